This design comes from an exercise in tuning for small area and a short achievable clock period on the open sky130 flow, not from production work. At most, simulation tests tie the RTL to the original design; equivalence was not proved. Order is by start time. A run may have started before the one above it ended, and the first run may already hold edits. Some runs may be left out. An edit can pass the tests and still lose a function that they never use. The RTL of runs 2 to 9, 12, 13, 17 to 19, 27 and 28 was laid out without a check of its function. No activity file was given, so power comes from the tool's default toggle rates.

File: config.mk
export PLATFORM = sky130hd
export DESIGN_NAME = Top_Module
export DESIGN_NICKNAME = Top_Module
export VERILOG_FILES = /design/flow/design.v
export SDC_FILE = /design/flow/constraint.sdc
export NUM_CORES = 4
export LEC_CHECK = 0
export CAP_MARGIN = 20
export CORE_MARGIN = 2
export CORE_UTILIZATION = 40
export SLEW_MARGIN = 20
File: constraint.sdc
create_clock -name core_clock -period 11.0 [get_ports {clk}]
set_input_delay 2.2000 -clock core_clock [delete_from_list [all_inputs] [get_ports {clk}]]
set_output_delay 2.2000 -clock core_clock [all_outputs]
set_load 0.01 [all_outputs]
File: design.v
`timescale 1ns / 1ps
module Top_Module(
    input clk,
    input wire [31:0] Num1,
    input wire [31:0] Num2,
    output reg [31:0] out
);
    wire sign_out;
    wire [9:0] exp_out;
    wire [2:0] special_out;
    wire [47:0] mantissa_out;
    wire [22:0] mantissa_out_ulp;
    wire [1:0] exp_inc_ulp;
    wire [31:0] result_norm;
    reg sign_inter1,sign_inter2,sign_inter3,sign_inter4;
    reg [9:0] exp_inter1,exp_inter2,exp_inter3,exp_inter4;
    reg [2:0] special_inter1,special_inter2,special_inter3,special_inter4;
    signCalc sign_calc(.clk(clk), .sign1(Num1[31]), .sign2(Num2[31]), .out(sign_out));
    expAdd exp_calc(.clk(clk), .exp1(Num1[30:23]), .exp2(Num2[30:23]), .out(exp_out));
    specialCalc special_calc(.num1(Num1), .num2(Num2), .out(special_out));
    ManMult Man_Calc(.clk(clk), .man1(Num1[22:0]), .man2(Num2[22:0]), .out(mantissa_out));
    ULP ulp_calc(.clk(clk), .mantissa_in(mantissa_out), .mantissa_out(mantissa_out_ulp), .exp_inc(exp_inc_ulp));
    normalization norm(.sign_in(sign_inter4), .special_in(special_inter4), .mantissa_in(mantissa_out_ulp), .exp_inc(exp_inc_ulp), .exponent_in(exp_inter4), .result(result_norm));
    always @ (posedge clk)
    begin
    sign_inter1 <= sign_out;
    sign_inter2<=sign_inter1;
    sign_inter3<=sign_inter2;
    sign_inter4 <= sign_inter3;
    exp_inter1 <= exp_out;
    exp_inter2<=exp_inter1;
    exp_inter3<=exp_inter2;
    exp_inter4<=exp_inter3;
    special_inter1 <= special_out;
    special_inter2 <= special_inter1;
    special_inter3 <= special_inter2;
    special_inter4 <= special_inter3;
    end
    always @ (*)
    begin
        out = result_norm;
    end
endmodule
module signCalc(
    input wire sign1,
    input wire sign2,
    input clk,
    output reg out
);
    always @ (*)
        out = sign1 ^ sign2;
endmodule
module expAdd(
    input wire [7:0] exp1,
    input wire [7:0] exp2,
    input clk,
    output wire [9:0] out
);
    assign out = {2'b00, exp1} + {2'b00, exp2} - 10'd127;
endmodule
module specialCalc(
    input wire [31:0] num1,
    input wire [31:0] num2,
    output wire [2:0] out
);
    wire zero1 = (num1[30:23] == 8'h00);           
    wire zero2 = (num2[30:23] == 8'h00);
    wire inf1  = (num1[30:23] == 8'hFF) && (num1[22:0] == 23'd0);
    wire inf2  = (num2[30:23] == 8'hFF) && (num2[22:0] == 23'd0);
    wire nan1  = (num1[30:23] == 8'hFF) && (num1[22:0] != 23'd0);
    wire nan2  = (num2[30:23] == 8'hFF) && (num2[22:0] != 23'd0);
    wire is_nan = nan1 | nan2 | (inf1 & zero2) | (inf2 & zero1);
    assign out = {is_nan, ~is_nan & (inf1 | inf2), ~is_nan & (zero1 | zero2)};
endmodule
 module ManMult(
        input wire [22:0] man1,
        input wire [22:0] man2,
        input clk,
        output wire [47:0] out
    );
        wire [30:0] booth_out;
        wire [47:0] C;
        wire [23:0] man1_append, man2_append;
        wire [42:0] dsp_out;
        assign man1_append = {1'b1, man1};
        assign man2_append = {1'b1, man2};
        booth_multiplier booth_inst(
            .clk(clk),
            .A(man1_append),
            .B(man2_append[23:17]),
            .P(booth_out)
        );
        assign C = {booth_out, 17'd0};  
        wire[24:0] man1_dsp;
        wire[17:0] man2_dsp;
        assign man1_dsp = {1'b0,man1_append};   
        assign man2_dsp = {1'b0,man2_append[16:0]};
        dsp_macro_0 dsp_inst (
            .CLK(clk),
            .A(man1_dsp),
            .B(man2_dsp),
            .P(dsp_out)
        );
        assign out = {5'd0, dsp_out} + C;
    endmodule
module dsp_macro_0(
    input CLK,
    input [24:0] A,
    input [17:0] B,
    output reg [42:0] P
);
    reg [42:0] p1, p2, p3;
    always @(posedge CLK) begin
        p1 <= A * B;
        p2 <= p1;
        p3 <= p2;
        P  <= p3;
    end
endmodule
module normalization (
    input sign_in,
    input [2:0] special_in,          
    input [22:0] mantissa_in,        
    input [1:0] exp_inc,             
    input [9:0] exponent_in,         
    output reg [31:0] result
);
    reg [9:0] exponent_temp;
    always @(*) begin
        exponent_temp = exponent_in + {8'd0, exp_inc};
        if (special_in[2])
            result = 32'h7FC00000;
        else if (special_in[1])
            result = {sign_in, 8'hFF, 23'd0};
        else if (special_in[0])
            result = {sign_in, 31'd0};
        else if (!exponent_temp[9] && exponent_temp >= 10'd255)
            result = {sign_in, 8'hFF, 23'd0};           
        else if (exponent_temp[9] || exponent_temp == 10'd0)
            result = {sign_in, 31'd0};                  
        else
            result = {sign_in, exponent_temp[7:0], mantissa_in};
    end
endmodule
module ULP (
    input [47:0] mantissa_in,
    input clk,
    output wire [22:0] mantissa_out,
    output wire [1:0] exp_inc
);
    wire top = mantissa_in[47];
    wire [22:0] mantissa_truncated = top ? mantissa_in[46:24] : mantissa_in[45:23];
    wire guard_bit = top ? mantissa_in[23] : mantissa_in[22];
    wire sticky_bit = top ? |mantissa_in[22:0] : |mantissa_in[21:0];
    wire rounding_condition = guard_bit & (sticky_bit | mantissa_truncated[0]);
    wire [23:0] mantissa_rounded = {1'b0, mantissa_truncated} + {23'd0, rounding_condition};
    assign mantissa_out = mantissa_rounded[22:0];
    assign exp_inc = {1'b0, top} + {1'b0, mantissa_rounded[23]};
endmodule
module booth_multiplier(
        input [23:0] A,
        input [6:0] B,
        input clk,
        output reg [30:0] P
    );
        reg [30:0] partial_sum;
        reg [7:0] booth_reg;
        reg [30:0] inter1,inter2,inter3;
        integer i;
        always @(*) begin
            booth_reg = {B, 1'b0};
            partial_sum = 0;
            for (i = 0; i < 4; i = i + 1) begin
                case (booth_reg[2:0])
                    3'b000, 3'b111: partial_sum = partial_sum;
                    3'b001, 3'b010: partial_sum = partial_sum + ({7'd0, A} << (2 * i));
                    3'b011:          partial_sum = partial_sum + ({7'd0, A} << (2 * i + 1));
                    3'b100:          partial_sum = partial_sum - ({7'd0, A} << (2 * i + 1));
                    3'b101, 3'b110:  partial_sum = partial_sum - ({7'd0, A} << (2 * i));
                    default:         partial_sum = partial_sum;
                endcase
                booth_reg = booth_reg >> 2;
            end
        end
        always @(posedge clk)
        begin
        inter3 <= partial_sum;
        inter2<=inter3;
        inter1<=inter2;
        P<=inter1;
        end
    endmodule
File: run.sh
#!/bin/bash
# synth_recipe.tcl (not shown) runs the flow's synth.tcl, then flattens the netlist and writes it again
# the make line also repeats each setting of config.mk as NAME=value (left out here)
make -C /OpenROAD-flow-scripts/flow DESIGN_CONFIG=/design/flow/config.mk WORK_HOME=/design/flow/orfs CLKGATE_MAP_FILE= SYNTH_SCRIPT=/design/flow/synth_recipe.tcl finish
==> results.json, run 1 <==
{
  "status": "finished clean",
  "cpLargestDelayFamily": "compound AO/OA/AOI/OAI gates",
  "fin_nets": 4726,
  "dieArea_mm2": 0.0858,
  "cts_hold_buf": 0,
  "dpl.hpwl_um": 80900,
  "syn_area_per_cell_um2": 8.69,
  "antenna_found_initial": 12,
  "vias": 27800,
  "clock-skew-final_ns": 0.00600,
  "avgRoutedWirePerCell_um": 19.5,
  "drc_errors": 0,
  "synth.largest_area_cell": "dfxtp_1",
  "core-area_mm2": 0.0824,
  "antenna_left": 0,
  "arrival_ns": 10.89,
  "grt_pass1_vias": 27000,
  "die_h_um": 293,
  "ys.flop_type": "dfxtp_1",
  "drive_gt1_share_pct": 8.99,
  "worst_pin_slew_ns": 1.03,
  "synthCells": 3843,
  "clock-sinks": 344,
  "ios": 97,
  "path_common_cell": "ha_1",
  "relSlewSlack_pct": 31.1,
  "path_class": "in -> reg",
  "netlist_area_mm2": 0.0334,
  "cts_tree": "yes",
  "cp_max_fo": 4,
  "cp-end-kind": "flop",
  "yosysWarnings": 5,
  "cp.required_ns": 11.40,
  "rsz0062_at_grt": "no",
  "die_x_um": 293,
  "cp_slowest_cell": "clkdlybuf4s50_1",
  "synth_cell_types": 108,
  "slowest_delay_ns": 0.59,
  "start_util_pct": 40.5,
  "viasPerCell": 5.41,
  "fin_crit_sh_pct": 95.4,
  "synth_edf_count": 0,
  "cts_max_level": 2,
  "grt_use_total_pct": 23.2,
  "period_minus_slack_ns": 10.49,
  "grt_pass1_wl_um": 155000,
  "clk_pin_slew_worst_paths_ns": 0.06,
  "async_flop_share_pct": 0,
  "hold_path_class": "reg -> reg",
  "synth.most_common_cell": "nand2_1",
  "place.gp.congestion": 0.979,
  "maxSlewViolCount": 0,
  "cts-root-buf": "clkbuf_16",
  "dp_slack_ns": -0.00694,
  "insertion_delay_ns": 0.53,
  "drt-total-wl_um": 100000,
  "finalHoldViolCount": 0,
  "drt-initial-drc-count": 2035,
  "critPathLaunchType": "input pin",
  "syn_to_final_growth_pct": 13.5,
  "max_cap_viol_count": 0,
  "path_buf_inv": 4,
  "dr.pass1.iters": 5,
  "clock.fmax_ghz": 0.0953,
  "synth_top_area_share_pct": 20.6,
  "ys_seq_elements": 344,
  "setup_viol": 0,
  "numCtsBuffers": 34,
  "synth_common_cells": "487 x nand2_1, 425 x inv_1, 344 x dfxtp_1",
  "grt_max_degree": 49,
  "timing.hold.ws_ns": 0.321,
  "port_buffers": 96,
  "clk_path_buf_depth": 3,
  "netlist_top_cells_area": "dfxtp_1 21%, fa_1 20%, ha_1 11%",
  "num_rows": 105,
  "ys_seq_area_share_pct": 20.6,
  "worst_slack_ns": 0.509,
  "grt-ovfl-total": 0
}
-- layer usage --
layer | wire, µm | track usage, % | part of all wire, %
met4 | 3170 | 7.37 | 3.2
met5 | 38 | 0 | 0.038
met2 | 44300 | 37.0 | 44
met1 | 45200 | 32.5 | 45
met3 | 7440 | 2.93 | 7.4
-- area by class of cell --
class | instances | area [µm²]
fill | 8002 | 44500
timing repair buffer | 316 | 2610
tap | 1070 | 1340
antenna | 1 | 2.50
inverter | 431 | 1620
clock inverter | 17 | 203
clock buffer | 43 | 935
multi-input combinational | 2911 | 24300
sequential | 344 | 6890
-- cells by family (layout without fill, tap and decap cells) --
logic type | Yosys count | count (layout) | synth area share [%]
and+or+nand+nor | 1182 | 1182 | 16.8
AOI/OAI and AO/OA | 739 | 739 | 15.1
adders and majority gates | 632 | 632 | 31.2
buffers and inverters | 588 | 807 | 6.74
DFF | 344 | 344 | 20.6
xor gates and xnor gates | 339 | 339 | 8.89
muxes | 19 | 19 | 0.596
other | 0 | 1 | 0
-- registers in the layout (all words and copies together) (netlist names), 10 cells and up --
register                    flops
Man_Calc.dsp_inst.P            41
exp_inter2                     10
Man_Calc.dsp_inst.p3           41
exp_inter1                     10
Man_Calc.booth_inst.inter3     31
Man_Calc.booth_inst.inter2     31
Man_Calc.booth_inst.inter1     31
Man_Calc.dsp_inst.p1           41
exp_inter4                     10
exp_inter3                     10
Man_Calc.booth_inst.P          31
Man_Calc.dsp_inst.p2           41
-- cells in the final DEF, fill, tap and decap left out, types with 86 or more instances in the layout --
| master | Yosys | final |
|---|---|---|
| and2_1 | 112 | 113 |
| buf_4 | 3 | 220 |
| nor2_1 | 251 | 250 |
| a21o_1 | 86 | 86 |
| ha_1 | 285 | 285 |
| xnor2_1 | 225 | 225 |
| o21ai_0 | 138 | 137 |
| clkdlybuf4s50_1 | 0 | 93 |
| a21oi_1 | 194 | 191 |
| fa_1 | 338 | 338 |
| nand2_1 | 487 | 487 |
| xor2_1 | 114 | 113 |
| inv_1 | 425 | 425 |
| dfxtp_1 | 344 | 344 |
-- final timing paths --
path | from | endpoint | slack [ns] | depth (start not counted)
setup / recovery | Num1[0] | Man_Calc.booth_inst.inter3[30] | 0.51 | 41
hold / removal | Man_Calc.dsp_inst.p2[8] | Man_Calc.dsp_inst.p3[8] | 0.32 | 0
hold reg to reg | Man_Calc.dsp_inst.p2[8] | Man_Calc.dsp_inst.p3[8] | 0.32 | 0
setup reg to reg | Man_Calc.dsp_inst.p3[40] | Man_Calc.dsp_inst.P[40] | 10.51 | 0
-- through the flow --
stage	utilization (%)	cells	cell area (µm²)	setup TNS, ns
finish	46.0	5133	37900	0
global route	46.0	5132	37900	0
CTS	45.9	5131	37800	0
detailed placement	44.5	5071	36700	-0.00694
global placement	44.5	5071	36700	0
floorplan	-	3843	33400	0
-- timing repair --
item                                   in CTS  in global routing
endpoints found under the hold margin       0                  0
setup endpoints to repair                   0                 15
gates resized for setup                     0                 12
setup buffers                               0                  1
Power of run 1 is not shown: the default activity estimate is doubtful for this run.
--- run 2: outline of the changes from run 1 ---
design.v: 192 -> 1665 lines; modules unchanged: 0
  Top_Module: edited, 42 -> 1665 lines, shown in part
  removed: signCalc, expAdd, specialCalc, ManMult, dsp_macro_0, normalization, ULP, booth_multiplier
  code outside the modules changed too, not shown
==> module Top_Module, changes in run 2, first 41 of 1696 lines <==
@@ -4,39 +4,1662 @@
     input wire [31:0] Num2,
     output reg [31:0] out
 );
-    wire sign_out;
-    wire [9:0] exp_out;
-    wire [2:0] special_out;
-    wire [47:0] mantissa_out;
-    wire [22:0] mantissa_out_ulp;
-    wire [1:0] exp_inc_ulp;
-    wire [31:0] result_norm;
-    reg sign_inter1,sign_inter2,sign_inter3,sign_inter4;
-    reg [9:0] exp_inter1,exp_inter2,exp_inter3,exp_inter4;
-    reg [2:0] special_inter1,special_inter2,special_inter3,special_inter4;
-    signCalc sign_calc(.clk(clk), .sign1(Num1[31]), .sign2(Num2[31]), .out(sign_out));
-    expAdd exp_calc(.clk(clk), .exp1(Num1[30:23]), .exp2(Num2[30:23]), .out(exp_out));
-    specialCalc special_calc(.num1(Num1), .num2(Num2), .out(special_out));
-    ManMult Man_Calc(.clk(clk), .man1(Num1[22:0]), .man2(Num2[22:0]), .out(mantissa_out));
-    ULP ulp_calc(.clk(clk), .mantissa_in(mantissa_out), .mantissa_out(mantissa_out_ulp), .exp_inc(exp_inc_ulp));
-    normalization norm(.sign_in(sign_inter4), .special_in(special_inter4), .mantissa_in(mantissa_out_ulp), .exp_inc(exp_inc_ulp), .exponent_in(exp_inter4), .result(result_norm));
-    always @ (posedge clk)
-    begin
-    sign_inter1 <= sign_out;
-    sign_inter2<=sign_inter1;
-    sign_inter3<=sign_inter2;
-    sign_inter4 <= sign_inter3;
-    exp_inter1 <= exp_out;
-    exp_inter2<=exp_inter1;
-    exp_inter3<=exp_inter2;
-    exp_inter4<=exp_inter3;
-    special_inter1 <= special_out;
-    special_inter2 <= special_inter1;
-    special_inter3 <= special_inter2;
-    special_inter4 <= special_inter3;
+    wire [7:0] ea = Num1[30:23];
+    wire [7:0] eb = Num2[30:23];
+    wire zero1 = (ea == 8'h00);
+    wire zero2 = (eb == 8'h00);
+    wire max1  = (ea == 8'hFF);
+    wire max2  = (eb == 8'hFF);
+    wire fz1   = (Num1[22:0] == 23'd0);
==> results.json, run 2 <==
{
  "path_cells": "buf_4, nand2_1, a2111oi_4, nand4b_2, or3b_4, nor3b_4, and2_4, nand3_1, fa_1, inv_1, ha_1, and3_1, nand3_1, xor2_1, nand4_1, nor3b_1, a21oi_1, o221ai_1, or3_1, a2111oi_0",
  "dieArea_mm2": 0.0634,
  "synth-simple-area-share_pct": 17.0,
  "ys_seq_elements": 233,
  "worst_pin_slew_ns": 0.975,
  "cts_setup_buffers": 0,
  "antenna_found_initial": 4,
  "synth_xor_area_share_pct": 2.10,
  "cts_resized": 0,
  "synth_cell_types": 82,
  "finalHoldViolCount": 0,
  "start_util_pct": 40.6,
  "reg2reg_slack_ns": 5.04,
  "syn_to_final_growth_pct": 10.9,
  "power_frac_clock_pct": 13.6,
  "cp-end-kind": "flop",
  "synthCells": 2546,
  "synth_top_family_by_area": "adder cells",
  "clock.fmax_ghz": 0.168,
  "synth_top_area_share_pct": 39.6,
  "synth_compound_area_share_pct": 6.26,
  "maxSlewViolCount": 0,
  "synth_common_cells": "508 x inv_1, 486 x fa_1, 337 x and2_1",
  "synth.largest_area_cell": "fa_1",
  "drive_gt1_share_pct": 4.66,
  "port_buffers": 96,
  "synthAdderAreaFrac_pct": 45.1,
  "path_common_cell": "nand3_1",
  "drc_errors": 0,
  "ys.flop_type": "dfxtp_1",
  "grt_max_degree": 50,
  "synth_edf_count": 0,
  "cts_max_level": 1,
  "combPwrFrac_pct": 65.7,
  "status": "finished clean",
  "avgRoutedWirePerCell_um": 19.9,
  "place.gp.congestion": 0.873,
  "rsz0062_at_grt": "no",
  "p_leak_nw": 12.6,
  "regMostFlops": "rx",
  "largest_register_ffs": 47,
  "layout_commonest_cell": "inv_1",
  "total_power_mw": 6.72,
  "p_switching_mw": 3.16,
  "grt_use_total_pct": 22.1,
  "clock-skew-final_ns": 0.0353,
  "dpl.hpwl_um": 48100,
  "relSlewSlack_pct": 34.9,
  "clk_path_buf_depth": 3,
  "insertion_delay_ns": 0.60,
  "numCtsBuffers": 27,
  "fin_util_pct": 45.0,
  "viasPerCell": 5.11,
  "die_x_um": 252,
  "cts_hold_buf": 0,
  "timing.hold.ws_ns": 0.326,
  "async_flop_share_pct": 0,
  "critPathLaunchType": "flop",
  "p_int_mw": 3.56,
  "hold_path_class": "reg -> reg",
  "arrival_ns": 6.42,
  "multiInputGateArea_mm2": 0.0174,
  "path_class": "reg -> reg",
  "synth_mux_area_share_pct": 0.550,
  "cp_slowest_cell": "or3_1",
  "cts_tree": "yes",
  "fin_crit_sh_pct": 54.2,
  "top_regs": "rx (47), ry (45), out (32)",
  "ys_seq_area_share_pct": 19.0,
  "clk_pin_slew_worst_paths_ns": 0.06,
  "tns_ns": 0,
  "clock-sinks": 233,
  "ir_worst_vdd_v": 0.000127,
  "yosysWarnings": 1,
  "grt_pass1_vias": 19200,
  "setup_viol": 0,
  "layout_common_cells": "508 x inv_1, 486 x fa_1, 337 x and2_1, 233 x dfxtp_1, 228 x nand2_1",
  "netlist_area_mm2": 0.0245,
  "power_density_mw_per_mm2": 247,
  "cp.required_ns": 11.46,
  "period_minus_slack_ns": 5.96,
  "antenna_left": 0,
  "syn_area_per_cell_um2": 9.64,
  "vias": 17400,
  "core-area_mm2": 0.0605,
  "max_cap_viol_count": 0,
  "p_sw_share_pct": 47.0,
  "grt-ovfl-total": 0,
  "cp_max_fo": 49,
  "cts-root-buf": "clkbuf_16",
  "regArea_mm2": 0.00466,
  "grt_pass1_wl_um": 108000,
  "netlist_top_cells_area": "fa_1 40%, dfxtp_1 19%, and2_1 8.6%",
  "dr.pass1.iters": 5,
  "n_fill_cell": 5751,
  "drt-total-wl_um": 67800,
  "p_seq_share_pct": 20.7,
  "num_rows": 90,
  "die_h_um": 252,
  "ios": 97,
  "synth.most_common_cell": "inv_1",
  "slowest_delay_ns": 0.70,
  "fin_nets": 3253,
  "drt-initial-drc-count": 1103
}
## run 2: per-stage QoR
| step | instance area (µm²) | instances | worst slack (ns) |
|---|---|---|---|
| finish | 27200 | 3400 | 5.04 |
| global placement | 26300 | 3348 | 5.30 |
| CTS | 27200 | 3398 | 5.06 |
| global route | 27200 | 3398 | 4.45 |
| floorplan | 24500 | 2546 | 5.39 |
| detailed placement | 26300 | 3348 | 5.08 |
## run 2: cells by family (layout without fill, tap and decap cells)
kind of cell,Yosys count,count (layout)
and+or+nand+nor,782,782
buffers and inverters,631,701
adders and majority gates,593,593
AOI/OAI and AO/OA,235,235
DFF,233,233
xor gates and xnor gates,59,59
muxes,13,13
other,0,2
## run 2: layout make-up
cell class | instances | share of cell area, %
Inverter | 509 | 7.02
Sequential cell | 233 | 17.1
Antenna cell | 2 | 0.0184
Tap cell | 782 | 3.60
Clock inverter | 18 | 0.667
Timing Repair Buffer | 142 | 4.80
Clock buffer | 32 | 2.70
Multi-Input combinational cell | 1682 | 64.1
## run 2: path summary, 6_finish.rpt
check                           startpoint       to  depth (start not counted)
worst min-delay path                 x2[1]    x3[1]                          0
worst min register to register       x2[1]    x3[1]                          0
worst max-delay path                p3[25]  out[10]                         20
worst max register to register      p3[25]  out[10]                         20
## run 2: power by group through the flow
stage	Combinational (mW)	Sequential, mW	Clock, mW
global placement	4.30	1.41	0
floorplan	2.94	1.36	0
finish	4.42	1.39	0.913
global route	4.99	1.43	0.973
detailed placement	4.37	1.41	0
CTS	4.39	1.40	0.943
## run 2: worst max-delay path, delay by kind of cell (launching register included)
family | cells | cell delay, ns
and+or+nand+nor | 11 | 2.75
AOI/OAI and AO/OA | 4 | 1.30
buffers and inverters | 2 | 0.50
adders and majority gates | 2 | 0.65
DFF | 1 | 0.38
xor gates and xnor gates | 1 | 0.21
## run 2: routing by layer
| metal | vias to the layer above | track usage (%) | share of wire, % |
|---|---|---|---|
| met5 | - | 0 | 0 |
| met4 | 0 | 8.45 | 3.8 |
| met3 | 169 | 3.98 | 8.1 |
| met2 | 679 | 35.6 | 46 |
| met1 | 8784 | 29.8 | 43 |
| li1 | 7753 | - | - |
==> inputs of run 3 (changes only) <==
==> design.v (replaced) <==
module Top_Module(
    input clk,
    input wire [31:0] Num1,
    input wire [31:0] Num2,
    output reg [31:0] out
);
    wire [24:0] be = {1'b1, Num2[22:0], 1'b0};
    reg [11:0] bo, bt, bn;         
    reg [22:0] ma;
    reg [7:0]  ea1, eb1;
    reg        fa1, fb1, s1;
    integer k;
    always @(posedge clk) begin
        for (k = 0; k < 12; k = k + 1) begin
            bo[k] <= be[2*k+1] ^ be[2*k];
            bt[k] <= (be[2*k+2] & ~be[2*k+1] & ~be[2*k]) | (~be[2*k+2] & be[2*k+1] & be[2*k]);
            bn[k] <= be[2*k+2];
        end
        ma  <= Num1[22:0];
        ea1 <= Num1[30:23];
        eb1 <= Num2[30:23];
        fa1 <= (Num1[22:0] == 23'd0);
        fb1 <= (Num2[22:0] == 23'd0);
        s1  <= Num1[31] ^ Num2[31];
    end
    wire zero1 = (ea1 == 8'h00);
    wire zero2 = (eb1 == 8'h00);
    wire max1  = (ea1 == 8'hFF);
    wire max2  = (eb1 == 8'hFF);
    wire inf1  = max1 & fa1;
    wire inf2  = max2 & fb1;
    wire is_nan = (max1 & ~fa1) | (max2 & ~fb1) | (inf1 & zero2) | (inf2 & zero1);
    wire is_inf = inf1 | inf2;
    wire is_zero = zero1 | zero2;
    wire [9:0] esum = {2'b00, ea1} + {2'b00, eb1} - 10'd127;
    wire [9:0] e2 = (is_nan | is_inf) ? 10'd383 : is_zero ? 10'h380 : esum;
    wire pp_0_0 = bn[0] ^ ((bo[0] & ma[0]));
    wire pp_0_1 = bn[0] ^ ((bo[0] & ma[1]) | (bt[0] & ma[0]));
    wire pp_0_2 = bn[0] ^ ((bo[0] & ma[2]) | (bt[0] & ma[1]));
    wire pp_0_3 = bn[0] ^ ((bo[0] & ma[3]) | (bt[0] & ma[2]));
    wire pp_0_4 = bn[0] ^ ((bo[0] & ma[4]) | (bt[0] & ma[3]));
    wire pp_0_5 = bn[0] ^ ((bo[0] & ma[5]) | (bt[0] & ma[4]));
    wire pp_0_6 = bn[0] ^ ((bo[0] & ma[6]) | (bt[0] & ma[5]));
    wire pp_0_7 = bn[0] ^ ((bo[0] & ma[7]) | (bt[0] & ma[6]));
    wire pp_0_8 = bn[0] ^ ((bo[0] & ma[8]) | (bt[0] & ma[7]));
    wire pp_0_9 = bn[0] ^ ((bo[0] & ma[9]) | (bt[0] & ma[8]));
    wire pp_0_10 = bn[0] ^ ((bo[0] & ma[10]) | (bt[0] & ma[9]));
    wire pp_0_11 = bn[0] ^ ((bo[0] & ma[11]) | (bt[0] & ma[10]));
    wire pp_0_12 = bn[0] ^ ((bo[0] & ma[12]) | (bt[0] & ma[11]));
    wire pp_0_13 = bn[0] ^ ((bo[0] & ma[13]) | (bt[0] & ma[12]));
    wire pp_0_14 = bn[0] ^ ((bo[0] & ma[14]) | (bt[0] & ma[13]));
    wire pp_0_15 = bn[0] ^ ((bo[0] & ma[15]) | (bt[0] & ma[14]));
    wire pp_0_16 = bn[0] ^ ((bo[0] & ma[16]) | (bt[0] & ma[15]));
    wire pp_0_17 = bn[0] ^ ((bo[0] & ma[17]) | (bt[0] & ma[16]));
    wire pp_0_18 = bn[0] ^ ((bo[0] & ma[18]) | (bt[0] & ma[17]));
    wire pp_0_19 = bn[0] ^ ((bo[0] & ma[19]) | (bt[0] & ma[18]));
    wire pp_0_20 = bn[0] ^ ((bo[0] & ma[20]) | (bt[0] & ma[19]));
    wire pp_0_21 = bn[0] ^ ((bo[0] & ma[21]) | (bt[0] & ma[20]));
    wire pp_0_22 = bn[0] ^ ((bo[0] & ma[22]) | (bt[0] & ma[21]));
    wire pp_0_23 = bn[0] ^ (bo[0] | (bt[0] & ma[22]));
    wire pp_0_24 = bn[0] ^ (bt[0]);
    wire sn_0 = ~bn[0];
    wire pp_1_0 = bn[1] ^ ((bo[1] & ma[0]));
    wire pp_1_1 = bn[1] ^ ((bo[1] & ma[1]) | (bt[1] & ma[0]));
    wire pp_1_2 = bn[1] ^ ((bo[1] & ma[2]) | (bt[1] & ma[1]));
    wire pp_1_3 = bn[1] ^ ((bo[1] & ma[3]) | (bt[1] & ma[2]));
    wire pp_1_4 = bn[1] ^ ((bo[1] & ma[4]) | (bt[1] & ma[3]));
    wire pp_1_5 = bn[1] ^ ((bo[1] & ma[5]) | (bt[1] & ma[4]));
    wire pp_1_6 = bn[1] ^ ((bo[1] & ma[6]) | (bt[1] & ma[5]));
    wire pp_1_7 = bn[1] ^ ((bo[1] & ma[7]) | (bt[1] & ma[6]));
    wire pp_1_8 = bn[1] ^ ((bo[1] & ma[8]) | (bt[1] & ma[7]));
    wire pp_1_9 = bn[1] ^ ((bo[1] & ma[9]) | (bt[1] & ma[8]));
    wire pp_1_10 = bn[1] ^ ((bo[1] & ma[10]) | (bt[1] & ma[9]));
    wire pp_1_11 = bn[1] ^ ((bo[1] & ma[11]) | (bt[1] & ma[10]));
    wire pp_1_12 = bn[1] ^ ((bo[1] & ma[12]) | (bt[1] & ma[11]));
    wire pp_1_13 = bn[1] ^ ((bo[1] & ma[13]) | (bt[1] & ma[12]));
    wire pp_1_14 = bn[1] ^ ((bo[1] & ma[14]) | (bt[1] & ma[13]));
    wire pp_1_15 = bn[1] ^ ((bo[1] & ma[15]) | (bt[1] & ma[14]));
    wire pp_1_16 = bn[1] ^ ((bo[1] & ma[16]) | (bt[1] & ma[15]));
    wire pp_1_17 = bn[1] ^ ((bo[1] & ma[17]) | (bt[1] & ma[16]));
    wire pp_1_18 = bn[1] ^ ((bo[1] & ma[18]) | (bt[1] & ma[17]));
    wire pp_1_19 = bn[1] ^ ((bo[1] & ma[19]) | (bt[1] & ma[18]));
    wire pp_1_20 = bn[1] ^ ((bo[1] & ma[20]) | (bt[1] & ma[19]));
    wire pp_1_21 = bn[1] ^ ((bo[1] & ma[21]) | (bt[1] & ma[20]));
    wire pp_1_22 = bn[1] ^ ((bo[1] & ma[22]) | (bt[1] & ma[21]));
    wire pp_1_23 = bn[1] ^ (bo[1] | (bt[1] & ma[22]));
    wire pp_1_24 = bn[1] ^ (bt[1]);
    wire sn_1 = ~bn[1];
    wire pp_2_0 = bn[2] ^ ((bo[2] & ma[0]));
    wire pp_2_1 = bn[2] ^ ((bo[2] & ma[1]) | (bt[2] & ma[0]));
    wire pp_2_2 = bn[2] ^ ((bo[2] & ma[2]) | (bt[2] & ma[1]));
    wire pp_2_3 = bn[2] ^ ((bo[2] & ma[3]) | (bt[2] & ma[2]));
    wire pp_2_4 = bn[2] ^ ((bo[2] & ma[4]) | (bt[2] & ma[3]));
    wire pp_2_5 = bn[2] ^ ((bo[2] & ma[5]) | (bt[2] & ma[4]));
    wire pp_2_6 = bn[2] ^ ((bo[2] & ma[6]) | (bt[2] & ma[5]));
    wire pp_2_7 = bn[2] ^ ((bo[2] & ma[7]) | (bt[2] & ma[6]));
    wire pp_2_8 = bn[2] ^ ((bo[2] & ma[8]) | (bt[2] & ma[7]));
    wire pp_2_9 = bn[2] ^ ((bo[2] & ma[9]) | (bt[2] & ma[8]));
    wire pp_2_10 = bn[2] ^ ((bo[2] & ma[10]) | (bt[2] & ma[9]));
    wire pp_2_11 = bn[2] ^ ((bo[2] & ma[11]) | (bt[2] & ma[10]));
    wire pp_2_12 = bn[2] ^ ((bo[2] & ma[12]) | (bt[2] & ma[11]));
    wire pp_2_13 = bn[2] ^ ((bo[2] & ma[13]) | (bt[2] & ma[12]));
    wire pp_2_14 = bn[2] ^ ((bo[2] & ma[14]) | (bt[2] & ma[13]));
    wire pp_2_15 = bn[2] ^ ((bo[2] & ma[15]) | (bt[2] & ma[14]));
    wire pp_2_16 = bn[2] ^ ((bo[2] & ma[16]) | (bt[2] & ma[15]));
    wire pp_2_17 = bn[2] ^ ((bo[2] & ma[17]) | (bt[2] & ma[16]));
    wire pp_2_18 = bn[2] ^ ((bo[2] & ma[18]) | (bt[2] & ma[17]));
    wire pp_2_19 = bn[2] ^ ((bo[2] & ma[19]) | (bt[2] & ma[18]));
    wire pp_2_20 = bn[2] ^ ((bo[2] & ma[20]) | (bt[2] & ma[19]));
    wire pp_2_21 = bn[2] ^ ((bo[2] & ma[21]) | (bt[2] & ma[20]));
    wire pp_2_22 = bn[2] ^ ((bo[2] & ma[22]) | (bt[2] & ma[21]));
    wire pp_2_23 = bn[2] ^ (bo[2] | (bt[2] & ma[22]));
    wire pp_2_24 = bn[2] ^ (bt[2]);
    wire sn_2 = ~bn[2];
    wire pp_3_0 = bn[3] ^ ((bo[3] & ma[0]));
    wire pp_3_1 = bn[3] ^ ((bo[3] & ma[1]) | (bt[3] & ma[0]));
    wire pp_3_2 = bn[3] ^ ((bo[3] & ma[2]) | (bt[3] & ma[1]));
    wire pp_3_3 = bn[3] ^ ((bo[3] & ma[3]) | (bt[3] & ma[2]));
    wire pp_3_4 = bn[3] ^ ((bo[3] & ma[4]) | (bt[3] & ma[3]));
    wire pp_3_5 = bn[3] ^ ((bo[3] & ma[5]) | (bt[3] & ma[4]));
    wire pp_3_6 = bn[3] ^ ((bo[3] & ma[6]) | (bt[3] & ma[5]));
    wire pp_3_7 = bn[3] ^ ((bo[3] & ma[7]) | (bt[3] & ma[6]));
    wire pp_3_8 = bn[3] ^ ((bo[3] & ma[8]) | (bt[3] & ma[7]));
    wire pp_3_9 = bn[3] ^ ((bo[3] & ma[9]) | (bt[3] & ma[8]));
    wire pp_3_10 = bn[3] ^ ((bo[3] & ma[10]) | (bt[3] & ma[9]));
    wire pp_3_11 = bn[3] ^ ((bo[3] & ma[11]) | (bt[3] & ma[10]));
    wire pp_3_12 = bn[3] ^ ((bo[3] & ma[12]) | (bt[3] & ma[11]));
    wire pp_3_13 = bn[3] ^ ((bo[3] & ma[13]) | (bt[3] & ma[12]));
    wire pp_3_14 = bn[3] ^ ((bo[3] & ma[14]) | (bt[3] & ma[13]));
    wire pp_3_15 = bn[3] ^ ((bo[3] & ma[15]) | (bt[3] & ma[14]));
    wire pp_3_16 = bn[3] ^ ((bo[3] & ma[16]) | (bt[3] & ma[15]));
    wire pp_3_17 = bn[3] ^ ((bo[3] & ma[17]) | (bt[3] & ma[16]));
    wire pp_3_18 = bn[3] ^ ((bo[3] & ma[18]) | (bt[3] & ma[17]));
    wire pp_3_19 = bn[3] ^ ((bo[3] & ma[19]) | (bt[3] & ma[18]));
    wire pp_3_20 = bn[3] ^ ((bo[3] & ma[20]) | (bt[3] & ma[19]));
    wire pp_3_21 = bn[3] ^ ((bo[3] & ma[21]) | (bt[3] & ma[20]));
    wire pp_3_22 = bn[3] ^ ((bo[3] & ma[22]) | (bt[3] & ma[21]));
    wire pp_3_23 = bn[3] ^ (bo[3] | (bt[3] & ma[22]));
    wire pp_3_24 = bn[3] ^ (bt[3]);
    wire sn_3 = ~bn[3];
    wire pp_4_0 = bn[4] ^ ((bo[4] & ma[0]));
    wire pp_4_1 = bn[4] ^ ((bo[4] & ma[1]) | (bt[4] & ma[0]));
    wire pp_4_2 = bn[4] ^ ((bo[4] & ma[2]) | (bt[4] & ma[1]));
    wire pp_4_3 = bn[4] ^ ((bo[4] & ma[3]) | (bt[4] & ma[2]));
    wire pp_4_4 = bn[4] ^ ((bo[4] & ma[4]) | (bt[4] & ma[3]));
    wire pp_4_5 = bn[4] ^ ((bo[4] & ma[5]) | (bt[4] & ma[4]));
    wire pp_4_6 = bn[4] ^ ((bo[4] & ma[6]) | (bt[4] & ma[5]));
    wire pp_4_7 = bn[4] ^ ((bo[4] & ma[7]) | (bt[4] & ma[6]));
    wire pp_4_8 = bn[4] ^ ((bo[4] & ma[8]) | (bt[4] & ma[7]));
    wire pp_4_9 = bn[4] ^ ((bo[4] & ma[9]) | (bt[4] & ma[8]));
    wire pp_4_10 = bn[4] ^ ((bo[4] & ma[10]) | (bt[4] & ma[9]));
    wire pp_4_11 = bn[4] ^ ((bo[4] & ma[11]) | (bt[4] & ma[10]));
    wire pp_4_12 = bn[4] ^ ((bo[4] & ma[12]) | (bt[4] & ma[11]));
    wire pp_4_13 = bn[4] ^ ((bo[4] & ma[13]) | (bt[4] & ma[12]));
    wire pp_4_14 = bn[4] ^ ((bo[4] & ma[14]) | (bt[4] & ma[13]));
    wire pp_4_15 = bn[4] ^ ((bo[4] & ma[15]) | (bt[4] & ma[14]));
    wire pp_4_16 = bn[4] ^ ((bo[4] & ma[16]) | (bt[4] & ma[15]));
    wire pp_4_17 = bn[4] ^ ((bo[4] & ma[17]) | (bt[4] & ma[16]));
    wire pp_4_18 = bn[4] ^ ((bo[4] & ma[18]) | (bt[4] & ma[17]));
    wire pp_4_19 = bn[4] ^ ((bo[4] & ma[19]) | (bt[4] & ma[18]));
    wire pp_4_20 = bn[4] ^ ((bo[4] & ma[20]) | (bt[4] & ma[19]));
    wire pp_4_21 = bn[4] ^ ((bo[4] & ma[21]) | (bt[4] & ma[20]));
    wire pp_4_22 = bn[4] ^ ((bo[4] & ma[22]) | (bt[4] & ma[21]));
    wire pp_4_23 = bn[4] ^ (bo[4] | (bt[4] & ma[22]));
    wire pp_4_24 = bn[4] ^ (bt[4]);
    wire sn_4 = ~bn[4];
    wire pp_5_0 = bn[5] ^ ((bo[5] & ma[0]));
    wire pp_5_1 = bn[5] ^ ((bo[5] & ma[1]) | (bt[5] & ma[0]));
    wire pp_5_2 = bn[5] ^ ((bo[5] & ma[2]) | (bt[5] & ma[1]));
    wire pp_5_3 = bn[5] ^ ((bo[5] & ma[3]) | (bt[5] & ma[2]));
    wire pp_5_4 = bn[5] ^ ((bo[5] & ma[4]) | (bt[5] & ma[3]));
    wire pp_5_5 = bn[5] ^ ((bo[5] & ma[5]) | (bt[5] & ma[4]));
    wire pp_5_6 = bn[5] ^ ((bo[5] & ma[6]) | (bt[5] & ma[5]));
    wire pp_5_7 = bn[5] ^ ((bo[5] & ma[7]) | (bt[5] & ma[6]));
    wire pp_5_8 = bn[5] ^ ((bo[5] & ma[8]) | (bt[5] & ma[7]));
    wire pp_5_9 = bn[5] ^ ((bo[5] & ma[9]) | (bt[5] & ma[8]));
    wire pp_5_10 = bn[5] ^ ((bo[5] & ma[10]) | (bt[5] & ma[9]));
    wire pp_5_11 = bn[5] ^ ((bo[5] & ma[11]) | (bt[5] & ma[10]));
    wire pp_5_12 = bn[5] ^ ((bo[5] & ma[12]) | (bt[5] & ma[11]));
    wire pp_5_13 = bn[5] ^ ((bo[5] & ma[13]) | (bt[5] & ma[12]));
    wire pp_5_14 = bn[5] ^ ((bo[5] & ma[14]) | (bt[5] & ma[13]));
    wire pp_5_15 = bn[5] ^ ((bo[5] & ma[15]) | (bt[5] & ma[14]));
    wire pp_5_16 = bn[5] ^ ((bo[5] & ma[16]) | (bt[5] & ma[15]));
    wire pp_5_17 = bn[5] ^ ((bo[5] & ma[17]) | (bt[5] & ma[16]));
    wire pp_5_18 = bn[5] ^ ((bo[5] & ma[18]) | (bt[5] & ma[17]));
    wire pp_5_19 = bn[5] ^ ((bo[5] & ma[19]) | (bt[5] & ma[18]));
    wire pp_5_20 = bn[5] ^ ((bo[5] & ma[20]) | (bt[5] & ma[19]));
    wire pp_5_21 = bn[5] ^ ((bo[5] & ma[21]) | (bt[5] & ma[20]));
    wire pp_5_22 = bn[5] ^ ((bo[5] & ma[22]) | (bt[5] & ma[21]));
    wire pp_5_23 = bn[5] ^ (bo[5] | (bt[5] & ma[22]));
    wire pp_5_24 = bn[5] ^ (bt[5]);
    wire sn_5 = ~bn[5];
    wire pp_6_0 = bn[6] ^ ((bo[6] & ma[0]));
    wire pp_6_1 = bn[6] ^ ((bo[6] & ma[1]) | (bt[6] & ma[0]));
    wire pp_6_2 = bn[6] ^ ((bo[6] & ma[2]) | (bt[6] & ma[1]));
    wire pp_6_3 = bn[6] ^ ((bo[6] & ma[3]) | (bt[6] & ma[2]));
    wire pp_6_4 = bn[6] ^ ((bo[6] & ma[4]) | (bt[6] & ma[3]));
    wire pp_6_5 = bn[6] ^ ((bo[6] & ma[5]) | (bt[6] & ma[4]));
    wire pp_6_6 = bn[6] ^ ((bo[6] & ma[6]) | (bt[6] & ma[5]));
    wire pp_6_7 = bn[6] ^ ((bo[6] & ma[7]) | (bt[6] & ma[6]));
    wire pp_6_8 = bn[6] ^ ((bo[6] & ma[8]) | (bt[6] & ma[7]));
    wire pp_6_9 = bn[6] ^ ((bo[6] & ma[9]) | (bt[6] & ma[8]));
    wire pp_6_10 = bn[6] ^ ((bo[6] & ma[10]) | (bt[6] & ma[9]));
    wire pp_6_11 = bn[6] ^ ((bo[6] & ma[11]) | (bt[6] & ma[10]));
    wire pp_6_12 = bn[6] ^ ((bo[6] & ma[12]) | (bt[6] & ma[11]));
    wire pp_6_13 = bn[6] ^ ((bo[6] & ma[13]) | (bt[6] & ma[12]));
    wire pp_6_14 = bn[6] ^ ((bo[6] & ma[14]) | (bt[6] & ma[13]));
    wire pp_6_15 = bn[6] ^ ((bo[6] & ma[15]) | (bt[6] & ma[14]));
    wire pp_6_16 = bn[6] ^ ((bo[6] & ma[16]) | (bt[6] & ma[15]));
    wire pp_6_17 = bn[6] ^ ((bo[6] & ma[17]) | (bt[6] & ma[16]));
    wire pp_6_18 = bn[6] ^ ((bo[6] & ma[18]) | (bt[6] & ma[17]));
    wire pp_6_19 = bn[6] ^ ((bo[6] & ma[19]) | (bt[6] & ma[18]));
    wire pp_6_20 = bn[6] ^ ((bo[6] & ma[20]) | (bt[6] & ma[19]));
    wire pp_6_21 = bn[6] ^ ((bo[6] & ma[21]) | (bt[6] & ma[20]));
    wire pp_6_22 = bn[6] ^ ((bo[6] & ma[22]) | (bt[6] & ma[21]));
    wire pp_6_23 = bn[6] ^ (bo[6] | (bt[6] & ma[22]));
    wire pp_6_24 = bn[6] ^ (bt[6]);
    wire sn_6 = ~bn[6];
    wire pp_7_0 = bn[7] ^ ((bo[7] & ma[0]));
    wire pp_7_1 = bn[7] ^ ((bo[7] & ma[1]) | (bt[7] & ma[0]));
    wire pp_7_2 = bn[7] ^ ((bo[7] & ma[2]) | (bt[7] & ma[1]));
    wire pp_7_3 = bn[7] ^ ((bo[7] & ma[3]) | (bt[7] & ma[2]));
    wire pp_7_4 = bn[7] ^ ((bo[7] & ma[4]) | (bt[7] & ma[3]));
    wire pp_7_5 = bn[7] ^ ((bo[7] & ma[5]) | (bt[7] & ma[4]));
    wire pp_7_6 = bn[7] ^ ((bo[7] & ma[6]) | (bt[7] & ma[5]));
    wire pp_7_7 = bn[7] ^ ((bo[7] & ma[7]) | (bt[7] & ma[6]));
    wire pp_7_8 = bn[7] ^ ((bo[7] & ma[8]) | (bt[7] & ma[7]));
    wire pp_7_9 = bn[7] ^ ((bo[7] & ma[9]) | (bt[7] & ma[8]));
    wire pp_7_10 = bn[7] ^ ((bo[7] & ma[10]) | (bt[7] & ma[9]));
    wire pp_7_11 = bn[7] ^ ((bo[7] & ma[11]) | (bt[7] & ma[10]));
    wire pp_7_12 = bn[7] ^ ((bo[7] & ma[12]) | (bt[7] & ma[11]));
    wire pp_7_13 = bn[7] ^ ((bo[7] & ma[13]) | (bt[7] & ma[12]));
    wire pp_7_14 = bn[7] ^ ((bo[7] & ma[14]) | (bt[7] & ma[13]));
    wire pp_7_15 = bn[7] ^ ((bo[7] & ma[15]) | (bt[7] & ma[14]));
    wire pp_7_16 = bn[7] ^ ((bo[7] & ma[16]) | (bt[7] & ma[15]));
    wire pp_7_17 = bn[7] ^ ((bo[7] & ma[17]) | (bt[7] & ma[16]));
    wire pp_7_18 = bn[7] ^ ((bo[7] & ma[18]) | (bt[7] & ma[17]));
    wire pp_7_19 = bn[7] ^ ((bo[7] & ma[19]) | (bt[7] & ma[18]));
    wire pp_7_20 = bn[7] ^ ((bo[7] & ma[20]) | (bt[7] & ma[19]));
    wire pp_7_21 = bn[7] ^ ((bo[7] & ma[21]) | (bt[7] & ma[20]));
    wire pp_7_22 = bn[7] ^ ((bo[7] & ma[22]) | (bt[7] & ma[21]));
    wire pp_7_23 = bn[7] ^ (bo[7] | (bt[7] & ma[22]));
    wire pp_7_24 = bn[7] ^ (bt[7]);
    wire sn_7 = ~bn[7];
    wire pp_8_0 = bn[8] ^ ((bo[8] & ma[0]));
    wire pp_8_1 = bn[8] ^ ((bo[8] & ma[1]) | (bt[8] & ma[0]));
    wire pp_8_2 = bn[8] ^ ((bo[8] & ma[2]) | (bt[8] & ma[1]));
    wire pp_8_3 = bn[8] ^ ((bo[8] & ma[3]) | (bt[8] & ma[2]));
    wire pp_8_4 = bn[8] ^ ((bo[8] & ma[4]) | (bt[8] & ma[3]));
    wire pp_8_5 = bn[8] ^ ((bo[8] & ma[5]) | (bt[8] & ma[4]));
    wire pp_8_6 = bn[8] ^ ((bo[8] & ma[6]) | (bt[8] & ma[5]));
    wire pp_8_7 = bn[8] ^ ((bo[8] & ma[7]) | (bt[8] & ma[6]));
    wire pp_8_8 = bn[8] ^ ((bo[8] & ma[8]) | (bt[8] & ma[7]));
    wire pp_8_9 = bn[8] ^ ((bo[8] & ma[9]) | (bt[8] & ma[8]));
    wire pp_8_10 = bn[8] ^ ((bo[8] & ma[10]) | (bt[8] & ma[9]));
    wire pp_8_11 = bn[8] ^ ((bo[8] & ma[11]) | (bt[8] & ma[10]));
    wire pp_8_12 = bn[8] ^ ((bo[8] & ma[12]) | (bt[8] & ma[11]));
    wire pp_8_13 = bn[8] ^ ((bo[8] & ma[13]) | (bt[8] & ma[12]));
    wire pp_8_14 = bn[8] ^ ((bo[8] & ma[14]) | (bt[8] & ma[13]));
    wire pp_8_15 = bn[8] ^ ((bo[8] & ma[15]) | (bt[8] & ma[14]));
    wire pp_8_16 = bn[8] ^ ((bo[8] & ma[16]) | (bt[8] & ma[15]));
    wire pp_8_17 = bn[8] ^ ((bo[8] & ma[17]) | (bt[8] & ma[16]));
    wire pp_8_18 = bn[8] ^ ((bo[8] & ma[18]) | (bt[8] & ma[17]));
    wire pp_8_19 = bn[8] ^ ((bo[8] & ma[19]) | (bt[8] & ma[18]));
    wire pp_8_20 = bn[8] ^ ((bo[8] & ma[20]) | (bt[8] & ma[19]));
    wire pp_8_21 = bn[8] ^ ((bo[8] & ma[21]) | (bt[8] & ma[20]));
    wire pp_8_22 = bn[8] ^ ((bo[8] & ma[22]) | (bt[8] & ma[21]));
    wire pp_8_23 = bn[8] ^ (bo[8] | (bt[8] & ma[22]));
    wire pp_8_24 = bn[8] ^ (bt[8]);
    wire sn_8 = ~bn[8];
    wire pp_9_0 = bn[9] ^ ((bo[9] & ma[0]));
    wire pp_9_1 = bn[9] ^ ((bo[9] & ma[1]) | (bt[9] & ma[0]));
    wire pp_9_2 = bn[9] ^ ((bo[9] & ma[2]) | (bt[9] & ma[1]));
    wire pp_9_3 = bn[9] ^ ((bo[9] & ma[3]) | (bt[9] & ma[2]));
    wire pp_9_4 = bn[9] ^ ((bo[9] & ma[4]) | (bt[9] & ma[3]));
    wire pp_9_5 = bn[9] ^ ((bo[9] & ma[5]) | (bt[9] & ma[4]));
    wire pp_9_6 = bn[9] ^ ((bo[9] & ma[6]) | (bt[9] & ma[5]));
    wire pp_9_7 = bn[9] ^ ((bo[9] & ma[7]) | (bt[9] & ma[6]));
    wire pp_9_8 = bn[9] ^ ((bo[9] & ma[8]) | (bt[9] & ma[7]));
    wire pp_9_9 = bn[9] ^ ((bo[9] & ma[9]) | (bt[9] & ma[8]));
    wire pp_9_10 = bn[9] ^ ((bo[9] & ma[10]) | (bt[9] & ma[9]));
    wire pp_9_11 = bn[9] ^ ((bo[9] & ma[11]) | (bt[9] & ma[10]));
    wire pp_9_12 = bn[9] ^ ((bo[9] & ma[12]) | (bt[9] & ma[11]));
    wire pp_9_13 = bn[9] ^ ((bo[9] & ma[13]) | (bt[9] & ma[12]));
    wire pp_9_14 = bn[9] ^ ((bo[9] & ma[14]) | (bt[9] & ma[13]));
    wire pp_9_15 = bn[9] ^ ((bo[9] & ma[15]) | (bt[9] & ma[14]));
    wire pp_9_16 = bn[9] ^ ((bo[9] & ma[16]) | (bt[9] & ma[15]));
    wire pp_9_17 = bn[9] ^ ((bo[9] & ma[17]) | (bt[9] & ma[16]));
    wire pp_9_18 = bn[9] ^ ((bo[9] & ma[18]) | (bt[9] & ma[17]));
    wire pp_9_19 = bn[9] ^ ((bo[9] & ma[19]) | (bt[9] & ma[18]));
    wire pp_9_20 = bn[9] ^ ((bo[9] & ma[20]) | (bt[9] & ma[19]));
    wire pp_9_21 = bn[9] ^ ((bo[9] & ma[21]) | (bt[9] & ma[20]));
    wire pp_9_22 = bn[9] ^ ((bo[9] & ma[22]) | (bt[9] & ma[21]));
    wire pp_9_23 = bn[9] ^ (bo[9] | (bt[9] & ma[22]));
    wire pp_9_24 = bn[9] ^ (bt[9]);
    wire sn_9 = ~bn[9];
    wire pp_10_0 = bn[10] ^ ((bo[10] & ma[0]));
    wire pp_10_1 = bn[10] ^ ((bo[10] & ma[1]) | (bt[10] & ma[0]));
    wire pp_10_2 = bn[10] ^ ((bo[10] & ma[2]) | (bt[10] & ma[1]));
    wire pp_10_3 = bn[10] ^ ((bo[10] & ma[3]) | (bt[10] & ma[2]));
    wire pp_10_4 = bn[10] ^ ((bo[10] & ma[4]) | (bt[10] & ma[3]));
    wire pp_10_5 = bn[10] ^ ((bo[10] & ma[5]) | (bt[10] & ma[4]));
    wire pp_10_6 = bn[10] ^ ((bo[10] & ma[6]) | (bt[10] & ma[5]));
    wire pp_10_7 = bn[10] ^ ((bo[10] & ma[7]) | (bt[10] & ma[6]));
    wire pp_10_8 = bn[10] ^ ((bo[10] & ma[8]) | (bt[10] & ma[7]));
    wire pp_10_9 = bn[10] ^ ((bo[10] & ma[9]) | (bt[10] & ma[8]));
    wire pp_10_10 = bn[10] ^ ((bo[10] & ma[10]) | (bt[10] & ma[9]));
    wire pp_10_11 = bn[10] ^ ((bo[10] & ma[11]) | (bt[10] & ma[10]));
    wire pp_10_12 = bn[10] ^ ((bo[10] & ma[12]) | (bt[10] & ma[11]));
    wire pp_10_13 = bn[10] ^ ((bo[10] & ma[13]) | (bt[10] & ma[12]));
    wire pp_10_14 = bn[10] ^ ((bo[10] & ma[14]) | (bt[10] & ma[13]));
    wire pp_10_15 = bn[10] ^ ((bo[10] & ma[15]) | (bt[10] & ma[14]));
    wire pp_10_16 = bn[10] ^ ((bo[10] & ma[16]) | (bt[10] & ma[15]));
    wire pp_10_17 = bn[10] ^ ((bo[10] & ma[17]) | (bt[10] & ma[16]));
    wire pp_10_18 = bn[10] ^ ((bo[10] & ma[18]) | (bt[10] & ma[17]));
    wire pp_10_19 = bn[10] ^ ((bo[10] & ma[19]) | (bt[10] & ma[18]));
    wire pp_10_20 = bn[10] ^ ((bo[10] & ma[20]) | (bt[10] & ma[19]));
    wire pp_10_21 = bn[10] ^ ((bo[10] & ma[21]) | (bt[10] & ma[20]));
    wire pp_10_22 = bn[10] ^ ((bo[10] & ma[22]) | (bt[10] & ma[21]));
    wire pp_10_23 = bn[10] ^ (bo[10] | (bt[10] & ma[22]));
    wire pp_10_24 = bn[10] ^ (bt[10]);
    wire sn_10 = ~bn[10];
    wire pp_11_0 = bn[11] ^ ((bo[11] & ma[0]));
    wire pp_11_1 = bn[11] ^ ((bo[11] & ma[1]) | (bt[11] & ma[0]));
    wire pp_11_2 = bn[11] ^ ((bo[11] & ma[2]) | (bt[11] & ma[1]));
    wire pp_11_3 = bn[11] ^ ((bo[11] & ma[3]) | (bt[11] & ma[2]));
    wire pp_11_4 = bn[11] ^ ((bo[11] & ma[4]) | (bt[11] & ma[3]));
    wire pp_11_5 = bn[11] ^ ((bo[11] & ma[5]) | (bt[11] & ma[4]));
    wire pp_11_6 = bn[11] ^ ((bo[11] & ma[6]) | (bt[11] & ma[5]));
    wire pp_11_7 = bn[11] ^ ((bo[11] & ma[7]) | (bt[11] & ma[6]));
    wire pp_11_8 = bn[11] ^ ((bo[11] & ma[8]) | (bt[11] & ma[7]));
    wire pp_11_9 = bn[11] ^ ((bo[11] & ma[9]) | (bt[11] & ma[8]));
    wire pp_11_10 = bn[11] ^ ((bo[11] & ma[10]) | (bt[11] & ma[9]));
    wire pp_11_11 = bn[11] ^ ((bo[11] & ma[11]) | (bt[11] & ma[10]));
    wire pp_11_12 = bn[11] ^ ((bo[11] & ma[12]) | (bt[11] & ma[11]));
    wire pp_11_13 = bn[11] ^ ((bo[11] & ma[13]) | (bt[11] & ma[12]));
    wire pp_11_14 = bn[11] ^ ((bo[11] & ma[14]) | (bt[11] & ma[13]));
    wire pp_11_15 = bn[11] ^ ((bo[11] & ma[15]) | (bt[11] & ma[14]));
    wire pp_11_16 = bn[11] ^ ((bo[11] & ma[16]) | (bt[11] & ma[15]));
    wire pp_11_17 = bn[11] ^ ((bo[11] & ma[17]) | (bt[11] & ma[16]));
    wire pp_11_18 = bn[11] ^ ((bo[11] & ma[18]) | (bt[11] & ma[17]));
    wire pp_11_19 = bn[11] ^ ((bo[11] & ma[19]) | (bt[11] & ma[18]));
    wire pp_11_20 = bn[11] ^ ((bo[11] & ma[20]) | (bt[11] & ma[19]));
    wire pp_11_21 = bn[11] ^ ((bo[11] & ma[21]) | (bt[11] & ma[20]));
    wire pp_11_22 = bn[11] ^ ((bo[11] & ma[22]) | (bt[11] & ma[21]));
    wire pp_11_23 = bn[11] ^ (bo[11] | (bt[11] & ma[22]));
    wire pp_11_24 = bn[11] ^ (bt[11]);
    wire sn_11 = ~bn[11];
    wire f0_s, f0_c;
    fa u_f0 (.a(bn[1]), .b(pp_0_2), .c(pp_1_0), .s(f0_s), .co(f0_c));
    wire h0_s, h0_c;
    ha u_h0 (.a(pp_0_3), .b(pp_1_1), .s(h0_s), .co(h0_c));
    wire f1_s, f1_c;
    fa u_f1 (.a(bn[2]), .b(pp_0_4), .c(pp_1_2), .s(f1_s), .co(f1_c));
    wire h1_s, h1_c;
    ha u_h1 (.a(pp_2_0), .b(h0_c), .s(h1_s), .co(h1_c));
    wire f2_s, f2_c;
    fa u_f2 (.a(pp_0_5), .b(pp_1_3), .c(pp_2_1), .s(f2_s), .co(f2_c));
    wire f3_s, f3_c;
    fa u_f3 (.a(f1_c), .b(h1_c), .c(f2_s), .s(f3_s), .co(f3_c));
    wire f4_s, f4_c;
    fa u_f4 (.a(bn[3]), .b(pp_0_6), .c(pp_1_4), .s(f4_s), .co(f4_c));
    wire f5_s, f5_c;
    fa u_f5 (.a(pp_2_2), .b(pp_3_0), .c(f2_c), .s(f5_s), .co(f5_c));
    wire f6_s, f6_c;
    fa u_f6 (.a(f4_s), .b(f3_c), .c(f5_s), .s(f6_s), .co(f6_c));
    wire f7_s, f7_c;
    fa u_f7 (.a(pp_0_7), .b(pp_1_5), .c(pp_2_3), .s(f7_s), .co(f7_c));
    wire f8_s, f8_c;
    fa u_f8 (.a(pp_3_1), .b(f4_c), .c(f7_s), .s(f8_s), .co(f8_c));
    wire h2_s, h2_c;
    ha u_h2 (.a(f5_c), .b(f8_s), .s(h2_s), .co(h2_c));
    wire f9_s, f9_c;
    fa u_f9 (.a(bn[4]), .b(pp_0_8), .c(pp_1_6), .s(f9_s), .co(f9_c));
    wire f10_s, f10_c;
    fa u_f10 (.a(pp_2_4), .b(pp_3_2), .c(pp_4_0), .s(f10_s), .co(f10_c));
    wire f11_s, f11_c;
    fa u_f11 (.a(f7_c), .b(f9_s), .c(f10_s), .s(f11_s), .co(f11_c));
    wire f12_s, f12_c;
    fa u_f12 (.a(f8_c), .b(f11_s), .c(h2_c), .s(f12_s), .co(f12_c));
    wire f13_s, f13_c;
    fa u_f13 (.a(pp_0_9), .b(pp_1_7), .c(pp_2_5), .s(f13_s), .co(f13_c));
    wire f14_s, f14_c;
    fa u_f14 (.a(pp_3_3), .b(pp_4_1), .c(f9_c), .s(f14_s), .co(f14_c));
    wire f15_s, f15_c;
    fa u_f15 (.a(f10_c), .b(f13_s), .c(f11_c), .s(f15_s), .co(f15_c));
    wire f16_s, f16_c;
    fa u_f16 (.a(f14_s), .b(f15_s), .c(f12_c), .s(f16_s), .co(f16_c));
    wire f17_s, f17_c;
    fa u_f17 (.a(bn[5]), .b(pp_0_10), .c(pp_1_8), .s(f17_s), .co(f17_c));
    wire f18_s, f18_c;
    fa u_f18 (.a(pp_2_6), .b(pp_3_4), .c(pp_4_2), .s(f18_s), .co(f18_c));
    wire f19_s, f19_c;
    fa u_f19 (.a(pp_5_0), .b(f13_c), .c(f17_s), .s(f19_s), .co(f19_c));
    wire f20_s, f20_c;
    fa u_f20 (.a(f18_s), .b(f14_c), .c(f19_s), .s(f20_s), .co(f20_c));
    wire h3_s, h3_c;
    ha u_h3 (.a(f15_c), .b(f20_s), .s(h3_s), .co(h3_c));
    wire f21_s, f21_c;
    fa u_f21 (.a(pp_0_11), .b(pp_1_9), .c(pp_2_7), .s(f21_s), .co(f21_c));
    wire f22_s, f22_c;
    fa u_f22 (.a(pp_3_5), .b(pp_4_3), .c(pp_5_1), .s(f22_s), .co(f22_c));
    wire f23_s, f23_c;
    fa u_f23 (.a(f17_c), .b(f18_c), .c(f21_s), .s(f23_s), .co(f23_c));
    wire f24_s, f24_c;
    fa u_f24 (.a(f22_s), .b(f19_c), .c(f23_s), .s(f24_s), .co(f24_c));
    wire f25_s, f25_c;
    fa u_f25 (.a(f20_c), .b(f24_s), .c(h3_c), .s(f25_s), .co(f25_c));
    wire f26_s, f26_c;
    fa u_f26 (.a(bn[6]), .b(pp_0_12), .c(pp_1_10), .s(f26_s), .co(f26_c));
    wire f27_s, f27_c;
    fa u_f27 (.a(pp_2_8), .b(pp_3_6), .c(pp_4_4), .s(f27_s), .co(f27_c));
    wire f28_s, f28_c;
    fa u_f28 (.a(pp_5_2), .b(pp_6_0), .c(f21_c), .s(f28_s), .co(f28_c));
    wire f29_s, f29_c;
    fa u_f29 (.a(f22_c), .b(f26_s), .c(f27_s), .s(f29_s), .co(f29_c));
    wire f30_s, f30_c;
    fa u_f30 (.a(f23_c), .b(f28_s), .c(f29_s), .s(f30_s), .co(f30_c));
    wire h4_s, h4_c;
    ha u_h4 (.a(f24_c), .b(f30_s), .s(h4_s), .co(h4_c));
    wire f31_s, f31_c;
    fa u_f31 (.a(pp_0_13), .b(pp_1_11), .c(pp_2_9), .s(f31_s), .co(f31_c));
    wire f32_s, f32_c;
    fa u_f32 (.a(pp_3_7), .b(pp_4_5), .c(pp_5_3), .s(f32_s), .co(f32_c));
    wire f33_s, f33_c;
    fa u_f33 (.a(pp_6_1), .b(f26_c), .c(f27_c), .s(f33_s), .co(f33_c));
    wire f34_s, f34_c;
    fa u_f34 (.a(f31_s), .b(f32_s), .c(f28_c), .s(f34_s), .co(f34_c));
    wire f35_s, f35_c;
    fa u_f35 (.a(f29_c), .b(f33_s), .c(f34_s), .s(f35_s), .co(f35_c));
    wire f36_s, f36_c;
    fa u_f36 (.a(f30_c), .b(h4_c), .c(f35_s), .s(f36_s), .co(f36_c));
    wire f37_s, f37_c;
    fa u_f37 (.a(bn[7]), .b(pp_0_14), .c(pp_1_12), .s(f37_s), .co(f37_c));
    wire f38_s, f38_c;
    fa u_f38 (.a(pp_2_10), .b(pp_3_8), .c(pp_4_6), .s(f38_s), .co(f38_c));
    wire f39_s, f39_c;
    fa u_f39 (.a(pp_5_4), .b(pp_6_2), .c(pp_7_0), .s(f39_s), .co(f39_c));
    wire f40_s, f40_c;
    fa u_f40 (.a(f31_c), .b(f32_c), .c(f37_s), .s(f40_s), .co(f40_c));
    wire f41_s, f41_c;
    fa u_f41 (.a(f38_s), .b(f39_s), .c(f33_c), .s(f41_s), .co(f41_c));
    wire f42_s, f42_c;
    fa u_f42 (.a(f40_s), .b(f34_c), .c(f41_s), .s(f42_s), .co(f42_c));
    wire h5_s, h5_c;
    ha u_h5 (.a(f35_c), .b(f42_s), .s(h5_s), .co(h5_c));
    wire f43_s, f43_c;
    fa u_f43 (.a(pp_0_15), .b(pp_1_13), .c(pp_2_11), .s(f43_s), .co(f43_c));
    wire f44_s, f44_c;
    fa u_f44 (.a(pp_3_9), .b(pp_4_7), .c(pp_5_5), .s(f44_s), .co(f44_c));
    wire f45_s, f45_c;
    fa u_f45 (.a(pp_6_3), .b(pp_7_1), .c(f37_c), .s(f45_s), .co(f45_c));
    wire f46_s, f46_c;
    fa u_f46 (.a(f38_c), .b(f39_c), .c(f43_s), .s(f46_s), .co(f46_c));
    wire f47_s, f47_c;
    fa u_f47 (.a(f44_s), .b(f40_c), .c(f45_s), .s(f47_s), .co(f47_c));
    wire f48_s, f48_c;
    fa u_f48 (.a(f46_s), .b(f41_c), .c(f47_s), .s(f48_s), .co(f48_c));
    wire f49_s, f49_c;
    fa u_f49 (.a(f42_c), .b(f48_s), .c(h5_c), .s(f49_s), .co(f49_c));
    wire f50_s, f50_c;
    fa u_f50 (.a(bn[8]), .b(pp_0_16), .c(pp_1_14), .s(f50_s), .co(f50_c));
    wire f51_s, f51_c;
    fa u_f51 (.a(pp_2_12), .b(pp_3_10), .c(pp_4_8), .s(f51_s), .co(f51_c));
    wire f52_s, f52_c;
    fa u_f52 (.a(pp_5_6), .b(pp_6_4), .c(pp_7_2), .s(f52_s), .co(f52_c));
    wire f53_s, f53_c;
    fa u_f53 (.a(pp_8_0), .b(f43_c), .c(f44_c), .s(f53_s), .co(f53_c));
    wire f54_s, f54_c;
    fa u_f54 (.a(f50_s), .b(f51_s), .c(f52_s), .s(f54_s), .co(f54_c));
    wire f55_s, f55_c;
    fa u_f55 (.a(f45_c), .b(f46_c), .c(f53_s), .s(f55_s), .co(f55_c));
    wire f56_s, f56_c;
    fa u_f56 (.a(f54_s), .b(f47_c), .c(f55_s), .s(f56_s), .co(f56_c));
    wire h6_s, h6_c;
    ha u_h6 (.a(f48_c), .b(f56_s), .s(h6_s), .co(h6_c));
    wire f57_s, f57_c;
    fa u_f57 (.a(pp_0_17), .b(pp_1_15), .c(pp_2_13), .s(f57_s), .co(f57_c));
    wire f58_s, f58_c;
    fa u_f58 (.a(pp_3_11), .b(pp_4_9), .c(pp_5_7), .s(f58_s), .co(f58_c));
    wire f59_s, f59_c;
    fa u_f59 (.a(pp_6_5), .b(pp_7_3), .c(pp_8_1), .s(f59_s), .co(f59_c));
    wire f60_s, f60_c;
    fa u_f60 (.a(f50_c), .b(f51_c), .c(f52_c), .s(f60_s), .co(f60_c));
    wire f61_s, f61_c;
    fa u_f61 (.a(f57_s), .b(f58_s), .c(f59_s), .s(f61_s), .co(f61_c));
    wire f62_s, f62_c;
    fa u_f62 (.a(f53_c), .b(f54_c), .c(f60_s), .s(f62_s), .co(f62_c));
    wire f63_s, f63_c;
    fa u_f63 (.a(f61_s), .b(f55_c), .c(f62_s), .s(f63_s), .co(f63_c));
    wire f64_s, f64_c;
    fa u_f64 (.a(f56_c), .b(f63_s), .c(h6_c), .s(f64_s), .co(f64_c));
    wire f65_s, f65_c;
    fa u_f65 (.a(bn[9]), .b(pp_0_18), .c(pp_1_16), .s(f65_s), .co(f65_c));
    wire f66_s, f66_c;
    fa u_f66 (.a(pp_2_14), .b(pp_3_12), .c(pp_4_10), .s(f66_s), .co(f66_c));
    wire f67_s, f67_c;
    fa u_f67 (.a(pp_5_8), .b(pp_6_6), .c(pp_7_4), .s(f67_s), .co(f67_c));
    wire f68_s, f68_c;
    fa u_f68 (.a(pp_8_2), .b(pp_9_0), .c(f57_c), .s(f68_s), .co(f68_c));
    wire f69_s, f69_c;
    fa u_f69 (.a(f58_c), .b(f59_c), .c(f65_s), .s(f69_s), .co(f69_c));
    wire f70_s, f70_c;
    fa u_f70 (.a(f66_s), .b(f67_s), .c(f60_c), .s(f70_s), .co(f70_c));
    wire f71_s, f71_c;
    fa u_f71 (.a(f61_c), .b(f68_s), .c(f69_s), .s(f71_s), .co(f71_c));
    wire f72_s, f72_c;
    fa u_f72 (.a(f62_c), .b(f70_s), .c(f71_s), .s(f72_s), .co(f72_c));
    wire h7_s, h7_c;
    ha u_h7 (.a(f63_c), .b(f72_s), .s(h7_s), .co(h7_c));
    wire f73_s, f73_c;
    fa u_f73 (.a(pp_0_19), .b(pp_1_17), .c(pp_2_15), .s(f73_s), .co(f73_c));
    wire f74_s, f74_c;
    fa u_f74 (.a(pp_3_13), .b(pp_4_11), .c(pp_5_9), .s(f74_s), .co(f74_c));
    wire f75_s, f75_c;
    fa u_f75 (.a(pp_6_7), .b(pp_7_5), .c(pp_8_3), .s(f75_s), .co(f75_c));
    wire f76_s, f76_c;
    fa u_f76 (.a(pp_9_1), .b(f65_c), .c(f66_c), .s(f76_s), .co(f76_c));
    wire f77_s, f77_c;
    fa u_f77 (.a(f67_c), .b(f73_s), .c(f74_s), .s(f77_s), .co(f77_c));
    wire f78_s, f78_c;
    fa u_f78 (.a(f75_s), .b(f68_c), .c(f69_c), .s(f78_s), .co(f78_c));
    wire f79_s, f79_c;
    fa u_f79 (.a(f76_s), .b(f77_s), .c(f70_c), .s(f79_s), .co(f79_c));
    wire f80_s, f80_c;
    fa u_f80 (.a(f71_c), .b(f78_s), .c(f79_s), .s(f80_s), .co(f80_c));
    wire f81_s, f81_c;
    fa u_f81 (.a(f72_c), .b(f80_s), .c(h7_c), .s(f81_s), .co(f81_c));
    wire f82_s, f82_c;
    fa u_f82 (.a(bn[10]), .b(pp_0_20), .c(pp_1_18), .s(f82_s), .co(f82_c));
    wire f83_s, f83_c;
    fa u_f83 (.a(pp_2_16), .b(pp_3_14), .c(pp_4_12), .s(f83_s), .co(f83_c));
    wire f84_s, f84_c;
    fa u_f84 (.a(pp_5_10), .b(pp_6_8), .c(pp_7_6), .s(f84_s), .co(f84_c));
    wire f85_s, f85_c;
    fa u_f85 (.a(pp_8_4), .b(pp_9_2), .c(pp_10_0), .s(f85_s), .co(f85_c));
    wire f86_s, f86_c;
    fa u_f86 (.a(f73_c), .b(f74_c), .c(f75_c), .s(f86_s), .co(f86_c));
    wire f87_s, f87_c;
    fa u_f87 (.a(f82_s), .b(f83_s), .c(f84_s), .s(f87_s), .co(f87_c));
    wire f88_s, f88_c;
    fa u_f88 (.a(f85_s), .b(f76_c), .c(f77_c), .s(f88_s), .co(f88_c));
    wire f89_s, f89_c;
    fa u_f89 (.a(f86_s), .b(f87_s), .c(f78_c), .s(f89_s), .co(f89_c));
    wire f90_s, f90_c;
    fa u_f90 (.a(f88_s), .b(f79_c), .c(f89_s), .s(f90_s), .co(f90_c));
    wire h8_s, h8_c;
    ha u_h8 (.a(f80_c), .b(f90_s), .s(h8_s), .co(h8_c));
    wire f91_s, f91_c;
    fa u_f91 (.a(pp_0_21), .b(pp_1_19), .c(pp_2_17), .s(f91_s), .co(f91_c));
    wire f92_s, f92_c;
    fa u_f92 (.a(pp_3_15), .b(pp_4_13), .c(pp_5_11), .s(f92_s), .co(f92_c));
    wire f93_s, f93_c;
    fa u_f93 (.a(pp_6_9), .b(pp_7_7), .c(pp_8_5), .s(f93_s), .co(f93_c));
    wire f94_s, f94_c;
    fa u_f94 (.a(pp_9_3), .b(pp_10_1), .c(f82_c), .s(f94_s), .co(f94_c));
    wire f95_s, f95_c;
    fa u_f95 (.a(f83_c), .b(f84_c), .c(f85_c), .s(f95_s), .co(f95_c));
    wire f96_s, f96_c;
    fa u_f96 (.a(f91_s), .b(f92_s), .c(f93_s), .s(f96_s), .co(f96_c));
    wire f97_s, f97_c;
    fa u_f97 (.a(f86_c), .b(f87_c), .c(f94_s), .s(f97_s), .co(f97_c));
    wire f98_s, f98_c;
    fa u_f98 (.a(f95_s), .b(f96_s), .c(f88_c), .s(f98_s), .co(f98_c));
    wire f99_s, f99_c;
    fa u_f99 (.a(f97_s), .b(f89_c), .c(f98_s), .s(f99_s), .co(f99_c));
    wire f100_s, f100_c;
    fa u_f100 (.a(f90_c), .b(f99_s), .c(h8_c), .s(f100_s), .co(f100_c));
    wire f101_s, f101_c;
    fa u_f101 (.a(bn[11]), .b(pp_0_22), .c(pp_1_20), .s(f101_s), .co(f101_c));
    wire f102_s, f102_c;
    fa u_f102 (.a(pp_2_18), .b(pp_3_16), .c(pp_4_14), .s(f102_s), .co(f102_c));
    wire f103_s, f103_c;
    fa u_f103 (.a(pp_5_12), .b(pp_6_10), .c(pp_7_8), .s(f103_s), .co(f103_c));
    wire f104_s, f104_c;
    fa u_f104 (.a(pp_8_6), .b(pp_9_4), .c(pp_10_2), .s(f104_s), .co(f104_c));
    wire f105_s, f105_c;
    fa u_f105 (.a(pp_11_0), .b(f91_c), .c(f92_c), .s(f105_s), .co(f105_c));
    wire f106_s, f106_c;
    fa u_f106 (.a(f93_c), .b(f101_s), .c(f102_s), .s(f106_s), .co(f106_c));
    wire f107_s, f107_c;
    fa u_f107 (.a(f103_s), .b(f104_s), .c(f94_c), .s(f107_s), .co(f107_c));
    wire f108_s, f108_c;
    fa u_f108 (.a(f95_c), .b(f96_c), .c(f105_s), .s(f108_s), .co(f108_c));
    wire f109_s, f109_c;
    fa u_f109 (.a(f106_s), .b(f97_c), .c(f107_s), .s(f109_s), .co(f109_c));
    wire f110_s, f110_c;
    fa u_f110 (.a(f108_s), .b(f98_c), .c(f109_s), .s(f110_s), .co(f110_c));
    wire h9_s, h9_c;
    ha u_h9 (.a(f99_c), .b(f110_s), .s(h9_s), .co(h9_c));
    wire f111_s, f111_c;
    fa u_f111 (.a(pp_0_23), .b(pp_1_21), .c(pp_2_19), .s(f111_s), .co(f111_c));
    wire f112_s, f112_c;
    fa u_f112 (.a(pp_3_17), .b(pp_4_15), .c(pp_5_13), .s(f112_s), .co(f112_c));
    wire f113_s, f113_c;
    fa u_f113 (.a(pp_6_11), .b(pp_7_9), .c(pp_8_7), .s(f113_s), .co(f113_c));
    wire f114_s, f114_c;
    fa u_f114 (.a(pp_9_5), .b(pp_10_3), .c(pp_11_1), .s(f114_s), .co(f114_c));
    wire f115_s, f115_c;
    fa u_f115 (.a(f101_c), .b(f102_c), .c(f103_c), .s(f115_s), .co(f115_c));
    wire f116_s, f116_c;
    fa u_f116 (.a(f104_c), .b(f111_s), .c(f112_s), .s(f116_s), .co(f116_c));
    wire f117_s, f117_c;
    fa u_f117 (.a(f113_s), .b(f114_s), .c(f105_c), .s(f117_s), .co(f117_c));
    wire f118_s, f118_c;
    fa u_f118 (.a(f106_c), .b(f115_s), .c(f116_s), .s(f118_s), .co(f118_c));
    wire f119_s, f119_c;
    fa u_f119 (.a(f107_c), .b(f108_c), .c(f117_s), .s(f119_s), .co(f119_c));
    wire f120_s, f120_c;
    fa u_f120 (.a(f118_s), .b(f109_c), .c(f119_s), .s(f120_s), .co(f120_c));
    wire f121_s, f121_c;
    fa u_f121 (.a(f110_c), .b(f120_s), .c(h9_c), .s(f121_s), .co(f121_c));
    wire f122_s, f122_c;
    fa u_f122 (.a(ma[0]), .b(pp_0_24), .c(pp_1_22), .s(f122_s), .co(f122_c));
    wire f123_s, f123_c;
    fa u_f123 (.a(pp_2_20), .b(pp_3_18), .c(pp_4_16), .s(f123_s), .co(f123_c));
    wire f124_s, f124_c;
    fa u_f124 (.a(pp_5_14), .b(pp_6_12), .c(pp_7_10), .s(f124_s), .co(f124_c));
    wire f125_s, f125_c;
    fa u_f125 (.a(pp_8_8), .b(pp_9_6), .c(pp_10_4), .s(f125_s), .co(f125_c));
    wire f126_s, f126_c;
    fa u_f126 (.a(pp_11_2), .b(f111_c), .c(f112_c), .s(f126_s), .co(f126_c));
    wire f127_s, f127_c;
    fa u_f127 (.a(f113_c), .b(f114_c), .c(f122_s), .s(f127_s), .co(f127_c));
    wire f128_s, f128_c;
    fa u_f128 (.a(f123_s), .b(f124_s), .c(f125_s), .s(f128_s), .co(f128_c));
    wire f129_s, f129_c;
    fa u_f129 (.a(f115_c), .b(f116_c), .c(f126_s), .s(f129_s), .co(f129_c));
    wire f130_s, f130_c;
    fa u_f130 (.a(f127_s), .b(f128_s), .c(f117_c), .s(f130_s), .co(f130_c));
    wire f131_s, f131_c;
    fa u_f131 (.a(f118_c), .b(f129_s), .c(f119_c), .s(f131_s), .co(f131_c));
    wire f132_s, f132_c;
    fa u_f132 (.a(f130_s), .b(f120_c), .c(f131_s), .s(f132_s), .co(f132_c));
    wire f133_s = ~(ma[1] ^ sn_0);
    wire f133_c = ma[1] | sn_0;
    wire f134_s, f134_c;
    fa u_f134 (.a(f133_s), .b(pp_1_23), .c(pp_2_21), .s(f134_s), .co(f134_c));
    wire f135_s, f135_c;
    fa u_f135 (.a(pp_3_19), .b(pp_4_17), .c(pp_5_15), .s(f135_s), .co(f135_c));
    wire f136_s, f136_c;
    fa u_f136 (.a(pp_6_13), .b(pp_7_11), .c(pp_8_9), .s(f136_s), .co(f136_c));
    wire f137_s, f137_c;
    fa u_f137 (.a(pp_9_7), .b(pp_10_5), .c(pp_11_3), .s(f137_s), .co(f137_c));
    wire f138_s, f138_c;
    fa u_f138 (.a(f122_c), .b(f123_c), .c(f124_c), .s(f138_s), .co(f138_c));
    wire f139_s, f139_c;
    fa u_f139 (.a(f125_c), .b(f134_s), .c(f135_s), .s(f139_s), .co(f139_c));
    wire f140_s, f140_c;
    fa u_f140 (.a(f136_s), .b(f137_s), .c(f126_c), .s(f140_s), .co(f140_c));
    wire f141_s, f141_c;
    fa u_f141 (.a(f127_c), .b(f128_c), .c(f138_s), .s(f141_s), .co(f141_c));
    wire f142_s, f142_c;
    fa u_f142 (.a(f139_s), .b(f129_c), .c(f140_s), .s(f142_s), .co(f142_c));
    wire f143_s, f143_c;
    fa u_f143 (.a(f141_s), .b(f130_c), .c(f142_s), .s(f143_s), .co(f143_c));
    wire h10_s, h10_c;
    ha u_h10 (.a(f131_c), .b(f143_s), .s(h10_s), .co(h10_c));
    wire f144_s = ~(ma[2] ^ f133_c);
    wire f144_c = ma[2] | f133_c;
    wire f145_s, f145_c;
    fa u_f145 (.a(f144_s), .b(pp_1_24), .c(pp_2_22), .s(f145_s), .co(f145_c));
    wire f146_s, f146_c;
    fa u_f146 (.a(pp_3_20), .b(pp_4_18), .c(pp_5_16), .s(f146_s), .co(f146_c));
    wire f147_s, f147_c;
    fa u_f147 (.a(pp_6_14), .b(pp_7_12), .c(pp_8_10), .s(f147_s), .co(f147_c));
    wire f148_s, f148_c;
    fa u_f148 (.a(pp_9_8), .b(pp_10_6), .c(pp_11_4), .s(f148_s), .co(f148_c));
    wire f149_s, f149_c;
    fa u_f149 (.a(f134_c), .b(f135_c), .c(f136_c), .s(f149_s), .co(f149_c));
    wire f150_s, f150_c;
    fa u_f150 (.a(f137_c), .b(f145_s), .c(f146_s), .s(f150_s), .co(f150_c));
    wire f151_s, f151_c;
    fa u_f151 (.a(f147_s), .b(f148_s), .c(f138_c), .s(f151_s), .co(f151_c));
    wire f152_s, f152_c;
    fa u_f152 (.a(f139_c), .b(f149_s), .c(f150_s), .s(f152_s), .co(f152_c));
    wire f153_s, f153_c;
    fa u_f153 (.a(f140_c), .b(f141_c), .c(f151_s), .s(f153_s), .co(f153_c));
    wire f154_s, f154_c;
    fa u_f154 (.a(f152_s), .b(f142_c), .c(f153_s), .s(f154_s), .co(f154_c));
    wire f155_s, f155_c;
    fa u_f155 (.a(f143_c), .b(f154_s), .c(h10_c), .s(f155_s), .co(f155_c));
    wire f156_s, f156_c;
    fa u_f156 (.a(ma[3]), .b(sn_1), .c(f144_c), .s(f156_s), .co(f156_c));
    wire f157_s, f157_c;
    fa u_f157 (.a(pp_2_23), .b(pp_3_21), .c(pp_4_19), .s(f157_s), .co(f157_c));
    wire f158_s, f158_c;
    fa u_f158 (.a(pp_5_17), .b(pp_6_15), .c(pp_7_13), .s(f158_s), .co(f158_c));
    wire f159_s, f159_c;
    fa u_f159 (.a(pp_8_11), .b(pp_9_9), .c(pp_10_7), .s(f159_s), .co(f159_c));
    wire f160_s, f160_c;
    fa u_f160 (.a(pp_11_5), .b(f156_s), .c(f145_c), .s(f160_s), .co(f160_c));
    wire f161_s, f161_c;
    fa u_f161 (.a(f146_c), .b(f147_c), .c(f148_c), .s(f161_s), .co(f161_c));
    wire f162_s, f162_c;
    fa u_f162 (.a(f157_s), .b(f158_s), .c(f159_s), .s(f162_s), .co(f162_c));
    wire f163_s, f163_c;
    fa u_f163 (.a(f149_c), .b(f150_c), .c(f160_s), .s(f163_s), .co(f163_c));
    wire f164_s, f164_c;
    fa u_f164 (.a(f161_s), .b(f162_s), .c(f151_c), .s(f164_s), .co(f164_c));
    wire f165_s, f165_c;
    fa u_f165 (.a(f152_c), .b(f163_s), .c(f153_c), .s(f165_s), .co(f165_c));
    wire f166_s, f166_c;
    fa u_f166 (.a(f164_s), .b(f154_c), .c(f165_s), .s(f166_s), .co(f166_c));
    wire f167_s = ~(ma[4] ^ pp_2_24);
    wire f167_c = ma[4] | pp_2_24;
    wire f168_s, f168_c;
    fa u_f168 (.a(pp_3_22), .b(pp_4_20), .c(pp_5_18), .s(f168_s), .co(f168_c));
    wire f169_s, f169_c;
    fa u_f169 (.a(pp_6_16), .b(pp_7_14), .c(pp_8_12), .s(f169_s), .co(f169_c));
    wire f170_s, f170_c;
    fa u_f170 (.a(pp_9_10), .b(pp_10_8), .c(pp_11_6), .s(f170_s), .co(f170_c));
    wire f171_s, f171_c;
    fa u_f171 (.a(f156_c), .b(f167_s), .c(f157_c), .s(f171_s), .co(f171_c));
    wire f172_s, f172_c;
    fa u_f172 (.a(f158_c), .b(f159_c), .c(f168_s), .s(f172_s), .co(f172_c));
    wire f173_s, f173_c;
    fa u_f173 (.a(f169_s), .b(f170_s), .c(f160_c), .s(f173_s), .co(f173_c));
    wire f174_s, f174_c;
    fa u_f174 (.a(f161_c), .b(f162_c), .c(f171_s), .s(f174_s), .co(f174_c));
    wire f175_s, f175_c;
    fa u_f175 (.a(f172_s), .b(f163_c), .c(f173_s), .s(f175_s), .co(f175_c));
    wire f176_s, f176_c;
    fa u_f176 (.a(f174_s), .b(f164_c), .c(f175_s), .s(f176_s), .co(f176_c));
    wire h11_s, h11_c;
    ha u_h11 (.a(f165_c), .b(f176_s), .s(h11_s), .co(h11_c));
    wire f177_s, f177_c;
    fa u_f177 (.a(ma[5]), .b(sn_2), .c(pp_3_23), .s(f177_s), .co(f177_c));
    wire f178_s, f178_c;
    fa u_f178 (.a(pp_4_21), .b(pp_5_19), .c(pp_6_17), .s(f178_s), .co(f178_c));
    wire f179_s, f179_c;
    fa u_f179 (.a(pp_7_15), .b(pp_8_13), .c(pp_9_11), .s(f179_s), .co(f179_c));
    wire f180_s, f180_c;
    fa u_f180 (.a(pp_10_9), .b(pp_11_7), .c(f167_c), .s(f180_s), .co(f180_c));
    wire f181_s, f181_c;
    fa u_f181 (.a(f168_c), .b(f169_c), .c(f170_c), .s(f181_s), .co(f181_c));
    wire f182_s, f182_c;
    fa u_f182 (.a(f177_s), .b(f178_s), .c(f179_s), .s(f182_s), .co(f182_c));
    wire f183_s, f183_c;
    fa u_f183 (.a(f180_s), .b(f171_c), .c(f172_c), .s(f183_s), .co(f183_c));
    wire f184_s, f184_c;
    fa u_f184 (.a(f181_s), .b(f182_s), .c(f173_c), .s(f184_s), .co(f184_c));
    wire f185_s, f185_c;
    fa u_f185 (.a(f174_c), .b(f183_s), .c(f175_c), .s(f185_s), .co(f185_c));
    wire f186_s, f186_c;
    fa u_f186 (.a(f184_s), .b(f176_c), .c(f185_s), .s(f186_s), .co(f186_c));
    wire f187_s = ~(ma[6] ^ pp_3_24);
    wire f187_c = ma[6] | pp_3_24;
    wire f188_s, f188_c;
    fa u_f188 (.a(pp_4_22), .b(pp_5_20), .c(pp_6_18), .s(f188_s), .co(f188_c));
    wire f189_s, f189_c;
    fa u_f189 (.a(pp_7_16), .b(pp_8_14), .c(pp_9_12), .s(f189_s), .co(f189_c));
    wire f190_s, f190_c;
    fa u_f190 (.a(pp_10_10), .b(pp_11_8), .c(f187_s), .s(f190_s), .co(f190_c));
    wire f191_s, f191_c;
    fa u_f191 (.a(f177_c), .b(f178_c), .c(f179_c), .s(f191_s), .co(f191_c));
    wire f192_s, f192_c;
    fa u_f192 (.a(f188_s), .b(f189_s), .c(f180_c), .s(f192_s), .co(f192_c));
    wire f193_s, f193_c;
    fa u_f193 (.a(f181_c), .b(f190_s), .c(f182_c), .s(f193_s), .co(f193_c));
    wire f194_s, f194_c;
    fa u_f194 (.a(f191_s), .b(f192_s), .c(f183_c), .s(f194_s), .co(f194_c));
    wire f195_s, f195_c;
    fa u_f195 (.a(f193_s), .b(f184_c), .c(f194_s), .s(f195_s), .co(f195_c));
    wire h12_s, h12_c;
    ha u_h12 (.a(f185_c), .b(f195_s), .s(h12_s), .co(h12_c));
    wire f196_s, f196_c;
    fa u_f196 (.a(ma[7]), .b(sn_3), .c(pp_4_23), .s(f196_s), .co(f196_c));
    wire f197_s, f197_c;
    fa u_f197 (.a(pp_5_21), .b(pp_6_19), .c(pp_7_17), .s(f197_s), .co(f197_c));
    wire f198_s, f198_c;
    fa u_f198 (.a(pp_8_15), .b(pp_9_13), .c(pp_10_11), .s(f198_s), .co(f198_c));
    wire f199_s, f199_c;
    fa u_f199 (.a(pp_11_9), .b(f187_c), .c(f188_c), .s(f199_s), .co(f199_c));
    wire f200_s, f200_c;
    fa u_f200 (.a(f189_c), .b(f196_s), .c(f197_s), .s(f200_s), .co(f200_c));
    wire f201_s, f201_c;
    fa u_f201 (.a(f198_s), .b(f190_c), .c(f191_c), .s(f201_s), .co(f201_c));
    wire f202_s, f202_c;
    fa u_f202 (.a(f199_s), .b(f192_c), .c(f200_s), .s(f202_s), .co(f202_c));
    wire f203_s, f203_c;
    fa u_f203 (.a(f193_c), .b(f201_s), .c(f202_s), .s(f203_s), .co(f203_c));
    wire f204_s, f204_c;
    fa u_f204 (.a(f194_c), .b(f203_s), .c(f195_c), .s(f204_s), .co(f204_c));
    wire f205_s = ~(ma[8] ^ pp_4_24);
    wire f205_c = ma[8] | pp_4_24;
    wire f206_s, f206_c;
    fa u_f206 (.a(pp_5_22), .b(pp_6_20), .c(pp_7_18), .s(f206_s), .co(f206_c));
    wire f207_s, f207_c;
    fa u_f207 (.a(pp_8_16), .b(pp_9_14), .c(pp_10_12), .s(f207_s), .co(f207_c));
    wire f208_s, f208_c;
    fa u_f208 (.a(pp_11_10), .b(f205_s), .c(f196_c), .s(f208_s), .co(f208_c));
    wire f209_s, f209_c;
    fa u_f209 (.a(f197_c), .b(f198_c), .c(f206_s), .s(f209_s), .co(f209_c));
    wire f210_s, f210_c;
    fa u_f210 (.a(f207_s), .b(f199_c), .c(f200_c), .s(f210_s), .co(f210_c));
    wire f211_s, f211_c;
    fa u_f211 (.a(f208_s), .b(f209_s), .c(f201_c), .s(f211_s), .co(f211_c));
    wire f212_s, f212_c;
    fa u_f212 (.a(f202_c), .b(f210_s), .c(f211_s), .s(f212_s), .co(f212_c));
    wire h13_s, h13_c;
    ha u_h13 (.a(f203_c), .b(f212_s), .s(h13_s), .co(h13_c));
    wire f213_s, f213_c;
    fa u_f213 (.a(ma[9]), .b(sn_4), .c(pp_5_23), .s(f213_s), .co(f213_c));
    wire f214_s, f214_c;
    fa u_f214 (.a(pp_6_21), .b(pp_7_19), .c(pp_8_17), .s(f214_s), .co(f214_c));
    wire f215_s, f215_c;
    fa u_f215 (.a(pp_9_15), .b(pp_10_13), .c(pp_11_11), .s(f215_s), .co(f215_c));
    wire f216_s, f216_c;
    fa u_f216 (.a(f205_c), .b(f206_c), .c(f207_c), .s(f216_s), .co(f216_c));
    wire f217_s, f217_c;
    fa u_f217 (.a(f213_s), .b(f214_s), .c(f215_s), .s(f217_s), .co(f217_c));
    wire f218_s, f218_c;
    fa u_f218 (.a(f208_c), .b(f209_c), .c(f216_s), .s(f218_s), .co(f218_c));
    wire f219_s, f219_c;
    fa u_f219 (.a(f217_s), .b(f210_c), .c(f218_s), .s(f219_s), .co(f219_c));
    wire f220_s, f220_c;
    fa u_f220 (.a(f211_c), .b(f219_s), .c(f212_c), .s(f220_s), .co(f220_c));
    wire f221_s = ~(ma[10] ^ pp_5_24);
    wire f221_c = ma[10] | pp_5_24;
    wire f222_s, f222_c;
    fa u_f222 (.a(pp_6_22), .b(pp_7_20), .c(pp_8_18), .s(f222_s), .co(f222_c));
    wire f223_s, f223_c;
    fa u_f223 (.a(pp_9_16), .b(pp_10_14), .c(pp_11_12), .s(f223_s), .co(f223_c));
    wire f224_s, f224_c;
    fa u_f224 (.a(f221_s), .b(f213_c), .c(f214_c), .s(f224_s), .co(f224_c));
    wire f225_s, f225_c;
    fa u_f225 (.a(f215_c), .b(f222_s), .c(f223_s), .s(f225_s), .co(f225_c));
    wire f226_s, f226_c;
    fa u_f226 (.a(f216_c), .b(f217_c), .c(f224_s), .s(f226_s), .co(f226_c));
    wire f227_s, f227_c;
    fa u_f227 (.a(f225_s), .b(f218_c), .c(f226_s), .s(f227_s), .co(f227_c));
    wire h14_s, h14_c;
    ha u_h14 (.a(f219_c), .b(f227_s), .s(h14_s), .co(h14_c));
    wire f228_s, f228_c;
    fa u_f228 (.a(ma[11]), .b(sn_5), .c(pp_6_23), .s(f228_s), .co(f228_c));
    wire f229_s, f229_c;
    fa u_f229 (.a(pp_7_21), .b(pp_8_19), .c(pp_9_17), .s(f229_s), .co(f229_c));
    wire f230_s, f230_c;
    fa u_f230 (.a(pp_10_15), .b(pp_11_13), .c(f221_c), .s(f230_s), .co(f230_c));
    wire f231_s, f231_c;
    fa u_f231 (.a(f222_c), .b(f223_c), .c(f228_s), .s(f231_s), .co(f231_c));
    wire f232_s, f232_c;
    fa u_f232 (.a(f229_s), .b(f230_s), .c(f224_c), .s(f232_s), .co(f232_c));
    wire f233_s, f233_c;
    fa u_f233 (.a(f225_c), .b(f231_s), .c(f226_c), .s(f233_s), .co(f233_c));
    wire f234_s, f234_c;
    fa u_f234 (.a(f232_s), .b(f227_c), .c(f233_s), .s(f234_s), .co(f234_c));
    wire f235_s = ~(ma[12] ^ pp_6_24);
    wire f235_c = ma[12] | pp_6_24;
    wire f236_s, f236_c;
    fa u_f236 (.a(pp_7_22), .b(pp_8_20), .c(pp_9_18), .s(f236_s), .co(f236_c));
    wire f237_s, f237_c;
    fa u_f237 (.a(pp_10_16), .b(pp_11_14), .c(f235_s), .s(f237_s), .co(f237_c));
    wire f238_s, f238_c;
    fa u_f238 (.a(f228_c), .b(f229_c), .c(f236_s), .s(f238_s), .co(f238_c));
    wire f239_s, f239_c;
    fa u_f239 (.a(f230_c), .b(f237_s), .c(f231_c), .s(f239_s), .co(f239_c));
    wire f240_s, f240_c;
    fa u_f240 (.a(f238_s), .b(f232_c), .c(f239_s), .s(f240_s), .co(f240_c));
    wire h15_s, h15_c;
    ha u_h15 (.a(f233_c), .b(f240_s), .s(h15_s), .co(h15_c));
    wire f241_s, f241_c;
    fa u_f241 (.a(ma[13]), .b(sn_6), .c(pp_7_23), .s(f241_s), .co(f241_c));
    wire f242_s, f242_c;
    fa u_f242 (.a(pp_8_21), .b(pp_9_19), .c(pp_10_17), .s(f242_s), .co(f242_c));
    wire f243_s, f243_c;
    fa u_f243 (.a(pp_11_15), .b(f235_c), .c(f236_c), .s(f243_s), .co(f243_c));
    wire f244_s, f244_c;
    fa u_f244 (.a(f241_s), .b(f242_s), .c(f237_c), .s(f244_s), .co(f244_c));
    wire f245_s, f245_c;
    fa u_f245 (.a(f238_c), .b(f243_s), .c(f244_s), .s(f245_s), .co(f245_c));
    wire f246_s, f246_c;
    fa u_f246 (.a(f239_c), .b(f245_s), .c(f240_c), .s(f246_s), .co(f246_c));
    wire f247_s = ~(ma[14] ^ pp_7_24);
    wire f247_c = ma[14] | pp_7_24;
    wire f248_s, f248_c;
    fa u_f248 (.a(pp_8_22), .b(pp_9_20), .c(pp_10_18), .s(f248_s), .co(f248_c));
    wire f249_s, f249_c;
    fa u_f249 (.a(pp_11_16), .b(f247_s), .c(f241_c), .s(f249_s), .co(f249_c));
    wire f250_s, f250_c;
    fa u_f250 (.a(f242_c), .b(f248_s), .c(f243_c), .s(f250_s), .co(f250_c));
    wire f251_s, f251_c;
    fa u_f251 (.a(f249_s), .b(f244_c), .c(f250_s), .s(f251_s), .co(f251_c));
    wire h16_s, h16_c;
    ha u_h16 (.a(f245_c), .b(f251_s), .s(h16_s), .co(h16_c));
    wire f252_s, f252_c;
    fa u_f252 (.a(ma[15]), .b(sn_7), .c(pp_8_23), .s(f252_s), .co(f252_c));
    wire f253_s, f253_c;
    fa u_f253 (.a(pp_9_21), .b(pp_10_19), .c(pp_11_17), .s(f253_s), .co(f253_c));
    wire f254_s, f254_c;
    fa u_f254 (.a(f247_c), .b(f248_c), .c(f252_s), .s(f254_s), .co(f254_c));
    wire f255_s, f255_c;
    fa u_f255 (.a(f253_s), .b(f249_c), .c(f254_s), .s(f255_s), .co(f255_c));
    wire f256_s, f256_c;
    fa u_f256 (.a(f250_c), .b(f255_s), .c(f251_c), .s(f256_s), .co(f256_c));
    wire f257_s = ~(ma[16] ^ pp_8_24);
    wire f257_c = ma[16] | pp_8_24;
    wire f258_s, f258_c;
    fa u_f258 (.a(pp_9_22), .b(pp_10_20), .c(pp_11_18), .s(f258_s), .co(f258_c));
    wire f259_s, f259_c;
    fa u_f259 (.a(f257_s), .b(f252_c), .c(f253_c), .s(f259_s), .co(f259_c));
    wire f260_s, f260_c;
    fa u_f260 (.a(f258_s), .b(f254_c), .c(f259_s), .s(f260_s), .co(f260_c));
    wire h17_s, h17_c;
    ha u_h17 (.a(f255_c), .b(f260_s), .s(h17_s), .co(h17_c));
    wire f261_s, f261_c;
    fa u_f261 (.a(ma[17]), .b(sn_8), .c(pp_9_23), .s(f261_s), .co(f261_c));
    wire f262_s, f262_c;
    fa u_f262 (.a(pp_10_21), .b(pp_11_19), .c(f257_c), .s(f262_s), .co(f262_c));
    wire f263_s, f263_c;
    fa u_f263 (.a(f258_c), .b(f261_s), .c(f262_s), .s(f263_s), .co(f263_c));
    wire f264_s, f264_c;
    fa u_f264 (.a(f259_c), .b(f263_s), .c(f260_c), .s(f264_s), .co(f264_c));
    wire f265_s = ~(ma[18] ^ pp_9_24);
    wire f265_c = ma[18] | pp_9_24;
    wire f266_s, f266_c;
    fa u_f266 (.a(pp_10_22), .b(pp_11_20), .c(f265_s), .s(f266_s), .co(f266_c));
    wire f267_s, f267_c;
    fa u_f267 (.a(f261_c), .b(f262_c), .c(f266_s), .s(f267_s), .co(f267_c));
    wire h18_s, h18_c;
    ha u_h18 (.a(f263_c), .b(f267_s), .s(h18_s), .co(h18_c));
    wire f268_s, f268_c;
    fa u_f268 (.a(ma[19]), .b(sn_9), .c(pp_10_23), .s(f268_s), .co(f268_c));
    wire f269_s, f269_c;
    fa u_f269 (.a(pp_11_21), .b(f265_c), .c(f268_s), .s(f269_s), .co(f269_c));
    wire f270_s, f270_c;
    fa u_f270 (.a(f266_c), .b(f269_s), .c(f267_c), .s(f270_s), .co(f270_c));
    wire f271_s = ~(ma[20] ^ pp_10_24);
    wire f271_c = ma[20] | pp_10_24;
    wire f272_s, f272_c;
    fa u_f272 (.a(pp_11_22), .b(f271_s), .c(f268_c), .s(f272_s), .co(f272_c));
    wire h19_s, h19_c;
    ha u_h19 (.a(f269_c), .b(f272_s), .s(h19_s), .co(h19_c));
    wire f273_s, f273_c;
    fa u_f273 (.a(ma[21]), .b(sn_10), .c(pp_11_23), .s(f273_s), .co(f273_c));
    wire f274_s, f274_c;
    fa u_f274 (.a(f271_c), .b(f273_s), .c(f272_c), .s(f274_s), .co(f274_c));
    wire f275_s = ~(ma[22] ^ pp_11_24);
    wire f275_c = ma[22] | pp_11_24;
    wire h20_s, h20_c;
    ha u_h20 (.a(f275_s), .b(f273_c), .s(h20_s), .co(h20_c));
    wire f276_s = ~(sn_11 ^ f275_c);
    wire f276_c = sn_11 | f275_c;
    wire [47:0] t0 = {f276_s, h20_s, h19_c, h19_s, h18_c, h18_s, h17_c, h17_s, h16_c, h16_s, h15_c, f234_c, h14_c, h14_s, h13_c, h13_s, h12_c, f186_c, h11_c, f166_c, f166_s, f155_s, f132_c, f132_s, f121_s, h9_s, f100_s, h8_s, f81_s, h7_s, f64_s, h6_s, f49_s, h5_s, f36_s, h4_s, f25_s, h3_s, f16_s, f12_s, f6_c, f6_s, f3_s, f1_s, h0_s, f0_s, pp_0_1, bn[0]};
    wire [47:0] t1 = {h20_c, f274_c, f274_s, f270_c, f270_s, f264_c, f264_s, f256_c, f256_s, f246_c, f246_s, h15_s, f234_s, f220_c, f220_s, f204_c, f204_s, h12_s, f186_s, h11_s, f155_c, 1'b0, h10_s, f121_c, 1'b0, f100_c, 1'b0, f81_c, 1'b0, f64_c, 1'b0, f49_c, 1'b0, f36_c, 1'b0, f25_c, 1'b0, f16_c, 1'b0, 1'b0, h2_s, 1'b0, 1'b0, h1_s, f0_c, 1'b0, 1'b0, pp_0_0};
    reg [47:0] r0, r1;
    reg        s2, n2;
    reg [9:0]  x2;
    always @(posedge clk) begin
        r0 <= t0;
        r1 <= t1;
        s2 <= s1 & ~is_nan;
        n2 <= is_nan;
        x2 <= e2;
    end
    wire [47:0] prod = r0 + r1;
    reg [25:0] p3;
    reg        st3, s3, n3;
    reg [9:0]  x3;
    always @(posedge clk) begin
        p3  <= prod[47:22];
        st3 <= |prod[21:0];
        s3  <= s2;
        n3  <= n2;
        x3  <= x2;
    end
    wire top = p3[25];
    wire [22:0] mt = top ? p3[24:2] : p3[23:1];
    wire guard = top ? p3[1] : p3[0];
    wire sticky = top ? (p3[0] | st3) : st3;
    wire rnd = guard & (sticky | mt[0]);
    wire [23:0] mr = {1'b0, mt} + {23'd0, rnd};
    wire [9:0] ex = x3 + {8'd0, top} + {8'd0, mr[23]};
    wire ovf = ~ex[9] & (ex[8] | (ex[7:0] == 8'hFF));
    wire unf = ex[9] | (ex == 10'd0);
    reg [31:0] res;
    always @(*) begin
        if (n3)
            res = 32'h7FC00000;
        else if (ovf)
            res = {s3, 8'hFF, 23'd0};
        else if (unf)
            res = {s3, 31'd0};
        else
            res = {s3, ex[7:0], mr[22:0]};
    end
    always @(posedge clk)
        out <= res;
endmodule
module fa(input a, input b, input c, output s, output co);
    assign s = a ^ b ^ c;
    assign co = (a & b) | (a & c) | (b & c);
endmodule
module ha(input a, input b, output s, output co);
    assign s = a ^ b;
    assign co = a & b;
endmodule
--- a/config.mk
+++ b/config.mk
@@ -9,3 +9,5 @@
 export CORE_MARGIN = 2
 export CORE_UTILIZATION = 40
 export SLEW_MARGIN = 20
+export SYNTH_HIERARCHICAL = 1
+export SYNTH_MINIMUM_KEEP_SIZE = 0
==> results.json, run 3 <==
{
  "synthCells": 1964,
  "netlist_area_mm2": 0.0203,
  "finalHoldViolCount": 0,
  "regMostFlops": "r0",
  "place.gp.congestion": 0.880,
  "p_leak_nw": 8.57,
  "num_rows": 82,
  "cts-root-buf": "clkbuf_16",
  "worst_slack_ns": 5.49,
  "clock.fmax_ghz": 0.182,
  "cts_hold_buf": 0,
  "dp_slack_ns": 5.44,
  "n_fill_cell": 4677,
  "cp_max_fo": 57,
  "avgRoutedWirePerCell_um": 21.8,
  "clock-skew-final_ns": 0.0252,
  "multiInputGateArea_mm2": 0.0146,
  "path_cells": "nand2_1, a21oi_1, and4bb_1, nand4_1, nor2_1, nor4bb_1, fa_1, ha_1, nand3_1, or2_1, xnor2_1, nor4_1, a31oi_1, nor2b_1, nor3_1, nand2_1, a2111oi_2",
  "ys_seq_elements": 242,
  "critPathLaunchType": "flop",
  "fin_crit_sh_pct": 50.1,
  "ios": 97,
  "die_h_um": 229,
  "clk_pin_slew_worst_paths_ns": 0.06,
  "drt-total-wl_um": 58200,
  "power_density_mw_per_mm2": 315,
  "netlist_top_cells_area": "fa_1 26%, dfxtp_1 24%, xnor2_1 14%",
  "path_buf_inv": 0,
  "placed_cells": 2624,
  "dieArea_mm2": 0.0526,
  "diodes": 0,
  "insertion_delay_ns": 0.58,
  "ys_seq_area_share_pct": 23.8,
  "vias": 15400,
  "grt_use_total_pct": 22.0,
  "syn_area_per_cell_um2": 10.3,
  "relSlewSlack_pct": 21.6,
  "path_common_cell": "nand2_1",
  "core-area_mm2": 0.0502,
  "synth.largest_area_cell": "fa_1",
  "die_x_um": 229,
  "viasPerCell": 5.75,
  "clock-sinks": 242,
  "grt_pass1_vias": 16300,
  "fin_nets": 2397,
  "worst_pin_slew_ns": 1.18,
  "syn_to_final_growth_pct": 12.6,
  "period_minus_slack_ns": 5.51,
  "antenna_left": 0,
  "synth_edf_count": 0,
  "drive_gt1_share_pct": 6.26,
  "cp-end-kind": "flop",
  "ys.flop_type": "dfxtp_1",
  "dr.pass1.iters": 6,
  "async_flop_share_pct": 0,
  "grt_pass1_wl_um": 91800,
  "rsz0062_at_grt": "no",
  "synth_cell_types": 76,
  "synth_top_area_share_pct": 26.2,
  "synth_common_cells": "316 x xnor2_1, 266 x a22oi_1, 266 x fa_1",
  "tns_ns": 0,
  "cts_tree": "yes",
  "grt_max_degree": 58,
  "antenna_found_initial": 1,
  "drt-initial-drc-count": 1357,
  "port_buffers": 96,
  "yosysWarnings": 7,
  "maxSlewViolCount": 0,
  "cpLargestDelayFamily": "simple AND/OR/NAND/NOR gates",
  "slowest_delay_ns": 1.02,
  "regArea_mm2": 0.00485,
  "start_util_pct": 40.5,
  "setup_viol": 0,
  "layout_commonest_cell": "xnor2_1",
  "max_cap_viol_count": 0,
  "ir_worst_vdd_v": 0.000170,
  "cts_max_level": 1,
  "synth.most_common_cell": "xnor2_1",
  "top_regs": "r0 (48), r1 (34), out (32)",
  "dpl.hpwl_um": 38600,
  "clk_path_buf_depth": 3,
  "status": "finished clean",
  "grt-ovfl-total": 0,
  "layout_common_cells": "316 x xnor2_1, 266 x a22oi_1, 266 x fa_1, 236 x dfxtp_1, 96 x clkdlybuf4s50_1",
  "arrival_ns": 5.99,
  "path_class": "reg -> reg",
  "cts_resized": 0,
  "cts_setup_buffers": 0,
  "hold_path_class": "reg -> reg",
  "cp_slowest_cell": "dfxtp_2",
  "largest_register_ffs": 48,
  "drc_errors": 0,
  "cp.required_ns": 11.48,
  "stdcell_count": 2670,
  "numCtsBuffers": 26
}
run 3: report_power, final:
group	internal, mW	total (mW)	switching, mW
registers	1.28	1.52	0.242
clock network	0.593	0.976	0.383
logic	2.13	4.71	2.58
total	4.00	7.20	3.21
run 3: area by class of cell:
type / count / area share, %
Multi-Input combinational cell: 1487 / 63.7
Clock inverter: 17 / 1.26
Inverter: 76 / 1.25
Tap cell: 672 / 3.68
Clock buffer: 29 / 2.98
Timing Repair Buffer: 147 / 5.88
Sequential cell: 242 / 21.2
run 3: per-stage QoR:
step | instance area, µm² | hold WS (ns) | power, mW | utilization [%]
floorplan | 20300 | 0.310 | 4.55 | -
finish | 22900 | 0.322 | 7.20 | 45.6
global placement | 21900 | 0.313 | 6.06 | 43.6
global route | 22900 | 0.326 | 7.90 | 45.6
CTS | 22900 | 0.324 | 7.18 | 45.6
detailed placement | 21900 | 0.313 | 6.18 | 43.6
run 3: final timing paths:
| kind | start | to | slack, ns | cells after the start |
|---|---|---|---|---|
| max reg2reg | p3[25] | out[19] | 5.49 | 17 |
| min | x2[4] | x3[4] | 0.32 | 0 |
| max | p3[25] | out[19] | 5.49 | 17 |
| min reg2reg | x2[4] | x3[4] | 0.32 | 0 |
run 3: kinds of logic after synthesis:
group	synth area share (%)
compound gates	17.0
xor+xnor	15.4
fa+ha+maj	31.5
simple gates	7.14
flops	23.8
buf+inv	4.40
mux	0.721
other cells	0.0185
run 3: Yosys stat by module, one instance, submodules excluded:
module      cells inside  flip-flops and latches  times used  area [µm²]
fa                     1                       0         264        20.0
ha                     1                       0          21        12.5
Top_Module          1679                     242           1       14800
run 3: metal layers:
layer | global-route usage, % | wire (µm) | up-vias
met5 | 0 | 0 | -
met4 | 7.71 | 1630 | 0
met3 | 5.08 | 5730 | 130
met2 | 34.7 | 26000 | 844
met1 | 29.7 | 24800 | 7544
li1 | - | - | 6845
==> inputs of run 4 (changes only) <==
==> flow/run.sh (new file) <==
#!/bin/bash
# standard layout, full log kept in this folder
bash standard.sh > standard.log 2>&1
==> standard.sh (new file) <==
#!/bin/bash
# synth_recipe.tcl (not shown) runs the flow's synth.tcl, then flattens the netlist and writes it again
# the make line also repeats each setting of config.mk as NAME=value (left out here)
make -C /OpenROAD-flow-scripts/flow DESIGN_CONFIG=/design/flow/config.mk WORK_HOME=/design/flow/orfs CLKGATE_MAP_FILE= SYNTH_SCRIPT=/design/flow/synth_recipe.tcl "${@:-finish}"
removed: run.sh
==> results.json, run 4 <==
{
  "tns_ns": 0,
  "cts_tree": "yes",
  "period_minus_slack_ns": 5.51,
  "insertion_delay_ns": 0.58,
  "worstHoldStart": "x2[4]",
  "vias": 15400,
  "drc_errors": 0,
  "hold_path_class": "reg -> reg",
  "grt_pass1_wl_um": 91800,
  "top_layer_used": "met4",
  "num_rows": 82,
  "hold_end": "x3[4]",
  "clock-sinks": 242,
  "drt-initial-drc-count": 1357,
  "yosysWarnings": 7,
  "n_fill_cell": 4677,
  "antenna_left": 0,
  "maxSlewViolCount": 0,
  "cp_max_fo": 57,
  "worst_pin_slew_ns": 1.18,
  "r2r-start": "p3[25]",
  "ios": 97,
  "viasPerCell": 5.75,
  "cts_setup_buffers": 0,
  "ys_seq_area_share_pct": 23.8,
  "grt_pass1_vias": 16300,
  "synth_edf_count": 0,
  "p_leak_nw": 8.57,
  "drt-total-wl_um": 58200,
  "dp_slack_ns": 5.44,
  "relSlewSlack_pct": 21.6,
  "top_regs": "r0 (48), r1 (34), out (32)",
  "largest_register_ffs": 48,
  "critPathLaunchType": "flop",
  "antenna_found_initial": 1,
  "grt-ovfl-total": 0,
  "clk_pin_slew_worst_paths_ns": 0.06,
  "port_buffers": 96,
  "die_h_um": 229,
  "placed_cells": 2624,
  "clock-skew-final_ns": 0.0252,
  "dr.pass1.iters": 6,
  "netlist_area_mm2": 0.0203,
  "finalHoldViolCount": 0,
  "regMostFlops": "r0",
  "route.met2.wl_um": 26000,
  "path_cells": "nand2_1, a21oi_1, and4bb_1, nand4_1, nor2_1, nor4bb_1, fa_1, ha_1, nand3_1, or2_1, xnor2_1, nor4_1, a31oi_1, nor2b_1, nor3_1, nand2_1, a2111oi_2",
  "avgRoutedWirePerCell_um": 21.8,
  "synth.most_common_cell": "xnor2_1",
  "slowest_delay_ns": 1.02,
  "cts_hold_buf": 0,
  "max_cap_viol_count": 0,
  "hold_depth": 0,
  "drive_gt1_share_pct": 6.26,
  "start_util_pct": 40.5,
  "arrival_ns": 5.99,
  "netlist_top_cells_area": "fa_1 26%, dfxtp_1 24%, xnor2_1 14%",
  "ys_seq_elements": 242,
  "ys.flop_type": "dfxtp_1",
  "path_class": "reg -> reg",
  "cts_resized": 0,
  "cts_max_level": 1,
  "crit_start": "p3[25]",
  "synth.largest_area_cell": "fa_1",
  "rsz0062_at_grt": "no",
  "layout_common_cells": "316 x xnor2_1, 266 x a22oi_1, 266 x fa_1, 236 x dfxtp_1, 96 x clkdlybuf4s50_1",
  "cp_slowest_cell": "dfxtp_2",
  "wl_met3_um": 5730,
  "worstRegToRegCells": 17,
  "layout_commonest_cell": "xnor2_1",
  "path_common_cell": "nand2_1",
  "stdcell_count": 2670,
  "cp-end-kind": "flop",
  "grt_use_total_pct": 22.0,
  "power_density_mw_per_mm2": 315,
  "synth_common_cells": "316 x xnor2_1, 266 x a22oi_1, 266 x fa_1",
  "cp.required_ns": 11.48,
  "syn_to_final_growth_pct": 12.6,
  "synthCells": 1964,
  "numCtsBuffers": 26,
  "reg2reg_slack_ns": 5.49,
  "synth_cell_types": 76,
  "dpl.hpwl_um": 38600,
  "status": "finished clean",
  "cts-root-buf": "clkbuf_16",
  "ir_worst_vdd_v": 0.000170,
  "grt_max_degree": 58,
  "synth_top_area_share_pct": 26.2,
  "total_power_mw": 7.20,
  "core-area_mm2": 0.0502,
  "met1_length_um": 24800,
  "clock.fmax_ghz": 0.182,
  "fin_crit_sh_pct": 50.1,
  "clk_path_buf_depth": 3,
  "async_flop_share_pct": 0,
  "worst_slack_ns": 5.49,
  "setup_viol": 0,
  "reg2reg_to": "out[19]",
  "fin_nets": 2397,
  "die_x_um": 229,
  "syn_area_per_cell_um2": 10.3,
  "dieArea_mm2": 0.0526,
  "place.gp.congestion": 0.880,
  "diodes": 0
}
==> run 4: per-stage QoR <==
| stage | hold slack, ns | cell area [µm²] | utilization (%) |
|---|---|---|---|
| 2_1_floorplan | 0.310 | 20300 | - |
| 3_3_place_gp | 0.313 | 21900 | 43.6 |
| 3_5_place_dp | 0.313 | 21900 | 43.6 |
| 4_1_cts | 0.324 | 22900 | 45.6 |
| 5_1_grt | 0.326 | 22900 | 45.6 |
| 6_report | 0.322 | 22900 | 45.6 |
==> run 4: power breakdown <==
part | leakage, nW | total [mW] | internal [mW] | switching, mW
Sequential | 2.04 | 1.52 | 1.28 | 0.242
Combinational | 6.08 | 4.71 | 2.13 | 2.58
Clock | 0.458 | 0.976 | 0.593 | 0.383
Total | 8.57 | 7.20 | 4.00 | 3.21
==> run 4: worst max path at each step <==
stage / to / cells past startpoint
floorplan: r0[23] / 10
global placement: out[19] / 17
detailed placement: out[19] / 17
CTS: out[19] / 17
global route: out[19] / 17
finish: out[19] / 17
==> run 4: per-module statistics from Yosys (local to each module, per instance) <==
module      cells  times used  area (µm²)  flops+latches
Top_Module   1679           1       14800            242
fa              1         264        20.0              0
ha              1          21        12.5              0
==> run 4: cell type report <==
cell class / instances / area [µm²] / share of cell area (%)
sequential: 242 / 4850 / 21.2
clock inverter: 17 / 289 / 1.26
multi-input combinational: 1487 / 14600 / 63.7
inverter: 76 / 285 / 1.25
tap: 672 / 841 / 3.68
timing repair buffer: 147 / 1340 / 5.88
clock buffer: 29 / 682 / 2.98
==> run 4: per-layer routing <==
metal  up-vias  global-route usage, %
met3       130                   5.08
met1      7544                   29.7
met4         0                   7.71
met2       844                   34.7
met5         -                      0
li1       6845                      -
==> run 4: critical path: cells and delay by family, from the launching register on <==
| family | cells | cell delay [ns] |
|---|---|---|
| AND/OR/NAND/NOR | 11 | 2.80 |
| flip-flops | 1 | 1.02 |
| AO/OA/AOI/OAI | 3 | 0.89 |
| adder cells (fa/ha/maj) | 2 | 0.54 |
| XOR/XNOR | 1 | 0.16 |
==> run 4: logic make-up (layout without fill, tap and decap cells) <==
kind of cell	count (synthesis)	in the layout	synth area share (%)
compound gates	479	479	17.0
xor+xnor	357	357	15.4
fa+ha+maj	352	352	31.5
buf+inv	235	269	4.40
flops	242	242	23.8
mux	14	14	0.721
other cells	1	1	0.0185
simple gates	284	284	7.14
==> inputs of run 5 (changes only) <==
==> run.sh (new file) <==
#!/bin/bash
# synth_recipe.tcl (not shown) runs the flow's synth.tcl, then flattens the netlist and writes it again
# the make line also repeats each setting of config.mk as NAME=value (left out here)
make -C /OpenROAD-flow-scripts/flow DESIGN_CONFIG=/design/flow/config.mk WORK_HOME=/design/flow/orfs CLKGATE_MAP_FILE= SYNTH_SCRIPT=/design/flow/synth_recipe.tcl finish
--- a/config.mk
+++ b/config.mk
@@ -5,6 +5,7 @@
 export SDC_FILE = /design/flow/constraint.sdc
 export NUM_CORES = 4
 export LEC_CHECK = 0
+export ABC_CLOCK_PERIOD_IN_PS = 2500
 export CAP_MARGIN = 20
 export CORE_MARGIN = 2
 export CORE_UTILIZATION = 40
removed: flow/run.sh
removed: standard.sh
==> results.json, run 5 <==
{
  "layout_common_cells": "316 x xnor2_1, 266 x a22oi_1, 266 x fa_1, 236 x dfxtp_1, 96 x clkdlybuf4s50_1",
  "ios": 97,
  "async_flop_share_pct": 0,
  "tns_ns": 0,
  "timing.hold.ws_ns": 0.322,
  "num_rows": 82,
  "grt_use_total_pct": 22.0,
  "ys.flop_type": "dfxtp_1",
  "ys_seq_elements": 242,
  "die_x_um": 229,
  "grt_max_degree": 58,
  "clock-sinks": 242,
  "synth_top_family_by_area": "adder cells",
  "syn_to_final_growth_pct": 12.6,
  "layout_commonest_cell": "xnor2_1",
  "total_power_mw": 7.20,
  "start_util_pct": 40.5,
  "maxSlewViolCount": 0,
  "synthAdderAreaFrac_pct": 31.5,
  "cts_max_level": 1,
  "dpl_cell_area_mm2": 0.0219,
  "dpl.hpwl_um": 38600,
  "status": "finished clean",
  "cp-end-kind": "flop",
  "p_leak_nw": 8.57,
  "arrival_ns": 5.99,
  "grt_pass1_wl_um": 91800,
  "top_regs": "r0 (48), r1 (34), out (32)",
  "met1_usage_pct": 29.7,
  "dp_slack_ns": 5.44,
  "drt-initial-drc-count": 1357,
  "stdcell_count": 2670,
  "hold_path_class": "reg -> reg",
  "critPathLaunchType": "flop",
  "max_cap_viol_count": 0,
  "worst_pin_slew_ns": 1.18,
  "synth_edf_count": 0,
  "cts-root-buf": "clkbuf_16",
  "met2_usage_pct": 34.7,
  "yosysWarnings": 7,
  "hold_end": "x3[4]",
  "worst_slack_ns": 5.49,
  "cts_resized": 0,
  "synth-simple-area-share_pct": 7.14,
  "synth_mux_area_share_pct": 0.721,
  "dr.pass1.iters": 6,
  "grt.busiest_layer": "met2",
  "clock-skew-final_ns": 0.0252,
  "power_density_mw_per_mm2": 315,
  "worstHoldStart": "x2[4]",
  "hold_depth": 0,
  "antenna_found_initial": 1,
  "clk_pin_slew_worst_paths_ns": 0.06,
  "core-area_mm2": 0.0502,
  "period_minus_slack_ns": 5.51,
  "drive_gt1_share_pct": 6.26,
  "reg2reg_to": "out[19]",
  "n_fill_cell": 4677,
  "synthCells": 1964,
  "clk_path_buf_depth": 3,
  "reg2reg_slack_ns": 5.49,
  "fin_nets": 2397,
  "placed_cells": 2624,
  "synth.most_common_cell": "xnor2_1",
  "largest_register_ffs": 48,
  "r2r-start": "p3[25]",
  "place.gp.congestion": 0.880,
  "synth.largest_area_cell": "fa_1",
  "diodes": 0,
  "port_buffers": 96,
  "ys_seq_area_share_pct": 23.8,
  "drt-total-wl_um": 58200,
  "dieArea_mm2": 0.0526,
  "cp_max_fo": 57,
  "vias": 15400,
  "synth_top_area_share_pct": 26.2,
  "synth_compound_area_share_pct": 17.0,
  "fin_util_pct": 45.6,
  "worstRegToRegCells": 17,
  "cp.required_ns": 11.48,
  "die_h_um": 229,
  "syn_area_per_cell_um2": 10.3,
  "grt_pass1_vias": 16300,
  "synth_xor_area_share_pct": 15.4,
  "fin_crit_sh_pct": 50.1,
  "netlist_area_mm2": 0.0203,
  "cts_setup_buffers": 0,
  "insertion_delay_ns": 0.58,
  "grt-ovfl-total": 0,
  "numCtsBuffers": 26,
  "netlist_top_cells_area": "fa_1 26%, dfxtp_1 24%, xnor2_1 14%",
  "antenna_left": 0,
  "synth_cell_types": 76,
  "clock.fmax_ghz": 0.182,
  "setup_viol": 0,
  "stdcell_area_mm2": 0.0229,
  "relSlewSlack_pct": 21.6,
  "drc_errors": 0,
  "synth_common_cells": "316 x xnor2_1, 266 x a22oi_1, 266 x fa_1",
  "avgRoutedWirePerCell_um": 21.8,
  "cts_tree": "yes",
  "path_class": "reg -> reg",
  "cts_hold_buf": 0,
  "rsz0062_at_grt": "no",
  "viasPerCell": 5.75,
  "finalHoldViolCount": 0,
  "ir_worst_vdd_v": 0.000170,
  "regMostFlops": "r0",
  "met3_usage_pct": 5.08
}
-- run 5: cell counts after synthesis --
No cell type changed its count.
-- run 5: cell families after synthesis --
group / Yosys count
AO/OA/AOI/OAI: 479
adder cells (fa/ha/maj): 352
buffers and inverters: 235
AND/OR/NAND/NOR: 284
multiplexers: 14
XOR/XNOR: 357
other: 1
flip-flops: 242
-- run 5: final cells by class --
type	instances	area (µm²)	share of cell area (%)
well taps	672	841	3.68
inverters	76	285	1.25
repair buffers	147	1340	5.88
clock inverters	17	289	1.26
clock buffers	29	682	2.98
flip-flops and latches	242	4850	21.2
multi-input cells	1487	14600	63.7
-- run 5: how the worst max path moves through the flow --
stage	from	end	slack, ns	cells after the start
4_1_cts	p3[25]	out[19]	5.43	17
2_1_floorplan	bn[1]	r0[23]	6.68	10
3_5_place_dp	p3[25]	out[19]	5.44	17
3_3_place_gp	p3[25]	out[19]	5.53	17
6_report	p3[25]	out[19]	5.49	17
5_1_grt	p3[25]	out[19]	4.82	17
-- run 5: layer usage --
metal / up-vias / part of all wire, %
met5: - / 0
met4: 0 / 2.8
met3: 130 / 9.9
met2: 844 / 45
met1: 7544 / 43
li1: 6845 / -
-- run 5: where the power goes --
group,total (mW),leakage [nW],switching [mW],internal [mW]
Sequential,1.52,2.04,0.242,1.28
Clock,0.976,0.458,0.383,0.593
Combinational,4.71,6.08,2.58,2.13
-- run 5: per-module statistics from Yosys (local to each module, per instance) --
module | cells inside | cell area [µm²] | flops+latches
Top_Module | 1679 | 14800 | 242
ha | 1 | 12.5 | 0
fa | 1 | 20.0 | 0
-- run 5: critical path: stages, from the launching register on --
cell and delay (ns):
dfxtp_2 1.02, nand2_1 0.10, a21oi_1 0.32, and4bb_1 0.33, nand4_1 0.24, nor2_1 0.29
nor4bb_1 0.42, fa_1 0.30, ha_1 0.24, nand3_1 0.14, or2_1 0.32, xnor2_1 0.16
nor4_1 0.08, a31oi_1 0.18, nor2b_1 0.07, nor3_1 0.33, nand2_1 0.48, a2111oi_2 0.39
==> inputs of run 6 (changes only) <==
==> flow/run.sh (new file) <==
#!/bin/bash
# Standard layout with port buffers of a faster cell and timing repair aimed
# below the clock period (a tighter repair target; constraints unchanged).
M=${SETUP_MARGIN:-7.5}
bash standard.sh SETUP_SLACK_MARGIN=$M "BUFFER_PORTS_ARGS=-buffer_cell sky130_fd_sc_hd__buf_2" finish > standard.log 2>&1
==> standard.sh (new file) <==
#!/bin/bash
# synth_recipe.tcl (not shown) runs the flow's synth.tcl, then flattens the netlist and writes it again
# the make line also repeats each setting of config.mk as NAME=value (left out here)
make -C /OpenROAD-flow-scripts/flow DESIGN_CONFIG=/design/flow/config.mk WORK_HOME=/design/flow/orfs CLKGATE_MAP_FILE= SYNTH_SCRIPT=/design/flow/synth_recipe.tcl "${@:-finish}"
--- a/config.mk
+++ b/config.mk
@@ -5,7 +5,6 @@
 export SDC_FILE = /design/flow/constraint.sdc
 export NUM_CORES = 4
 export LEC_CHECK = 0
-export ABC_CLOCK_PERIOD_IN_PS = 2500
 export CAP_MARGIN = 20
 export CORE_MARGIN = 2
 export CORE_UTILIZATION = 40
removed: run.sh
==> results.json, run 6 <==
{
  "status": "finished clean",
  "synth.most_common_cell": "xnor2_1",
  "grt_use_total_pct": 24.8,
  "cp_max_fo": 14,
  "fin_nets": 2550,
  "cts_max_level": 1,
  "path_class": "reg -> reg",
  "synth_cell_types": 76,
  "layout_commonest_cell": "xnor2_1",
  "rsz0062_at_grt": "yes",
  "period_minus_slack_ns": 3.90,
  "largest_register_ffs": 48,
  "avgRoutedWirePerCell_um": 24.0,
  "critPathLaunchType": "flop",
  "cp-end-kind": "flop",
  "clock.fmax_ghz": 0.256,
  "diodes": 0,
  "dp_slack_ns": 6.06,
  "max_cap_viol_count": 0,
  "drt-initial-drc-count": 1678,
  "grt_max_degree": 29,
  "syn_to_final_growth_pct": 31.4,
  "die_h_um": 229,
  "route.met2.wl_um": 30000,
  "syn_area_per_cell_um2": 10.3,
  "worst_pin_slew_ns": 0.771,
  "drc_errors": 0,
  "antenna_found_initial": 1,
  "clk_path_buf_depth": 3,
  "drt-total-wl_um": 67700,
  "top_regs": "r0 (48), r1 (34), out (32)",
  "ir_worst_vdd_v": 0.000268,
  "yosysWarnings": 7,
  "async_flop_share_pct": 0,
  "ys_seq_area_share_pct": 23.8,
  "num_rows": 82,
  "place.gp.congestion": 0.865,
  "ys.flop_type": "dfxtp_1",
  "tns_ns": 0,
  "worst_slack_ns": 7.10,
  "grt_pass1_vias": 17200,
  "dr.pass1.iters": 7,
  "synth_edf_count": 0,
  "antenna_left": 0,
  "dpl.hpwl_um": 39100,
  "netlist_area_mm2": 0.0203,
  "synth_common_cells": "316 x xnor2_1, 266 x a22oi_1, 266 x fa_1",
  "cp.required_ns": 11.52,
  "worstHoldStart": "x2[8]",
  "wl_met3_um": 7060,
  "regMostFlops": "r0",
  "regArea_mm2": 0.00497,
  "clock-sinks": 242,
  "cts_hold_buf": 0,
  "layout_common_cells": "274 x xnor2_1, 202 x dfxtp_1, 170 x a22oi_1, 155 x fa_1, 111 x fa_2",
  "arrival_ns": 4.42,
  "cts-root-buf": "clkbuf_16",
  "start_util_pct": 40.5,
  "drive_gt1_share_pct": 33.3,
  "netlist_top_cells_area": "fa_1 26%, dfxtp_1 24%, xnor2_1 14%",
  "reg2reg_to": "r0[23]",
  "multiInputGateArea_mm2": 0.0161,
  "n_fill_cell": 4135,
  "ys_seq_elements": 242,
  "top_layer_used": "met5",
  "die_x_um": 229,
  "numCtsBuffers": 27,
  "grt_pass1_wl_um": 101000,
  "clock-skew-final_ns": 0.0173,
  "hold_path_class": "reg -> reg",
  "total_power_mw": 7.90,
  "port_buffers": 96,
  "maxSlewViolCount": 0,
  "power_density_mw_per_mm2": 296,
  "insertion_delay_ns": 0.58,
  "hold_end": "x3[8]",
  "fin_crit_sh_pct": 35.4,
  "relSlewSlack_pct": 48.2,
  "core-area_mm2": 0.0502,
  "reg2reg_slack_ns": 7.10,
  "synth.largest_area_cell": "fa_1",
  "met1_length_um": 27100,
  "vias": 16700,
  "synth_top_area_share_pct": 26.2,
  "grt-ovfl-total": 0,
  "fin_util_pct": 53.2,
  "p_leak_nw": 10.3,
  "worstRegToRegCells": 8,
  "synthCells": 1964,
  "ios": 97,
  "viasPerCell": 5.92,
  "hold_depth": 0,
  "finalHoldViolCount": 0,
  "clk_pin_slew_worst_paths_ns": 0.06,
  "dieArea_mm2": 0.0526,
  "r2r-start": "ma[21]",
  "setup_viol": 0,
  "cts_tree": "yes"
}
## run 6: cells by family after synthesis
kind of cell               Yosys count  share of synthesized area (%)
AOI/OAI and AO/OA                  479                           17.0
xor gates and xnor gates           357                           15.4
adders and majority gates          352                           31.5
and+or+nand+nor                    284                           7.14
DFF                                242                           23.8
buffers and inverters              235                           4.40
muxes                               14                          0.721
other                                1                         0.0185
## run 6: final cells by class
| class | count | share of cell area [%] |
|---|---|---|
| inverters | 76 | 1.08 |
| clock buffers | 35 | 2.79 |
| well taps | 672 | 3.15 |
| repair buffers | 295 | 13.2 |
| multi-input cells | 1491 | 60.5 |
| clock inverters | 14 | 0.666 |
| flip-flops and latches | 242 | 18.6 |
## run 6: power by group
part | leakage (nW) | switching (mW) | internal (mW)
clock | 0.455 | 0.376 | 0.552
sequential | 2.05 | 0.235 | 1.28
combinational | 7.76 | 2.85 | 2.60
## run 6: repair_timing
| item | 4_1_cts | 5_1_grt |
|---|---|---|
| setup endpoints to repair | 78 | 63 |
| cloned | 33 | 4 |
| pin swaps | 75 | 79 |
| setup buffers | 72 | 43 |
| gates resized for setup | 358 | 136 |
## run 6: worst max-delay path by stage
| stage | from | to | slack [ns] |
|---|---|---|---|
| CTS | bt[6] | r0[23] | 7.22 |
| global route | p3[25] | out[28] | 7.05 |
| floorplan | ma[19] | r0[23] | 7.25 |
| detailed placement | p3[25] | out[19] | 6.06 |
| global placement | p3[25] | out[19] | 6.14 |
| finish | ma[21] | r0[23] | 7.10 |
## run 6: routing by layer
metal / up-vias / track usage (%)
met5: - / 0.735
met4: 2 / 11.8
met3: 247 / 5.83
met2: 1058 / 38.5
met1: 8235 / 32.7
li1: 7190 / -
## run 6: modules after synthesis (local to each module, per instance)
module / flip-flops and latches / cells inside
Top_Module: 242 / 1679
fa: 0 / 1
ha: 0 / 1
## run 6: critical path, stage by stage (launching register included)
cell,delay (ns)
dfxtp_4,0.53
a22oi_2,0.15
xnor2_1,0.29
fa_2,0.52
fa_2,0.41
fa_2,0.39
fa_2,0.56
fa_2,0.45
fa_2,0.53
## run 6: stage by stage
step                instances  hold WS [ns]  instance area [µm²]
floorplan                1964         0.310                21100
detailed placement       2624         0.312                21700
global route             2825         0.329                26700
finish                   2825         0.326                26700
CTS                      2778         0.326                25600
global placement         2624         0.311                21700
==> inputs of run 7 (changes only) <==
==> design.v (replaced) <==
module Top_Module(
    input clk,
    input wire [31:0] Num1,
    input wire [31:0] Num2,
    output reg [31:0] out
);
    wire [24:0] be = {1'b1, Num2[22:0], 1'b0};
    reg [11:0] bo, bt, bn;         
    reg [22:0] ma;
    reg [7:0]  ea1, eb1;
    reg        fa1, fb1, s1;
    integer k;
    always @(posedge clk) begin
        for (k = 0; k < 12; k = k + 1) begin
            bo[k] <= be[2*k+1] ^ be[2*k];
            bt[k] <= (be[2*k+2] & ~be[2*k+1] & ~be[2*k]) | (~be[2*k+2] & be[2*k+1] & be[2*k]);
            bn[k] <= be[2*k+2];
        end
        ma  <= Num1[22:0];
        ea1 <= Num1[30:23];
        eb1 <= Num2[30:23];
        fa1 <= (Num1[22:0] == 23'd0);
        fb1 <= (Num2[22:0] == 23'd0);
        s1  <= Num1[31] ^ Num2[31];
    end
    wire zero1 = (ea1 == 8'h00);
    wire zero2 = (eb1 == 8'h00);
    wire max1  = (ea1 == 8'hFF);
    wire max2  = (eb1 == 8'hFF);
    wire inf1  = max1 & fa1;
    wire inf2  = max2 & fb1;
    wire is_nan = (max1 & ~fa1) | (max2 & ~fb1) | (inf1 & zero2) | (inf2 & zero1);
    wire is_inf = inf1 | inf2;
    wire is_zero = zero1 | zero2;
    wire [9:0] esum = {2'b00, ea1} + {2'b00, eb1} - 10'd127;
    wire [9:0] e2 = (is_nan | is_inf) ? 10'd383 : is_zero ? 10'h380 : esum;
    wire pp_0_0 = bn[0] ^ ((bo[0] & ma[0]));
    wire pp_0_1 = bn[0] ^ ((bo[0] & ma[1]) | (bt[0] & ma[0]));
    wire pp_0_2 = bn[0] ^ ((bo[0] & ma[2]) | (bt[0] & ma[1]));
    wire pp_0_3 = bn[0] ^ ((bo[0] & ma[3]) | (bt[0] & ma[2]));
    wire pp_0_4 = bn[0] ^ ((bo[0] & ma[4]) | (bt[0] & ma[3]));
    wire pp_0_5 = bn[0] ^ ((bo[0] & ma[5]) | (bt[0] & ma[4]));
    wire pp_0_6 = bn[0] ^ ((bo[0] & ma[6]) | (bt[0] & ma[5]));
    wire pp_0_7 = bn[0] ^ ((bo[0] & ma[7]) | (bt[0] & ma[6]));
    wire pp_0_8 = bn[0] ^ ((bo[0] & ma[8]) | (bt[0] & ma[7]));
    wire pp_0_9 = bn[0] ^ ((bo[0] & ma[9]) | (bt[0] & ma[8]));
    wire pp_0_10 = bn[0] ^ ((bo[0] & ma[10]) | (bt[0] & ma[9]));
    wire pp_0_11 = bn[0] ^ ((bo[0] & ma[11]) | (bt[0] & ma[10]));
    wire pp_0_12 = bn[0] ^ ((bo[0] & ma[12]) | (bt[0] & ma[11]));
    wire pp_0_13 = bn[0] ^ ((bo[0] & ma[13]) | (bt[0] & ma[12]));
    wire pp_0_14 = bn[0] ^ ((bo[0] & ma[14]) | (bt[0] & ma[13]));
    wire pp_0_15 = bn[0] ^ ((bo[0] & ma[15]) | (bt[0] & ma[14]));
    wire pp_0_16 = bn[0] ^ ((bo[0] & ma[16]) | (bt[0] & ma[15]));
    wire pp_0_17 = bn[0] ^ ((bo[0] & ma[17]) | (bt[0] & ma[16]));
    wire pp_0_18 = bn[0] ^ ((bo[0] & ma[18]) | (bt[0] & ma[17]));
    wire pp_0_19 = bn[0] ^ ((bo[0] & ma[19]) | (bt[0] & ma[18]));
    wire pp_0_20 = bn[0] ^ ((bo[0] & ma[20]) | (bt[0] & ma[19]));
    wire pp_0_21 = bn[0] ^ ((bo[0] & ma[21]) | (bt[0] & ma[20]));
    wire pp_0_22 = bn[0] ^ ((bo[0] & ma[22]) | (bt[0] & ma[21]));
    wire pp_0_23 = bn[0] ^ (bo[0] | (bt[0] & ma[22]));
    wire pp_0_24 = bn[0] ^ (bt[0]);
    wire sn_0 = ~bn[0];
    wire pp_1_0 = bn[1] ^ ((bo[1] & ma[0]));
    wire pp_1_1 = bn[1] ^ ((bo[1] & ma[1]) | (bt[1] & ma[0]));
    wire pp_1_2 = bn[1] ^ ((bo[1] & ma[2]) | (bt[1] & ma[1]));
    wire pp_1_3 = bn[1] ^ ((bo[1] & ma[3]) | (bt[1] & ma[2]));
    wire pp_1_4 = bn[1] ^ ((bo[1] & ma[4]) | (bt[1] & ma[3]));
    wire pp_1_5 = bn[1] ^ ((bo[1] & ma[5]) | (bt[1] & ma[4]));
    wire pp_1_6 = bn[1] ^ ((bo[1] & ma[6]) | (bt[1] & ma[5]));
    wire pp_1_7 = bn[1] ^ ((bo[1] & ma[7]) | (bt[1] & ma[6]));
    wire pp_1_8 = bn[1] ^ ((bo[1] & ma[8]) | (bt[1] & ma[7]));
    wire pp_1_9 = bn[1] ^ ((bo[1] & ma[9]) | (bt[1] & ma[8]));
    wire pp_1_10 = bn[1] ^ ((bo[1] & ma[10]) | (bt[1] & ma[9]));
    wire pp_1_11 = bn[1] ^ ((bo[1] & ma[11]) | (bt[1] & ma[10]));
    wire pp_1_12 = bn[1] ^ ((bo[1] & ma[12]) | (bt[1] & ma[11]));
    wire pp_1_13 = bn[1] ^ ((bo[1] & ma[13]) | (bt[1] & ma[12]));
    wire pp_1_14 = bn[1] ^ ((bo[1] & ma[14]) | (bt[1] & ma[13]));
    wire pp_1_15 = bn[1] ^ ((bo[1] & ma[15]) | (bt[1] & ma[14]));
    wire pp_1_16 = bn[1] ^ ((bo[1] & ma[16]) | (bt[1] & ma[15]));
    wire pp_1_17 = bn[1] ^ ((bo[1] & ma[17]) | (bt[1] & ma[16]));
    wire pp_1_18 = bn[1] ^ ((bo[1] & ma[18]) | (bt[1] & ma[17]));
    wire pp_1_19 = bn[1] ^ ((bo[1] & ma[19]) | (bt[1] & ma[18]));
    wire pp_1_20 = bn[1] ^ ((bo[1] & ma[20]) | (bt[1] & ma[19]));
    wire pp_1_21 = bn[1] ^ ((bo[1] & ma[21]) | (bt[1] & ma[20]));
    wire pp_1_22 = bn[1] ^ ((bo[1] & ma[22]) | (bt[1] & ma[21]));
    wire pp_1_23 = bn[1] ^ (bo[1] | (bt[1] & ma[22]));
    wire pp_1_24 = bn[1] ^ (bt[1]);
    wire sn_1 = ~bn[1];
    wire pp_2_0 = bn[2] ^ ((bo[2] & ma[0]));
    wire pp_2_1 = bn[2] ^ ((bo[2] & ma[1]) | (bt[2] & ma[0]));
    wire pp_2_2 = bn[2] ^ ((bo[2] & ma[2]) | (bt[2] & ma[1]));
    wire pp_2_3 = bn[2] ^ ((bo[2] & ma[3]) | (bt[2] & ma[2]));
    wire pp_2_4 = bn[2] ^ ((bo[2] & ma[4]) | (bt[2] & ma[3]));
    wire pp_2_5 = bn[2] ^ ((bo[2] & ma[5]) | (bt[2] & ma[4]));
    wire pp_2_6 = bn[2] ^ ((bo[2] & ma[6]) | (bt[2] & ma[5]));
    wire pp_2_7 = bn[2] ^ ((bo[2] & ma[7]) | (bt[2] & ma[6]));
    wire pp_2_8 = bn[2] ^ ((bo[2] & ma[8]) | (bt[2] & ma[7]));
    wire pp_2_9 = bn[2] ^ ((bo[2] & ma[9]) | (bt[2] & ma[8]));
    wire pp_2_10 = bn[2] ^ ((bo[2] & ma[10]) | (bt[2] & ma[9]));
    wire pp_2_11 = bn[2] ^ ((bo[2] & ma[11]) | (bt[2] & ma[10]));
    wire pp_2_12 = bn[2] ^ ((bo[2] & ma[12]) | (bt[2] & ma[11]));
    wire pp_2_13 = bn[2] ^ ((bo[2] & ma[13]) | (bt[2] & ma[12]));
    wire pp_2_14 = bn[2] ^ ((bo[2] & ma[14]) | (bt[2] & ma[13]));
    wire pp_2_15 = bn[2] ^ ((bo[2] & ma[15]) | (bt[2] & ma[14]));
    wire pp_2_16 = bn[2] ^ ((bo[2] & ma[16]) | (bt[2] & ma[15]));
    wire pp_2_17 = bn[2] ^ ((bo[2] & ma[17]) | (bt[2] & ma[16]));
    wire pp_2_18 = bn[2] ^ ((bo[2] & ma[18]) | (bt[2] & ma[17]));
    wire pp_2_19 = bn[2] ^ ((bo[2] & ma[19]) | (bt[2] & ma[18]));
    wire pp_2_20 = bn[2] ^ ((bo[2] & ma[20]) | (bt[2] & ma[19]));
    wire pp_2_21 = bn[2] ^ ((bo[2] & ma[21]) | (bt[2] & ma[20]));
    wire pp_2_22 = bn[2] ^ ((bo[2] & ma[22]) | (bt[2] & ma[21]));
    wire pp_2_23 = bn[2] ^ (bo[2] | (bt[2] & ma[22]));
    wire pp_2_24 = bn[2] ^ (bt[2]);
    wire sn_2 = ~bn[2];
    wire pp_3_0 = bn[3] ^ ((bo[3] & ma[0]));
    wire pp_3_1 = bn[3] ^ ((bo[3] & ma[1]) | (bt[3] & ma[0]));
    wire pp_3_2 = bn[3] ^ ((bo[3] & ma[2]) | (bt[3] & ma[1]));
    wire pp_3_3 = bn[3] ^ ((bo[3] & ma[3]) | (bt[3] & ma[2]));
    wire pp_3_4 = bn[3] ^ ((bo[3] & ma[4]) | (bt[3] & ma[3]));
    wire pp_3_5 = bn[3] ^ ((bo[3] & ma[5]) | (bt[3] & ma[4]));
    wire pp_3_6 = bn[3] ^ ((bo[3] & ma[6]) | (bt[3] & ma[5]));
    wire pp_3_7 = bn[3] ^ ((bo[3] & ma[7]) | (bt[3] & ma[6]));
    wire pp_3_8 = bn[3] ^ ((bo[3] & ma[8]) | (bt[3] & ma[7]));
    wire pp_3_9 = bn[3] ^ ((bo[3] & ma[9]) | (bt[3] & ma[8]));
    wire pp_3_10 = bn[3] ^ ((bo[3] & ma[10]) | (bt[3] & ma[9]));
    wire pp_3_11 = bn[3] ^ ((bo[3] & ma[11]) | (bt[3] & ma[10]));
    wire pp_3_12 = bn[3] ^ ((bo[3] & ma[12]) | (bt[3] & ma[11]));
    wire pp_3_13 = bn[3] ^ ((bo[3] & ma[13]) | (bt[3] & ma[12]));
    wire pp_3_14 = bn[3] ^ ((bo[3] & ma[14]) | (bt[3] & ma[13]));
    wire pp_3_15 = bn[3] ^ ((bo[3] & ma[15]) | (bt[3] & ma[14]));
    wire pp_3_16 = bn[3] ^ ((bo[3] & ma[16]) | (bt[3] & ma[15]));
    wire pp_3_17 = bn[3] ^ ((bo[3] & ma[17]) | (bt[3] & ma[16]));
    wire pp_3_18 = bn[3] ^ ((bo[3] & ma[18]) | (bt[3] & ma[17]));
    wire pp_3_19 = bn[3] ^ ((bo[3] & ma[19]) | (bt[3] & ma[18]));
    wire pp_3_20 = bn[3] ^ ((bo[3] & ma[20]) | (bt[3] & ma[19]));
    wire pp_3_21 = bn[3] ^ ((bo[3] & ma[21]) | (bt[3] & ma[20]));
    wire pp_3_22 = bn[3] ^ ((bo[3] & ma[22]) | (bt[3] & ma[21]));
    wire pp_3_23 = bn[3] ^ (bo[3] | (bt[3] & ma[22]));
    wire pp_3_24 = bn[3] ^ (bt[3]);
    wire sn_3 = ~bn[3];
    wire pp_4_0 = bn[4] ^ ((bo[4] & ma[0]));
    wire pp_4_1 = bn[4] ^ ((bo[4] & ma[1]) | (bt[4] & ma[0]));
    wire pp_4_2 = bn[4] ^ ((bo[4] & ma[2]) | (bt[4] & ma[1]));
    wire pp_4_3 = bn[4] ^ ((bo[4] & ma[3]) | (bt[4] & ma[2]));
    wire pp_4_4 = bn[4] ^ ((bo[4] & ma[4]) | (bt[4] & ma[3]));
    wire pp_4_5 = bn[4] ^ ((bo[4] & ma[5]) | (bt[4] & ma[4]));
    wire pp_4_6 = bn[4] ^ ((bo[4] & ma[6]) | (bt[4] & ma[5]));
    wire pp_4_7 = bn[4] ^ ((bo[4] & ma[7]) | (bt[4] & ma[6]));
    wire pp_4_8 = bn[4] ^ ((bo[4] & ma[8]) | (bt[4] & ma[7]));
    wire pp_4_9 = bn[4] ^ ((bo[4] & ma[9]) | (bt[4] & ma[8]));
    wire pp_4_10 = bn[4] ^ ((bo[4] & ma[10]) | (bt[4] & ma[9]));
    wire pp_4_11 = bn[4] ^ ((bo[4] & ma[11]) | (bt[4] & ma[10]));
    wire pp_4_12 = bn[4] ^ ((bo[4] & ma[12]) | (bt[4] & ma[11]));
    wire pp_4_13 = bn[4] ^ ((bo[4] & ma[13]) | (bt[4] & ma[12]));
    wire pp_4_14 = bn[4] ^ ((bo[4] & ma[14]) | (bt[4] & ma[13]));
    wire pp_4_15 = bn[4] ^ ((bo[4] & ma[15]) | (bt[4] & ma[14]));
    wire pp_4_16 = bn[4] ^ ((bo[4] & ma[16]) | (bt[4] & ma[15]));
    wire pp_4_17 = bn[4] ^ ((bo[4] & ma[17]) | (bt[4] & ma[16]));
    wire pp_4_18 = bn[4] ^ ((bo[4] & ma[18]) | (bt[4] & ma[17]));
    wire pp_4_19 = bn[4] ^ ((bo[4] & ma[19]) | (bt[4] & ma[18]));
    wire pp_4_20 = bn[4] ^ ((bo[4] & ma[20]) | (bt[4] & ma[19]));
    wire pp_4_21 = bn[4] ^ ((bo[4] & ma[21]) | (bt[4] & ma[20]));
    wire pp_4_22 = bn[4] ^ ((bo[4] & ma[22]) | (bt[4] & ma[21]));
    wire pp_4_23 = bn[4] ^ (bo[4] | (bt[4] & ma[22]));
    wire pp_4_24 = bn[4] ^ (bt[4]);
    wire sn_4 = ~bn[4];
    wire pp_5_0 = bn[5] ^ ((bo[5] & ma[0]));
    wire pp_5_1 = bn[5] ^ ((bo[5] & ma[1]) | (bt[5] & ma[0]));
    wire pp_5_2 = bn[5] ^ ((bo[5] & ma[2]) | (bt[5] & ma[1]));
    wire pp_5_3 = bn[5] ^ ((bo[5] & ma[3]) | (bt[5] & ma[2]));
    wire pp_5_4 = bn[5] ^ ((bo[5] & ma[4]) | (bt[5] & ma[3]));
    wire pp_5_5 = bn[5] ^ ((bo[5] & ma[5]) | (bt[5] & ma[4]));
    wire pp_5_6 = bn[5] ^ ((bo[5] & ma[6]) | (bt[5] & ma[5]));
    wire pp_5_7 = bn[5] ^ ((bo[5] & ma[7]) | (bt[5] & ma[6]));
    wire pp_5_8 = bn[5] ^ ((bo[5] & ma[8]) | (bt[5] & ma[7]));
    wire pp_5_9 = bn[5] ^ ((bo[5] & ma[9]) | (bt[5] & ma[8]));
    wire pp_5_10 = bn[5] ^ ((bo[5] & ma[10]) | (bt[5] & ma[9]));
    wire pp_5_11 = bn[5] ^ ((bo[5] & ma[11]) | (bt[5] & ma[10]));
    wire pp_5_12 = bn[5] ^ ((bo[5] & ma[12]) | (bt[5] & ma[11]));
    wire pp_5_13 = bn[5] ^ ((bo[5] & ma[13]) | (bt[5] & ma[12]));
    wire pp_5_14 = bn[5] ^ ((bo[5] & ma[14]) | (bt[5] & ma[13]));
    wire pp_5_15 = bn[5] ^ ((bo[5] & ma[15]) | (bt[5] & ma[14]));
    wire pp_5_16 = bn[5] ^ ((bo[5] & ma[16]) | (bt[5] & ma[15]));
    wire pp_5_17 = bn[5] ^ ((bo[5] & ma[17]) | (bt[5] & ma[16]));
    wire pp_5_18 = bn[5] ^ ((bo[5] & ma[18]) | (bt[5] & ma[17]));
    wire pp_5_19 = bn[5] ^ ((bo[5] & ma[19]) | (bt[5] & ma[18]));
    wire pp_5_20 = bn[5] ^ ((bo[5] & ma[20]) | (bt[5] & ma[19]));
    wire pp_5_21 = bn[5] ^ ((bo[5] & ma[21]) | (bt[5] & ma[20]));
    wire pp_5_22 = bn[5] ^ ((bo[5] & ma[22]) | (bt[5] & ma[21]));
    wire pp_5_23 = bn[5] ^ (bo[5] | (bt[5] & ma[22]));
    wire pp_5_24 = bn[5] ^ (bt[5]);
    wire sn_5 = ~bn[5];
    wire pp_6_0 = bn[6] ^ ((bo[6] & ma[0]));
    wire pp_6_1 = bn[6] ^ ((bo[6] & ma[1]) | (bt[6] & ma[0]));
    wire pp_6_2 = bn[6] ^ ((bo[6] & ma[2]) | (bt[6] & ma[1]));
    wire pp_6_3 = bn[6] ^ ((bo[6] & ma[3]) | (bt[6] & ma[2]));
    wire pp_6_4 = bn[6] ^ ((bo[6] & ma[4]) | (bt[6] & ma[3]));
    wire pp_6_5 = bn[6] ^ ((bo[6] & ma[5]) | (bt[6] & ma[4]));
    wire pp_6_6 = bn[6] ^ ((bo[6] & ma[6]) | (bt[6] & ma[5]));
    wire pp_6_7 = bn[6] ^ ((bo[6] & ma[7]) | (bt[6] & ma[6]));
    wire pp_6_8 = bn[6] ^ ((bo[6] & ma[8]) | (bt[6] & ma[7]));
    wire pp_6_9 = bn[6] ^ ((bo[6] & ma[9]) | (bt[6] & ma[8]));
    wire pp_6_10 = bn[6] ^ ((bo[6] & ma[10]) | (bt[6] & ma[9]));
    wire pp_6_11 = bn[6] ^ ((bo[6] & ma[11]) | (bt[6] & ma[10]));
    wire pp_6_12 = bn[6] ^ ((bo[6] & ma[12]) | (bt[6] & ma[11]));
    wire pp_6_13 = bn[6] ^ ((bo[6] & ma[13]) | (bt[6] & ma[12]));
    wire pp_6_14 = bn[6] ^ ((bo[6] & ma[14]) | (bt[6] & ma[13]));
    wire pp_6_15 = bn[6] ^ ((bo[6] & ma[15]) | (bt[6] & ma[14]));
    wire pp_6_16 = bn[6] ^ ((bo[6] & ma[16]) | (bt[6] & ma[15]));
    wire pp_6_17 = bn[6] ^ ((bo[6] & ma[17]) | (bt[6] & ma[16]));
    wire pp_6_18 = bn[6] ^ ((bo[6] & ma[18]) | (bt[6] & ma[17]));
    wire pp_6_19 = bn[6] ^ ((bo[6] & ma[19]) | (bt[6] & ma[18]));
    wire pp_6_20 = bn[6] ^ ((bo[6] & ma[20]) | (bt[6] & ma[19]));
    wire pp_6_21 = bn[6] ^ ((bo[6] & ma[21]) | (bt[6] & ma[20]));
    wire pp_6_22 = bn[6] ^ ((bo[6] & ma[22]) | (bt[6] & ma[21]));
    wire pp_6_23 = bn[6] ^ (bo[6] | (bt[6] & ma[22]));
    wire pp_6_24 = bn[6] ^ (bt[6]);
    wire sn_6 = ~bn[6];
    wire pp_7_0 = bn[7] ^ ((bo[7] & ma[0]));
    wire pp_7_1 = bn[7] ^ ((bo[7] & ma[1]) | (bt[7] & ma[0]));
    wire pp_7_2 = bn[7] ^ ((bo[7] & ma[2]) | (bt[7] & ma[1]));
    wire pp_7_3 = bn[7] ^ ((bo[7] & ma[3]) | (bt[7] & ma[2]));
    wire pp_7_4 = bn[7] ^ ((bo[7] & ma[4]) | (bt[7] & ma[3]));
    wire pp_7_5 = bn[7] ^ ((bo[7] & ma[5]) | (bt[7] & ma[4]));
    wire pp_7_6 = bn[7] ^ ((bo[7] & ma[6]) | (bt[7] & ma[5]));
    wire pp_7_7 = bn[7] ^ ((bo[7] & ma[7]) | (bt[7] & ma[6]));
    wire pp_7_8 = bn[7] ^ ((bo[7] & ma[8]) | (bt[7] & ma[7]));
    wire pp_7_9 = bn[7] ^ ((bo[7] & ma[9]) | (bt[7] & ma[8]));
    wire pp_7_10 = bn[7] ^ ((bo[7] & ma[10]) | (bt[7] & ma[9]));
    wire pp_7_11 = bn[7] ^ ((bo[7] & ma[11]) | (bt[7] & ma[10]));
    wire pp_7_12 = bn[7] ^ ((bo[7] & ma[12]) | (bt[7] & ma[11]));
    wire pp_7_13 = bn[7] ^ ((bo[7] & ma[13]) | (bt[7] & ma[12]));
    wire pp_7_14 = bn[7] ^ ((bo[7] & ma[14]) | (bt[7] & ma[13]));
    wire pp_7_15 = bn[7] ^ ((bo[7] & ma[15]) | (bt[7] & ma[14]));
    wire pp_7_16 = bn[7] ^ ((bo[7] & ma[16]) | (bt[7] & ma[15]));
    wire pp_7_17 = bn[7] ^ ((bo[7] & ma[17]) | (bt[7] & ma[16]));
    wire pp_7_18 = bn[7] ^ ((bo[7] & ma[18]) | (bt[7] & ma[17]));
    wire pp_7_19 = bn[7] ^ ((bo[7] & ma[19]) | (bt[7] & ma[18]));
    wire pp_7_20 = bn[7] ^ ((bo[7] & ma[20]) | (bt[7] & ma[19]));
    wire pp_7_21 = bn[7] ^ ((bo[7] & ma[21]) | (bt[7] & ma[20]));
    wire pp_7_22 = bn[7] ^ ((bo[7] & ma[22]) | (bt[7] & ma[21]));
    wire pp_7_23 = bn[7] ^ (bo[7] | (bt[7] & ma[22]));
    wire pp_7_24 = bn[7] ^ (bt[7]);
    wire sn_7 = ~bn[7];
    wire pp_8_0 = bn[8] ^ ((bo[8] & ma[0]));
    wire pp_8_1 = bn[8] ^ ((bo[8] & ma[1]) | (bt[8] & ma[0]));
    wire pp_8_2 = bn[8] ^ ((bo[8] & ma[2]) | (bt[8] & ma[1]));
    wire pp_8_3 = bn[8] ^ ((bo[8] & ma[3]) | (bt[8] & ma[2]));
    wire pp_8_4 = bn[8] ^ ((bo[8] & ma[4]) | (bt[8] & ma[3]));
    wire pp_8_5 = bn[8] ^ ((bo[8] & ma[5]) | (bt[8] & ma[4]));
    wire pp_8_6 = bn[8] ^ ((bo[8] & ma[6]) | (bt[8] & ma[5]));
    wire pp_8_7 = bn[8] ^ ((bo[8] & ma[7]) | (bt[8] & ma[6]));
    wire pp_8_8 = bn[8] ^ ((bo[8] & ma[8]) | (bt[8] & ma[7]));
    wire pp_8_9 = bn[8] ^ ((bo[8] & ma[9]) | (bt[8] & ma[8]));
    wire pp_8_10 = bn[8] ^ ((bo[8] & ma[10]) | (bt[8] & ma[9]));
    wire pp_8_11 = bn[8] ^ ((bo[8] & ma[11]) | (bt[8] & ma[10]));
    wire pp_8_12 = bn[8] ^ ((bo[8] & ma[12]) | (bt[8] & ma[11]));
    wire pp_8_13 = bn[8] ^ ((bo[8] & ma[13]) | (bt[8] & ma[12]));
    wire pp_8_14 = bn[8] ^ ((bo[8] & ma[14]) | (bt[8] & ma[13]));
    wire pp_8_15 = bn[8] ^ ((bo[8] & ma[15]) | (bt[8] & ma[14]));
    wire pp_8_16 = bn[8] ^ ((bo[8] & ma[16]) | (bt[8] & ma[15]));
    wire pp_8_17 = bn[8] ^ ((bo[8] & ma[17]) | (bt[8] & ma[16]));
    wire pp_8_18 = bn[8] ^ ((bo[8] & ma[18]) | (bt[8] & ma[17]));
    wire pp_8_19 = bn[8] ^ ((bo[8] & ma[19]) | (bt[8] & ma[18]));
    wire pp_8_20 = bn[8] ^ ((bo[8] & ma[20]) | (bt[8] & ma[19]));
    wire pp_8_21 = bn[8] ^ ((bo[8] & ma[21]) | (bt[8] & ma[20]));
    wire pp_8_22 = bn[8] ^ ((bo[8] & ma[22]) | (bt[8] & ma[21]));
    wire pp_8_23 = bn[8] ^ (bo[8] | (bt[8] & ma[22]));
    wire pp_8_24 = bn[8] ^ (bt[8]);
    wire sn_8 = ~bn[8];
    wire pp_9_0 = bn[9] ^ ((bo[9] & ma[0]));
    wire pp_9_1 = bn[9] ^ ((bo[9] & ma[1]) | (bt[9] & ma[0]));
    wire pp_9_2 = bn[9] ^ ((bo[9] & ma[2]) | (bt[9] & ma[1]));
    wire pp_9_3 = bn[9] ^ ((bo[9] & ma[3]) | (bt[9] & ma[2]));
    wire pp_9_4 = bn[9] ^ ((bo[9] & ma[4]) | (bt[9] & ma[3]));
    wire pp_9_5 = bn[9] ^ ((bo[9] & ma[5]) | (bt[9] & ma[4]));
    wire pp_9_6 = bn[9] ^ ((bo[9] & ma[6]) | (bt[9] & ma[5]));
    wire pp_9_7 = bn[9] ^ ((bo[9] & ma[7]) | (bt[9] & ma[6]));
    wire pp_9_8 = bn[9] ^ ((bo[9] & ma[8]) | (bt[9] & ma[7]));
    wire pp_9_9 = bn[9] ^ ((bo[9] & ma[9]) | (bt[9] & ma[8]));
    wire pp_9_10 = bn[9] ^ ((bo[9] & ma[10]) | (bt[9] & ma[9]));
    wire pp_9_11 = bn[9] ^ ((bo[9] & ma[11]) | (bt[9] & ma[10]));
    wire pp_9_12 = bn[9] ^ ((bo[9] & ma[12]) | (bt[9] & ma[11]));
    wire pp_9_13 = bn[9] ^ ((bo[9] & ma[13]) | (bt[9] & ma[12]));
    wire pp_9_14 = bn[9] ^ ((bo[9] & ma[14]) | (bt[9] & ma[13]));
    wire pp_9_15 = bn[9] ^ ((bo[9] & ma[15]) | (bt[9] & ma[14]));
    wire pp_9_16 = bn[9] ^ ((bo[9] & ma[16]) | (bt[9] & ma[15]));
    wire pp_9_17 = bn[9] ^ ((bo[9] & ma[17]) | (bt[9] & ma[16]));
    wire pp_9_18 = bn[9] ^ ((bo[9] & ma[18]) | (bt[9] & ma[17]));
    wire pp_9_19 = bn[9] ^ ((bo[9] & ma[19]) | (bt[9] & ma[18]));
    wire pp_9_20 = bn[9] ^ ((bo[9] & ma[20]) | (bt[9] & ma[19]));
    wire pp_9_21 = bn[9] ^ ((bo[9] & ma[21]) | (bt[9] & ma[20]));
    wire pp_9_22 = bn[9] ^ ((bo[9] & ma[22]) | (bt[9] & ma[21]));
    wire pp_9_23 = bn[9] ^ (bo[9] | (bt[9] & ma[22]));
    wire pp_9_24 = bn[9] ^ (bt[9]);
    wire sn_9 = ~bn[9];
    wire pp_10_0 = bn[10] ^ ((bo[10] & ma[0]));
    wire pp_10_1 = bn[10] ^ ((bo[10] & ma[1]) | (bt[10] & ma[0]));
    wire pp_10_2 = bn[10] ^ ((bo[10] & ma[2]) | (bt[10] & ma[1]));
    wire pp_10_3 = bn[10] ^ ((bo[10] & ma[3]) | (bt[10] & ma[2]));
    wire pp_10_4 = bn[10] ^ ((bo[10] & ma[4]) | (bt[10] & ma[3]));
    wire pp_10_5 = bn[10] ^ ((bo[10] & ma[5]) | (bt[10] & ma[4]));
    wire pp_10_6 = bn[10] ^ ((bo[10] & ma[6]) | (bt[10] & ma[5]));
    wire pp_10_7 = bn[10] ^ ((bo[10] & ma[7]) | (bt[10] & ma[6]));
    wire pp_10_8 = bn[10] ^ ((bo[10] & ma[8]) | (bt[10] & ma[7]));
    wire pp_10_9 = bn[10] ^ ((bo[10] & ma[9]) | (bt[10] & ma[8]));
    wire pp_10_10 = bn[10] ^ ((bo[10] & ma[10]) | (bt[10] & ma[9]));
    wire pp_10_11 = bn[10] ^ ((bo[10] & ma[11]) | (bt[10] & ma[10]));
    wire pp_10_12 = bn[10] ^ ((bo[10] & ma[12]) | (bt[10] & ma[11]));
    wire pp_10_13 = bn[10] ^ ((bo[10] & ma[13]) | (bt[10] & ma[12]));
    wire pp_10_14 = bn[10] ^ ((bo[10] & ma[14]) | (bt[10] & ma[13]));
    wire pp_10_15 = bn[10] ^ ((bo[10] & ma[15]) | (bt[10] & ma[14]));
    wire pp_10_16 = bn[10] ^ ((bo[10] & ma[16]) | (bt[10] & ma[15]));
    wire pp_10_17 = bn[10] ^ ((bo[10] & ma[17]) | (bt[10] & ma[16]));
    wire pp_10_18 = bn[10] ^ ((bo[10] & ma[18]) | (bt[10] & ma[17]));
    wire pp_10_19 = bn[10] ^ ((bo[10] & ma[19]) | (bt[10] & ma[18]));
    wire pp_10_20 = bn[10] ^ ((bo[10] & ma[20]) | (bt[10] & ma[19]));
    wire pp_10_21 = bn[10] ^ ((bo[10] & ma[21]) | (bt[10] & ma[20]));
    wire pp_10_22 = bn[10] ^ ((bo[10] & ma[22]) | (bt[10] & ma[21]));
    wire pp_10_23 = bn[10] ^ (bo[10] | (bt[10] & ma[22]));
    wire pp_10_24 = bn[10] ^ (bt[10]);
    wire sn_10 = ~bn[10];
    wire pp_11_0 = bn[11] ^ ((bo[11] & ma[0]));
    wire pp_11_1 = bn[11] ^ ((bo[11] & ma[1]) | (bt[11] & ma[0]));
    wire pp_11_2 = bn[11] ^ ((bo[11] & ma[2]) | (bt[11] & ma[1]));
    wire pp_11_3 = bn[11] ^ ((bo[11] & ma[3]) | (bt[11] & ma[2]));
    wire pp_11_4 = bn[11] ^ ((bo[11] & ma[4]) | (bt[11] & ma[3]));
    wire pp_11_5 = bn[11] ^ ((bo[11] & ma[5]) | (bt[11] & ma[4]));
    wire pp_11_6 = bn[11] ^ ((bo[11] & ma[6]) | (bt[11] & ma[5]));
    wire pp_11_7 = bn[11] ^ ((bo[11] & ma[7]) | (bt[11] & ma[6]));
    wire pp_11_8 = bn[11] ^ ((bo[11] & ma[8]) | (bt[11] & ma[7]));
    wire pp_11_9 = bn[11] ^ ((bo[11] & ma[9]) | (bt[11] & ma[8]));
    wire pp_11_10 = bn[11] ^ ((bo[11] & ma[10]) | (bt[11] & ma[9]));
    wire pp_11_11 = bn[11] ^ ((bo[11] & ma[11]) | (bt[11] & ma[10]));
    wire pp_11_12 = bn[11] ^ ((bo[11] & ma[12]) | (bt[11] & ma[11]));
    wire pp_11_13 = bn[11] ^ ((bo[11] & ma[13]) | (bt[11] & ma[12]));
    wire pp_11_14 = bn[11] ^ ((bo[11] & ma[14]) | (bt[11] & ma[13]));
    wire pp_11_15 = bn[11] ^ ((bo[11] & ma[15]) | (bt[11] & ma[14]));
    wire pp_11_16 = bn[11] ^ ((bo[11] & ma[16]) | (bt[11] & ma[15]));
    wire pp_11_17 = bn[11] ^ ((bo[11] & ma[17]) | (bt[11] & ma[16]));
    wire pp_11_18 = bn[11] ^ ((bo[11] & ma[18]) | (bt[11] & ma[17]));
    wire pp_11_19 = bn[11] ^ ((bo[11] & ma[19]) | (bt[11] & ma[18]));
    wire pp_11_20 = bn[11] ^ ((bo[11] & ma[20]) | (bt[11] & ma[19]));
    wire pp_11_21 = bn[11] ^ ((bo[11] & ma[21]) | (bt[11] & ma[20]));
    wire pp_11_22 = bn[11] ^ ((bo[11] & ma[22]) | (bt[11] & ma[21]));
    wire pp_11_23 = bn[11] ^ (bo[11] | (bt[11] & ma[22]));
    wire pp_11_24 = bn[11] ^ (bt[11]);
    wire sn_11 = ~bn[11];
    wire f0_s, f0_c;
    fa u_f0 (.a(bn[3]), .b(pp_0_6), .c(pp_1_4), .s(f0_s), .co(f0_c));
    wire h0_s, h0_c;
    ha u_h0 (.a(pp_0_7), .b(pp_1_5), .s(h0_s), .co(h0_c));
    wire f1_s, f1_c;
    fa u_f1 (.a(bn[4]), .b(pp_0_8), .c(pp_1_6), .s(f1_s), .co(f1_c));
    wire h1_s, h1_c;
    ha u_h1 (.a(pp_2_4), .b(pp_3_2), .s(h1_s), .co(h1_c));
    wire f2_s, f2_c;
    fa u_f2 (.a(pp_0_9), .b(pp_1_7), .c(pp_2_5), .s(f2_s), .co(f2_c));
    wire f3_s, f3_c;
    fa u_f3 (.a(pp_3_3), .b(pp_4_1), .c(h1_c), .s(f3_s), .co(f3_c));
    wire f4_s, f4_c;
    fa u_f4 (.a(bn[5]), .b(pp_0_10), .c(pp_1_8), .s(f4_s), .co(f4_c));
    wire f5_s, f5_c;
    fa u_f5 (.a(pp_2_6), .b(pp_3_4), .c(pp_4_2), .s(f5_s), .co(f5_c));
    wire f6_s, f6_c;
    fa u_f6 (.a(pp_5_0), .b(f2_c), .c(f4_s), .s(f6_s), .co(f6_c));
    wire f7_s, f7_c;
    fa u_f7 (.a(pp_0_11), .b(pp_1_9), .c(pp_2_7), .s(f7_s), .co(f7_c));
    wire f8_s, f8_c;
    fa u_f8 (.a(pp_3_5), .b(pp_4_3), .c(pp_5_1), .s(f8_s), .co(f8_c));
    wire h2_s, h2_c;
    ha u_h2 (.a(f4_c), .b(f5_c), .s(h2_s), .co(h2_c));
    wire f9_s, f9_c;
    fa u_f9 (.a(bn[6]), .b(pp_0_12), .c(pp_1_10), .s(f9_s), .co(f9_c));
    wire f10_s, f10_c;
    fa u_f10 (.a(pp_2_8), .b(pp_3_6), .c(pp_4_4), .s(f10_s), .co(f10_c));
    wire f11_s, f11_c;
    fa u_f11 (.a(pp_5_2), .b(pp_6_0), .c(f7_c), .s(f11_s), .co(f11_c));
    wire h3_s, h3_c;
    ha u_h3 (.a(f8_c), .b(f9_s), .s(h3_s), .co(h3_c));
    wire f12_s, f12_c;
    fa u_f12 (.a(pp_0_13), .b(pp_1_11), .c(pp_2_9), .s(f12_s), .co(f12_c));
    wire f13_s, f13_c;
    fa u_f13 (.a(pp_3_7), .b(pp_4_5), .c(pp_5_3), .s(f13_s), .co(f13_c));
    wire f14_s, f14_c;
    fa u_f14 (.a(pp_6_1), .b(f9_c), .c(f10_c), .s(f14_s), .co(f14_c));
    wire f15_s, f15_c;
    fa u_f15 (.a(f12_s), .b(f13_s), .c(h3_c), .s(f15_s), .co(f15_c));
    wire f16_s, f16_c;
    fa u_f16 (.a(bn[7]), .b(pp_0_14), .c(pp_1_12), .s(f16_s), .co(f16_c));
    wire f17_s, f17_c;
    fa u_f17 (.a(pp_2_10), .b(pp_3_8), .c(pp_4_6), .s(f17_s), .co(f17_c));
    wire f18_s, f18_c;
    fa u_f18 (.a(pp_5_4), .b(pp_6_2), .c(pp_7_0), .s(f18_s), .co(f18_c));
    wire f19_s, f19_c;
    fa u_f19 (.a(f12_c), .b(f13_c), .c(f16_s), .s(f19_s), .co(f19_c));
    wire f20_s, f20_c;
    fa u_f20 (.a(f17_s), .b(f18_s), .c(f14_c), .s(f20_s), .co(f20_c));
    wire f21_s, f21_c;
    fa u_f21 (.a(pp_0_15), .b(pp_1_13), .c(pp_2_11), .s(f21_s), .co(f21_c));
    wire f22_s, f22_c;
    fa u_f22 (.a(pp_3_9), .b(pp_4_7), .c(pp_5_5), .s(f22_s), .co(f22_c));
    wire f23_s, f23_c;
    fa u_f23 (.a(pp_6_3), .b(pp_7_1), .c(f16_c), .s(f23_s), .co(f23_c));
    wire f24_s, f24_c;
    fa u_f24 (.a(f17_c), .b(f18_c), .c(f21_s), .s(f24_s), .co(f24_c));
    wire f25_s, f25_c;
    fa u_f25 (.a(f22_s), .b(f19_c), .c(f23_s), .s(f25_s), .co(f25_c));
    wire f26_s, f26_c;
    fa u_f26 (.a(bn[8]), .b(pp_0_16), .c(pp_1_14), .s(f26_s), .co(f26_c));
    wire f27_s, f27_c;
    fa u_f27 (.a(pp_2_12), .b(pp_3_10), .c(pp_4_8), .s(f27_s), .co(f27_c));
    wire f28_s, f28_c;
    fa u_f28 (.a(pp_5_6), .b(pp_6_4), .c(pp_7_2), .s(f28_s), .co(f28_c));
    wire f29_s, f29_c;
    fa u_f29 (.a(pp_8_0), .b(f21_c), .c(f22_c), .s(f29_s), .co(f29_c));
    wire f30_s, f30_c;
    fa u_f30 (.a(f26_s), .b(f27_s), .c(f28_s), .s(f30_s), .co(f30_c));
    wire h4_s, h4_c;
    ha u_h4 (.a(f23_c), .b(f24_c), .s(h4_s), .co(h4_c));
    wire f31_s, f31_c;
    fa u_f31 (.a(pp_0_17), .b(pp_1_15), .c(pp_2_13), .s(f31_s), .co(f31_c));
    wire f32_s, f32_c;
    fa u_f32 (.a(pp_3_11), .b(pp_4_9), .c(pp_5_7), .s(f32_s), .co(f32_c));
    wire f33_s, f33_c;
    fa u_f33 (.a(pp_6_5), .b(pp_7_3), .c(pp_8_1), .s(f33_s), .co(f33_c));
    wire f34_s, f34_c;
    fa u_f34 (.a(f26_c), .b(f27_c), .c(f28_c), .s(f34_s), .co(f34_c));
    wire f35_s, f35_c;
    fa u_f35 (.a(f31_s), .b(f32_s), .c(f33_s), .s(f35_s), .co(f35_c));
    wire f36_s, f36_c;
    fa u_f36 (.a(f29_c), .b(f30_c), .c(f34_s), .s(f36_s), .co(f36_c));
    wire f37_s, f37_c;
    fa u_f37 (.a(bn[9]), .b(pp_0_18), .c(pp_1_16), .s(f37_s), .co(f37_c));
    wire f38_s, f38_c;
    fa u_f38 (.a(pp_2_14), .b(pp_3_12), .c(pp_4_10), .s(f38_s), .co(f38_c));
    wire f39_s, f39_c;
    fa u_f39 (.a(pp_5_8), .b(pp_6_6), .c(pp_7_4), .s(f39_s), .co(f39_c));
    wire f40_s, f40_c;
    fa u_f40 (.a(pp_8_2), .b(pp_9_0), .c(f31_c), .s(f40_s), .co(f40_c));
    wire f41_s, f41_c;
    fa u_f41 (.a(f32_c), .b(f33_c), .c(f37_s), .s(f41_s), .co(f41_c));
    wire f42_s, f42_c;
    fa u_f42 (.a(f38_s), .b(f39_s), .c(f34_c), .s(f42_s), .co(f42_c));
    wire f43_s, f43_c;
    fa u_f43 (.a(f35_c), .b(f40_s), .c(f41_s), .s(f43_s), .co(f43_c));
    wire f44_s, f44_c;
    fa u_f44 (.a(pp_0_19), .b(pp_1_17), .c(pp_2_15), .s(f44_s), .co(f44_c));
    wire f45_s, f45_c;
    fa u_f45 (.a(pp_3_13), .b(pp_4_11), .c(pp_5_9), .s(f45_s), .co(f45_c));
    wire f46_s, f46_c;
    fa u_f46 (.a(pp_6_7), .b(pp_7_5), .c(pp_8_3), .s(f46_s), .co(f46_c));
    wire f47_s, f47_c;
    fa u_f47 (.a(pp_9_1), .b(f37_c), .c(f38_c), .s(f47_s), .co(f47_c));
    wire f48_s, f48_c;
    fa u_f48 (.a(f39_c), .b(f44_s), .c(f45_s), .s(f48_s), .co(f48_c));
    wire f49_s, f49_c;
    fa u_f49 (.a(f46_s), .b(f40_c), .c(f41_c), .s(f49_s), .co(f49_c));
    wire f50_s, f50_c;
    fa u_f50 (.a(f47_s), .b(f48_s), .c(f42_c), .s(f50_s), .co(f50_c));
    wire f51_s, f51_c;
    fa u_f51 (.a(bn[10]), .b(pp_0_20), .c(pp_1_18), .s(f51_s), .co(f51_c));
    wire f52_s, f52_c;
    fa u_f52 (.a(pp_2_16), .b(pp_3_14), .c(pp_4_12), .s(f52_s), .co(f52_c));
    wire f53_s, f53_c;
    fa u_f53 (.a(pp_5_10), .b(pp_6_8), .c(pp_7_6), .s(f53_s), .co(f53_c));
    wire f54_s, f54_c;
    fa u_f54 (.a(pp_8_4), .b(pp_9_2), .c(pp_10_0), .s(f54_s), .co(f54_c));
    wire f55_s, f55_c;
    fa u_f55 (.a(f44_c), .b(f45_c), .c(f46_c), .s(f55_s), .co(f55_c));
    wire f56_s, f56_c;
    fa u_f56 (.a(f51_s), .b(f52_s), .c(f53_s), .s(f56_s), .co(f56_c));
    wire f57_s, f57_c;
    fa u_f57 (.a(f54_s), .b(f47_c), .c(f48_c), .s(f57_s), .co(f57_c));
    wire f58_s, f58_c;
    fa u_f58 (.a(f55_s), .b(f56_s), .c(f49_c), .s(f58_s), .co(f58_c));
    wire f59_s, f59_c;
    fa u_f59 (.a(pp_0_21), .b(pp_1_19), .c(pp_2_17), .s(f59_s), .co(f59_c));
    wire f60_s, f60_c;
    fa u_f60 (.a(pp_3_15), .b(pp_4_13), .c(pp_5_11), .s(f60_s), .co(f60_c));
    wire f61_s, f61_c;
    fa u_f61 (.a(pp_6_9), .b(pp_7_7), .c(pp_8_5), .s(f61_s), .co(f61_c));
    wire f62_s, f62_c;
    fa u_f62 (.a(pp_9_3), .b(pp_10_1), .c(f51_c), .s(f62_s), .co(f62_c));
    wire f63_s, f63_c;
    fa u_f63 (.a(f52_c), .b(f53_c), .c(f54_c), .s(f63_s), .co(f63_c));
    wire f64_s, f64_c;
    fa u_f64 (.a(f59_s), .b(f60_s), .c(f61_s), .s(f64_s), .co(f64_c));
    wire f65_s, f65_c;
    fa u_f65 (.a(f55_c), .b(f56_c), .c(f62_s), .s(f65_s), .co(f65_c));
    wire h5_s, h5_c;
    ha u_h5 (.a(f63_s), .b(f64_s), .s(h5_s), .co(h5_c));
    wire f66_s, f66_c;
    fa u_f66 (.a(bn[11]), .b(pp_0_22), .c(pp_1_20), .s(f66_s), .co(f66_c));
    wire f67_s, f67_c;
    fa u_f67 (.a(pp_2_18), .b(pp_3_16), .c(pp_4_14), .s(f67_s), .co(f67_c));
    wire f68_s, f68_c;
    fa u_f68 (.a(pp_5_12), .b(pp_6_10), .c(pp_7_8), .s(f68_s), .co(f68_c));
    wire f69_s, f69_c;
    fa u_f69 (.a(pp_8_6), .b(pp_9_4), .c(pp_10_2), .s(f69_s), .co(f69_c));
    wire f70_s, f70_c;
    fa u_f70 (.a(pp_11_0), .b(f59_c), .c(f60_c), .s(f70_s), .co(f70_c));
    wire f71_s, f71_c;
    fa u_f71 (.a(f61_c), .b(f66_s), .c(f67_s), .s(f71_s), .co(f71_c));
    wire f72_s, f72_c;
    fa u_f72 (.a(f68_s), .b(f69_s), .c(f62_c), .s(f72_s), .co(f72_c));
    wire f73_s, f73_c;
    fa u_f73 (.a(f63_c), .b(f64_c), .c(f70_s), .s(f73_s), .co(f73_c));
    wire f74_s, f74_c;
    fa u_f74 (.a(f71_s), .b(h5_c), .c(f65_c), .s(f74_s), .co(f74_c));
    wire f75_s, f75_c;
    fa u_f75 (.a(pp_0_23), .b(pp_1_21), .c(pp_2_19), .s(f75_s), .co(f75_c));
    wire f76_s, f76_c;
    fa u_f76 (.a(pp_3_17), .b(pp_4_15), .c(pp_5_13), .s(f76_s), .co(f76_c));
    wire f77_s, f77_c;
    fa u_f77 (.a(pp_6_11), .b(pp_7_9), .c(pp_8_7), .s(f77_s), .co(f77_c));
    wire f78_s, f78_c;
    fa u_f78 (.a(pp_9_5), .b(pp_10_3), .c(pp_11_1), .s(f78_s), .co(f78_c));
    wire f79_s, f79_c;
    fa u_f79 (.a(f66_c), .b(f67_c), .c(f68_c), .s(f79_s), .co(f79_c));
    wire f80_s, f80_c;
    fa u_f80 (.a(f69_c), .b(f75_s), .c(f76_s), .s(f80_s), .co(f80_c));
    wire f81_s, f81_c;
    fa u_f81 (.a(f77_s), .b(f78_s), .c(f70_c), .s(f81_s), .co(f81_c));
    wire f82_s, f82_c;
    fa u_f82 (.a(f71_c), .b(f79_s), .c(f80_s), .s(f82_s), .co(f82_c));
    wire f83_s, f83_c;
    fa u_f83 (.a(f72_c), .b(f73_c), .c(f81_s), .s(f83_s), .co(f83_c));
    wire f84_s, f84_c;
    fa u_f84 (.a(ma[0]), .b(pp_0_24), .c(pp_1_22), .s(f84_s), .co(f84_c));
    wire f85_s, f85_c;
    fa u_f85 (.a(pp_2_20), .b(pp_3_18), .c(pp_4_16), .s(f85_s), .co(f85_c));
    wire f86_s, f86_c;
    fa u_f86 (.a(pp_5_14), .b(pp_6_12), .c(pp_7_10), .s(f86_s), .co(f86_c));
    wire f87_s, f87_c;
    fa u_f87 (.a(pp_8_8), .b(pp_9_6), .c(pp_10_4), .s(f87_s), .co(f87_c));
    wire f88_s, f88_c;
    fa u_f88 (.a(pp_11_2), .b(f75_c), .c(f76_c), .s(f88_s), .co(f88_c));
    wire f89_s, f89_c;
    fa u_f89 (.a(f77_c), .b(f78_c), .c(f84_s), .s(f89_s), .co(f89_c));
    wire f90_s, f90_c;
    fa u_f90 (.a(f85_s), .b(f86_s), .c(f87_s), .s(f90_s), .co(f90_c));
    wire f91_s, f91_c;
    fa u_f91 (.a(f79_c), .b(f80_c), .c(f88_s), .s(f91_s), .co(f91_c));
    wire f92_s, f92_c;
    fa u_f92 (.a(f89_s), .b(f90_s), .c(f81_c), .s(f92_s), .co(f92_c));
    wire f93_s = ~(ma[1] ^ sn_0);
    wire f93_c = ma[1] | sn_0;
    wire f94_s, f94_c;
    fa u_f94 (.a(f93_s), .b(pp_1_23), .c(pp_2_21), .s(f94_s), .co(f94_c));
    wire f95_s, f95_c;
    fa u_f95 (.a(pp_3_19), .b(pp_4_17), .c(pp_5_15), .s(f95_s), .co(f95_c));
    wire f96_s, f96_c;
    fa u_f96 (.a(pp_6_13), .b(pp_7_11), .c(pp_8_9), .s(f96_s), .co(f96_c));
    wire f97_s, f97_c;
    fa u_f97 (.a(pp_9_7), .b(pp_10_5), .c(pp_11_3), .s(f97_s), .co(f97_c));
    wire f98_s, f98_c;
    fa u_f98 (.a(f84_c), .b(f85_c), .c(f86_c), .s(f98_s), .co(f98_c));
    wire f99_s, f99_c;
    fa u_f99 (.a(f87_c), .b(f94_s), .c(f95_s), .s(f99_s), .co(f99_c));
    wire f100_s, f100_c;
    fa u_f100 (.a(f96_s), .b(f97_s), .c(f88_c), .s(f100_s), .co(f100_c));
    wire f101_s, f101_c;
    fa u_f101 (.a(f89_c), .b(f90_c), .c(f98_s), .s(f101_s), .co(f101_c));
    wire f102_s, f102_c;
    fa u_f102 (.a(f99_s), .b(f91_c), .c(f100_s), .s(f102_s), .co(f102_c));
    wire f103_s = ~(ma[2] ^ f93_c);
    wire f103_c = ma[2] | f93_c;
    wire f104_s, f104_c;
    fa u_f104 (.a(f103_s), .b(pp_1_24), .c(pp_2_22), .s(f104_s), .co(f104_c));
    wire f105_s, f105_c;
    fa u_f105 (.a(pp_3_20), .b(pp_4_18), .c(pp_5_16), .s(f105_s), .co(f105_c));
    wire f106_s, f106_c;
    fa u_f106 (.a(pp_6_14), .b(pp_7_12), .c(pp_8_10), .s(f106_s), .co(f106_c));
    wire f107_s, f107_c;
    fa u_f107 (.a(pp_9_8), .b(pp_10_6), .c(pp_11_4), .s(f107_s), .co(f107_c));
    wire f108_s, f108_c;
    fa u_f108 (.a(f94_c), .b(f95_c), .c(f96_c), .s(f108_s), .co(f108_c));
    wire f109_s, f109_c;
    fa u_f109 (.a(f97_c), .b(f104_s), .c(f105_s), .s(f109_s), .co(f109_c));
    wire f110_s, f110_c;
    fa u_f110 (.a(f106_s), .b(f107_s), .c(f98_c), .s(f110_s), .co(f110_c));
    wire f111_s, f111_c;
    fa u_f111 (.a(f99_c), .b(f108_s), .c(f109_s), .s(f111_s), .co(f111_c));
    wire f112_s, f112_c;
    fa u_f112 (.a(f100_c), .b(f101_c), .c(f110_s), .s(f112_s), .co(f112_c));
    wire f113_s, f113_c;
    fa u_f113 (.a(ma[3]), .b(sn_1), .c(f103_c), .s(f113_s), .co(f113_c));
    wire f114_s, f114_c;
    fa u_f114 (.a(pp_2_23), .b(pp_3_21), .c(pp_4_19), .s(f114_s), .co(f114_c));
    wire f115_s, f115_c;
    fa u_f115 (.a(pp_5_17), .b(pp_6_15), .c(pp_7_13), .s(f115_s), .co(f115_c));
    wire f116_s, f116_c;
    fa u_f116 (.a(pp_8_11), .b(pp_9_9), .c(pp_10_7), .s(f116_s), .co(f116_c));
    wire f117_s, f117_c;
    fa u_f117 (.a(pp_11_5), .b(f113_s), .c(f104_c), .s(f117_s), .co(f117_c));
    wire f118_s, f118_c;
    fa u_f118 (.a(f105_c), .b(f106_c), .c(f107_c), .s(f118_s), .co(f118_c));
    wire f119_s, f119_c;
    fa u_f119 (.a(f114_s), .b(f115_s), .c(f116_s), .s(f119_s), .co(f119_c));
    wire f120_s, f120_c;
    fa u_f120 (.a(f108_c), .b(f109_c), .c(f117_s), .s(f120_s), .co(f120_c));
    wire f121_s, f121_c;
    fa u_f121 (.a(f118_s), .b(f119_s), .c(f110_c), .s(f121_s), .co(f121_c));
    wire f122_s = ~(ma[4] ^ pp_2_24);
    wire f122_c = ma[4] | pp_2_24;
    wire f123_s, f123_c;
    fa u_f123 (.a(pp_3_22), .b(pp_4_20), .c(pp_5_18), .s(f123_s), .co(f123_c));
    wire f124_s, f124_c;
    fa u_f124 (.a(pp_6_16), .b(pp_7_14), .c(pp_8_12), .s(f124_s), .co(f124_c));
    wire f125_s, f125_c;
    fa u_f125 (.a(pp_9_10), .b(pp_10_8), .c(pp_11_6), .s(f125_s), .co(f125_c));
    wire f126_s, f126_c;
    fa u_f126 (.a(f113_c), .b(f122_s), .c(f114_c), .s(f126_s), .co(f126_c));
    wire f127_s, f127_c;
    fa u_f127 (.a(f115_c), .b(f116_c), .c(f123_s), .s(f127_s), .co(f127_c));
    wire f128_s, f128_c;
    fa u_f128 (.a(f124_s), .b(f125_s), .c(f117_c), .s(f128_s), .co(f128_c));
    wire f129_s, f129_c;
    fa u_f129 (.a(f118_c), .b(f119_c), .c(f126_s), .s(f129_s), .co(f129_c));
    wire f130_s, f130_c;
    fa u_f130 (.a(f127_s), .b(f120_c), .c(f128_s), .s(f130_s), .co(f130_c));
    wire f131_s, f131_c;
    fa u_f131 (.a(ma[5]), .b(sn_2), .c(pp_3_23), .s(f131_s), .co(f131_c));
    wire f132_s, f132_c;
    fa u_f132 (.a(pp_4_21), .b(pp_5_19), .c(pp_6_17), .s(f132_s), .co(f132_c));
    wire f133_s, f133_c;
    fa u_f133 (.a(pp_7_15), .b(pp_8_13), .c(pp_9_11), .s(f133_s), .co(f133_c));
    wire f134_s, f134_c;
    fa u_f134 (.a(pp_10_9), .b(pp_11_7), .c(f122_c), .s(f134_s), .co(f134_c));
    wire f135_s, f135_c;
    fa u_f135 (.a(f123_c), .b(f124_c), .c(f125_c), .s(f135_s), .co(f135_c));
    wire f136_s, f136_c;
    fa u_f136 (.a(f131_s), .b(f132_s), .c(f133_s), .s(f136_s), .co(f136_c));
    wire f137_s, f137_c;
    fa u_f137 (.a(f134_s), .b(f126_c), .c(f127_c), .s(f137_s), .co(f137_c));
    wire f138_s, f138_c;
    fa u_f138 (.a(f135_s), .b(f136_s), .c(f128_c), .s(f138_s), .co(f138_c));
    wire f139_s = ~(ma[6] ^ pp_3_24);
    wire f139_c = ma[6] | pp_3_24;
    wire f140_s, f140_c;
    fa u_f140 (.a(pp_4_22), .b(pp_5_20), .c(pp_6_18), .s(f140_s), .co(f140_c));
    wire f141_s, f141_c;
    fa u_f141 (.a(pp_7_16), .b(pp_8_14), .c(pp_9_12), .s(f141_s), .co(f141_c));
    wire f142_s, f142_c;
    fa u_f142 (.a(pp_10_10), .b(pp_11_8), .c(f139_s), .s(f142_s), .co(f142_c));
    wire f143_s, f143_c;
    fa u_f143 (.a(f131_c), .b(f132_c), .c(f133_c), .s(f143_s), .co(f143_c));
    wire f144_s, f144_c;
    fa u_f144 (.a(f140_s), .b(f141_s), .c(f134_c), .s(f144_s), .co(f144_c));
    wire f145_s, f145_c;
    fa u_f145 (.a(f135_c), .b(f142_s), .c(f136_c), .s(f145_s), .co(f145_c));
    wire f146_s, f146_c;
    fa u_f146 (.a(f143_s), .b(f144_s), .c(f137_c), .s(f146_s), .co(f146_c));
    wire f147_s, f147_c;
    fa u_f147 (.a(ma[7]), .b(sn_3), .c(pp_4_23), .s(f147_s), .co(f147_c));
    wire f148_s, f148_c;
    fa u_f148 (.a(pp_5_21), .b(pp_6_19), .c(pp_7_17), .s(f148_s), .co(f148_c));
    wire f149_s, f149_c;
    fa u_f149 (.a(pp_8_15), .b(pp_9_13), .c(pp_10_11), .s(f149_s), .co(f149_c));
    wire f150_s, f150_c;
    fa u_f150 (.a(pp_11_9), .b(f139_c), .c(f140_c), .s(f150_s), .co(f150_c));
    wire f151_s, f151_c;
    fa u_f151 (.a(f141_c), .b(f147_s), .c(f148_s), .s(f151_s), .co(f151_c));
    wire f152_s, f152_c;
    fa u_f152 (.a(f149_s), .b(f142_c), .c(f143_c), .s(f152_s), .co(f152_c));
    wire f153_s, f153_c;
    fa u_f153 (.a(f150_s), .b(f144_c), .c(f151_s), .s(f153_s), .co(f153_c));
    wire f154_s = ~(ma[8] ^ pp_4_24);
    wire f154_c = ma[8] | pp_4_24;
    wire f155_s, f155_c;
    fa u_f155 (.a(pp_5_22), .b(pp_6_20), .c(pp_7_18), .s(f155_s), .co(f155_c));
    wire f156_s, f156_c;
    fa u_f156 (.a(pp_8_16), .b(pp_9_14), .c(pp_10_12), .s(f156_s), .co(f156_c));
    wire f157_s, f157_c;
    fa u_f157 (.a(pp_11_10), .b(f154_s), .c(f147_c), .s(f157_s), .co(f157_c));
    wire f158_s, f158_c;
    fa u_f158 (.a(f148_c), .b(f149_c), .c(f155_s), .s(f158_s), .co(f158_c));
    wire f159_s, f159_c;
    fa u_f159 (.a(f156_s), .b(f150_c), .c(f151_c), .s(f159_s), .co(f159_c));
    wire f160_s, f160_c;
    fa u_f160 (.a(f157_s), .b(f158_s), .c(f152_c), .s(f160_s), .co(f160_c));
    wire f161_s, f161_c;
    fa u_f161 (.a(ma[9]), .b(sn_4), .c(pp_5_23), .s(f161_s), .co(f161_c));
    wire f162_s, f162_c;
    fa u_f162 (.a(pp_6_21), .b(pp_7_19), .c(pp_8_17), .s(f162_s), .co(f162_c));
    wire f163_s, f163_c;
    fa u_f163 (.a(pp_9_15), .b(pp_10_13), .c(pp_11_11), .s(f163_s), .co(f163_c));
    wire f164_s, f164_c;
    fa u_f164 (.a(f154_c), .b(f155_c), .c(f156_c), .s(f164_s), .co(f164_c));
    wire f165_s, f165_c;
    fa u_f165 (.a(f161_s), .b(f162_s), .c(f163_s), .s(f165_s), .co(f165_c));
    wire f166_s, f166_c;
    fa u_f166 (.a(f157_c), .b(f158_c), .c(f164_s), .s(f166_s), .co(f166_c));
    wire f167_s = ~(ma[10] ^ pp_5_24);
    wire f167_c = ma[10] | pp_5_24;
    wire f168_s, f168_c;
    fa u_f168 (.a(pp_6_22), .b(pp_7_20), .c(pp_8_18), .s(f168_s), .co(f168_c));
    wire f169_s, f169_c;
    fa u_f169 (.a(pp_9_16), .b(pp_10_14), .c(pp_11_12), .s(f169_s), .co(f169_c));
    wire f170_s, f170_c;
    fa u_f170 (.a(f167_s), .b(f161_c), .c(f162_c), .s(f170_s), .co(f170_c));
    wire f171_s, f171_c;
    fa u_f171 (.a(f163_c), .b(f168_s), .c(f169_s), .s(f171_s), .co(f171_c));
    wire h6_s, h6_c;
    ha u_h6 (.a(f164_c), .b(f165_c), .s(h6_s), .co(h6_c));
    wire f172_s, f172_c;
    fa u_f172 (.a(ma[11]), .b(sn_5), .c(pp_6_23), .s(f172_s), .co(f172_c));
    wire f173_s, f173_c;
    fa u_f173 (.a(pp_7_21), .b(pp_8_19), .c(pp_9_17), .s(f173_s), .co(f173_c));
    wire f174_s, f174_c;
    fa u_f174 (.a(pp_10_15), .b(pp_11_13), .c(f167_c), .s(f174_s), .co(f174_c));
    wire f175_s, f175_c;
    fa u_f175 (.a(f168_c), .b(f169_c), .c(f172_s), .s(f175_s), .co(f175_c));
    wire f176_s, f176_c;
    fa u_f176 (.a(f173_s), .b(f174_s), .c(f170_c), .s(f176_s), .co(f176_c));
    wire f177_s = ~(ma[12] ^ pp_6_24);
    wire f177_c = ma[12] | pp_6_24;
    wire f178_s, f178_c;
    fa u_f178 (.a(pp_7_22), .b(pp_8_20), .c(pp_9_18), .s(f178_s), .co(f178_c));
    wire f179_s, f179_c;
    fa u_f179 (.a(pp_10_16), .b(pp_11_14), .c(f177_s), .s(f179_s), .co(f179_c));
    wire f180_s, f180_c;
    fa u_f180 (.a(f172_c), .b(f173_c), .c(f178_s), .s(f180_s), .co(f180_c));
    wire f181_s, f181_c;
    fa u_f181 (.a(f174_c), .b(f179_s), .c(f175_c), .s(f181_s), .co(f181_c));
    wire f182_s, f182_c;
    fa u_f182 (.a(ma[13]), .b(sn_6), .c(pp_7_23), .s(f182_s), .co(f182_c));
    wire f183_s, f183_c;
    fa u_f183 (.a(pp_8_21), .b(pp_9_19), .c(pp_10_17), .s(f183_s), .co(f183_c));
    wire f184_s, f184_c;
    fa u_f184 (.a(pp_11_15), .b(f177_c), .c(f178_c), .s(f184_s), .co(f184_c));
    wire f185_s, f185_c;
    fa u_f185 (.a(f182_s), .b(f183_s), .c(f179_c), .s(f185_s), .co(f185_c));
    wire f186_s = ~(ma[14] ^ pp_7_24);
    wire f186_c = ma[14] | pp_7_24;
    wire f187_s, f187_c;
    fa u_f187 (.a(pp_8_22), .b(pp_9_20), .c(pp_10_18), .s(f187_s), .co(f187_c));
    wire f188_s, f188_c;
    fa u_f188 (.a(pp_11_16), .b(f186_s), .c(f182_c), .s(f188_s), .co(f188_c));
    wire f189_s, f189_c;
    fa u_f189 (.a(f183_c), .b(f187_s), .c(f184_c), .s(f189_s), .co(f189_c));
    wire f190_s, f190_c;
    fa u_f190 (.a(ma[15]), .b(sn_7), .c(pp_8_23), .s(f190_s), .co(f190_c));
    wire f191_s, f191_c;
    fa u_f191 (.a(pp_9_21), .b(pp_10_19), .c(pp_11_17), .s(f191_s), .co(f191_c));
    wire f192_s, f192_c;
    fa u_f192 (.a(f186_c), .b(f187_c), .c(f190_s), .s(f192_s), .co(f192_c));
    wire f193_s = ~(ma[16] ^ pp_8_24);
    wire f193_c = ma[16] | pp_8_24;
    wire f194_s, f194_c;
    fa u_f194 (.a(pp_9_22), .b(pp_10_20), .c(pp_11_18), .s(f194_s), .co(f194_c));
    wire h7_s, h7_c;
    ha u_h7 (.a(f193_s), .b(f190_c), .s(h7_s), .co(h7_c));
    wire f195_s, f195_c;
    fa u_f195 (.a(ma[17]), .b(sn_8), .c(pp_9_23), .s(f195_s), .co(f195_c));
    wire f196_s, f196_c;
    fa u_f196 (.a(pp_10_21), .b(pp_11_19), .c(f193_c), .s(f196_s), .co(f196_c));
    wire f197_s = ~(ma[18] ^ pp_9_24);
    wire f197_c = ma[18] | pp_9_24;
    wire f198_s, f198_c;
    fa u_f198 (.a(pp_10_22), .b(pp_11_20), .c(f197_s), .s(f198_s), .co(f198_c));
    wire f199_s, f199_c;
    fa u_f199 (.a(ma[19]), .b(sn_9), .c(pp_10_23), .s(f199_s), .co(f199_c));
    wire [47:0] t0 = {1'b1, 1'b1, ma[21], ~ma[20], pp_11_21, f195_c, f194_c, f191_c, f191_s, f188_s, f180_c, f180_s, f171_c, f170_s, f165_s, f153_c, f145_c, f145_s, f129_c, f129_s, f111_c, f111_s, f101_s, f82_c, f82_s, f72_s, f57_c, f57_s, f43_c, f36_c, f35_s, f29_s, f24_s, f19_s, f11_c, f10_s, f7_s, f5_s, f1_c, pp_4_0, pp_2_3, pp_2_2, pp_0_5, bn[2], pp_0_3, bn[1], pp_0_1, bn[0]};
    wire [47:0] t1 = {sn_11, ma[22], ma[20], pp_10_24, f197_c, f196_c, f195_s, f194_s, f188_c, f185_c, f184_s, f176_c, f175_s, f171_s, f159_c, f159_s, f152_s, f138_c, f137_s, f121_c, f120_s, f102_c, f92_c, f91_s, f74_c, f73_s, h5_s, f50_c, f49_s, f42_s, h4_c, f30_s, f20_c, f15_c, f14_s, h2_c, f8_s, f3_c, f2_s, h0_c, pp_3_1, pp_3_0, pp_1_3, pp_0_4, pp_1_1, pp_0_2, 1'b0, pp_0_0};
    wire [47:0] t2 = {1'b0, pp_11_24, sn_10, pp_11_22, f199_s, f198_s, h7_c, h7_s, f192_s, f189_s, f185_s, f181_s, h6_c, h6_s, f166_s, f160_s, f153_s, f146_s, f130_c, f130_s, f112_c, f112_s, f102_s, f83_c, f83_s, f74_s, f65_s, f58_s, f50_s, f43_s, f36_s, h4_s, f25_s, f20_s, f15_s, h3_s, h2_s, f6_s, f3_s, h1_s, h0_s, f0_s, pp_2_1, pp_1_2, 1'b0, pp_1_0, 1'b0, 1'b0};
    wire [47:0] t3 = {1'b0, 1'b0, pp_11_23, f199_c, f198_c, 1'b0, f196_s, f192_c, f189_c, 1'b0, f181_c, 1'b0, f176_s, f166_c, f160_c, 1'b0, f146_c, 1'b0, f138_s, 1'b0, f121_s, 1'b0, 1'b0, f92_s, 1'b0, 1'b0, f58_c, 1'b0, 1'b0, 1'b0, 1'b0, f25_c, 1'b0, 1'b0, 1'b0, f11_s, f6_c, 1'b0, 1'b0, f1_s, f0_c, 1'b0, 1'b0, pp_2_0, 1'b0, 1'b0, 1'b0, 1'b0};
    reg [47:0] r0, r1, r2, r3;
    reg        s2, n2;
    reg [9:0]  x2;
    always @(posedge clk) begin
        r0 <= t0;
        r1 <= t1;
        r2 <= t2;
        r3 <= t3;
        s2 <= s1 & ~is_nan;
        n2 <= is_nan;
        x2 <= e2;
    end
    wire qf200_s, qf200_c;
    fa u_qf200 (.a(r0[2]), .b(r1[2]), .c(r2[2]), .s(qf200_s), .co(qf200_c));
    wire qh8_s, qh8_c;
    ha u_qh8 (.a(r0[3]), .b(r1[3]), .s(qh8_s), .co(qh8_c));
    wire qf201_s, qf201_c;
    fa u_qf201 (.a(r0[4]), .b(r1[4]), .c(r2[4]), .s(qf201_s), .co(qf201_c));
    wire qh9_s, qh9_c;
    ha u_qh9 (.a(r3[4]), .b(qh8_c), .s(qh9_s), .co(qh9_c));
    wire qf202_s, qf202_c;
    fa u_qf202 (.a(r0[5]), .b(r1[5]), .c(r2[5]), .s(qf202_s), .co(qf202_c));
    wire qf203_s, qf203_c;
    fa u_qf203 (.a(qf201_c), .b(qh9_c), .c(qf202_s), .s(qf203_s), .co(qf203_c));
    wire qf204_s, qf204_c;
    fa u_qf204 (.a(r0[6]), .b(r1[6]), .c(r2[6]), .s(qf204_s), .co(qf204_c));
    wire qh10_s, qh10_c;
    ha u_qh10 (.a(qf202_c), .b(qf204_s), .s(qh10_s), .co(qh10_c));
    wire qf205_s, qf205_c;
    fa u_qf205 (.a(r0[7]), .b(r1[7]), .c(r2[7]), .s(qf205_s), .co(qf205_c));
    wire qf206_s, qf206_c;
    fa u_qf206 (.a(r3[7]), .b(qf204_c), .c(qf205_s), .s(qf206_s), .co(qf206_c));
    wire qf207_s, qf207_c;
    fa u_qf207 (.a(r0[8]), .b(r1[8]), .c(r2[8]), .s(qf207_s), .co(qf207_c));
    wire qf208_s, qf208_c;
    fa u_qf208 (.a(r3[8]), .b(qf205_c), .c(qf207_s), .s(qf208_s), .co(qf208_c));
    wire qf209_s, qf209_c;
    fa u_qf209 (.a(r0[9]), .b(r1[9]), .c(r2[9]), .s(qf209_s), .co(qf209_c));
    wire qh11_s, qh11_c;
    ha u_qh11 (.a(qf207_c), .b(qf209_s), .s(qh11_s), .co(qh11_c));
    wire qf210_s, qf210_c;
    fa u_qf210 (.a(r0[10]), .b(r1[10]), .c(r2[10]), .s(qf210_s), .co(qf210_c));
    wire qf211_s, qf211_c;
    fa u_qf211 (.a(qf209_c), .b(qf210_s), .c(qh11_c), .s(qf211_s), .co(qf211_c));
    wire qf212_s, qf212_c;
    fa u_qf212 (.a(r0[11]), .b(r1[11]), .c(r2[11]), .s(qf212_s), .co(qf212_c));
    wire qf213_s, qf213_c;
    fa u_qf213 (.a(r3[11]), .b(qf210_c), .c(qf212_s), .s(qf213_s), .co(qf213_c));
    wire qf214_s, qf214_c;
    fa u_qf214 (.a(r0[12]), .b(r1[12]), .c(r2[12]), .s(qf214_s), .co(qf214_c));
    wire qf215_s, qf215_c;
    fa u_qf215 (.a(r3[12]), .b(qf212_c), .c(qf214_s), .s(qf215_s), .co(qf215_c));
    wire qf216_s, qf216_c;
    fa u_qf216 (.a(r0[13]), .b(r1[13]), .c(r2[13]), .s(qf216_s), .co(qf216_c));
    wire qh12_s, qh12_c;
    ha u_qh12 (.a(qf214_c), .b(qf216_s), .s(qh12_s), .co(qh12_c));
    wire qf217_s, qf217_c;
    fa u_qf217 (.a(r0[14]), .b(r1[14]), .c(r2[14]), .s(qf217_s), .co(qf217_c));
    wire qf218_s, qf218_c;
    fa u_qf218 (.a(qf216_c), .b(qf217_s), .c(qh12_c), .s(qf218_s), .co(qf218_c));
    wire qf219_s, qf219_c;
    fa u_qf219 (.a(r0[15]), .b(r1[15]), .c(r2[15]), .s(qf219_s), .co(qf219_c));
    wire qh13_s, qh13_c;
    ha u_qh13 (.a(qf217_c), .b(qf219_s), .s(qh13_s), .co(qh13_c));
    wire qf220_s, qf220_c;
    fa u_qf220 (.a(r0[16]), .b(r1[16]), .c(r2[16]), .s(qf220_s), .co(qf220_c));
    wire qf221_s, qf221_c;
    fa u_qf221 (.a(r3[16]), .b(qf219_c), .c(qf220_s), .s(qf221_s), .co(qf221_c));
    wire qf222_s, qf222_c;
    fa u_qf222 (.a(r0[17]), .b(r1[17]), .c(r2[17]), .s(qf222_s), .co(qf222_c));
    wire qh14_s, qh14_c;
    ha u_qh14 (.a(qf220_c), .b(qf222_s), .s(qh14_s), .co(qh14_c));
    wire qf223_s, qf223_c;
    fa u_qf223 (.a(r0[18]), .b(r1[18]), .c(r2[18]), .s(qf223_s), .co(qf223_c));
    wire qf224_s, qf224_c;
    fa u_qf224 (.a(qf222_c), .b(qf223_s), .c(qh14_c), .s(qf224_s), .co(qf224_c));
    wire qf225_s, qf225_c;
    fa u_qf225 (.a(r0[19]), .b(r1[19]), .c(r2[19]), .s(qf225_s), .co(qf225_c));
    wire qh15_s, qh15_c;
    ha u_qh15 (.a(qf223_c), .b(qf225_s), .s(qh15_s), .co(qh15_c));
    wire qf226_s, qf226_c;
    fa u_qf226 (.a(r0[20]), .b(r1[20]), .c(r2[20]), .s(qf226_s), .co(qf226_c));
    wire qf227_s, qf227_c;
    fa u_qf227 (.a(qf225_c), .b(qf226_s), .c(qh15_c), .s(qf227_s), .co(qf227_c));
    wire qf228_s, qf228_c;
    fa u_qf228 (.a(r0[21]), .b(r1[21]), .c(r2[21]), .s(qf228_s), .co(qf228_c));
    wire qf229_s, qf229_c;
    fa u_qf229 (.a(r3[21]), .b(qf226_c), .c(qf228_s), .s(qf229_s), .co(qf229_c));
    wire qf230_s, qf230_c;
    fa u_qf230 (.a(r0[22]), .b(r1[22]), .c(r2[22]), .s(qf230_s), .co(qf230_c));
    wire qh16_s, qh16_c;
    ha u_qh16 (.a(qf228_c), .b(qf230_s), .s(qh16_s), .co(qh16_c));
    wire qf231_s, qf231_c;
    fa u_qf231 (.a(r0[23]), .b(r1[23]), .c(r2[23]), .s(qf231_s), .co(qf231_c));
    wire qf232_s, qf232_c;
    fa u_qf232 (.a(qf230_c), .b(qf231_s), .c(qh16_c), .s(qf232_s), .co(qf232_c));
    wire qf233_s, qf233_c;
    fa u_qf233 (.a(r0[24]), .b(r1[24]), .c(r2[24]), .s(qf233_s), .co(qf233_c));
    wire qf234_s, qf234_c;
    fa u_qf234 (.a(r3[24]), .b(qf231_c), .c(qf233_s), .s(qf234_s), .co(qf234_c));
    wire qf235_s, qf235_c;
    fa u_qf235 (.a(r0[25]), .b(r1[25]), .c(r2[25]), .s(qf235_s), .co(qf235_c));
    wire qh17_s, qh17_c;
    ha u_qh17 (.a(qf233_c), .b(qf235_s), .s(qh17_s), .co(qh17_c));
    wire qf236_s, qf236_c;
    fa u_qf236 (.a(r0[26]), .b(r1[26]), .c(r2[26]), .s(qf236_s), .co(qf236_c));
    wire qf237_s, qf237_c;
    fa u_qf237 (.a(qf235_c), .b(qf236_s), .c(qh17_c), .s(qf237_s), .co(qf237_c));
    wire qf238_s, qf238_c;
    fa u_qf238 (.a(r0[27]), .b(r1[27]), .c(r2[27]), .s(qf238_s), .co(qf238_c));
    wire qf239_s, qf239_c;
    fa u_qf239 (.a(r3[27]), .b(qf236_c), .c(qf238_s), .s(qf239_s), .co(qf239_c));
    wire qf240_s, qf240_c;
    fa u_qf240 (.a(r0[28]), .b(r1[28]), .c(r2[28]), .s(qf240_s), .co(qf240_c));
    wire qh18_s, qh18_c;
    ha u_qh18 (.a(qf238_c), .b(qf240_s), .s(qh18_s), .co(qh18_c));
    wire qf241_s, qf241_c;
    fa u_qf241 (.a(r0[29]), .b(r1[29]), .c(r2[29]), .s(qf241_s), .co(qf241_c));
    wire qf242_s, qf242_c;
    fa u_qf242 (.a(r3[29]), .b(qf240_c), .c(qf241_s), .s(qf242_s), .co(qf242_c));
    wire qf243_s, qf243_c;
    fa u_qf243 (.a(r0[30]), .b(r1[30]), .c(r2[30]), .s(qf243_s), .co(qf243_c));
    wire qh19_s, qh19_c;
    ha u_qh19 (.a(qf241_c), .b(qf243_s), .s(qh19_s), .co(qh19_c));
    wire qf244_s, qf244_c;
    fa u_qf244 (.a(r0[31]), .b(r1[31]), .c(r2[31]), .s(qf244_s), .co(qf244_c));
    wire qf245_s, qf245_c;
    fa u_qf245 (.a(r3[31]), .b(qf243_c), .c(qf244_s), .s(qf245_s), .co(qf245_c));
    wire qf246_s, qf246_c;
    fa u_qf246 (.a(r0[32]), .b(r1[32]), .c(r2[32]), .s(qf246_s), .co(qf246_c));
    wire qh20_s, qh20_c;
    ha u_qh20 (.a(qf244_c), .b(qf246_s), .s(qh20_s), .co(qh20_c));
    wire qf247_s, qf247_c;
    fa u_qf247 (.a(r0[33]), .b(r1[33]), .c(r2[33]), .s(qf247_s), .co(qf247_c));
    wire qf248_s, qf248_c;
    fa u_qf248 (.a(r3[33]), .b(qf246_c), .c(qf247_s), .s(qf248_s), .co(qf248_c));
    wire qf249_s, qf249_c;
    fa u_qf249 (.a(r0[34]), .b(r1[34]), .c(r2[34]), .s(qf249_s), .co(qf249_c));
    wire qf250_s, qf250_c;
    fa u_qf250 (.a(r3[34]), .b(qf247_c), .c(qf249_s), .s(qf250_s), .co(qf250_c));
    wire qf251_s, qf251_c;
    fa u_qf251 (.a(r0[35]), .b(r1[35]), .c(r2[35]), .s(qf251_s), .co(qf251_c));
    wire qf252_s, qf252_c;
    fa u_qf252 (.a(r3[35]), .b(qf249_c), .c(qf251_s), .s(qf252_s), .co(qf252_c));
    wire qf253_s, qf253_c;
    fa u_qf253 (.a(r0[36]), .b(r1[36]), .c(r2[36]), .s(qf253_s), .co(qf253_c));
    wire qh21_s, qh21_c;
    ha u_qh21 (.a(qf251_c), .b(qf253_s), .s(qh21_s), .co(qh21_c));
    wire qf254_s, qf254_c;
    fa u_qf254 (.a(r0[37]), .b(r1[37]), .c(r2[37]), .s(qf254_s), .co(qf254_c));
    wire qf255_s, qf255_c;
    fa u_qf255 (.a(r3[37]), .b(qf253_c), .c(qf254_s), .s(qf255_s), .co(qf255_c));
    wire qf256_s, qf256_c;
    fa u_qf256 (.a(r0[38]), .b(r1[38]), .c(r2[38]), .s(qf256_s), .co(qf256_c));
    wire qh22_s, qh22_c;
    ha u_qh22 (.a(qf254_c), .b(qf256_s), .s(qh22_s), .co(qh22_c));
    wire qf257_s, qf257_c;
    fa u_qf257 (.a(r0[39]), .b(r1[39]), .c(r2[39]), .s(qf257_s), .co(qf257_c));
    wire qf258_s, qf258_c;
    fa u_qf258 (.a(r3[39]), .b(qf256_c), .c(qf257_s), .s(qf258_s), .co(qf258_c));
    wire qf259_s, qf259_c;
    fa u_qf259 (.a(r0[40]), .b(r1[40]), .c(r2[40]), .s(qf259_s), .co(qf259_c));
    wire qf260_s, qf260_c;
    fa u_qf260 (.a(r3[40]), .b(qf257_c), .c(qf259_s), .s(qf260_s), .co(qf260_c));
    wire qf261_s, qf261_c;
    fa u_qf261 (.a(r0[41]), .b(r1[41]), .c(r2[41]), .s(qf261_s), .co(qf261_c));
    wire qf262_s, qf262_c;
    fa u_qf262 (.a(r3[41]), .b(qf259_c), .c(qf261_s), .s(qf262_s), .co(qf262_c));
    wire qf263_s, qf263_c;
    fa u_qf263 (.a(r0[42]), .b(r1[42]), .c(r2[42]), .s(qf263_s), .co(qf263_c));
    wire qh23_s, qh23_c;
    ha u_qh23 (.a(qf261_c), .b(qf263_s), .s(qh23_s), .co(qh23_c));
    wire qf264_s, qf264_c;
    fa u_qf264 (.a(r0[43]), .b(r1[43]), .c(r2[43]), .s(qf264_s), .co(qf264_c));
    wire qf265_s, qf265_c;
    fa u_qf265 (.a(r3[43]), .b(qf263_c), .c(qf264_s), .s(qf265_s), .co(qf265_c));
    wire qf266_s, qf266_c;
    fa u_qf266 (.a(r0[44]), .b(r1[44]), .c(r2[44]), .s(qf266_s), .co(qf266_c));
    wire qf267_s, qf267_c;
    fa u_qf267 (.a(r3[44]), .b(qf264_c), .c(qf266_s), .s(qf267_s), .co(qf267_c));
    wire qf268_s, qf268_c;
    fa u_qf268 (.a(r0[45]), .b(r1[45]), .c(r2[45]), .s(qf268_s), .co(qf268_c));
    wire qf269_s, qf269_c;
    fa u_qf269 (.a(r3[45]), .b(qf266_c), .c(qf268_s), .s(qf269_s), .co(qf269_c));
    wire qf270_s = ~(r1[46] ^ r2[46]);
    wire qf270_c = r1[46] | r2[46];
    wire qh24_s, qh24_c;
    ha u_qh24 (.a(qf270_s), .b(qf268_c), .s(qh24_s), .co(qh24_c));
    wire qf271_s = ~(r1[47] ^ qf270_c);
    wire qf271_c = r1[47] | qf270_c;
    wire [47:0] u0 = {qf271_s, qh24_s, qf267_c, qf265_c, qh23_c, qh23_s, qf260_c, qf258_c, qh22_c, qh22_s, qh21_c, qh21_s, qf250_c, qf248_c, qh20_c, qh20_s, qh19_c, qh19_s, qh18_c, qh18_s, qf239_s, qf237_s, qh17_s, qf234_s, qf232_s, qh16_s, qf229_s, qf227_s, qh15_s, qf224_s, qh14_s, qh13_c, qh13_s, qf218_s, qh12_s, qf213_c, qf213_s, qf211_s, qh11_s, qf206_c, qh10_c, qh10_s, qf203_s, qf201_s, qh8_s, qf200_s, r0[1], r0[0]};
    wire [47:0] u1 = {qh24_c, qf269_c, qf269_s, qf267_s, qf265_s, qf262_c, qf262_s, qf260_s, qf258_s, qf255_c, qf255_s, qf252_c, qf252_s, qf250_s, qf248_s, qf245_c, qf245_s, qf242_c, qf242_s, qf239_c, qf237_c, 1'b0, qf234_c, qf232_c, 1'b0, qf229_c, qf227_c, 1'b0, qf224_c, 1'b0, qf221_c, qf221_s, qf218_c, 1'b0, qf215_c, qf215_s, qf211_c, 1'b0, qf208_c, qf208_s, qf206_s, qf203_c, 1'b0, qh9_s, qf200_c, 1'b0, 1'b0, r1[0]};
    wire [47:0] prod = u0 + u1;
    reg [25:0] p3;
    reg        st3, s3, n3;
    reg [9:0]  x3;
    always @(posedge clk) begin
        p3  <= prod[47:22];
        st3 <= |prod[21:0];
        s3  <= s2;
        n3  <= n2;
        x3  <= x2;
    end
    wire top = p3[25];
    wire [22:0] mt = top ? p3[24:2] : p3[23:1];
    wire guard = top ? p3[1] : p3[0];
    wire sticky = top ? (p3[0] | st3) : st3;
    wire rnd = guard & (sticky | mt[0]);
    wire [23:0] ones;
    assign ones[0] = 1'b1;
    genvar gi;
    generate for (gi = 1; gi < 24; gi = gi + 1) begin : g_ones
        assign ones[gi] = &mt[gi-1:0];
    end endgenerate
    wire [22:0] mr = mt ^ ({23{rnd}} & ones[22:0]);
    wire cry = rnd & ones[23];
    wire [9:0] ea = x3 + {9'd0, top};
    wire [9:0] eb = x3 + {9'd0, top} + 10'd1;
    wire ovf_a = ~ea[9] & (ea[8] | (ea[7:0] == 8'hFF));
    wire ovf_b = ~eb[9] & (eb[8] | (eb[7:0] == 8'hFF));
    wire unf_a = ea[9] | (ea == 10'd0);
    wire unf_b = eb[9] | (eb == 10'd0);
    wire [7:0] ex = cry ? eb[7:0] : ea[7:0];
    wire ovf = cry ? ovf_b : ovf_a;
    wire unf = cry ? unf_b : unf_a;
    reg [31:0] res;
    always @(*) begin
        if (n3)
            res = 32'h7FC00000;
        else if (ovf)
            res = {s3, 8'hFF, 23'd0};
        else if (unf)
            res = {s3, 31'd0};
        else
            res = {s3, ex, mr};
    end
    always @(posedge clk)
        out <= res;
endmodule
module fa(input a, input b, input c, output s, output co);
    assign s = a ^ b ^ c;
    assign co = (a & b) | (a & c) | (b & c);
endmodule
module ha(input a, input b, output s, output co);
    assign s = a ^ b;
    assign co = a & b;
endmodule
==> flow/run.sh (replaced) <==
#!/bin/bash
# Standard layout (standard.sh) with two changes to how it is made:
# port buffers use buf_2 instead of the default delay-cell choice, and timing
# repair aims for a setup slack of 7.7 ns instead of 0. The clock period and
# all constraints are unchanged. Full tool output goes to standard.log.
bash standard.sh SETUP_SLACK_MARGIN=7.7 "BUFFER_PORTS_ARGS=-buffer_cell sky130_fd_sc_hd__buf_2" finish > standard.log 2>&1
==> results.json, run 7 <==
{
  "port_buffers": 96,
  "cp.required_ns": 11.43,
  "met3_usage_pct": 5.72,
  "ios": 97,
  "yosysWarnings": 7,
  "dieArea_mm2": 0.0586,
  "netlist_area_mm2": 0.0227,
  "async_flop_share_pct": 0,
  "hold_path_class": "reg -> reg",
  "cp_max_fo": 3,
  "clk_path_buf_depth": 3,
  "netlist_top_cells_area": "dfxtp_1 28%, fa_1 23%, xnor2_1 12%",
  "vias": 17500,
  "path_class": "reg -> reg",
  "synth_common_cells": "317 x dfxtp_1, 306 x xnor2_1, 269 x a22oi_1",
  "grt_max_degree": 28,
  "fin_nets": 2680,
  "synthCells": 2174,
  "insertion_delay_ns": 0.57,
  "dpl.hpwl_um": 42700,
  "arrival_ns": 4.04,
  "synth_edf_count": 0,
  "relSlewSlack_pct": 39.0,
  "clock.fmax_ghz": 0.277,
  "maxSlewViolCount": 0,
  "cts_max_level": 2,
  "synth.most_common_cell": "dfxtp_1",
  "ys_seq_area_share_pct": 28.0,
  "clk_pin_slew_worst_paths_ns": 0.06,
  "critPathLaunchType": "flop",
  "met2_usage_pct": 35.3,
  "antenna_left": 0,
  "grt_pass1_vias": 18700,
  "numCtsBuffers": 39,
  "core-area_mm2": 0.0562,
  "setup_viol": 0,
  "synth.largest_area_cell": "dfxtp_1",
  "avgRoutedWirePerCell_um": 21.9,
  "grt-ovfl-total": 0,
  "cp-end-kind": "flop",
  "die_x_um": 242,
  "top_regs": "r0 (46), r1 (46), r2 (44)",
  "ys_seq_elements": 317,
  "viasPerCell": 5.77,
  "finalHoldViolCount": 0,
  "cts_tree": "yes",
  "status": "finished clean",
  "dr.pass1.iters": 6,
  "diodes": 0,
  "grt_pass1_wl_um": 104000,
  "layout_commonest_cell": "dfxtp_1",
  "ys.flop_type": "dfxtp_1",
  "grt.busiest_layer": "met2",
  "synth_top_area_share_pct": 28.0,
  "rsz0062_at_grt": "yes",
  "die_h_um": 242,
  "cts-root-buf": "clkbuf_16",
  "clock-sinks": 317,
  "antenna_found_initial": 0,
  "tns_ns": 0,
  "max_cap_viol_count": 0,
  "drc_errors": 0,
  "start_util_pct": 40.4,
  "syn_area_per_cell_um2": 10.4,
  "worst_pin_slew_ns": 0.906,
  "met1_usage_pct": 29.3,
  "fin_crit_sh_pct": 32.8,
  "place.gp.congestion": 0.837,
  "synth_cell_types": 80,
  "period_minus_slack_ns": 3.61,
  "layout_common_cells": "306 x dfxtp_1, 302 x xnor2_1, 269 x a22oi_1, 254 x fa_1, 98 x buf_4",
  "drt-total-wl_um": 66600,
  "clock-skew-final_ns": 0.0296,
  "drt-initial-drc-count": 1617,
  "num_rows": 87,
  "fin_util_pct": 47.1,
  "drive_gt1_share_pct": 18.3,
  "grt_use_total_pct": 22.4,
  "syn_to_final_growth_pct": 16.7
}
## run 7: cell types whose count changed after synthesis, sizes merged, moves of 6 or more
| cell | change |
|---|---|
| or3 | +9 |
| a21o | +9 |
| xnor2 | -10 |
| a31oi | -6 |
| nand2 | +9 |
| ha | +12 |
| dfxtp | +75 |
| a211oi | -6 |
| nor3 | +8 |
| a21oi | +22 |
| inv | +9 |
| o21ai | +13 |
## run 7: final cells by class
type | instances | area [µm²]
clock buffers | 51 | 1110
clock inverters | 16 | 165
fillers | 5157 | 29700
inverters | 85 | 319
multi-input cells | 1607 | 16200
flip-flops and latches | 317 | 6360
well taps | 756 | 946
repair buffers | 206 | 1400
## run 7: routing by layer
metal / up-vias / wire, µm / share of wire, %
li1: 7757 / - / -
met1: 8600 / 28100 / 42
met2: 974 / 29700 / 45
met3: 212 / 6410 / 9.6
met4: 0 / 2340 / 3.5
met5: - / 0 / 0
## run 7: cell families (layout without fill, tap and decap cells)
kind of cell	after synthesis	count (layout)	synth area share [%]
AO/OA/AOI/OAI	536	538	16.6
XOR/XNOR	352	352	13.6
adder cells (fa/ha/maj)	359	359	28.5
buffers and inverters	252	358	4.42
flip-flops	317	317	28.0
multiplexers	20	20	0.922
other	1	1	0.0165
AND/OR/NAND/NOR	337	337	8.03
## run 7: path summary, 6_finish.rpt
kind	cells past startpoint	endpoint	startpoint	slack (ns)
setup / recovery	12	st3	r0[5]	7.39
hold / removal	0	n3	n2	0.32
setup reg to reg	12	st3	r0[5]	7.39
hold reg to reg	0	n3	n2	0.32
## run 7: metrics by stage
step	setup WS, ns	cells	area (µm²)	hold slack, ns
2_1_floorplan	7.61	2174	22800	0.310
3_5_place_dp	6.43	2919	24000	0.314
6_report	7.39	3038	26500	0.323
3_3_place_gp	6.52	2919	24000	0.314
4_1_cts	7.39	3013	26000	0.326
5_1_grt	7.33	3038	26500	0.331
## run 7: critical path: stages (launching register included)
cell and delay, ns:
dfxtp_2 0.32, fa_1 0.52, fa_2 0.38, ha_4 0.17, or3_4 0.36, o22a_4 0.23
buf_6 0.13, a221oi_4 0.32, a21oi_2 0.11, xor2_1 0.18, nor4_2 0.28, nand4_1 0.13
or3_4 0.35
## run 7: Yosys stat by module, one instance, submodules excluded
module      flip-flops and latches  area (µm²)  times used  cells inside
Top_Module                     317       17200           1          1889
fa                               0        20.0         260             1
ha                               0        12.5          25             1
## run 7: timing repair
| action | in CTS | in global routing |
|---|---|---|
| gates cloned | 4 | 0 |
| endpoints found under the setup margin | 57 | 54 |
| gates resized for setup | 93 | 64 |
| hold buffers | 0 | 0 |
| buffers inserted | 23 | 25 |
| pin swaps | 51 | 50 |
Power of run 7 is not shown: the default activity estimate is doubtful for this run.
==> inputs of run 8 (changes only) <==
==> flow/run.sh (replaced) <==
#!/bin/bash
# Standard layout (standard.sh) with two changes to how it is made:
# port buffers use buf_2 instead of the default delay-cell choice, and timing
# repair aims for a setup slack of 0 ns instead of 0. The clock period and
# all constraints are unchanged. Full tool output goes to standard.log.
bash standard.sh SETUP_SLACK_MARGIN=0 "BUFFER_PORTS_ARGS=-buffer_cell sky130_fd_sc_hd__buf_2" finish > standard.log 2>&1
==> results.json, run 8 <==
{
  "top_regs": "r0 (46), r1 (46), r2 (44)",
  "antenna_left": 0,
  "relSlewSlack_pct": 22.2,
  "netlist_top_cells_area": "dfxtp_1 28%, fa_1 23%, xnor2_1 12%",
  "reg2reg_slack_ns": 6.69,
  "cts_tree": "yes",
  "path_cells": "fa_1, ha_1, fa_1, ha_1, nand2_1, o31ai_1, o21bai_1, nor4b_1, o21ai_0, a21o_1, o2bb2ai_1, xnor2_1",
  "finalHoldViolCount": 0,
  "die_h_um": 242,
  "grt_use_total_pct": 21.9,
  "hold_end": "x3[8]",
  "ys_seq_area_share_pct": 28.0,
  "clk_pin_slew_worst_paths_ns": 0.06,
  "numCtsBuffers": 39,
  "port_buffers": 96,
  "worstRegToRegCells": 12,
  "dieArea_mm2": 0.0586,
  "cp.required_ns": 11.43,
  "multiInputGateArea_mm2": 0.0153,
  "reg2reg_to": "p3[14]",
  "drive_gt1_share_pct": 10.9,
  "start_util_pct": 40.4,
  "worst_pin_slew_ns": 1.15,
  "dr.pass1.iters": 6,
  "slowest_delay_ns": 0.97,
  "avgRoutedWirePerCell_um": 21.9,
  "status": "finished clean",
  "maxSlewViolCount": 0,
  "stdcell_area_mm2": 0.0252,
  "core-area_mm2": 0.0562,
  "cts-root-buf": "clkbuf_16",
  "synth.largest_area_cell": "dfxtp_1",
  "synthCells": 2174,
  "vias": 17100,
  "layout_common_cells": "313 x dfxtp_1, 306 x xnor2_1, 269 x a22oi_1, 261 x fa_1, 98 x ha_1",
  "syn_to_final_growth_pct": 11.0,
  "drc_errors": 0,
  "drt-total-wl_um": 65100,
  "arrival_ns": 4.74,
  "layout_commonest_cell": "dfxtp_1",
  "grt_pass1_vias": 18000,
  "rsz0062_at_grt": "no",
  "tns_ns": 0,
  "synth_edf_count": 0,
  "grt-ovfl-total": 0,
  "diodes": 0,
  "dpl_cell_area_mm2": 0.0238,
  "viasPerCell": 5.72,
  "cts_resized": 0,
  "path_class": "reg -> reg",
  "num_rows": 87,
  "r2r-start": "r0[9]",
  "n_fill_cell": 5264,
  "synth_cell_types": 80,
  "critPathLaunchType": "flop",
  "clk_path_buf_depth": 3,
  "clock.fmax_ghz": 0.232,
  "cts_setup_buffers": 0,
  "cp-end-kind": "flop",
  "cts_hold_buf": 0,
  "synth_top_area_share_pct": 28.0,
  "hold_path_class": "reg -> reg",
  "cts_max_level": 2,
  "place.gp.congestion": 0.851,
  "syn_area_per_cell_um2": 10.4,
  "netlist_area_mm2": 0.0227,
  "async_flop_share_pct": 0,
  "synth_common_cells": "317 x dfxtp_1, 306 x xnor2_1, 269 x a22oi_1",
  "fin_crit_sh_pct": 39.2,
  "antenna_found_initial": 1,
  "clock-skew-final_ns": 0.0318,
  "clock-sinks": 317,
  "insertion_delay_ns": 0.57,
  "setup_viol": 0,
  "ys_seq_elements": 317,
  "cp_max_fo": 6,
  "dpl.hpwl_um": 43100,
  "yosysWarnings": 7,
  "period_minus_slack_ns": 4.31,
  "drt-initial-drc-count": 1618,
  "fin_nets": 2625,
  "grt_max_degree": 55,
  "ys.flop_type": "dfxtp_1",
  "synth.most_common_cell": "dfxtp_1",
  "cp_slowest_cell": "nor4b_1",
  "grt_pass1_wl_um": 101000,
  "ios": 97,
  "regArea_mm2": 0.00635,
  "hold_depth": 0,
  "max_cap_viol_count": 0,
  "die_x_um": 242,
  "fin_util_pct": 44.8,
  "worstHoldStart": "x2[8]"
}
==> run 8: changes by cell type in the layout (fill, tap and decap cells not counted), moves of 7 or more <==
| cell | delta |
|---|---|
| dfxtp_1 | +7 |
| o21ai_0 | +11 |
| buf_4 | -42 |
| buf_6 | -7 |
| ha_1 | +20 |
| ha_2 | -8 |
| fa_1 | +7 |
| fa_2 | -7 |
| a21oi_1 | +12 |
| a21oi_2 | -9 |
| ha_4 | -12 |
==> run 8: final cells by class <==
class | count | area share (%)
multi-input cells | 1605 | 60.9
clock buffers | 49 | 4.23
well taps | 756 | 3.76
repair buffers | 153 | 3.62
clock inverters | 15 | 0.994
inverters | 85 | 1.27
flip-flops and latches | 317 | 25.2
==> run 8: layer usage <==
layer  track usage, %  share of wire [%]  vias up
met5                0                  0        -
met1             28.8                 43     8385
met4             8.51                3.5        0
met3             5.52                9.8      195
li1                 -                  -     7638
met2             34.7                 44      837
==> run 8: how the worst max path moves through the flow <==
| stage | to | start | slack, ns | cells past startpoint |
|---|---|---|---|---|
| 2_1_floorplan | st3 | r0[4] | 7.38 | 11 |
| 3_3_place_gp | out[18] | p3[25] | 6.55 | 12 |
| 3_5_place_dp | out[18] | p3[25] | 6.47 | 12 |
| 4_1_cts | out[18] | p3[25] | 6.45 | 12 |
| 5_1_grt | out[12] | p3[25] | 6.35 | 13 |
| 6_report | p3[14] | r0[9] | 6.69 | 12 |
==> run 8: logic make-up (layout without fill, tap and decap cells) <==
| kind of cell | count (synthesis) | after routing | synth area share (%) |
|---|---|---|---|
| simple gates | 337 | 337 | 8.03 |
| xor+xnor | 352 | 352 | 13.6 |
| flops | 317 | 317 | 28.0 |
| fa+ha+maj | 359 | 359 | 28.5 |
| other cells | 1 | 1 | 0.0165 |
| mux | 20 | 20 | 0.922 |
| buf+inv | 252 | 302 | 4.42 |
| compound gates | 536 | 536 | 16.6 |
==> run 8: worst max-delay path, delay by kind of cell, from the launching register on <==
family                   cells  cell delay [ns]
adder cells (fa/ha/maj)      4             1.42
XOR/XNOR                     1             0.12
AND/OR/NAND/NOR              2             1.11
AO/OA/AOI/OAI                5             1.20
flip-flops                   1             0.31
==> run 8: per-module statistics from Yosys, one instance, submodules excluded <==
module      copies in the design  area, µm²  cells inside  flops+latches
fa                           260       20.0             1              0
ha                            25       12.5             1              0
Top_Module                     1      17200          1889            317
==> run 8: stage by stage <==
step / std cells / setup WS (ns) / hold slack (ns)
after floorplan: 2174 / 7.38 / 0.310
after global placement: 2915 / 6.55 / 0.315
after detailed placement: 2915 / 6.47 / 0.315
after CTS: 2979 / 6.45 / 0.327
after global routing: 2980 / 6.35 / 0.329
final: 2980 / 6.69 / 0.324
Power of run 8 is not shown: the default activity estimate is doubtful for this run.
## Run 9: large edit since run 8, in outline
design.v: 1015 -> 1132 lines; modules unchanged: 2
  Top_Module: edited, 1007 -> 1124 lines, shown in part
==> module Top_Module, changes in run 9, first 36 of 1165 lines <==
@@ -347,624 +347,741 @@
     wire pp_11_24 = bn[11] ^ (bt[11]);
     wire sn_11 = ~bn[11];
     wire f0_s, f0_c;
-    fa u_f0 (.a(bn[3]), .b(pp_0_6), .c(pp_1_4), .s(f0_s), .co(f0_c));
+    fa u_f0 (.a(bn[1]), .b(pp_0_2), .c(pp_1_0), .s(f0_s), .co(f0_c));
     wire h0_s, h0_c;
-    ha u_h0 (.a(pp_0_7), .b(pp_1_5), .s(h0_s), .co(h0_c));
+    ha u_h0 (.a(pp_0_3), .b(pp_1_1), .s(h0_s), .co(h0_c));
     wire f1_s, f1_c;
-    fa u_f1 (.a(bn[4]), .b(pp_0_8), .c(pp_1_6), .s(f1_s), .co(f1_c));
+    fa u_f1 (.a(bn[2]), .b(pp_0_4), .c(pp_1_2), .s(f1_s), .co(f1_c));
     wire h1_s, h1_c;
-    ha u_h1 (.a(pp_2_4), .b(pp_3_2), .s(h1_s), .co(h1_c));
+    ha u_h1 (.a(pp_2_0), .b(h0_c), .s(h1_s), .co(h1_c));
     wire f2_s, f2_c;
-    fa u_f2 (.a(pp_0_9), .b(pp_1_7), .c(pp_2_5), .s(f2_s), .co(f2_c));
+    fa u_f2 (.a(pp_0_5), .b(pp_1_3), .c(pp_2_1), .s(f2_s), .co(f2_c));
     wire f3_s, f3_c;
-    fa u_f3 (.a(pp_3_3), .b(pp_4_1), .c(h1_c), .s(f3_s), .co(f3_c));
+    fa u_f3 (.a(h1_c), .b(f1_c), .c(f2_s), .s(f3_s), .co(f3_c));
     wire f4_s, f4_c;
-    fa u_f4 (.a(bn[5]), .b(pp_0_10), .c(pp_1_8), .s(f4_s), .co(f4_c));
+    fa u_f4 (.a(bn[3]), .b(pp_0_6), .c(pp_1_4), .s(f4_s), .co(f4_c));
     wire f5_s, f5_c;
-    fa u_f5 (.a(pp_2_6), .b(pp_3_4), .c(pp_4_2), .s(f5_s), .co(f5_c));
+    fa u_f5 (.a(pp_2_2), .b(pp_3_0), .c(f2_c), .s(f5_s), .co(f5_c));
     wire f6_s, f6_c;
-    fa u_f6 (.a(pp_5_0), .b(f2_c), .c(f4_s), .s(f6_s), .co(f6_c));
+    fa u_f6 (.a(f4_s), .b(f3_c), .c(f5_s), .s(f6_s), .co(f6_c));
     wire f7_s, f7_c;
-    fa u_f7 (.a(pp_0_11), .b(pp_1_9), .c(pp_2_7), .s(f7_s), .co(f7_c));
+    fa u_f7 (.a(pp_0_7), .b(pp_1_5), .c(pp_2_3), .s(f7_s), .co(f7_c));
     wire f8_s, f8_c;
-    fa u_f8 (.a(pp_3_5), .b(pp_4_3), .c(pp_5_1), .s(f8_s), .co(f8_c));
-    wire h2_s, h2_c;
==> flow/run.sh (replaced) <==
#!/bin/bash
# Standard layout (standard.sh) with two changes to how it is made:
# port buffers use buf_2 instead of the default delay-cell choice, and timing
# repair aims for a setup slack of 7.7 ns instead of 0. The clock period and
# all constraints are unchanged. Full tool output goes to standard.log.
bash standard.sh SETUP_SLACK_MARGIN=7.7 "BUFFER_PORTS_ARGS=-buffer_cell sky130_fd_sc_hd__buf_2" finish > standard.log 2>&1
==> results.json, run 9 <==
{
  "cts_tree": "yes",
  "syn_to_final_growth_pct": 13.6,
  "worstRegToRegCells": 10,
  "path_class": "reg -> reg",
  "clock-sinks": 279,
  "cp_max_fo": 4,
  "clk_pin_slew_worst_paths_ns": 0.06,
  "dpl.hpwl_um": 41000,
  "cts_hold_buf": 0,
  "cts_max_level": 1,
  "top_regs": "out (32), p3 (26), ma (23)",
  "max_cap_viol_count": 0,
  "finalHoldViolCount": 0,
  "numCtsBuffers": 31,
  "hold_depth": 0,
  "die_x_um": 235,
  "ys.flop_type": "dfxtp_1",
  "arrival_ns": 3.86,
  "relSlewSlack_pct": 37.7,
  "grt_pass1_wl_um": 97700,
  "clock-skew-final_ns": 0.0238,
  "drive_gt1_share_pct": 16.2,
  "rsz0062_at_grt": "yes",
  "dpl_cell_area_mm2": 0.0224,
  "diodes": 0,
  "synth_cell_types": 78,
  "period_minus_slack_ns": 3.38,
  "fin_nets": 2515,
  "yosysWarnings": 7,
  "ys_seq_area_share_pct": 26.1,
  "grt_use_total_pct": 22.1,
  "core-area_mm2": 0.0527,
  "path_cells": "fa_1, fa_1, ha_4, nand3_2, or2_4, o31a_1, o31a_1, o311ai_4, o31a_1, xor2_1",
  "drc_errors": 0,
  "synth_edf_count": 0,
  "viasPerCell": 5.85,
  "insertion_delay_ns": 0.58,
  "n_fill_cell": 4855,
  "largest_register_ffs": 32,
  "cp-end-kind": "flop",
  "drt-total-wl_um": 62700,
  "grt_pass1_vias": 17300,
  "cts-root-buf": "clkbuf_16",
  "regArea_mm2": 0.00563,
  "worst_pin_slew_ns": 0.927,
  "syn_area_per_cell_um2": 10.5,
  "cp_slowest_cell": "fa_1",
  "cp.required_ns": 11.48,
  "synth.largest_area_cell": "dfxtp_1",
  "hold_path_class": "reg -> reg",
  "port_buffers": 96,
  "antenna_found_initial": 3,
  "ys_seq_elements": 279,
  "die_h_um": 235,
  "grt-ovfl-total": 0,
  "synth_common_cells": "316 x xnor2_1, 279 x dfxtp_1, 265 x a22oi_1, 265 x fa_1, 136 x clkbuf_1",
  "cpLargestDelayFamily": "adder cells",
  "slowest_delay_ns": 0.55,
  "status": "finished clean",
  "ios": 97,
  "dieArea_mm2": 0.0553,
  "netlist_top_cells_area": "dfxtp_1 26%, fa_1 25%, xnor2_1 13%",
  "tns_ns": 0,
  "path_common_cell": "o31a_1",
  "vias": 16400,
  "stdcell_area_mm2": 0.0243,
  "num_rows": 84,
  "place.gp.congestion": 0.865,
  "setup_viol": 0,
  "async_flop_share_pct": 0,
  "synth.most_common_cell": "xnor2_1",
  "synth_top_area_share_pct": 26.1,
  "maxSlewViolCount": 0,
  "dr.pass1.iters": 8,
  "netlist_area_mm2": 0.0214,
  "avgRoutedWirePerCell_um": 22.4,
  "grt_max_degree": 28,
  "start_util_pct": 40.6,
  "clock.fmax_ghz": 0.296,
  "regMostFlops": "out",
  "multiInputGateArea_mm2": 0.0152,
  "layout_commonest_cell": "xnor2_1",
  "antenna_left": 0,
  "layout_common_cells": "315 x xnor2_1, 265 x a22oi_1, 260 x fa_1, 260 x dfxtp_1, 96 x buf_2",
  "clk_path_buf_depth": 3,
  "crit_cells": 10,
  "critPathLaunchType": "flop",
  "fin_crit_sh_pct": 30.7,
  "drt-initial-drc-count": 1476,
  "synthCells": 2045,
  "path_buf_inv": 0
}
run 9: cell count changes in the layout (fill, tap and decap cells not counted), sizes merged, moves of 7 or more:
| cell | before | now |
|---|---|---|
| clkbuf | 49 | 40 |
| xnor2 | 306 | 316 |
| nor2 | 63 | 46 |
| nor2b | 11 | 4 |
| a21o | 25 | 14 |
| buf | 153 | 185 |
| o21ai | 59 | 44 |
| nand4 | 20 | 28 |
| dfxtp | 317 | 279 |
| nor3 | 24 | 32 |
| xor2 | 46 | 35 |
| or3 | 11 | 3 |
| a21oi | 75 | 65 |
run 9: final cells by class:
type | count | share of cell area (%)
inverters | 80 | 1.25
multi-input cells | 1514 | 62.7
flip-flops and latches | 279 | 23.2
clock buffers | 40 | 3.58
repair buffers | 185 | 5.06
well taps | 688 | 3.54
clock inverters | 17 | 0.701
run 9: worst register-to-register path: stages (launching register included):
cell and delay [ns]:
dfxtp_2 0.32, fa_1 0.55, fa_1 0.46, ha_4 0.31
nand3_2 0.08, or2_4 0.25, o31a_1 0.37, o31a_1 0.33
o311ai_4 0.26, o31a_1 0.19, xor2_1 0.17
run 9: logic make-up after synthesis:
group,after synthesis,share of synthesized area (%)
AOI/OAI and AO/OA,494,16.4
buffers and inverters,254,4.79
and+or+nand+nor,290,7.09
adders and majority gates,359,30.3
other,1,0.0175
DFF,279,26.1
muxes,17,0.825
xor gates and xnor gates,351,14.4
run 9: Yosys stat by module, one instance, submodules excluded:
module | flops+latches | area [µm²] | copies in the design | cells inside
ha | 0 | 12.5 | 22 | 1
fa | 0 | 20.0 | 264 | 1
Top_Module | 279 | 15800 | 1 | 1759
run 9: final timing paths:
| kind | from | end | slack, ns |
|---|---|---|---|
| max reg2reg | q24_0 | p3[24] | 7.62 |
| min | x2[8] | x3[8] | 0.33 |
| max | q24_0 | p3[24] | 7.62 |
| min reg2reg | x2[8] | x3[8] | 0.33 |
run 9: through the flow:
step                      std cells  setup slack [ns]  utilization (%)  hold slack, ns
after global placement         2706              6.62             42.6           0.315
after CTS                      2777              7.60             45.3           0.333
after detailed placement       2706              6.51             42.6           0.313
after global routing           2803              7.51             46.1           0.333
final                          2803              7.62             46.1           0.326
after floorplan                2045              7.72                -           0.310
run 9: timing repair:
action                     CTS  global route
resized for setup           65            46
gates cloned                 2             0
setup endpoints to repair   76            48
buffers inserted            12            26
pin swaps                   19            23
run 9: layer usage:
metal  track usage (%)  routed length (µm)  vias to the layer above  share of wire [%]
met5                 0                  49                        -              0.078
met4              8.38                2520                        6                4.0
met3              5.65                5950                      222                9.5
met2              35.3               28200                      938                 45
met1              28.9               26000                     8018                 41
li1                  -                   -                     7207                  -
Power of run 9 is not shown: the default activity estimate is doubtful for this run.
==> run 10: too many edits to list; what changed since run 9 <==
design.v: 1132 -> 1117 lines; modules unchanged: 2
  Top_Module: edited, 1124 -> 1109 lines, shown in part
==> module Top_Module, changes in run 10, first 35 of 1121 lines <==
@@ -368,18 +368,20 @@
     fa u_f7 (.a(pp_0_7), .b(pp_1_5), .c(pp_2_3), .s(f7_s), .co(f7_c));
     wire f8_s, f8_c;
     fa u_f8 (.a(pp_3_1), .b(f4_c), .c(f7_s), .s(f8_s), .co(f8_c));
+    wire h2_s, h2_c;
+    ha u_h2 (.a(f5_c), .b(f8_s), .s(h2_s), .co(h2_c));
     wire f9_s, f9_c;
-    fa u_f9 (.a(bn[4]), .b(pp_0_8), .c(pp_1_6), .s(f9_s), .co(f9_c));
+    fa u_f9 (.a(f7_c), .b(f8_c), .c(h2_c), .s(f9_s), .co(f9_c));
     wire f10_s, f10_c;
-    fa u_f10 (.a(pp_2_4), .b(pp_3_2), .c(pp_4_0), .s(f10_s), .co(f10_c));
+    fa u_f10 (.a(bn[4]), .b(pp_0_8), .c(pp_1_6), .s(f10_s), .co(f10_c));
     wire f11_s, f11_c;
-    fa u_f11 (.a(f7_c), .b(f9_s), .c(f10_s), .s(f11_s), .co(f11_c));
+    fa u_f11 (.a(pp_2_4), .b(pp_3_2), .c(pp_4_0), .s(f11_s), .co(f11_c));
     wire f12_s, f12_c;
     fa u_f12 (.a(pp_0_9), .b(pp_1_7), .c(pp_2_5), .s(f12_s), .co(f12_c));
     wire f13_s, f13_c;
-    fa u_f13 (.a(pp_3_3), .b(pp_4_1), .c(f9_c), .s(f13_s), .co(f13_c));
+    fa u_f13 (.a(pp_3_3), .b(pp_4_1), .c(f10_c), .s(f13_s), .co(f13_c));
     wire f14_s, f14_c;
-    fa u_f14 (.a(f10_c), .b(f12_s), .c(f11_c), .s(f14_s), .co(f14_c));
+    fa u_f14 (.a(f11_c), .b(f12_s), .c(f13_s), .s(f14_s), .co(f14_c));
     wire f15_s, f15_c;
     fa u_f15 (.a(bn[5]), .b(pp_0_10), .c(pp_1_8), .s(f15_s), .co(f15_c));
     wire f16_s, f16_c;
@@ -415,673 +417,656 @@
     wire f31_s, f31_c;
     fa u_f31 (.a(f28_s), .b(f29_s), .c(f25_c), .s(f31_s), .co(f31_c));
     wire f32_s, f32_c;
-    fa u_f32 (.a(bn[7]), .b(pp_0_14), .c(pp_1_12), .s(f32_s), .co(f32_c));
+    fa u_f32 (.a(f26_c), .b(f30_s), .c(f31_s), .s(f32_s), .co(f32_c));
     wire f33_s, f33_c;
-    fa u_f33 (.a(pp_2_10), .b(pp_3_8), .c(pp_4_6), .s(f33_s), .co(f33_c));
+    fa u_f33 (.a(bn[7]), .b(pp_0_14), .c(pp_1_12), .s(f33_s), .co(f33_c));
==> results.json, run 10 <==
{
  "crit_cells": 14,
  "drc_errors": 0,
  "synthAdderAreaFrac_pct": 30.8,
  "worst_slack_ns": 7.65,
  "drt-initial-drc-count": 1485,
  "port_buffers": 96,
  "stdcell_count": 2802,
  "arrival_ns": 3.84,
  "layout_common_cells": "314 x xnor2_1, 265 x fa_1, 264 x a22oi_1, 239 x dfxtp_1, 96 x buf_2",
  "place.gp.congestion": 0.868,
  "route.met2.wl_um": 28300,
  "rsz0062_at_grt": "yes",
  "clock-skew-final_ns": 0.0119,
  "synth.most_common_cell": "xnor2_1",
  "worstRegToRegCells": 14,
  "layout_commonest_cell": "xnor2_1",
  "tns_ns": 0,
  "setup_viol": 0,
  "cts_hold_buf": 0,
  "synth_top_area_share_pct": 25.5,
  "largest_register_ffs": 32,
  "maxSlewViolCount": 0,
  "path_buf_inv": 2,
  "synth_mux_area_share_pct": 0.939,
  "finalHoldViolCount": 0,
  "grt_pass1_vias": 17000,
  "critPathLaunchType": "flop",
  "status": "finished clean",
  "drt-total-wl_um": 61700,
  "synth_compound_area_share_pct": 16.2,
  "reg2reg_slack_ns": 7.65,
  "worst_pin_slew_ns": 0.835,
  "cp-end-kind": "flop",
  "vias": 16100,
  "insertion_delay_ns": 0.58,
  "cpLargestDelayFamily": "adder cells",
  "clock-sinks": 264,
  "ys_seq_elements": 264,
  "ios": 97,
  "yosysWarnings": 7,
  "max_cap_viol_count": 0,
  "cts_max_level": 1,
  "synth_top_family_by_area": "adder cells",
  "synth_xor_area_share_pct": 14.8,
  "fin_util_pct": 46.1,
  "cts_tree": "yes",
  "synthCells": 2040,
  "grt_max_degree": 28,
  "numCtsBuffers": 30,
  "cts-root-buf": "clkbuf_16",
  "regMostFlops": "out",
  "fin_crit_sh_pct": 30.5,
  "dpl.hpwl_um": 39800,
  "r2r-start": "q25_2",
  "avgRoutedWirePerCell_um": 22.0,
  "syn_area_per_cell_um2": 10.3,
  "antenna_found_initial": 4,
  "ys_seq_area_share_pct": 25.1,
  "cp.required_ns": 11.49,
  "placed_cells": 2709,
  "synth_edf_count": 0,
  "top_layer_used": "met5",
  "netlist_area_mm2": 0.0211,
  "async_flop_share_pct": 0,
  "path_class": "reg -> reg",
  "antenna_left": 0,
  "clock.fmax_ghz": 0.298,
  "syn_to_final_growth_pct": 14.6,
  "relSlewSlack_pct": 43.9,
  "clk_path_buf_depth": 3,
  "num_rows": 84,
  "start_util_pct": 40.2,
  "synth-simple-area-share_pct": 7.58,
  "cp_max_fo": 5,
  "grt-ovfl-total": 0,
  "die_h_um": 233,
  "wl_met3_um": 5740,
  "dp_slack_ns": 6.68,
  "ys.flop_type": "dfxtp_1",
  "slowest_delay_ns": 0.48,
  "top_regs": "out (32), p3 (26), ma (23)",
  "dieArea_mm2": 0.0545,
  "hold_path_class": "reg -> reg",
  "synth.largest_area_cell": "fa_1",
  "reg2reg_to": "p3[18]",
  "met1_length_um": 25300,
  "path_cells": "fa_1, ha_2, fa_2, ha_4, nand3_4, nor4_4, a32oi_1, nand3_1, and3_4, buf_4, buf_6, a41oi_4, a21oi_2, xor2_1",
  "dr.pass1.iters": 8,
  "drive_gt1_share_pct": 15.8,
  "cp_slowest_cell": "fa_1",
  "netlist_top_cells_area": "fa_1 25%, dfxtp_1 25%, xnor2_1 13%",
  "clk_pin_slew_worst_paths_ns": 0.06,
  "die_x_um": 233,
  "viasPerCell": 5.76,
  "grt_use_total_pct": 22.5,
  "synth_common_cells": "315 x xnor2_1, 268 x fa_1, 266 x a22oi_1",
  "crit_start": "q25_2",
  "crit_end": "p3[18]",
  "worstHoldStart": "x2[4]",
  "synth_cell_types": 75,
  "grt_pass1_wl_um": 95000,
  "period_minus_slack_ns": 3.35,
  "fin_nets": 2514,
  "core-area_mm2": 0.0523
}
## run 10: changes by cell type in the layout (fill, tap and decap cells not counted), moves of 10 or more
cell	previous run	this run
buf_4	78	55
dfxtp_1	260	239
nand4_1	28	17
nor2_1	42	53
nand2_1	76	87
o21ai_0	37	47
nor3_1	31	14
## run 10: worst reg2reg max path, cell delays in order, from the launching register on
cell and delay (ns):
dfxtp_2 0.32, fa_1 0.48, ha_2 0.21, fa_2 0.38, ha_4 0.29, nand3_4 0.10
nor4_4 0.33, a32oi_1 0.15, nand3_1 0.15, and3_4 0.20, buf_4 0.10, buf_6 0.10
a41oi_4 0.12, a21oi_2 0.16, xor2_1 0.20
## run 10: worst min-delay path by stage
stage	end	slack (ns)	depth (start not counted)
4_1_cts	x3[4]	0.33	0
3_5_place_dp	x3[4]	0.31	0
3_3_place_gp	s3	0.31	0
2_1_floorplan	n3	0.31	0
6_report	x3[4]	0.33	0
5_1_grt	x3[4]	0.33	0
## run 10: area by class of cell
cell class / count / area, µm²
Multi-Input combinational cell: 1530 / 15300
Tap cell: 688 / 861
Clock buffer: 41 / 842
Clock inverter: 12 / 106
Timing Repair Buffer: 182 / 1410
Sequential cell: 264 / 5340
Inverter: 84 / 315
Antenna cell: 1 / 2.50
Fill cell: 4894 / 28200
## run 10: cell families after synthesis
kind of cell               after synthesis
xor gates and xnor gates               356
and+or+nand+nor                        309
buffers and inverters                  249
muxes                                   19
DFF                                    264
adders and majority gates              357
AOI/OAI and AO/OA                      485
other                                    1
## run 10: modules after synthesis (local to each module, per instance)
| module | cell area (µm²) | times used | cells |
|---|---|---|---|
| fa | 20.0 | 266 | 1 |
| Top_Module | 15500 | 1 | 1754 |
| ha | 12.5 | 20 | 1 |
## run 10: through the flow
step | instance area [µm²] | hold WS (ns)
floorplan | 21200 | 0.310
global placement | 22200 | 0.312
detailed placement | 22200 | 0.312
CTS | 23700 | 0.326
global route | 24100 | 0.331
finish | 24100 | 0.327
## run 10: timing repair
item,4_1_cts,5_1_grt
setup endpoints to repair,101,54
pin swaps,13,25
resized for setup,74,69
cloned,3,4
hold endpoints to repair,0,0
setup buffers,18,14
## run 10: metal layers
metal	vias to the layer above	GRT usage, %
met2	837	36.7
li1	7161	-
met5	-	0
met4	4	8.31
met1	7942	29.0
met3	184	5.22
Power of run 10 is not shown: the default activity estimate is doubtful for this run.
==> inputs of run 11 (changes only) <==
==> flow/run.sh (replaced) <==
#!/bin/bash
# Standard layout (standard.sh) with two changes to how it is made:
# port buffers use buf_2 instead of the default delay-cell choice, and timing
# repair aims for a setup slack of 7.8 ns instead of 0. The clock period and
# all constraints are unchanged. Full tool output goes to standard.log.
bash standard.sh SETUP_SLACK_MARGIN=7.8 "BUFFER_PORTS_ARGS=-buffer_cell sky130_fd_sc_hd__buf_2" finish > standard.log 2>&1
--- a/config.mk
+++ b/config.mk
@@ -7,7 +7,9 @@
 export LEC_CHECK = 0
 export CAP_MARGIN = 20
 export CORE_MARGIN = 2
-export CORE_UTILIZATION = 40
+export CORE_UTILIZATION = 55
+export CTS_CLUSTER_DIAMETER = 120
+export CTS_CLUSTER_SIZE = 30
 export SLEW_MARGIN = 20
 export SYNTH_HIERARCHICAL = 1
 export SYNTH_MINIMUM_KEEP_SIZE = 0
==> results.json, run 11 <==
{
  "ios": 97,
  "antenna_found_initial": 0,
  "cp.required_ns": 11.45,
  "dr.pass1.iters": 5,
  "path_cells": "fa_1, ha_2, fa_2, a311oi_4, o311ai_4, a32oi_1, nand3_1, and3_4, or4b_4, a41oi_2, xnor2_1",
  "grt_max_degree": 32,
  "fin_crit_sh_pct": 30.7,
  "clock.fmax_ghz": 0.296,
  "layout_commonest_cell": "xnor2_1",
  "clock-skew-final_ns": 0.0127,
  "drt-total-wl_um": 60300,
  "fin_nets": 2502,
  "insertion_delay_ns": 0.52,
  "viasPerCell": 6.17,
  "layout_common_cells": "313 x xnor2_1, 264 x a22oi_1, 262 x fa_1, 223 x dfxtp_1, 88 x nand2_1",
  "ys.flop_type": "dfxtp_1",
  "ir_worst_vdd_v": 0.000245,
  "drt-initial-drc-count": 1485,
  "reg2reg_slack_ns": 7.62,
  "max_cap_viol_count": 0,
  "reg2reg_to": "p3[24]",
  "place.gp.congestion": 0.878,
  "grt_pass1_wl_um": 91300,
  "fin_util_pct": 62.3,
  "hold_path_class": "reg -> reg",
  "avgRoutedWirePerCell_um": 23.2,
  "core-area_mm2": 0.0377,
  "die_h_um": 200,
  "async_flop_share_pct": 0,
  "antenna_left": 0,
  "cts-root-buf": "clkbuf_16",
  "p_leak_nw": 9.10,
  "start_util_pct": 55.9,
  "drc_errors": 0,
  "yosysWarnings": 7,
  "period_minus_slack_ns": 3.38,
  "rsz0062_at_grt": "yes",
  "top_regs": "out (32), p3 (26), ma (23)",
  "cpLargestDelayFamily": "adder cells",
  "worstRegToRegCells": 11,
  "synth_edf_count": 0,
  "netlist_top_cells_area": "fa_1 25%, dfxtp_1 25%, xnor2_1 13%",
  "clock-sinks": 264,
  "relSlewSlack_pct": 44.6,
  "tns_ns": 0,
  "worstHoldStart": "x2[5]",
  "status": "finished clean",
  "worst_pin_slew_ns": 0.824,
  "synth_common_cells": "315 x xnor2_1, 268 x fa_1, 266 x a22oi_1",
  "n_fill_cell": 3209,
  "ys_seq_area_share_pct": 25.1,
  "grt_use_total_pct": 29.9,
  "num_rows": 71,
  "netlist_area_mm2": 0.0211,
  "grt_pass1_vias": 16200,
  "diodes": 0,
  "synth_cell_types": 75,
  "cp_max_fo": 3,
  "arrival_ns": 3.83,
  "hold_depth": 0,
  "die_x_um": 200,
  "r2r-start": "q8_0",
  "clk_path_buf_depth": 3,
  "synth_top_area_share_pct": 25.5,
  "maxSlewViolCount": 0,
  "clk_pin_slew_worst_paths_ns": 0.11,
  "finalHoldViolCount": 0,
  "hold_end": "x3[5]",
  "setup_viol": 0,
  "numCtsBuffers": 13,
  "synth.most_common_cell": "xnor2_1",
  "path_class": "reg -> reg",
  "path_buf_inv": 0,
  "port_buffers": 96,
  "slowest_delay_ns": 0.53,
  "critPathLaunchType": "flop",
  "vias": 16000,
  "cp-end-kind": "flop",
  "synth.largest_area_cell": "fa_1",
  "syn_area_per_cell_um2": 10.3,
  "largest_register_ffs": 32,
  "grt-ovfl-total": 0,
  "drive_gt1_share_pct": 16.0,
  "cts_hold_buf": 0,
  "power_density_mw_per_mm2": 330,
  "dieArea_mm2": 0.0399,
  "cts_tree": "yes",
  "ys_seq_elements": 264,
  "dpl.hpwl_um": 38300,
  "cp_slowest_cell": "or4b_4",
  "synthCells": 2040,
  "regMostFlops": "out",
  "syn_to_final_growth_pct": 11.4,
  "cts_max_level": 1
}
[run 11: worst max path at each step]
stage            from  endpoint  slack [ns]  cells after the start
2_1_floorplan   q29_0    p3[24]        7.80                     11
3_3_place_gp   p3[25]   out[20]        7.01                     12
3_5_place_dp   p3[25]   out[20]        6.93                     12
4_1_cts         q29_0    p3[24]        7.64                     11
5_1_grt          q8_0    p3[24]        7.49                     11
6_report         q8_0    p3[24]        7.62                     11
[run 11: final cells by class]
class	instances	area [µm²]	area share, %
clock buffer	15	343	1.46
clock inverter	3	45.0	0.192
inverter	84	315	1.34
multi-input combinational	1531	15300	65.3
sequential	264	5390	23.0
tap	511	639	2.72
timing repair buffer	186	1420	6.07
[run 11: layer usage]
metal | global-route usage [%] | vias to the layer above | wire length (µm)
met5 | 0 | - | 0
met4 | 10.8 | 0 | 2080
met3 | 5.81 | 158 | 5270
met2 | 47.6 | 785 | 27400
met1 | 40.8 | 7924 | 25500
li1 | - | 7132 | -
[run 11: through the flow]
step                      cells  hold WS [ns]  cell area (µm²)  total power [mW]  worst slack, ns
after CTS                  2571         0.333            23000              7.55             7.64
after global placement     2525         0.312            22000              6.38             7.01
final                      2594         0.333            23500              7.74             7.62
after global routing       2594         0.337            23500              8.42             7.49
after floorplan            2040         0.310            21200              5.20             7.80
after detailed placement   2525         0.312            22000              6.47             6.93
[run 11: repair_timing]
item	in CTS	in global routing
endpoints found under the setup margin	103	89
pin swaps	14	19
buffers inserted	25	20
gates cloned	3	3
resized for setup	84	80
[run 11: cell families after synthesis]
| family | Yosys count | share of synthesized area [%] |
|---|---|---|
| multiplexers | 19 | 0.938 |
| other | 1 | 0.0178 |
| AO/OA/AOI/OAI | 485 | 16.2 |
| adder cells (fa/ha/maj) | 357 | 30.8 |
| buffers and inverters | 249 | 4.60 |
| AND/OR/NAND/NOR | 309 | 7.58 |
| flip-flops | 264 | 25.1 |
| XOR/XNOR | 356 | 14.8 |
[run 11: power by group]
| group | total [mW] | switching, mW | leakage [nW] | internal [mW] |
|---|---|---|---|---|
| clock network | 0.561 | 0.326 | 0.190 | 0.235 |
| registers | 1.63 | 0.245 | 2.23 | 1.39 |
| logic | 5.54 | 2.98 | 6.68 | 2.57 |
[run 11: modules after synthesis (local to each module, per instance)]
module | cells inside | flip-flops and latches | area, µm² | times used
Top_Module | 1754 | 264 | 15500 | 1
fa | 1 | 0 | 20.0 | 266
ha | 1 | 0 | 12.5 | 20
==> inputs of run 12 (changes only) <==
--- a/design.v
+++ b/design.v
@@ -1058,9 +1058,173 @@
     fa u_mf278 (.a(q44_0), .b(q44_1), .c(q44_2), .s(mf278_s), .co(mf278_c));
     wire mh19_s, mh19_c;
     ha u_mh19 (.a(q45_0), .b(q45_1), .s(mh19_s), .co(mh19_c));
-    wire [39:0] u0 = {q47_0, q46_0, mh19_s, mf278_s, q43_0, mf277_s, q41_0, mh18_s, mh17_c, mh17_s, mh16_c, mh16_s, mh15_c, mh15_s, mh14_c, mh14_s, mh13_c, mh13_s, mh12_c, mh12_s, mf265_s, mf263_s, mh11_s, mf260_s, mf258_s, mh10_s, mf255_s, mh9_s, mf252_s, mf250_s, mh8_s, mf249_s, mh7_s, mf248_s, mh6_s, mf247_s, mh5_s, mf246_s, mh4_s, lc2};
-    wire [39:0] u1 = {q47_1, mh19_c, mf278_c, 1'b0, mf277_c, 1'b0, mh18_c, mf276_c, mf276_s, mf275_c, mf275_s, mf274_c, mf274_s, mf273_c, mf273_s, mf271_c, mf271_s, mf268_c, mf268_s, mf265_c, mf263_c, 1'b0, mf260_c, mf258_c, 1'b0, mf255_c, 1'b0, mf252_c, 1'b0, 1'b0, mf249_c, 1'b0, mf248_c, 1'b0, mf247_c, 1'b0, mf246_c, 1'b0, mf245_c, mf245_s};
-    wire [39:0] ph = u0 + u1;       
+    wire [39:0] u0 = {q47_0, q46_0, mh19_s, mf278_s, q43_0, mf277_s, q41_0, mh18_s, mh17_c, mh17_s, mh16_c, mh16_s, mh15_c, mh15_s, mh14_c, mh14_s, mh13_c, mh13_s, mh12_c, mh12_s, mf265_s, mf263_s, mh11_s, mf260_s, mf258_s, mh10_s, mf255_s, mh9_s, mf252_s, mf250_s, mh8_s, mf249_s, mh7_s, mf248_s, mh6_s, mf247_s, mh5_s, mf246_s, mh4_s, mf245_s};
+    wire [39:0] u1 = {q47_1, mh19_c, mf278_c, 1'b0, mf277_c, 1'b0, mh18_c, mf276_c, mf276_s, mf275_c, mf275_s, mf274_c, mf274_s, mf273_c, mf273_s, mf271_c, mf271_s, mf268_c, mf268_s, mf265_c, mf263_c, 1'b0, mf260_c, mf258_c, 1'b0, mf255_c, 1'b0, mf252_c, 1'b0, 1'b0, mf249_c, 1'b0, mf248_c, 1'b0, mf247_c, 1'b0, mf246_c, 1'b0, mf245_c, 1'b0};
+    wire [39:0] cp = u0 ^ u1;
+    wire [39:0] cg = u0 & u1;
+    wire kc0 = cg[0] | (cp[0] & lc2);
+    wire kg1 = cg[1] | (cp[1] & kc0);
+    wire kg2 = cg[3] | (cp[3] & cg[2]);
+    wire kp2 = cp[3] & cp[2];
+    wire kg3 = cg[5] | (cp[5] & cg[4]);
+    wire kp3 = cp[5] & cp[4];
+    wire kg4 = cg[7] | (cp[7] & cg[6]);
+    wire kp4 = cp[7] & cp[6];
+    wire kg5 = cg[9] | (cp[9] & cg[8]);
+    wire kp5 = cp[9] & cp[8];
+    wire kg6 = cg[11] | (cp[11] & cg[10]);
+    wire kp6 = cp[11] & cp[10];
+    wire kg7 = cg[13] | (cp[13] & cg[12]);
+    wire kp7 = cp[13] & cp[12];
+    wire kg8 = cg[15] | (cp[15] & cg[14]);
+    wire kp8 = cp[15] & cp[14];
+    wire kg9 = cg[17] | (cp[17] & cg[16]);
+    wire kp9 = cp[17] & cp[16];
+    wire kg10 = cg[19] | (cp[19] & cg[18]);
+    wire kp10 = cp[19] & cp[18];
+    wire kg11 = cg[21] | (cp[21] & cg[20]);
+    wire kp11 = cp[21] & cp[20];
+    wire kg12 = cg[23] | (cp[23] & cg[22]);
+    wire kp12 = cp[23] & cp[22];
+    wire kg13 = cg[25] | (cp[25] & cg[24]);
+    wire kp13 = cp[25] & cp[24];
+    wire kg14 = cg[27] | (cp[27] & cg[26]);
+    wire kp14 = cp[27] & cp[26];
+    wire kg15 = cg[29] | (cp[29] & cg[28]);
+    wire kp15 = cp[29] & cp[28];
+    wire kg16 = cg[31] | (cp[31] & cg[30]);
+    wire kp16 = cp[31] & cp[30];
+    wire kg17 = cg[33] | (cp[33] & cg[32]);
+    wire kp17 = cp[33] & cp[32];
+    wire kg18 = cg[35] | (cp[35] & cg[34]);
+    wire kp18 = cp[35] & cp[34];
+    wire kg19 = cg[37] | (cp[37] & cg[36]);
+    wire kp19 = cp[37] & cp[36];
+    wire kg20 = cg[39] | (cp[39] & cg[38]);
+    wire kp20 = cp[39] & cp[38];
+    wire kg21 = cg[2] | (cp[2] & kg1);
+    wire kg22 = kg2 | (kp2 & kg1);
+    wire kg23 = cg[6] | (cp[6] & kg3);
+    wire kp23 = cp[6] & kp3;
+    wire kg24 = kg4 | (kp4 & kg3);
+    wire kp24 = kp4 & kp3;
+    wire kg25 = cg[10] | (cp[10] & kg5);
+    wire kp25 = cp[10] & kp5;
+    wire kg26 = kg6 | (kp6 & kg5);
+    wire kp26 = kp6 & kp5;
+    wire kg27 = cg[14] | (cp[14] & kg7);
+    wire kp27 = cp[14] & kp7;
+    wire kg28 = kg8 | (kp8 & kg7);
+    wire kp28 = kp8 & kp7;
+    wire kg29 = cg[18] | (cp[18] & kg9);
+    wire kp29 = cp[18] & kp9;
+    wire kg30 = kg10 | (kp10 & kg9);
+    wire kp30 = kp10 & kp9;
+    wire kg31 = cg[22] | (cp[22] & kg11);
+    wire kp31 = cp[22] & kp11;
+    wire kg32 = kg12 | (kp12 & kg11);
+    wire kp32 = kp12 & kp11;
+    wire kg33 = cg[26] | (cp[26] & kg13);
+    wire kp33 = cp[26] & kp13;
+    wire kg34 = kg14 | (kp14 & kg13);
+    wire kp34 = kp14 & kp13;
+    wire kg35 = cg[30] | (cp[30] & kg15);
+    wire kp35 = cp[30] & kp15;
+    wire kg36 = kg16 | (kp16 & kg15);
+    wire kp36 = kp16 & kp15;
+    wire kg37 = cg[34] | (cp[34] & kg17);
+    wire kp37 = cp[34] & kp17;
+    wire kg38 = kg18 | (kp18 & kg17);
+    wire kp38 = kp18 & kp17;
+    wire kg39 = cg[38] | (cp[38] & kg19);
+    wire kp39 = cp[38] & kp19;
+    wire kg40 = kg20 | (kp20 & kg19);
+    wire kp40 = kp20 & kp19;
+    wire kg41 = cg[4] | (cp[4] & kg22);
+    wire kg42 = kg3 | (kp3 & kg22);
+    wire kg43 = kg23 | (kp23 & kg22);
+    wire kg44 = kg24 | (kp24 & kg22);
+    wire kg45 = cg[12] | (cp[12] & kg26);
+    wire kp45 = cp[12] & kp26;
+    wire kg46 = kg7 | (kp7 & kg26);
+    wire kp46 = kp7 & kp26;
+    wire kg47 = kg27 | (kp27 & kg26);
+    wire kp47 = kp27 & kp26;
+    wire kg48 = kg28 | (kp28 & kg26);
+    wire kp48 = kp28 & kp26;
+    wire kg49 = cg[20] | (cp[20] & kg30);
+    wire kp49 = cp[20] & kp30;
+    wire kg50 = kg11 | (kp11 & kg30);
+    wire kp50 = kp11 & kp30;
+    wire kg51 = kg31 | (kp31 & kg30);
+    wire kp51 = kp31 & kp30;
+    wire kg52 = kg32 | (kp32 & kg30);
+    wire kp52 = kp32 & kp30;
+    wire kg53 = cg[28] | (cp[28] & kg34);
+    wire kp53 = cp[28] & kp34;
+    wire kg54 = kg15 | (kp15 & kg34);
+    wire kp54 = kp15 & kp34;
+    wire kg55 = kg35 | (kp35 & kg34);
+    wire kp55 = kp35 & kp34;
+    wire kg56 = kg36 | (kp36 & kg34);
+    wire kp56 = kp36 & kp34;
+    wire kg57 = cg[36] | (cp[36] & kg38);
+    wire kp57 = cp[36] & kp38;
+    wire kg58 = kg19 | (kp19 & kg38);
+    wire kp58 = kp19 & kp38;
+    wire kg59 = kg39 | (kp39 & kg38);
+    wire kp59 = kp39 & kp38;
+    wire kg60 = kg40 | (kp40 & kg38);
+    wire kp60 = kp40 & kp38;
+    wire kg61 = cg[8] | (cp[8] & kg44);
+    wire kg62 = kg5 | (kp5 & kg44);
+    wire kg63 = kg25 | (kp25 & kg44);
+    wire kg64 = kg26 | (kp26 & kg44);
+    wire kg65 = kg45 | (kp45 & kg44);
+    wire kg66 = kg46 | (kp46 & kg44);
+    wire kg67 = kg47 | (kp47 & kg44);
+    wire kg68 = kg48 | (kp48 & kg44);
+    wire kg69 = cg[24] | (cp[24] & kg52);
+    wire kp69 = cp[24] & kp52;
+    wire kg70 = kg13 | (kp13 & kg52);
+    wire kp70 = kp13 & kp52;
+    wire kg71 = kg33 | (kp33 & kg52);
+    wire kp71 = kp33 & kp52;
+    wire kg72 = kg34 | (kp34 & kg52);
+    wire kp72 = kp34 & kp52;
+    wire kg73 = kg53 | (kp53 & kg52);
+    wire kp73 = kp53 & kp52;
+    wire kg74 = kg54 | (kp54 & kg52);
+    wire kp74 = kp54 & kp52;
+    wire kg75 = kg55 | (kp55 & kg52);
+    wire kp75 = kp55 & kp52;
+    wire kg76 = kg56 | (kp56 & kg52);
+    wire kp76 = kp56 & kp52;
+    wire kg77 = cg[16] | (cp[16] & kg68);
+    wire kg78 = kg9 | (kp9 & kg68);
+    wire kg79 = kg29 | (kp29 & kg68);
+    wire kg80 = kg30 | (kp30 & kg68);
+    wire kg81 = kg49 | (kp49 & kg68);
+    wire kg82 = kg50 | (kp50 & kg68);
+    wire kg83 = kg51 | (kp51 & kg68);
+    wire kg84 = kg52 | (kp52 & kg68);
+    wire kg85 = kg69 | (kp69 & kg68);
+    wire kg86 = kg70 | (kp70 & kg68);
+    wire kg87 = kg71 | (kp71 & kg68);
+    wire kg88 = kg72 | (kp72 & kg68);
+    wire kg89 = kg73 | (kp73 & kg68);
+    wire kg90 = kg74 | (kp74 & kg68);
+    wire kg91 = kg75 | (kp75 & kg68);
+    wire kg92 = kg76 | (kp76 & kg68);
+    wire kg93 = cg[32] | (cp[32] & kg92);
+    wire kg94 = kg17 | (kp17 & kg92);
+    wire kg95 = kg37 | (kp37 & kg92);
+    wire kg96 = kg38 | (kp38 & kg92);
+    wire kg97 = kg57 | (kp57 & kg92);
+    wire kg98 = kg58 | (kp58 & kg92);
+    wire kg99 = kg59 | (kp59 & kg92);
+    wire kg100 = kg60 | (kp60 & kg92);
+    wire [39:0] ph = cp ^ {kg99, kg98, kg97, kg96, kg95, kg94, kg93, kg92, kg91, kg90, kg89, kg88, kg87, kg86, kg85, kg84, kg83, kg82, kg81, kg80, kg79, kg78, kg77, kg68, kg67, kg66, kg65, kg64, kg63, kg62, kg61, kg44, kg43, kg42, kg41, kg22, kg21, kg1, kc0, lc2};
     reg [25:0] p3;
     reg        st3, s3, n3;
     reg [9:0]  x3;
==> results.json, run 12 <==
{
  "r2r-start": "q27_0",
  "netlist_top_cells_area": "fa_1 26%, dfxtp_1 26%, xnor2_1 13%",
  "cts-root-buf": "clkbuf_16",
  "worst_pin_slew_ns": 0.773,
  "status": "finished clean",
  "ios": 97,
  "cts_tree": "yes",
  "n_fill_cell": 2971,
  "core-area_mm2": 0.0373,
  "async_flop_share_pct": 0,
  "regArea_mm2": 0.00535,
  "synth_common_cells": "307 x xnor2_1, 270 x fa_1, 265 x a22oi_1",
  "synthCells": 1958,
  "rsz0062_at_grt": "yes",
  "period_minus_slack_ns": 3.54,
  "vias": 15900,
  "drt-total-wl_um": 63700,
  "relSlewSlack_pct": 48.1,
  "regMostFlops": "out",
  "maxSlewViolCount": 0,
  "grt_pass1_vias": 16800,
  "place.gp.congestion": 0.851,
  "max_cap_viol_count": 0,
  "drt-initial-drc-count": 1521,
  "ir_worst_vdd_v": 0.000250,
  "p_int_mw": 4.36,
  "dpl.hpwl_um": 38000,
  "syn_to_final_growth_pct": 17.7,
  "layout_common_cells": "299 x xnor2_1, 255 x fa_1, 254 x a22oi_1, 233 x dfxtp_1, 86 x buf_2",
  "insertion_delay_ns": 0.53,
  "synth_cell_types": 70,
  "avgRoutedWirePerCell_um": 25.2,
  "netlist_area_mm2": 0.0207,
  "synth_edf_count": 0,
  "cp_max_fo": 2,
  "largest_register_ffs": 32,
  "dieArea_mm2": 0.0392,
  "fin_crit_sh_pct": 32.2,
  "synth.largest_area_cell": "fa_1",
  "start_util_pct": 55.4,
  "dpl_cell_area_mm2": 0.0217,
  "arrival_ns": 3.95,
  "p_leak_nw": 9.50,
  "path_class": "reg -> reg",
  "port_buffers": 96,
  "diodes": 0,
  "setup_viol": 0,
  "cts_hold_buf": 0,
  "stdcell_area_mm2": 0.0243,
  "combPwrFrac_pct": 71.3,
  "power_frac_clock_pct": 8.0,
  "tns_ns": 0,
  "grt-ovfl-total": 0,
  "synth.most_common_cell": "xnor2_1",
  "antenna_found_initial": 2,
  "p_seq_share_pct": 20.7,
  "ys_seq_elements": 264,
  "grt_use_total_pct": 33.0,
  "syn_area_per_cell_um2": 10.6,
  "clk_path_buf_depth": 3,
  "grt_max_degree": 31,
  "top_regs": "out (32), p3 (26), ma (23)",
  "antenna_left": 0,
  "clock-sinks": 264,
  "yosysWarnings": 7,
  "fin_nets": 2477,
  "cp.required_ns": 11.41,
  "drive_gt1_share_pct": 21.3,
  "clock-skew-final_ns": 0.0465,
  "grt_pass1_wl_um": 97700,
  "power_density_mw_per_mm2": 323,
  "p_switching_mw": 3.49,
  "ys.flop_type": "dfxtp_1",
  "clock.fmax_ghz": 0.282,
  "numCtsBuffers": 14,
  "ys_seq_area_share_pct": 25.6,
  "dr.pass1.iters": 6,
  "multiInputGateArea_mm2": 0.0152,
  "num_rows": 71,
  "worstHoldStart": "x2[7]",
  "hold_path_class": "reg -> reg",
  "cp-end-kind": "flop",
  "drc_errors": 0,
  "viasPerCell": 6.27,
  "p_sw_share_pct": 44.5,
  "layout_commonest_cell": "xnor2_1",
  "cts_max_level": 1,
  "die_x_um": 198,
  "finalHoldViolCount": 0,
  "crit_start": "q27_0",
  "clk_pin_slew_worst_paths_ns": 0.12,
  "synth_top_area_share_pct": 26.1,
  "die_h_um": 198,
  "critPathLaunchType": "flop"
}
==> run 12: changes by cell type in the layout (fill, tap and decap cells not counted), sizes merged, moves of 9 or more <==
cell / previous run / this run
bufbuf: 0 / 11
buf: 182 / 220
nand2: 89 / 78
a31oi: 19 / 10
a21oi: 68 / 59
inv: 87 / 77
==> run 12: power by group through the flow <==
stage	clock, mW	combinational, mW	sequential (mW)
after floorplan	0	3.25	1.58
after global placement	0	4.40	1.61
after detailed placement	0	4.48	1.63
after CTS	0.646	5.11	1.61
after global routing	0.681	6.17	1.66
final	0.628	5.60	1.62
==> run 12: layer usage <==
| layer | share of wire (%) | vias up | track usage [%] |
|---|---|---|---|
| met5 | 0.039 | - | 0 |
| met4 | 4.3 | 4 | 13.5 |
| met3 | 9.9 | 227 | 7.32 |
| met2 | 46 | 925 | 54.6 |
| met1 | 39 | 7791 | 41.9 |
| li1 | - | 6912 | - |
==> run 12: cells by family after synthesis <==
logic type      Yosys count  synth area share (%)
simple gates            289                  7.61
compound gates          445                  15.2
flops                   264                  25.6
buf+inv                 234                  4.41
other cells               1                0.0181
fa+ha+maj               361                  31.7
mux                      17                 0.871
xor+xnor                347                  14.7
==> run 12: worst max-delay path, cell delays in order, from the launching register on <==
cell and delay (ns):
dfxtp_2 0.34, fa_1 0.56, fa_2 0.49, ha_4 0.31, nand4_1 0.23, nor4_4 0.28
a31oi_4 0.17, a21oi_4 0.19, o21ai_2 0.09, nand2_2 0.12, a21oi_4 0.07, o21ai_2 0.13
fa_2 0.43
==> run 12: layout make-up <==
class	instances	area share [%]
clock inverter	5	0.411
inverter	75	1.16
timing repair buffer	235	9.95
clock buffer	15	1.54
multi-input combinational	1461	62.5
sequential	264	22.0
tap	474	2.44
==> run 12: timing repair <==
action,4_1_cts,5_1_grt
setup endpoints to repair,99,83
gates cloned,14,2
pin swaps,44,70
gates resized for setup,157,134
setup buffers,45,21
==> run 12: path summary, 6_finish.rpt <==
kind	end	slack, ns	depth (start not counted)
setup / recovery	p3[18]	7.46	12
hold / removal	x3[7]	0.33	0
setup reg to reg	p3[18]	7.46	12
hold reg to reg	x3[7]	0.33	0
==> run 12: per-module statistics from Yosys, one instance, submodules excluded <==
module	cells inside	copies in the design	flip-flops and latches
fa	1	266	0
ha	1	20	0
Top_Module	1672	1	264
==> run 12: through the flow <==
step | cells | util (%) | setup slack, ns | total power, mW | hold WS [ns]
finish | 2529 | 65.2 | 7.46 | 7.85 | 0.330
CTS | 2506 | 63.1 | 7.41 | 7.37 | 0.334
global route | 2529 | 65.2 | 7.38 | 8.52 | 0.340
floorplan | 1958 | - | 7.74 | 4.83 | 0.310
global placement | 2427 | 58.0 | 6.30 | 6.02 | 0.312
detailed placement | 2427 | 58.0 | 6.17 | 6.11 | 0.313
==> inputs of run 13 (changes only) <==
--- a/design.v
+++ b/design.v
@@ -1063,167 +1063,206 @@
     wire [39:0] cp = u0 ^ u1;
     wire [39:0] cg = u0 & u1;
     wire kc0 = cg[0] | (cp[0] & lc2);
-    wire kg1 = cg[1] | (cp[1] & kc0);
-    wire kg2 = cg[3] | (cp[3] & cg[2]);
-    wire kp2 = cp[3] & cp[2];
-    wire kg3 = cg[5] | (cp[5] & cg[4]);
-    wire kp3 = cp[5] & cp[4];
-    wire kg4 = cg[7] | (cp[7] & cg[6]);
-    wire kp4 = cp[7] & cp[6];
-    wire kg5 = cg[9] | (cp[9] & cg[8]);
-    wire kp5 = cp[9] & cp[8];
-    wire kg6 = cg[11] | (cp[11] & cg[10]);
-    wire kp6 = cp[11] & cp[10];
-    wire kg7 = cg[13] | (cp[13] & cg[12]);
-    wire kp7 = cp[13] & cp[12];
-    wire kg8 = cg[15] | (cp[15] & cg[14]);
-    wire kp8 = cp[15] & cp[14];
-    wire kg9 = cg[17] | (cp[17] & cg[16]);
-    wire kp9 = cp[17] & cp[16];
-    wire kg10 = cg[19] | (cp[19] & cg[18]);
-    wire kp10 = cp[19] & cp[18];
-    wire kg11 = cg[21] | (cp[21] & cg[20]);
-    wire kp11 = cp[21] & cp[20];
-    wire kg12 = cg[23] | (cp[23] & cg[22]);
-    wire kp12 = cp[23] & cp[22];
-    wire kg13 = cg[25] | (cp[25] & cg[24]);
-    wire kp13 = cp[25] & cp[24];
-    wire kg14 = cg[27] | (cp[27] & cg[26]);
-    wire kp14 = cp[27] & cp[26];
-    wire kg15 = cg[29] | (cp[29] & cg[28]);
-    wire kp15 = cp[29] & cp[28];
-    wire kg16 = cg[31] | (cp[31] & cg[30]);
-    wire kp16 = cp[31] & cp[30];
-    wire kg17 = cg[33] | (cp[33] & cg[32]);
-    wire kp17 = cp[33] & cp[32];
-    wire kg18 = cg[35] | (cp[35] & cg[34]);
-    wire kp18 = cp[35] & cp[34];
-    wire kg19 = cg[37] | (cp[37] & cg[36]);
-    wire kp19 = cp[37] & cp[36];
-    wire kg20 = cg[39] | (cp[39] & cg[38]);
-    wire kp20 = cp[39] & cp[38];
-    wire kg21 = cg[2] | (cp[2] & kg1);
-    wire kg22 = kg2 | (kp2 & kg1);
-    wire kg23 = cg[6] | (cp[6] & kg3);
-    wire kp23 = cp[6] & kp3;
-    wire kg24 = kg4 | (kp4 & kg3);
-    wire kp24 = kp4 & kp3;
-    wire kg25 = cg[10] | (cp[10] & kg5);
-    wire kp25 = cp[10] & kp5;
-    wire kg26 = kg6 | (kp6 & kg5);
-    wire kp26 = kp6 & kp5;
-    wire kg27 = cg[14] | (cp[14] & kg7);
-    wire kp27 = cp[14] & kp7;
-    wire kg28 = kg8 | (kp8 & kg7);
-    wire kp28 = kp8 & kp7;
-    wire kg29 = cg[18] | (cp[18] & kg9);
-    wire kp29 = cp[18] & kp9;
-    wire kg30 = kg10 | (kp10 & kg9);
-    wire kp30 = kp10 & kp9;
-    wire kg31 = cg[22] | (cp[22] & kg11);
-    wire kp31 = cp[22] & kp11;
-    wire kg32 = kg12 | (kp12 & kg11);
-    wire kp32 = kp12 & kp11;
-    wire kg33 = cg[26] | (cp[26] & kg13);
-    wire kp33 = cp[26] & kp13;
-    wire kg34 = kg14 | (kp14 & kg13);
-    wire kp34 = kp14 & kp13;
-    wire kg35 = cg[30] | (cp[30] & kg15);
-    wire kp35 = cp[30] & kp15;
-    wire kg36 = kg16 | (kp16 & kg15);
-    wire kp36 = kp16 & kp15;
-    wire kg37 = cg[34] | (cp[34] & kg17);
-    wire kp37 = cp[34] & kp17;
-    wire kg38 = kg18 | (kp18 & kg17);
-    wire kp38 = kp18 & kp17;
-    wire kg39 = cg[38] | (cp[38] & kg19);
-    wire kp39 = cp[38] & kp19;
-    wire kg40 = kg20 | (kp20 & kg19);
-    wire kp40 = kp20 & kp19;
-    wire kg41 = cg[4] | (cp[4] & kg22);
-    wire kg42 = kg3 | (kp3 & kg22);
-    wire kg43 = kg23 | (kp23 & kg22);
-    wire kg44 = kg24 | (kp24 & kg22);
-    wire kg45 = cg[12] | (cp[12] & kg26);
-    wire kp45 = cp[12] & kp26;
-    wire kg46 = kg7 | (kp7 & kg26);
-    wire kp46 = kp7 & kp26;
-    wire kg47 = kg27 | (kp27 & kg26);
-    wire kp47 = kp27 & kp26;
-    wire kg48 = kg28 | (kp28 & kg26);
-    wire kp48 = kp28 & kp26;
-    wire kg49 = cg[20] | (cp[20] & kg30);
-    wire kp49 = cp[20] & kp30;
-    wire kg50 = kg11 | (kp11 & kg30);
-    wire kp50 = kp11 & kp30;
-    wire kg51 = kg31 | (kp31 & kg30);
-    wire kp51 = kp31 & kp30;
-    wire kg52 = kg32 | (kp32 & kg30);
-    wire kp52 = kp32 & kp30;
-    wire kg53 = cg[28] | (cp[28] & kg34);
-    wire kp53 = cp[28] & kp34;
-    wire kg54 = kg15 | (kp15 & kg34);
-    wire kp54 = kp15 & kp34;
-    wire kg55 = kg35 | (kp35 & kg34);
-    wire kp55 = kp35 & kp34;
-    wire kg56 = kg36 | (kp36 & kg34);
-    wire kp56 = kp36 & kp34;
-    wire kg57 = cg[36] | (cp[36] & kg38);
-    wire kp57 = cp[36] & kp38;
-    wire kg58 = kg19 | (kp19 & kg38);
-    wire kp58 = kp19 & kp38;
-    wire kg59 = kg39 | (kp39 & kg38);
-    wire kp59 = kp39 & kp38;
-    wire kg60 = kg40 | (kp40 & kg38);
-    wire kp60 = kp40 & kp38;
-    wire kg61 = cg[8] | (cp[8] & kg44);
-    wire kg62 = kg5 | (kp5 & kg44);
-    wire kg63 = kg25 | (kp25 & kg44);
-    wire kg64 = kg26 | (kp26 & kg44);
-    wire kg65 = kg45 | (kp45 & kg44);
-    wire kg66 = kg46 | (kp46 & kg44);
-    wire kg67 = kg47 | (kp47 & kg44);
-    wire kg68 = kg48 | (kp48 & kg44);
-    wire kg69 = cg[24] | (cp[24] & kg52);
-    wire kp69 = cp[24] & kp52;
-    wire kg70 = kg13 | (kp13 & kg52);
-    wire kp70 = kp13 & kp52;
-    wire kg71 = kg33 | (kp33 & kg52);
-    wire kp71 = kp33 & kp52;
-    wire kg72 = kg34 | (kp34 & kg52);
-    wire kp72 = kp34 & kp52;
-    wire kg73 = kg53 | (kp53 & kg52);
-    wire kp73 = kp53 & kp52;
-    wire kg74 = kg54 | (kp54 & kg52);
-    wire kp74 = kp54 & kp52;
-    wire kg75 = kg55 | (kp55 & kg52);
-    wire kp75 = kp55 & kp52;
-    wire kg76 = kg56 | (kp56 & kg52);
-    wire kp76 = kp56 & kp52;
-    wire kg77 = cg[16] | (cp[16] & kg68);
-    wire kg78 = kg9 | (kp9 & kg68);
-    wire kg79 = kg29 | (kp29 & kg68);
-    wire kg80 = kg30 | (kp30 & kg68);
-    wire kg81 = kg49 | (kp49 & kg68);
-    wire kg82 = kg50 | (kp50 & kg68);
-    wire kg83 = kg51 | (kp51 & kg68);
-    wire kg84 = kg52 | (kp52 & kg68);
-    wire kg85 = kg69 | (kp69 & kg68);
-    wire kg86 = kg70 | (kp70 & kg68);
-    wire kg87 = kg71 | (kp71 & kg68);
-    wire kg88 = kg72 | (kp72 & kg68);
-    wire kg89 = kg73 | (kp73 & kg68);
-    wire kg90 = kg74 | (kp74 & kg68);
-    wire kg91 = kg75 | (kp75 & kg68);
-    wire kg92 = kg76 | (kp76 & kg68);
-    wire kg93 = cg[32] | (cp[32] & kg92);
-    wire kg94 = kg17 | (kp17 & kg92);
-    wire kg95 = kg37 | (kp37 & kg92);
-    wire kg96 = kg38 | (kp38 & kg92);
-    wire kg97 = kg57 | (kp57 & kg92);
-    wire kg98 = kg58 | (kp58 & kg92);
-    wire kg99 = kg59 | (kp59 & kg92);
-    wire kg100 = kg60 | (kp60 & kg92);
+    wire kg1;
+    gc u_k1 (.gh(cg[1]), .ph(cp[1]), .gl(kc0), .g(kg1));
+    wire kg2, kp2;
+    pgc u_k2 (.gh(cg[3]), .ph(cp[3]), .gl(cg[2]), .pl(cp[2]), .g(kg2), .p(kp2));
+    wire kg3, kp3;
+    pgc u_k3 (.gh(cg[5]), .ph(cp[5]), .gl(cg[4]), .pl(cp[4]), .g(kg3), .p(kp3));
+    wire kg4, kp4;
+    pgc u_k4 (.gh(cg[7]), .ph(cp[7]), .gl(cg[6]), .pl(cp[6]), .g(kg4), .p(kp4));
+    wire kg5, kp5;
+    pgc u_k5 (.gh(cg[9]), .ph(cp[9]), .gl(cg[8]), .pl(cp[8]), .g(kg5), .p(kp5));
+    wire kg6, kp6;
+    pgc u_k6 (.gh(cg[11]), .ph(cp[11]), .gl(cg[10]), .pl(cp[10]), .g(kg6), .p(kp6));
+    wire kg7, kp7;
+    pgc u_k7 (.gh(cg[13]), .ph(cp[13]), .gl(cg[12]), .pl(cp[12]), .g(kg7), .p(kp7));
+    wire kg8, kp8;
+    pgc u_k8 (.gh(cg[15]), .ph(cp[15]), .gl(cg[14]), .pl(cp[14]), .g(kg8), .p(kp8));
+    wire kg9, kp9;
+    pgc u_k9 (.gh(cg[17]), .ph(cp[17]), .gl(cg[16]), .pl(cp[16]), .g(kg9), .p(kp9));
+    wire kg10, kp10;
+    pgc u_k10 (.gh(cg[19]), .ph(cp[19]), .gl(cg[18]), .pl(cp[18]), .g(kg10), .p(kp10));
+    wire kg11, kp11;
+    pgc u_k11 (.gh(cg[21]), .ph(cp[21]), .gl(cg[20]), .pl(cp[20]), .g(kg11), .p(kp11));
+    wire kg12, kp12;
+    pgc u_k12 (.gh(cg[23]), .ph(cp[23]), .gl(cg[22]), .pl(cp[22]), .g(kg12), .p(kp12));
+    wire kg13, kp13;
+    pgc u_k13 (.gh(cg[25]), .ph(cp[25]), .gl(cg[24]), .pl(cp[24]), .g(kg13), .p(kp13));
+    wire kg14, kp14;
+    pgc u_k14 (.gh(cg[27]), .ph(cp[27]), .gl(cg[26]), .pl(cp[26]), .g(kg14), .p(kp14));
+    wire kg15, kp15;
+    pgc u_k15 (.gh(cg[29]), .ph(cp[29]), .gl(cg[28]), .pl(cp[28]), .g(kg15), .p(kp15));
+    wire kg16, kp16;
+    pgc u_k16 (.gh(cg[31]), .ph(cp[31]), .gl(cg[30]), .pl(cp[30]), .g(kg16), .p(kp16));
+    wire kg17, kp17;
+    pgc u_k17 (.gh(cg[33]), .ph(cp[33]), .gl(cg[32]), .pl(cp[32]), .g(kg17), .p(kp17));
+    wire kg18, kp18;
+    pgc u_k18 (.gh(cg[35]), .ph(cp[35]), .gl(cg[34]), .pl(cp[34]), .g(kg18), .p(kp18));
+    wire kg19, kp19;
+    pgc u_k19 (.gh(cg[37]), .ph(cp[37]), .gl(cg[36]), .pl(cp[36]), .g(kg19), .p(kp19));
+    wire kg20, kp20;
+    pgc u_k20 (.gh(cg[39]), .ph(cp[39]), .gl(cg[38]), .pl(cp[38]), .g(kg20), .p(kp20));
+    wire kg21;
+    gc u_k21 (.gh(cg[2]), .ph(cp[2]), .gl(kg1), .g(kg21));
+    wire kg22;
+    gc u_k22 (.gh(kg2), .ph(kp2), .gl(kg1), .g(kg22));
+    wire kg23, kp23;
+    pgc u_k23 (.gh(cg[6]), .ph(cp[6]), .gl(kg3), .pl(kp3), .g(kg23), .p(kp23));
+    wire kg24, kp24;
+    pgc u_k24 (.gh(kg4), .ph(kp4), .gl(kg3), .pl(kp3), .g(kg24), .p(kp24));
+    wire kg25, kp25;
+    pgc u_k25 (.gh(cg[10]), .ph(cp[10]), .gl(kg5), .pl(kp5), .g(kg25), .p(kp25));
+    wire kg26, kp26;
+    pgc u_k26 (.gh(kg6), .ph(kp6), .gl(kg5), .pl(kp5), .g(kg26), .p(kp26));
+    wire kg27, kp27;
+    pgc u_k27 (.gh(cg[14]), .ph(cp[14]), .gl(kg7), .pl(kp7), .g(kg27), .p(kp27));
+    wire kg28, kp28;
+    pgc u_k28 (.gh(kg8), .ph(kp8), .gl(kg7), .pl(kp7), .g(kg28), .p(kp28));
+    wire kg29, kp29;
+    pgc u_k29 (.gh(cg[18]), .ph(cp[18]), .gl(kg9), .pl(kp9), .g(kg29), .p(kp29));
+    wire kg30, kp30;
+    pgc u_k30 (.gh(kg10), .ph(kp10), .gl(kg9), .pl(kp9), .g(kg30), .p(kp30));
+    wire kg31, kp31;
+    pgc u_k31 (.gh(cg[22]), .ph(cp[22]), .gl(kg11), .pl(kp11), .g(kg31), .p(kp31));
+    wire kg32, kp32;
+    pgc u_k32 (.gh(kg12), .ph(kp12), .gl(kg11), .pl(kp11), .g(kg32), .p(kp32));
+    wire kg33, kp33;
+    pgc u_k33 (.gh(cg[26]), .ph(cp[26]), .gl(kg13), .pl(kp13), .g(kg33), .p(kp33));
+    wire kg34, kp34;
+    pgc u_k34 (.gh(kg14), .ph(kp14), .gl(kg13), .pl(kp13), .g(kg34), .p(kp34));
+    wire kg35, kp35;
+    pgc u_k35 (.gh(cg[30]), .ph(cp[30]), .gl(kg15), .pl(kp15), .g(kg35), .p(kp35));
+    wire kg36, kp36;
+    pgc u_k36 (.gh(kg16), .ph(kp16), .gl(kg15), .pl(kp15), .g(kg36), .p(kp36));
+    wire kg37, kp37;
+    pgc u_k37 (.gh(cg[34]), .ph(cp[34]), .gl(kg17), .pl(kp17), .g(kg37), .p(kp37));
+    wire kg38, kp38;
+    pgc u_k38 (.gh(kg18), .ph(kp18), .gl(kg17), .pl(kp17), .g(kg38), .p(kp38));
+    wire kg39, kp39;
+    pgc u_k39 (.gh(cg[38]), .ph(cp[38]), .gl(kg19), .pl(kp19), .g(kg39), .p(kp39));
+    wire kg40, kp40;
+    pgc u_k40 (.gh(kg20), .ph(kp20), .gl(kg19), .pl(kp19), .g(kg40), .p(kp40));
+    wire kg41;
+    gc u_k41 (.gh(cg[4]), .ph(cp[4]), .gl(kg22), .g(kg41));
+    wire kg42;
+    gc u_k42 (.gh(kg3), .ph(kp3), .gl(kg22), .g(kg42));
+    wire kg43;
+    gc u_k43 (.gh(kg23), .ph(kp23), .gl(kg22), .g(kg43));
+    wire kg44;
+    gc u_k44 (.gh(kg24), .ph(kp24), .gl(kg22), .g(kg44));
+    wire kg45, kp45;
+    pgc u_k45 (.gh(cg[12]), .ph(cp[12]), .gl(kg26), .pl(kp26), .g(kg45), .p(kp45));
+    wire kg46, kp46;
+    pgc u_k46 (.gh(kg7), .ph(kp7), .gl(kg26), .pl(kp26), .g(kg46), .p(kp46));
+    wire kg47, kp47;
+    pgc u_k47 (.gh(kg27), .ph(kp27), .gl(kg26), .pl(kp26), .g(kg47), .p(kp47));
+    wire kg48, kp48;
+    pgc u_k48 (.gh(kg28), .ph(kp28), .gl(kg26), .pl(kp26), .g(kg48), .p(kp48));
+    wire kg49, kp49;
+    pgc u_k49 (.gh(cg[20]), .ph(cp[20]), .gl(kg30), .pl(kp30), .g(kg49), .p(kp49));
+    wire kg50, kp50;
+    pgc u_k50 (.gh(kg11), .ph(kp11), .gl(kg30), .pl(kp30), .g(kg50), .p(kp50));
+    wire kg51, kp51;
+    pgc u_k51 (.gh(kg31), .ph(kp31), .gl(kg30), .pl(kp30), .g(kg51), .p(kp51));
+    wire kg52, kp52;
+    pgc u_k52 (.gh(kg32), .ph(kp32), .gl(kg30), .pl(kp30), .g(kg52), .p(kp52));
+    wire kg53, kp53;
+    pgc u_k53 (.gh(cg[28]), .ph(cp[28]), .gl(kg34), .pl(kp34), .g(kg53), .p(kp53));
+    wire kg54, kp54;
+    pgc u_k54 (.gh(kg15), .ph(kp15), .gl(kg34), .pl(kp34), .g(kg54), .p(kp54));
+    wire kg55, kp55;
+    pgc u_k55 (.gh(kg35), .ph(kp35), .gl(kg34), .pl(kp34), .g(kg55), .p(kp55));
+    wire kg56, kp56;
+    pgc u_k56 (.gh(kg36), .ph(kp36), .gl(kg34), .pl(kp34), .g(kg56), .p(kp56));
+    wire kg57, kp57;
+    pgc u_k57 (.gh(cg[36]), .ph(cp[36]), .gl(kg38), .pl(kp38), .g(kg57), .p(kp57));
+    wire kg58, kp58;
+    pgc u_k58 (.gh(kg19), .ph(kp19), .gl(kg38), .pl(kp38), .g(kg58), .p(kp58));
+    wire kg59, kp59;
+    pgc u_k59 (.gh(kg39), .ph(kp39), .gl(kg38), .pl(kp38), .g(kg59), .p(kp59));
+    wire kg60, kp60;
+    pgc u_k60 (.gh(kg40), .ph(kp40), .gl(kg38), .pl(kp38), .g(kg60), .p(kp60));
+    wire kg61;
+    gc u_k61 (.gh(cg[8]), .ph(cp[8]), .gl(kg44), .g(kg61));
+    wire kg62;
+    gc u_k62 (.gh(kg5), .ph(kp5), .gl(kg44), .g(kg62));
+    wire kg63;
+    gc u_k63 (.gh(kg25), .ph(kp25), .gl(kg44), .g(kg63));
+    wire kg64;
+    gc u_k64 (.gh(kg26), .ph(kp26), .gl(kg44), .g(kg64));
+    wire kg65;
+    gc u_k65 (.gh(kg45), .ph(kp45), .gl(kg44), .g(kg65));
+    wire kg66;
+    gc u_k66 (.gh(kg46), .ph(kp46), .gl(kg44), .g(kg66));
+    wire kg67;
+    gc u_k67 (.gh(kg47), .ph(kp47), .gl(kg44), .g(kg67));
+    wire kg68;
+    gc u_k68 (.gh(kg48), .ph(kp48), .gl(kg44), .g(kg68));
+    wire kg69, kp69;
+    pgc u_k69 (.gh(cg[24]), .ph(cp[24]), .gl(kg52), .pl(kp52), .g(kg69), .p(kp69));
+    wire kg70, kp70;
+    pgc u_k70 (.gh(kg13), .ph(kp13), .gl(kg52), .pl(kp52), .g(kg70), .p(kp70));
+    wire kg71, kp71;
+    pgc u_k71 (.gh(kg33), .ph(kp33), .gl(kg52), .pl(kp52), .g(kg71), .p(kp71));
+    wire kg72, kp72;
+    pgc u_k72 (.gh(kg34), .ph(kp34), .gl(kg52), .pl(kp52), .g(kg72), .p(kp72));
+    wire kg73, kp73;
+    pgc u_k73 (.gh(kg53), .ph(kp53), .gl(kg52), .pl(kp52), .g(kg73), .p(kp73));
+    wire kg74, kp74;
+    pgc u_k74 (.gh(kg54), .ph(kp54), .gl(kg52), .pl(kp52), .g(kg74), .p(kp74));
+    wire kg75, kp75;
+    pgc u_k75 (.gh(kg55), .ph(kp55), .gl(kg52), .pl(kp52), .g(kg75), .p(kp75));
+    wire kg76, kp76;
+    pgc u_k76 (.gh(kg56), .ph(kp56), .gl(kg52), .pl(kp52), .g(kg76), .p(kp76));
+    wire kg77;
+    gc u_k77 (.gh(cg[16]), .ph(cp[16]), .gl(kg68), .g(kg77));
+    wire kg78;
+    gc u_k78 (.gh(kg9), .ph(kp9), .gl(kg68), .g(kg78));
+    wire kg79;
+    gc u_k79 (.gh(kg29), .ph(kp29), .gl(kg68), .g(kg79));
+    wire kg80;
+    gc u_k80 (.gh(kg30), .ph(kp30), .gl(kg68), .g(kg80));
+    wire kg81;
+    gc u_k81 (.gh(kg49), .ph(kp49), .gl(kg68), .g(kg81));
+    wire kg82;
+    gc u_k82 (.gh(kg50), .ph(kp50), .gl(kg68), .g(kg82));
+    wire kg83;
+    gc u_k83 (.gh(kg51), .ph(kp51), .gl(kg68), .g(kg83));
+    wire kg84;
+    gc u_k84 (.gh(kg52), .ph(kp52), .gl(kg68), .g(kg84));
+    wire kg85;
+    gc u_k85 (.gh(kg69), .ph(kp69), .gl(kg68), .g(kg85));
+    wire kg86;
+    gc u_k86 (.gh(kg70), .ph(kp70), .gl(kg68), .g(kg86));
+    wire kg87;
+    gc u_k87 (.gh(kg71), .ph(kp71), .gl(kg68), .g(kg87));
+    wire kg88;
+    gc u_k88 (.gh(kg72), .ph(kp72), .gl(kg68), .g(kg88));
+    wire kg89;
+    gc u_k89 (.gh(kg73), .ph(kp73), .gl(kg68), .g(kg89));
+    wire kg90;
+    gc u_k90 (.gh(kg74), .ph(kp74), .gl(kg68), .g(kg90));
+    wire kg91;
+    gc u_k91 (.gh(kg75), .ph(kp75), .gl(kg68), .g(kg91));
+    wire kg92;
+    gc u_k92 (.gh(kg76), .ph(kp76), .gl(kg68), .g(kg92));
+    wire kg93;
+    gc u_k93 (.gh(cg[32]), .ph(cp[32]), .gl(kg92), .g(kg93));
+    wire kg94;
+    gc u_k94 (.gh(kg17), .ph(kp17), .gl(kg92), .g(kg94));
+    wire kg95;
+    gc u_k95 (.gh(kg37), .ph(kp37), .gl(kg92), .g(kg95));
+    wire kg96;
+    gc u_k96 (.gh(kg38), .ph(kp38), .gl(kg92), .g(kg96));
+    wire kg97;
+    gc u_k97 (.gh(kg57), .ph(kp57), .gl(kg92), .g(kg97));
+    wire kg98;
+    gc u_k98 (.gh(kg58), .ph(kp58), .gl(kg92), .g(kg98));
+    wire kg99;
+    gc u_k99 (.gh(kg59), .ph(kp59), .gl(kg92), .g(kg99));
+    wire kg100;
+    gc u_k100 (.gh(kg60), .ph(kp60), .gl(kg92), .g(kg100));
     wire [39:0] ph = cp ^ {kg99, kg98, kg97, kg96, kg95, kg94, kg93, kg92, kg91, kg90, kg89, kg88, kg87, kg86, kg85, kg84, kg83, kg82, kg81, kg80, kg79, kg78, kg77, kg68, kg67, kg66, kg65, kg64, kg63, kg62, kg61, kg44, kg43, kg42, kg41, kg22, kg21, kg1, kc0, lc2};
     reg [25:0] p3;
     reg        st3, s3, n3;
@@ -1279,3 +1318,10 @@
     assign s = a ^ b;
     assign co = a & b;
 endmodule
+module pgc(input gh, input ph, input gl, input pl, output g, output p);
+    assign g = gh | (ph & gl);
+    assign p = ph & pl;
+endmodule
+module gc(input gh, input ph, input gl, output g);
+    assign g = gh | (ph & gl);
+endmodule
==> results.json, run 13 <==
{
  "cts_tree": "yes",
  "setup_viol": 0,
  "reg2reg_slack_ns": 7.79,
  "dr.pass1.iters": 6,
  "syn_area_per_cell_um2": 10.4,
  "num_rows": 72,
  "cp.required_ns": 11.43,
  "synth_common_cells": "287 x xnor2_1, 269 x a22oi_1, 267 x fa_1",
  "vias": 15900,
  "syn_to_final_growth_pct": 13.4,
  "yosysWarnings": 7,
  "grt_max_degree": 31,
  "cp-end-kind": "flop",
  "tns_ns": 0,
  "grt_pass1_vias": 16300,
  "clock-skew-final_ns": 0.0179,
  "power_density_mw_per_mm2": 325,
  "cp_max_fo": 8,
  "path_common_cell": "buf_6",
  "synth_cell_types": 66,
  "hold_end": "x3[2]",
  "largest_register_ffs": 32,
  "fin_crit_sh_pct": 29.2,
  "grt_pass1_wl_um": 93000,
  "critPathLaunchType": "flop",
  "synthCells": 2049,
  "cp_slowest_cell": "or4_4",
  "slowest_delay_ns": 0.41,
  "insertion_delay_ns": 0.53,
  "worstHoldStart": "x2[2]",
  "synth_mux_area_share_pct": 1.37,
  "synth_xor_area_share_pct": 14.9,
  "ir_worst_vdd_v": 0.000232,
  "combPwrFrac_pct": 71.1,
  "numCtsBuffers": 14,
  "max_cap_viol_count": 0,
  "synth_compound_area_share_pct": 16.5,
  "maxSlewViolCount": 0,
  "die_h_um": 201,
  "path_class": "reg -> reg",
  "r2r-start": "p3[25]",
  "reg2reg_to": "out[17]",
  "drt-initial-drc-count": 1330,
  "synth_top_family_by_area": "adder cells",
  "place.gp.congestion": 0.895,
  "antenna_found_initial": 0,
  "synth-simple-area-share_pct": 7.62,
  "status": "finished clean",
  "clk_pin_slew_worst_paths_ns": 0.11,
  "async_flop_share_pct": 0,
  "dpl.hpwl_um": 37900,
  "start_util_pct": 55.4,
  "viasPerCell": 6.02,
  "clock-sinks": 264,
  "diodes": 0,
  "synth.largest_area_cell": "fa_1",
  "drt-total-wl_um": 60600,
  "antenna_left": 0,
  "power_frac_clock_pct": 8.0,
  "port_buffers": 96,
  "ys.flop_type": "dfxtp_1",
  "finalHoldViolCount": 0,
  "hold_depth": 0,
  "top_regs": "out (32), p3 (26), ma (23)",
  "synth_top_area_share_pct": 25.1,
  "cts-root-buf": "clkbuf_16",
  "drive_gt1_share_pct": 16.1,
  "die_x_um": 201,
  "avgRoutedWirePerCell_um": 23.0,
  "path_cells": "buf_12, ha_4, buf_6, buf_6, nor2b_4, a31oi_1, o211ai_1, buf_4, nand2b_4, ha_4, or4_4, a21oi_2, a2111oi_4, o22ai_4, buf_6, a21oi_2",
  "synthAdderAreaFrac_pct": 30.3,
  "clk_path_buf_depth": 3,
  "hold_path_class": "reg -> reg",
  "total_power_mw": 7.85,
  "layout_commonest_cell": "xnor2_1",
  "core-area_mm2": 0.0385,
  "cts_max_level": 1,
  "p_leak_nw": 9.93,
  "n_fill_cell": 3235,
  "layout_common_cells": "285 x xnor2_1, 265 x a22oi_1, 261 x fa_1, 228 x dfxtp_1, 94 x a21o_1",
  "p_int_mw": 4.43,
  "ys_seq_elements": 264,
  "synth.most_common_cell": "xnor2_1",
  "ys_seq_area_share_pct": 24.8,
  "grt-ovfl-total": 0,
  "period_minus_slack_ns": 3.21,
  "cts_hold_buf": 0,
  "synth_edf_count": 0,
  "grt_use_total_pct": 29.3,
  "regMostFlops": "out",
  "clock.fmax_ghz": 0.311,
  "relSlewSlack_pct": 41.5,
  "worstRegToRegCells": 16,
  "drc_errors": 0,
  "arrival_ns": 3.64,
  "netlist_top_cells_area": "fa_1 25%, dfxtp_1 25%, xnor2_1 12%",
  "worst_pin_slew_ns": 0.871,
  "ios": 97,
  "p_seq_share_pct": 20.8,
  "dieArea_mm2": 0.0403,
  "rsz0062_at_grt": "yes",
  "p_sw_share_pct": 43.6,
  "fin_nets": 2537,
  "p_switching_mw": 3.42,
  "netlist_area_mm2": 0.0213
}
-- run 13: cell count changes after synthesis, sizes merged, moves of 10 or more --
cell	before	now
xnor2	307	287
a21o	7	98
xor2	40	75
nor2	54	39
nand3	32	18
a21oi	59	33
and2	9	61
clkbuf	125	135
-- run 13: repair_timing --
action                     in CTS  in global routing
setup endpoints to repair      99                 64
gates resized for setup        95                 98
buffers inserted               24                 23
gates cloned                    6                  3
pin swaps                      20                 37
hold endpoints to repair        0                  0
-- run 13: cell type report --
cell class | instances | area (µm²) | share of cell area, %
clock inverters | 5 | 101 | 0.420
repair buffers | 196 | 1670 | 6.93
well taps | 518 | 648 | 2.68
clock buffers | 16 | 379 | 1.57
inverters | 79 | 297 | 1.23
flip-flops and latches | 264 | 5380 | 22.3
multi-input cells | 1561 | 15700 | 64.9
-- run 13: cells by family (layout without fill, tap and decap cells) --
group                      after synthesis  count (layout)
buffers and inverters                  244             296
AOI/OAI and AO/OA                      493             495
other                                    2              20
muxes                                   28              28
DFF                                    264             264
and+or+nand+nor                        300             300
xor gates and xnor gates               362             362
adders and majority gates              356             356
-- run 13: routing by layer --
layer	global-route usage (%)	wire length, µm	vias to the layer above
met4	8.44	1840	0
met3	4.71	5800	156
met2	46.7	27400	783
li1	-	-	7128
met5	0	0	-
met1	41.5	25600	7827
-- run 13: Yosys stat by module (local to each module, per instance) --
module / cells inside / area [µm²] / times used
Top_Module: 1609 / 14600 / 1
fa: 1 / 20.0 / 266
gc: 1 / 7.51 / 38
ha: 1 / 12.5 / 20
pgc: 2 / 13.8 / 58
-- run 13: power by group through the flow --
stage	clock network, mW	logic, mW	registers [mW]
after floorplan	0	3.68	1.58
after global routing	0.684	6.22	1.68
after global placement	0	4.82	1.64
final	0.631	5.58	1.63
after detailed placement	0	4.89	1.65
after CTS	0.651	5.33	1.63
-- run 13: per-stage QoR --
stage / util (%) / area [µm²] / cells / worst slack (ns) / hold slack (ns)
floorplan: - / 21500 / 2067 / 7.80 / 0.310
global placement: 57.8 / 22200 / 2562 / 6.49 / 0.311
detailed placement: 57.8 / 22200 / 2562 / 6.39 / 0.312
CTS: 61.0 / 23500 / 2613 / 7.80 / 0.333
global route: 62.8 / 24100 / 2639 / 7.68 / 0.345
finish: 62.8 / 24100 / 2639 / 7.79 / 0.332
-- run 13: critical path: cells and delay by family, from the launching register on --
family                   cells  cell delay [ns]
AND/OR/NAND/NOR              3             0.61
flip-flops                   1             0.37
buffers and inverters        5             0.73
adder cells (fa/ha/maj)      2             0.42
AO/OA/AOI/OAI                6             0.97
-- run 13: how the worst max path moves through the flow --
stage,startpoint,to,slack [ns],cells after the start
after floorplan,ma[5],ls2,7.80,9
after global placement,p3[25],out[18],6.49,14
after detailed placement,p3[25],out[7],6.39,14
after CTS,out[21],out[21],7.80,1
after global routing,p3[25],out[13],7.68,17
final,p3[25],out[17],7.79,16
==> inputs of run 14 (changes only) <==
--- a/design.v
+++ b/design.v
@@ -1264,15 +1264,24 @@
     wire kg100;
     gc u_k100 (.gh(kg60), .ph(kp60), .gl(kg92), .g(kg100));
     wire [39:0] ph = cp ^ {kg99, kg98, kg97, kg96, kg95, kg94, kg93, kg92, kg91, kg90, kg89, kg88, kg87, kg86, kg85, kg84, kg83, kg82, kg81, kg80, kg79, kg78, kg77, kg68, kg67, kg66, kg65, kg64, kg63, kg62, kg61, kg44, kg43, kg42, kg41, kg22, kg21, kg1, kc0, lc2};
+    wire ov0 = ~x2[9] & (x2[8] | (x2[7:0] == 8'hFF));    
+    wire ov1 = ~x2[9] & (x2[8] | (x2[7:1] == 7'h7F));    
+    wire ov2 = ~x2[9] & (x2[8] | (x2[7:0] >= 8'hFD));    
+    wire un0 = x2[9] | (x2 == 10'd0);                    
+    wire un1 = x2[9];                                    
+    wire un2 = x2[9] & (x2 != 10'h3FF);                  
     reg [25:0] p3;
     reg        st3, s3, n3;
-    reg [9:0]  x3;
+    reg [7:0]  x3;
+    reg [2:0]  ov3, un3;
     always @(posedge clk) begin
         p3  <= ph[39:14];
         st3 <= (|ph[13:0]) | ls2;
         s3  <= s2;
         n3  <= n2;
-        x3  <= x2;
+        x3  <= x2[7:0];
+        ov3 <= {ov2, ov1, ov0};
+        un3 <= {un2, un1, un0};
     end
     wire top = p3[25];
     wire [22:0] mt = top ? p3[24:2] : p3[23:1];
@@ -1287,15 +1296,13 @@
     end endgenerate
     wire [22:0] mr = mt ^ ({23{rnd}} & ones[22:0]);
     wire cry = rnd & ones[23];
-    wire [9:0] ea = x3 + {9'd0, top};
-    wire [9:0] eb = x3 + {9'd0, top} + 10'd1;
-    wire ovf_a = ~ea[9] & (ea[8] | (ea[7:0] == 8'hFF));
-    wire ovf_b = ~eb[9] & (eb[8] | (eb[7:0] == 8'hFF));
-    wire unf_a = ea[9] | (ea == 10'd0);
-    wire unf_b = eb[9] | (eb == 10'd0);
-    wire [7:0] ex = cry ? eb[7:0] : ea[7:0];
-    wire ovf = cry ? ovf_b : ovf_a;
-    wire unf = cry ? unf_b : unf_a;
+    wire [7:0] e1x = x3 + 8'd1;
+    wire [7:0] e2x = x3 + 8'd2;
+    wire i2 = top & cry;
+    wire i1 = top ^ cry;
+    wire [7:0] ex = i2 ? e2x : i1 ? e1x : x3;
+    wire ovf = i2 ? ov3[2] : i1 ? ov3[1] : ov3[0];
+    wire unf = i2 ? un3[2] : i1 ? un3[1] : un3[0];
     reg [31:0] res;
     always @(*) begin
         if (n3)
==> flow/run.sh (replaced) <==
#!/bin/bash
# Standard layout (standard.sh) with two changes to how it is made:
# port buffers use buf_2 instead of the default delay-cell choice, and timing
# repair aims for a setup slack of 7.75 ns instead of 0. The clock period and
# all constraints are unchanged. Full tool output goes to standard.log.
bash standard.sh SETUP_SLACK_MARGIN=7.75 "BUFFER_PORTS_ARGS=-buffer_cell sky130_fd_sc_hd__buf_2" finish > standard.log 2>&1
==> results.json, run 14 <==
{
  "status": "finished clean",
  "grt-ovfl-total": 0,
  "ys.flop_type": "dfxtp_1",
  "start_util_pct": 55.5,
  "p_leak_nw": 9.72,
  "path_common_cell": "mux2_4",
  "setup_viol": 0,
  "p_switching_mw": 3.40,
  "maxSlewViolCount": 0,
  "slowest_delay_ns": 0.48,
  "ys_seq_area_share_pct": 25.8,
  "synth.most_common_cell": "xnor2_1",
  "die_x_um": 198,
  "synthCells": 1941,
  "place.gp.congestion": 0.890,
  "netlist_area_mm2": 0.0208,
  "crit_cells": 11,
  "worst_pin_slew_ns": 0.600,
  "p_seq_share_pct": 21.0,
  "core-area_mm2": 0.0374,
  "power_frac_clock_pct": 7.8,
  "synth.largest_area_cell": "dfxtp_1",
  "r2r-start": "p3[25]",
  "clk_pin_slew_worst_paths_ns": 0.11,
  "period_minus_slack_ns": 3.23,
  "port_buffers": 96,
  "path_buf_inv": 1,
  "path_cells": "buf_12, mux2_4, nand4_4, nor4_4, nand4_1, nor2_4, ha_4, mux2_2, mux2_4, or3_4, nor3b_4",
  "rsz0062_at_grt": "yes",
  "cts_max_level": 1,
  "fin_nets": 2436,
  "cts_tree": "yes",
  "cp.required_ns": 11.47,
  "layout_common_cells": "282 x xnor2_1, 259 x a22oi_1, 256 x fa_1, 234 x dfxtp_1, 99 x a21o_1",
  "hold_path_class": "reg -> reg",
  "drive_gt1_share_pct": 16.0,
  "grt_max_degree": 31,
  "clock-skew-final_ns": 0.0311,
  "yosysWarnings": 7,
  "top_regs": "out (32), p3 (26), ma (23)",
  "largest_register_ffs": 32,
  "antenna_found_initial": 2,
  "worstRegToRegCells": 11,
  "hold_depth": 0,
  "ios": 97,
  "cts_hold_buf": 0,
  "cts-root-buf": "clkbuf_16",
  "antenna_left": 0,
  "synth_common_cells": "286 x xnor2_1, 268 x dfxtp_1, 267 x fa_1",
  "syn_to_final_growth_pct": 12.9,
  "cp_slowest_cell": "or3_4",
  "dieArea_mm2": 0.0393,
  "reg2reg_slack_ns": 7.77,
  "grt_pass1_vias": 15800,
  "ir_worst_vdd_v": 0.000219,
  "finalHoldViolCount": 0,
  "dr.pass1.iters": 6,
  "path_class": "reg -> reg",
  "worstHoldStart": "s2",
  "syn_area_per_cell_um2": 10.7,
  "layout_commonest_cell": "xnor2_1",
  "combPwrFrac_pct": 71.1,
  "regMostFlops": "out",
  "synth_top_area_share_pct": 25.8,
  "clock-sinks": 268,
  "clk_path_buf_depth": 3,
  "clock.fmax_ghz": 0.310,
  "drt-total-wl_um": 59000,
  "netlist_top_cells_area": "dfxtp_1 26%, fa_1 26%, xnor2_1 12%",
  "numCtsBuffers": 14,
  "vias": 15300,
  "drt-initial-drc-count": 1384,
  "p_int_mw": 4.37,
  "diodes": 0,
  "synth_edf_count": 0,
  "fin_crit_sh_pct": 29.4,
  "p_sw_share_pct": 43.8,
  "tns_ns": 0,
  "ys_seq_elements": 268,
  "num_rows": 71,
  "synth_cell_types": 62,
  "drc_errors": 0,
  "max_cap_viol_count": 0,
  "relSlewSlack_pct": 60.0,
  "critPathLaunchType": "flop",
  "grt_use_total_pct": 30.4,
  "arrival_ns": 3.69,
  "hold_end": "s3",
  "grt_pass1_wl_um": 91200,
  "die_h_um": 198,
  "cp-end-kind": "flop",
  "async_flop_share_pct": 0,
  "dpl.hpwl_um": 36700,
  "viasPerCell": 6.05,
  "insertion_delay_ns": 0.54,
  "cp_max_fo": 8,
  "power_density_mw_per_mm2": 332,
  "cpLargestDelayFamily": "simple AND/OR/NAND/NOR gates",
  "n_fill_cell": 3051,
  "avgRoutedWirePerCell_um": 23.3,
  "fin_util_pct": 62.7,
  "reg2reg_to": "out[21]"
}
## run 14: cell count changes after synthesis, sizes merged, moves of 6 or more
cell / delta
o21ai: -14
clkbuf: -15
xor2: -13
nor2: -11
nand3: -6
inv: -10
nand2: -21
## run 14: what timing repair did
item,4_1_cts,5_1_grt
gates cloned,9,2
setup buffers,26,11
pin swaps,28,26
gates resized for setup,103,61
endpoints found under the hold margin,0,0
setup endpoints to repair,86,53
## run 14: cell families after synthesis
| logic type | Yosys count | synth area share (%) |
|---|---|---|
| AO/OA/AOI/OAI | 475 | 16.5 |
| adder cells (fa/ha/maj) | 353 | 30.9 |
| XOR/XNOR | 348 | 14.7 |
| flip-flops | 268 | 25.8 |
| AND/OR/NAND/NOR | 251 | 6.72 |
| buffers and inverters | 220 | 4.05 |
| multiplexers | 24 | 1.28 |
| other | 2 | 0.0362 |
## run 14: area by class of cell
class / count / area [µm²] / share of cell area (%)
Multi-Input combinational cell: 1473 / 15000 / 63.9
Sequential cell: 268 / 5450 / 23.3
Inverter: 69 / 263 / 1.12
Clock buffer: 15 / 375 / 1.60
Clock inverter: 3 / 80.1 / 0.342
Timing Repair Buffer: 192 / 1640 / 7.00
Tap cell: 511 / 639 / 2.73
## run 14: how the worst max path moves through the flow
| stage | endpoint | slack, ns | startpoint |
|---|---|---|---|
| after CTS | out[21] | 7.71 | p3[25] |
| final | out[21] | 7.77 | p3[25] |
| after detailed placement | out[21] | 6.65 | p3[25] |
| after global placement | out[11] | 6.80 | p3[25] |
| after floorplan | ls2 | 7.75 | bn[3] |
| after global routing | ls2 | 7.67 | bt[2] |
## run 14: through the flow
stage	power [mW]	setup WS [ns]	cells	hold slack (ns)	cell area (µm²)
3_3_place_gp	6.46	6.80	2465	0.312	21800
3_5_place_dp	6.54	6.65	2465	0.322	21800
4_1_cts	7.51	7.71	2518	0.348	23100
6_report	7.78	7.77	2531	0.347	23400
5_1_grt	8.54	7.67	2531	0.357	23400
2_1_floorplan	5.22	7.75	1959	0.310	20900
## run 14: modules after synthesis, one instance, submodules excluded
module,cell area [µm²],flip-flops and latches,copies in the design,cells
Top_Module,14100,268,1,1501
fa,20.0,0,266,1
gc,7.51,0,38,1
ha,12.5,0,20,1
pgc,13.8,0,58,2
## run 14: layer usage
metal	vias to the layer above	track usage, %	part of all wire (%)
met5	-	0	0
met4	0	11.1	3.5
met3	172	7.36	10
met2	863	48.6	45
met1	7502	40.3	41
li1	6786	-	-
## run 14: power by group through the flow
stage / registers [mW] / clock network (mW) / logic, mW
detailed placement: 1.67 / 0 / 4.86
floorplan: 1.61 / 0 / 3.61
CTS: 1.63 / 0.629 / 5.25
finish: 1.64 / 0.609 / 5.53
global route: 1.68 / 0.670 / 6.19
global placement: 1.66 / 0 / 4.80
## run 14: worst reg2reg max path, cell delays in order, from the launching register on
cell and delay (ns):
dfxtp_4 0.41, buf_12 0.15, mux2_4 0.22, nand4_4 0.15
nor4_4 0.29, nand4_1 0.21, nor2_4 0.20, ha_4 0.19
mux2_2 0.33, mux2_4 0.32, or3_4 0.48, nor3b_4 0.22
==> inputs of run 15 (changes only) <==
==> flow/run.sh (replaced) <==
#!/bin/bash
# Standard layout (standard.sh) with two changes to how it is made:
# port buffers use buf_2 instead of the default delay-cell choice, and timing
# repair aims for a setup slack of 7.85 ns instead of 0. The clock period and
# all constraints are unchanged. Full tool output goes to standard.log.
bash standard.sh SETUP_SLACK_MARGIN=7.85 "BUFFER_PORTS_ARGS=-buffer_cell sky130_fd_sc_hd__buf_2" finish > standard.log 2>&1
==> results.json, run 15 <==
{
  "ys_seq_elements": 268,
  "n_fill_cell": 3107,
  "dp_slack_ns": 6.90,
  "viasPerCell": 6.11,
  "synthCells": 1941,
  "cts_max_level": 1,
  "grt-ovfl-total": 0,
  "layout_common_cells": "283 x xnor2_1, 260 x a22oi_1, 256 x fa_1, 225 x dfxtp_1, 97 x a21o_1",
  "wl_met3_um": 5720,
  "fin_crit_sh_pct": 29.1,
  "top_layer_used": "met5",
  "p_switching_mw": 3.35,
  "clock.fmax_ghz": 0.313,
  "tns_ns": 0,
  "ys.flop_type": "dfxtp_1",
  "yosysWarnings": 7,
  "die_h_um": 198,
  "syn_to_final_growth_pct": 12.3,
  "cts-root-buf": "clkbuf_16",
  "max_cap_viol_count": 0,
  "dr.pass1.iters": 6,
  "ys_seq_area_share_pct": 25.8,
  "drive_gt1_share_pct": 15.5,
  "arrival_ns": 3.58,
  "syn_area_per_cell_um2": 10.7,
  "hold_depth": 0,
  "start_util_pct": 55.5,
  "layout_commonest_cell": "xnor2_1",
  "drt-initial-drc-count": 1341,
  "antenna_left": 0,
  "combPwrFrac_pct": 71.5,
  "synth.largest_area_cell": "dfxtp_1",
  "setup_viol": 0,
  "power_frac_clock_pct": 7.1,
  "crit_start": "ma[6]",
  "path_class": "reg -> reg",
  "die_x_um": 198,
  "relSlewSlack_pct": 59.8,
  "synth_cell_types": 62,
  "synth_common_cells": "286 x xnor2_1, 268 x dfxtp_1, 267 x fa_1",
  "insertion_delay_ns": 0.51,
  "p_int_mw": 4.38,
  "p_seq_share_pct": 21.3,
  "top_regs": "out (32), p3 (26), ma (23)",
  "port_buffers": 96,
  "stdcell_count": 2507,
  "async_flop_share_pct": 0,
  "status": "finished clean",
  "rsz0062_at_grt": "yes",
  "reg2reg_slack_ns": 7.80,
  "netlist_area_mm2": 0.0208,
  "clk_path_buf_depth": 3,
  "r2r-start": "ma[6]",
  "period_minus_slack_ns": 3.20,
  "met1_length_um": 24400,
  "diodes": 0,
  "hold_end": "n3",
  "grt_pass1_wl_um": 89700,
  "num_rows": 71,
  "power_density_mw_per_mm2": 331,
  "route.met2.wl_um": 26100,
  "dpl.hpwl_um": 36600,
  "netlist_top_cells_area": "dfxtp_1 26%, fa_1 26%, xnor2_1 12%",
  "largest_register_ffs": 32,
  "placed_cells": 2461,
  "ir_worst_vdd_v": 0.000222,
  "critPathLaunchType": "flop",
  "reg2reg_to": "ls2",
  "grt_pass1_vias": 15700,
  "worstHoldStart": "n2",
  "place.gp.congestion": 0.881,
  "worstRegToRegCells": 13,
  "p_leak_nw": 9.60,
  "avgRoutedWirePerCell_um": 23.2,
  "regMostFlops": "out",
  "ios": 97,
  "cp.required_ns": 11.39,
  "worst_pin_slew_ns": 0.603,
  "clock-sinks": 268,
  "fin_nets": 2413,
  "drt-total-wl_um": 58200,
  "clock-skew-final_ns": 0.0177,
  "grt_use_total_pct": 29.7,
  "cts_tree": "yes",
  "cp_max_fo": 13,
  "core-area_mm2": 0.0374,
  "vias": 15300,
  "hold_path_class": "reg -> reg",
  "clk_pin_slew_worst_paths_ns": 0.10,
  "synth_edf_count": 0,
  "finalHoldViolCount": 0,
  "worst_slack_ns": 7.80,
  "synth_top_area_share_pct": 25.8,
  "grt_max_degree": 31,
  "antenna_found_initial": 2,
  "maxSlewViolCount": 0,
  "drc_errors": 0,
  "p_sw_share_pct": 43.3,
  "numCtsBuffers": 13,
  "cp-end-kind": "flop",
  "dieArea_mm2": 0.0393,
  "total_power_mw": 7.72,
  "synth.most_common_cell": "xnor2_1"
}
==> run 15: kinds of logic after synthesis <==
| logic type | synth area share [%] |
|---|---|
| xor gates and xnor gates | 14.7 |
| muxes | 1.28 |
| AOI/OAI and AO/OA | 16.5 |
| other | 0.0362 |
| DFF | 25.8 |
| buffers and inverters | 4.05 |
| and+or+nand+nor | 6.72 |
| adders and majority gates | 30.9 |
==> run 15: how the worst max path moves through the flow <==
| stage | end | slack (ns) | cells after the start |
|---|---|---|---|
| global route | ls2 | 7.68 | 13 |
| finish | ls2 | 7.80 | 13 |
| global placement | out[11] | 7.03 | 11 |
| detailed placement | out[16] | 6.90 | 11 |
| floorplan | ls2 | 7.77 | 13 |
| CTS | p3[25] | 7.76 | 11 |
==> run 15: per-module statistics from Yosys, one instance, submodules excluded <==
module | cell area, µm² | flops+latches | cells inside | copies in the design
Top_Module | 14100 | 268 | 1501 | 1
fa | 20.0 | 0 | 1 | 266
pgc | 13.8 | 0 | 2 | 58
ha | 12.5 | 0 | 1 | 20
gc | 7.51 | 0 | 1 | 38
==> run 15: metal layers <==
metal	up-vias	global-route usage, %
li1	6739	-
met1	7527	40.2
met2	874	46.7
met3	163	7.32
met4	6	10.1
met5	-	0.511
==> run 15: what timing repair did <==
action | in CTS | in global routing
resized for setup | 107 | 96
buffers inserted | 12 | 7
pin swaps | 21 | 22
endpoints found under the setup margin | 136 | 95
hold buffers | 0 | 0
cloned | 9 | 2
==> run 15: cell type report <==
cell class                      instances  area (µm²)  area share, %
Tap cell                              511         639           2.74
Sequential cell                       268        5460           23.4
Clock inverter                          2        32.5          0.139
Multi-Input combinational cell       1473       15000           64.2
Timing Repair Buffer                  170        1610           6.90
Clock buffer                           14         339           1.45
Inverter                               69         263           1.13
==> run 15: critical path, stage by stage, from the launching register on <==
cell	delay [ns]
dfxtp_4	0.38
buf_12	0.17
a22oi_2	0.19
xnor2_1	0.11
fa_1	0.56
fa_1	0.46
ha_4	0.30
ha_4	0.20
nor3_2	0.14
a211oi_2	0.08
nor3_1	0.19
nor2_1	0.08
nor4_2	0.13
nand3_1	0.09
==> run 15: power groups by stage <==
| stage | Clock [mW] | Sequential, mW | Combinational, mW |
|---|---|---|---|
| after global routing | 0.608 | 1.69 | 6.20 |
| after CTS | 0.570 | 1.64 | 5.26 |
| final | 0.551 | 1.65 | 5.53 |
| after floorplan | 0 | 1.61 | 3.63 |
| after global placement | 0 | 1.65 | 4.80 |
| after detailed placement | 0 | 1.65 | 4.87 |
==> run 15: through the flow <==
| stage | hold WS [ns] | util (%) | instance area (µm²) |
|---|---|---|---|
| finish | 0.336 | 62.4 | 23300 |
| global route | 0.347 | 62.4 | 23300 |
| CTS | 0.337 | 61.1 | 22800 |
| detailed placement | 0.312 | 58.1 | 21700 |
| global placement | 0.315 | 58.1 | 21700 |
| floorplan | 0.310 | - | 20900 |
==> inputs of run 16 (changes only) <==
==> flow/run.sh (replaced) <==
#!/bin/bash
# Standard layout (standard.sh) with two changes to how it is made:
# port buffers use buf_2 instead of the default delay-cell choice, and timing
# repair aims for a setup slack of 8.0 ns instead of 0. The clock period and
# all constraints are unchanged. Full tool output goes to standard.log.
bash standard.sh SETUP_SLACK_MARGIN=8.0 "BUFFER_PORTS_ARGS=-buffer_cell sky130_fd_sc_hd__buf_2" finish > standard.log 2>&1
==> results.json, run 16 <==
{
  "hold_path_class": "reg -> reg",
  "finalHoldViolCount": 0,
  "place.gp.congestion": 0.895,
  "ios": 97,
  "fin_crit_sh_pct": 28.9,
  "synth.largest_area_cell": "dfxtp_1",
  "synth_top_area_share_pct": 25.8,
  "cts-root-buf": "clkbuf_16",
  "regMostFlops": "out",
  "ys_seq_area_share_pct": 25.8,
  "grt-ovfl-total": 0,
  "path_cells": "buf_6",
  "critPathLaunchType": "flop",
  "dr.pass1.iters": 6,
  "viasPerCell": 6.14,
  "netlist_area_mm2": 0.0208,
  "num_rows": 71,
  "grt_pass1_vias": 16200,
  "cp-end-kind": "primary output",
  "maxSlewViolCount": 0,
  "synthCells": 1941,
  "top_regs": "out (32), p3 (26), ma (23)",
  "cp_slowest_cell": "dfxtp_2",
  "ys.flop_type": "dfxtp_1",
  "setup_viol": 0,
  "fin_nets": 2471,
  "ys_seq_elements": 268,
  "status": "finished clean",
  "layout_commonest_cell": "xnor2_1",
  "clock-skew-final_ns": 0.0466,
  "grt_max_degree": 31,
  "start_util_pct": 55.5,
  "cp_max_fo": 1,
  "rsz0062_at_grt": "yes",
  "dpl_cell_area_mm2": 0.0219,
  "dieArea_mm2": 0.0393,
  "relSlewSlack_pct": 52.3,
  "insertion_delay_ns": 0.54,
  "grt_use_total_pct": 31.0,
  "grt_pass1_wl_um": 92700,
  "slowest_delay_ns": 0.35,
  "path_class": "reg -> out",
  "synth_edf_count": 0,
  "ir_worst_vdd_v": 0.000249,
  "power_density_mw_per_mm2": 331,
  "p_leak_nw": 10.1,
  "vias": 15800,
  "path_buf_inv": 1,
  "synth_cell_types": 62,
  "cts_tree": "yes",
  "cpLargestDelayFamily": "flip-flops",
  "clk_path_buf_depth": 3,
  "arrival_ns": 0.98,
  "stdcell_area_mm2": 0.0248,
  "async_flop_share_pct": 0,
  "drc_errors": 0,
  "drive_gt1_share_pct": 24.1,
  "antenna_left": 0,
  "numCtsBuffers": 14,
  "clock.fmax_ghz": 0.314,
  "syn_to_final_growth_pct": 19.5,
  "layout_common_cells": "271 x xnor2_1, 230 x a22oi_1, 211 x fa_1, 204 x dfxtp_1, 96 x a21o_1",
  "worst_pin_slew_ns": 0.696,
  "core-area_mm2": 0.0374,
  "avgRoutedWirePerCell_um": 24.3,
  "max_cap_viol_count": 0,
  "drt-initial-drc-count": 1860,
  "largest_register_ffs": 32,
  "period_minus_slack_ns": 3.18,
  "netlist_top_cells_area": "dfxtp_1 26%, fa_1 26%, xnor2_1 12%",
  "dpl.hpwl_um": 37000,
  "die_h_um": 198,
  "synth.most_common_cell": "xnor2_1",
  "cts_max_level": 1,
  "yosysWarnings": 7,
  "syn_area_per_cell_um2": 10.7,
  "synth_common_cells": "286 x xnor2_1, 268 x dfxtp_1, 267 x fa_1",
  "cp.required_ns": 8.80,
  "antenna_found_initial": 1,
  "total_power_mw": 8.22,
  "tns_ns": 0,
  "clock-sinks": 268,
  "clk_pin_slew_worst_paths_ns": 0.11,
  "port_buffers": 96,
  "drt-total-wl_um": 62400,
  "die_x_um": 198
}
run 16: cell counts after synthesis:
No cell type changed its count.
run 16: metal layers:
layer  part of all wire (%)  wire (µm)  track usage (%)
met5                      0          0            0.511
met4                    4.3       2680             11.6
met3                     11       6970             7.20
met2                     45      27800             48.8
met1                     40      25000             41.6
run 16: metrics by stage:
stage / worst slack, ns / hold slack [ns] / utilization (%) / cells
final: 7.82 / 0.342 / 66.4 / 2571
after global routing: 7.70 / 0.351 / 66.4 / 2569
after CTS: 7.78 / 0.344 / 63.0 / 2535
after detailed placement: 6.97 / 0.318 / 58.5 / 2460
after global placement: 7.07 / 0.319 / 58.5 / 2460
after floorplan: 7.87 / 0.310 / - / 1959
run 16: area by class of cell:
cell class              instances  area (µm²)
multi-input cells            1474       15500
fillers                      2888       12600
flip-flops and latches        268        5500
repair buffers                226        2450
well taps                     511         639
clock buffers                  17         383
inverters                      69         263
clock inverters                 4        96.3
diodes                          2        5.00
run 16: worst reg2reg max path: cells and delay by family (launching register included):
family / cells / cell delay, ns
adder cells (fa/ha/maj): 4 / 1.20
AO/OA/AOI/OAI: 6 / 1.19
flip-flops: 1 / 0.34
XOR/XNOR: 2 / 0.33
run 16: logic make-up after synthesis:
| group | count (synthesis) | synth area share [%] |
|---|---|---|
| AOI/OAI and AO/OA | 475 | 16.5 |
| DFF | 268 | 25.8 |
| xor gates and xnor gates | 348 | 14.7 |
| and+or+nand+nor | 251 | 6.72 |
| muxes | 24 | 1.28 |
| adders and majority gates | 353 | 30.9 |
| other | 2 | 0.0362 |
| buffers and inverters | 220 | 4.05 |
run 16: worst paths after layout:
path | from | to | slack (ns) | depth (start not counted)
setup / recovery | out[27] | out[27] | 7.82 | 1
hold / removal | s2 | s3 | 0.34 | 0
setup reg to reg | q22_0 | p3[25] | 7.83 | 12
hold reg to reg | s2 | s3 | 0.34 | 0
run 16: timing repair:
item	4_1_cts	5_1_grt
hold buffers	0	0
cloned	7	10
setup buffers	47	24
pin swaps	56	63
resized for setup	178	187
setup endpoints to repair	150	120
run 16: where the power goes:
group / internal (mW) / switching (mW)
clock: 0.288 / 0.348
combinational: 2.99 / 2.94
sequential: 1.42 / 0.232
total: 4.70 / 3.52
run 16: modules after synthesis (local to each module, per instance):
| module | flip-flops and latches | cell area [µm²] | cells inside |
|---|---|---|---|
| Top_Module | 268 | 14100 | 1501 |
| fa | 0 | 20.0 | 1 |
| gc | 0 | 7.51 | 1 |
| ha | 0 | 12.5 | 1 |
| pgc | 0 | 13.8 | 2 |
==> inputs of run 17 (changes only) <==
--- a/design.v
+++ b/design.v
@@ -845,6 +845,9 @@
     wire f244_s = ~(sn_11 ^ f242_c);
     wire f244_c = sn_11 | f242_c;
     wire [8:0] lsum = {1'b0, h2_s, f6_s, f3_s, f1_s, h0_s, f0_s, pp_0_1, bn[0]} + {1'b0, f6_c, 1'b0, 1'b0, h1_s, f0_c, 1'b0, 1'b0, pp_0_0};
+    wire [7:0] lx = {h2_s, f6_s, f3_s, f1_s, h0_s, f0_s, pp_0_1, bn[0]};
+    wire [7:0] ly = {f6_c, 1'b0, 1'b0, h1_s, f0_c, 1'b0, 1'b0, pp_0_0};
+    wire lsz = (lx[0] ^ ly[0]) | (|((lx[7:1] ^ ly[7:1]) ^ (lx[6:0] | ly[6:0])));
     reg q8_0, q8_1, q8_2, q9_0, q9_1, q10_0, q10_1, q11_0, q11_1, q12_0, q12_1, q13_0, q13_1, q14_0, q14_1, q15_0, q15_1, q16_0, q16_1, q17_0, q17_1, q18_0, q18_1, q19_0, q19_1, q19_2, q19_3, q20_0, q20_1, q20_2, q21_0, q21_1, q21_2, q22_0, q22_1, q22_2, q23_0, q23_1, q23_2, q24_0, q24_1, q24_2, q24_3, q25_0, q25_1, q25_2, q26_0, q26_1, q26_2, q27_0, q27_1, q27_2, q27_3, q28_0, q28_1, q28_2, q29_0, q29_1, q29_2, q29_3, q30_0, q30_1, q30_2, q31_0, q31_1, q31_2, q31_3, q32_0, q32_1, q32_2, q33_0, q33_1, q34_0, q34_1, q35_0, q35_1, q35_2, q36_0, q36_1, q37_0, q37_1, q37_2, q38_0, q38_1, q39_0, q39_1, q39_2, q40_0, q40_1, q41_0, q42_0, q42_1, q42_2, q43_0, q44_0, q44_1, q44_2, q45_0, q45_1, q46_0, q47_0, q47_1;
     reg        s2, n2;
     reg [9:0]  x2;
@@ -953,7 +956,7 @@
         q47_0 <= f244_s;
         q47_1 <= f243_c;
         lc2 <= lsum[8];
-        ls2 <= |lsum[7:0];
+        ls2 <= lsz;
         s2 <= s1 & ~is_nan;
         n2 <= is_nan;
         x2 <= e2;
==> flow/run.sh (replaced) <==
#!/bin/bash
# Standard layout (standard.sh) with two changes to how it is made:
# port buffers use buf_2 instead of the default delay-cell choice, and timing
# repair aims for a setup slack of 7.85 ns instead of 0. The clock period and
# all constraints are unchanged. Full tool output goes to standard.log.
bash standard.sh SETUP_SLACK_MARGIN=7.85 "BUFFER_PORTS_ARGS=-buffer_cell sky130_fd_sc_hd__buf_2" finish > standard.log 2>&1
==> results.json, run 17 <==
{
  "cp-end-kind": "flop",
  "antenna_left": 0,
  "cts_tree": "yes",
  "clock-skew-final_ns": 0.0370,
  "p_switching_mw": 3.51,
  "setup_viol": 0,
  "synth_common_cells": "288 x xnor2_1, 268 x dfxtp_1, 267 x fa_1",
  "p_leak_nw": 9.76,
  "relSlewSlack_pct": 20.2,
  "max_cap_viol_count": 0,
  "period_minus_slack_ns": 3.18,
  "dpl.hpwl_um": 38400,
  "fin_util_pct": 63.7,
  "drt-initial-drc-count": 1554,
  "netlist_top_cells_area": "dfxtp_1 26%, fa_1 26%, xnor2_1 12%",
  "layout_commonest_cell": "xnor2_1",
  "tns_ns": 0,
  "num_rows": 71,
  "start_util_pct": 55.4,
  "viasPerCell": 6.23,
  "path_class": "in -> reg",
  "avgRoutedWirePerCell_um": 24.8,
  "dpl_cell_area_mm2": 0.0216,
  "rsz0062_at_grt": "yes",
  "p_sw_share_pct": 43.8,
  "cts_max_level": 1,
  "yosysWarnings": 7,
  "synth_top_area_share_pct": 25.9,
  "port_buffers": 96,
  "layout_common_cells": "286 x xnor2_1, 256 x a22oi_1, 251 x fa_1, 219 x dfxtp_1, 97 x a21o_1",
  "largest_register_ffs": 32,
  "die_h_um": 198,
  "syn_to_final_growth_pct": 14.8,
  "drive_gt1_share_pct": 17.5,
  "grt-ovfl-total": 0,
  "cp.required_ns": 11.44,
  "grt_pass1_wl_um": 92900,
  "fin_crit_sh_pct": 28.9,
  "finalHoldViolCount": 0,
  "grt_use_total_pct": 31.1,
  "dieArea_mm2": 0.0392,
  "netlist_area_mm2": 0.0207,
  "power_frac_clock_pct": 7.1,
  "arrival_ns": 3.61,
  "vias": 15600,
  "drt-total-wl_um": 62100,
  "fin_nets": 2448,
  "ys_seq_area_share_pct": 25.9,
  "clock-sinks": 268,
  "top_regs": "out (32), p3 (26), ma (23)",
  "critPathLaunchType": "input pin",
  "insertion_delay_ns": 0.53,
  "maxSlewViolCount": 0,
  "status": "finished clean",
  "antenna_found_initial": 0,
  "cp_max_fo": 2,
  "syn_area_per_cell_um2": 10.7,
  "clk_path_buf_depth": 3,
  "worst_pin_slew_ns": 1.19,
  "dr.pass1.iters": 6,
  "cts_hold_buf": 0,
  "hold_path_class": "reg -> reg",
  "die_x_um": 198,
  "power_density_mw_per_mm2": 338,
  "synth.largest_area_cell": "dfxtp_1",
  "grt_pass1_vias": 15900,
  "drc_errors": 0,
  "ys.flop_type": "dfxtp_1",
  "clock.fmax_ghz": 0.315,
  "n_fill_cell": 2975,
  "synth.most_common_cell": "xnor2_1",
  "synthCells": 1941,
  "synth_edf_count": 0,
  "combPwrFrac_pct": 72.2,
  "grt_max_degree": 31,
  "total_power_mw": 8.02,
  "regMostFlops": "out",
  "async_flop_share_pct": 0,
  "ys_seq_elements": 268,
  "numCtsBuffers": 13,
  "stdcell_area_mm2": 0.0238,
  "p_seq_share_pct": 20.6,
  "core-area_mm2": 0.0373,
  "synth_cell_types": 52,
  "ios": 97,
  "clk_pin_slew_worst_paths_ns": 0.11,
  "p_int_mw": 4.51,
  "ir_worst_vdd_v": 0.000233,
  "cts-root-buf": "clkbuf_16",
  "place.gp.congestion": 0.870
}
## run 17: worst max-delay path, cell delays in order
cell	delay, ns
buf_2	0.10
nor4_1	0.99
nand4_1	0.18
nor2_1	0.14
## run 17: power groups by stage
stage | Combinational, mW | Sequential, mW | Clock (mW)
after CTS | 5.47 | 1.64 | 0.586
after global routing | 6.43 | 1.69 | 0.619
after floorplan | 3.61 | 1.61 | 0
after detailed placement | 4.94 | 1.66 | 0
final | 5.79 | 1.65 | 0.571
after global placement | 4.88 | 1.65 | 0
## run 17: repair_timing
item / CTS / global route
setup buffers: 19 / 25
pin swaps: 20 / 42
cloned: 6 / 10
setup endpoints to repair: 122 / 91
gates resized for setup: 105 / 143
## run 17: worst paths after layout
kind | slack [ns] | cells after the start | from | end
min | 0.35 | 0 | n2 | n3
min reg2reg | 0.35 | 0 | n2 | n3
max | 7.82 | 4 | Num1[1] | fa1
max reg2reg | 7.82 | 11 | q31_0 | p3[23]
## run 17: routing by layer
metal | track usage (%) | wire (µm) | vias up
li1 | - | - | 6783
met2 | 49.0 | 27800 | 905
met5 | 0 | 0 | -
met4 | 10.3 | 2380 | 0
met3 | 6.39 | 6120 | 178
met1 | 42.9 | 25800 | 7739
## run 17: cell type report
class	instances	area (µm²)	area share (%)
clock buffers	14	339	1.43
inverters	72	274	1.15
repair buffers	203	2010	8.46
flip-flops and latches	268	5480	23.1
clock inverters	4	50.0	0.211
multi-input cells	1468	15000	63.2
well taps	474	593	2.50
diodes	1	2.50	0.0105
## run 17: Yosys stat by module, one instance, submodules excluded
module,cells inside,copies in the design,cell area [µm²]
Top_Module,1501,1,14000
fa,1,266,20.0
pgc,2,58,13.8
ha,1,20,12.5
gc,1,38,7.51
## run 17: logic make-up after synthesis
group / synth area share (%)
mux: 0.810
flops: 25.9
compound gates: 16.3
buf+inv: 4.19
simple gates: 6.69
xor+xnor: 14.8
other cells: 0.0363
fa+ha+maj: 31.3
## run 17: stage by stage
step	setup slack (ns)	hold WS (ns)	instances
global placement	6.49	0.312	2425
global route	7.77	0.358	2503
detailed placement	6.29	0.317	2425
CTS	7.80	0.344	2468
finish	7.82	0.346	2504
floorplan	7.77	0.310	1959
==> inputs of run 18 (changes only) <==
--- a/design.v
+++ b/design.v
@@ -7,8 +7,23 @@
     wire [24:0] be = {1'b1, Num2[22:0], 1'b0};
     reg [11:0] bo, bt, bn;         
     reg [22:0] ma;
-    reg [7:0]  ea1, eb1;
-    reg        fa1, fb1, s1;
+    reg [9:0]  x1;
+    reg        s1, n1;
+    wire [7:0] ea = Num1[30:23];
+    wire [7:0] eb = Num2[30:23];
+    wire zero1 = (ea == 8'h00);
+    wire zero2 = (eb == 8'h00);
+    wire max1  = (ea == 8'hFF);
+    wire max2  = (eb == 8'hFF);
+    wire fz1   = (Num1[22:0] == 23'd0);
+    wire fz2   = (Num2[22:0] == 23'd0);
+    wire inf1  = max1 & fz1;
+    wire inf2  = max2 & fz2;
+    wire is_nan = (max1 & ~fz1) | (max2 & ~fz2) | (inf1 & zero2) | (inf2 & zero1);
+    wire is_inf = inf1 | inf2;
+    wire is_zero = zero1 | zero2;
+    wire [9:0] esum = {2'b00, ea} + {2'b00, eb} - 10'd127;
+    wire [9:0] e1 = (is_nan | is_inf) ? 10'd383 : is_zero ? 10'h380 : esum;
     integer k;
     always @(posedge clk) begin
         for (k = 0; k < 12; k = k + 1) begin
@@ -16,24 +31,11 @@
             bt[k] <= (be[2*k+2] & ~be[2*k+1] & ~be[2*k]) | (~be[2*k+2] & be[2*k+1] & be[2*k]);
             bn[k] <= be[2*k+2];
         end
-        ma  <= Num1[22:0];
-        ea1 <= Num1[30:23];
-        eb1 <= Num2[30:23];
-        fa1 <= (Num1[22:0] == 23'd0);
-        fb1 <= (Num2[22:0] == 23'd0);
-        s1  <= Num1[31] ^ Num2[31];
+        ma <= Num1[22:0];
+        x1 <= e1;
+        s1 <= (Num1[31] ^ Num2[31]) & ~is_nan;
+        n1 <= is_nan;
     end
-    wire zero1 = (ea1 == 8'h00);
-    wire zero2 = (eb1 == 8'h00);
-    wire max1  = (ea1 == 8'hFF);
-    wire max2  = (eb1 == 8'hFF);
-    wire inf1  = max1 & fa1;
-    wire inf2  = max2 & fb1;
-    wire is_nan = (max1 & ~fa1) | (max2 & ~fb1) | (inf1 & zero2) | (inf2 & zero1);
-    wire is_inf = inf1 | inf2;
-    wire is_zero = zero1 | zero2;
-    wire [9:0] esum = {2'b00, ea1} + {2'b00, eb1} - 10'd127;
-    wire [9:0] e2 = (is_nan | is_inf) ? 10'd383 : is_zero ? 10'h380 : esum;
     wire pp_0_0 = bn[0] ^ ((bo[0] & ma[0]));
     wire pp_0_1 = bn[0] ^ ((bo[0] & ma[1]) | (bt[0] & ma[0]));
     wire pp_0_2 = bn[0] ^ ((bo[0] & ma[2]) | (bt[0] & ma[1]));
@@ -957,9 +959,9 @@
         q47_1 <= f243_c;
         lc2 <= lsum[8];
         ls2 <= lsz;
-        s2 <= s1 & ~is_nan;
-        n2 <= is_nan;
-        x2 <= e2;
+        s2 <= s1;
+        n2 <= n1;
+        x2 <= x1;
     end
     wire mf245_s, mf245_c;
     fa u_mf245 (.a(q8_0), .b(q8_1), .c(q8_2), .s(mf245_s), .co(mf245_c));
==> results.json, run 18 <==
{
  "clock.fmax_ghz": 0.293,
  "combPwrFrac_pct": 73.2,
  "fin_nets": 2436,
  "hold_path_class": "reg -> reg",
  "reg2reg_slack_ns": 7.73,
  "num_rows": 70,
  "stdcell_area_mm2": 0.0237,
  "setup_viol": 0,
  "status": "finished clean",
  "stdcell_count": 2485,
  "syn_area_per_cell_um2": 10.7,
  "maxSlewViolCount": 0,
  "worstRegToRegCells": 14,
  "relSlewSlack_pct": 39.1,
  "synth_compound_area_share_pct": 16.4,
  "netlist_top_cells_area": "fa_1 26%, dfxtp_1 25%, xnor2_1 12%",
  "synthCells": 1924,
  "synth_top_area_share_pct": 26.0,
  "cts-root-buf": "clkbuf_16",
  "p_sw_share_pct": 44.2,
  "dpl_cell_area_mm2": 0.0216,
  "grt_pass1_vias": 16300,
  "grt_pass1_wl_um": 92900,
  "synth_cell_types": 54,
  "insertion_delay_ns": 0.52,
  "clk_pin_slew_worst_paths_ns": 0.11,
  "placed_cells": 2403,
  "arrival_ns": 3.82,
  "vias": 15500,
  "ir_worst_vdd_v": 0.000269,
  "core-area_mm2": 0.0367,
  "synth_top_family_by_area": "adder cells",
  "clock-sinks": 261,
  "ios": 97,
  "synth-simple-area-share_pct": 6.56,
  "cp.required_ns": 11.41,
  "syn_to_final_growth_pct": 15.4,
  "die_h_um": 197,
  "p_switching_mw": 3.53,
  "synth.largest_area_cell": "fa_1",
  "die_x_um": 197,
  "r2r-start": "p3[25]",
  "dpl.hpwl_um": 37400,
  "async_flop_share_pct": 0,
  "p_int_mw": 4.45,
  "power_density_mw_per_mm2": 336,
  "largest_register_ffs": 32,
  "finalHoldViolCount": 0,
  "fin_util_pct": 64.6,
  "avgRoutedWirePerCell_um": 24.2,
  "max_cap_viol_count": 0,
  "p_leak_nw": 9.75,
  "netlist_area_mm2": 0.0205,
  "port_buffers": 96,
  "p_seq_share_pct": 20.3,
  "drt-total-wl_um": 60100,
  "cts_hold_buf": 0,
  "drc_errors": 0,
  "place.gp.congestion": 0.821,
  "layout_commonest_cell": "xnor2_1",
  "tns_ns": 0,
  "power_frac_clock_pct": 6.5,
  "antenna_left": 0,
  "period_minus_slack_ns": 3.41,
  "synth_edf_count": 0,
  "drive_gt1_share_pct": 18.7,
  "viasPerCell": 6.23,
  "path_class": "in -> reg",
  "hold_depth": 0,
  "drt-initial-drc-count": 1577,
  "grt_max_degree": 31,
  "clock-skew-final_ns": 0.0339,
  "ys.flop_type": "dfxtp_1",
  "cts_tree": "yes",
  "critPathLaunchType": "input pin",
  "start_util_pct": 56.0,
  "cp_max_fo": 3,
  "cts_max_level": 1,
  "n_fill_cell": 2940,
  "synth_mux_area_share_pct": 0.981,
  "worstHoldStart": "n2",
  "cp-end-kind": "flop",
  "clk_path_buf_depth": 3,
  "dp_slack_ns": 6.74,
  "numCtsBuffers": 12,
  "worst_slack_ns": 7.59,
  "top_regs": "out (32), p3 (26), ma (23)",
  "reg2reg_to": "out[3]",
  "worst_pin_slew_ns": 0.906,
  "dieArea_mm2": 0.0389,
  "fin_crit_sh_pct": 31.0,
  "synth.most_common_cell": "xnor2_1",
  "rsz0062_at_grt": "yes",
  "synth_xor_area_share_pct": 14.9,
  "regMostFlops": "out",
  "ys_seq_elements": 261,
  "ys_seq_area_share_pct": 25.4,
  "dr.pass1.iters": 8,
  "grt-ovfl-total": 0,
  "synthAdderAreaFrac_pct": 31.5,
  "synth_common_cells": "284 x xnor2_1, 267 x fa_1, 265 x a22oi_1",
  "yosysWarnings": 7,
  "antenna_found_initial": 0,
  "grt_use_total_pct": 31.2,
  "layout_common_cells": "282 x xnor2_1, 261 x a22oi_1, 257 x fa_1, 219 x dfxtp_1, 97 x a21o_1",
  "hold_end": "n3"
}
==> run 18: cell types whose count changed after synthesis, sizes merged, moves of 5 or more <==
cell / change
dfxtp: -7
nor2: -5
xor2: +5
nand2: -9
a311oi: -5
or4: +7
==> run 18: cells by family (layout without fill, tap and decap cells) <==
family          Yosys count  after routing
simple gates            236            239
flops                   261            261
buf+inv                 224            295
mux                      19             19
compound gates          475            475
xor+xnor                350            350
other cells               2             21
fa+ha+maj               357            357
==> run 18: layer usage <==
layer / vias up / share of wire [%] / GRT usage [%]
met3: 127 / 11 / 7.91
li1: 6740 / - / -
met1: 7783 / 42 / 43.9
met4: 2 / 2.3 / 7.27
met2: 839 / 45 / 48.5
met5: - / 0.097 / 1.15
==> run 18: worst max-delay path by stage <==
stage	from	endpoint	slack [ns]	cells past startpoint
floorplan	Num2[25]	x1[8]	7.21	8
global placement	Num1[25]	x1[8]	6.98	9
detailed placement	p3[25]	out[10]	6.74	12
CTS	Num2[25]	x1[8]	7.59	9
global route	Num2[24]	x1[7]	7.52	11
finish	Num2[25]	x1[8]	7.59	9
==> run 18: layout make-up <==
cell class / count / area [µm²] / area share [%]
clock inverters: 2 / 25.0 / 0.106
repair buffers: 207 / 1990 / 8.40
diodes: 1 / 2.50 / 0.0106
flip-flops and latches: 261 / 5320 / 22.4
clock buffers: 14 / 318 / 1.34
multi-input cells: 1460 / 15200 / 64.1
inverters: 72 / 273 / 1.15
well taps: 468 / 586 / 2.47
==> run 18: power groups by stage <==
| stage | clock [mW] | sequential (mW) | combinational [mW] |
|---|---|---|---|
| 4_1_cts | 0.535 | 1.61 | 5.71 |
| 3_5_place_dp | 0 | 1.62 | 4.98 |
| 5_1_grt | 0.565 | 1.66 | 6.50 |
| 2_1_floorplan | 0 | 1.59 | 3.61 |
| 6_report | 0.515 | 1.62 | 5.84 |
| 3_3_place_gp | 0 | 1.62 | 4.90 |
==> run 18: per-stage QoR <==
step | total power [mW] | hold WS (ns)
4_1_cts | 7.86 | 0.339
3_3_place_gp | 6.52 | 0.311
3_5_place_dp | 6.61 | 0.312
5_1_grt | 8.72 | 0.343
6_report | 7.98 | 0.334
2_1_floorplan | 5.20 | 0.310
==> run 18: worst max-delay path, cell delays in order <==
cell and delay (ns):
buf_8 0.10, ha_4 0.27, ha_4 0.18, a21o_1 0.18
a21oi_2 0.17, o21ai_2 0.08, a31oi_1 0.16, xnor2_1 0.08
or4_1 0.38
==> run 18: per-module statistics from Yosys, one instance, submodules excluded <==
| module | flops+latches | cells | copies in the design |
|---|---|---|---|
| Top_Module | 261 | 1484 | 1 |
| fa | 0 | 1 | 266 |
| gc | 0 | 1 | 38 |
| ha | 0 | 1 | 20 |
| pgc | 0 | 2 | 58 |
==> run 18: repair_timing <==
item	4_1_cts	5_1_grt
setup endpoints to repair	145	89
resized for setup	166	103
cloned	10	1
setup buffers	38	16
pin swaps	53	34
==> inputs of run 19 (changes only) <==
--- a/config.mk
+++ b/config.mk
@@ -8,8 +8,8 @@
 export CAP_MARGIN = 20
 export CORE_MARGIN = 2
 export CORE_UTILIZATION = 55
-export CTS_CLUSTER_DIAMETER = 120
-export CTS_CLUSTER_SIZE = 30
+export CTS_CLUSTER_DIAMETER = 100
+export CTS_CLUSTER_SIZE = 20
 export SLEW_MARGIN = 20
 export SYNTH_HIERARCHICAL = 1
 export SYNTH_MINIMUM_KEEP_SIZE = 0
==> results.json, run 19 <==
{
  "maxSlewViolCount": 0,
  "synth.most_common_cell": "xnor2_1",
  "p_int_mw": 4.52,
  "dieArea_mm2": 0.0389,
  "layout_commonest_cell": "xnor2_1",
  "ys_seq_elements": 261,
  "combPwrFrac_pct": 72.2,
  "fin_nets": 2436,
  "grt_pass1_vias": 16200,
  "clk_pin_slew_worst_paths_ns": 0.08,
  "port_buffers": 96,
  "period_minus_slack_ns": 3.44,
  "cp_slowest_cell": "or4_1",
  "cts_hold_buf": 0,
  "ios": 97,
  "core-area_mm2": 0.0367,
  "worst_pin_slew_ns": 0.826,
  "hold_depth": 0,
  "fin_crit_sh_pct": 31.3,
  "tns_ns": 0,
  "antenna_found_initial": 0,
  "clock-sinks": 261,
  "cp.required_ns": 11.39,
  "synth.largest_area_cell": "fa_1",
  "power_frac_clock_pct": 7.6,
  "dpl.hpwl_um": 37400,
  "hold_end": "x2[2]",
  "ys.flop_type": "dfxtp_1",
  "synthCells": 1924,
  "p_leak_nw": 9.82,
  "worstRegToRegCells": 14,
  "cpLargestDelayFamily": "compound AO/OA/AOI/OAI gates",
  "antenna_left": 0,
  "die_h_um": 197,
  "p_switching_mw": 3.53,
  "ir_worst_vdd_v": 0.000268,
  "drive_gt1_share_pct": 18.8,
  "largest_register_ffs": 32,
  "clock-skew-final_ns": 0.0228,
  "ys_seq_area_share_pct": 25.4,
  "p_seq_share_pct": 20.1,
  "multiInputGateArea_mm2": 0.0152,
  "viasPerCell": 6.25,
  "cp-end-kind": "flop",
  "grt-ovfl-total": 0,
  "worst_slack_ns": 7.56,
  "power_density_mw_per_mm2": 337,
  "worstHoldStart": "x1[2]",
  "synth_cell_types": 54,
  "top_regs": "out (32), p3 (26), ma (23)",
  "netlist_top_cells_area": "fa_1 26%, dfxtp_1 25%, xnor2_1 12%",
  "clk_path_buf_depth": 3,
  "status": "finished clean",
  "grt_use_total_pct": 31.2,
  "path_cells": "buf_8, ha_4, ha_4, a21o_1, a21oi_2, o21ai_2, a31oi_1, xnor2_1, or4_1",
  "cts_max_level": 1,
  "avgRoutedWirePerCell_um": 24.4,
  "drc_errors": 0,
  "syn_area_per_cell_um2": 10.7,
  "regArea_mm2": 0.00532,
  "synth_edf_count": 0,
  "max_cap_viol_count": 0,
  "setup_viol": 0,
  "r2r-start": "p3[25]",
  "vias": 15500,
  "cp_max_fo": 3,
  "p_sw_share_pct": 43.9,
  "numCtsBuffers": 17,
  "netlist_area_mm2": 0.0205,
  "diodes": 0,
  "async_flop_share_pct": 0,
  "grt_max_degree": 29,
  "synth_top_area_share_pct": 26.0,
  "synth_common_cells": "284 x xnor2_1, 267 x fa_1, 265 x a22oi_1",
  "dpl_cell_area_mm2": 0.0216,
  "drt-initial-drc-count": 1543,
  "place.gp.congestion": 0.821,
  "grt_pass1_wl_um": 92700,
  "insertion_delay_ns": 0.52,
  "cts_tree": "yes",
  "path_class": "in -> reg",
  "clock.fmax_ghz": 0.290,
  "start_util_pct": 56.0,
  "finalHoldViolCount": 0,
  "dr.pass1.iters": 6,
  "die_x_um": 197,
  "regMostFlops": "out",
  "arrival_ns": 3.84,
  "slowest_delay_ns": 0.39,
  "relSlewSlack_pct": 44.5,
  "critPathLaunchType": "input pin",
  "cts-root-buf": "clkbuf_16",
  "syn_to_final_growth_pct": 16.1,
  "drt-total-wl_um": 60600,
  "stdcell_area_mm2": 0.0239,
  "n_fill_cell": 2937,
  "reg2reg_to": "out[2]",
  "path_common_cell": "ha_4",
  "layout_common_cells": "280 x xnor2_1, 258 x a22oi_1, 256 x fa_1, 224 x dfxtp_1, 97 x a21o_1",
  "path_buf_inv": 1,
  "hold_path_class": "reg -> reg",
  "num_rows": 70,
  "dp_slack_ns": 6.74,
  "rsz0062_at_grt": "yes",
  "reg2reg_slack_ns": 7.76,
  "yosysWarnings": 7
}
==> run 19: repair_timing <==
action / CTS / global route
gates cloned: 11 / 2
gates resized for setup: 151 / 127
buffers inserted: 30 / 17
pin swaps: 38 / 40
hold endpoints to repair: 0 / 0
setup endpoints to repair: 141 / 97
==> run 19: final cells by class <==
class                           count  area share (%)
Sequential cell                   261            22.3
Clock buffer                       18            1.84
Multi-Input combinational cell   1460            63.7
Inverter                           72            1.14
Clock inverter                      3           0.136
Timing Repair Buffer              202            8.42
Tap cell                          468            2.45
==> run 19: cells by family (layout without fill, tap and decap cells) <==
logic type               Yosys count  after routing  share of synthesized area [%]
XOR/XNOR                         350            350                           14.9
multiplexers                      19             19                          0.980
AO/OA/AOI/OAI                    475            475                           16.4
adder cells (fa/ha/maj)          357            357                           31.5
other                              2             20                         0.0366
AND/OR/NAND/NOR                  236            239                           6.56
buffers and inverters            224            295                           4.15
flip-flops                       261            261                           25.4
==> run 19: worst max-delay path by stage <==
| stage | to | depth (start not counted) | from | slack, ns |
|---|---|---|---|---|
| after global routing | x1[8] | 9 | Num2[25] | 7.48 |
| after detailed placement | out[10] | 12 | p3[25] | 6.74 |
| after CTS | x1[8] | 9 | Num2[25] | 7.56 |
| after floorplan | x1[8] | 8 | Num2[25] | 7.21 |
| final | x1[8] | 9 | Num2[25] | 7.56 |
| after global placement | x1[8] | 9 | Num1[25] | 6.98 |
==> run 19: power by group through the flow <==
| stage | combinational [mW] | clock, mW | sequential [mW] |
|---|---|---|---|
| after detailed placement | 4.98 | 0 | 1.62 |
| after CTS | 5.56 | 0.637 | 1.61 |
| after global placement | 4.90 | 0 | 1.62 |
| after global routing | 6.48 | 0.671 | 1.66 |
| final | 5.82 | 0.615 | 1.62 |
| after floorplan | 3.61 | 0 | 1.59 |
==> run 19: per-module statistics from Yosys (local to each module, per instance) <==
module      times used  flip-flops and latches  cells
gc                  38                       0      1
pgc                 58                       0      2
fa                 266                       0      1
ha                  20                       0      1
Top_Module           1                     261   1484
==> run 19: routing by layer <==
layer	wire (µm)	part of all wire, %	track usage, %
met1	25600	42	43.9
met2	27100	45	48.5
met3	6480	11	8.33
met4	1240	2.0	6.32
met5	61	0.10	0
==> run 19: metrics by stage <==
stage	cells	power [mW]	hold slack (ns)	util, %
floorplan	1942	5.20	0.310	-
global placement	2403	6.52	0.311	58.8
detailed placement	2403	6.61	0.312	58.8
CTS	2465	7.81	0.320	63.2
global route	2484	8.81	0.333	65.0
finish	2484	8.05	0.318	65.0
==> inputs of run 20 (changes only) <==
--- a/design.v
+++ b/design.v
@@ -7,23 +7,8 @@
     wire [24:0] be = {1'b1, Num2[22:0], 1'b0};
     reg [11:0] bo, bt, bn;         
     reg [22:0] ma;
-    reg [9:0]  x1;
-    reg        s1, n1;
-    wire [7:0] ea = Num1[30:23];
-    wire [7:0] eb = Num2[30:23];
-    wire zero1 = (ea == 8'h00);
-    wire zero2 = (eb == 8'h00);
-    wire max1  = (ea == 8'hFF);
-    wire max2  = (eb == 8'hFF);
-    wire fz1   = (Num1[22:0] == 23'd0);
-    wire fz2   = (Num2[22:0] == 23'd0);
-    wire inf1  = max1 & fz1;
-    wire inf2  = max2 & fz2;
-    wire is_nan = (max1 & ~fz1) | (max2 & ~fz2) | (inf1 & zero2) | (inf2 & zero1);
-    wire is_inf = inf1 | inf2;
-    wire is_zero = zero1 | zero2;
-    wire [9:0] esum = {2'b00, ea} + {2'b00, eb} - 10'd127;
-    wire [9:0] e1 = (is_nan | is_inf) ? 10'd383 : is_zero ? 10'h380 : esum;
+    reg [7:0]  ea1, eb1;
+    reg        s1;
     integer k;
     always @(posedge clk) begin
         for (k = 0; k < 12; k = k + 1) begin
@@ -31,11 +16,24 @@
             bt[k] <= (be[2*k+2] & ~be[2*k+1] & ~be[2*k]) | (~be[2*k+2] & be[2*k+1] & be[2*k]);
             bn[k] <= be[2*k+2];
         end
-        ma <= Num1[22:0];
-        x1 <= e1;
-        s1 <= (Num1[31] ^ Num2[31]) & ~is_nan;
-        n1 <= is_nan;
+        ma  <= Num1[22:0];
+        ea1 <= Num1[30:23];
+        eb1 <= Num2[30:23];
+        s1  <= Num1[31] ^ Num2[31];
     end
+    wire fa1 = (ma == 23'd0);
+    wire fb1 = ~(|bo) & ~(|bt[10:0]);
+    wire zero1 = (ea1 == 8'h00);
+    wire zero2 = (eb1 == 8'h00);
+    wire max1  = (ea1 == 8'hFF);
+    wire max2  = (eb1 == 8'hFF);
+    wire inf1  = max1 & fa1;
+    wire inf2  = max2 & fb1;
+    wire is_nan = (max1 & ~fa1) | (max2 & ~fb1) | (inf1 & zero2) | (inf2 & zero1);
+    wire is_inf = inf1 | inf2;
+    wire is_zero = zero1 | zero2;
+    wire [9:0] esum = {2'b00, ea1} + {2'b00, eb1} - 10'd127;
+    wire [9:0] e2 = (is_nan | is_inf) ? 10'd383 : is_zero ? 10'h380 : esum;
     wire pp_0_0 = bn[0] ^ ((bo[0] & ma[0]));
     wire pp_0_1 = bn[0] ^ ((bo[0] & ma[1]) | (bt[0] & ma[0]));
     wire pp_0_2 = bn[0] ^ ((bo[0] & ma[2]) | (bt[0] & ma[1]));
@@ -959,9 +957,9 @@
         q47_1 <= f243_c;
         lc2 <= lsum[8];
         ls2 <= lsz;
-        s2 <= s1;
-        n2 <= n1;
-        x2 <= x1;
+        s2 <= s1 & ~is_nan;
+        n2 <= is_nan;
+        x2 <= e2;
     end
     wire mf245_s, mf245_c;
     fa u_mf245 (.a(q8_0), .b(q8_1), .c(q8_2), .s(mf245_s), .co(mf245_c));
--- a/config.mk
+++ b/config.mk
@@ -8,8 +8,8 @@
 export CAP_MARGIN = 20
 export CORE_MARGIN = 2
 export CORE_UTILIZATION = 55
-export CTS_CLUSTER_DIAMETER = 100
-export CTS_CLUSTER_SIZE = 20
+export CTS_CLUSTER_DIAMETER = 120
+export CTS_CLUSTER_SIZE = 30
 export SLEW_MARGIN = 20
 export SYNTH_HIERARCHICAL = 1
 export SYNTH_MINIMUM_KEEP_SIZE = 0
==> results.json, run 20 <==
{
  "path_buf_inv": 0,
  "drive_gt1_share_pct": 18.0,
  "antenna_left": 0,
  "cts-root-buf": "clkbuf_16",
  "hold_path_class": "reg -> reg",
  "worst_pin_slew_ns": 0.622,
  "layout_commonest_cell": "xnor2_1",
  "path_class": "reg -> reg",
  "cp_max_fo": 3,
  "diodes": 0,
  "clock-skew-final_ns": 0.0258,
  "clk_path_buf_depth": 3,
  "core-area_mm2": 0.0375,
  "antenna_found_initial": 1,
  "synth_common_cells": "282 x xnor2_1, 267 x fa_1, 266 x dfxtp_1",
  "hold_end": "n3",
  "insertion_delay_ns": 0.53,
  "top_regs": "out (32), p3 (26), ma (23)",
  "place.gp.congestion": 0.843,
  "fin_crit_sh_pct": 29.0,
  "path_common_cell": "a21o_1",
  "critPathLaunchType": "flop",
  "r2r-start": "q27_2",
  "grt_pass1_vias": 15800,
  "drt-total-wl_um": 60200,
  "maxSlewViolCount": 0,
  "period_minus_slack_ns": 3.19,
  "hold_depth": 0,
  "cts_hold_buf": 0,
  "grt_pass1_wl_um": 90900,
  "die_x_um": 199,
  "clock.fmax_ghz": 0.314,
  "synth.most_common_cell": "xnor2_1",
  "num_rows": 71,
  "status": "finished clean",
  "ys.flop_type": "dfxtp_1",
  "clock-sinks": 266,
  "finalHoldViolCount": 0,
  "yosysWarnings": 7,
  "synth.largest_area_cell": "fa_1",
  "grt_use_total_pct": 30.5,
  "dieArea_mm2": 0.0394,
  "worstRegToRegCells": 11,
  "synthCells": 1960,
  "cp-end-kind": "flop",
  "numCtsBuffers": 13,
  "viasPerCell": 6.14,
  "drc_errors": 0,
  "netlist_top_cells_area": "fa_1 26%, dfxtp_1 26%, xnor2_1 12%",
  "rsz0062_at_grt": "yes",
  "layout_common_cells": "278 x xnor2_1, 256 x a22oi_1, 251 x fa_1, 227 x dfxtp_1, 95 x a21o_1",
  "die_h_um": 199,
  "slowest_delay_ns": 0.54,
  "syn_to_final_growth_pct": 14.0,
  "clk_pin_slew_worst_paths_ns": 0.11,
  "drt-initial-drc-count": 1556,
  "tns_ns": 0,
  "n_fill_cell": 3083,
  "grt_max_degree": 31,
  "reg2reg_to": "p3[25]",
  "ys_seq_elements": 266,
  "fin_nets": 2438,
  "dr.pass1.iters": 6,
  "synth_top_area_share_pct": 25.7,
  "max_cap_viol_count": 0,
  "cts_tree": "yes",
  "synth_cell_types": 60,
  "ys_seq_area_share_pct": 25.6,
  "async_flop_share_pct": 0,
  "dpl.hpwl_um": 37600,
  "cts_max_level": 1,
  "relSlewSlack_pct": 58.6,
  "largest_register_ffs": 32,
  "setup_viol": 0,
  "syn_area_per_cell_um2": 10.6,
  "grt-ovfl-total": 0,
  "worstHoldStart": "n2",
  "reg2reg_slack_ns": 7.81,
  "cp_slowest_cell": "fa_1",
  "cpLargestDelayFamily": "adder cells",
  "arrival_ns": 3.62,
  "regMostFlops": "out",
  "path_cells": "fa_1, fa_1, ha_4, and2_4, a21o_1, a21o_4, a21o_1, a21o_4, a21o_1, xnor2_2, xnor2_1",
  "start_util_pct": 55.5,
  "netlist_area_mm2": 0.0208,
  "cp.required_ns": 11.43,
  "ios": 97,
  "vias": 15500,
  "port_buffers": 96,
  "synth_edf_count": 0,
  "avgRoutedWirePerCell_um": 23.8,
  "timing.hold.ws_ns": 0.334
}
[run 20: cell type report]
cell class | instances | area [µm²] | area share [%]
Multi-Input combinational cell | 1460 | 15100 | 63.6
Sequential cell | 266 | 5410 | 22.8
Timing Repair Buffer | 208 | 1910 | 8.06
Tap cell | 511 | 639 | 2.70
Clock buffer | 13 | 325 | 1.37
Inverter | 69 | 263 | 1.11
Clock inverter | 5 | 76.3 | 0.322
[run 20: cell families (layout without fill, tap and decap cells)]
| group | after synthesis | in the layout | synth area share, % |
|---|---|---|---|
| xor gates and xnor gates | 347 | 347 | 14.6 |
| buffers and inverters | 255 | 295 | 4.74 |
| adders and majority gates | 355 | 355 | 31.0 |
| DFF | 266 | 266 | 25.6 |
| AOI/OAI and AO/OA | 471 | 471 | 16.3 |
| and+or+nand+nor | 245 | 248 | 6.75 |
| muxes | 19 | 19 | 0.992 |
| other | 2 | 20 | 0.0361 |
[run 20: routing by layer]
metal	routed length, µm	vias up	part of all wire, %	global-route usage (%)
met5	45	-	0.075	0
met4	1550	4	2.6	8.40
met3	6840	119	11	9.56
met2	25900	872	43	45.6
met1	25900	7799	43	42.8
li1	-	6755	-	-
[run 20: metrics by stage]
stage	instances	cell area [µm²]	setup slack, ns	util [%]
2_1_floorplan	1978	21000	7.78	-
3_3_place_gp	2451	21700	6.88	57.9
3_5_place_dp	2451	21700	6.79	57.9
4_1_cts	2520	23200	7.78	61.9
5_1_grt	2532	23700	7.71	63.3
6_report	2532	23700	7.81	63.3
[run 20: timing repair]
item | CTS | global route
gates resized for setup | 134 | 94
cloned | 9 | 2
buffers inserted | 42 | 10
pin swaps | 40 | 33
endpoints found under the setup margin | 123 | 89
[run 20: worst max-delay path by stage]
stage / startpoint / endpoint / slack [ns] / cells past startpoint
6_report: q27_2 / p3[25] / 7.81 / 11
5_1_grt: ma[7] / ls2 / 7.71 / 10
4_1_cts: ma[3] / ls2 / 7.78 / 10
3_5_place_dp: p3[25] / out[21] / 6.79 / 10
3_3_place_gp: p3[25] / out[11] / 6.88 / 10
2_1_floorplan: bt[1] / ls2 / 7.78 / 11
[run 20: Yosys stat by module, one instance, submodules excluded]
module      copies in the design  flip-flops and latches  cells inside
pgc                           58                       0             2
Top_Module                     1                     266          1520
gc                            38                       0             1
ha                            20                       0             1
fa                           266                       0             1
Power of run 20 is not shown: the default activity estimate is doubtful for this run.
==> inputs of run 21 (changes only) <==
==> flow/run.sh (replaced) <==
#!/bin/bash
# Standard layout (standard.sh) with changes to how it is made only:
# port buffers are inserted by flow/ports.tcl (buf_1 on inputs, buf_2 on
# outputs) instead of the default cell choice, and timing repair aims for a
# setup slack of 7.85 ns instead of 0. The clock period and all constraints are
# unchanged. Full tool output goes to standard.log.
bash standard.sh SETUP_SLACK_MARGIN=7.85 DONT_BUFFER_PORTS=1 "PRE_GLOBAL_PLACE_TCL=$(pwd)/flow/ports.tcl" finish > standard.log 2>&1
==> flow/ports.tcl (new file) <==
# Port buffers: every input and every output port gets a buffer, as in the
# standard flow; inputs a buf_1, outputs a buf_2.
buffer_ports -inputs -buffer_cell sky130_fd_sc_hd__buf_1
buffer_ports -outputs -buffer_cell sky130_fd_sc_hd__buf_2
--- a/config.mk
+++ b/config.mk
@@ -8,8 +8,8 @@
 export CAP_MARGIN = 20
 export CORE_MARGIN = 2
 export CORE_UTILIZATION = 55
-export CTS_CLUSTER_DIAMETER = 120
-export CTS_CLUSTER_SIZE = 30
+export CTS_CLUSTER_DIAMETER = 100
+export CTS_CLUSTER_SIZE = 20
 export SLEW_MARGIN = 20
 export SYNTH_HIERARCHICAL = 1
 export SYNTH_MINIMUM_KEEP_SIZE = 0
==> results.json, run 21 <==
{
  "clk_path_buf_depth": 3,
  "async_flop_share_pct": 0,
  "cp.required_ns": 11.42,
  "dpl.hpwl_um": 37000,
  "clock-sinks": 266,
  "synth_top_family_by_area": "adder cells",
  "antenna_found_initial": 6,
  "place.gp.congestion": 0.835,
  "cts_tree": "yes",
  "syn_to_final_growth_pct": 11.2,
  "ios": 97,
  "period_minus_slack_ns": 3.19,
  "cp_max_fo": 7,
  "synth.largest_area_cell": "fa_1",
  "synth_common_cells": "282 x xnor2_1, 267 x fa_1, 266 x dfxtp_1",
  "ys.flop_type": "dfxtp_1",
  "cp-end-kind": "flop",
  "grt_max_degree": 28,
  "start_util_pct": 55.5,
  "fin_crit_sh_pct": 29.0,
  "clk_pin_slew_worst_paths_ns": 0.09,
  "cts_max_level": 1,
  "clock.fmax_ghz": 0.313,
  "rsz0062_at_grt": "yes",
  "max_cap_viol_count": 0,
  "antenna_left": 0,
  "avgRoutedWirePerCell_um": 24.8,
  "met1_usage_pct": 44.2,
  "layout_commonest_cell": "xnor2_1",
  "synth_top_area_share_pct": 25.7,
  "synthAdderAreaFrac_pct": 31.0,
  "grt_pass1_vias": 15800,
  "status": "finished clean",
  "synth_compound_area_share_pct": 16.3,
  "arrival_ns": 3.61,
  "yosysWarnings": 7,
  "drc_errors": 0,
  "met2_usage_pct": 45.9,
  "drt-initial-drc-count": 1717,
  "drt-total-wl_um": 60500,
  "maxSlewViolCount": 0,
  "met3_usage_pct": 10.0,
  "critPathLaunchType": "flop",
  "synth_edf_count": 0,
  "setup_viol": 0,
  "insertion_delay_ns": 0.54,
  "grt-ovfl-total": 0,
  "finalHoldViolCount": 0,
  "netlist_area_mm2": 0.0208,
  "path_class": "reg -> reg",
  "syn_area_per_cell_um2": 10.6,
  "port_buffers": 96,
  "num_rows": 71,
  "synthCells": 1960,
  "hold_path_class": "reg -> reg",
  "largest_register_ffs": 32,
  "die_h_um": 199,
  "cts_hold_buf": 0,
  "layout_common_cells": "278 x xnor2_1, 257 x a22oi_1, 253 x fa_1, 240 x dfxtp_1, 95 x a21o_1",
  "cts-root-buf": "clkbuf_16",
  "n_fill_cell": 3107,
  "clock-skew-final_ns": 0.0269,
  "dr.pass1.iters": 6,
  "timing.hold.ws_ns": 0.304,
  "viasPerCell": 6.23,
  "synth.most_common_cell": "xnor2_1",
  "placed_cells": 2355,
  "grt.busiest_layer": "met2",
  "vias": 15200,
  "tns_ns": 0,
  "netlist_top_cells_area": "fa_1 26%, dfxtp_1 26%, xnor2_1 12%",
  "numCtsBuffers": 17,
  "die_x_um": 199,
  "grt_use_total_pct": 31.1,
  "drive_gt1_share_pct": 12.9,
  "ys_seq_elements": 266,
  "relSlewSlack_pct": 59.2,
  "core-area_mm2": 0.0375,
  "dpl_cell_area_mm2": 0.0212,
  "top_regs": "out (32), p3 (26), ma (23)",
  "grt_pass1_wl_um": 92700,
  "dieArea_mm2": 0.0394,
  "synth_cell_types": 60,
  "synth_mux_area_share_pct": 0.992,
  "worst_pin_slew_ns": 0.612,
  "synth_xor_area_share_pct": 14.6,
  "ys_seq_area_share_pct": 25.6,
  "fin_nets": 2346,
  "stdcell_area_mm2": 0.0231,
  "stdcell_count": 2442,
  "synth-simple-area-share_pct": 6.75,
  "regMostFlops": "out"
}
run 21: logic make-up (layout without fill, tap and decap cells):
kind of cell             after synthesis  in the layout
AO/OA/AOI/OAI                        471            471
XOR/XNOR                             347            347
adder cells (fa/ha/maj)              355            355
buffers and inverters                255            205
flip-flops                           266            266
multiplexers                          19             19
other                                  2             23
AND/OR/NAND/NOR                      245            245
run 21: per-layer routing:
layer  part of all wire (%)  up-vias  wire [µm]
met5                  0.055        -         33
met4                    2.3        6       1400
met3                     12      132       7510
met2                     43      953      26100
met1                     42     7560      25400
li1                       -     6570          -
run 21: modules after synthesis, one instance, submodules excluded:
module / flip-flops and latches / copies in the design / area [µm²] / cells
Top_Module: 266 / 1 / 14100 / 1520
fa: 0 / 266 / 20.0 / 1
pgc: 0 / 58 / 13.8 / 2
ha: 0 / 20 / 12.5 / 1
gc: 0 / 38 / 7.51 / 1
run 21: path summary, 6_finish.rpt:
kind                             start  endpoint  slack (ns)  depth (start not counted)
worst min register to register      s2        s3        0.30                          0
worst max register to register  p3[25]   out[11]        7.81                         12
worst min-delay path                s2        s3        0.30                          0
worst max-delay path            p3[25]   out[11]        7.81                         12
run 21: through the flow:
step	setup WS [ns]	util (%)
after global placement	6.88	56.6
after CTS	7.77	60.2
final	7.81	61.7
after floorplan	7.78	-
after detailed placement	6.78	56.6
after global routing	7.68	61.7
run 21: what timing repair did:
item,CTS,global route
gates resized for setup,100,87
endpoints found under the setup margin,85,62
pin swaps,28,55
gates cloned,7,1
setup buffers,31,24
run 21: worst max-delay path: stages, from the launching register on:
cell	delay (ns)
dfxtp_4	0.39
buf_8	0.15
mux2i_4	0.19
nor4b_4	0.28
and4_4	0.28
nand4_1	0.14
nor2_2	0.15
ha_4	0.22
mux2_4	0.30
o21a_4	0.24
or3_4	0.40
buf_12	0.16
a2111oi_4	0.18
run 21: cell type report:
| type | count | area, µm² | share of cell area, % |
|---|---|---|---|
| clock buffer | 17 | 425 | 1.84 |
| clock inverter | 4 | 53.8 | 0.232 |
| tap | 511 | 639 | 2.76 |
| inverter | 69 | 263 | 1.14 |
| multi-input combinational | 1457 | 15000 | 64.8 |
| sequential | 266 | 5400 | 23.3 |
| antenna | 3 | 7.51 | 0.0324 |
| timing repair buffer | 115 | 1370 | 5.94 |
Power of run 21 is not shown: the default activity estimate is doubtful for this run.
==> inputs of run 22 (changes only) <==
--- a/config.mk
+++ b/config.mk
@@ -7,9 +7,10 @@
 export LEC_CHECK = 0
 export CAP_MARGIN = 20
 export CORE_MARGIN = 2
-export CORE_UTILIZATION = 55
+export CORE_UTILIZATION = 62
 export CTS_CLUSTER_DIAMETER = 100
 export CTS_CLUSTER_SIZE = 20
+export PLACE_DENSITY = 0.72
 export SLEW_MARGIN = 20
 export SYNTH_HIERARCHICAL = 1
 export SYNTH_MINIMUM_KEEP_SIZE = 0
==> results.json, run 22 <==
{
  "status": "finished clean",
  "fin_crit_sh_pct": 28.6,
  "viasPerCell": 6.61,
  "netlist_top_cells_area": "fa_1 26%, dfxtp_1 26%, xnor2_1 12%",
  "grt_pass1_wl_um": 89900,
  "dieArea_mm2": 0.0350,
  "worst_pin_slew_ns": 0.593,
  "grt-ovfl-total": 0,
  "dpl.hpwl_um": 35900,
  "synthAdderAreaFrac_pct": 31.0,
  "grt_use_total_pct": 32.7,
  "syn_area_per_cell_um2": 10.6,
  "dpl_cell_area_mm2": 0.0211,
  "synth.largest_area_cell": "fa_1",
  "synth_top_family_by_area": "adder cells",
  "drc_errors": 0,
  "path_common_cell": "fa_1",
  "vias": 15600,
  "synth_compound_area_share_pct": 16.3,
  "hold_depth": 0,
  "synth.most_common_cell": "xnor2_1",
  "synth-simple-area-share_pct": 6.75,
  "relSlewSlack_pct": 60.5,
  "maxSlewViolCount": 0,
  "clock-skew-final_ns": 0.0161,
  "cp_slowest_cell": "fa_1",
  "synthCells": 1960,
  "clk_path_buf_depth": 3,
  "antenna_found_initial": 1,
  "worstRegToRegCells": 7,
  "start_util_pct": 62.5,
  "drive_gt1_share_pct": 13.0,
  "port_buffers": 96,
  "place.gp.congestion": 0.880,
  "max_cap_viol_count": 0,
  "num_rows": 67,
  "largest_register_ffs": 32,
  "async_flop_share_pct": 0,
  "ys.flop_type": "dfxtp_1",
  "drt-initial-drc-count": 2224,
  "layout_commonest_cell": "xnor2_1",
  "antenna_left": 0,
  "avgRoutedWirePerCell_um": 25.1,
  "ys_seq_elements": 266,
  "slowest_delay_ns": 0.60,
  "reg2reg_slack_ns": 7.86,
  "grt_pass1_vias": 16400,
  "dr.pass1.iters": 7,
  "timing.hold.ws_ns": 0.332,
  "insertion_delay_ns": 0.53,
  "synth_xor_area_share_pct": 14.6,
  "core-area_mm2": 0.0333,
  "cts_max_level": 1,
  "numCtsBuffers": 17,
  "critPathLaunchType": "flop",
  "grt_max_degree": 28,
  "layout_common_cells": "278 x xnor2_1, 255 x a22oi_1, 255 x fa_1, 235 x dfxtp_1, 95 x a21o_1",
  "die_h_um": 187,
  "cts-root-buf": "clkbuf_16",
  "cpLargestDelayFamily": "adder cells",
  "path_cells": "buf_6, a22oi_1, xnor2_1, fa_1, fa_1, fa_1, fa_1",
  "finalHoldViolCount": 0,
  "cp.required_ns": 11.40,
  "fin_nets": 2335,
  "syn_to_final_growth_pct": 10.9,
  "netlist_area_mm2": 0.0208,
  "crit_cells": 7,
  "die_x_um": 187,
  "path_buf_inv": 1,
  "cp_max_fo": 26,
  "regMostFlops": "out",
  "arrival_ns": 3.54,
  "synth_edf_count": 0,
  "top_regs": "out (32), p3 (26), ma (23)",
  "ys_seq_area_share_pct": 25.6,
  "hold_path_class": "reg -> reg",
  "drt-total-wl_um": 59300,
  "clock-sinks": 266,
  "cp-end-kind": "flop",
  "path_class": "reg -> reg",
  "synth_mux_area_share_pct": 0.992,
  "stdcell_area_mm2": 0.0231,
  "clk_pin_slew_worst_paths_ns": 0.08,
  "yosysWarnings": 7,
  "rsz0062_at_grt": "yes",
  "setup_viol": 0,
  "cts_tree": "yes",
  "synth_top_area_share_pct": 25.7,
  "tns_ns": 0,
  "clock.fmax_ghz": 0.318,
  "synth_common_cells": "282 x xnor2_1, 267 x fa_1, 266 x dfxtp_1",
  "ios": 97,
  "period_minus_slack_ns": 3.14,
  "synth_cell_types": 60
}
-- run 22: cell counts after synthesis --
No cell type changed its count.
-- run 22: Yosys stat by module (local to each module, per instance) --
| module | cells | flip-flops and latches |
|---|---|---|
| Top_Module | 1520 | 266 |
| fa | 1 | 0 |
| gc | 1 | 0 |
| ha | 1 | 0 |
| pgc | 2 | 0 |
-- run 22: per-layer routing --
| layer | track usage (%) | vias up | share of wire, % |
|---|---|---|---|
| met5 | 0 | - | 0 |
| met2 | 50.3 | 1114 | 44 |
| li1 | - | 6552 | - |
| met4 | 13.9 | 0 | 4.8 |
| met1 | 43.1 | 7707 | 38 |
| met3 | 10.2 | 268 | 13 |
-- run 22: per-stage QoR --
step           util (%)  setup WS [ns]  std cells
2_1_floorplan         -           7.78       1978
3_3_place_gp       63.4           6.92       2287
3_5_place_dp       63.4           6.70       2287
4_1_cts            67.4           7.81       2346
5_1_grt            69.3           7.74       2364
6_report           69.3           7.86       2365
-- run 22: kinds of logic after synthesis --
| group | after synthesis |
|---|---|
| compound gates | 471 |
| xor+xnor | 347 |
| fa+ha+maj | 355 |
| buf+inv | 255 |
| flops | 266 |
| mux | 19 |
| other cells | 2 |
| simple gates | 245 |
-- run 22: area by class of cell --
class                           count  area, µm²
Multi-Input combinational cell   1457      15000
Fill cell                        2397      10200
Sequential cell                   266       5410
Timing Repair Buffer              104       1340
Tap cell                          448        561
Clock buffer                       17        425
Inverter                           69        263
Clock inverter                      3       30.0
Antenna cell                        1       2.50
-- run 22: worst paths after layout --
check / start / endpoint
min reg2reg: n2 / n3
min: n2 / n3
max reg2reg: ma[12] / q18_1
max: ma[12] / q18_1
-- run 22: what timing repair did --
item / CTS / global route
pin swaps: 36 / 45
hold buffers: 0 / 0
setup endpoints to repair: 98 / 59
gates cloned: 5 / 3
buffers inserted: 34 / 15
gates resized for setup: 113 / 101
Power of run 22 is not shown: the default activity estimate is doubtful for this run.
==> inputs of run 23 (changes only) <==
==> flow/run.sh (replaced) <==
#!/bin/bash
# Standard layout (standard.sh) with two changes to how it is made:
# port buffers use buf_2 instead of the default delay-cell choice, and timing
# repair aims for a setup slack of 7.85 ns instead of 0. The clock period and
# all constraints are unchanged. Full tool output goes to standard.log.
bash standard.sh SETUP_SLACK_MARGIN=7.85 "BUFFER_PORTS_ARGS=-buffer_cell sky130_fd_sc_hd__buf_2" finish > standard.log 2>&1
--- a/config.mk
+++ b/config.mk
@@ -7,10 +7,9 @@
 export LEC_CHECK = 0
 export CAP_MARGIN = 20
 export CORE_MARGIN = 2
-export CORE_UTILIZATION = 62
+export CORE_UTILIZATION = 55
 export CTS_CLUSTER_DIAMETER = 100
 export CTS_CLUSTER_SIZE = 20
-export PLACE_DENSITY = 0.72
 export SLEW_MARGIN = 20
 export SYNTH_HIERARCHICAL = 1
 export SYNTH_MINIMUM_KEEP_SIZE = 0
removed: flow/ports.tcl
==> results.json, run 23 <==
{
  "drive_gt1_share_pct": 18.4,
  "fin_nets": 2456,
  "critPathLaunchType": "flop",
  "worst_pin_slew_ns": 0.610,
  "status": "finished clean",
  "async_flop_share_pct": 0,
  "grt_use_total_pct": 30.7,
  "insertion_delay_ns": 0.54,
  "vias": 15500,
  "cts_tree": "yes",
  "synth_common_cells": "282 x xnor2_1, 267 x fa_1, 266 x dfxtp_1",
  "top_regs": "out (32), p3 (26), ma (23)",
  "largest_register_ffs": 32,
  "dr.pass1.iters": 6,
  "avgRoutedWirePerCell_um": 23.7,
  "ios": 97,
  "cts-root-buf": "clkbuf_16",
  "grt_max_degree": 28,
  "antenna_found_initial": 1,
  "grt_pass1_vias": 15800,
  "core-area_mm2": 0.0375,
  "period_minus_slack_ns": 3.20,
  "die_h_um": 199,
  "clock-sinks": 266,
  "synth_cell_types": 60,
  "drt-total-wl_um": 60400,
  "cts_hold_buf": 0,
  "grt-ovfl-total": 0,
  "ys_seq_area_share_pct": 25.6,
  "drc_errors": 0,
  "hold_path_class": "reg -> reg",
  "place.gp.congestion": 0.843,
  "synth.largest_area_cell": "fa_1",
  "port_buffers": 96,
  "clock-skew-final_ns": 0.0268,
  "arrival_ns": 3.62,
  "cp-end-kind": "flop",
  "setup_viol": 0,
  "synth_top_area_share_pct": 25.7,
  "synth.most_common_cell": "xnor2_1",
  "yosysWarnings": 7,
  "syn_area_per_cell_um2": 10.6,
  "cts_max_level": 1,
  "relSlewSlack_pct": 59.4,
  "clk_path_buf_depth": 3,
  "fin_crit_sh_pct": 29.1,
  "tns_ns": 0,
  "numCtsBuffers": 17,
  "layout_common_cells": "276 x xnor2_1, 256 x a22oi_1, 253 x fa_1, 231 x dfxtp_1, 95 x a21o_1",
  "netlist_area_mm2": 0.0208,
  "start_util_pct": 55.5,
  "ys.flop_type": "dfxtp_1",
  "viasPerCell": 6.07,
  "rsz0062_at_grt": "yes",
  "ys_seq_elements": 266,
  "path_class": "reg -> reg",
  "grt_pass1_wl_um": 91400,
  "num_rows": 71,
  "diodes": 0,
  "die_x_um": 199,
  "drt-initial-drc-count": 1496,
  "netlist_top_cells_area": "fa_1 26%, dfxtp_1 26%, xnor2_1 12%",
  "n_fill_cell": 3049,
  "maxSlewViolCount": 0,
  "synthCells": 1960,
  "dieArea_mm2": 0.0394,
  "layout_commonest_cell": "xnor2_1",
  "clock.fmax_ghz": 0.313,
  "cp_max_fo": 3,
  "syn_to_final_growth_pct": 14.9,
  "clk_pin_slew_worst_paths_ns": 0.08,
  "antenna_left": 0,
  "cp.required_ns": 11.43,
  "max_cap_viol_count": 0,
  "synth_edf_count": 0,
  "dpl.hpwl_um": 37600,
  "regMostFlops": "out",
  "finalHoldViolCount": 0
}
==> run 23: cell counts after synthesis <==
Identical to the previous run, type by type.
==> run 23: final timing paths <==
kind | depth (start not counted) | from | slack [ns] | end
worst max-delay path | 12 | q20_2 | 7.80 | p3[25]
worst min-delay path | 0 | n2 | 0.33 | n3
worst max register to register | 12 | q20_2 | 7.80 | p3[25]
worst min register to register | 0 | n2 | 0.33 | n3
==> run 23: through the flow <==
step	worst slack (ns)	utilization [%]	instance area (µm²)	instances	hold WS [ns]
2_1_floorplan	7.78	-	21000	1978	0.310
3_3_place_gp	6.88	57.9	21700	2451	0.313
3_5_place_dp	6.79	57.9	21700	2451	0.313
4_1_cts	7.78	62.1	23300	2525	0.327
5_1_grt	7.70	63.8	23900	2548	0.336
6_report	7.80	63.8	23900	2548	0.327
==> run 23: timing repair <==
action / 4_1_cts / 5_1_grt
setup endpoints to repair: 124 / 86
gates cloned: 9 / 1
resized for setup: 137 / 87
pin swaps: 42 / 45
setup buffers: 45 / 22
==> run 23: cell type report <==
class                   instances  area [µm²]  share of cell area, %
repair buffers                223        2050                   8.55
multi-input cells            1459       15100                   63.1
well taps                     511         639                   2.67
clock inverters                 3        50.0                  0.209
clock buffers                  17         425                   1.78
inverters                      69         263                   1.10
flip-flops and latches        266        5410                   22.6
==> run 23: kinds of logic (layout without fill, tap and decap cells) <==
logic type                 after synthesis  in the layout  share of synthesized area [%]
adders and majority gates              355            355                           31.0
xor gates and xnor gates               347            347                           14.6
AOI/OAI and AO/OA                      471            471                           16.3
DFF                                    266            266                           25.6
muxes                                   19             19                          0.992
buffers and inverters                  255            312                           4.74
other                                    2             20                         0.0361
and+or+nand+nor                        245            247                           6.75
==> run 23: metal layers <==
metal  up-vias  global-route usage (%)  share of wire, %
met5         -                       0             0.030
met4         2                    8.71               2.5
met3       101                    10.2                12
met2       824                    45.3                43
met1      7751                    43.1                43
li1       6789                       -                 -
==> run 23: worst max-delay path, stage by stage, from the launching register on <==
cell     delay [ns]
dfxtp_2        0.32
fa_1           0.50
ha_2           0.21
fa_2           0.37
ha_4           0.23
and2_4         0.13
and2_4         0.15
and2_4         0.15
a21o_4         0.25
a21o_4         0.23
a21o_1         0.21
xnor2_2        0.14
xnor2_1        0.19
==> run 23: modules after synthesis (local to each module, per instance) <==
| module | area [µm²] | flops+latches | cells inside | copies in the design |
|---|---|---|---|---|
| ha | 12.5 | 0 | 1 | 20 |
| pgc | 13.8 | 0 | 2 | 58 |
| gc | 7.51 | 0 | 1 | 38 |
| fa | 20.0 | 0 | 1 | 266 |
| Top_Module | 14100 | 266 | 1520 | 1 |
Power of run 23 is not shown: the default activity estimate is doubtful for this run.
==> inputs of run 24 (changes only) <==
--- a/config.mk
+++ b/config.mk
@@ -7,9 +7,10 @@
 export LEC_CHECK = 0
 export CAP_MARGIN = 20
 export CORE_MARGIN = 2
-export CORE_UTILIZATION = 55
+export CORE_UTILIZATION = 62
 export CTS_CLUSTER_DIAMETER = 100
 export CTS_CLUSTER_SIZE = 20
+export PLACE_DENSITY = 0.72
 export SLEW_MARGIN = 20
 export SYNTH_HIERARCHICAL = 1
 export SYNTH_MINIMUM_KEEP_SIZE = 0
==> results.json, run 24 <==
{
  "status": "finished clean",
  "crit_end": "p3[19]",
  "clock.fmax_ghz": 0.314,
  "fin_nets": 2435,
  "numCtsBuffers": 17,
  "grt_pass1_vias": 16300,
  "synth_common_cells": "282 x xnor2_1, 267 x fa_1, 266 x dfxtp_1",
  "antenna_left": 0,
  "ys_seq_area_share_pct": 25.6,
  "reg2reg_to": "p3[19]",
  "synth_top_area_share_pct": 25.7,
  "cts_max_level": 1,
  "syn_to_final_growth_pct": 13.5,
  "cp-end-kind": "flop",
  "die_x_um": 187,
  "port_buffers": 96,
  "ys_seq_elements": 266,
  "worstRegToRegCells": 12,
  "finalHoldViolCount": 0,
  "grt-ovfl-total": 0,
  "netlist_top_cells_area": "fa_1 26%, dfxtp_1 26%, xnor2_1 12%",
  "period_minus_slack_ns": 3.19,
  "multiInputGateArea_mm2": 0.0150,
  "diodes": 0,
  "grt_pass1_wl_um": 90100,
  "hold_depth": 0,
  "maxSlewViolCount": 0,
  "path_class": "reg -> reg",
  "place.gp.congestion": 0.868,
  "insertion_delay_ns": 0.53,
  "ios": 97,
  "yosysWarnings": 7,
  "drt-initial-drc-count": 1994,
  "tns_ns": 0,
  "clock-sinks": 266,
  "clock-skew-final_ns": 0.0149,
  "relSlewSlack_pct": 60.8,
  "rsz0062_at_grt": "yes",
  "regMostFlops": "out",
  "synth.most_common_cell": "xnor2_1",
  "r2r-start": "q20_2",
  "syn_area_per_cell_um2": 10.6,
  "netlist_area_mm2": 0.0208,
  "vias": 15900,
  "dpl.hpwl_um": 36300,
  "top_regs": "out (32), p3 (26), ma (23)",
  "grt_max_degree": 28,
  "clk_pin_slew_worst_paths_ns": 0.08,
  "clk_path_buf_depth": 3,
  "die_h_um": 187,
  "n_fill_cell": 2435,
  "drc_errors": 0,
  "cp_max_fo": 7,
  "synthCells": 1960,
  "fin_crit_sh_pct": 29.0,
  "viasPerCell": 6.46,
  "regArea_mm2": 0.00543,
  "async_flop_share_pct": 0,
  "crit_start": "q20_2",
  "antenna_found_initial": 0,
  "dieArea_mm2": 0.0350,
  "layout_commonest_cell": "xnor2_1",
  "dr.pass1.iters": 9,
  "reg2reg_slack_ns": 7.81,
  "cts_tree": "yes",
  "core-area_mm2": 0.0333,
  "setup_viol": 0,
  "drt-total-wl_um": 59500,
  "layout_common_cells": "278 x xnor2_1, 256 x a22oi_1, 254 x fa_1, 222 x dfxtp_1, 95 x a21o_1",
  "max_cap_viol_count": 0,
  "synth_cell_types": 60,
  "cp.required_ns": 11.44,
  "num_rows": 67,
  "grt_use_total_pct": 32.8,
  "start_util_pct": 62.5,
  "critPathLaunchType": "flop",
  "worst_pin_slew_ns": 0.587,
  "hold_path_class": "reg -> reg",
  "cts-root-buf": "clkbuf_16",
  "synth_edf_count": 0,
  "largest_register_ffs": 32,
  "synth.largest_area_cell": "fa_1",
  "arrival_ns": 3.63,
  "avgRoutedWirePerCell_um": 24.1,
  "ys.flop_type": "dfxtp_1",
  "drive_gt1_share_pct": 17.8
}
-- run 24: cell types whose count changed in the layout (fill, tap and decap cells not counted), sizes merged --
cell and change:
bufbuf -1, bufinv -1, clkbuf +1, or3 -2
buf -19, clkinv +1
-- run 24: final cells by class --
type	count	area share, %
Inverter	69	1.11
Multi-Input combinational cell	1457	63.6
Tap cell	448	2.37
Clock inverter	3	0.111
Clock buffer	17	1.80
Timing Repair Buffer	204	8.02
Sequential cell	266	23.0
-- run 24: critical path: stages, from the launching register on --
cell and delay (ns):
dfxtp_2 0.32, fa_1 0.48, ha_2 0.21, fa_2 0.41, ha_4 0.26, and2_4 0.14
and2_4 0.15, and2_4 0.15, a21o_4 0.24, a21o_4 0.23, buf_12 0.13, a21o_1 0.15
xor2_1 0.23
-- run 24: cells by family (layout without fill, tap and decap cells) --
kind of cell               count (synthesis)  after routing  synth area share [%]
xor gates and xnor gates                 347            347                  14.6
DFF                                      266            266                  25.6
muxes                                     19             19                 0.992
buffers and inverters                    255            293                  4.74
other                                      2             20                0.0361
and+or+nand+nor                          245            245                  6.75
AOI/OAI and AO/OA                        471            471                  16.3
adders and majority gates                355            355                  31.0
-- run 24: worst min path at each step --
stage | startpoint | end | slack, ns
floorplan | n2 | n3 | 0.31
global placement | s2 | s3 | 0.31
detailed placement | n2 | n3 | 0.32
CTS | s2 | s3 | 0.33
global route | s2 | s3 | 0.34
finish | n2 | n3 | 0.33
-- run 24: timing repair --
action,CTS,global route
endpoints found under the setup margin,137,89
hold buffers,0,0
hold endpoints to repair,0,0
resized for setup,130,96
pin swaps,33,52
setup buffers,33,23
cloned,6,1
-- run 24: metal layers --
metal	track usage, %	vias to the layer above	share of wire [%]
met5	0	-	0
met4	12.2	0	4.0
met3	9.51	245	14
met2	49.6	1175	44
met1	45.2	7743	38
li1	-	6756	-
-- run 24: modules after synthesis, one instance, submodules excluded --
module / flops+latches / cells / area [µm²]
Top_Module: 266 / 1520 / 14100
fa: 0 / 1 / 20.0
ha: 0 / 1 / 12.5
gc: 0 / 1 / 7.51
pgc: 0 / 2 / 13.8
-- run 24: per-stage QoR --
step	hold WS, ns	instances	cell area, µm²	utilization (%)	setup slack [ns]
after global placement	0.311	2381	21600	64.8	6.92
final	0.326	2464	23600	71.0	7.81
after CTS	0.326	2440	23000	69.1	7.80
after floorplan	0.310	1978	21000	-	7.78
after detailed placement	0.318	2381	21600	64.8	6.80
after global routing	0.343	2464	23600	71.0	7.73
Power of run 24 is not shown: the default activity estimate is doubtful for this run.
==> inputs of run 25 (changes only) <==
--- a/design.v
+++ b/design.v
@@ -8,7 +8,7 @@
     reg [11:0] bo, bt, bn;         
     reg [22:0] ma;
     reg [7:0]  ea1, eb1;
-    reg        s1;
+    reg        fa1, fb1, s1;
     integer k;
     always @(posedge clk) begin
         for (k = 0; k < 12; k = k + 1) begin
@@ -19,10 +19,10 @@
         ma  <= Num1[22:0];
         ea1 <= Num1[30:23];
         eb1 <= Num2[30:23];
+        fa1 <= (Num1[22:0] == 23'd0);
+        fb1 <= (Num2[22:0] == 23'd0);
         s1  <= Num1[31] ^ Num2[31];
     end
-    wire fa1 = (ma == 23'd0);
-    wire fb1 = ~(|bo) & ~(|bt[10:0]);
     wire zero1 = (ea1 == 8'h00);
     wire zero2 = (eb1 == 8'h00);
     wire max1  = (ea1 == 8'hFF);
@@ -845,9 +845,6 @@
     wire f244_s = ~(sn_11 ^ f242_c);
     wire f244_c = sn_11 | f242_c;
     wire [8:0] lsum = {1'b0, h2_s, f6_s, f3_s, f1_s, h0_s, f0_s, pp_0_1, bn[0]} + {1'b0, f6_c, 1'b0, 1'b0, h1_s, f0_c, 1'b0, 1'b0, pp_0_0};
-    wire [7:0] lx = {h2_s, f6_s, f3_s, f1_s, h0_s, f0_s, pp_0_1, bn[0]};
-    wire [7:0] ly = {f6_c, 1'b0, 1'b0, h1_s, f0_c, 1'b0, 1'b0, pp_0_0};
-    wire lsz = (lx[0] ^ ly[0]) | (|((lx[7:1] ^ ly[7:1]) ^ (lx[6:0] | ly[6:0])));
     reg q8_0, q8_1, q8_2, q9_0, q9_1, q10_0, q10_1, q11_0, q11_1, q12_0, q12_1, q13_0, q13_1, q14_0, q14_1, q15_0, q15_1, q16_0, q16_1, q17_0, q17_1, q18_0, q18_1, q19_0, q19_1, q19_2, q19_3, q20_0, q20_1, q20_2, q21_0, q21_1, q21_2, q22_0, q22_1, q22_2, q23_0, q23_1, q23_2, q24_0, q24_1, q24_2, q24_3, q25_0, q25_1, q25_2, q26_0, q26_1, q26_2, q27_0, q27_1, q27_2, q27_3, q28_0, q28_1, q28_2, q29_0, q29_1, q29_2, q29_3, q30_0, q30_1, q30_2, q31_0, q31_1, q31_2, q31_3, q32_0, q32_1, q32_2, q33_0, q33_1, q34_0, q34_1, q35_0, q35_1, q35_2, q36_0, q36_1, q37_0, q37_1, q37_2, q38_0, q38_1, q39_0, q39_1, q39_2, q40_0, q40_1, q41_0, q42_0, q42_1, q42_2, q43_0, q44_0, q44_1, q44_2, q45_0, q45_1, q46_0, q47_0, q47_1;
     reg        s2, n2;
     reg [9:0]  x2;
@@ -956,7 +953,7 @@
         q47_0 <= f244_s;
         q47_1 <= f243_c;
         lc2 <= lsum[8];
-        ls2 <= lsz;
+        ls2 <= |lsum[7:0];
         s2 <= s1 & ~is_nan;
         n2 <= is_nan;
         x2 <= e2;
==> config.mk (replaced) <==
export PLATFORM = sky130hd
export DESIGN_NAME = Top_Module
export DESIGN_NICKNAME = Top_Module
export VERILOG_FILES = /design/flow/design.v
export SDC_FILE = /design/flow/constraint.sdc
export NUM_CORES = 4
export LEC_CHECK = 0
export CAP_MARGIN = 5
export CORE_MARGIN = 2
export CORE_UTILIZATION = 55
export CTS_CLUSTER_DIAMETER = 120
export CTS_CLUSTER_SIZE = 30
export SLEW_MARGIN = 5
export SYNTH_HIERARCHICAL = 1
export SYNTH_MINIMUM_KEEP_SIZE = 0
==> results.json, run 25 <==
{
  "netlist_top_cells_area": "dfxtp_1 26%, fa_1 26%, xnor2_1 12%",
  "path_buf_inv": 1,
  "port_buffers": 96,
  "finalHoldViolCount": 0,
  "tns_ns": 0,
  "grt-ovfl-total": 0,
  "dieArea_mm2": 0.0393,
  "maxSlewViolCount": 0,
  "num_rows": 71,
  "clk_path_buf_depth": 3,
  "n_fill_cell": 3097,
  "drc_errors": 0,
  "cp-end-kind": "flop",
  "synth-simple-area-share_pct": 6.72,
  "synth.most_common_cell": "xnor2_1",
  "cts_tree": "yes",
  "dpl_cell_area_mm2": 0.0217,
  "synth_top_area_share_pct": 25.8,
  "layout_commonest_cell": "xnor2_1",
  "grt_pass1_vias": 15900,
  "async_flop_share_pct": 0,
  "insertion_delay_ns": 0.53,
  "core-area_mm2": 0.0374,
  "largest_register_ffs": 32,
  "numCtsBuffers": 14,
  "ys.flop_type": "dfxtp_1",
  "regMostFlops": "out",
  "max_cap_viol_count": 0,
  "arrival_ns": 3.60,
  "synth_xor_area_share_pct": 14.7,
  "netlist_area_mm2": 0.0208,
  "status": "finished clean",
  "place.gp.congestion": 0.881,
  "layout_common_cells": "283 x xnor2_1, 261 x a22oi_1, 254 x fa_1, 221 x dfxtp_1, 98 x a21o_1",
  "clock-skew-final_ns": 0.0366,
  "cp_max_fo": 13,
  "power_density_mw_per_mm2": 334,
  "synthAdderAreaFrac_pct": 30.9,
  "period_minus_slack_ns": 3.19,
  "yosysWarnings": 7,
  "fin_crit_sh_pct": 29.0,
  "viasPerCell": 6.04,
  "ir_worst_vdd_v": 0.000266,
  "synth_top_family_by_area": "adder cells",
  "stdcell_area_mm2": 0.0235,
  "hold_path_class": "reg -> reg",
  "clk_pin_slew_worst_paths_ns": 0.10,
  "setup_viol": 0,
  "syn_area_per_cell_um2": 10.7,
  "synthCells": 1941,
  "dp_slack_ns": 6.90,
  "p_leak_nw": 9.68,
  "start_util_pct": 55.5,
  "synth_common_cells": "286 x xnor2_1, 268 x dfxtp_1, 267 x fa_1",
  "synth_compound_area_share_pct": 16.5,
  "dpl.hpwl_um": 36500,
  "synth_cell_types": 62,
  "antenna_left": 0,
  "relSlewSlack_pct": 59.4,
  "critPathLaunchType": "flop",
  "rsz0062_at_grt": "yes",
  "syn_to_final_growth_pct": 13.1,
  "avgRoutedWirePerCell_um": 23.3,
  "worst_slack_ns": 7.81,
  "clock.fmax_ghz": 0.314,
  "fin_util_pct": 62.8,
  "dr.pass1.iters": 7,
  "ios": 97,
  "worst_pin_slew_ns": 0.608,
  "top_regs": "out (32), p3 (26), ma (23)",
  "ys_seq_elements": 268,
  "die_x_um": 198,
  "antenna_found_initial": 0,
  "fin_nets": 2417,
  "drive_gt1_share_pct": 15.8,
  "cts_max_level": 1,
  "synth_edf_count": 0,
  "path_class": "reg -> reg",
  "synth_mux_area_share_pct": 1.28,
  "grt_use_total_pct": 29.9,
  "grt_max_degree": 31,
  "diodes": 0,
  "total_power_mw": 7.84,
  "synth.largest_area_cell": "dfxtp_1",
  "cpLargestDelayFamily": "adder cells",
  "grt_pass1_wl_um": 90300,
  "drt-initial-drc-count": 1498,
  "cts-root-buf": "clkbuf_16",
  "slowest_delay_ns": 0.55,
  "die_h_um": 198,
  "path_cells": "buf_12, a22oi_1, xnor2_1, fa_1, fa_1, ha_4, ha_4, nor3_2, a211oi_2, nor3_1, nor2_1, nor4_2, nand3_1",
  "drt-total-wl_um": 58600,
  "reg2reg_slack_ns": 7.81,
  "ys_seq_area_share_pct": 25.8,
  "vias": 15200,
  "cp.required_ns": 11.41,
  "cp_slowest_cell": "fa_1",
  "clock-sinks": 268
}
run 25: kinds of logic after synthesis:
group	after synthesis
AO/OA/AOI/OAI	475
adder cells (fa/ha/maj)	353
flip-flops	268
XOR/XNOR	348
other	2
multiplexers	24
AND/OR/NAND/NOR	251
buffers and inverters	220
run 25: Yosys stat by module, one instance, submodules excluded:
module	flops+latches	area (µm²)
pgc	0	13.8
fa	0	20.0
Top_Module	268	14100
gc	0	7.51
ha	0	12.5
run 25: timing repair:
item	4_1_cts	5_1_grt
hold buffers	0	0
cloned	9	4
pin swaps	22	29
setup buffers	11	9
setup endpoints to repair	147	90
resized for setup	110	101
run 25: layer usage:
layer | share of wire, % | track usage [%] | vias up
li1 | - | - | 6743
met1 | 41 | 39.6 | 7433
met2 | 44 | 46.9 | 843
met3 | 10 | 7.73 | 168
met4 | 3.7 | 11.7 | 0
met5 | 0 | 0.255 | -
run 25: layout make-up:
| class | instances | area [µm²] | share of cell area (%) |
|---|---|---|---|
| sequential | 268 | 5470 | 23.3 |
| multi-input combinational | 1473 | 15000 | 63.7 |
| tap | 511 | 639 | 2.72 |
| inverter | 69 | 263 | 1.12 |
| timing repair buffer | 173 | 1680 | 7.16 |
| clock buffer | 15 | 375 | 1.60 |
| clock inverter | 5 | 95.1 | 0.405 |
run 25: worst paths after layout:
kind,end,from,depth (start not counted)
min,n3,n2,0
min reg2reg,n3,n2,0
max reg2reg,ls2,ma[5],13
max,ls2,ma[5],13
run 25: metrics by stage:
stage / hold WS, ns / instances
2_1_floorplan: 0.310 / 1959
3_5_place_dp: 0.312 / 2461
4_1_cts: 0.338 / 2501
5_1_grt: 0.347 / 2514
6_report: 0.337 / 2514
3_3_place_gp: 0.315 / 2461
run 25: report_power, final:
part | leakage, nW | switching, mW | internal [mW]
Clock | 0.230 | 0.346 | 0.286
Combinational | 7.19 | 2.80 | 2.76
Sequential | 2.26 | 0.238 | 1.41
Total | 9.68 | 3.38 | 4.46
==> inputs of run 26 (changes only) <==
--- a/design.v
+++ b/design.v
@@ -8,7 +8,7 @@
     reg [11:0] bo, bt, bn;         
     reg [22:0] ma;
     reg [7:0]  ea1, eb1;
-    reg        fa1, fb1, s1;
+    reg        s1;
     integer k;
     always @(posedge clk) begin
         for (k = 0; k < 12; k = k + 1) begin
@@ -19,10 +19,10 @@
         ma  <= Num1[22:0];
         ea1 <= Num1[30:23];
         eb1 <= Num2[30:23];
-        fa1 <= (Num1[22:0] == 23'd0);
-        fb1 <= (Num2[22:0] == 23'd0);
         s1  <= Num1[31] ^ Num2[31];
     end
+    wire fa1 = (ma == 23'd0);
+    wire fb1 = ~(|bo) & ~(|bt[10:0]);
     wire zero1 = (ea1 == 8'h00);
     wire zero2 = (eb1 == 8'h00);
     wire max1  = (ea1 == 8'hFF);
@@ -845,6 +845,9 @@
     wire f244_s = ~(sn_11 ^ f242_c);
     wire f244_c = sn_11 | f242_c;
     wire [8:0] lsum = {1'b0, h2_s, f6_s, f3_s, f1_s, h0_s, f0_s, pp_0_1, bn[0]} + {1'b0, f6_c, 1'b0, 1'b0, h1_s, f0_c, 1'b0, 1'b0, pp_0_0};
+    wire [7:0] lx = {h2_s, f6_s, f3_s, f1_s, h0_s, f0_s, pp_0_1, bn[0]};
+    wire [7:0] ly = {f6_c, 1'b0, 1'b0, h1_s, f0_c, 1'b0, 1'b0, pp_0_0};
+    wire lsz = (lx[0] ^ ly[0]) | (|((lx[7:1] ^ ly[7:1]) ^ (lx[6:0] | ly[6:0])));
     reg q8_0, q8_1, q8_2, q9_0, q9_1, q10_0, q10_1, q11_0, q11_1, q12_0, q12_1, q13_0, q13_1, q14_0, q14_1, q15_0, q15_1, q16_0, q16_1, q17_0, q17_1, q18_0, q18_1, q19_0, q19_1, q19_2, q19_3, q20_0, q20_1, q20_2, q21_0, q21_1, q21_2, q22_0, q22_1, q22_2, q23_0, q23_1, q23_2, q24_0, q24_1, q24_2, q24_3, q25_0, q25_1, q25_2, q26_0, q26_1, q26_2, q27_0, q27_1, q27_2, q27_3, q28_0, q28_1, q28_2, q29_0, q29_1, q29_2, q29_3, q30_0, q30_1, q30_2, q31_0, q31_1, q31_2, q31_3, q32_0, q32_1, q32_2, q33_0, q33_1, q34_0, q34_1, q35_0, q35_1, q35_2, q36_0, q36_1, q37_0, q37_1, q37_2, q38_0, q38_1, q39_0, q39_1, q39_2, q40_0, q40_1, q41_0, q42_0, q42_1, q42_2, q43_0, q44_0, q44_1, q44_2, q45_0, q45_1, q46_0, q47_0, q47_1;
     reg        s2, n2;
     reg [9:0]  x2;
@@ -953,7 +956,7 @@
         q47_0 <= f244_s;
         q47_1 <= f243_c;
         lc2 <= lsum[8];
-        ls2 <= |lsum[7:0];
+        ls2 <= lsz;
         s2 <= s1 & ~is_nan;
         n2 <= is_nan;
         x2 <= e2;
==> results.json, run 26 <==
{
  "status": "finished clean",
  "max_cap_viol_count": 0,
  "clock.fmax_ghz": 0.314,
  "regMostFlops": "out",
  "port_buffers": 96,
  "hold_depth": 0,
  "num_rows": 71,
  "drive_gt1_share_pct": 18.0,
  "critPathLaunchType": "flop",
  "ios": 97,
  "largest_register_ffs": 32,
  "cts_max_level": 1,
  "cts_hold_buf": 0,
  "start_util_pct": 55.5,
  "met2_usage_pct": 45.6,
  "synth_compound_area_share_pct": 16.3,
  "cp_max_fo": 3,
  "synth_top_family_by_area": "adder cells",
  "setup_viol": 0,
  "synthAdderAreaFrac_pct": 31.0,
  "synth_common_cells": "282 x xnor2_1, 267 x fa_1, 266 x dfxtp_1",
  "synth_cell_types": 60,
  "cp.required_ns": 11.43,
  "cp-end-kind": "flop",
  "antenna_left": 0,
  "synth_edf_count": 0,
  "clock-skew-final_ns": 0.0258,
  "period_minus_slack_ns": 3.19,
  "layout_commonest_cell": "xnor2_1",
  "netlist_top_cells_area": "fa_1 26%, dfxtp_1 26%, xnor2_1 12%",
  "grt.busiest_layer": "met2",
  "viasPerCell": 6.14,
  "maxSlewViolCount": 0,
  "top_regs": "out (32), p3 (26), ma (23)",
  "diodes": 0,
  "worst_pin_slew_ns": 0.622,
  "crit_start": "q27_2",
  "insertion_delay_ns": 0.53,
  "fin_util_pct": 63.3,
  "clk_path_buf_depth": 3,
  "antenna_found_initial": 1,
  "rsz0062_at_grt": "yes",
  "syn_area_per_cell_um2": 10.6,
  "synth_mux_area_share_pct": 0.992,
  "clk_pin_slew_worst_paths_ns": 0.11,
  "grt_use_total_pct": 30.5,
  "synth.most_common_cell": "xnor2_1",
  "r2r-start": "q27_2",
  "path_class": "reg -> reg",
  "met3_usage_pct": 9.56,
  "finalHoldViolCount": 0,
  "synth.largest_area_cell": "fa_1",
  "dieArea_mm2": 0.0394,
  "arrival_ns": 3.62,
  "syn_to_final_growth_pct": 14.0,
  "fin_crit_sh_pct": 29.0,
  "async_flop_share_pct": 0,
  "dpl.hpwl_um": 37600,
  "ys_seq_elements": 266,
  "cts-root-buf": "clkbuf_16",
  "fin_nets": 2438,
  "met1_usage_pct": 42.8,
  "hold_path_class": "reg -> reg",
  "synthCells": 1960,
  "ys_seq_area_share_pct": 25.6,
  "dr.pass1.iters": 6,
  "synth_xor_area_share_pct": 14.6,
  "place.gp.congestion": 0.843,
  "tns_ns": 0,
  "numCtsBuffers": 13,
  "worstRegToRegCells": 11,
  "drc_errors": 0,
  "die_x_um": 199,
  "drt-total-wl_um": 60200,
  "layout_common_cells": "278 x xnor2_1, 256 x a22oi_1, 251 x fa_1, 227 x dfxtp_1, 95 x a21o_1",
  "yosysWarnings": 7,
  "core-area_mm2": 0.0375,
  "relSlewSlack_pct": 58.6,
  "clock-sinks": 266,
  "grt_pass1_wl_um": 90900,
  "avgRoutedWirePerCell_um": 23.8,
  "grt_pass1_vias": 15800,
  "reg2reg_slack_ns": 7.81,
  "vias": 15500,
  "ys.flop_type": "dfxtp_1",
  "worstHoldStart": "n2",
  "grt-ovfl-total": 0,
  "grt_max_degree": 31,
  "drt-initial-drc-count": 1556,
  "synth-simple-area-share_pct": 6.75,
  "netlist_area_mm2": 0.0208,
  "synth_top_area_share_pct": 25.7,
  "die_h_um": 199,
  "cts_tree": "yes"
}
## run 26: through the flow
stage / worst slack, ns / instances / hold WS, ns / instance area (µm²)
2_1_floorplan: 7.78 / 1978 / 0.310 / 21000
3_3_place_gp: 6.88 / 2451 / 0.313 / 21700
3_5_place_dp: 6.79 / 2451 / 0.313 / 21700
4_1_cts: 7.78 / 2520 / 0.339 / 23200
5_1_grt: 7.71 / 2532 / 0.349 / 23700
6_report: 7.81 / 2532 / 0.334 / 23700
## run 26: area by class of cell
| type | instances | area (µm²) |
|---|---|---|
| Tap cell | 511 | 639 |
| Timing Repair Buffer | 208 | 1910 |
| Inverter | 69 | 263 |
| Fill cell | 3083 | 13800 |
| Sequential cell | 266 | 5410 |
| Clock inverter | 5 | 76.3 |
| Multi-Input combinational cell | 1460 | 15100 |
| Clock buffer | 13 | 325 |
## run 26: cells by family (layout without fill, tap and decap cells)
logic type                 after synthesis  after routing
AOI/OAI and AO/OA                      471            471
muxes                                   19             19
adders and majority gates              355            355
and+or+nand+nor                        245            248
DFF                                    266            266
buffers and inverters                  255            295
other                                    2             20
xor gates and xnor gates               347            347
## run 26: what timing repair did
item,in CTS,in global routing
gates resized for setup,134,94
setup buffers,42,10
endpoints found under the setup margin,123,89
pin swaps,40,33
gates cloned,9,2
## run 26: worst paths after layout
path / to
setup / recovery: p3[25]
hold / removal: n3
setup reg to reg: p3[25]
hold reg to reg: n3
## run 26: critical path, cell delays in order (launching register included)
cell and delay, ns:
dfxtp_2 0.33, fa_1 0.54, fa_1 0.45, ha_4 0.27, and2_4 0.16, a21o_1 0.19
a21o_4 0.23, a21o_1 0.18, a21o_4 0.20, a21o_1 0.21, xnor2_2 0.14, xnor2_1 0.18
## run 26: metal layers
layer	wire, µm	share of wire (%)
met1	25900	43
met5	45	0.075
met2	25900	43
met3	6840	11
met4	1550	2.6
## run 26: modules after synthesis, one instance, submodules excluded
module	copies in the design	cell area, µm²	flops+latches	cells inside
Top_Module	1	14100	266	1520
fa	266	20.0	0	1
gc	38	7.51	0	1
ha	20	12.5	0	1
pgc	58	13.8	0	2
Power of run 26 is not shown: the default activity estimate is doubtful for this run.
==> run 27: too many edits to list; what changed since run 26 <==
design.v: 1337 -> 1318 lines; modules unchanged: 4
  Top_Module: edited, 1322 -> 1303 lines, shown in part
==> module Top_Module, changes in run 27, first 33 of 1416 lines <==
@@ -371,700 +371,695 @@
     wire h2_s, h2_c;
     ha u_h2 (.a(f5_c), .b(f8_s), .s(h2_s), .co(h2_c));
     wire f9_s, f9_c;
-    fa u_f9 (.a(f7_c), .b(f8_c), .c(h2_c), .s(f9_s), .co(f9_c));
+    fa u_f9 (.a(bn[4]), .b(pp_0_8), .c(pp_1_6), .s(f9_s), .co(f9_c));
     wire f10_s, f10_c;
-    fa u_f10 (.a(bn[4]), .b(pp_0_8), .c(pp_1_6), .s(f10_s), .co(f10_c));
+    fa u_f10 (.a(pp_2_4), .b(pp_3_2), .c(pp_4_0), .s(f10_s), .co(f10_c));
     wire f11_s, f11_c;
-    fa u_f11 (.a(pp_2_4), .b(pp_3_2), .c(pp_4_0), .s(f11_s), .co(f11_c));
+    fa u_f11 (.a(f7_c), .b(f9_s), .c(f10_s), .s(f11_s), .co(f11_c));
     wire f12_s, f12_c;
-    fa u_f12 (.a(pp_0_9), .b(pp_1_7), .c(pp_2_5), .s(f12_s), .co(f12_c));
+    fa u_f12 (.a(f8_c), .b(f11_s), .c(h2_c), .s(f12_s), .co(f12_c));
     wire f13_s, f13_c;
-    fa u_f13 (.a(pp_3_3), .b(pp_4_1), .c(f10_c), .s(f13_s), .co(f13_c));
+    fa u_f13 (.a(pp_0_9), .b(pp_1_7), .c(pp_2_5), .s(f13_s), .co(f13_c));
     wire f14_s, f14_c;
-    fa u_f14 (.a(f11_c), .b(f12_s), .c(f13_s), .s(f14_s), .co(f14_c));
+    fa u_f14 (.a(pp_3_3), .b(pp_4_1), .c(f9_c), .s(f14_s), .co(f14_c));
     wire f15_s, f15_c;
-    fa u_f15 (.a(bn[5]), .b(pp_0_10), .c(pp_1_8), .s(f15_s), .co(f15_c));
+    fa u_f15 (.a(f10_c), .b(f13_s), .c(f11_c), .s(f15_s), .co(f15_c));
     wire f16_s, f16_c;
-    fa u_f16 (.a(pp_2_6), .b(pp_3_4), .c(pp_4_2), .s(f16_s), .co(f16_c));
+    fa u_f16 (.a(f14_s), .b(f15_s), .c(f12_c), .s(f16_s), .co(f16_c));
     wire f17_s, f17_c;
-    fa u_f17 (.a(pp_5_0), .b(f12_c), .c(f15_s), .s(f17_s), .co(f17_c));
+    fa u_f17 (.a(f13_c), .b(f14_c), .c(f15_c), .s(f17_s), .co(f17_c));
     wire f18_s, f18_c;
-    fa u_f18 (.a(f16_s), .b(f13_c), .c(f17_s), .s(f18_s), .co(f18_c));
+    fa u_f18 (.a(bn[5]), .b(pp_0_10), .c(pp_1_8), .s(f18_s), .co(f18_c));
--- a/config.mk
+++ b/config.mk
@@ -5,11 +5,11 @@
 export SDC_FILE = /design/flow/constraint.sdc
 export NUM_CORES = 4
 export LEC_CHECK = 0
-export CAP_MARGIN = 5
+export CAP_MARGIN = 20
 export CORE_MARGIN = 2
 export CORE_UTILIZATION = 55
 export CTS_CLUSTER_DIAMETER = 120
 export CTS_CLUSTER_SIZE = 30
-export SLEW_MARGIN = 5
+export SLEW_MARGIN = 20
 export SYNTH_HIERARCHICAL = 1
 export SYNTH_MINIMUM_KEEP_SIZE = 0
==> results.json, run 27 <==
{
  "viasPerCell": 6.08,
  "synthCells": 1953,
  "arrival_ns": 4.02,
  "placed_cells": 2401,
  "top_regs": "out (32), p3 (26), ma (23)",
  "clock.fmax_ghz": 0.276,
  "worst_pin_slew_ns": 1.19,
  "cp-end-kind": "flop",
  "cts_hold_buf": 0,
  "power_frac_clock_pct": 7.5,
  "p_switching_mw": 3.27,
  "drc_errors": 0,
  "stdcell_count": 2477,
  "cts_tree": "yes",
  "cp_max_fo": 26,
  "layout_commonest_cell": "xnor2_1",
  "ys_seq_area_share_pct": 25.3,
  "layout_common_cells": "279 x xnor2_1, 253 x a22oi_1, 246 x fa_1, 229 x dfxtp_1, 92 x a21o_1",
  "port_buffers": 96,
  "cp.required_ns": 11.40,
  "p_leak_nw": 9.57,
  "cts_max_level": 1,
  "grt-ovfl-total": 0,
  "place.gp.congestion": 0.850,
  "synth.most_common_cell": "xnor2_1",
  "clk_pin_slew_worst_paths_ns": 0.10,
  "vias": 15100,
  "synth_cell_types": 59,
  "synth_top_area_share_pct": 26.0,
  "grt_max_degree": 31,
  "ios": 97,
  "combPwrFrac_pct": 71.1,
  "synth.largest_area_cell": "fa_1",
  "grt_pass1_wl_um": 89100,
  "path_class": "reg -> reg",
  "ys.flop_type": "dfxtp_1",
  "antenna_found_initial": 5,
  "netlist_top_cells_area": "fa_1 26%, dfxtp_1 25%, xnor2_1 12%",
  "die_h_um": 198,
  "insertion_delay_ns": 0.53,
  "regArea_mm2": 0.00531,
  "start_util_pct": 55.4,
  "finalHoldViolCount": 0,
  "multiInputGateArea_mm2": 0.0150,
  "dpl.hpwl_um": 36800,
  "yosysWarnings": 7,
  "drt-total-wl_um": 57800,
  "period_minus_slack_ns": 3.62,
  "setup_viol": 0,
  "regMostFlops": "out",
  "avgRoutedWirePerCell_um": 23.3,
  "cts-root-buf": "clkbuf_16",
  "hold_path_class": "reg -> reg",
  "diodes": 0,
  "largest_register_ffs": 32,
  "num_rows": 71,
  "fin_crit_sh_pct": 32.9,
  "antenna_left": 0,
  "ys_seq_elements": 261,
  "numCtsBuffers": 13,
  "stdcell_area_mm2": 0.0234,
  "ir_worst_vdd_v": 0.000226,
  "total_power_mw": 7.43,
  "fin_nets": 2423,
  "drt-initial-drc-count": 1248,
  "status": "finished clean",
  "tns_ns": 0,
  "n_fill_cell": 3100,
  "p_sw_share_pct": 44.0,
  "synth_common_cells": "285 x xnor2_1, 268 x fa_1, 266 x a22oi_1",
  "dpl_cell_area_mm2": 0.0215,
  "die_x_um": 198,
  "syn_to_final_growth_pct": 13.2,
  "clk_path_buf_depth": 3,
  "syn_area_per_cell_um2": 10.6,
  "grt_pass1_vias": 15700,
  "fin_util_pct": 62.7,
  "relSlewSlack_pct": 20.3,
  "dr.pass1.iters": 6,
  "drive_gt1_share_pct": 17.7,
  "p_seq_share_pct": 21.4,
  "power_density_mw_per_mm2": 318,
  "synth_edf_count": 0,
  "p_int_mw": 4.16,
  "maxSlewViolCount": 0,
  "clock-sinks": 261,
  "netlist_area_mm2": 0.0207,
  "core-area_mm2": 0.0373,
  "async_flop_share_pct": 0,
  "max_cap_viol_count": 0,
  "rsz0062_at_grt": "yes",
  "dieArea_mm2": 0.0391,
  "clock-skew-final_ns": 0.0243,
  "grt_use_total_pct": 29.7,
  "critPathLaunchType": "flop"
}
[run 27: repair_timing]
| item | in CTS | in global routing |
|---|---|---|
| pin swaps | 19 | 34 |
| setup buffers | 35 | 13 |
| endpoints found under the setup margin | 129 | 95 |
| resized for setup | 115 | 110 |
| cloned | 8 | 2 |
[run 27: kinds of logic after synthesis]
kind of cell / count (synthesis) / synth area share [%]
adders and majority gates: 358 / 31.4
xor gates and xnor gates: 351 / 14.9
other: 2 / 0.0363
muxes: 15 / 0.763
and+or+nand+nor: 237 / 6.58
DFF: 261 / 25.3
AOI/OAI and AO/OA: 469 / 16.3
buffers and inverters: 260 / 4.78
[run 27: power groups by stage]
| stage | clock (mW) | combinational (mW) | sequential (mW) |
|---|---|---|---|
| 2_1_floorplan | 0 | 3.62 | 1.56 |
| 3_3_place_gp | 0 | 4.70 | 1.61 |
| 3_5_place_dp | 0 | 4.76 | 1.63 |
| 4_1_cts | 0.576 | 5.20 | 1.59 |
| 5_1_grt | 0.607 | 5.96 | 1.63 |
| 6_report | 0.554 | 5.28 | 1.59 |
[run 27: layout make-up]
| class | count | share of cell area (%) |
|---|---|---|
| sequential | 261 | 22.7 |
| timing repair buffer | 200 | 7.90 |
| clock inverter | 5 | 0.230 |
| inverter | 73 | 1.17 |
| multi-input combinational | 1451 | 64.1 |
| clock buffer | 13 | 1.39 |
| tap | 474 | 2.54 |
[run 27: per-stage QoR]
stage / hold WS [ns] / setup WS (ns)
after CTS: 0.341 / 7.40
after floorplan: 0.310 / 7.53
after global routing: 0.348 / 7.25
after global placement: 0.313 / 6.53
final: 0.336 / 7.38
after detailed placement: 0.316 / 6.42
[run 27: worst paths after layout]
check	start	to	slack [ns]	depth (start not counted)
worst max-delay path	ma[8]	ls2	7.38	10
worst min-delay path	s2	s3	0.34	0
worst max register to register	ma[8]	ls2	7.38	10
worst min register to register	s2	s3	0.34	0
[run 27: metal layers]
layer  wire, µm  track usage [%]  vias up  share of wire (%)
li1           -                -     6710                  -
met1      24600             40.1     7464                 43
met2      25500             45.5      740                 44
met3       6110             9.59      138                 11
met4       1460             9.22       10                2.5
met5        128             1.66        -               0.22
[run 27: Yosys stat by module (local to each module, per instance)]
module	area, µm²	times used	cells inside	flops+latches
gc	7.51	36	1	0
fa	20.0	267	1	0
ha	12.5	19	1	0
Top_Module	14100	1	1523	261
pgc	13.8	54	2	0
[run 27: critical path, cell delays in order, from the launching register on]
cell and delay (ns):
dfxtp_1 0.37, buf_12 0.21, a22oi_2 0.08, xnor2_1 0.25, fa_1 0.47, fa_1 0.43
fa_1 0.48, fa_1 0.51, ha_1 0.31, nor4_2 0.28, nand3_1 0.10
--- run 28: outline of the changes from run 27 ---
design.v: 1318 -> 1329 lines; modules unchanged: 4
  Top_Module: edited, 1303 -> 1314 lines, shown in part
==> module Top_Module, changes in run 28, first 34 of 1290 lines <==
@@ -371,139 +371,143 @@
     wire h2_s, h2_c;
     ha u_h2 (.a(f5_c), .b(f8_s), .s(h2_s), .co(h2_c));
     wire f9_s, f9_c;
-    fa u_f9 (.a(bn[4]), .b(pp_0_8), .c(pp_1_6), .s(f9_s), .co(f9_c));
+    fa u_f9 (.a(f7_c), .b(f8_c), .c(h2_c), .s(f9_s), .co(f9_c));
     wire f10_s, f10_c;
-    fa u_f10 (.a(pp_2_4), .b(pp_3_2), .c(pp_4_0), .s(f10_s), .co(f10_c));
+    fa u_f10 (.a(bn[4]), .b(pp_0_8), .c(pp_1_6), .s(f10_s), .co(f10_c));
     wire f11_s, f11_c;
-    fa u_f11 (.a(f7_c), .b(f9_s), .c(f10_s), .s(f11_s), .co(f11_c));
+    fa u_f11 (.a(pp_2_4), .b(pp_3_2), .c(pp_4_0), .s(f11_s), .co(f11_c));
+    wire h3_s, h3_c;
+    ha u_h3 (.a(f10_s), .b(f11_s), .s(h3_s), .co(h3_c));
     wire f12_s, f12_c;
-    fa u_f12 (.a(f8_c), .b(f11_s), .c(h2_c), .s(f12_s), .co(f12_c));
+    fa u_f12 (.a(pp_0_9), .b(pp_1_7), .c(pp_2_5), .s(f12_s), .co(f12_c));
     wire f13_s, f13_c;
-    fa u_f13 (.a(pp_0_9), .b(pp_1_7), .c(pp_2_5), .s(f13_s), .co(f13_c));
+    fa u_f13 (.a(pp_3_3), .b(pp_4_1), .c(f10_c), .s(f13_s), .co(f13_c));
     wire f14_s, f14_c;
-    fa u_f14 (.a(pp_3_3), .b(pp_4_1), .c(f9_c), .s(f14_s), .co(f14_c));
+    fa u_f14 (.a(f11_c), .b(f12_s), .c(h3_c), .s(f14_s), .co(f14_c));
+    wire h4_s, h4_c;
+    ha u_h4 (.a(f13_s), .b(f14_s), .s(h4_s), .co(h4_c));
     wire f15_s, f15_c;
-    fa u_f15 (.a(f10_c), .b(f13_s), .c(f11_c), .s(f15_s), .co(f15_c));
+    fa u_f15 (.a(bn[5]), .b(pp_0_10), .c(pp_1_8), .s(f15_s), .co(f15_c));
     wire f16_s, f16_c;
-    fa u_f16 (.a(f14_s), .b(f15_s), .c(f12_c), .s(f16_s), .co(f16_c));
+    fa u_f16 (.a(pp_2_6), .b(pp_3_4), .c(pp_4_2), .s(f16_s), .co(f16_c));
     wire f17_s, f17_c;
-    fa u_f17 (.a(f13_c), .b(f14_c), .c(f15_c), .s(f17_s), .co(f17_c));
+    fa u_f17 (.a(pp_5_0), .b(f12_c), .c(f15_s), .s(f17_s), .co(f17_c));
==> results.json, run 28 <==
{
  "status": "finished clean",
  "antenna_left": 0,
  "layout_commonest_cell": "xnor2_1",
  "drt-total-wl_um": 64300,
  "synthCells": 1968,
  "critPathLaunchType": "flop",
  "hold_path_class": "reg -> reg",
  "regMostFlops": "out",
  "vias": 15900,
  "die_x_um": 198,
  "p_sw_share_pct": 44.5,
  "drive_gt1_share_pct": 25.7,
  "n_fill_cell": 2817,
  "syn_area_per_cell_um2": 10.5,
  "core-area_mm2": 0.0373,
  "drt-initial-drc-count": 1852,
  "stdcell_area_mm2": 0.0251,
  "worst_slack_ns": 7.67,
  "avgRoutedWirePerCell_um": 25.4,
  "cts-root-buf": "clkbuf_16",
  "top_regs": "out (32), p3 (26), ma (23)",
  "clk_path_buf_depth": 3,
  "dpl_cell_area_mm2": 0.0217,
  "crit_start": "p3[25]",
  "grt_pass1_vias": 16400,
  "power_density_mw_per_mm2": 305,
  "synth_common_cells": "291 x xnor2_1, 266 x fa_1, 265 x a22oi_1",
  "synth_top_area_share_pct": 25.8,
  "port_buffers": 96,
  "viasPerCell": 6.30,
  "cpLargestDelayFamily": "simple AND/OR/NAND/NOR gates",
  "cp.required_ns": 11.47,
  "dp_slack_ns": 6.47,
  "power_frac_clock_pct": 7.0,
  "cts_hold_buf": 0,
  "antenna_found_initial": 0,
  "worstHoldStart": "n2",
  "p_leak_nw": 10.2,
  "synth.most_common_cell": "xnor2_1",
  "grt_max_degree": 31,
  "cp_slowest_cell": "or3_4",
  "path_cells": "buf_12, nand2b_4, a2111oi_4, buf_4, nand4_4, or3_4, nor3_4, ha_4, mux2_2, mux2_4, buf_6, or3_4, a21oi_2",
  "yosysWarnings": 7,
  "p_seq_share_pct": 20.4,
  "num_rows": 71,
  "regArea_mm2": 0.00530,
  "synth.largest_area_cell": "fa_1",
  "clock-skew-final_ns": 0.0160,
  "syn_to_final_growth_pct": 21.6,
  "start_util_pct": 55.4,
  "layout_common_cells": "268 x xnor2_1, 212 x a22oi_1, 205 x dfxtp_1, 199 x fa_1, 97 x a21o_1",
  "diodes": 0,
  "path_buf_inv": 3,
  "fin_util_pct": 67.4,
  "synth_edf_count": 0,
  "grt_use_total_pct": 32.2,
  "cp-end-kind": "flop",
  "fin_nets": 2477,
  "insertion_delay_ns": 0.53,
  "ios": 97,
  "multiInputGateArea_mm2": 0.0156,
  "tns_ns": 0,
  "place.gp.congestion": 0.851,
  "clock-sinks": 258,
  "maxSlewViolCount": 0,
  "p_int_mw": 4.26,
  "arrival_ns": 3.80,
  "async_flop_share_pct": 0,
  "synth_cell_types": 57,
  "dpl.hpwl_um": 37800,
  "cp_max_fo": 7,
  "grt-ovfl-total": 0,
  "ir_worst_vdd_v": 0.000282,
  "dr.pass1.iters": 7,
  "clk_pin_slew_worst_paths_ns": 0.11,
  "dieArea_mm2": 0.0391,
  "setup_viol": 0,
  "worst_pin_slew_ns": 0.657,
  "path_common_cell": "or3_4",
  "ys_seq_area_share_pct": 25.0,
  "slowest_delay_ns": 0.43,
  "drc_errors": 0,
  "netlist_top_cells_area": "fa_1 26%, dfxtp_1 25%, xnor2_1 12%",
  "max_cap_viol_count": 0,
  "relSlewSlack_pct": 56.0,
  "grt_pass1_wl_um": 95700,
  "timing.hold.ws_ns": 0.340,
  "rsz0062_at_grt": "yes",
  "period_minus_slack_ns": 3.33,
  "combPwrFrac_pct": 72.6,
  "largest_register_ffs": 32,
  "fin_crit_sh_pct": 30.3,
  "p_switching_mw": 3.42,
  "cts_max_level": 1,
  "path_class": "reg -> reg",
  "die_h_um": 198,
  "netlist_area_mm2": 0.0207,
  "cts_tree": "yes",
  "ys.flop_type": "dfxtp_1",
  "ys_seq_elements": 258,
  "finalHoldViolCount": 0,
  "r2r-start": "p3[25]",
  "clock.fmax_ghz": 0.300,
  "numCtsBuffers": 12
}
==> run 28: cell types whose count changed after synthesis, moves of 5 or more <==
| cell | delta |
|---|---|
| a21oi_1 | +7 |
| a21boi_0 | -5 |
| nand2_1 | +7 |
| xor2_1 | -9 |
| and2_1 | +6 |
| xnor2_1 | +6 |
| a31oi_1 | -5 |
| a21o_1 | +5 |
==> run 28: stage by stage <==
step	cells	power, mW
after floorplan	1981	4.97
after global placement	2422	6.26
after detailed placement	2422	6.31
after CTS	2497	7.38
after global routing	2530	8.33
final	2530	7.68
==> run 28: area by class of cell <==
cell class | count | share of cell area [%]
Multi-Input combinational cell | 1463 | 61.9
Sequential cell | 258 | 21.1
Timing Repair Buffer | 246 | 12.1
Tap cell | 474 | 2.36
Clock buffer | 12 | 1.19
Inverter | 73 | 1.09
Clock inverter | 4 | 0.234
==> run 28: cells by family after synthesis <==
| logic type | after synthesis | share of synthesized area [%] |
|---|---|---|
| AOI/OAI and AO/OA | 476 | 16.6 |
| xor gates and xnor gates | 348 | 14.7 |
| adders and majority gates | 358 | 31.3 |
| buffers and inverters | 261 | 4.79 |
| DFF | 258 | 25.0 |
| muxes | 13 | 0.678 |
| other | 2 | 0.0363 |
| and+or+nand+nor | 252 | 6.84 |
==> run 28: repair_timing <==
action	4_1_cts	5_1_grt
buffers inserted	36	25
resized for setup	255	178
endpoints found under the hold margin	0	0
cloned	23	8
setup endpoints to repair	136	92
pin swaps	42	100
==> run 28: path summary, 6_finish.rpt <==
check / endpoint / slack (ns) / cells past startpoint
max: out[5] / 7.67 / 13
max reg2reg: out[5] / 7.67 / 13
min reg2reg: n3 / 0.34 / 0
min: n3 / 0.34 / 0
==> run 28: power groups by stage <==
stage / logic, mW / clock network [mW] / registers [mW]
finish: 5.57 / 0.539 / 1.56
global route: 6.14 / 0.585 / 1.60
CTS: 5.27 / 0.557 / 1.56
detailed placement: 4.74 / 0 / 1.57
global placement: 4.70 / 0 / 1.56
floorplan: 3.44 / 0 / 1.54
==> run 28: Yosys stat by module, one instance, submodules excluded <==
module | cells | cell area [µm²] | flip-flops and latches | copies in the design
Top_Module | 1528 | 14000 | 258 | 1
fa | 1 | 20.0 | 0 | 264
gc | 1 | 7.51 | 0 | 38
ha | 1 | 12.5 | 0 | 22
pgc | 2 | 13.8 | 0 | 58
==> run 28: per-layer routing <==
layer  GRT usage (%)  vias up  share of wire (%)
met1            44.8     7880                 41
met5               0        -                  0
met4            11.3        0                3.7
met3            9.42      196                 13
li1                -     6859                  -
met2            47.9     1002                 43
==> run 28: worst reg2reg max path, delay by kind of cell, from the launching register on <==
kind            cells  cell delay [ns]
flops               1             0.37
simple gates        5             1.26
mux                 2             0.55
fa+ha+maj           1             0.23
compound gates      2             0.41
buf+inv             3             0.46

[re-timing with driven ports]
No port has a modelled driver above. Below, the same layouts with a new extraction and two added sets of constraints. Step 1: set_driving_cell puts a clkbuf_16 on clk and a buf_2 on each other input, an assumption about the parent block. Step 2 moves the port delays by t, midway between the first and last clock arrival at a register: inputs arrive t later, outputs are due t later. That takes back most of the time a late clock gives input paths. Three values: ideal, step 1, step 2; two values: the first two.
run | shift t [ns] | slack for setup (ns) | worst setup path at the end | worst slew at a driven data input, ns
run 1 | 0.575 | 0.509 / 0.530 / -0.046 | input to register | 0.19
run 2 | 0.639 | 5.042 / 5.042 / 5.042 | register to register | 0.04
run 3 | 0.618 | 5.493 / 5.493 / 5.493 | register to register | 0.04
run 4 | 0.618 | 5.493 / 5.493 / 5.493 | register to register | 0.04
run 5 | 0.618 | 5.493 / 5.493 / 5.493 | register to register | 0.04
run 6 | 0.630 | 7.101 / 7.101 / 7.101 | register to register | 0.04
run 7 | 0.610 | 7.394 / 7.394 / 7.394 | register to register | 0.04
run 8 | 0.614 | 6.692 / 6.692 / 6.692 | register to register | 0.05
run 9 | 0.624 | 7.622 / 7.622 / 7.573 | input to register | 0.05
run 10 | 0.633 | 7.649 / 7.649 / 7.474 | input to register | 0.04
run 11 | 0.575 | 7.621 / 7.621 / 7.572 | input to register | 0.04
run 12 | 0.565 | 7.459 / 7.459 / 7.457 | input to register | 0.05
run 13 | 0.575 | 7.787 / 7.767 / 7.732 | input to register | 0.04
run 14 | 0.579 | 7.771 / 7.747 / 7.482 | input to register | 0.04
run 15 | 0.559 | 7.802 / 7.789 / 7.437 | input to register | 0.04
run 16 | 0.573 | 7.816 / 7.759 / 7.547 | input to register | 0.03
run 17 | 0.565 | 7.824 / 7.791 / 7.296 | input to register | 0.08
run 18 | 0.561 | 7.590 / 7.603 / 7.042 | input to register | 0.05
run 19 | 0.566 | 7.555 / 7.569 / 7.003 | input to register | 0.05
run 20 | 0.575 | 7.812 / 7.766 / 7.812 | register to register | 0.05
run 21 | 0.578 | 7.808 / 7.808 / 7.808 | register to register | 0.14
run 22 | 0.574 | 7.858 / 7.833 / 7.858 | register to register | 0.15
run 23 | 0.579 | 7.801 / 7.767 / 7.801 | register to register | 0.05
run 24 | 0.579 | 7.810 / 7.773 / 7.810 | register to register | 0.05
run 25 | 0.573 | 7.814 / 7.780 / 7.480 | input to register | 0.04
run 26 | 0.575 | 7.812 / 7.766 / 7.812 | register to register | 0.05
run 27 | 0.575 | 7.382 / 7.382 / 7.382 | register to register | 0.05
run 28 | 0.578 | 7.667 / 7.667 / 7.667 | register to register | 0.04
With both steps, setup timing fails in run 1, where it was met with ideal ports. For run 1, which loses most, drivers alone change the setup slack by +0.021 ns; drivers and shift together by -0.555 ns.
